Context: an optimization exercise on an open-source flow, tuned for small area. The choices shown serve that exercise and are no tape-out recipe.
Only simulation tests tie the RTL to the original design; equivalence was not proved.
The runs stand in the order in which they began. Some may have run side by side, so a run need not build on the results above it, and the first need not be the original design.
Some runs may be left out. An edit can pass the tests and still lose a function that they never use.
The clock cells of runs 4 to 19 come from the design's own scripts or RTL, not from TritonCTS.
The clock input has no modelled driver; a real chip could not lean on it and would need a root buffer or a full tree.
Power is estimated from default activity; no workload was simulated.

==> flow/run.sh <==
#!/bin/bash
# synth_recipe.tcl (not shown) runs the flow's synth.tcl, then flattens the netlist and writes it again
# the make line also repeats each setting of config.mk as NAME=value (left out here)
make -C /OpenROAD-flow-scripts/flow DESIGN_CONFIG=/design/flow/config.mk WORK_HOME=/design/flow/orfs CLKGATE_MAP_FILE= SYNTH_SCRIPT=/design/flow/synth_recipe.tcl finish
==> flow/config.mk <==
export PLATFORM = sky130hd
export DESIGN_NAME = FSM
export DESIGN_NICKNAME = FSM
export VERILOG_FILES = /design/flow/design.v
export SDC_FILE = /design/flow/constraint.sdc
export NUM_CORES = 4
export LEC_CHECK = 0
export CAP_MARGIN = 20
export CORE_MARGIN = 2
export CORE_UTILIZATION = 40
export SLEW_MARGIN = 20
==> flow/constraint.sdc <==
create_clock -name core_clock -period 10.0 [get_ports {clk}]
set_input_delay 2.0000 -clock core_clock [delete_from_list [all_inputs] [get_ports {clk}]]
set_output_delay 2.0000 -clock core_clock [all_outputs]
set_load 0.01 [all_outputs]
==> flow/design.v <==
`timescale 1ns / 1ps
module ALU(
    input [2:0] opcode,
    input [7:0] in1,
    input [7:0] in2,
    output reg [7:0] result
    );
    always @(*) begin
        case(opcode)
            3'b000: result = in1 ^ in2;
            3'b001: result = in1 & in2;
            3'b010: result = in1 | in2;
            3'b011: result = in1 + in2;
            3'b100: result = in1 + ((~in2) + 8'b1);  
            default: result = 8'b0;
        endcase
    end
endmodule
`timescale 1ns / 1ps
module BCDtoSevenSeg(
    input [3:0] an,
    output reg [6:0] disp
    );
   always @ (*) begin
    case (an)
        0: disp=7'b0000001;
        1: disp=7'b1001111;
        2: disp=7'b0010010;
        3: disp=7'b0000110;
        4: disp=7'b1001100;
        5: disp=7'b0100100;
        6: disp=7'b0100000;
        7: disp=7'b0001111;
        8: disp=7'b0000000;
        9: disp=7'b0000100;
        10: disp=7'b0001000;
        11: disp=7'b1100000;
        12: disp=7'b0110001;
        13: disp=7'b1000010;
        14: disp=7'b0110000;
        15: disp=7'b0111000;
    endcase
    end
endmodule
`timescale 1ns / 1ps
module DFF(
    input clk,
    input rst,
    input en,
    input D,
    output reg Q
    );
    always @ (posedge clk) begin
        if (rst)
            Q <= 1'b0;
        else if (en)
            Q <= D;
    end
endmodule
`timescale 1ns / 1ps
module DebounceCLK(
    input clkin,
    input rst,
    output reg clkout,
    output rise
    );
    reg [26:0]counter;
    assign rise = (counter == 2_500 - 1) & ~clkout;
    always @(posedge clkin) begin
        if(rst) begin
            counter <= 0;
            clkout <= 1'b0;
        end else if(counter == 2_500 - 1) begin
            counter <= 0;
            clkout <= ~clkout;
        end else
            counter <= counter + 1;
    end
endmodule
`timescale 1ns / 1ps
module Debouncer(
    input clk,
    input rst,
    input pushbutton_in,
    output pushbutton_out
    );
    wire slow_clk, slow_clk_en;
    wire Q1,Q2,Q2_bar;
    DebounceCLK u1(clk,rst,slow_clk,slow_clk_en);
    DFF d0(clk,rst,slow_clk_en,pushbutton_in,Q1);
    DFF d1(clk,rst,slow_clk_en,Q1,Q2);
    assign Q2_bar = ~Q2;
    assign pushbutton_out = Q1 & Q2_bar;
endmodule
`timescale 1ns / 1ps
module DisplayCLK(
    input clkin,
    input rst,
    output reg clkout
    );
    reg [20:0] counter;
    always @(posedge clkin) begin
        if(rst) begin
            counter <= 0;
            clkout <= 0;
        end else if(counter != 500 - 1) begin
            counter <= counter + 1;  
            clkout <= 0;  
        end else begin
            counter <= 0;  
            clkout <= 1;  
        end
    end 
endmodule
`timescale 1ns / 1ps
module DisplayTop(
    input clk,
    input rst,
    input [15:0] display_value,
    output [3:0] an,
    output [6:0] seg
    );
    wire clkout;
    wire [3:0] mux_out;
    wire [1:0] counter_out;
    Four_to_One_MUX a2 (display_value[3:0], display_value[7:4], display_value[11:8], display_value[15:12], counter_out, mux_out);
    DisplayCLK a3 (clk, rst, clkout);
    Two_bit_counter a4 (clk, rst, clkout, counter_out);
    Two_Four_Decoder a5 (counter_out, an);
    BCDtoSevenSeg a6 (mux_out, seg);
endmodule
`timescale 1ns / 1ps
module Four_to_One_MUX(
    input [3:0] A,
    input [3:0] B,
    input [3:0] C,
    input [3:0] D,
    input [1:0] selector,
    output [3:0] mux_out
    );
    assign mux_out = (selector == 0) ? A:
                      (selector == 1) ? B: 
                      (selector == 2) ? C:D;
endmodule
`timescale 1ns / 1ps
module Two_Four_Decoder(
    input [1:0] enable,
    output reg [3:0] an
    );
    always @(enable) begin
        case (enable)
            0: an = 4'b1110;
            1: an = 4'b1101;
            2: an = 4'b1011;
            3: an = 4'b0111; 
        endcase
    end
endmodule
`timescale 1ns / 1ps
module Two_bit_counter(
    input clk,
    input rst,
    input en,
    output [1:0] out
    );
    reg [1:0] temp;
    always @ (posedge clk) begin
        if (rst)
            temp <= 2'b00;
        else if (en)
            temp <= temp + 1;
    end
    assign out = temp;
endmodule
`timescale 1ns / 1ps
module FSM(
    input clk,
    input rst,
    input btnL,
    input btnR,
    input [7:0] sw,
    output [3:0] an,
    output [6:0] seg,
    output reg [3:0] led
    );
    parameter INONE = 2'b00;
    parameter INTWO = 2'b01;
    parameter OPERATION = 2'b10;
    parameter RESULT = 2'b11;
    reg [1:0] current_state;
    reg [1:0] next_state;
    reg [7:0] operand_one;
    reg [7:0] operand_two;
    reg [2:0] alu_op;
    wire [7:0] alu_result;
    ALU a0 (alu_op, operand_one, operand_two, alu_result);
    wire btnL_d;
    wire btnR_d;
    Debouncer c0 (clk, rst, btnL, btnL_d);
    Debouncer c1 (clk, rst, btnR, btnR_d);
    reg btnR_d_prev;
    always @(posedge clk) begin
        if(rst)
            btnR_d_prev <= 1'b0;
        else
            btnR_d_prev <= btnR_d;
    end
    wire btnR_rising_edge = btnR_d & ~btnR_d_prev;
    wire [15:0] display_val = (current_state != RESULT) ? {operand_two, operand_one}: {8'b0, alu_result};
    DisplayTop d0 (clk, rst, display_val, an, seg);
    always @(posedge clk) begin
        if(rst) begin
            current_state <= INONE;
        end else if(btnL_d) begin
            current_state <= INONE;
        end else
            current_state <= next_state;
    end
    always @(*) begin
        case (current_state)
            INONE: begin   
                    if(btnR_rising_edge)
                        next_state = INTWO;
                    else
                        next_state = INONE;
                    end
            INTWO:begin   
                    if(btnR_rising_edge)
                        next_state = OPERATION;
                     else
                        next_state = INTWO;
                  end
            OPERATION:begin   
                    if(btnR_rising_edge)
                        next_state = RESULT;
                    else
                        next_state = OPERATION;
                  end
            RESULT: begin  
                    if(btnL_d)
                        next_state = INONE;
                    else
                        next_state = RESULT;
                    end
            default: next_state = INONE;
        endcase
    end
    always @(posedge clk) begin
        if(rst) begin
            operand_one <= 0;
            operand_two <= 0;
            alu_op <= 0;
        end
        else if(current_state == INONE && next_state == INTWO) begin
            operand_one <= sw;
        end 
        else if(current_state == INTWO && next_state == OPERATION) begin
            operand_two <= sw;
        end
        else if(current_state == OPERATION && next_state == RESULT) begin
            alu_op <= sw[2:0];  
        end
        else if(current_state == RESULT && next_state == INONE) begin
            operand_one <= 0;
            operand_two <= 0;
            alu_op <= 0;
        end
    end
    always @(*) begin
        case(current_state)
            INONE:
                led = 4'b1;
            INTWO:
                led = 4'b10;
            OPERATION:
                led = 4'b100;
            RESULT:
                led = 4'b1000;
        endcase
    end
endmodule
==> flow_summary.yaml, run 1 <==
run_status:
  outcome: "timing/DRC/antenna clean"
sta:
  tightest_slew_ns: 0.686
  finalCritPeriodShare: 0.626
  slew_viol_final: 0
  rsz0062_at_grt: "false"
  tns_ns: 0
  max_slew_margin: 0.542
  fin_skew_ns: 0.00800
  hold_viol: 0
  fmax_ghz: 0.160
  finalCriticalPeriod_ns: 6.26
  finalSetupViolCount: 0
grt:
  met1_usage: 0.228
  grt_pass1_vias: 4986
  antenna_found_initial: 0
  grt_max_degree: 35
  busiest_layer: "met2"
  grt_overflow: 0
  grt_pass1_wl_um: 23500
  use_met3: 0.0304
  grt_usage: 0.176
  met2_usage: 0.297
clock_network:
  cts_resized: 0
  post-cts-setup-buffer-count: 0
  htree_levels: 3
  cts.sinks: 106
  clkTransAtPathRegs_ns: 0.07
  cts-root-buf: "clkbuf_16"
  cts_hold_buf: 0
  clock_latency_ns: 0.35
  cts_buffers: 9
  clockBufferDepth: 2
  cts_tree: "yes"
yosys:
  synth_top_area_share: 0.343
  yosysUniqueCellTypes: 63
  syn_nets: 814
  yosysTopAreaCell: "dfxtp_1"
  syn_area_per_cell_sq_um: 8.15
  synthArstFlopShare: 0
  synthFlopType: "dfxtp_1"
  ys_seq_elements: 106
  synthTopCellsByArea: "dfxtp_1 34%, ha_1 8.3%, xor2_1 6.7%, nor2_1 6.5%, nand3_1 4.7%"
  synthCells: 759
  synth-seq-area-share: 0.343
  yosysWarnings: 8
  synth_edf_count: 0
  syn-cell-area_sq_um: 6180
route:
  first_pass_iters: 6
  routed_wirelength_um: 14100
  wl_per_cell_um: 14.6
  ant_nets: 0
  vias: 5231
  drc: 0
  drtIter0Drc: 317
  viasPerCell: 5.42
floorplanning:
  core_area_sq_um: 15100
  die-area_sq_um: 16500
  die-height_um: 128
  floorplan.initialDensity: 0.408
  rows: 45
  ios: 27
  die_x_um: 128
place:
  dpl_cell_area_sq_um: 6570
  dp_cells: 949
  io_buffers: 26
  dp_hpwl_um: 10300
  routabilityCongestion: 0.946
worst_hold_path:
  min_path_type: "reg -> reg"
worst_setup_path:
  crit_type: "reg -> out"
  worstPathMaxFanout: 5
  cp.required_ns: 8.00
  critPathArrivalTime_ns: 4.26
  start_kind: "register"
  cp-end-kind: "output port"
cells_and_area:
  final_util: 0.453
  layoutNonFillerInstCount: 965
  antenna_cells: 0
  areaGrowthSynthToFinish_pct: 10.9
  drive_above_1_share: 0.0528
  fin_area_sq_um: 6860
  final_nets: 827
flow_run:
  maxCapViolations: 0
power_and_ir_drop:
  vdd_drop_max_mv: 0.131
  powerDensity_nw_per_um2: 116
  p_leak_nw: 2.44
  totalPowerFinal_mw: 0.796
report_power, final:
part	leakage [nW]	internal, mW	switching (mW)	total (mW)
Combinational	1.43	0.00804	0.0112	0.0193
Sequential	0.855	0.425	0.00302	0.428
Clock	0.149	0.194	0.155	0.349
Total	2.44	0.627	0.170	0.796
worst paths after layout:
path              slack (ns)              from  cells past startpoint                to
setup / recovery        3.74    operand_two[0]                     14            seg[3]
hold / removal          0.44  c0.u1.counter[0]                      1  c0.u1.counter[0]
setup reg to reg        7.74  d0.a3.counter[0]                      6  d0.a3.counter[2]
hold reg to reg         0.44  c0.u1.counter[0]                      1  c0.u1.counter[0]
synth_stat cells (2+ instances only):
master / number
a211oi_1: 2
a21oi_1: 42
a221oi_1: 2
a31oi_1: 2
and2_1: 4
and3_1: 7
and4_1: 8
buf_2: 4
buf_6: 3
clkbuf_1: 18
dfxtp_1: 106
fa_1: 2
ha_1: 41
inv_1: 40
mux2_2: 2
mux2i_1: 16
nand2_1: 66
nand2b_1: 6
nand3_1: 58
nand4_1: 17
nor2_1: 107
nor2b_1: 10
nor3_1: 16
nor3b_1: 3
nor4_1: 18
nor4b_1: 2
o2111ai_1: 2
o2111ai_2: 2
o211ai_1: 8
o21a_1: 3
o21ai_0: 20
o21bai_1: 3
o22ai_1: 3
o31a_1: 2
or2_2: 8
or2b_1: 2
or3_1: 11
xnor2_1: 22
xor2_1: 47
logic make-up after synthesis:
| group | synth area share |
|---|---|
| xor+xnor | 0.0977 |
| buf+inv | 0.0451 |
| flops | 0.343 |
| fa+ha+maj | 0.0894 |
| mux | 0.0332 |
| compound gates | 0.115 |
| simple gates | 0.276 |
flip-flops by register name, indices dropped and copies added, names as in the netlist:
register,count
operand_one,8
c0.d1.Q,1
operand_two,8
alu_op,3
btnR_d_prev,1
current_state,2
d0.a3.clkout,1
d0.a4.temp,2
c1.d1.Q,1
c0.u1.clkout,1
d0.a3.counter,21
c0.d0.Q,1
c1.u1.counter,27
c0.u1.counter,27
c1.d0.Q,1
c1.u1.clkout,1
through the flow:
step	hold slack [ns]	setup slack, ns
5_1_grt	0.484	3.48
4_1_cts	0.447	3.75
6_report	0.444	3.74
3_3_place_gp	0.429	4.31
3_5_place_dp	0.434	4.14
2_1_floorplan	0.418	4.99
layout make-up:
type                    instances  area (sq um)
well taps                     188           235
clock buffers                   9           225
fillers                      1474          8290
multi-input cells             587          3780
inverters                      40           150
flip-flops and latches        106          2120
repair buffers                 28           275
clock inverters                 7          67.6
placed cells by master, fill, tap and decap left out, drive strengths merged, types with 3 or more instances in the layout:
| master | n |
|---|---|
| a211oi | 3 |
| a21oi | 43 |
| and2 | 4 |
| and3 | 7 |
| and4 | 8 |
| clkbuf | 9 |
| clkdlybuf4s50 | 26 |
| clkinv | 5 |
| dfxtp | 106 |
| ha | 41 |
| inv | 41 |
| mux2i | 16 |
| nand2 | 66 |
| nand2b | 6 |
| nand3 | 58 |
| nand4 | 17 |
| nor2 | 107 |
| nor2b | 10 |
| nor3 | 16 |
| nor3b | 3 |
| nor4 | 18 |
| o2111ai | 4 |
| o211ai | 8 |
| o21a | 3 |
| o21ai | 20 |
| o21bai | 3 |
| o22ai | 3 |
| or2 | 8 |
| or3 | 11 |
| xnor2 | 22 |
| xor2 | 47 |
per-layer routing:
metal  part of all wire  wire, um  vias up
met4              0.016       221        0
met2               0.48      6760       92
met3              0.038       528       17
li1                   -         -     2652
met5                  0         0        -
met1               0.47      6570     2470
worst max-delay path, stage by stage, from the launching register on:
cell,delay (ns)
dfxtp_1,0.41
ha_1,0.21
inv_1,0.06
fa_1,0.40
and2b_2,0.21
o31ai_1,0.44
mux2i_1,0.25
nor2_1,0.06
o311a_1,0.32
nor2_1,0.31
inv_1,0.15
ha_1,0.30
mux2i_1,0.19
mux2i_1,0.11
clkdlybuf4s50_1,0.49
==> inputs of run 2 (changes only) <==
==> flow/design.v (replaced) <==
`timescale 1ns / 1ps
module FSM(
    input clk,
    input rst,
    input btnL,
    input btnR,
    input [7:0] sw,
    output [3:0] an,
    output reg [6:0] seg,
    output reg [3:0] led
    );
    reg [8:0] d;
    reg [2:0] q5;
    reg [1:0] dig;
    wire wrap = (d == 9'd499);
    wire rise = (d == 9'd498) & (q5 == 3'd4) & ~dig[0];
    always @(posedge clk) begin
        if (rst) begin
            d   <= 9'h1ff;
            q5  <= 3'd0;
            dig <= 2'd0;
        end else begin
            d <= wrap ? 9'd0 : d + 9'd1;
            if (wrap) begin
                q5  <= (q5 == 3'd4) ? 3'd0 : q5 + 3'd1;
                dig <= dig + 2'd1;
            end
        end
    end
    reg q1l, dl, q1r, pr;
    always @(posedge clk) begin
        if (rst) begin
            q1l <= 1'b0;
            dl  <= 1'b0;
            q1r <= 1'b0;
        end else if (rise) begin
            q1l <= btnL;
            dl  <= btnL & ~q1l;
            q1r <= btnR;
        end
    end
    always @(posedge clk)
        pr <= ~rst & rise & btnR & ~q1r;
    reg [1:0] s;
    reg [7:0] op1, op2;
    reg [7:0] alu;
    always @(*) begin
        case (sw[2:0])
            3'd0: alu = op1 ^ op2;
            3'd1: alu = op1 & op2;
            3'd2: alu = op1 | op2;
            3'd3: alu = op1 + op2;
            3'd4: alu = op1 - op2;
            default: alu = 8'd0;
        endcase
    end
    always @(posedge clk) begin
        if (rst) begin
            s   <= 2'd0;
            op1 <= 8'd0;
            op2 <= 8'd0;
        end else begin
            if (dl)
                s <= 2'd0;
            else if (pr && s != 2'd3)
                s <= s + 2'd1;
            case (s)
                2'd0: if (pr) op1 <= sw;
                2'd1: if (pr) op2 <= sw;
                2'd2: if (pr && !dl) begin
                          op1 <= alu;
                          op2 <= 8'd0;
                      end
                2'd3: if (dl) begin
                          op1 <= 8'd0;
                          op2 <= 8'd0;
                      end
            endcase
        end
    end
    always @(*) begin
        case (s)
            2'd0: led = 4'b0001;
            2'd1: led = 4'b0010;
            2'd2: led = 4'b0100;
            2'd3: led = 4'b1000;
        endcase
    end
    reg [3:0] nib;
    always @(*) begin
        case (dig)
            2'd0: nib = op1[3:0];
            2'd1: nib = op1[7:4];
            2'd2: nib = op2[3:0];
            2'd3: nib = op2[7:4];
        endcase
    end
    assign an = ~(4'b0001 << dig);
    always @(*) begin
        case (nib)
            4'h0: seg = 7'b0000001;
            4'h1: seg = 7'b1001111;
            4'h2: seg = 7'b0010010;
            4'h3: seg = 7'b0000110;
            4'h4: seg = 7'b1001100;
            4'h5: seg = 7'b0100100;
            4'h6: seg = 7'b0100000;
            4'h7: seg = 7'b0001111;
            4'h8: seg = 7'b0000000;
            4'h9: seg = 7'b0000100;
            4'ha: seg = 7'b0001000;
            4'hb: seg = 7'b1100000;
            4'hc: seg = 7'b0110001;
            4'hd: seg = 7'b1000010;
            4'he: seg = 7'b0110000;
            4'hf: seg = 7'b0111000;
        endcase
    end
endmodule
==> flow_summary.yaml, run 2 <==
clock_network:
  clockBufferDepth: 2
  cts_hold_buf: 0
  cts-root-buf: "clkbuf_8"
  cts.sinks: 36
  cts_tree: "yes"
  cts_buffers: 5
  post-cts-setup-buffer-count: 0
  clock_latency_ns: 0.30
  cts_resized: 0
  clkTransAtPathRegs_ns: 0.08
  htree_levels: 2
route:
  drc: 0
  dr_wl_met2_um: 3430
  ant_nets: 0
  routed_wirelength_um: 7390
  vias: 2729
  drtIter0Drc: 212
  wl_met1_um: 3570
  first_pass_iters: 5
  viasPerCell: 5.52
  wl_per_cell_um: 15.0
  wl_met3_um: 325
  highest_layer: "met4"
sta:
  fin_skew_ns: 0.00704
  finalCritPeriodShare: 0.502
  hold_viol: 0
  finalCriticalPeriod_ns: 5.02
  max_slew_margin: 0.361
  rsz0062_at_grt: "false"
  tns_ns: 0
  finalSetupViolCount: 0
  slew_viol_final: 0
  tightest_slew_ns: 0.955
  finalWorstSetupSlack_ns: 4.98
  fmax_ghz: 0.199
worst_setup_path:
  critPathArrivalTime_ns: 3.02
  crit_type: "reg -> out"
  crit_chain: "inv_1 -> ha_1 -> a222oi_1 -> mux2i_1 -> inv_1 -> ha_1 -> mux2i_1 -> a21oi_1 -> clkdlybuf4s50_1"
  worstPathMaxFanout: 6
  cp-startpoint: "dig[0]"
  max_stage_delay_ns: 0.55
  start_kind: "register"
  crit_buf_inv: 3
  rrSetupSlack_ns: 7.41
  cp-end-kind: "output port"
  cp.required_ns: 8.00
  slowest_stage: "clkdlybuf4s50_1"
  path_delay_family: "buffers and inverters"
  r2r-start: "op2[0]"
yosys:
  synthArstFlopShare: 0
  syn_area_per_cell_sq_um: 8.23
  synth-seq-area-share: 0.234
  syn_nets: 431
  ys_seq_elements: 36
  synth_most_common_cell: "ha_1"
  synthTopCellsByArea: "dfxtp_1 23%, ha_1 18%, a21oi_1 4.2%, mux2i_1 4.2%, inv_1 4.1%"
  yosys-top-cells-count: "44 x ha_1, 36 x dfxtp_1, 34 x inv_1, 26 x a21oi_1"
  synth_edf_count: 0
  yosysWarnings: 1
  yosysUniqueCellTypes: 56
  synthFlopType: "dfxtp_1"
  syn-cell-area_sq_um: 3080
  synth_top_area_share: 0.234
  synthCells: 374
  yosysTopAreaCell: "dfxtp_1"
cells_and_area:
  most-common-layout-cells: "44 x ha_1, 36 x dfxtp_1, 34 x inv_1"
  regMostFlops: "d"
  layoutNonFillerInstCount: 494
  antenna_cells: 0
  drive_above_1_share: 0.0658
  largest_reg_flops: 9
  mostFrequentLayoutCell: "ha_1"
  top_regs: "d: 9 flops, op1: 8 flops, op2: 8 flops"
  final_util: 0.477
  final_nets: 451
  areaGrowthSynthToFinish_pct: 14.3
place:
  dp_cells: 486
  io_buffers: 26
  dp_slack_ns: 4.75
  dp_hpwl_um: 5480
  routabilityCongestion: 0.891
grt:
  grt_overflow: 0
  grt_pass1_vias: 2591
  grt_usage: 0.185
  grt_max_degree: 27
  grt_pass1_wl_um: 12600
  antenna_found_initial: 0
power_and_ir_drop:
  totalPowerFinal_mw: 0.343
  p_leak_nw: 1.32
  vdd_drop_max_mv: 0.0752
  powerDensity_nw_per_um2: 97.6
floorplanning:
  die_x_um: 91.7
  die-height_um: 91.7
  floorplan.initialDensity: 0.418
  rows: 31
  core_area_sq_um: 7370
  ios: 27
  die-area_sq_um: 8420
flow_run:
  maxCapViolations: 0
run_status:
  outcome: "timing/DRC/antenna clean"
worst_hold_path:
  min_path_type: "reg -> reg"
  hold_start: "q5[2]"
-- run 2: changes by cell type after synthesis, moves of 18 or more --
cell     delta
dfxtp_1    -70
nand2_1    -42
nand3_1    -43
nor2_1     -85
nor4_1     -18
xor2_1     -45
-- run 2: layout make-up --
class                           count  area [sq um]
Fill cell                         740          3850
Multi-Input combinational cell    290          2170
Sequential cell                    36           721
Timing Repair Buffer               27           268
Inverter                           34           128
Tap cell                           99           124
Clock buffer                        5          68.8
Clock inverter                      3          42.5
-- run 2: through the flow --
stage / hold slack (ns) / cell area, sq um
2_1_floorplan: 0.451 / 3080
3_3_place_gp: 0.465 / 3400
3_5_place_dp: 0.478 / 3400
4_1_cts: 0.491 / 3510
5_1_grt: 0.538 / 3520
6_report: 0.485 / 3520
-- run 2: report_power, final --
| part | switching [mW] | leakage, nW | total (mW) | internal (mW) |
|---|---|---|---|---|
| logic | 0.0273 | 0.979 | 0.0492 | 0.0220 |
| clock network | 0.0597 | 0.0541 | 0.134 | 0.0739 |
| registers | 0.00856 | 0.292 | 0.161 | 0.152 |
| total | 0.0955 | 1.32 | 0.343 | 0.248 |
-- run 2: cell families (layout without fill, tap and decap cells) --
| family | after synthesis | count (layout) | synth area share |
|---|---|---|---|
| AO/OA/AOI/OAI | 97 | 97 | 0.213 |
| buffers and inverters | 48 | 69 | 0.0642 |
| AND/OR/NAND/NOR | 119 | 119 | 0.214 |
| flip-flops | 36 | 36 | 0.234 |
| adder cells (fa/ha/maj) | 45 | 45 | 0.185 |
| XOR/XNOR | 13 | 13 | 0.0370 |
| multiplexers | 16 | 16 | 0.0532 |
-- run 2: worst paths after layout --
path	cells past startpoint	endpoint
worst max-delay path	9	seg[3]
worst min-delay path	2	q5[2]
worst max register to register	9	op1[5]
worst min register to register	2	q5[2]
-- run 2: worst reg2reg max path: stages, from the launching register on --
cell and delay, ns:
dfxtp_1 0.45, inv_1 0.11, ha_1 0.31, mux2i_1 0.24, ha_1 0.28, nor2b_1 0.14, o31a_1 0.27, o21a_1 0.19
or4_1 0.46, nand3_1 0.09
-- run 2: per-layer routing --
layer / track usage / up-vias
met5: 0 / -
met2: 0.314 / 59
li1: - / 1367
met4: 0.0423 / 0
met1: 0.250 / 1296
met3: 0.0230 / 7
==> inputs of run 3 (changes only) <==
--- a/flow/design.v
+++ b/flow/design.v
@@ -14,7 +14,7 @@
     reg [1:0] dig;
-    wire wrap = (d == 9'd499);
-    wire rise = (d == 9'd498) & (q5 == 3'd4) & ~dig[0];
+    wire wrap = (d == 9'd55);
+    wire rise = (d == 9'd27) & q5[2] & ~q5[1] & ~dig[0];
     always @(posedge clk) begin
         if (rst) begin
-            d   <= 9'h1ff;
+            d   <= 9'd311;
             q5  <= 3'd0;
@@ -22,6 +22,6 @@
         end else begin
-            d <= wrap ? 9'd0 : d + 9'd1;
+            d <= {d[7:0], d[8] ^ d[4] ^ wrap};
             if (wrap) begin
-                q5  <= (q5 == 3'd4) ? 3'd0 : q5 + 3'd1;
-                dig <= dig + 2'd1;
+                q5  <= {q5[1], q5[0], ~(q5[2] | q5[1])};
+                dig <= {dig[1] ^ dig[0], ~dig[0]};
             end
@@ -45,13 +45,20 @@
     reg [7:0] op1, op2;
-    reg [7:0] alu;
-    always @(*) begin
-        case (sw[2:0])
-            3'd0: alu = op1 ^ op2;
-            3'd1: alu = op1 & op2;
-            3'd2: alu = op1 | op2;
-            3'd3: alu = op1 + op2;
-            3'd4: alu = op1 - op2;
-            default: alu = 8'd0;
-        endcase
-    end
+    wire sub   = sw[2];
+    wire arith = (sw[2:0] == 3'd3) | (sw[2:0] == 3'd4);
+    wire orop  = (sw[2:0] == 3'd2);
+    wire sel_m = (sw[2:0] == 3'd1) | orop;
+    wire sel_s = (sw[2:0] == 3'd0) | arith;
+    wire [7:0] bb = op2 ^ {8{sub}};
+    wire [8:0] x;
+    wire [7:0] m, sm;
+    assign x[0] = arith ? sub : orop;
+    genvar i;
+    generate
+        for (i = 0; i < 8; i = i + 1) begin : fa
+            assign sm[i] = op1[i] ^ bb[i] ^ x[i];
+            assign m[i] = (op1[i] & bb[i]) | (op1[i] & x[i]) | (bb[i] & x[i]);
+            assign x[i+1] = arith ? m[i] : orop;
+        end
+    endgenerate
+    wire [7:0] alu = ({8{sel_m}} & m) | ({8{sel_s}} & sm);
     always @(posedge clk) begin
==> flow/flow/run.sh (new file) <==
#!/bin/bash
# Layout flow:
# 1. the standard synthesis script, without the adder-cell extraction;
# 2. its combinational logic re-mapped for area by ABC (several seeds, the
#    smallest result kept), flip-flops untouched, proven equal with yosys;
# 3. the standard ORFS layout, with buf_1 port buffers and a few clock
#    buffers (flow/clkbuf.tcl) in place of TritonCTS's tree.
set -uo pipefail
W=$(pwd)
RES=$W/orfs/results/$FLOW_PLATFORM/FSM/base
LIB=$FLOW_HOME/platforms/sky130hd/lib/sky130_fd_sc_hd__tt_025C_1v80.lib

bash standard.sh ADDER_MAP_FILE= $RES/1_2_yosys.v > 1_synth.log 2>&1 || exit 1
cp $RES/1_2_yosys.v $W/synth_std.v

subst() {
  sed -e "s|@LIB@|$LIB|g" -e "s|@IN@|$W/synth_std.v|g" -e "s|@OUT@|$3|g" \
      -e "s|@ABC@|$4|g" -e "s|@TOP@|$FLOW_TOP|g" "$1" > "$2"
}
DS="strash; &get -n; &deepsyn -T 40 -S"
i=0
for seed in 1 2 3 4; do
  for map in "dch -f; amap" "&get -n; &dch -f; &nf -a -p -R 1000; &put"; do
    i=$((i+1))
    echo "$DS $seed; &put; $map" | tr ';' '\n' > rs_$i.abc
    subst flow/resynth.ys rs_$i.ys $W/rs_$i.v $W/rs_$i.abc
  done
done
for j in $(seq 1 $i); do echo $j; done | xargs -P ${NUM_CORES:-4} -I{} sh -c 'yosys -s rs_{}.ys > 2_resynth_{}.log 2>&1'
best=""; best_area=""
for j in $(seq 1 $i); do
  a=$(grep "Chip area" 2_resynth_$j.log | tail -1 | awk '{print $NF}')
  [ -z "$a" ] && continue
  if [ -z "$best" ] || awk "BEGIN{exit !($a < $best_area)}"; then best=$j; best_area=$a; fi
done
echo "re-mapping areas:"; grep -H "Chip area" 2_resynth_*.log
if [ -n "$best" ]; then
  subst flow/equiv.ys equiv.ys $W/rs_$best.v none
  if yosys -s equiv.ys > 2_equiv.log 2>&1; then
    echo "re-mapped netlist rs_$best ($best_area) proven equal; using it"
    cp $W/rs_$best.v $RES/1_2_yosys.v
    touch $RES/1_2_yosys.v
  else
    echo "re-mapped netlist not proven equal; keeping the standard netlist"
  fi
fi

export FLOW_FLOW_DIR=$W/flow
export FLOW_CLOCK_SLEW_LIMIT=0.118
bash standard.sh \
  "BUFFER_PORTS_ARGS=-buffer_cell sky130_fd_sc_hd__buf_1" \
  "PRE_CTS_TCL=$W/flow/pre_cts.tcl" \
  finish > 3_layout.log 2>&1 || exit 1
==> flow/flow/clkbuf.tcl (new file) <==
# Drive the clock port's sinks through a few clock buffers, one per group of
# sinks; the groups come from recursive bisection of the sink locations, and
# each buffer is placed at its group's centroid. This replaces TritonCTS's
# two-level tree, which is larger than this small design needs.
proc my_split_groups { items nparts } {
  # items: list of {x y iterm}; returns a list of nparts groups
  if {$nparts <= 1 || [llength $items] <= 1} { return [list $items] }
  set xs [lmap it $items {lindex $it 0}]
  set ys [lmap it $items {lindex $it 1}]
  set dx [expr {[tcl::mathfunc::max {*}$xs] - [tcl::mathfunc::min {*}$xs]}]
  set dy [expr {[tcl::mathfunc::max {*}$ys] - [tcl::mathfunc::min {*}$ys]}]
  set key [expr {$dx >= $dy ? 0 : 1}]
  set sorted [lsort -integer -index $key $items]
  set n1 [expr {$nparts / 2}]
  set cut [expr {int(round(double([llength $items]) * $n1 / $nparts))}]
  set a [lrange $sorted 0 [expr {$cut - 1}]]
  set b [lrange $sorted $cut end]
  return [concat [my_split_groups $a $n1] [my_split_groups $b [expr {$nparts - $n1}]]]
}

proc my_clock_buffers { master_name nbuf } {
  set db [ord::get_db]
  set block [ord::get_db_block]
  set port_net [$block findNet clk]
  set master [$db findMaster $master_name]
  set items {}
  foreach it [$port_net getITerms] {
    set b [[$it getInst] getBBox]
    lappend items [list [expr {([$b xMin] + [$b xMax]) / 2}] [expr {([$b yMin] + [$b yMax]) / 2}] $it]
  }
  $port_net setSigType CLOCK
  set k 0
  foreach group [my_split_groups $items $nbuf] {
    set buf [odb::dbInst_create $block $master clkbuf_$k]
    set net [odb::dbNet_create $block clknet_$k]
    $net setSigType CLOCK
    set sx 0; set sy 0
    foreach item $group {
      set it [lindex $item 2]
      $it disconnect
      $it connect $net
      incr sx [lindex $item 0]; incr sy [lindex $item 1]
    }
    set c [llength $group]
    [$buf findITerm A] connect $port_net
    [$buf findITerm X] connect $net
    $buf setLocation [expr {$sx / $c - [$master getWidth] / 2}] [expr {$sy / $c - [$master getHeight] / 2}]
    $buf setPlacementStatus PLACED
    puts "clock buffer clkbuf_$k ($master_name) drives $c sinks"
    incr k
  }
}

proc my_undo_clock_buffers { } {
  set block [ord::get_db_block]
  set port_net [$block findNet clk]
  foreach inst [$block getInsts] {
    if {![string match clkbuf_* [$inst getName]]} { continue }
    set net [[$inst findITerm X] getNet]
    foreach it [$net getITerms] {
      if {[$it getInst] == $inst} { continue }
      $it disconnect
      $it connect $port_net
    }
    odb::dbInst_destroy $inst
    odb::dbNet_destroy $net
  }
}

proc my_max_clock_slew { } {
  estimate_parasitics -placement
  set worst 0.0
  foreach pin [get_pins */CLK] {
    set s [get_property $pin slew_max]
    if {$s > $worst} { set worst $s }
  }
  return $worst
}

proc my_clock_tree { limit } {
  set configs {
    {sky130_fd_sc_hd__clkbuf_8 1} {sky130_fd_sc_hd__clkbuf_4 2}
    {sky130_fd_sc_hd__clkbuf_4 3} {sky130_fd_sc_hd__clkbuf_16 1}
    {sky130_fd_sc_hd__clkbuf_8 2} {sky130_fd_sc_hd__clkbuf_4 4}
    {sky130_fd_sc_hd__clkbuf_8 3} {sky130_fd_sc_hd__clkbuf_8 4}
  }
  set_propagated_clock [all_clocks]
  foreach cfg $configs {
    my_clock_buffers {*}$cfg
    set s [my_max_clock_slew]
    puts "clock buffers $cfg: estimated worst clock-pin slew $s"
    if {$s <= $limit} {
      unset_propagated_clock [all_clocks]
      return
    }
    my_undo_clock_buffers
  }
  my_clock_buffers {*}[lindex $configs end]
  unset_propagated_clock [all_clocks]
}
==> flow/flow/equiv.ys (new file) <==
# Prove the re-mapped netlist equal to the standard one, flip-flops paired by name.
read_liberty -ignore_miss_func @LIB@
read_verilog @IN@
hierarchy -top @TOP@
flatten
rename -hide w:*.*
rename -hide w:_*
rename @TOP@ gold
design -stash gold
read_liberty -ignore_miss_func @LIB@
read_verilog @OUT@
hierarchy -top @TOP@
flatten
rename -hide w:*.*
rename -hide w:_*
rename @TOP@ gate
design -stash gate
design -copy-from gold -as gold gold
design -copy-from gate -as gate gate
opt_clean
equiv_make gold gate equiv
hierarchy -top equiv
equiv_simple
equiv_induct
equiv_status -assert
==> flow/flow/pre_cts.tcl (new file) <==
# PRE_CTS hook: build the clock buffering with my_clock_tree (clkbuf.tcl)
# instead of TritonCTS; cts.tcl then legalizes and repairs timing as usual.
source $::env(FLOW_FLOW_DIR)/clkbuf.tcl
rename clock_tree_synthesis my_tritoncts
proc clock_tree_synthesis { args } {
  my_clock_tree $::env(FLOW_CLOCK_SLEW_LIMIT)
}
==> flow/flow/resynth.ys (new file) <==
# Re-map the combinational logic of the standard synthesis netlist for area.
# Flip-flop instances (names and cells) are kept as they are.
read_liberty -ignore_miss_func @LIB@
read_verilog @IN@
hierarchy -top @TOP@
blackbox sky130_fd_sc_hd__dfxtp_1
flatten
rename -hide w:*.*
opt_clean
abc -liberty @LIB@ -dont_use sky130_fd_sc_hd__probe_p_8 -dont_use sky130_fd_sc_hd__probec_p_8 -dont_use sky130_fd_sc_hd__lpflow_bleeder_1 -dont_use sky130_fd_sc_hd__lpflow_clkbufkapwr_1 -dont_use sky130_fd_sc_hd__lpflow_clkbufkapwr_16 -dont_use sky130_fd_sc_hd__lpflow_clkbufkapwr_2 -dont_use sky130_fd_sc_hd__lpflow_clkbufkapwr_4 -dont_use sky130_fd_sc_hd__lpflow_clkbufkapwr_8 -dont_use sky130_fd_sc_hd__lpflow_clkinvkapwr_1 -dont_use sky130_fd_sc_hd__lpflow_clkinvkapwr_16 -dont_use sky130_fd_sc_hd__lpflow_clkinvkapwr_2 -dont_use sky130_fd_sc_hd__lpflow_clkinvkapwr_4 -dont_use sky130_fd_sc_hd__lpflow_clkinvkapwr_8 -dont_use sky130_fd_sc_hd__lpflow_decapkapwr_12 -dont_use sky130_fd_sc_hd__lpflow_decapkapwr_3 -dont_use sky130_fd_sc_hd__lpflow_decapkapwr_4 -dont_use sky130_fd_sc_hd__lpflow_decapkapwr_6 -dont_use sky130_fd_sc_hd__lpflow_decapkapwr_8 -dont_use sky130_fd_sc_hd__lpflow_inputiso0n_1 -dont_use sky130_fd_sc_hd__lpflow_inputiso0p_1 -dont_use sky130_fd_sc_hd__lpflow_inputiso1n_1 -dont_use sky130_fd_sc_hd__lpflow_inputiso1p_1 -dont_use sky130_fd_sc_hd__lpflow_inputisolatch_1 -dont_use sky130_fd_sc_hd__lpflow_isobufsrc_1 -dont_use sky130_fd_sc_hd__lpflow_isobufsrc_16 -dont_use sky130_fd_sc_hd__lpflow_isobufsrc_2 -dont_use sky130_fd_sc_hd__lpflow_isobufsrc_4 -dont_use sky130_fd_sc_hd__lpflow_isobufsrc_8 -dont_use sky130_fd_sc_hd__lpflow_isobufsrckapwr_16 -dont_use sky130_fd_sc_hd__lpflow_lsbuf_lh_hl_isowell_tap_1 -dont_use sky130_fd_sc_hd__lpflow_lsbuf_lh_hl_isowell_tap_2 -dont_use sky130_fd_sc_hd__lpflow_lsbuf_lh_hl_isowell_tap_4 -dont_use sky130_fd_sc_hd__lpflow_lsbuf_lh_isowell_4 -dont_use sky130_fd_sc_hd__lpflow_lsbuf_lh_isowell_tap_1 -dont_use sky130_fd_sc_hd__lpflow_lsbuf_lh_isowell_tap_2 -dont_use sky130_fd_sc_hd__lpflow_lsbuf_lh_isowell_tap_4 -dont_use sky130_fd_sc_hd__fill_1 -dont_use sky130_fd_sc_hd__fill_2 -dont_use sky130_fd_sc_hd__fill_4 -dont_use sky130_fd_sc_hd__fill_8  -script @ABC@
setundef -zero
splitnets
opt_clean -purge
hilomap -singleton -hicell sky130_fd_sc_hd__conb_1 HI -locell sky130_fd_sc_hd__conb_1 LO
insbuf -buf sky130_fd_sc_hd__buf_4 A X
opt_clean -purge
stat -liberty @LIB@
write_verilog -noattr -noexpr -nohex -nodec @OUT@
==> flow/standard.sh (new file) <==
#!/bin/bash
# synth_recipe.tcl (not shown) runs the flow's synth.tcl, then flattens the netlist and writes it again
# the make line also repeats each setting of config.mk as NAME=value (left out here)
make -C /OpenROAD-flow-scripts/flow DESIGN_CONFIG=/design/flow/config.mk WORK_HOME=/design/flow/orfs CLKGATE_MAP_FILE= SYNTH_SCRIPT=/design/flow/synth_recipe.tcl "${@:-finish}"
--- a/flow/config.mk
+++ b/flow/config.mk
@@ -7,5 +7,6 @@
 export LEC_CHECK = 0
+export ABC_AREA = 1
 export CAP_MARGIN = 20
 export CORE_MARGIN = 2
-export CORE_UTILIZATION = 40
+export CORE_UTILIZATION = 85
 export SLEW_MARGIN = 20
removed: flow/run.sh
==> flow_summary.yaml, run 3 <==
run_status:
  tool.error: "[ERROR GPL-0301] Utilization 108.547 % exceeds 100%."
  lastStage: "3_1_place_gp_skip_io"
  outcome: "stopped before the end"
floorplanning:
  die-height_um: 50.6
  die_x_um: 50.6
  floorplan.initialDensity: 0.922
  rows: 16
yosys:
  syn_nets: 268
  syn-cell-area_sq_um: 1850
  yosysWarnings: 1
  synthCells: 256
  syn_area_per_cell_sq_um: 7.21
==> inputs of run 4 (changes only) <==
--- a/flow/config.mk
+++ b/flow/config.mk
@@ -10,3 +10,3 @@
 export CORE_MARGIN = 2
-export CORE_UTILIZATION = 85
+export CORE_UTILIZATION = 40
 export SLEW_MARGIN = 20
==> flow_summary.yaml, run 4 <==
run_status:
  outcome: "timing/DRC/antenna clean"
sta:
  fmax_ghz: 0.192
  max_slew_margin: 0.431
  fin_skew_ns: 0.0121
  tightest_slew_ns: 0.845
  rsz0062_at_grt: "false"
  finalCriticalPeriod_ns: 5.20
  finalCritPeriodShare: 0.520
  finalSetupViolCount: 0
  hold_viol: 0
  tns_ns: 0
  slew_viol_final: 0
place:
  routabilityCongestion: 0.876
  dp_hpwl_um: 3470
  dpl_cell_area_sq_um: 2020
  io_buffers: 26
yosys:
  syn-cell-area_sq_um: 1860
  synthCells: 262
  syn_nets: 274
  yosysWarnings: 1
  syn_area_per_cell_sq_um: 7.08
grt:
  grt_pass1_wl_um: 7870
  antenna_found_initial: 0
  grt_pass1_vias: 1748
  grt_usage: 0.180
  grt_max_degree: 21
  grt_overflow: 0
route:
  ant_nets: 0
  routed_wirelength_um: 4510
  vias: 1868
  viasPerCell: 5.45
  wl_per_cell_um: 13.2
  drtIter0Drc: 196
  first_pass_iters: 4
  drc: 0
cells_and_area:
  mostFrequentLayoutCell: "clkinv_1"
  drive_above_1_share: 0.0103
  areaGrowthSynthToFinish_pct: 11.0
  final_util: 0.467
  top_regs: "d: 9 flops, op1: 8 flops, op2: 8 flops"
  regMostFlops: "d"
  final_nets: 305
  antenna_cells: 0
  most-common-layout-cells: "48 x clkinv_1, 37 x nor2_1, 36 x dfxtp_1"
  largest_reg_flops: 9
  fin_area_sq_um: 2060
worst_setup_path:
  start_kind: "input port"
  path_delay_family: "compound AO/OA/AOI/OAI gates"
  cp.required_ns: 10.04
  critPathArrivalTime_ns: 5.24
  crit_chain: "buf_1 -> o221ai_1 -> nand2_1 -> o221ai_1 -> o21ai_0 -> o21ai_0 -> nor2b_1 -> a31o_1 -> nand2_1 -> nand2_1 -> o22ai_1 -> nor2_1 -> a21oi_1 -> nor2_1 -> o21ai_0 -> o21ai_0 -> nor2_1 -> nor2_1 -> a222oi_1 -> clkinv_1"
  worstPathMaxFanout: 12
  max_stage_delay_ns: 0.40
  cp-end-kind: "register"
  crit_buf_inv: 2
  crit_type: "in -> reg"
  slowest_stage: "buf_1"
clock_network:
  cts_hold_buf: 0
  clkTransAtPathRegs_ns: 0.09
  post-cts-setup-buffer-count: 0
  clock_latency_ns: 0.15
  cts_resized: 0
power_and_ir_drop:
  p_leak_nw: 0.673
  vdd_drop_max_mv: 0.112
  powerDensity_nw_per_um2: 112
floorplanning:
  ios: 27
  floorplan.initialDensity: 0.420
  die-height_um: 72.1
  core_area_sq_um: 4410
  die-area_sq_um: 5200
  rows: 24
  die_x_um: 72.1
flow_run:
  maxCapViolations: 0
worst_hold_path:
  min_path_type: "reg -> reg"
-- run 4: area by class of cell --
| type | count | area, sq um |
|---|---|---|
| Fill cell | 474 | 2350 |
| Multi-Input combinational cell | 178 | 955 |
| Sequential cell | 36 | 721 |
| Inverter | 48 | 180 |
| Timing Repair Buffer | 26 | 97.6 |
| Tap cell | 52 | 65.1 |
| Buffer | 3 | 41.3 |
-- run 4: path summary, 6_finish.rpt --
kind | from | endpoint | slack, ns | cells past startpoint
hold / removal | q1r | pr | 0.40 | 1
setup / recovery | sw[0] | op1[7] | 4.80 | 20
hold reg to reg | q1r | pr | 0.40 | 1
setup reg to reg | op1[0] | op1[7] | 6.54 | 21
-- run 4: metrics by stage --
stage | worst slack (ns) | hold WS (ns) | total power [mW] | std cells
2_1_floorplan | 5.47 | 0.399 | 0.163 | 262
3_3_place_gp | 4.86 | 0.412 | 0.171 | 340
3_5_place_dp | 4.73 | 0.409 | 0.170 | 340
4_1_cts | 4.72 | 0.409 | 0.219 | 343
5_1_grt | 4.43 | 0.423 | 0.245 | 343
6_report | 4.80 | 0.400 | 0.232 | 343
-- run 4: where the power goes --
| group | internal [mW] | total, mW | switching, mW |
|---|---|---|---|
| Combinational | 0.00678 | 0.0203 | 0.0135 |
| Clock | 0.0275 | 0.0643 | 0.0368 |
| Sequential | 0.146 | 0.147 | 0.00114 |
| Total | 0.180 | 0.232 | 0.0514 |
-- run 4: metal layers --
| metal | wire, um | GRT usage | up-vias |
|---|---|---|---|
| li1 | - | - | 986 |
| met1 | 2120 | 0.256 | 820 |
| met2 | 2040 | 0.299 | 56 |
| met3 | 306 | 0.0167 | 6 |
| met4 | 51 | 0.0377 | 0 |
| met5 | 0 | 0 | - |
==> inputs of run 5 (changes only) <==
--- a/flow/config.mk
+++ b/flow/config.mk
@@ -9,4 +9,4 @@
 export CAP_MARGIN = 20
-export CORE_MARGIN = 2
-export CORE_UTILIZATION = 40
+export CORE_AREA = 2.3 2.72 60.7 60.3
+export DIE_AREA = 0 0 63 63
 export SLEW_MARGIN = 20
==> flow_summary.yaml, run 5 <==
run_status:
  outcome: "timing/DRC/antenna clean"
worst_setup_path:
  crit_buf_inv: 2
  cp-end-kind: "register"
  start_kind: "input port"
  crit_chain: "buf_1 -> clkinv_1 -> o22ai_1 -> nand2_1 -> a21oi_1 -> or3_1 -> o21ai_0 -> a221oi_1 -> o22ai_1 -> nor2b_1 -> o22ai_1 -> a21oi_1 -> o21ai_0 -> a21oi_1 -> a2111oi_0 -> o21ai_0"
  worstPathMaxFanout: 11
  slowest_stage: "a221oi_1"
  cp-startpoint: "sw[0]"
  crit_type: "in -> reg"
  rrSetupSlack_ns: 6.78
  max_stage_delay_ns: 0.39
  path_delay_family: "compound AO/OA/AOI/OAI gates"
  r2r-start: "op2[1]"
  critPathArrivalTime_ns: 5.22
  cp.required_ns: 10.05
clock_network:
  clock_latency_ns: 0.17
  cts_hold_buf: 0
  cts_resized: 0
  post-cts-setup-buffer-count: 0
  clkTransAtPathRegs_ns: 0.12
power_and_ir_drop:
  powerDensity_nw_per_um2: 112
  p_leak_nw: 0.649
  vdd_drop_max_mv: 0.0783
  pwr-share-comb: 0.097
  pwr-share-clk: 0.254
  netSwitchingPower_mw: 0.0547
  totalPowerFinal_mw: 0.227
  swShare: 0.242
  internal-power_mw: 0.172
  p_seq_frac: 0.649
route:
  first_pass_iters: 4
  viasPerCell: 5.93
  routed_wirelength_um: 4710
  drtIter0Drc: 188
  drc: 0
  ant_nets: 0
  vias: 1956
  wl_per_cell_um: 14.3
yosys:
  syn_area_per_cell_sq_um: 7.21
  syn_nets: 268
  syn-cell-area_sq_um: 1850
  synthCells: 256
  yosysWarnings: 1
worst_hold_path:
  min_path_type: "reg -> reg"
  hold_start: "q1r"
floorplanning:
  die_x_um: 63
  die-height_um: 63
  ios: 27
  die-area_sq_um: 3970
  floorplan.initialDensity: 0.557
  core_area_sq_um: 3310
  rows: 21
grt:
  grt_max_degree: 19
  grt_overflow: 0
  grt_pass1_wl_um: 8210
  antenna_found_initial: 0
  grt_usage: 0.245
  grt_pass1_vias: 1830
cells_and_area:
  antenna_cells: 0
  final_nets: 298
  top_regs: "d: 9 flops, op1: 8 flops, op2: 8 flops"
  largest_reg_flops: 9
  fin_area_sq_um: 2030
  drive_above_1_share: 0.00704
  areaGrowthSynthToFinish_pct: 9.90
  regMostFlops: "d"
  most-common-layout-cells: "45 x clkinv_1, 44 x nor2_1, 36 x dfxtp_1"
  layoutNonFillerInstCount: 330
  final_util: 0.613
  mostFrequentLayoutCell: "clkinv_1"
flow_run:
  maxCapViolations: 0
place:
  dpl_cell_area_sq_um: 2000
  dp_hpwl_um: 3480
  io_buffers: 26
  dp_slack_ns: 4.72
  routabilityCongestion: 0.942
  dp_cells: 328
sta:
  rsz0062_at_grt: "false"
  tightest_slew_ns: 0.990
  finalWorstSetupSlack_ns: 4.83
  max_slew_margin: 0.333
  fin_skew_ns: 0.00719
  finalCriticalPeriod_ns: 5.17
  finalSetupViolCount: 0
  fmax_ghz: 0.193
  hold_viol: 0
  hold-worst-slack_ns: 0.439
  slew_viol_final: 0
  finalCritPeriodShare: 0.517
  tns_ns: 0
-- run 5: power groups by stage --
stage / Combinational (mW) / Sequential (mW) / Clock (mW)
2_1_floorplan: 0.0142 / 0.150 / 0
3_3_place_gp: 0.0212 / 0.150 / 0
3_5_place_dp: 0.0216 / 0.150 / 0
4_1_cts: 0.0217 / 0.150 / 0.0402
5_1_grt: 0.0250 / 0.147 / 0.0634
6_report: 0.0220 / 0.147 / 0.0575
-- run 5: cell type report --
type | instances | area [sq um]
Inverter | 45 | 169
Tap cell | 46 | 57.6
Sequential cell | 36 | 721
Timing Repair Buffer | 26 | 97.6
Fill cell | 344 | 1280
Buffer | 2 | 27.5
Multi-Input combinational cell | 175 | 956
-- run 5: worst paths after layout --
path / to / cells past startpoint
worst max-delay path: op1[7] / 16
worst max register to register: op1[7] / 15
worst min register to register: pr / 1
worst min-delay path: pr / 1
-- run 5: routing by layer --
layer	wire, um	track usage
met1	2170	0.325
met2	2210	0.441
met3	278	0.0126
met4	49	0.0417
met5	0	0
-- run 5: worst register-to-register path, cell delays in order (launching register included) --
cell,delay (ns)
dfxtp_1,0.43
clkinv_1,0.13
a211oi_1,0.22
a31oi_1,0.08
a21oi_1,0.25
or3_1,0.16
o21ai_0,0.14
a221oi_1,0.39
o22ai_1,0.18
nor2b_1,0.18
o22ai_1,0.20
a21oi_1,0.11
o21ai_0,0.17
a21oi_1,0.06
a2111oi_0,0.25
o21ai_0,0.14
==> inputs of run 6 (changes only) <==
--- a/flow/flow/run.sh
+++ b/flow/flow/run.sh
@@ -48,5 +48,7 @@
 export FLOW_FLOW_DIR=$W/flow
-export FLOW_CLOCK_SLEW_LIMIT=0.118
+export FLOW_CLOCK_SLEW_LIMIT=0.108
+export FLOW_EARLY_CLOCK_BUFFER=sky130_fd_sc_hd__clkbuf_4
 bash standard.sh \
   "BUFFER_PORTS_ARGS=-buffer_cell sky130_fd_sc_hd__buf_1" \
+  "PRE_GLOBAL_PLACE_TCL=$W/flow/pre_place.tcl" \
   "PRE_CTS_TCL=$W/flow/pre_cts.tcl" \
==> flow/flow/pre_cts.tcl (replaced) <==
# PRE_CTS hook: replace TritonCTS with the clock buffering of clkbuf.tcl.
# If the early clock buffer meets the slew limit it is kept; else it is
# upsized, and failing that replaced by my_clock_tree's buffers.
source $::env(FLOW_FLOW_DIR)/clkbuf.tcl
rename clock_tree_synthesis my_tritoncts
proc clock_tree_synthesis { args } {
  set limit $::env(FLOW_CLOCK_SLEW_LIMIT)
  set block [ord::get_db_block]
  set buf [$block findInst clkbuf_0]
  if {$buf != "NULL"} {
    set_propagated_clock [all_clocks]
    foreach m {sky130_fd_sc_hd__clkbuf_4 sky130_fd_sc_hd__clkbuf_8 sky130_fd_sc_hd__clkbuf_16} {
      set master [[ord::get_db] findMaster $m]
      if {[[$buf getMaster] getArea] > [$master getArea]} { continue }
      $buf swapMaster $master
      set s [my_max_clock_slew]
      puts "early clock buffer as $m: estimated worst clock-pin slew $s"
      if {$s <= $limit} {
        unset_propagated_clock [all_clocks]
        return
      }
    }
    unset_propagated_clock [all_clocks]
    my_undo_clock_buffers
  }
  my_clock_tree $limit
}
==> flow/flow/pre_place.tcl (new file) <==
# PRE_GLOBAL_PLACE hook: put one clock buffer between the clock port and all
# flip-flops before global placement, so the placer keeps the clock net short.
source $::env(FLOW_FLOW_DIR)/clkbuf.tcl
my_clock_buffers $::env(FLOW_EARLY_CLOCK_BUFFER) 1
==> flow_summary.yaml, run 6 <==
run_status:
  outcome: "timing/DRC/antenna clean"
cells_and_area:
  antenna_cells: 0
  ff_latch_area_sq_um: 721
  areaGrowthSynthToFinish_pct: 10.6
  regMostFlops: "d"
  most-common-layout-cells: "48 x clkinv_1, 37 x nor2_1, 36 x dfxtp_1"
  multi_input_area_sq_um: 955
  final_nets: 305
  mostFrequentLayoutCell: "clkinv_1"
  top_regs: "d: 9 flops, op1: 8 flops, op2: 8 flops"
  num-fill-cells: 332
  drive_above_1_share: 0.0103
  final_util: 0.620
  layoutNonFillerInstCount: 337
  largest_reg_flops: 9
route:
  drc: 0
  ant_nets: 0
  viasPerCell: 5.55
  wl_per_cell_um: 12.7
  vias: 1870
  drtIter0Drc: 194
  routed_wirelength_um: 4270
  first_pass_iters: 4
sta:
  hold-worst-slack_ns: 0.423
  slew_viol_final: 0
  tns_ns: 0
  tightest_slew_ns: 0.750
  max_slew_margin: 0.495
  hold_viol: 0
  fmax_ghz: 0.194
  fin_skew_ns: 0.00935
  finalWorstSetupSlack_ns: 4.84
  rsz0062_at_grt: "false"
  finalSetupViolCount: 0
  finalCriticalPeriod_ns: 5.16
  finalCritPeriodShare: 0.516
clock_network:
  clock_latency_ns: 0.14
  post-cts-setup-buffer-count: 0
  clkTransAtPathRegs_ns: 0.08
  cts_resized: 0
  cts_hold_buf: 0
place:
  dp_slack_ns: 4.73
  routabilityCongestion: 0.821
  io_buffers: 26
  dp_hpwl_um: 3260
  dp_cells: 334
floorplanning:
  die-area_sq_um: 3970
  ios: 27
  die-height_um: 63
  rows: 21
  die_x_um: 63
  core_area_sq_um: 3310
  floorplan.initialDensity: 0.560
grt:
  grt_pass1_vias: 1776
  antenna_found_initial: 0
  grt_overflow: 0
  grt_max_degree: 21
  grt_pass1_wl_um: 7560
  grt_usage: 0.226
yosys:
  synthCells: 262
  yosysWarnings: 1
  syn-cell-area_sq_um: 1860
  syn_area_per_cell_sq_um: 7.08
  syn_nets: 274
worst_setup_path:
  cp.required_ns: 10.02
  cp.depth: 20
  rrSetupSlack_ns: 6.58
  path_delay_family: "compound AO/OA/AOI/OAI gates"
  crit_chain: "buf_1 -> o221ai_1 -> nand2_1 -> o221ai_1 -> o21ai_0 -> o21ai_0 -> nor2b_1 -> a31o_1 -> nand2_1 -> nand2_1 -> o22ai_1 -> nor2_1 -> a21oi_1 -> nor2_1 -> o21ai_0 -> o21ai_0 -> nor2_1 -> nor2_1 -> a222oi_1 -> clkinv_1"
  cp-end-kind: "register"
  slowest_stage: "buf_1"
  crit_buf_inv: 2
  critPathArrivalTime_ns: 5.18
  crit_type: "in -> reg"
  worstPathMaxFanout: 12
  r2r_cells: 21
  max_stage_delay_ns: 0.38
  start_kind: "input port"
worst_hold_path:
  min_path_type: "reg -> reg"
  holdPathStages: 1
flow_run:
  maxCapViolations: 0
power_and_ir_drop:
  powerDensity_nw_per_um2: 112
  vdd_drop_max_mv: 0.101
  p_leak_nw: 0.673
==> run 6: where the power goes <==
group	switching [mW]	leakage [nW]	internal, mW
Clock	0.0355	0.0216	0.0275
Combinational	0.0133	0.359	0.00678
Sequential	0.00123	0.293	0.146
==> run 6: final timing paths <==
| path | end | startpoint |
|---|---|---|
| max | op1[7] | sw[0] |
| min | pr | q1r |
| max reg2reg | op1[7] | op1[0] |
| min reg2reg | pr | q1r |
==> run 6: worst register-to-register path, delay by kind of cell (launching register included) <==
kind,cells,cell delay (ns)
AO/OA/AOI/OAI,10,1.84
buffers and inverters,2,0.22
flip-flops,1,0.37
AND/OR/NAND/NOR,9,0.86
==> run 6: per-stage QoR <==
step,area [sq um],power (mW)
2_1_floorplan,1860,0.163
3_3_place_gp,2010,0.170
3_5_place_dp,2010,0.170
4_1_cts,2050,0.220
5_1_grt,2050,0.241
6_report,2050,0.230
==> run 6: routing by layer <==
| metal | vias up | global-route usage | part of all wire |
|---|---|---|---|
| li1 | 983 | - | - |
| met1 | 840 | 0.307 | 0.49 |
| met2 | 41 | 0.386 | 0.45 |
| met3 | 6 | 0.0162 | 0.045 |
| met4 | 0 | 0.0583 | 0.018 |
| met5 | - | 0 | 0 |
==> run 6: area by class of cell <==
class | instances | area share
repair buffers | 26 | 0.0476
flip-flops and latches | 36 | 0.351
multi-input cells | 178 | 0.465
inverters | 48 | 0.0878
plain buffers | 3 | 0.0201
well taps | 46 | 0.0280
==> inputs of run 7 (changes only) <==
==> flow/flow/run.sh (replaced) <==
#!/bin/bash
# Layout flow:
# 1. the standard synthesis script, without the adder-cell extraction;
# 2. its combinational logic re-mapped for area by ABC in rounds: each round
#    starts several seeded runs (deepsyn, then mapping) from the smallest
#    netlist so far; flip-flops are untouched and the result is proven equal
#    to step 1's netlist with yosys;
# 3. the standard ORFS layout, with buf_1 port buffers and the clock buffered
#    by flow/clkbuf.tcl (one buffer placed with the design, or a few buffers)
#    in place of TritonCTS's tree.
set -uo pipefail
W=$(pwd)
RES=$W/orfs/results/$FLOW_PLATFORM/FSM/base
LIB=$FLOW_HOME/platforms/sky130hd/lib/sky130_fd_sc_hd__tt_025C_1v80.lib
P=${NUM_CORES:-4}
ROUNDS=8

bash standard.sh ADDER_MAP_FILE= $RES/1_2_yosys.v > 1_synth.log 2>&1 || exit 1
cp $RES/1_2_yosys.v $W/synth_std.v

subst() {  # template out in.v out.v abc-script
  sed -e "s|@LIB@|$LIB|g" -e "s|@IN@|$3|g" -e "s|@OUT@|$4|g" \
      -e "s|@ABC@|$5|g" -e "s|@TOP@|$FLOW_TOP|g" "$1" > "$2"
}
area_of() { grep "Chip area" "$1" 2>/dev/null | tail -1 | awk '{print $NF}'; }

mkdir -p rs
best=$W/synth_std.v
best_area=1e9
for r in $(seq 1 $ROUNDS); do
  for c in $(seq 1 $P); do
    seed=$(( (r * P + c) % 101 ))
    if [ $c -eq $P ]; then map="&get -n; &dch -f; &nf -a -p -R 1000; &put"; else map="dch -f; amap"; fi
    echo "strash; &get -n; &deepsyn -T 20 -S $seed; &put; $map" | tr ';' '\n' > rs/r${r}_$c.abc
    subst flow/resynth.ys rs/r${r}_$c.ys $best $W/rs/r${r}_$c.v $W/rs/r${r}_$c.abc
  done
  for c in $(seq 1 $P); do echo $c; done | \
    xargs -P $P -I{} sh -c "yosys -s rs/r${r}_{}.ys > rs/r${r}_{}.log 2>&1"
  for c in $(seq 1 $P); do
    a=$(area_of rs/r${r}_$c.log)
    [ -z "$a" ] && continue
    if awk "BEGIN{exit !($a < $best_area)}"; then best=$W/rs/r${r}_$c.v; best_area=$a; fi
  done
  echo "round $r: best so far $best_area ($best)"
done

if [ "$best" != "$W/synth_std.v" ]; then
  subst flow/equiv.ys equiv.ys $W/synth_std.v $best none
  if yosys -s equiv.ys > 2_equiv.log 2>&1; then
    echo "re-mapped netlist $best ($best_area) proven equal; using it"
    cp $best $RES/1_2_yosys.v
    touch $RES/1_2_yosys.v
  else
    echo "re-mapped netlist not proven equal; keeping the standard netlist"
  fi
fi

export FLOW_FLOW_DIR=$W/flow
export FLOW_CLOCK_SLEW_LIMIT=0.108
export FLOW_EARLY_CLOCK_BUFFER=sky130_fd_sc_hd__clkbuf_4
bash standard.sh \
  "BUFFER_PORTS_ARGS=-buffer_cell sky130_fd_sc_hd__buf_1" \
  "PRE_GLOBAL_PLACE_TCL=$W/flow/pre_place.tcl" \
  "PRE_CTS_TCL=$W/flow/pre_cts.tcl" \
  finish > 3_layout.log 2>&1 || exit 1
--- a/flow/flow/pre_cts.tcl
+++ b/flow/flow/pre_cts.tcl
@@ -10,2 +10,3 @@
   if {$buf != "NULL"} {
+    $buf setDoNotTouch 0
     set_propagated_clock [all_clocks]
==> flow/flow/pre_place.tcl (replaced) <==
# PRE_GLOBAL_PLACE hook: put one clock buffer between the clock port and all
# flip-flops before global placement, so the placer keeps the clock net short.
# It is marked don't-touch so that remove_buffers leaves it; the PRE_CTS hook
# clears the mark.
source $::env(FLOW_FLOW_DIR)/clkbuf.tcl
my_clock_buffers $::env(FLOW_EARLY_CLOCK_BUFFER) 1
[[ord::get_db_block] findInst clkbuf_0] setDoNotTouch 1
==> flow_summary.yaml, run 7 <==
run_status:
  outcome: "timing/DRC/antenna clean"
worst_setup_path:
  cp-end-kind: "output port"
  worstPathMaxFanout: 5
  start_kind: "register"
  cp.required_ns: 8.00
  r2r-start: "op2[1]"
  crit_type: "reg -> out"
  r2r_cells: 20
  reg2reg_to: "op1[7]"
  critPathArrivalTime_ns: 3.15
  rrSetupSlack_ns: 6.54
worst_hold_path:
  holdPathStages: 1
  min_to: "pr"
  min_path_type: "reg -> reg"
  hold_start: "q1r"
sta:
  tightest_slew_ns: 0.746
  rsz0062_at_grt: "false"
  finalSetupViolCount: 0
  fin_skew_ns: 0.0127
  max_slew_margin: 0.503
  tns_ns: 0
  finalCritPeriodShare: 0.515
  hold-worst-slack_ns: 0.423
  hold_viol: 0
  slew_viol_final: 0
  fmax_ghz: 0.194
  finalCriticalPeriod_ns: 5.15
cells_and_area:
  largest_reg_flops: 9
  antenna_cells: 0
  most-common-layout-cells: "46 x clkinv_1, 36 x dfxtp_1, 28 x o22ai_1"
  final_util: 0.599
  top_regs: "d: 9 flops, op1: 8 flops, op2: 8 flops"
  layoutNonFillerInstCount: 317
  num-fill-cells: 336
  mostFrequentLayoutCell: "clkinv_1"
  regMostFlops: "d"
  areaGrowthSynthToFinish_pct: 11.0
  final_nets: 285
  drive_above_1_share: 0.0111
place:
  routabilityCongestion: 0.843
  dp_cells: 315
  io_buffers: 26
  dp_hpwl_um: 3200
power_and_ir_drop:
  p_leak_nw: 0.674
  powerDensity_nw_per_um2: 117
  vdd_drop_max_mv: 0.0885
  totalPowerFinal_mw: 0.233
grt:
  grt_usage: 0.225
  grt_overflow: 0
  met1_usage: 0.329
  grt_pass1_wl_um: 7490
  use_met3: 0.00901
  grt_max_degree: 14
  met2_usage: 0.379
  grt_pass1_vias: 1643
  busiest_layer: "met2"
  antenna_found_initial: 0
route:
  vias: 1770
  drc: 0
  wl_per_cell_um: 13.4
  drtIter0Drc: 132
  viasPerCell: 5.58
  routed_wirelength_um: 4250
  ant_nets: 0
  first_pass_iters: 4
flow_run:
  maxCapViolations: 0
clock_network:
  cts_hold_buf: 0
  clock_latency_ns: 0.14
  cts_resized: 0
  clkTransAtPathRegs_ns: 0.08
  post-cts-setup-buffer-count: 0
yosys:
  yosysWarnings: 1
  syn_area_per_cell_sq_um: 7.38
  syn_nets: 254
  synthCells: 242
  syn-cell-area_sq_um: 1790
floorplanning:
  floorplan.initialDensity: 0.540
  ios: 27
  die-area_sq_um: 3970
  rows: 21
  die-height_um: 63
  die_x_um: 63
  core_area_sq_um: 3310
-- run 7: changes by cell type in the layout (fill, tap and decap cells not counted), moves of 3 or more --
| cell | before | now |
|---|---|---|
| o21a_1 | 1 | 7 |
| nor2_1 | 37 | 27 |
| o211ai_1 | 2 | 7 |
| a21oi_1 | 20 | 6 |
| nand2b_1 | 3 | 0 |
| or2_0 | 14 | 6 |
| nand2_1 | 21 | 25 |
-- run 7: metrics by stage --
step	setup slack [ns]	area, sq um
2_1_floorplan	5.35	1790
3_3_place_gp	5.10	1950
3_5_place_dp	5.06	1950
4_1_cts	5.05	1980
5_1_grt	4.39	1980
6_report	4.85	1980
-- run 7: worst max path at each step --
stage                      start  depth (start not counted)  slack (ns)  endpoint
final                     dig[0]                         17        4.85    seg[0]
after global routing      dig[0]                         17        4.39    seg[0]
after CTS                 dig[0]                         17        5.05    seg[0]
after detailed placement  dig[0]                         17        5.06    seg[0]
after global placement    dig[0]                         17        5.10    seg[0]
after floorplan           dig[0]                         16        5.35    seg[0]
-- run 7: worst max-delay path: stages, from the launching register on --
cell and delay (ns):
dfxtp_1 0.40, clkinv_1 0.15, nand2_1 0.19, o22ai_1 0.11, nor2_1 0.13, clkinv_1 0.09
nor2_1 0.18, nor3_1 0.10, nor2_1 0.13, nand2_1 0.08, o21ai_0 0.10, o21ai_0 0.16
a31oi_1 0.25, o21ai_0 0.15, o31ai_1 0.32, clkinv_1 0.11, o22ai_1 0.16, buf_1 0.17
-- run 7: per-layer routing --
layer / wire length [um] / vias up
li1: - / 929
met1: 2170 / 802
met5: 0 / -
met2: 1910 / 33
met4: 46 / 0
met3: 116 / 6
-- run 7: area by class of cell --
type	instances	area [sq um]	area share
flip-flops and latches	36	721	0.363
repair buffers	26	97.6	0.0492
multi-input cells	160	893	0.450
plain buffers	3	41.3	0.0208
well taps	46	57.6	0.0290
inverters	46	173	0.0871
-- run 7: where the power goes --
part	internal, mW	switching (mW)
sequential	0.146	0.00115
clock	0.0275	0.0366
combinational	0.00736	0.0142
total	0.181	0.0520
==> inputs of run 8 (changes only) <==
--- a/flow/flow/clkbuf.tcl
+++ b/flow/flow/clkbuf.tcl
@@ -80,7 +80,11 @@
 proc my_clock_tree { limit } {
+  # {cell count}, in order of total area
   set configs {
     {sky130_fd_sc_hd__clkbuf_8 1} {sky130_fd_sc_hd__clkbuf_4 2}
+    {sky130_fd_sc_hd__buf_12 1} {sky130_fd_sc_hd__buf_6 2}
     {sky130_fd_sc_hd__clkbuf_4 3} {sky130_fd_sc_hd__clkbuf_16 1}
-    {sky130_fd_sc_hd__clkbuf_8 2} {sky130_fd_sc_hd__clkbuf_4 4}
-    {sky130_fd_sc_hd__clkbuf_8 3} {sky130_fd_sc_hd__clkbuf_8 4}
+    {sky130_fd_sc_hd__clkbuf_8 2} {sky130_fd_sc_hd__buf_8 2}
+    {sky130_fd_sc_hd__clkbuf_4 4} {sky130_fd_sc_hd__buf_6 3}
+    {sky130_fd_sc_hd__buf_12 2} {sky130_fd_sc_hd__clkbuf_8 3}
+    {sky130_fd_sc_hd__buf_8 3} {sky130_fd_sc_hd__clkbuf_8 4}
   }
==> flow_summary.yaml, run 8 <==
run_status:
  outcome: "timing/DRC/antenna clean"
worst_setup_path:
  path_delay_family: "compound AO/OA/AOI/OAI gates"
  crit_type: "in -> reg"
  reg2reg_to: "op1[7]"
  rrSetupSlack_ns: 6.59
  crit_buf_inv: 4
  start_kind: "input port"
  slowest_stage: "o21ai_0"
  r2r_cells: 17
  max_stage_delay_ns: 0.36
  critPathArrivalTime_ns: 5.07
  crit_chain: "buf_1 -> clkinv_1 -> nor3_1 -> a222oi_1 -> o21ai_0 -> clkinv_1 -> a211oi_1 -> clkinv_1 -> o21ai_0 -> o21ai_0 -> a21oi_1 -> nor3_1 -> o311ai_0 -> o221ai_1"
  cp-end-kind: "register"
  r2r-start: "op2[1]"
  worstPathMaxFanout: 7
  cp.required_ns: 9.99
clock_network:
  clock_latency_ns: 0.12
  clkTransAtPathRegs_ns: 0.09
  cts_hold_buf: 0
  cts_resized: 0
  post-cts-setup-buffer-count: 0
power_and_ir_drop:
  powerDensity_nw_per_um2: 112
  vdd_drop_max_mv: 0.104
  p_leak_nw: 0.642
floorplanning:
  die-area_sq_um: 3970
  die-height_um: 63
  floorplan.initialDensity: 0.541
  ios: 27
  die_x_um: 63
  rows: 21
  core_area_sq_um: 3310
cells_and_area:
  layoutNonFillerInstCount: 318
  top_regs: "d: 9 flops, op1: 8 flops, op2: 8 flops"
  num-fill-cells: 326
  fin_area_sq_um: 1990
  ff_latch_area_sq_um: 721
  most-common-layout-cells: "47 x clkinv_1, 36 x dfxtp_1, 32 x o22ai_1"
  largest_reg_flops: 9
  multi_input_area_sq_um: 895
  antenna_cells: 0
  final_nets: 286
  mostFrequentLayoutCell: "clkinv_1"
  drive_above_1_share: 0.0147
  final_util: 0.601
  areaGrowthSynthToFinish_pct: 11.0
  regMostFlops: "d"
place:
  dp_cells: 316
  dpl_cell_area_sq_um: 1960
  io_buffers: 26
  routabilityCongestion: 0.905
  dp_hpwl_um: 3220
grt:
  grt_usage: 0.219
  antenna_found_initial: 0
  use_met3: 0.0126
  grt_overflow: 0
  grt_pass1_vias: 1668
  grt_max_degree: 13
  met2_usage: 0.384
  met1_usage: 0.308
  busiest_layer: "met2"
  grt_pass1_wl_um: 7400
route:
  vias: 1836
  first_pass_iters: 5
  viasPerCell: 5.77
  drc: 0
  routed_wirelength_um: 4300
  ant_nets: 0
  drtIter0Drc: 148
  wl_per_cell_um: 13.5
sta:
  tns_ns: 0
  fmax_ghz: 0.197
  rsz0062_at_grt: "false"
  hold_viol: 0
  finalSetupViolCount: 0
  max_slew_margin: 0.221
  tightest_slew_ns: 1.16
  slew_viol_final: 0
  finalCritPeriodShare: 0.508
  fin_skew_ns: 0.0126
  finalCriticalPeriod_ns: 5.08
yosys:
  yosysWarnings: 1
  syn_nets: 254
  syn_area_per_cell_sq_um: 7.40
  syn-cell-area_sq_um: 1790
  synthCells: 242
worst_hold_path:
  hold_start: "q1r"
  min_to: "pr"
  min_path_type: "reg -> reg"
  holdPathStages: 1
flow_run:
  maxCapViolations: 0
run 8: cell count changes in the layout (fill, tap and decap cells not counted), moves of 2 or more:
cell	change
a21oi_1	+8
o21a_1	-5
o21ai_0	-4
o22ai_1	+4
buf_6	+3
clkbuf_8	-3
nand2_1	-3
o221ai_1	-3
o32ai_1	+3
a221oi_1	-2
a222oi_1	+2
nor2_1	-2
run 8: worst max-delay path by stage:
stage,from,to,slack [ns],cells after the start
finish,sw[2],op1[6],4.92,14
floorplan,sw[2],op1[6],5.60,13
detailed placement,sw[2],op1[6],4.85,14
CTS,sw[2],op1[6],4.85,14
global placement,sw[2],op1[6],4.99,14
global route,sw[2],op1[7],4.59,16
run 8: cell type report:
type                       count  share of cell area
multi-input combinational    159               0.450
sequential                    36               0.362
inverter                      47              0.0887
timing repair buffer          27              0.0529
tap                           46              0.0289
buffer                         3              0.0170
run 8: worst register-to-register path, delay by kind of cell, from the launching register on:
kind,cells,cell delay (ns)
simple gates,1,0.28
compound gates,13,2.26
flops,1,0.33
buf+inv,3,0.41
run 8: report_power, final:
group	internal (mW)	switching [mW]	leakage, nW
registers	0.146	0.00121	0.293
clock network	0.0240	0.0362	0.0182
logic	0.00535	0.0106	0.331
run 8: layer usage:
layer,routed length (um),vias to the layer above
met5,0,-
met4,33,0
met3,203,5
met2,1970,53
met1,2100,822
li1,-,956
run 8: metrics by stage:
stage	worst slack (ns)	power (mW)	hold WS [ns]
final	4.92	0.223	0.414
after global routing	4.59	0.232	0.440
after CTS	4.85	0.212	0.427
after detailed placement	4.85	0.193	0.428
after global placement	4.99	0.193	0.415
after floorplan	5.60	0.160	0.400
==> inputs of run 9 (changes only) <==
--- a/flow/flow/run.sh
+++ b/flow/flow/run.sh
@@ -8,4 +8,3 @@
 # 3. the standard ORFS layout, with buf_1 port buffers and the clock buffered
-#    by flow/clkbuf.tcl (one buffer placed with the design, or a few buffers)
-#    in place of TritonCTS's tree.
+#    by a few buffers from flow/clkbuf.tcl in place of TritonCTS's tree.
 set -uo pipefail
@@ -15,3 +14,3 @@
 P=${NUM_CORES:-4}
-ROUNDS=8
+ROUNDS=12
 
@@ -58,7 +57,5 @@
 export FLOW_FLOW_DIR=$W/flow
-export FLOW_CLOCK_SLEW_LIMIT=0.108
-export FLOW_EARLY_CLOCK_BUFFER=sky130_fd_sc_hd__clkbuf_4
+export FLOW_CLOCK_SLEW_LIMIT=0.110
 bash standard.sh \
   "BUFFER_PORTS_ARGS=-buffer_cell sky130_fd_sc_hd__buf_1" \
-  "PRE_GLOBAL_PLACE_TCL=$W/flow/pre_place.tcl" \
   "PRE_CTS_TCL=$W/flow/pre_cts.tcl" \
==> flow/flow/pre_cts.tcl (replaced) <==
# PRE_CTS hook: replace TritonCTS with the clock buffering of clkbuf.tcl;
# cts.tcl then legalizes the placement and repairs timing as usual.
source $::env(FLOW_FLOW_DIR)/clkbuf.tcl
rename clock_tree_synthesis my_tritoncts
proc clock_tree_synthesis { args } {
  my_clock_tree $::env(FLOW_CLOCK_SLEW_LIMIT)
}
--- a/flow/config.mk
+++ b/flow/config.mk
@@ -11,2 +11,3 @@
 export DIE_AREA = 0 0 63 63
+export GPL_TIMING_DRIVEN = 0
 export SLEW_MARGIN = 20
removed: flow/flow/pre_place.tcl
==> flow_summary.yaml, run 9 <==
cells_and_area:
  final_util: 0.598
  final_nets: 291
  num-fill-cells: 344
  drive_above_1_share: 0.0108
  top_regs: "d: 9 flops, op1: 8 flops, op2: 8 flops"
  antenna_cells: 0
  regMostFlops: "d"
  largest_reg_flops: 9
  layoutNonFillerInstCount: 323
  multi_input_area_sq_um: 902
  mostFrequentLayoutCell: "clkinv_1"
  areaGrowthSynthToFinish_pct: 10.6
  most-common-layout-cells: "46 x clkinv_1, 42 x nor2_1, 36 x dfxtp_1"
  ff_latch_area_sq_um: 721
  fin_area_sq_um: 1980
sta:
  slew_viol_final: 0
  fmax_ghz: 0.217
  tightest_slew_ns: 0.667
  finalCritPeriodShare: 0.461
  fin_skew_ns: 0.00412
  tns_ns: 0
  hold-worst-slack_ns: 0.432
  rsz0062_at_grt: "false"
  finalWorstSetupSlack_ns: 5.39
  max_slew_margin: 0.553
  finalSetupViolCount: 0
  finalCriticalPeriod_ns: 4.61
  hold_viol: 0
route:
  viasPerCell: 5.63
  wl_met3_um: 121
  highest_layer: "met4"
  routed_wirelength_um: 4120
  vias: 1819
  drtIter0Drc: 105
  wl_per_cell_um: 12.8
  first_pass_iters: 4
  ant_nets: 0
  drc: 0
  dr_wl_met2_um: 1800
  wl_met1_um: 2160
worst_setup_path:
  worstPathMaxFanout: 4
  cp.required_ns: 10.00
  reg2reg_to: "op1[7]"
  r2r-start: "op2[1]"
  crit_type: "in -> reg"
  start_kind: "input port"
  rrSetupSlack_ns: 6.66
  cp-end-kind: "register"
  r2r_cells: 17
  critPathArrivalTime_ns: 4.61
clock_network:
  cts_hold_buf: 0
  post-cts-setup-buffer-count: 0
  clock_latency_ns: 0.12
  cts_resized: 0
  clkTransAtPathRegs_ns: 0.09
grt:
  grt_pass1_wl_um: 7120
  antenna_found_initial: 0
  grt_pass1_vias: 1642
  grt_max_degree: 19
  grt_usage: 0.210
  grt_overflow: 0
worst_hold_path:
  min_to: "pr"
  min_path_type: "reg -> reg"
  holdPathStages: 1
  hold_start: "q1r"
place:
  dp_slack_ns: 5.29
  io_buffers: 26
  dp_hpwl_um: 3090
  dp_cells: 321
  dpl_cell_area_sq_um: 1950
  routabilityCongestion: 0.835
power_and_ir_drop:
  vdd_drop_max_mv: 0.107
  powerDensity_nw_per_um2: 112
  p_leak_nw: 0.647
  totalPowerFinal_mw: 0.222
yosys:
  syn-cell-area_sq_um: 1790
  yosysWarnings: 1
  syn_area_per_cell_sq_um: 7.19
  syn_nets: 261
  synthCells: 249
floorplanning:
  core_area_sq_um: 3310
  ios: 27
  rows: 21
  floorplan.initialDensity: 0.541
  die-height_um: 63
  die-area_sq_um: 3970
  die_x_um: 63
run_status:
  outcome: "timing/DRC/antenna clean"
flow_run:
  maxCapViolations: 0
[run 9: layout make-up]
class | instances | share of cell area
Timing Repair Buffer | 26 | 0.0493
Inverter | 46 | 0.0872
Multi-Input combinational cell | 167 | 0.455
Tap cell | 46 | 0.0291
Buffer | 2 | 0.0152
Sequential cell | 36 | 0.364
[run 9: where the power goes]
part	internal (mW)	switching, mW	leakage [nW]
Combinational	0.00606	0.0120	0.340
Clock	0.0230	0.0340	0.0148
Sequential	0.146	0.00114	0.293
[run 9: worst max path at each step]
stage,start,end,slack [ns],cells past startpoint
floorplan,sw[1],op1[7],5.85,13
CTS,sw[1],op1[7],5.28,14
finish,sw[1],op1[7],5.39,14
detailed placement,sw[1],op1[7],5.29,14
global placement,sw[1],op1[7],5.29,14
global route,sw[1],op1[7],5.02,14
[run 9: critical path, stage by stage]
cell and delay (ns):
buf_1 0.16, clkinv_1 0.15, o21ai_0 0.32, clkinv_1 0.14, o21ai_0 0.29, o21ai_0 0.21
nor2_1 0.11, o21ai_0 0.13, nor2b_1 0.18, o22ai_1 0.25, nor2b_1 0.24, o22ai_1 0.12
o211ai_1 0.18, o221ai_1 0.12
[run 9: metal layers]
layer	global-route usage	up-vias
met3	0.00721	5
met5	0	-
met4	0.0167	0
li1	-	945
met2	0.362	37
met1	0.305	832
==> inputs of run 10 (changes only) <==
--- a/flow/design.v
+++ b/flow/design.v
@@ -15,3 +15,3 @@
     wire wrap = (d == 9'd55);
-    wire rise = (d == 9'd27) & q5[2] & ~q5[1] & ~dig[0];
+    wire rise = (d[6:0] == 7'd27) & ~d[8] & q5[2] & ~q5[1] & ~dig[0];
     always @(posedge clk) begin
@@ -29,3 +29,3 @@
     end
-    reg q1l, dl, q1r, pr;
+    reg q1l, pl, q1r, pr;
     always @(posedge clk) begin
@@ -33,3 +33,2 @@
             q1l <= 1'b0;
-            dl  <= 1'b0;
             q1r <= 1'b0;
@@ -37,3 +36,2 @@
             q1l <= btnL;
-            dl  <= btnL & ~q1l;
             q1r <= btnR;
@@ -41,4 +39,6 @@
     end
-    always @(posedge clk)
+    always @(posedge clk) begin
+        pl <= ~rst & rise & btnL & ~q1l;
         pr <= ~rst & rise & btnR & ~q1r;
+    end
     reg [1:0] s;
@@ -69,3 +69,3 @@
         end else begin
-            if (dl)
+            if (pl)
                 s <= 2'd0;
@@ -76,3 +76,3 @@
                 2'd1: if (pr) op2 <= sw;
-                2'd2: if (pr && !dl) begin
+                2'd2: if (pr && !pl) begin
                           op1 <= alu;
@@ -80,3 +80,3 @@
                       end
-                2'd3: if (dl) begin
+                2'd3: if (pl) begin
                           op1 <= 8'd0;
==> flow_summary.yaml, run 10 <==
run_status:
  outcome: "timing/DRC/antenna clean"
route:
  vias: 1886
  drc: 0
  wl_per_cell_um: 13.3
  routed_wirelength_um: 4350
  viasPerCell: 5.77
  first_pass_iters: 4
  ant_nets: 0
  drtIter0Drc: 151
floorplanning:
  ios: 27
  die-height_um: 63
  core_area_sq_um: 3310
  floorplan.initialDensity: 0.547
  die_x_um: 63
  rows: 21
  die-area_sq_um: 3970
flow_run:
  maxCapViolations: 0
yosys:
  syn_area_per_cell_sq_um: 7.21
  yosysWarnings: 1
  syn-cell-area_sq_um: 1810
  syn_nets: 263
  synthCells: 251
grt:
  met2_usage: 0.390
  grt_max_degree: 19
  grt_pass1_vias: 1702
  grt_overflow: 0
  grt_usage: 0.226
  use_met3: 0.00721
  antenna_found_initial: 0
  busiest_layer: "met2"
  met1_usage: 0.321
  grt_pass1_wl_um: 7620
sta:
  tightest_slew_ns: 0.747
  finalCritPeriodShare: 0.485
  slew_viol_final: 0
  max_slew_margin: 0.502
  hold_viol: 0
  fin_skew_ns: 0.00876
  hold-worst-slack_ns: 0.423
  tns_ns: 0
  fmax_ghz: 0.206
  rsz0062_at_grt: "false"
  finalCriticalPeriod_ns: 4.85
  finalSetupViolCount: 0
power_and_ir_drop:
  vdd_drop_max_mv: 0.0922
  totalPowerFinal_mw: 0.227
  p_leak_nw: 0.657
  pwr-share-comb: 0.091
  powerDensity_nw_per_um2: 113
  internal-power_mw: 0.176
  pwr-share-clk: 0.262
  netSwitchingPower_mw: 0.0516
  swShare: 0.227
  p_seq_frac: 0.647
cells_and_area:
  final_nets: 295
  regMostFlops: "d"
  drive_above_1_share: 0.0214
  most-common-layout-cells: "49 x clkinv_1, 38 x nor2_1, 36 x dfxtp_1"
  largest_reg_flops: 9
  num-fill-cells: 335
  areaGrowthSynthToFinish_pct: 11.5
  top_regs: "d: 9 flops, op1: 8 flops, op2: 8 flops"
  layoutNonFillerInstCount: 327
  antenna_cells: 0
  mostFrequentLayoutCell: "clkinv_1"
worst_hold_path:
  min_path_type: "reg -> reg"
  hold_start: "q1l"
  holdPathStages: 1
place:
  dp_hpwl_um: 3270
  routabilityCongestion: 0.790
  dp_cells: 325
  io_buffers: 26
worst_setup_path:
  cp-end-kind: "output port"
  critPathArrivalTime_ns: 2.85
  worstPathMaxFanout: 6
  cp-startpoint: "dig[0]"
  r2r-start: "op2[1]"
  crit_type: "reg -> out"
  r2r_cells: 15
  cp.required_ns: 8.00
  start_kind: "register"
clock_network:
  cts_hold_buf: 0
  post-cts-setup-buffer-count: 0
  clock_latency_ns: 0.13
  cts_resized: 0
  clkTransAtPathRegs_ns: 0.10
## run 10: changes by cell type in the layout (fill, tap and decap cells not counted), sizes merged, moves of 3 or more
cell	before	now
a21oi	11	15
a22oi	0	6
o21ai	15	18
clkinv	46	49
nand2	22	19
o31ai	0	3
o32ai	4	1
nor2	42	38
## run 10: stage by stage
step	setup WS, ns	instance area, sq um	util
5_1_grt	4.77	2020	0.610
6_report	5.15	2020	0.610
3_3_place_gp	3.54	1970	0.594
2_1_floorplan	5.69	1810	-
3_5_place_dp	5.26	1990	0.601
4_1_cts	5.25	2020	0.610
## run 10: final timing paths
check                           endpoint  slack [ns]
worst max register to register    op1[7]        7.32
worst min-delay path                  pl        0.42
worst max-delay path              seg[0]        5.15
worst min register to register        pl        0.42
## run 10: power by group through the flow
stage	Sequential (mW)	Clock, mW	Combinational [mW]
after floorplan	0.150	0	0.0129
after global placement	0.150	0	0.0200
after detailed placement	0.150	0	0.0206
after CTS	0.150	0.0442	0.0208
after global routing	0.147	0.0645	0.0238
final	0.147	0.0594	0.0208
## run 10: critical path, cell delays in order, from the launching register on
cell	delay, ns
dfxtp_1	0.39
clkinv_1	0.14
nand2_1	0.18
o22ai_1	0.10
nor2_1	0.34
nor2_1	0.14
o21ai_0	0.32
o31ai_1	0.17
a21oi_1	0.14
nor2_1	0.06
o21ai_0	0.24
nor2_1	0.08
o32a_1	0.29
buf_1	0.13
## run 10: area by class of cell
class | count | area [sq um] | area share
timing repair buffer | 28 | 108 | 0.0533
multi-input combinational | 166 | 918 | 0.455
buffer | 2 | 30.0 | 0.0149
tap | 46 | 57.6 | 0.0285
sequential | 36 | 721 | 0.357
inverter | 49 | 184 | 0.0911
## run 10: routing by layer
| layer | up-vias | part of all wire |
|---|---|---|
| li1 | 969 | - |
| met1 | 857 | 0.48 |
| met2 | 55 | 0.45 |
| met3 | 5 | 0.048 |
| met4 | 0 | 0.016 |
| met5 | - | 0 |
==> inputs of run 11 (changes only) <==
--- a/flow/flow/run.sh
+++ b/flow/flow/run.sh
@@ -3,6 +3,8 @@
 # 1. the standard synthesis script, without the adder-cell extraction;
-# 2. its combinational logic re-mapped for area by ABC in rounds: each round
-#    starts several seeded runs (deepsyn, then mapping) from the smallest
-#    netlist so far; flip-flops are untouched and the result is proven equal
-#    to step 1's netlist with yosys;
+# 2. its combinational logic re-mapped for area by ABC: flow/netlist.v, a
+#    netlist found by a longer run of the same search before (gen/), is used
+#    as the starting point if yosys proves it equal to step 1's netlist; then
+#    rounds of the search: each round starts several seeded runs (deepsyn,
+#    then mapping) from the smallest netlist so far. Flip-flops are untouched
+#    and the result is proven equal to step 1's netlist with yosys;
 # 3. the standard ORFS layout, with buf_1 port buffers and the clock buffered
@@ -14,3 +16,3 @@
 P=${NUM_CORES:-4}
-ROUNDS=12
+ROUNDS=${FLOW_RS_ROUNDS:-4}
 
@@ -28,2 +30,13 @@
 best_area=1e9
+if [ -f flow/netlist.v ]; then
+  subst flow/equiv.ys equiv_pre.ys $W/synth_std.v $W/flow/netlist.v none
+  subst flow/area.ys area_pre.ys $W/flow/netlist.v none none
+  if yosys -s equiv_pre.ys > 2_equiv_pre.log 2>&1 && yosys -s area_pre.ys > 2_area_pre.log 2>&1; then
+    best=$W/flow/netlist.v
+    best_area=$(area_of 2_area_pre.log)
+    echo "flow/netlist.v proven equal to the standard netlist; starting from it ($best_area)"
+  else
+    echo "flow/netlist.v not proven equal; starting from the standard netlist"
+  fi
+fi
 for r in $(seq 1 $ROUNDS); do
==> flow/flow/area.ys (new file) <==
# Cell area of a mapped netlist.
read_liberty -lib @LIB@
read_verilog @IN@
hierarchy -top @TOP@
stat -liberty @LIB@
==> flow/flow/netlist.v (new file) <==
/* Generated by Yosys 0.63+post (git sha1 UNKNOWN-dirty, g++ 11.4.0-1ubuntu1~22.04.3 -fPIC -O3) */

module FSM(clk, rst, btnL, btnR, sw, an, seg, led);
  input clk;
  wire clk;
  input rst;
  wire rst;
  input btnL;
  wire btnL;
  input btnR;
  wire btnR;
  input [7:0] sw;
  wire [7:0] sw;
  output [3:0] an;
  wire [3:0] an;
  output [6:0] seg;
  wire [6:0] seg;
  output [3:0] led;
  wire [3:0] led;
  wire _036_;
  wire _037_;
  wire _038_;
  wire _039_;
  wire _040_;
  wire _041_;
  wire _042_;
  wire _043_;
  wire _044_;
  wire _045_;
  wire _046_;
  wire _047_;
  wire _048_;
  wire _049_;
  wire _050_;
  wire _051_;
  wire _052_;
  wire _053_;
  wire _054_;
  wire _055_;
  wire _056_;
  wire _057_;
  wire _058_;
  wire _059_;
  wire _060_;
  wire _061_;
  wire _062_;
  wire _063_;
  wire _064_;
  wire _065_;
  wire _066_;
  wire _067_;
  wire _068_;
  wire _069_;
  wire _070_;
  wire _071_;
  wire _072_;
  wire _073_;
  wire _074_;
  wire _075_;
  wire _076_;
  wire _077_;
  wire _078_;
  wire _079_;
  wire _080_;
  wire _081_;
  wire _082_;
  wire _083_;
  wire _084_;
  wire _085_;
  wire _086_;
  wire _087_;
  wire _088_;
  wire _089_;
  wire _090_;
  wire _091_;
  wire _092_;
  wire _093_;
  wire _094_;
  wire _095_;
  wire _096_;
  wire _097_;
  wire _098_;
  wire _099_;
  wire _100_;
  wire _101_;
  wire _102_;
  wire _103_;
  wire _104_;
  wire _105_;
  wire _106_;
  wire _107_;
  wire _108_;
  wire _109_;
  wire _110_;
  wire _111_;
  wire _112_;
  wire _113_;
  wire _114_;
  wire _115_;
  wire _116_;
  wire _117_;
  wire _118_;
  wire _119_;
  wire _120_;
  wire _121_;
  wire _122_;
  wire _123_;
  wire _124_;
  wire _125_;
  wire _126_;
  wire _127_;
  wire _128_;
  wire _129_;
  wire _130_;
  wire _131_;
  wire _132_;
  wire _133_;
  wire _134_;
  wire _135_;
  wire _136_;
  wire _137_;
  wire _138_;
  wire _139_;
  wire _140_;
  wire _141_;
  wire _142_;
  wire _143_;
  wire _144_;
  wire _145_;
  wire _146_;
  wire _147_;
  wire _148_;
  wire _149_;
  wire _150_;
  wire _151_;
  wire _152_;
  wire _153_;
  wire _154_;
  wire _155_;
  wire _156_;
  wire _157_;
  wire _158_;
  wire _159_;
  wire _160_;
  wire _161_;
  wire _162_;
  wire _163_;
  wire _164_;
  wire _165_;
  wire _166_;
  wire _167_;
  wire _168_;
  wire _169_;
  wire _170_;
  wire _171_;
  wire _172_;
  wire _173_;
  wire _174_;
  wire _175_;
  wire _176_;
  wire _177_;
  wire _178_;
  wire _179_;
  wire _180_;
  wire _181_;
  wire _182_;
  wire _183_;
  wire _184_;
  wire _185_;
  wire _000_;
  wire _001_;
  wire _002_;
  wire _003_;
  wire _004_;
  wire _005_;
  wire _006_;
  wire _007_;
  wire _008_;
  wire _009_;
  wire _010_;
  wire _011_;
  wire _012_;
  wire _013_;
  wire _014_;
  wire _015_;
  wire _016_;
  wire _017_;
  wire _018_;
  wire _019_;
  wire _020_;
  wire _021_;
  wire _022_;
  wire _023_;
  wire _024_;
  wire _025_;
  wire _026_;
  wire _027_;
  wire _028_;
  wire _029_;
  wire _030_;
  wire _031_;
  wire _032_;
  wire _033_;
  wire _034_;
  wire _035_;
  wire \d[0] ;
  wire \d[1] ;
  wire \d[2] ;
  wire \d[3] ;
  wire \d[4] ;
  wire \d[5] ;
  wire \d[6] ;
  wire \d[7] ;
  wire \d[8] ;
  wire \dig[0] ;
  wire \dig[1] ;
  wire \op1[0] ;
  wire \op1[1] ;
  wire \op1[2] ;
  wire \op1[3] ;
  wire \op1[4] ;
  wire \op1[5] ;
  wire \op1[6] ;
  wire \op1[7] ;
  wire \op2[0] ;
  wire \op2[1] ;
  wire \op2[2] ;
  wire \op2[3] ;
  wire \op2[4] ;
  wire \op2[5] ;
  wire \op2[6] ;
  wire \op2[7] ;
  wire pl;
  wire pr;
  wire q1l;
  wire q1r;
  wire \q5[0] ;
  wire \q5[1] ;
  wire \q5[2] ;
  wire \s[0] ;
  wire \s[1] ;
  sky130_fd_sc_hd__clkinv_1 _186_ (
    .A(\d[5] ),
    .Y(_185_)
  );
  sky130_fd_sc_hd__clkinv_1 _187_ (
    .A(sw[0]),
    .Y(_036_)
  );
  sky130_fd_sc_hd__clkinv_1 _188_ (
    .A(\op1[0] ),
    .Y(_037_)
  );
  sky130_fd_sc_hd__clkinv_1 _189_ (
    .A(\op2[1] ),
    .Y(_038_)
  );
  sky130_fd_sc_hd__clkinv_1 _190_ (
    .A(\op1[1] ),
    .Y(_039_)
  );
  sky130_fd_sc_hd__clkinv_1 _191_ (
    .A(sw[2]),
    .Y(_040_)
  );
  sky130_fd_sc_hd__clkinv_1 _192_ (
    .A(\op1[2] ),
    .Y(_041_)
  );
  sky130_fd_sc_hd__clkinv_1 _193_ (
    .A(sw[3]),
    .Y(_042_)
  );
  sky130_fd_sc_hd__clkinv_1 _194_ (
    .A(\op1[3] ),
    .Y(_043_)
  );
  sky130_fd_sc_hd__clkinv_1 _195_ (
    .A(sw[4]),
    .Y(_044_)
  );
  sky130_fd_sc_hd__clkinv_1 _196_ (
    .A(\op1[4] ),
    .Y(_045_)
  );
  sky130_fd_sc_hd__clkinv_1 _197_ (
    .A(\op2[0] ),
    .Y(_046_)
  );
  sky130_fd_sc_hd__clkinv_1 _198_ (
    .A(\op2[2] ),
    .Y(_047_)
  );
  sky130_fd_sc_hd__clkinv_1 _199_ (
    .A(\op2[3] ),
    .Y(_048_)
  );
  sky130_fd_sc_hd__clkinv_1 _200_ (
    .A(\op2[4] ),
    .Y(_049_)
  );
  sky130_fd_sc_hd__clkinv_1 _201_ (
    .A(\op2[5] ),
    .Y(_050_)
  );
  sky130_fd_sc_hd__clkinv_1 _202_ (
    .A(\op2[6] ),
    .Y(_051_)
  );
  sky130_fd_sc_hd__clkinv_1 _203_ (
    .A(sw[5]),
    .Y(_052_)
  );
  sky130_fd_sc_hd__clkinv_1 _204_ (
    .A(\op1[5] ),
    .Y(_053_)
  );
  sky130_fd_sc_hd__clkinv_1 _205_ (
    .A(\q5[0] ),
    .Y(_054_)
  );
  sky130_fd_sc_hd__clkinv_1 _206_ (
    .A(\q5[1] ),
    .Y(_055_)
  );
  sky130_fd_sc_hd__clkinv_1 _207_ (
    .A(\d[8] ),
    .Y(_056_)
  );
  sky130_fd_sc_hd__clkinv_1 _208_ (
    .A(\d[2] ),
    .Y(_057_)
  );
  sky130_fd_sc_hd__clkinv_1 _209_ (
    .A(rst),
    .Y(_058_)
  );
  sky130_fd_sc_hd__clkinv_1 _210_ (
    .A(\op2[7] ),
    .Y(_059_)
  );
  sky130_fd_sc_hd__clkinv_1 _211_ (
    .A(\s[0] ),
    .Y(_060_)
  );
  sky130_fd_sc_hd__clkinv_1 _212_ (
    .A(sw[7]),
    .Y(_061_)
  );
  sky130_fd_sc_hd__clkinv_1 _213_ (
    .A(\op1[7] ),
    .Y(_062_)
  );
  sky130_fd_sc_hd__clkinv_1 _214_ (
    .A(\op1[6] ),
    .Y(_063_)
  );
  sky130_fd_sc_hd__clkinv_1 _215_ (
    .A(\dig[0] ),
    .Y(_064_)
  );
  sky130_fd_sc_hd__clkinv_1 _216_ (
    .A(\dig[1] ),
    .Y(_065_)
  );
  sky130_fd_sc_hd__clkinv_1 _217_ (
    .A(sw[6]),
    .Y(_066_)
  );
  sky130_fd_sc_hd__clkinv_1 _218_ (
    .A(sw[1]),
    .Y(_067_)
  );
  sky130_fd_sc_hd__clkinv_1 _219_ (
    .A(\s[1] ),
    .Y(_068_)
  );
  sky130_fd_sc_hd__clkinv_1 _220_ (
    .A(\q5[2] ),
    .Y(_069_)
  );
  sky130_fd_sc_hd__nand2_1 _221_ (
    .A(_064_),
    .B(_065_),
    .Y(an[0])
  );
  sky130_fd_sc_hd__nand2_1 _222_ (
    .A(\dig[0] ),
    .B(_065_),
    .Y(an[1])
  );
  sky130_fd_sc_hd__nand2_1 _223_ (
    .A(_064_),
    .B(\dig[1] ),
    .Y(an[2])
  );
  sky130_fd_sc_hd__nand2_1 _224_ (
    .A(\dig[0] ),
    .B(\dig[1] ),
    .Y(an[3])
  );
  sky130_fd_sc_hd__o22ai_1 _225_ (
    .A1(_037_),
    .A2(an[0]),
    .B1(_046_),
    .B2(an[2]),
    .Y(_070_)
  );
  sky130_fd_sc_hd__o22ai_1 _226_ (
    .A1(_045_),
    .A2(an[1]),
    .B1(_049_),
    .B2(an[3]),
    .Y(_071_)
  );
  sky130_fd_sc_hd__nor2_1 _227_ (
    .A(_070_),
    .B(_071_),
    .Y(_072_)
  );
  sky130_fd_sc_hd__o22ai_1 _228_ (
    .A1(\op2[3] ),
    .A2(an[2]),
    .B1(\op2[7] ),
    .B2(an[3]),
    .Y(_073_)
  );
  sky130_fd_sc_hd__o22ai_1 _229_ (
    .A1(\op1[7] ),
    .A2(an[1]),
    .B1(\op1[3] ),
    .B2(an[0]),
    .Y(_074_)
  );
  sky130_fd_sc_hd__nor2_1 _230_ (
    .A(_073_),
    .B(_074_),
    .Y(_075_)
  );
  sky130_fd_sc_hd__nor2_1 _231_ (
    .A(_072_),
    .B(_075_),
    .Y(_076_)
  );
  sky130_fd_sc_hd__o22ai_1 _232_ (
    .A1(\op2[6] ),
    .A2(an[3]),
    .B1(\op2[2] ),
    .B2(an[2]),
    .Y(_077_)
  );
  sky130_fd_sc_hd__o22ai_1 _233_ (
    .A1(\op1[6] ),
    .A2(an[1]),
    .B1(\op1[2] ),
    .B2(an[0]),
    .Y(_078_)
  );
  sky130_fd_sc_hd__nor2_1 _234_ (
    .A(_077_),
    .B(_078_),
    .Y(_079_)
  );
  sky130_fd_sc_hd__o21ai_0 _235_ (
    .A1(_070_),
    .A2(_071_),
    .B1(_079_),
    .Y(_080_)
  );
  sky130_fd_sc_hd__o22ai_1 _236_ (
    .A1(_039_),
    .A2(an[0]),
    .B1(_038_),
    .B2(an[2]),
    .Y(_081_)
  );
  sky130_fd_sc_hd__o22ai_1 _237_ (
    .A1(_050_),
    .A2(an[3]),
    .B1(_053_),
    .B2(an[1]),
    .Y(_082_)
  );
  sky130_fd_sc_hd__nor2_1 _238_ (
    .A(_081_),
    .B(_082_),
    .Y(_083_)
  );
  sky130_fd_sc_hd__clkinv_1 _239_ (
    .A(_083_),
    .Y(_084_)
  );
  sky130_fd_sc_hd__nor2_1 _240_ (
    .A(_080_),
    .B(_083_),
    .Y(_085_)
  );
  sky130_fd_sc_hd__a31oi_1 _241_ (
    .A1(_072_),
    .A2(_079_),
    .A3(_075_),
    .B1(_085_),
    .Y(_086_)
  );
  sky130_fd_sc_hd__clkinv_1 _242_ (
    .A(_086_),
    .Y(_087_)
  );
  sky130_fd_sc_hd__nand2_1 _243_ (
    .A(_075_),
    .B(_084_),
    .Y(_088_)
  );
  sky130_fd_sc_hd__nor2_1 _244_ (
    .A(_075_),
    .B(_084_),
    .Y(_089_)
  );
  sky130_fd_sc_hd__clkinv_1 _245_ (
    .A(_089_),
    .Y(_090_)
  );
  sky130_fd_sc_hd__nand2_1 _246_ (
    .A(_079_),
    .B(_089_),
    .Y(_091_)
  );
  sky130_fd_sc_hd__nand2_1 _247_ (
    .A(_088_),
    .B(_091_),
    .Y(_092_)
  );
  sky130_fd_sc_hd__a21oi_1 _248_ (
    .A1(_072_),
    .A2(_079_),
    .B1(_092_),
    .Y(_093_)
  );
  sky130_fd_sc_hd__o21ai_0 _249_ (
    .A1(_076_),
    .A2(_084_),
    .B1(_093_),
    .Y(_094_)
  );
  sky130_fd_sc_hd__a21oi_1 _250_ (
    .A1(_086_),
    .A2(_094_),
    .B1(_076_),
    .Y(seg[4])
  );
  sky130_fd_sc_hd__o21ai_0 _251_ (
    .A1(_077_),
    .A2(_078_),
    .B1(_072_),
    .Y(_095_)
  );
  sky130_fd_sc_hd__nand2_1 _252_ (
    .A(_080_),
    .B(_095_),
    .Y(_096_)
  );
  sky130_fd_sc_hd__o22ai_1 _253_ (
    .A1(_090_),
    .A2(_096_),
    .B1(_088_),
    .B2(_095_),
    .Y(_097_)
  );
  sky130_fd_sc_hd__or2_0 _254_ (
    .A(_085_),
    .B(_097_),
    .X(seg[3])
  );
  sky130_fd_sc_hd__o31ai_1 _255_ (
    .A1(_087_),
    .A2(_089_),
    .A3(_080_),
    .B1(_094_),
    .Y(seg[1])
  );
  sky130_fd_sc_hd__nor2_1 _256_ (
    .A(_185_),
    .B(rst),
    .Y(_034_)
  );
  sky130_fd_sc_hd__nor2b_1 _257_ (
    .A(rst),
    .B_N(\d[6] ),
    .Y(_033_)
  );
  sky130_fd_sc_hd__nand2_1 _258_ (
    .A(\d[4] ),
    .B(_056_),
    .Y(_098_)
  );
  sky130_fd_sc_hd__nor2_1 _259_ (
    .A(\d[6] ),
    .B(_098_),
    .Y(_099_)
  );
  sky130_fd_sc_hd__nand3_1 _260_ (
    .A(\d[1] ),
    .B(\d[0] ),
    .C(_099_),
    .Y(_100_)
  );
  sky130_fd_sc_hd__or3_1 _261_ (
    .A(_057_),
    .B(\d[7] ),
    .C(_185_),
    .X(_101_)
  );
  sky130_fd_sc_hd__nor3_1 _262_ (
    .A(\d[3] ),
    .B(_101_),
    .C(_100_),
    .Y(_102_)
  );
  sky130_fd_sc_hd__clkinv_1 _263_ (
    .A(_102_),
    .Y(_103_)
  );
  sky130_fd_sc_hd__nor2_1 _264_ (
    .A(_064_),
    .B(_103_),
    .Y(_104_)
  );
  sky130_fd_sc_hd__a211oi_1 _265_ (
    .A1(_064_),
    .A2(_103_),
    .B1(_104_),
    .C1(rst),
    .Y(_032_)
  );
  sky130_fd_sc_hd__nor2_1 _266_ (
    .A(_060_),
    .B(\s[1] ),
    .Y(led[1])
  );
  sky130_fd_sc_hd__nand2_1 _267_ (
    .A(pr),
    .B(led[1]),
    .Y(_105_)
  );
  sky130_fd_sc_hd__clkinv_1 _268_ (
    .A(_105_),
    .Y(_106_)
  );
  sky130_fd_sc_hd__nor2_1 _269_ (
    .A(pl),
    .B(rst),
    .Y(_107_)
  );
  sky130_fd_sc_hd__o21ai_0 _270_ (
    .A1(\s[0] ),
    .A2(pr),
    .B1(_107_),
    .Y(_108_)
  );
  sky130_fd_sc_hd__nor2_1 _271_ (
    .A(_106_),
    .B(_108_),
    .Y(_031_)
  );
  sky130_fd_sc_hd__nor2_1 _272_ (
    .A(\s[0] ),
    .B(_068_),
    .Y(led[2])
  );
  sky130_fd_sc_hd__nor3_1 _273_ (
    .A(\s[0] ),
    .B(_068_),
    .C(_108_),
    .Y(_109_)
  );
  sky130_fd_sc_hd__o221ai_1 _274_ (
    .A1(_036_),
    .A2(sw[1]),
    .B1(_040_),
    .B2(_067_),
    .C1(_109_),
    .Y(_110_)
  );
  sky130_fd_sc_hd__clkinv_1 _275_ (
    .A(_110_),
    .Y(_111_)
  );
  sky130_fd_sc_hd__nor2_1 _276_ (
    .A(\s[0] ),
    .B(\s[1] ),
    .Y(led[0])
  );
  sky130_fd_sc_hd__nor2_1 _277_ (
    .A(_060_),
    .B(_068_),
    .Y(led[3])
  );
  sky130_fd_sc_hd__a221o_1 _278_ (
    .A1(pr),
    .A2(led[0]),
    .B1(pl),
    .B2(led[3]),
    .C1(rst),
    .X(_112_)
  );
  sky130_fd_sc_hd__a22oi_1 _279_ (
    .A1(sw[0]),
    .A2(_067_),
    .B1(_036_),
    .B2(sw[1]),
    .Y(_113_)
  );
  sky130_fd_sc_hd__or3_1 _280_ (
    .A(_112_),
    .B(_113_),
    .C(sw[2]),
    .X(_114_)
  );
  sky130_fd_sc_hd__a21oi_1 _281_ (
    .A1(\op1[0] ),
    .A2(_114_),
    .B1(_046_),
    .Y(_115_)
  );
  sky130_fd_sc_hd__o21ai_0 _282_ (
    .A1(\op1[0] ),
    .A2(_111_),
    .B1(_115_),
    .Y(_116_)
  );
  sky130_fd_sc_hd__nand3_1 _283_ (
    .A(pr),
    .B(led[0]),
    .C(_058_),
    .Y(_117_)
  );
  sky130_fd_sc_hd__or2_0 _284_ (
    .A(_109_),
    .B(_112_),
    .X(_118_)
  );
  sky130_fd_sc_hd__o21a_1 _285_ (
    .A1(\op2[0] ),
    .A2(_110_),
    .B1(_118_),
    .X(_119_)
  );
  sky130_fd_sc_hd__o221ai_1 _286_ (
    .A1(_036_),
    .A2(_117_),
    .B1(_037_),
    .B2(_119_),
    .C1(_116_),
    .Y(_030_)
  );
  sky130_fd_sc_hd__o21a_1 _287_ (
    .A1(_038_),
    .A2(_114_),
    .B1(_118_),
    .X(_120_)
  );
  sky130_fd_sc_hd__o221ai_1 _288_ (
    .A1(\op1[0] ),
    .A2(sw[2]),
    .B1(sw[0]),
    .B2(_037_),
    .C1(\op2[0] ),
    .Y(_121_)
  );
  sky130_fd_sc_hd__nor2b_1 _289_ (
    .A(\op2[1] ),
    .B_N(_121_),
    .Y(_122_)
  );
  sky130_fd_sc_hd__nor2_1 _290_ (
    .A(_038_),
    .B(_121_),
    .Y(_123_)
  );
  sky130_fd_sc_hd__nor2_1 _291_ (
    .A(_122_),
    .B(_123_),
    .Y(_124_)
  );
  sky130_fd_sc_hd__nand2_1 _292_ (
    .A(_039_),
    .B(_124_),
    .Y(_125_)
  );
  sky130_fd_sc_hd__o21a_1 _293_ (
    .A1(_039_),
    .A2(_124_),
    .B1(_125_),
    .X(_126_)
  );
  sky130_fd_sc_hd__o22a_1 _294_ (
    .A1(_039_),
    .A2(_120_),
    .B1(_110_),
    .B2(_126_),
    .X(_127_)
  );
  sky130_fd_sc_hd__o21ai_0 _295_ (
    .A1(_067_),
    .A2(_117_),
    .B1(_127_),
    .Y(_029_)
  );
  sky130_fd_sc_hd__nor2_1 _296_ (
    .A(_040_),
    .B(_125_),
    .Y(_128_)
  );
  sky130_fd_sc_hd__nor3_1 _297_ (
    .A(_036_),
    .B(_039_),
    .C(_122_),
    .Y(_129_)
  );
  sky130_fd_sc_hd__nor3_1 _298_ (
    .A(_123_),
    .B(_129_),
    .C(_128_),
    .Y(_130_)
  );
  sky130_fd_sc_hd__nor2b_1 _299_ (
    .A(\op2[2] ),
    .B_N(_130_),
    .Y(_131_)
  );
  sky130_fd_sc_hd__nor2_1 _300_ (
    .A(_047_),
    .B(_130_),
    .Y(_132_)
  );
  sky130_fd_sc_hd__o21ai_0 _301_ (
    .A1(_131_),
    .A2(_132_),
    .B1(_041_),
    .Y(_133_)
  );
  sky130_fd_sc_hd__o311ai_0 _302_ (
    .A1(_131_),
    .A2(_132_),
    .A3(_041_),
    .B1(_133_),
    .C1(_111_),
    .Y(_134_)
  );
  sky130_fd_sc_hd__o21a_1 _303_ (
    .A1(_047_),
    .A2(_114_),
    .B1(_118_),
    .X(_135_)
  );
  sky130_fd_sc_hd__o221ai_1 _304_ (
    .A1(_041_),
    .A2(_135_),
    .B1(_040_),
    .B2(_117_),
    .C1(_134_),
    .Y(_028_)
  );
  sky130_fd_sc_hd__o22ai_1 _305_ (
    .A1(sw[0]),
    .A2(_041_),
    .B1(sw[2]),
    .B2(\op1[2] ),
    .Y(_136_)
  );
  sky130_fd_sc_hd__o22ai_1 _306_ (
    .A1(_047_),
    .A2(_130_),
    .B1(_131_),
    .B2(_136_),
    .Y(_137_)
  );
  sky130_fd_sc_hd__nor2b_1 _307_ (
    .A(_048_),
    .B_N(_137_),
    .Y(_138_)
  );
  sky130_fd_sc_hd__nor2_1 _308_ (
    .A(\op2[3] ),
    .B(_137_),
    .Y(_139_)
  );
  sky130_fd_sc_hd__o21ai_0 _309_ (
    .A1(_138_),
    .A2(_139_),
    .B1(_043_),
    .Y(_140_)
  );
  sky130_fd_sc_hd__o311ai_0 _310_ (
    .A1(_138_),
    .A2(_139_),
    .A3(_043_),
    .B1(_140_),
    .C1(_111_),
    .Y(_141_)
  );
  sky130_fd_sc_hd__o21a_1 _311_ (
    .A1(_048_),
    .A2(_114_),
    .B1(_118_),
    .X(_142_)
  );
  sky130_fd_sc_hd__o221ai_1 _312_ (
    .A1(_042_),
    .A2(_117_),
    .B1(_043_),
    .B2(_142_),
    .C1(_141_),
    .Y(_027_)
  );
  sky130_fd_sc_hd__o22ai_1 _313_ (
    .A1(_036_),
    .A2(_043_),
    .B1(_040_),
    .B2(\op1[3] ),
    .Y(_143_)
  );
  sky130_fd_sc_hd__o22ai_1 _314_ (
    .A1(\op2[3] ),
    .A2(_137_),
    .B1(_138_),
    .B2(_143_),
    .Y(_144_)
  );
  sky130_fd_sc_hd__nand2_1 _315_ (
    .A(_049_),
    .B(_144_),
    .Y(_145_)
  );
  sky130_fd_sc_hd__o21ai_0 _316_ (
    .A1(_049_),
    .A2(_144_),
    .B1(_145_),
    .Y(_146_)
  );
  sky130_fd_sc_hd__o21ai_0 _317_ (
    .A1(_045_),
    .A2(_146_),
    .B1(_111_),
    .Y(_147_)
  );
  sky130_fd_sc_hd__a21oi_1 _318_ (
    .A1(_045_),
    .A2(_146_),
    .B1(_147_),
    .Y(_148_)
  );
  sky130_fd_sc_hd__o21a_1 _319_ (
    .A1(_049_),
    .A2(_114_),
    .B1(_118_),
    .X(_149_)
  );
  sky130_fd_sc_hd__nor2_1 _320_ (
    .A(_045_),
    .B(_149_),
    .Y(_150_)
  );
  sky130_fd_sc_hd__nor2_1 _321_ (
    .A(_148_),
    .B(_150_),
    .Y(_151_)
  );
  sky130_fd_sc_hd__o21ai_0 _322_ (
    .A1(_044_),
    .A2(_117_),
    .B1(_151_),
    .Y(_026_)
  );
  sky130_fd_sc_hd__nand2_1 _323_ (
    .A(_058_),
    .B(_106_),
    .Y(_152_)
  );
  sky130_fd_sc_hd__o21a_1 _324_ (
    .A1(_106_),
    .A2(_118_),
    .B1(_117_),
    .X(_153_)
  );
  sky130_fd_sc_hd__o22ai_1 _325_ (
    .A1(_036_),
    .A2(_152_),
    .B1(_046_),
    .B2(_153_),
    .Y(_025_)
  );
  sky130_fd_sc_hd__o22ai_1 _326_ (
    .A1(_038_),
    .A2(_153_),
    .B1(_067_),
    .B2(_152_),
    .Y(_024_)
  );
  sky130_fd_sc_hd__o22ai_1 _327_ (
    .A1(_040_),
    .A2(_152_),
    .B1(_047_),
    .B2(_153_),
    .Y(_023_)
  );
  sky130_fd_sc_hd__o22ai_1 _328_ (
    .A1(_042_),
    .A2(_152_),
    .B1(_048_),
    .B2(_153_),
    .Y(_022_)
  );
  sky130_fd_sc_hd__o22ai_1 _329_ (
    .A1(_044_),
    .A2(_152_),
    .B1(_049_),
    .B2(_153_),
    .Y(_021_)
  );
  sky130_fd_sc_hd__o22ai_1 _330_ (
    .A1(_050_),
    .A2(_153_),
    .B1(_052_),
    .B2(_152_),
    .Y(_020_)
  );
  sky130_fd_sc_hd__o22ai_1 _331_ (
    .A1(_051_),
    .A2(_153_),
    .B1(_066_),
    .B2(_152_),
    .Y(_019_)
  );
  sky130_fd_sc_hd__o22ai_1 _332_ (
    .A1(_040_),
    .A2(\op1[4] ),
    .B1(sw[2]),
    .B2(_045_),
    .Y(_154_)
  );
  sky130_fd_sc_hd__o221ai_1 _333_ (
    .A1(sw[0]),
    .A2(sw[2]),
    .B1(_146_),
    .B2(_154_),
    .C1(_145_),
    .Y(_155_)
  );
  sky130_fd_sc_hd__nor2_1 _334_ (
    .A(_050_),
    .B(_155_),
    .Y(_156_)
  );
  sky130_fd_sc_hd__a21oi_1 _335_ (
    .A1(_050_),
    .A2(_155_),
    .B1(_156_),
    .Y(_157_)
  );
  sky130_fd_sc_hd__nand2_1 _336_ (
    .A(\op1[5] ),
    .B(_157_),
    .Y(_158_)
  );
  sky130_fd_sc_hd__o211ai_1 _337_ (
    .A1(\op1[5] ),
    .A2(_157_),
    .B1(_111_),
    .C1(_158_),
    .Y(_159_)
  );
  sky130_fd_sc_hd__o21a_1 _338_ (
    .A1(_050_),
    .A2(_114_),
    .B1(_118_),
    .X(_160_)
  );
  sky130_fd_sc_hd__o221ai_1 _339_ (
    .A1(_052_),
    .A2(_117_),
    .B1(_053_),
    .B2(_160_),
    .C1(_159_),
    .Y(_018_)
  );
  sky130_fd_sc_hd__nand2_1 _340_ (
    .A(_058_),
    .B(_103_),
    .Y(_161_)
  );
  sky130_fd_sc_hd__nand2_1 _341_ (
    .A(_058_),
    .B(_102_),
    .Y(_162_)
  );
  sky130_fd_sc_hd__o32ai_1 _342_ (
    .A1(\q5[1] ),
    .A2(\q5[2] ),
    .A3(_162_),
    .B1(_054_),
    .B2(_161_),
    .Y(_016_)
  );
  sky130_fd_sc_hd__o22ai_1 _343_ (
    .A1(_054_),
    .A2(_162_),
    .B1(_055_),
    .B2(_161_),
    .Y(_015_)
  );
  sky130_fd_sc_hd__o21ai_0 _344_ (
    .A1(\d[4] ),
    .A2(_056_),
    .B1(_098_),
    .Y(_163_)
  );
  sky130_fd_sc_hd__nand2_1 _345_ (
    .A(_103_),
    .B(_163_),
    .Y(_164_)
  );
  sky130_fd_sc_hd__nand2_1 _346_ (
    .A(_058_),
    .B(_164_),
    .Y(_014_)
  );
  sky130_fd_sc_hd__nor2_1 _347_ (
    .A(_057_),
    .B(rst),
    .Y(_011_)
  );
  sky130_fd_sc_hd__o22ai_1 _348_ (
    .A1(_055_),
    .A2(_162_),
    .B1(_069_),
    .B2(_161_),
    .Y(_010_)
  );
  sky130_fd_sc_hd__o21ai_0 _349_ (
    .A1(\dig[1] ),
    .A2(_104_),
    .B1(_058_),
    .Y(_165_)
  );
  sky130_fd_sc_hd__a21oi_1 _350_ (
    .A1(\dig[1] ),
    .A2(_104_),
    .B1(_165_),
    .Y(_006_)
  );
  sky130_fd_sc_hd__a211oi_1 _351_ (
    .A1(_068_),
    .A2(_105_),
    .B1(pl),
    .C1(rst),
    .Y(_005_)
  );
  sky130_fd_sc_hd__o22ai_1 _352_ (
    .A1(_059_),
    .A2(_153_),
    .B1(_061_),
    .B2(_152_),
    .Y(_004_)
  );
  sky130_fd_sc_hd__a221oi_1 _353_ (
    .A1(sw[0]),
    .A2(\op1[5] ),
    .B1(sw[2]),
    .B2(_053_),
    .C1(_156_),
    .Y(_166_)
  );
  sky130_fd_sc_hd__a21oi_1 _354_ (
    .A1(_050_),
    .A2(_155_),
    .B1(_166_),
    .Y(_167_)
  );
  sky130_fd_sc_hd__nand2_1 _355_ (
    .A(\op2[6] ),
    .B(_167_),
    .Y(_168_)
  );
  sky130_fd_sc_hd__nor2_1 _356_ (
    .A(\op2[6] ),
    .B(_167_),
    .Y(_169_)
  );
  sky130_fd_sc_hd__o22ai_1 _357_ (
    .A1(sw[0]),
    .A2(_063_),
    .B1(sw[2]),
    .B2(\op1[6] ),
    .Y(_170_)
  );
  sky130_fd_sc_hd__o21ai_0 _358_ (
    .A1(_169_),
    .A2(_170_),
    .B1(_168_),
    .Y(_171_)
  );
  sky130_fd_sc_hd__o22ai_1 _359_ (
    .A1(_059_),
    .A2(\op1[7] ),
    .B1(\op2[7] ),
    .B2(_062_),
    .Y(_172_)
  );
  sky130_fd_sc_hd__nand2_1 _360_ (
    .A(_171_),
    .B(_172_),
    .Y(_173_)
  );
  sky130_fd_sc_hd__o211ai_1 _361_ (
    .A1(_171_),
    .A2(_172_),
    .B1(_173_),
    .C1(_111_),
    .Y(_174_)
  );
  sky130_fd_sc_hd__o21a_1 _362_ (
    .A1(_059_),
    .A2(_114_),
    .B1(_118_),
    .X(_175_)
  );
  sky130_fd_sc_hd__o221ai_1 _363_ (
    .A1(_061_),
    .A2(_117_),
    .B1(_062_),
    .B2(_175_),
    .C1(_174_),
    .Y(_003_)
  );
  sky130_fd_sc_hd__nand4_1 _364_ (
    .A(_057_),
    .B(\q5[2] ),
    .C(_064_),
    .D(\d[3] ),
    .Y(_176_)
  );
  sky130_fd_sc_hd__nor4_1 _365_ (
    .A(\d[5] ),
    .B(\q5[1] ),
    .C(_176_),
    .D(_100_),
    .Y(_177_)
  );
  sky130_fd_sc_hd__clkinv_1 _366_ (
    .A(_177_),
    .Y(_178_)
  );
  sky130_fd_sc_hd__o221ai_1 _367_ (
    .A1(q1r),
    .A2(_177_),
    .B1(btnR),
    .B2(_178_),
    .C1(_058_),
    .Y(_179_)
  );
  sky130_fd_sc_hd__clkinv_1 _368_ (
    .A(_179_),
    .Y(_008_)
  );
  sky130_fd_sc_hd__nor2_1 _369_ (
    .A(q1r),
    .B(_179_),
    .Y(_001_)
  );
  sky130_fd_sc_hd__o221ai_1 _370_ (
    .A1(q1l),
    .A2(_177_),
    .B1(btnL),
    .B2(_178_),
    .C1(_058_),
    .Y(_180_)
  );
  sky130_fd_sc_hd__clkinv_1 _371_ (
    .A(_180_),
    .Y(_007_)
  );
  sky130_fd_sc_hd__nor2_1 _372_ (
    .A(q1l),
    .B(_180_),
    .Y(_000_)
  );
  sky130_fd_sc_hd__nor2_1 _373_ (
    .A(_093_),
    .B(_097_),
    .Y(seg[5])
  );
  sky130_fd_sc_hd__o22ai_1 _374_ (
    .A1(_072_),
    .A2(_075_),
    .B1(_096_),
    .B2(seg[5]),
    .Y(seg[2])
  );
  sky130_fd_sc_hd__o32ai_1 _375_ (
    .A1(_072_),
    .A2(_085_),
    .A3(seg[2]),
    .B1(_090_),
    .B2(_096_),
    .Y(seg[6])
  );
  sky130_fd_sc_hd__a21oi_1 _376_ (
    .A1(_086_),
    .A2(_090_),
    .B1(_092_),
    .Y(seg[0])
  );
  sky130_fd_sc_hd__o21ai_0 _377_ (
    .A1(\op2[6] ),
    .A2(_167_),
    .B1(_168_),
    .Y(_181_)
  );
  sky130_fd_sc_hd__nand2_1 _378_ (
    .A(_063_),
    .B(_181_),
    .Y(_182_)
  );
  sky130_fd_sc_hd__o211ai_1 _379_ (
    .A1(_063_),
    .A2(_181_),
    .B1(_182_),
    .C1(_111_),
    .Y(_183_)
  );
  sky130_fd_sc_hd__o21a_1 _380_ (
    .A1(_051_),
    .A2(_114_),
    .B1(_118_),
    .X(_184_)
  );
  sky130_fd_sc_hd__o221ai_1 _381_ (
    .A1(_066_),
    .A2(_117_),
    .B1(_063_),
    .B2(_184_),
    .C1(_183_),
    .Y(_017_)
  );
  sky130_fd_sc_hd__or2_0 _382_ (
    .A(\d[4] ),
    .B(rst),
    .X(_035_)
  );
  sky130_fd_sc_hd__or2_0 _383_ (
    .A(rst),
    .B(\d[3] ),
    .X(_002_)
  );
  sky130_fd_sc_hd__or2_0 _384_ (
    .A(rst),
    .B(\d[0] ),
    .X(_013_)
  );
  sky130_fd_sc_hd__or2_0 _385_ (
    .A(rst),
    .B(\d[1] ),
    .X(_012_)
  );
  sky130_fd_sc_hd__or2_0 _386_ (
    .A(rst),
    .B(\d[7] ),
    .X(_009_)
  );
  sky130_fd_sc_hd__dfxtp_1 \d[0]$_SDFF_PP1_  (
    .CLK(clk),
    .D(_014_),
    .Q(\d[0] )
  );
  sky130_fd_sc_hd__dfxtp_1 \d[1]$_SDFF_PP1_  (
    .CLK(clk),
    .D(_013_),
    .Q(\d[1] )
  );
  sky130_fd_sc_hd__dfxtp_1 \d[2]$_SDFF_PP1_  (
    .CLK(clk),
    .D(_012_),
    .Q(\d[2] )
  );
  sky130_fd_sc_hd__dfxtp_1 \d[3]$_SDFF_PP0_  (
    .CLK(clk),
    .D(_011_),
    .Q(\d[3] )
  );
  sky130_fd_sc_hd__dfxtp_1 \d[4]$_SDFF_PP1_  (
    .CLK(clk),
    .D(_002_),
    .Q(\d[4] )
  );
  sky130_fd_sc_hd__dfxtp_1 \d[5]$_SDFF_PP1_  (
    .CLK(clk),
    .D(_035_),
    .Q(\d[5] )
  );
  sky130_fd_sc_hd__dfxtp_1 \d[6]$_SDFF_PP0_  (
    .CLK(clk),
    .D(_034_),
    .Q(\d[6] )
  );
  sky130_fd_sc_hd__dfxtp_1 \d[7]$_SDFF_PP0_  (
    .CLK(clk),
    .D(_033_),
    .Q(\d[7] )
  );
  sky130_fd_sc_hd__dfxtp_1 \d[8]$_SDFF_PP1_  (
    .CLK(clk),
    .D(_009_),
    .Q(\d[8] )
  );
  sky130_fd_sc_hd__dfxtp_1 \dig[0]$_SDFFE_PP0N_  (
    .CLK(clk),
    .D(_032_),
    .Q(\dig[0] )
  );
  sky130_fd_sc_hd__dfxtp_1 \dig[1]$_SDFFE_PP0N_  (
    .CLK(clk),
    .D(_006_),
    .Q(\dig[1] )
  );
  sky130_fd_sc_hd__dfxtp_1 \op1[0]$_SDFFE_PP0P_  (
    .CLK(clk),
    .D(_030_),
    .Q(\op1[0] )
  );
  sky130_fd_sc_hd__dfxtp_1 \op1[1]$_SDFFE_PP0P_  (
    .CLK(clk),
    .D(_029_),
    .Q(\op1[1] )
  );
  sky130_fd_sc_hd__dfxtp_1 \op1[2]$_SDFFE_PP0P_  (
    .CLK(clk),
    .D(_028_),
    .Q(\op1[2] )
  );
  sky130_fd_sc_hd__dfxtp_1 \op1[3]$_SDFFE_PP0P_  (
    .CLK(clk),
    .D(_027_),
    .Q(\op1[3] )
  );
  sky130_fd_sc_hd__dfxtp_1 \op1[4]$_SDFFE_PP0P_  (
    .CLK(clk),
    .D(_026_),
    .Q(\op1[4] )
  );
  sky130_fd_sc_hd__dfxtp_1 \op1[5]$_SDFFE_PP0P_  (
    .CLK(clk),
    .D(_018_),
    .Q(\op1[5] )
  );
  sky130_fd_sc_hd__dfxtp_1 \op1[6]$_SDFFE_PP0P_  (
    .CLK(clk),
    .D(_017_),
    .Q(\op1[6] )
  );
  sky130_fd_sc_hd__dfxtp_1 \op1[7]$_SDFFE_PP0P_  (
    .CLK(clk),
    .D(_003_),
    .Q(\op1[7] )
  );
  sky130_fd_sc_hd__dfxtp_1 \op2[0]$_SDFFE_PP0P_  (
    .CLK(clk),
    .D(_025_),
    .Q(\op2[0] )
  );
  sky130_fd_sc_hd__dfxtp_1 \op2[1]$_SDFFE_PP0P_  (
    .CLK(clk),
    .D(_024_),
    .Q(\op2[1] )
  );
  sky130_fd_sc_hd__dfxtp_1 \op2[2]$_SDFFE_PP0P_  (
    .CLK(clk),
    .D(_023_),
    .Q(\op2[2] )
  );
  sky130_fd_sc_hd__dfxtp_1 \op2[3]$_SDFFE_PP0P_  (
    .CLK(clk),
    .D(_022_),
    .Q(\op2[3] )
  );
  sky130_fd_sc_hd__dfxtp_1 \op2[4]$_SDFFE_PP0P_  (
    .CLK(clk),
    .D(_021_),
    .Q(\op2[4] )
  );
  sky130_fd_sc_hd__dfxtp_1 \op2[5]$_SDFFE_PP0P_  (
    .CLK(clk),
    .D(_020_),
    .Q(\op2[5] )
  );
  sky130_fd_sc_hd__dfxtp_1 \op2[6]$_SDFFE_PP0P_  (
    .CLK(clk),
    .D(_019_),
    .Q(\op2[6] )
  );
  sky130_fd_sc_hd__dfxtp_1 \op2[7]$_SDFFE_PP0P_  (
    .CLK(clk),
    .D(_004_),
    .Q(\op2[7] )
  );
  sky130_fd_sc_hd__dfxtp_1 \pl$_DFF_P_  (
    .CLK(clk),
    .D(_000_),
    .Q(pl)
  );
  sky130_fd_sc_hd__dfxtp_1 \pr$_DFF_P_  (
    .CLK(clk),
    .D(_001_),
    .Q(pr)
  );
  sky130_fd_sc_hd__dfxtp_1 \q1l$_SDFFE_PP0P_  (
    .CLK(clk),
    .D(_007_),
    .Q(q1l)
  );
  sky130_fd_sc_hd__dfxtp_1 \q1r$_SDFFE_PP0P_  (
    .CLK(clk),
    .D(_008_),
    .Q(q1r)
  );
  sky130_fd_sc_hd__dfxtp_1 \q5[0]$_SDFFE_PP0N_  (
    .CLK(clk),
    .D(_016_),
    .Q(\q5[0] )
  );
  sky130_fd_sc_hd__dfxtp_1 \q5[1]$_SDFFE_PP0N_  (
    .CLK(clk),
    .D(_015_),
    .Q(\q5[1] )
  );
  sky130_fd_sc_hd__dfxtp_1 \q5[2]$_SDFFE_PP0N_  (
    .CLK(clk),
    .D(_010_),
    .Q(\q5[2] )
  );
  sky130_fd_sc_hd__dfxtp_1 \s[0]$_SDFFE_PP0P_  (
    .CLK(clk),
    .D(_031_),
    .Q(\s[0] )
  );
  sky130_fd_sc_hd__dfxtp_1 \s[1]$_SDFFE_PP0P_  (
    .CLK(clk),
    .D(_005_),
    .Q(\s[1] )
  );
endmodule
==> flow_summary.yaml, run 11 <==
cells_and_area:
  layoutNonFillerInstCount: 312
  final_nets: 280
  largest_reg_flops: 9
  mostFrequentLayoutCell: "clkinv_1"
  regMostFlops: "d"
  final_util: 0.586
  drive_above_1_share: 0.00752
  areaGrowthSynthToFinish_pct: 10.5
  most-common-layout-cells: "43 x clkinv_1, 36 x dfxtp_1, 29 x o22ai_1, 29 x nor2_1, 28 x nand2_1"
  antenna_cells: 0
  num-fill-cells: 352
  top_regs: "d: 9 flops, op1: 8 flops, op2: 8 flops"
yosys:
  syn_area_per_cell_sq_um: 7.38
  syn-cell-area_sq_um: 1760
  synthCells: 238
  syn_nets: 250
  yosysWarnings: 1
sta:
  finalCriticalPeriod_ns: 4.96
  slew_viol_final: 0
  max_slew_margin: 0.448
  finalCritPeriodShare: 0.496
  rsz0062_at_grt: "false"
  tns_ns: 0
  fin_skew_ns: 0.00704
  tightest_slew_ns: 0.828
  fmax_ghz: 0.202
  hold-worst-slack_ns: 0.418
  finalSetupViolCount: 0
  finalWorstSetupSlack_ns: 5.04
  hold_viol: 0
floorplanning:
  die-height_um: 63
  floorplan.initialDensity: 0.530
  core_area_sq_um: 3310
  ios: 27
  die_x_um: 63
  rows: 21
  die-area_sq_um: 3970
grt:
  grt_max_degree: 19
  grt_usage: 0.197
  antenna_found_initial: 0
  grt_pass1_wl_um: 6540
  grt_overflow: 0
  grt_pass1_vias: 1448
flow_run:
  maxCapViolations: 0
worst_setup_path:
  r2r_cells: 20
  critPathArrivalTime_ns: 4.93
  crit_type: "in -> reg"
  start_kind: "input port"
  reg2reg_to: "op1[7]"
  cp-end-kind: "register"
  cp.required_ns: 9.97
  worstPathMaxFanout: 7
  r2r-start: "op1[0]"
  rrSetupSlack_ns: 6.60
power_and_ir_drop:
  internal-power_mw: 0.174
  pwr-share-clk: 0.267
  p_leak_nw: 0.646
  powerDensity_nw_per_um2: 116
  pwr-share-comb: 0.079
  p_seq_frac: 0.655
  swShare: 0.224
  netSwitchingPower_mw: 0.0502
  vdd_drop_max_mv: 0.0960
worst_hold_path:
  hold_start: "q1l"
  min_to: "pl"
  min_path_type: "reg -> reg"
  holdPathStages: 1
place:
  routabilityCongestion: 0.912
  io_buffers: 26
  dp_slack_ns: 4.90
  dp_cells: 310
  dp_hpwl_um: 3060
route:
  drc: 0
  first_pass_iters: 4
  ant_nets: 0
  routed_wirelength_um: 4010
  wl_per_cell_um: 12.9
  viasPerCell: 5.54
  drtIter0Drc: 79
  vias: 1729
run_status:
  outcome: "timing/DRC/antenna clean"
clock_network:
  cts_hold_buf: 0
  cts_resized: 0
  clkTransAtPathRegs_ns: 0.10
  clock_latency_ns: 0.13
  post-cts-setup-buffer-count: 0
run 11: changes by cell type in the layout (fill, tap and decap cells not counted), moves of 3 or more:
cell / previous run / this run
a21oi_1: 15 / 5
a22oi_1: 6 / 2
clkinv_1: 49 / 43
nand2_1: 19 / 28
nor2_1: 38 / 29
nor2b_1: 1 / 6
o211ai_1: 5 / 8
o221ai_1: 9 / 12
run 11: power by group through the flow:
stage	combinational (mW)	clock (mW)	sequential [mW]
2_1_floorplan	0.0112	0	0.150
4_1_cts	0.0178	0.0442	0.150
3_5_place_dp	0.0177	0	0.150
3_3_place_gp	0.0176	0	0.150
6_report	0.0177	0.0599	0.147
5_1_grt	0.0200	0.0653	0.147
run 11: per-stage QoR:
step	area, sq um	total power [mW]
2_1_floorplan	1760	0.161
3_3_place_gp	1910	0.168
3_5_place_dp	1910	0.168
4_1_cts	1940	0.212
5_1_grt	1940	0.233
6_report	1940	0.225
run 11: how the worst max path moves through the flow:
stage	slack, ns	cells after the start	start	endpoint
global placement	4.95	21	sw[2]	op1[7]
detailed placement	4.90	20	sw[2]	op1[7]
global route	4.61	21	sw[2]	op1[7]
floorplan	5.54	19	sw[2]	op1[7]
finish	5.04	20	sw[2]	op1[7]
CTS	4.89	20	sw[2]	op1[7]
run 11: per-layer routing:
metal	track usage	wire, um
met5	0	0
met4	0.0167	29
met3	0.0144	182
met2	0.323	1780
met1	0.292	2020
run 11: critical path: stages:
cell and delay [ns]:
buf_1 0.17, o221ai_1 0.26, nor2b_1 0.19, nor2_1 0.08, nand2_1 0.08, nor2_1 0.04
nor3_1 0.25, nor2b_1 0.21, o22ai_1 0.13, nor2b_1 0.17, o22ai_1 0.21, nand2_1 0.10
o21ai_0 0.14, o221ai_1 0.22, a21oi_1 0.16, nor2_1 0.08, nand2_1 0.07, o21ai_0 0.09
o21ai_0 0.16, o221ai_1 0.12
run 11: layout make-up:
type,count,area (sq um),share of cell area
repair buffers,26,97.6,0.0503
multi-input cells,159,873,0.450
well taps,46,57.6,0.0297
plain buffers,2,30.0,0.0155
inverters,43,161,0.0832
flip-flops and latches,36,721,0.371
==> inputs of run 12 (changes only) <==
==> flow/flow/netlist.v (replaced) <==
/* Generated by Yosys 0.63+post (git sha1 UNKNOWN-dirty, g++ 11.4.0-1ubuntu1~22.04.3 -fPIC -O3) */

module FSM(clk, rst, btnL, btnR, sw, an, seg, led);
  input clk;
  wire clk;
  input rst;
  wire rst;
  input btnL;
  wire btnL;
  input btnR;
  wire btnR;
  input [7:0] sw;
  wire [7:0] sw;
  output [3:0] an;
  wire [3:0] an;
  output [6:0] seg;
  wire [6:0] seg;
  output [3:0] led;
  wire [3:0] led;
  wire _036_;
  wire _037_;
  wire _038_;
  wire _039_;
  wire _040_;
  wire _041_;
  wire _042_;
  wire _043_;
  wire _044_;
  wire _045_;
  wire _046_;
  wire _047_;
  wire _048_;
  wire _049_;
  wire _050_;
  wire _051_;
  wire _052_;
  wire _053_;
  wire _054_;
  wire _055_;
  wire _056_;
  wire _057_;
  wire _058_;
  wire _059_;
  wire _060_;
  wire _061_;
  wire _062_;
  wire _063_;
  wire _064_;
  wire _065_;
  wire _066_;
  wire _067_;
  wire _068_;
  wire _069_;
  wire _070_;
  wire _071_;
  wire _072_;
  wire _073_;
  wire _074_;
  wire _075_;
  wire _076_;
  wire _077_;
  wire _078_;
  wire _079_;
  wire _080_;
  wire _081_;
  wire _082_;
  wire _083_;
  wire _084_;
  wire _085_;
  wire _086_;
  wire _087_;
  wire _088_;
  wire _089_;
  wire _090_;
  wire _091_;
  wire _092_;
  wire _093_;
  wire _094_;
  wire _095_;
  wire _096_;
  wire _097_;
  wire _098_;
  wire _099_;
  wire _100_;
  wire _101_;
  wire _102_;
  wire _103_;
  wire _104_;
  wire _105_;
  wire _106_;
  wire _107_;
  wire _108_;
  wire _109_;
  wire _110_;
  wire _111_;
  wire _112_;
  wire _113_;
  wire _114_;
  wire _115_;
  wire _116_;
  wire _117_;
  wire _118_;
  wire _119_;
  wire _120_;
  wire _121_;
  wire _122_;
  wire _123_;
  wire _124_;
  wire _125_;
  wire _126_;
  wire _127_;
  wire _128_;
  wire _129_;
  wire _130_;
  wire _131_;
  wire _132_;
  wire _133_;
  wire _134_;
  wire _135_;
  wire _136_;
  wire _137_;
  wire _138_;
  wire _139_;
  wire _140_;
  wire _141_;
  wire _142_;
  wire _143_;
  wire _144_;
  wire _145_;
  wire _146_;
  wire _147_;
  wire _148_;
  wire _149_;
  wire _150_;
  wire _151_;
  wire _152_;
  wire _153_;
  wire _154_;
  wire _155_;
  wire _156_;
  wire _157_;
  wire _158_;
  wire _159_;
  wire _160_;
  wire _161_;
  wire _162_;
  wire _163_;
  wire _164_;
  wire _165_;
  wire _166_;
  wire _167_;
  wire _168_;
  wire _169_;
  wire _170_;
  wire _171_;
  wire _172_;
  wire _173_;
  wire _174_;
  wire _175_;
  wire _176_;
  wire _177_;
  wire _178_;
  wire _179_;
  wire _180_;
  wire _181_;
  wire _182_;
  wire _183_;
  wire _184_;
  wire _185_;
  wire _186_;
  wire _000_;
  wire _001_;
  wire _002_;
  wire _003_;
  wire _004_;
  wire _005_;
  wire _006_;
  wire _007_;
  wire _008_;
  wire _009_;
  wire _010_;
  wire _011_;
  wire _012_;
  wire _013_;
  wire _014_;
  wire _015_;
  wire _016_;
  wire _017_;
  wire _018_;
  wire _019_;
  wire _020_;
  wire _021_;
  wire _022_;
  wire _023_;
  wire _024_;
  wire _025_;
  wire _026_;
  wire _027_;
  wire _028_;
  wire _029_;
  wire _030_;
  wire _031_;
  wire _032_;
  wire _033_;
  wire _034_;
  wire _035_;
  wire \d[0] ;
  wire \d[1] ;
  wire \d[2] ;
  wire \d[3] ;
  wire \d[4] ;
  wire \d[5] ;
  wire \d[6] ;
  wire \d[7] ;
  wire \d[8] ;
  wire \dig[0] ;
  wire \dig[1] ;
  wire \op1[0] ;
  wire \op1[1] ;
  wire \op1[2] ;
  wire \op1[3] ;
  wire \op1[4] ;
  wire \op1[5] ;
  wire \op1[6] ;
  wire \op1[7] ;
  wire \op2[0] ;
  wire \op2[1] ;
  wire \op2[2] ;
  wire \op2[3] ;
  wire \op2[4] ;
  wire \op2[5] ;
  wire \op2[6] ;
  wire \op2[7] ;
  wire pl;
  wire pr;
  wire q1l;
  wire q1r;
  wire \q5[0] ;
  wire \q5[1] ;
  wire \q5[2] ;
  wire \s[0] ;
  wire \s[1] ;
  sky130_fd_sc_hd__clkinv_1 _187_ (
    .A(rst),
    .Y(_186_)
  );
  sky130_fd_sc_hd__clkinv_1 _188_ (
    .A(\op1[3] ),
    .Y(_036_)
  );
  sky130_fd_sc_hd__clkinv_1 _189_ (
    .A(\op1[4] ),
    .Y(_037_)
  );
  sky130_fd_sc_hd__clkinv_1 _190_ (
    .A(\op1[5] ),
    .Y(_038_)
  );
  sky130_fd_sc_hd__clkinv_1 _191_ (
    .A(\op2[5] ),
    .Y(_039_)
  );
  sky130_fd_sc_hd__clkinv_1 _192_ (
    .A(\q5[2] ),
    .Y(_040_)
  );
  sky130_fd_sc_hd__clkinv_1 _193_ (
    .A(\op2[7] ),
    .Y(_041_)
  );
  sky130_fd_sc_hd__clkinv_1 _194_ (
    .A(\d[3] ),
    .Y(_042_)
  );
  sky130_fd_sc_hd__clkinv_1 _195_ (
    .A(\op2[3] ),
    .Y(_043_)
  );
  sky130_fd_sc_hd__clkinv_1 _196_ (
    .A(\op2[2] ),
    .Y(_044_)
  );
  sky130_fd_sc_hd__clkinv_1 _197_ (
    .A(\op1[6] ),
    .Y(_045_)
  );
  sky130_fd_sc_hd__clkinv_1 _198_ (
    .A(\dig[0] ),
    .Y(_046_)
  );
  sky130_fd_sc_hd__clkinv_1 _199_ (
    .A(sw[0]),
    .Y(_047_)
  );
  sky130_fd_sc_hd__clkinv_1 _200_ (
    .A(sw[1]),
    .Y(_048_)
  );
  sky130_fd_sc_hd__clkinv_1 _201_ (
    .A(\s[0] ),
    .Y(_049_)
  );
  sky130_fd_sc_hd__clkinv_1 _202_ (
    .A(\op2[6] ),
    .Y(_050_)
  );
  sky130_fd_sc_hd__clkinv_1 _203_ (
    .A(sw[2]),
    .Y(_051_)
  );
  sky130_fd_sc_hd__clkinv_1 _204_ (
    .A(\op1[0] ),
    .Y(_052_)
  );
  sky130_fd_sc_hd__clkinv_1 _205_ (
    .A(\op2[0] ),
    .Y(_053_)
  );
  sky130_fd_sc_hd__clkinv_1 _206_ (
    .A(\op1[1] ),
    .Y(_054_)
  );
  sky130_fd_sc_hd__clkinv_1 _207_ (
    .A(\op2[1] ),
    .Y(_055_)
  );
  sky130_fd_sc_hd__clkinv_1 _208_ (
    .A(\op2[4] ),
    .Y(_056_)
  );
  sky130_fd_sc_hd__clkinv_1 _209_ (
    .A(\q5[1] ),
    .Y(_057_)
  );
  sky130_fd_sc_hd__clkinv_1 _210_ (
    .A(\dig[1] ),
    .Y(_058_)
  );
  sky130_fd_sc_hd__clkinv_1 _211_ (
    .A(\s[1] ),
    .Y(_059_)
  );
  sky130_fd_sc_hd__clkinv_1 _212_ (
    .A(sw[3]),
    .Y(_060_)
  );
  sky130_fd_sc_hd__clkinv_1 _213_ (
    .A(sw[4]),
    .Y(_061_)
  );
  sky130_fd_sc_hd__clkinv_1 _214_ (
    .A(sw[5]),
    .Y(_062_)
  );
  sky130_fd_sc_hd__clkinv_1 _215_ (
    .A(\q5[0] ),
    .Y(_063_)
  );
  sky130_fd_sc_hd__clkinv_1 _216_ (
    .A(\d[8] ),
    .Y(_064_)
  );
  sky130_fd_sc_hd__clkinv_1 _217_ (
    .A(sw[7]),
    .Y(_065_)
  );
  sky130_fd_sc_hd__clkinv_1 _218_ (
    .A(sw[6]),
    .Y(_066_)
  );
  sky130_fd_sc_hd__nand2_1 _219_ (
    .A(\dig[0] ),
    .B(_058_),
    .Y(an[1])
  );
  sky130_fd_sc_hd__nand2_1 _220_ (
    .A(_046_),
    .B(_058_),
    .Y(an[0])
  );
  sky130_fd_sc_hd__nand2_1 _221_ (
    .A(_046_),
    .B(\dig[1] ),
    .Y(an[2])
  );
  sky130_fd_sc_hd__nand2_1 _222_ (
    .A(\dig[0] ),
    .B(\dig[1] ),
    .Y(an[3])
  );
  sky130_fd_sc_hd__o22ai_1 _223_ (
    .A1(_037_),
    .A2(an[1]),
    .B1(_053_),
    .B2(an[2]),
    .Y(_067_)
  );
  sky130_fd_sc_hd__o22ai_1 _224_ (
    .A1(_052_),
    .A2(an[0]),
    .B1(_056_),
    .B2(an[3]),
    .Y(_068_)
  );
  sky130_fd_sc_hd__nor2_1 _225_ (
    .A(_067_),
    .B(_068_),
    .Y(_069_)
  );
  sky130_fd_sc_hd__o22ai_1 _226_ (
    .A1(\op2[7] ),
    .A2(an[3]),
    .B1(\op2[3] ),
    .B2(an[2]),
    .Y(_070_)
  );
  sky130_fd_sc_hd__o22ai_1 _227_ (
    .A1(\op1[7] ),
    .A2(an[1]),
    .B1(\op1[3] ),
    .B2(an[0]),
    .Y(_071_)
  );
  sky130_fd_sc_hd__nor2_1 _228_ (
    .A(_070_),
    .B(_071_),
    .Y(_072_)
  );
  sky130_fd_sc_hd__nor2_1 _229_ (
    .A(_069_),
    .B(_072_),
    .Y(_073_)
  );
  sky130_fd_sc_hd__o22ai_1 _230_ (
    .A1(\op2[2] ),
    .A2(an[2]),
    .B1(\op2[6] ),
    .B2(an[3]),
    .Y(_074_)
  );
  sky130_fd_sc_hd__o22ai_1 _231_ (
    .A1(\op1[6] ),
    .A2(an[1]),
    .B1(\op1[2] ),
    .B2(an[0]),
    .Y(_075_)
  );
  sky130_fd_sc_hd__nor2_1 _232_ (
    .A(_074_),
    .B(_075_),
    .Y(_076_)
  );
  sky130_fd_sc_hd__o21ai_0 _233_ (
    .A1(_067_),
    .A2(_068_),
    .B1(_076_),
    .Y(_077_)
  );
  sky130_fd_sc_hd__o22ai_1 _234_ (
    .A1(_054_),
    .A2(an[0]),
    .B1(_055_),
    .B2(an[2]),
    .Y(_078_)
  );
  sky130_fd_sc_hd__o22ai_1 _235_ (
    .A1(_038_),
    .A2(an[1]),
    .B1(_039_),
    .B2(an[3]),
    .Y(_079_)
  );
  sky130_fd_sc_hd__nor2_1 _236_ (
    .A(_078_),
    .B(_079_),
    .Y(_080_)
  );
  sky130_fd_sc_hd__clkinv_1 _237_ (
    .A(_080_),
    .Y(_081_)
  );
  sky130_fd_sc_hd__nor2_1 _238_ (
    .A(_077_),
    .B(_080_),
    .Y(_082_)
  );
  sky130_fd_sc_hd__a31oi_1 _239_ (
    .A1(_069_),
    .A2(_076_),
    .A3(_072_),
    .B1(_082_),
    .Y(_083_)
  );
  sky130_fd_sc_hd__clkinv_1 _240_ (
    .A(_083_),
    .Y(_084_)
  );
  sky130_fd_sc_hd__nand2_1 _241_ (
    .A(_072_),
    .B(_081_),
    .Y(_085_)
  );
  sky130_fd_sc_hd__nor2_1 _242_ (
    .A(_072_),
    .B(_081_),
    .Y(_086_)
  );
  sky130_fd_sc_hd__clkinv_1 _243_ (
    .A(_086_),
    .Y(_087_)
  );
  sky130_fd_sc_hd__nand2_1 _244_ (
    .A(_076_),
    .B(_086_),
    .Y(_088_)
  );
  sky130_fd_sc_hd__nand2_1 _245_ (
    .A(_085_),
    .B(_088_),
    .Y(_089_)
  );
  sky130_fd_sc_hd__a21oi_1 _246_ (
    .A1(_069_),
    .A2(_076_),
    .B1(_089_),
    .Y(_090_)
  );
  sky130_fd_sc_hd__o21ai_0 _247_ (
    .A1(_073_),
    .A2(_081_),
    .B1(_090_),
    .Y(_091_)
  );
  sky130_fd_sc_hd__a21oi_1 _248_ (
    .A1(_083_),
    .A2(_091_),
    .B1(_073_),
    .Y(seg[4])
  );
  sky130_fd_sc_hd__o31ai_1 _249_ (
    .A1(_084_),
    .A2(_086_),
    .A3(_077_),
    .B1(_091_),
    .Y(seg[1])
  );
  sky130_fd_sc_hd__nor2b_1 _250_ (
    .A(rst),
    .B_N(\d[5] ),
    .Y(_034_)
  );
  sky130_fd_sc_hd__nor2b_1 _251_ (
    .A(rst),
    .B_N(\d[6] ),
    .Y(_033_)
  );
  sky130_fd_sc_hd__nand2_1 _252_ (
    .A(\d[4] ),
    .B(_064_),
    .Y(_092_)
  );
  sky130_fd_sc_hd__nor2_1 _253_ (
    .A(\d[6] ),
    .B(_092_),
    .Y(_093_)
  );
  sky130_fd_sc_hd__nand3_1 _254_ (
    .A(\d[1] ),
    .B(\d[0] ),
    .C(_093_),
    .Y(_094_)
  );
  sky130_fd_sc_hd__nand3_1 _255_ (
    .A(_042_),
    .B(\d[5] ),
    .C(\d[2] ),
    .Y(_095_)
  );
  sky130_fd_sc_hd__nor3_1 _256_ (
    .A(\d[7] ),
    .B(_095_),
    .C(_094_),
    .Y(_096_)
  );
  sky130_fd_sc_hd__clkinv_1 _257_ (
    .A(_096_),
    .Y(_097_)
  );
  sky130_fd_sc_hd__nor2_1 _258_ (
    .A(_046_),
    .B(_097_),
    .Y(_098_)
  );
  sky130_fd_sc_hd__a211oi_1 _259_ (
    .A1(_046_),
    .A2(_097_),
    .B1(rst),
    .C1(_098_),
    .Y(_032_)
  );
  sky130_fd_sc_hd__nor2_1 _260_ (
    .A(rst),
    .B(pl),
    .Y(_099_)
  );
  sky130_fd_sc_hd__o21ai_0 _261_ (
    .A1(\s[0] ),
    .A2(pr),
    .B1(_099_),
    .Y(_100_)
  );
  sky130_fd_sc_hd__nor2_1 _262_ (
    .A(_049_),
    .B(\s[1] ),
    .Y(led[1])
  );
  sky130_fd_sc_hd__nand2_1 _263_ (
    .A(pr),
    .B(led[1]),
    .Y(_101_)
  );
  sky130_fd_sc_hd__clkinv_1 _264_ (
    .A(_101_),
    .Y(_102_)
  );
  sky130_fd_sc_hd__nor2_1 _265_ (
    .A(_100_),
    .B(_102_),
    .Y(_031_)
  );
  sky130_fd_sc_hd__nor2_1 _266_ (
    .A(\s[0] ),
    .B(\s[1] ),
    .Y(led[0])
  );
  sky130_fd_sc_hd__nor2_1 _267_ (
    .A(_049_),
    .B(_059_),
    .Y(led[3])
  );
  sky130_fd_sc_hd__a221o_1 _268_ (
    .A1(pr),
    .A2(led[0]),
    .B1(pl),
    .B2(led[3]),
    .C1(rst),
    .X(_103_)
  );
  sky130_fd_sc_hd__nor2_1 _269_ (
    .A(\s[0] ),
    .B(_059_),
    .Y(led[2])
  );
  sky130_fd_sc_hd__nor3_1 _270_ (
    .A(\s[0] ),
    .B(_059_),
    .C(_100_),
    .Y(_104_)
  );
  sky130_fd_sc_hd__nor2_1 _271_ (
    .A(_103_),
    .B(_104_),
    .Y(_105_)
  );
  sky130_fd_sc_hd__a22oi_1 _272_ (
    .A1(sw[0]),
    .A2(_048_),
    .B1(_047_),
    .B2(sw[1]),
    .Y(_106_)
  );
  sky130_fd_sc_hd__nor3_1 _273_ (
    .A(sw[2]),
    .B(_106_),
    .C(_103_),
    .Y(_107_)
  );
  sky130_fd_sc_hd__nor2_1 _274_ (
    .A(_105_),
    .B(_107_),
    .Y(_108_)
  );
  sky130_fd_sc_hd__clkinv_1 _275_ (
    .A(_108_),
    .Y(_109_)
  );
  sky130_fd_sc_hd__o221ai_1 _276_ (
    .A1(_047_),
    .A2(sw[1]),
    .B1(_048_),
    .B2(_051_),
    .C1(_104_),
    .Y(_110_)
  );
  sky130_fd_sc_hd__clkinv_1 _277_ (
    .A(_110_),
    .Y(_111_)
  );
  sky130_fd_sc_hd__a22oi_1 _278_ (
    .A1(\op1[0] ),
    .A2(_109_),
    .B1(_052_),
    .B2(_111_),
    .Y(_112_)
  );
  sky130_fd_sc_hd__o211ai_1 _279_ (
    .A1(_105_),
    .A2(_111_),
    .B1(\op1[0] ),
    .C1(_053_),
    .Y(_113_)
  );
  sky130_fd_sc_hd__nand3_1 _280_ (
    .A(pr),
    .B(led[0]),
    .C(_186_),
    .Y(_114_)
  );
  sky130_fd_sc_hd__clkinv_1 _281_ (
    .A(_114_),
    .Y(_115_)
  );
  sky130_fd_sc_hd__o221ai_1 _282_ (
    .A1(_047_),
    .A2(_114_),
    .B1(_053_),
    .B2(_112_),
    .C1(_113_),
    .Y(_030_)
  );
  sky130_fd_sc_hd__nor2_1 _283_ (
    .A(\op2[1] ),
    .B(_105_),
    .Y(_116_)
  );
  sky130_fd_sc_hd__o221ai_1 _284_ (
    .A1(sw[2]),
    .A2(\op1[0] ),
    .B1(sw[0]),
    .B2(_052_),
    .C1(\op2[0] ),
    .Y(_117_)
  );
  sky130_fd_sc_hd__nor2b_1 _285_ (
    .A(\op2[1] ),
    .B_N(_117_),
    .Y(_118_)
  );
  sky130_fd_sc_hd__nor2_1 _286_ (
    .A(_055_),
    .B(_117_),
    .Y(_119_)
  );
  sky130_fd_sc_hd__nor2_1 _287_ (
    .A(_118_),
    .B(_119_),
    .Y(_120_)
  );
  sky130_fd_sc_hd__o22ai_1 _288_ (
    .A1(_108_),
    .A2(_116_),
    .B1(_110_),
    .B2(_120_),
    .Y(_121_)
  );
  sky130_fd_sc_hd__nand2_1 _289_ (
    .A(\op1[1] ),
    .B(_121_),
    .Y(_122_)
  );
  sky130_fd_sc_hd__nand2_1 _290_ (
    .A(_054_),
    .B(_120_),
    .Y(_123_)
  );
  sky130_fd_sc_hd__o221ai_1 _291_ (
    .A1(_048_),
    .A2(_114_),
    .B1(_110_),
    .B2(_123_),
    .C1(_122_),
    .Y(_029_)
  );
  sky130_fd_sc_hd__nor2_1 _292_ (
    .A(_051_),
    .B(_123_),
    .Y(_124_)
  );
  sky130_fd_sc_hd__nor3_1 _293_ (
    .A(_047_),
    .B(_054_),
    .C(_118_),
    .Y(_125_)
  );
  sky130_fd_sc_hd__nor3_1 _294_ (
    .A(_119_),
    .B(_125_),
    .C(_124_),
    .Y(_126_)
  );
  sky130_fd_sc_hd__nor2b_1 _295_ (
    .A(\op2[2] ),
    .B_N(_126_),
    .Y(_127_)
  );
  sky130_fd_sc_hd__nor2_1 _296_ (
    .A(_044_),
    .B(_126_),
    .Y(_128_)
  );
  sky130_fd_sc_hd__nor2_1 _297_ (
    .A(_127_),
    .B(_128_),
    .Y(_129_)
  );
  sky130_fd_sc_hd__nand2_1 _298_ (
    .A(\op1[2] ),
    .B(_129_),
    .Y(_130_)
  );
  sky130_fd_sc_hd__o21ai_0 _299_ (
    .A1(\op1[2] ),
    .A2(_129_),
    .B1(_130_),
    .Y(_131_)
  );
  sky130_fd_sc_hd__o211ai_1 _300_ (
    .A1(\op2[2] ),
    .A2(_105_),
    .B1(\op1[2] ),
    .C1(_109_),
    .Y(_132_)
  );
  sky130_fd_sc_hd__o221ai_1 _301_ (
    .A1(_051_),
    .A2(_114_),
    .B1(_110_),
    .B2(_131_),
    .C1(_132_),
    .Y(_028_)
  );
  sky130_fd_sc_hd__nand2_1 _302_ (
    .A(\op1[2] ),
    .B(_047_),
    .Y(_133_)
  );
  sky130_fd_sc_hd__o21ai_0 _303_ (
    .A1(\op1[2] ),
    .A2(sw[2]),
    .B1(_133_),
    .Y(_134_)
  );
  sky130_fd_sc_hd__o22ai_1 _304_ (
    .A1(_044_),
    .A2(_126_),
    .B1(_127_),
    .B2(_134_),
    .Y(_135_)
  );
  sky130_fd_sc_hd__nor2b_1 _305_ (
    .A(_043_),
    .B_N(_135_),
    .Y(_136_)
  );
  sky130_fd_sc_hd__nor2_1 _306_ (
    .A(\op2[3] ),
    .B(_135_),
    .Y(_137_)
  );
  sky130_fd_sc_hd__o21ai_0 _307_ (
    .A1(_136_),
    .A2(_137_),
    .B1(_036_),
    .Y(_138_)
  );
  sky130_fd_sc_hd__o311ai_0 _308_ (
    .A1(_136_),
    .A2(_137_),
    .A3(_036_),
    .B1(_111_),
    .C1(_138_),
    .Y(_139_)
  );
  sky130_fd_sc_hd__o211ai_1 _309_ (
    .A1(\op2[3] ),
    .A2(_105_),
    .B1(\op1[3] ),
    .C1(_109_),
    .Y(_140_)
  );
  sky130_fd_sc_hd__o211ai_1 _310_ (
    .A1(_060_),
    .A2(_114_),
    .B1(_140_),
    .C1(_139_),
    .Y(_027_)
  );
  sky130_fd_sc_hd__o22ai_1 _311_ (
    .A1(_036_),
    .A2(_047_),
    .B1(\op1[3] ),
    .B2(_051_),
    .Y(_141_)
  );
  sky130_fd_sc_hd__o22ai_1 _312_ (
    .A1(\op2[3] ),
    .A2(_135_),
    .B1(_136_),
    .B2(_141_),
    .Y(_142_)
  );
  sky130_fd_sc_hd__nand2_1 _313_ (
    .A(_056_),
    .B(_142_),
    .Y(_143_)
  );
  sky130_fd_sc_hd__o21ai_0 _314_ (
    .A1(_056_),
    .A2(_142_),
    .B1(_143_),
    .Y(_144_)
  );
  sky130_fd_sc_hd__nand2_1 _315_ (
    .A(_037_),
    .B(_144_),
    .Y(_145_)
  );
  sky130_fd_sc_hd__o21ai_0 _316_ (
    .A1(_037_),
    .A2(_144_),
    .B1(_145_),
    .Y(_146_)
  );
  sky130_fd_sc_hd__o211ai_1 _317_ (
    .A1(\op2[4] ),
    .A2(_105_),
    .B1(\op1[4] ),
    .C1(_109_),
    .Y(_147_)
  );
  sky130_fd_sc_hd__o221ai_1 _318_ (
    .A1(_061_),
    .A2(_114_),
    .B1(_110_),
    .B2(_146_),
    .C1(_147_),
    .Y(_026_)
  );
  sky130_fd_sc_hd__nand2_1 _319_ (
    .A(_186_),
    .B(_102_),
    .Y(_148_)
  );
  sky130_fd_sc_hd__o21ai_0 _320_ (
    .A1(_105_),
    .A2(_115_),
    .B1(_101_),
    .Y(_149_)
  );
  sky130_fd_sc_hd__o22ai_1 _321_ (
    .A1(_047_),
    .A2(_148_),
    .B1(_053_),
    .B2(_149_),
    .Y(_025_)
  );
  sky130_fd_sc_hd__o22ai_1 _322_ (
    .A1(_055_),
    .A2(_149_),
    .B1(_048_),
    .B2(_148_),
    .Y(_024_)
  );
  sky130_fd_sc_hd__o22ai_1 _323_ (
    .A1(_051_),
    .A2(_148_),
    .B1(_044_),
    .B2(_149_),
    .Y(_023_)
  );
  sky130_fd_sc_hd__o22ai_1 _324_ (
    .A1(_060_),
    .A2(_148_),
    .B1(_043_),
    .B2(_149_),
    .Y(_022_)
  );
  sky130_fd_sc_hd__o22ai_1 _325_ (
    .A1(_061_),
    .A2(_148_),
    .B1(_056_),
    .B2(_149_),
    .Y(_021_)
  );
  sky130_fd_sc_hd__o22ai_1 _326_ (
    .A1(_039_),
    .A2(_149_),
    .B1(_062_),
    .B2(_148_),
    .Y(_020_)
  );
  sky130_fd_sc_hd__o22ai_1 _327_ (
    .A1(_050_),
    .A2(_149_),
    .B1(_066_),
    .B2(_148_),
    .Y(_019_)
  );
  sky130_fd_sc_hd__o22ai_1 _328_ (
    .A1(\op1[4] ),
    .A2(_051_),
    .B1(_037_),
    .B2(sw[2]),
    .Y(_150_)
  );
  sky130_fd_sc_hd__o221ai_1 _329_ (
    .A1(sw[0]),
    .A2(sw[2]),
    .B1(_144_),
    .B2(_150_),
    .C1(_143_),
    .Y(_151_)
  );
  sky130_fd_sc_hd__o22ai_1 _330_ (
    .A1(\op1[5] ),
    .A2(\op2[5] ),
    .B1(_038_),
    .B2(_039_),
    .Y(_152_)
  );
  sky130_fd_sc_hd__nand2_1 _331_ (
    .A(_151_),
    .B(_152_),
    .Y(_153_)
  );
  sky130_fd_sc_hd__o21ai_0 _332_ (
    .A1(_151_),
    .A2(_152_),
    .B1(_153_),
    .Y(_154_)
  );
  sky130_fd_sc_hd__o211ai_1 _333_ (
    .A1(\op2[5] ),
    .A2(_105_),
    .B1(\op1[5] ),
    .C1(_109_),
    .Y(_155_)
  );
  sky130_fd_sc_hd__o221ai_1 _334_ (
    .A1(_062_),
    .A2(_114_),
    .B1(_110_),
    .B2(_154_),
    .C1(_155_),
    .Y(_018_)
  );
  sky130_fd_sc_hd__nand2_1 _335_ (
    .A(_186_),
    .B(_097_),
    .Y(_156_)
  );
  sky130_fd_sc_hd__nand2_1 _336_ (
    .A(_186_),
    .B(_096_),
    .Y(_157_)
  );
  sky130_fd_sc_hd__o32ai_1 _337_ (
    .A1(\q5[2] ),
    .A2(\q5[1] ),
    .A3(_157_),
    .B1(_063_),
    .B2(_156_),
    .Y(_016_)
  );
  sky130_fd_sc_hd__o22ai_1 _338_ (
    .A1(_063_),
    .A2(_157_),
    .B1(_057_),
    .B2(_156_),
    .Y(_015_)
  );
  sky130_fd_sc_hd__o21ai_0 _339_ (
    .A1(\d[4] ),
    .A2(_064_),
    .B1(_092_),
    .Y(_158_)
  );
  sky130_fd_sc_hd__nand2_1 _340_ (
    .A(_097_),
    .B(_158_),
    .Y(_159_)
  );
  sky130_fd_sc_hd__nand2_1 _341_ (
    .A(_186_),
    .B(_159_),
    .Y(_014_)
  );
  sky130_fd_sc_hd__nor2b_1 _342_ (
    .A(rst),
    .B_N(\d[2] ),
    .Y(_011_)
  );
  sky130_fd_sc_hd__o22ai_1 _343_ (
    .A1(_057_),
    .A2(_157_),
    .B1(_040_),
    .B2(_156_),
    .Y(_010_)
  );
  sky130_fd_sc_hd__o21ai_0 _344_ (
    .A1(\dig[1] ),
    .A2(_098_),
    .B1(_186_),
    .Y(_160_)
  );
  sky130_fd_sc_hd__a21oi_1 _345_ (
    .A1(\dig[1] ),
    .A2(_098_),
    .B1(_160_),
    .Y(_006_)
  );
  sky130_fd_sc_hd__a211oi_1 _346_ (
    .A1(_059_),
    .A2(_101_),
    .B1(rst),
    .C1(pl),
    .Y(_005_)
  );
  sky130_fd_sc_hd__o22ai_1 _347_ (
    .A1(_041_),
    .A2(_149_),
    .B1(_065_),
    .B2(_148_),
    .Y(_004_)
  );
  sky130_fd_sc_hd__nand2_1 _348_ (
    .A(\op1[7] ),
    .B(\op2[7] ),
    .Y(_161_)
  );
  sky130_fd_sc_hd__o21ai_0 _349_ (
    .A1(\op1[7] ),
    .A2(\op2[7] ),
    .B1(_161_),
    .Y(_162_)
  );
  sky130_fd_sc_hd__o22ai_1 _350_ (
    .A1(_045_),
    .A2(_047_),
    .B1(\op1[6] ),
    .B2(_051_),
    .Y(_163_)
  );
  sky130_fd_sc_hd__nand2_1 _351_ (
    .A(\op2[6] ),
    .B(_163_),
    .Y(_164_)
  );
  sky130_fd_sc_hd__o22ai_1 _352_ (
    .A1(\op1[5] ),
    .A2(sw[2]),
    .B1(_038_),
    .B2(sw[0]),
    .Y(_165_)
  );
  sky130_fd_sc_hd__nor2_1 _353_ (
    .A(_039_),
    .B(_165_),
    .Y(_166_)
  );
  sky130_fd_sc_hd__a21oi_1 _354_ (
    .A1(_039_),
    .A2(_165_),
    .B1(_151_),
    .Y(_167_)
  );
  sky130_fd_sc_hd__nor2_1 _355_ (
    .A(_166_),
    .B(_167_),
    .Y(_168_)
  );
  sky130_fd_sc_hd__nand2_1 _356_ (
    .A(_164_),
    .B(_168_),
    .Y(_169_)
  );
  sky130_fd_sc_hd__o21ai_0 _357_ (
    .A1(\op2[6] ),
    .A2(_163_),
    .B1(_169_),
    .Y(_170_)
  );
  sky130_fd_sc_hd__nand2_1 _358_ (
    .A(_162_),
    .B(_170_),
    .Y(_171_)
  );
  sky130_fd_sc_hd__o21ai_0 _359_ (
    .A1(_162_),
    .A2(_170_),
    .B1(_171_),
    .Y(_172_)
  );
  sky130_fd_sc_hd__o211ai_1 _360_ (
    .A1(\op2[7] ),
    .A2(_105_),
    .B1(\op1[7] ),
    .C1(_109_),
    .Y(_173_)
  );
  sky130_fd_sc_hd__o221ai_1 _361_ (
    .A1(_065_),
    .A2(_114_),
    .B1(_110_),
    .B2(_172_),
    .C1(_173_),
    .Y(_003_)
  );
  sky130_fd_sc_hd__or4_1 _362_ (
    .A(\q5[1] ),
    .B(\d[2] ),
    .C(\dig[0] ),
    .D(\d[5] ),
    .X(_174_)
  );
  sky130_fd_sc_hd__nor4_1 _363_ (
    .A(_040_),
    .B(_042_),
    .C(_174_),
    .D(_094_),
    .Y(_175_)
  );
  sky130_fd_sc_hd__clkinv_1 _364_ (
    .A(_175_),
    .Y(_176_)
  );
  sky130_fd_sc_hd__o221ai_1 _365_ (
    .A1(q1r),
    .A2(_175_),
    .B1(btnR),
    .B2(_176_),
    .C1(_186_),
    .Y(_177_)
  );
  sky130_fd_sc_hd__clkinv_1 _366_ (
    .A(_177_),
    .Y(_008_)
  );
  sky130_fd_sc_hd__nor2_1 _367_ (
    .A(q1r),
    .B(_177_),
    .Y(_001_)
  );
  sky130_fd_sc_hd__o221ai_1 _368_ (
    .A1(q1l),
    .A2(_175_),
    .B1(btnL),
    .B2(_176_),
    .C1(_186_),
    .Y(_178_)
  );
  sky130_fd_sc_hd__clkinv_1 _369_ (
    .A(_178_),
    .Y(_007_)
  );
  sky130_fd_sc_hd__nor2_1 _370_ (
    .A(q1l),
    .B(_178_),
    .Y(_000_)
  );
  sky130_fd_sc_hd__o21ai_0 _371_ (
    .A1(_074_),
    .A2(_075_),
    .B1(_069_),
    .Y(_179_)
  );
  sky130_fd_sc_hd__nand2_1 _372_ (
    .A(_077_),
    .B(_179_),
    .Y(_180_)
  );
  sky130_fd_sc_hd__o22ai_1 _373_ (
    .A1(_087_),
    .A2(_180_),
    .B1(_085_),
    .B2(_179_),
    .Y(_181_)
  );
  sky130_fd_sc_hd__nor2_1 _374_ (
    .A(_090_),
    .B(_181_),
    .Y(seg[5])
  );
  sky130_fd_sc_hd__o22ai_1 _375_ (
    .A1(_069_),
    .A2(_072_),
    .B1(_180_),
    .B2(seg[5]),
    .Y(seg[2])
  );
  sky130_fd_sc_hd__o32ai_1 _376_ (
    .A1(_069_),
    .A2(_082_),
    .A3(seg[2]),
    .B1(_087_),
    .B2(_180_),
    .Y(seg[6])
  );
  sky130_fd_sc_hd__a21oi_1 _377_ (
    .A1(_083_),
    .A2(_087_),
    .B1(_089_),
    .Y(seg[0])
  );
  sky130_fd_sc_hd__o22ai_1 _378_ (
    .A1(\op1[6] ),
    .A2(\op2[6] ),
    .B1(_045_),
    .B2(_050_),
    .Y(_182_)
  );
  sky130_fd_sc_hd__nand2_1 _379_ (
    .A(_168_),
    .B(_182_),
    .Y(_183_)
  );
  sky130_fd_sc_hd__o21ai_0 _380_ (
    .A1(_168_),
    .A2(_182_),
    .B1(_183_),
    .Y(_184_)
  );
  sky130_fd_sc_hd__o211ai_1 _381_ (
    .A1(\op2[6] ),
    .A2(_105_),
    .B1(\op1[6] ),
    .C1(_109_),
    .Y(_185_)
  );
  sky130_fd_sc_hd__o221ai_1 _382_ (
    .A1(_066_),
    .A2(_114_),
    .B1(_110_),
    .B2(_184_),
    .C1(_185_),
    .Y(_017_)
  );
  sky130_fd_sc_hd__or2_0 _383_ (
    .A(_082_),
    .B(_181_),
    .X(seg[3])
  );
  sky130_fd_sc_hd__or2_0 _384_ (
    .A(rst),
    .B(\d[4] ),
    .X(_035_)
  );
  sky130_fd_sc_hd__nand2_1 _385_ (
    .A(_186_),
    .B(_042_),
    .Y(_002_)
  );
  sky130_fd_sc_hd__or2_0 _386_ (
    .A(rst),
    .B(\d[0] ),
    .X(_013_)
  );
  sky130_fd_sc_hd__or2_0 _387_ (
    .A(rst),
    .B(\d[1] ),
    .X(_012_)
  );
  sky130_fd_sc_hd__or2_0 _388_ (
    .A(rst),
    .B(\d[7] ),
    .X(_009_)
  );
  sky130_fd_sc_hd__dfxtp_1 \d[0]$_SDFF_PP1_  (
    .CLK(clk),
    .D(_014_),
    .Q(\d[0] )
  );
  sky130_fd_sc_hd__dfxtp_1 \d[1]$_SDFF_PP1_  (
    .CLK(clk),
    .D(_013_),
    .Q(\d[1] )
  );
  sky130_fd_sc_hd__dfxtp_1 \d[2]$_SDFF_PP1_  (
    .CLK(clk),
    .D(_012_),
    .Q(\d[2] )
  );
  sky130_fd_sc_hd__dfxtp_1 \d[3]$_SDFF_PP0_  (
    .CLK(clk),
    .D(_011_),
    .Q(\d[3] )
  );
  sky130_fd_sc_hd__dfxtp_1 \d[4]$_SDFF_PP1_  (
    .CLK(clk),
    .D(_002_),
    .Q(\d[4] )
  );
  sky130_fd_sc_hd__dfxtp_1 \d[5]$_SDFF_PP1_  (
    .CLK(clk),
    .D(_035_),
    .Q(\d[5] )
  );
  sky130_fd_sc_hd__dfxtp_1 \d[6]$_SDFF_PP0_  (
    .CLK(clk),
    .D(_034_),
    .Q(\d[6] )
  );
  sky130_fd_sc_hd__dfxtp_1 \d[7]$_SDFF_PP0_  (
    .CLK(clk),
    .D(_033_),
    .Q(\d[7] )
  );
  sky130_fd_sc_hd__dfxtp_1 \d[8]$_SDFF_PP1_  (
    .CLK(clk),
    .D(_009_),
    .Q(\d[8] )
  );
  sky130_fd_sc_hd__dfxtp_1 \dig[0]$_SDFFE_PP0N_  (
    .CLK(clk),
    .D(_032_),
    .Q(\dig[0] )
  );
  sky130_fd_sc_hd__dfxtp_1 \dig[1]$_SDFFE_PP0N_  (
    .CLK(clk),
    .D(_006_),
    .Q(\dig[1] )
  );
  sky130_fd_sc_hd__dfxtp_1 \op1[0]$_SDFFE_PP0P_  (
    .CLK(clk),
    .D(_030_),
    .Q(\op1[0] )
  );
  sky130_fd_sc_hd__dfxtp_1 \op1[1]$_SDFFE_PP0P_  (
    .CLK(clk),
    .D(_029_),
    .Q(\op1[1] )
  );
  sky130_fd_sc_hd__dfxtp_1 \op1[2]$_SDFFE_PP0P_  (
    .CLK(clk),
    .D(_028_),
    .Q(\op1[2] )
  );
  sky130_fd_sc_hd__dfxtp_1 \op1[3]$_SDFFE_PP0P_  (
    .CLK(clk),
    .D(_027_),
    .Q(\op1[3] )
  );
  sky130_fd_sc_hd__dfxtp_1 \op1[4]$_SDFFE_PP0P_  (
    .CLK(clk),
    .D(_026_),
    .Q(\op1[4] )
  );
  sky130_fd_sc_hd__dfxtp_1 \op1[5]$_SDFFE_PP0P_  (
    .CLK(clk),
    .D(_018_),
    .Q(\op1[5] )
  );
  sky130_fd_sc_hd__dfxtp_1 \op1[6]$_SDFFE_PP0P_  (
    .CLK(clk),
    .D(_017_),
    .Q(\op1[6] )
  );
  sky130_fd_sc_hd__dfxtp_1 \op1[7]$_SDFFE_PP0P_  (
    .CLK(clk),
    .D(_003_),
    .Q(\op1[7] )
  );
  sky130_fd_sc_hd__dfxtp_1 \op2[0]$_SDFFE_PP0P_  (
    .CLK(clk),
    .D(_025_),
    .Q(\op2[0] )
  );
  sky130_fd_sc_hd__dfxtp_1 \op2[1]$_SDFFE_PP0P_  (
    .CLK(clk),
    .D(_024_),
    .Q(\op2[1] )
  );
  sky130_fd_sc_hd__dfxtp_1 \op2[2]$_SDFFE_PP0P_  (
    .CLK(clk),
    .D(_023_),
    .Q(\op2[2] )
  );
  sky130_fd_sc_hd__dfxtp_1 \op2[3]$_SDFFE_PP0P_  (
    .CLK(clk),
    .D(_022_),
    .Q(\op2[3] )
  );
  sky130_fd_sc_hd__dfxtp_1 \op2[4]$_SDFFE_PP0P_  (
    .CLK(clk),
    .D(_021_),
    .Q(\op2[4] )
  );
  sky130_fd_sc_hd__dfxtp_1 \op2[5]$_SDFFE_PP0P_  (
    .CLK(clk),
    .D(_020_),
    .Q(\op2[5] )
  );
  sky130_fd_sc_hd__dfxtp_1 \op2[6]$_SDFFE_PP0P_  (
    .CLK(clk),
    .D(_019_),
    .Q(\op2[6] )
  );
  sky130_fd_sc_hd__dfxtp_1 \op2[7]$_SDFFE_PP0P_  (
    .CLK(clk),
    .D(_004_),
    .Q(\op2[7] )
  );
  sky130_fd_sc_hd__dfxtp_1 \pl$_DFF_P_  (
    .CLK(clk),
    .D(_000_),
    .Q(pl)
  );
  sky130_fd_sc_hd__dfxtp_1 \pr$_DFF_P_  (
    .CLK(clk),
    .D(_001_),
    .Q(pr)
  );
  sky130_fd_sc_hd__dfxtp_1 \q1l$_SDFFE_PP0P_  (
    .CLK(clk),
    .D(_007_),
    .Q(q1l)
  );
  sky130_fd_sc_hd__dfxtp_1 \q1r$_SDFFE_PP0P_  (
    .CLK(clk),
    .D(_008_),
    .Q(q1r)
  );
  sky130_fd_sc_hd__dfxtp_1 \q5[0]$_SDFFE_PP0N_  (
    .CLK(clk),
    .D(_016_),
    .Q(\q5[0] )
  );
  sky130_fd_sc_hd__dfxtp_1 \q5[1]$_SDFFE_PP0N_  (
    .CLK(clk),
    .D(_015_),
    .Q(\q5[1] )
  );
  sky130_fd_sc_hd__dfxtp_1 \q5[2]$_SDFFE_PP0N_  (
    .CLK(clk),
    .D(_010_),
    .Q(\q5[2] )
  );
  sky130_fd_sc_hd__dfxtp_1 \s[0]$_SDFFE_PP0P_  (
    .CLK(clk),
    .D(_031_),
    .Q(\s[0] )
  );
  sky130_fd_sc_hd__dfxtp_1 \s[1]$_SDFFE_PP0P_  (
    .CLK(clk),
    .D(_005_),
    .Q(\s[1] )
  );
endmodule
==> flow_summary.yaml, run 12 <==
run_status:
  outcome: "timing/DRC/antenna clean"
floorplanning:
  rows: 21
  die-height_um: 63
  die-area_sq_um: 3970
  floorplan.initialDensity: 0.530
  core_area_sq_um: 3310
  die_x_um: 63
  ios: 27
sta:
  finalCritPeriodShare: 0.496
  finalSetupViolCount: 0
  hold_viol: 0
  slew_viol_final: 0
  max_slew_margin: 0.448
  finalCriticalPeriod_ns: 4.96
  fmax_ghz: 0.202
  rsz0062_at_grt: "false"
  tns_ns: 0
  fin_skew_ns: 0.00704
  tightest_slew_ns: 0.828
cells_and_area:
  mostFrequentLayoutCell: "clkinv_1"
  final_nets: 280
  most-common-layout-cells: "43 x clkinv_1, 36 x dfxtp_1, 29 x o22ai_1, 29 x nor2_1, 28 x nand2_1"
  top_regs: "d: 9 flops, op1: 8 flops, op2: 8 flops"
  largest_reg_flops: 9
  num-fill-cells: 352
  areaGrowthSynthToFinish_pct: 10.5
  regMostFlops: "d"
  drive_above_1_share: 0.00752
  antenna_cells: 0
grt:
  antenna_found_initial: 0
  grt_max_degree: 19
  grt_pass1_wl_um: 6540
  grt_pass1_vias: 1448
  grt_usage: 0.197
  grt_overflow: 0
worst_hold_path:
  min_path_type: "reg -> reg"
worst_setup_path:
  critPathArrivalTime_ns: 4.93
  crit_type: "in -> reg"
  worstPathMaxFanout: 7
  start_kind: "input port"
  cp-end-kind: "register"
  cp.required_ns: 9.97
clock_network:
  clkTransAtPathRegs_ns: 0.10
  clock_latency_ns: 0.13
  cts_resized: 0
  post-cts-setup-buffer-count: 0
  cts_hold_buf: 0
yosys:
  yosysWarnings: 1
  syn_nets: 250
  synthCells: 238
  syn-cell-area_sq_um: 1760
  syn_area_per_cell_sq_um: 7.38
power_and_ir_drop:
  pwr-share-clk: 0.267
  pwr-share-comb: 0.079
  powerDensity_nw_per_um2: 116
  netSwitchingPower_mw: 0.0502
  internal-power_mw: 0.174
  swShare: 0.224
  p_seq_frac: 0.655
  p_leak_nw: 0.646
  vdd_drop_max_mv: 0.0960
  totalPowerFinal_mw: 0.225
route:
  ant_nets: 0
  drc: 0
  wl_per_cell_um: 12.9
  first_pass_iters: 4
  drtIter0Drc: 79
  routed_wirelength_um: 4010
  vias: 1729
  viasPerCell: 5.54
flow_run:
  maxCapViolations: 0
place:
  io_buffers: 26
  dp_hpwl_um: 3060
  routabilityCongestion: 0.912
[run 12: cell counts in the layout (fill, tap and decap cells not counted)]
No cell type changed its count.
[run 12: final cells by class]
type,count,area [sq um],share of cell area
inverter,43,161,0.0832
tap,46,57.6,0.0297
buffer,2,30.0,0.0155
timing repair buffer,26,97.6,0.0503
multi-input combinational,159,873,0.450
sequential,36,721,0.371
[run 12: worst max-delay path, cell delays in order]
cell,delay (ns)
buf_1,0.17
o221ai_1,0.26
nor2b_1,0.19
nor2_1,0.08
nand2_1,0.08
nor2_1,0.04
nor3_1,0.25
nor2b_1,0.21
o22ai_1,0.13
nor2b_1,0.17
o22ai_1,0.21
nand2_1,0.10
o21ai_0,0.14
o221ai_1,0.22
a21oi_1,0.16
nor2_1,0.08
nand2_1,0.07
o21ai_0,0.09
o21ai_0,0.16
o221ai_1,0.12
[run 12: layer usage]
layer  share of wire  up-vias  GRT usage
li1                -      916          -
met1            0.50      774      0.292
met4          0.0072        0     0.0167
met5               0        -          0
met3           0.045        3     0.0144
met2            0.44       36      0.323
[run 12: power groups by stage]
stage               registers [mW]  clock network, mW  logic (mW)
floorplan                    0.150                  0      0.0112
global placement             0.150                  0      0.0176
detailed placement           0.150                  0      0.0177
CTS                          0.150             0.0442      0.0178
global route                 0.147             0.0653      0.0200
finish                       0.147             0.0599      0.0177
[run 12: worst paths after layout]
check | from | endpoint | slack, ns | depth (start not counted)
min reg2reg | q1l | pl | 0.42 | 1
min | q1l | pl | 0.42 | 1
max reg2reg | op1[0] | op1[7] | 6.60 | 20
max | sw[2] | op1[7] | 5.04 | 20
[run 12: through the flow]
stage,hold WS [ns],setup WS (ns),cell area (sq um),utilization,instances
after global placement,0.404,4.95,1910,0.577,310
after detailed placement,0.407,4.90,1910,0.577,310
after global routing,0.444,4.61,1940,0.586,312
after CTS,0.407,4.89,1940,0.586,312
final,0.418,5.04,1940,0.586,312
after floorplan,0.393,5.54,1760,-,238
==> inputs of run 13 (changes only) <==
--- a/flow/design.v
+++ b/flow/design.v
@@ -80,6 +80,4 @@
                       end
-                2'd3: if (pl) begin
-                          op1 <= 8'd0;
-                          op2 <= 8'd0;
-                      end
+                2'd3: if (pl)
+                          op1 <= 8'd0;   
             endcase
==> flow/flow/netlist.v (replaced) <==
/* Generated by Yosys 0.63+post (git sha1 UNKNOWN-dirty, g++ 11.4.0-1ubuntu1~22.04.3 -fPIC -O3) */

module FSM(clk, rst, btnL, btnR, sw, an, seg, led);
  input clk;
  wire clk;
  input rst;
  wire rst;
  input btnL;
  wire btnL;
  input btnR;
  wire btnR;
  input [7:0] sw;
  wire [7:0] sw;
  output [3:0] an;
  wire [3:0] an;
  output [6:0] seg;
  wire [6:0] seg;
  output [3:0] led;
  wire [3:0] led;
  wire _036_;
  wire _037_;
  wire _038_;
  wire _039_;
  wire _040_;
  wire _041_;
  wire _042_;
  wire _043_;
  wire _044_;
  wire _045_;
  wire _046_;
  wire _047_;
  wire _048_;
  wire _049_;
  wire _050_;
  wire _051_;
  wire _052_;
  wire _053_;
  wire _054_;
  wire _055_;
  wire _056_;
  wire _057_;
  wire _058_;
  wire _059_;
  wire _060_;
  wire _061_;
  wire _062_;
  wire _063_;
  wire _064_;
  wire _065_;
  wire _066_;
  wire _067_;
  wire _068_;
  wire _069_;
  wire _070_;
  wire _071_;
  wire _072_;
  wire _073_;
  wire _074_;
  wire _075_;
  wire _076_;
  wire _077_;
  wire _078_;
  wire _079_;
  wire _080_;
  wire _081_;
  wire _082_;
  wire _083_;
  wire _084_;
  wire _085_;
  wire _086_;
  wire _087_;
  wire _088_;
  wire _089_;
  wire _090_;
  wire _091_;
  wire _092_;
  wire _093_;
  wire _094_;
  wire _095_;
  wire _096_;
  wire _097_;
  wire _098_;
  wire _099_;
  wire _100_;
  wire _101_;
  wire _102_;
  wire _103_;
  wire _104_;
  wire _105_;
  wire _106_;
  wire _107_;
  wire _108_;
  wire _109_;
  wire _110_;
  wire _111_;
  wire _112_;
  wire _113_;
  wire _114_;
  wire _115_;
  wire _116_;
  wire _117_;
  wire _118_;
  wire _119_;
  wire _120_;
  wire _121_;
  wire _122_;
  wire _123_;
  wire _124_;
  wire _125_;
  wire _126_;
  wire _127_;
  wire _128_;
  wire _129_;
  wire _130_;
  wire _131_;
  wire _132_;
  wire _133_;
  wire _134_;
  wire _135_;
  wire _136_;
  wire _137_;
  wire _138_;
  wire _139_;
  wire _140_;
  wire _141_;
  wire _142_;
  wire _143_;
  wire _144_;
  wire _145_;
  wire _146_;
  wire _147_;
  wire _148_;
  wire _149_;
  wire _150_;
  wire _151_;
  wire _152_;
  wire _153_;
  wire _154_;
  wire _155_;
  wire _156_;
  wire _157_;
  wire _158_;
  wire _159_;
  wire _160_;
  wire _161_;
  wire _162_;
  wire _163_;
  wire _164_;
  wire _165_;
  wire _166_;
  wire _167_;
  wire _168_;
  wire _169_;
  wire _170_;
  wire _171_;
  wire _172_;
  wire _173_;
  wire _174_;
  wire _175_;
  wire _176_;
  wire _177_;
  wire _178_;
  wire _179_;
  wire _180_;
  wire _181_;
  wire _182_;
  wire _183_;
  wire _184_;
  wire _185_;
  wire _186_;
  wire _187_;
  wire _188_;
  wire _189_;
  wire _000_;
  wire _001_;
  wire _002_;
  wire _003_;
  wire _004_;
  wire _005_;
  wire _006_;
  wire _007_;
  wire _008_;
  wire _009_;
  wire _010_;
  wire _011_;
  wire _012_;
  wire _013_;
  wire _014_;
  wire _015_;
  wire _016_;
  wire _017_;
  wire _018_;
  wire _019_;
  wire _020_;
  wire _021_;
  wire _022_;
  wire _023_;
  wire _024_;
  wire _025_;
  wire _026_;
  wire _027_;
  wire _028_;
  wire _029_;
  wire _030_;
  wire _031_;
  wire _032_;
  wire _033_;
  wire _034_;
  wire _035_;
  wire \d[0] ;
  wire \d[1] ;
  wire \d[2] ;
  wire \d[3] ;
  wire \d[4] ;
  wire \d[5] ;
  wire \d[6] ;
  wire \d[7] ;
  wire \d[8] ;
  wire \dig[0] ;
  wire \dig[1] ;
  wire \op1[0] ;
  wire \op1[1] ;
  wire \op1[2] ;
  wire \op1[3] ;
  wire \op1[4] ;
  wire \op1[5] ;
  wire \op1[6] ;
  wire \op1[7] ;
  wire \op2[0] ;
  wire \op2[1] ;
  wire \op2[2] ;
  wire \op2[3] ;
  wire \op2[4] ;
  wire \op2[5] ;
  wire \op2[6] ;
  wire \op2[7] ;
  wire pl;
  wire pr;
  wire q1l;
  wire q1r;
  wire \q5[0] ;
  wire \q5[1] ;
  wire \q5[2] ;
  wire \s[0] ;
  wire \s[1] ;
  sky130_fd_sc_hd__clkinv_1 _190_ (
    .A(\op1[6] ),
    .Y(_189_)
  );
  sky130_fd_sc_hd__clkinv_1 _191_ (
    .A(\op2[2] ),
    .Y(_036_)
  );
  sky130_fd_sc_hd__clkinv_1 _192_ (
    .A(\op2[4] ),
    .Y(_037_)
  );
  sky130_fd_sc_hd__clkinv_1 _193_ (
    .A(\op1[1] ),
    .Y(_038_)
  );
  sky130_fd_sc_hd__clkinv_1 _194_ (
    .A(\op2[7] ),
    .Y(_039_)
  );
  sky130_fd_sc_hd__clkinv_1 _195_ (
    .A(\dig[1] ),
    .Y(_040_)
  );
  sky130_fd_sc_hd__clkinv_1 _196_ (
    .A(\q5[1] ),
    .Y(_041_)
  );
  sky130_fd_sc_hd__clkinv_1 _197_ (
    .A(\d[5] ),
    .Y(_042_)
  );
  sky130_fd_sc_hd__clkinv_1 _198_ (
    .A(\op1[7] ),
    .Y(_043_)
  );
  sky130_fd_sc_hd__clkinv_1 _199_ (
    .A(sw[2]),
    .Y(_044_)
  );
  sky130_fd_sc_hd__clkinv_1 _200_ (
    .A(rst),
    .Y(_045_)
  );
  sky130_fd_sc_hd__clkinv_1 _201_ (
    .A(\d[2] ),
    .Y(_046_)
  );
  sky130_fd_sc_hd__clkinv_1 _202_ (
    .A(\op1[5] ),
    .Y(_047_)
  );
  sky130_fd_sc_hd__clkinv_1 _203_ (
    .A(sw[0]),
    .Y(_048_)
  );
  sky130_fd_sc_hd__clkinv_1 _204_ (
    .A(\op1[2] ),
    .Y(_049_)
  );
  sky130_fd_sc_hd__clkinv_1 _205_ (
    .A(\s[0] ),
    .Y(_050_)
  );
  sky130_fd_sc_hd__clkinv_1 _206_ (
    .A(\op2[6] ),
    .Y(_051_)
  );
  sky130_fd_sc_hd__clkinv_1 _207_ (
    .A(\op2[0] ),
    .Y(_052_)
  );
  sky130_fd_sc_hd__clkinv_1 _208_ (
    .A(\op2[3] ),
    .Y(_053_)
  );
  sky130_fd_sc_hd__clkinv_1 _209_ (
    .A(\dig[0] ),
    .Y(_054_)
  );
  sky130_fd_sc_hd__clkinv_1 _210_ (
    .A(\q5[2] ),
    .Y(_055_)
  );
  sky130_fd_sc_hd__clkinv_1 _211_ (
    .A(\s[1] ),
    .Y(_056_)
  );
  sky130_fd_sc_hd__clkinv_1 _212_ (
    .A(sw[1]),
    .Y(_057_)
  );
  sky130_fd_sc_hd__clkinv_1 _213_ (
    .A(\op2[1] ),
    .Y(_058_)
  );
  sky130_fd_sc_hd__clkinv_1 _214_ (
    .A(sw[7]),
    .Y(_059_)
  );
  sky130_fd_sc_hd__clkinv_1 _215_ (
    .A(\d[8] ),
    .Y(_060_)
  );
  sky130_fd_sc_hd__clkinv_1 _216_ (
    .A(\q5[0] ),
    .Y(_061_)
  );
  sky130_fd_sc_hd__clkinv_1 _217_ (
    .A(sw[6]),
    .Y(_062_)
  );
  sky130_fd_sc_hd__clkinv_1 _218_ (
    .A(sw[5]),
    .Y(_063_)
  );
  sky130_fd_sc_hd__clkinv_1 _219_ (
    .A(sw[4]),
    .Y(_064_)
  );
  sky130_fd_sc_hd__clkinv_1 _220_ (
    .A(sw[3]),
    .Y(_065_)
  );
  sky130_fd_sc_hd__clkinv_1 _221_ (
    .A(\op2[5] ),
    .Y(_066_)
  );
  sky130_fd_sc_hd__or2_0 _222_ (
    .A(rst),
    .B(\d[3] ),
    .X(_002_)
  );
  sky130_fd_sc_hd__nand2_1 _223_ (
    .A(_040_),
    .B(_054_),
    .Y(an[0])
  );
  sky130_fd_sc_hd__nand2_1 _224_ (
    .A(_040_),
    .B(\dig[0] ),
    .Y(an[1])
  );
  sky130_fd_sc_hd__nand2_1 _225_ (
    .A(\dig[1] ),
    .B(_054_),
    .Y(an[2])
  );
  sky130_fd_sc_hd__nand2_1 _226_ (
    .A(\dig[1] ),
    .B(\dig[0] ),
    .Y(an[3])
  );
  sky130_fd_sc_hd__o22ai_1 _227_ (
    .A1(\op1[2] ),
    .A2(an[0]),
    .B1(\op2[2] ),
    .B2(an[2]),
    .Y(_067_)
  );
  sky130_fd_sc_hd__o22ai_1 _228_ (
    .A1(\op1[6] ),
    .A2(an[1]),
    .B1(\op2[6] ),
    .B2(an[3]),
    .Y(_068_)
  );
  sky130_fd_sc_hd__nor2_1 _229_ (
    .A(_067_),
    .B(_068_),
    .Y(_069_)
  );
  sky130_fd_sc_hd__clkinv_1 _230_ (
    .A(_069_),
    .Y(_070_)
  );
  sky130_fd_sc_hd__o22ai_1 _231_ (
    .A1(\op1[0] ),
    .A2(an[0]),
    .B1(\op2[4] ),
    .B2(an[3]),
    .Y(_071_)
  );
  sky130_fd_sc_hd__o22ai_1 _232_ (
    .A1(\op2[0] ),
    .A2(an[2]),
    .B1(\op1[4] ),
    .B2(an[1]),
    .Y(_072_)
  );
  sky130_fd_sc_hd__nor2_1 _233_ (
    .A(_071_),
    .B(_072_),
    .Y(_073_)
  );
  sky130_fd_sc_hd__clkinv_1 _234_ (
    .A(_073_),
    .Y(_074_)
  );
  sky130_fd_sc_hd__nor2_1 _235_ (
    .A(_070_),
    .B(_073_),
    .Y(_075_)
  );
  sky130_fd_sc_hd__clkinv_1 _236_ (
    .A(_075_),
    .Y(_076_)
  );
  sky130_fd_sc_hd__o22ai_1 _237_ (
    .A1(_066_),
    .A2(an[3]),
    .B1(_038_),
    .B2(an[0]),
    .Y(_077_)
  );
  sky130_fd_sc_hd__o22ai_1 _238_ (
    .A1(_047_),
    .A2(an[1]),
    .B1(_058_),
    .B2(an[2]),
    .Y(_078_)
  );
  sky130_fd_sc_hd__nor2_1 _239_ (
    .A(_077_),
    .B(_078_),
    .Y(_079_)
  );
  sky130_fd_sc_hd__clkinv_1 _240_ (
    .A(_079_),
    .Y(_080_)
  );
  sky130_fd_sc_hd__o22ai_1 _241_ (
    .A1(\op1[3] ),
    .A2(an[0]),
    .B1(\op1[7] ),
    .B2(an[1]),
    .Y(_081_)
  );
  sky130_fd_sc_hd__o22ai_1 _242_ (
    .A1(\op2[7] ),
    .A2(an[3]),
    .B1(\op2[3] ),
    .B2(an[2]),
    .Y(_082_)
  );
  sky130_fd_sc_hd__nor2_1 _243_ (
    .A(_081_),
    .B(_082_),
    .Y(_083_)
  );
  sky130_fd_sc_hd__nor2_1 _244_ (
    .A(_080_),
    .B(_083_),
    .Y(_084_)
  );
  sky130_fd_sc_hd__nor2_1 _245_ (
    .A(_070_),
    .B(_083_),
    .Y(_085_)
  );
  sky130_fd_sc_hd__nor2_1 _246_ (
    .A(_080_),
    .B(_085_),
    .Y(_086_)
  );
  sky130_fd_sc_hd__nor2_1 _247_ (
    .A(_079_),
    .B(_083_),
    .Y(_087_)
  );
  sky130_fd_sc_hd__clkinv_1 _248_ (
    .A(_087_),
    .Y(_088_)
  );
  sky130_fd_sc_hd__o32ai_1 _249_ (
    .A1(_074_),
    .A2(_087_),
    .A3(_086_),
    .B1(_076_),
    .B2(_084_),
    .Y(seg[5])
  );
  sky130_fd_sc_hd__nor2_1 _250_ (
    .A(_069_),
    .B(_074_),
    .Y(_089_)
  );
  sky130_fd_sc_hd__nor2_1 _251_ (
    .A(_087_),
    .B(seg[5]),
    .Y(_090_)
  );
  sky130_fd_sc_hd__nor3_1 _252_ (
    .A(_085_),
    .B(_089_),
    .C(_090_),
    .Y(seg[4])
  );
  sky130_fd_sc_hd__o21ai_0 _253_ (
    .A1(_074_),
    .A2(_083_),
    .B1(_080_),
    .Y(_091_)
  );
  sky130_fd_sc_hd__o21a_1 _254_ (
    .A1(_085_),
    .A2(_089_),
    .B1(_091_),
    .X(seg[2])
  );
  sky130_fd_sc_hd__nor2_1 _255_ (
    .A(_050_),
    .B(\s[1] ),
    .Y(led[1])
  );
  sky130_fd_sc_hd__nand2_1 _256_ (
    .A(pr),
    .B(led[1]),
    .Y(_092_)
  );
  sky130_fd_sc_hd__clkinv_1 _257_ (
    .A(_092_),
    .Y(_093_)
  );
  sky130_fd_sc_hd__nor2_1 _258_ (
    .A(pl),
    .B(rst),
    .Y(_094_)
  );
  sky130_fd_sc_hd__o21ai_0 _259_ (
    .A1(pr),
    .A2(\s[0] ),
    .B1(_094_),
    .Y(_095_)
  );
  sky130_fd_sc_hd__nor2_1 _260_ (
    .A(_093_),
    .B(_095_),
    .Y(_017_)
  );
  sky130_fd_sc_hd__o21ai_0 _261_ (
    .A1(_075_),
    .A2(_089_),
    .B1(_084_),
    .Y(_096_)
  );
  sky130_fd_sc_hd__nor2_1 _262_ (
    .A(_070_),
    .B(_074_),
    .Y(_097_)
  );
  sky130_fd_sc_hd__nor2_1 _263_ (
    .A(_090_),
    .B(_097_),
    .Y(_098_)
  );
  sky130_fd_sc_hd__o21ai_0 _264_ (
    .A1(_079_),
    .A2(_098_),
    .B1(_096_),
    .Y(seg[3])
  );
  sky130_fd_sc_hd__a21boi_0 _265_ (
    .A1(_086_),
    .A2(_097_),
    .B1_N(_096_),
    .Y(_099_)
  );
  sky130_fd_sc_hd__a21oi_1 _266_ (
    .A1(_088_),
    .A2(_099_),
    .B1(_075_),
    .Y(seg[1])
  );
  sky130_fd_sc_hd__nand2_1 _267_ (
    .A(_076_),
    .B(_083_),
    .Y(_100_)
  );
  sky130_fd_sc_hd__a22o_1 _268_ (
    .A1(_087_),
    .A2(_097_),
    .B1(_086_),
    .B2(_100_),
    .X(seg[0])
  );
  sky130_fd_sc_hd__o31ai_1 _269_ (
    .A1(_069_),
    .A2(_074_),
    .A3(_091_),
    .B1(_099_),
    .Y(seg[6])
  );
  sky130_fd_sc_hd__nand2_1 _270_ (
    .A(\d[4] ),
    .B(_060_),
    .Y(_101_)
  );
  sky130_fd_sc_hd__nor2_1 _271_ (
    .A(\d[6] ),
    .B(_101_),
    .Y(_102_)
  );
  sky130_fd_sc_hd__nand3_1 _272_ (
    .A(\d[0] ),
    .B(\d[1] ),
    .C(_102_),
    .Y(_103_)
  );
  sky130_fd_sc_hd__nand4_1 _273_ (
    .A(_046_),
    .B(\d[3] ),
    .C(_054_),
    .D(\q5[2] ),
    .Y(_104_)
  );
  sky130_fd_sc_hd__nor4_1 _274_ (
    .A(\q5[1] ),
    .B(\d[5] ),
    .C(_104_),
    .D(_103_),
    .Y(_105_)
  );
  sky130_fd_sc_hd__clkinv_1 _275_ (
    .A(_105_),
    .Y(_106_)
  );
  sky130_fd_sc_hd__o221ai_1 _276_ (
    .A1(q1l),
    .A2(_105_),
    .B1(btnL),
    .B2(_106_),
    .C1(_045_),
    .Y(_107_)
  );
  sky130_fd_sc_hd__clkinv_1 _277_ (
    .A(_107_),
    .Y(_006_)
  );
  sky130_fd_sc_hd__nor2_1 _278_ (
    .A(q1l),
    .B(_107_),
    .Y(_000_)
  );
  sky130_fd_sc_hd__o221ai_1 _279_ (
    .A1(q1r),
    .A2(_105_),
    .B1(btnR),
    .B2(_106_),
    .C1(_045_),
    .Y(_108_)
  );
  sky130_fd_sc_hd__clkinv_1 _280_ (
    .A(_108_),
    .Y(_007_)
  );
  sky130_fd_sc_hd__nor2_1 _281_ (
    .A(q1r),
    .B(_108_),
    .Y(_001_)
  );
  sky130_fd_sc_hd__nor2_1 _282_ (
    .A(\s[0] ),
    .B(_056_),
    .Y(led[2])
  );
  sky130_fd_sc_hd__nor3_1 _283_ (
    .A(\s[0] ),
    .B(_056_),
    .C(_095_),
    .Y(_109_)
  );
  sky130_fd_sc_hd__or3_1 _284_ (
    .A(rst),
    .B(_109_),
    .C(_093_),
    .X(_110_)
  );
  sky130_fd_sc_hd__nand2_1 _285_ (
    .A(_045_),
    .B(_093_),
    .Y(_111_)
  );
  sky130_fd_sc_hd__o22ai_1 _286_ (
    .A1(_039_),
    .A2(_110_),
    .B1(_059_),
    .B2(_111_),
    .Y(_003_)
  );
  sky130_fd_sc_hd__nor2_1 _287_ (
    .A(_048_),
    .B(sw[1]),
    .Y(_112_)
  );
  sky130_fd_sc_hd__clkinv_1 _288_ (
    .A(_112_),
    .Y(_113_)
  );
  sky130_fd_sc_hd__a21oi_1 _289_ (
    .A1(\op1[0] ),
    .A2(\op2[0] ),
    .B1(_112_),
    .Y(_114_)
  );
  sky130_fd_sc_hd__o32ai_1 _290_ (
    .A1(\op1[0] ),
    .A2(_044_),
    .A3(_052_),
    .B1(_048_),
    .B2(_114_),
    .Y(_115_)
  );
  sky130_fd_sc_hd__nand2_1 _291_ (
    .A(\op2[1] ),
    .B(_115_),
    .Y(_116_)
  );
  sky130_fd_sc_hd__nor2_1 _292_ (
    .A(\op2[1] ),
    .B(_115_),
    .Y(_117_)
  );
  sky130_fd_sc_hd__o22ai_1 _293_ (
    .A1(\op1[1] ),
    .A2(sw[2]),
    .B1(_038_),
    .B2(sw[0]),
    .Y(_118_)
  );
  sky130_fd_sc_hd__a31oi_1 _294_ (
    .A1(_113_),
    .A2(_118_),
    .A3(_116_),
    .B1(_117_),
    .Y(_119_)
  );
  sky130_fd_sc_hd__nand2_1 _295_ (
    .A(\op2[2] ),
    .B(_119_),
    .Y(_120_)
  );
  sky130_fd_sc_hd__nor2_1 _296_ (
    .A(\op2[2] ),
    .B(_119_),
    .Y(_121_)
  );
  sky130_fd_sc_hd__o22ai_1 _297_ (
    .A1(sw[2]),
    .A2(\op1[2] ),
    .B1(sw[0]),
    .B2(_049_),
    .Y(_122_)
  );
  sky130_fd_sc_hd__a31oi_1 _298_ (
    .A1(_113_),
    .A2(_122_),
    .A3(_120_),
    .B1(_121_),
    .Y(_123_)
  );
  sky130_fd_sc_hd__nand2_1 _299_ (
    .A(\op2[3] ),
    .B(_123_),
    .Y(_124_)
  );
  sky130_fd_sc_hd__nor2_1 _300_ (
    .A(\op2[3] ),
    .B(_123_),
    .Y(_125_)
  );
  sky130_fd_sc_hd__a2bb2o_1 _301_ (
    .A1_N(\op1[3] ),
    .A2_N(sw[2]),
    .B1(\op1[3] ),
    .B2(_048_),
    .X(_126_)
  );
  sky130_fd_sc_hd__a31oi_1 _302_ (
    .A1(_113_),
    .A2(_126_),
    .A3(_124_),
    .B1(_125_),
    .Y(_127_)
  );
  sky130_fd_sc_hd__nand2_1 _303_ (
    .A(\op2[4] ),
    .B(_127_),
    .Y(_128_)
  );
  sky130_fd_sc_hd__nor2_1 _304_ (
    .A(\op2[4] ),
    .B(_127_),
    .Y(_129_)
  );
  sky130_fd_sc_hd__a2bb2o_1 _305_ (
    .A1_N(sw[2]),
    .A2_N(\op1[4] ),
    .B1(_048_),
    .B2(\op1[4] ),
    .X(_130_)
  );
  sky130_fd_sc_hd__a31oi_1 _306_ (
    .A1(_113_),
    .A2(_130_),
    .A3(_128_),
    .B1(_129_),
    .Y(_131_)
  );
  sky130_fd_sc_hd__nand2_1 _307_ (
    .A(\op2[5] ),
    .B(_131_),
    .Y(_132_)
  );
  sky130_fd_sc_hd__nor2_1 _308_ (
    .A(\op2[5] ),
    .B(_131_),
    .Y(_133_)
  );
  sky130_fd_sc_hd__o22ai_1 _309_ (
    .A1(sw[2]),
    .A2(\op1[5] ),
    .B1(_047_),
    .B2(sw[0]),
    .Y(_134_)
  );
  sky130_fd_sc_hd__a31oi_1 _310_ (
    .A1(_113_),
    .A2(_134_),
    .A3(_132_),
    .B1(_133_),
    .Y(_135_)
  );
  sky130_fd_sc_hd__nand2_1 _311_ (
    .A(\op2[6] ),
    .B(_135_),
    .Y(_136_)
  );
  sky130_fd_sc_hd__nor2_1 _312_ (
    .A(\op2[6] ),
    .B(_135_),
    .Y(_137_)
  );
  sky130_fd_sc_hd__o22ai_1 _313_ (
    .A1(\op1[6] ),
    .A2(sw[2]),
    .B1(_189_),
    .B2(sw[0]),
    .Y(_138_)
  );
  sky130_fd_sc_hd__a31oi_1 _314_ (
    .A1(_113_),
    .A2(_138_),
    .A3(_136_),
    .B1(_137_),
    .Y(_139_)
  );
  sky130_fd_sc_hd__a32oi_1 _315_ (
    .A1(_039_),
    .A2(_043_),
    .A3(_113_),
    .B1(\op2[7] ),
    .B2(\op1[7] ),
    .Y(_140_)
  );
  sky130_fd_sc_hd__nand2_1 _316_ (
    .A(_139_),
    .B(_140_),
    .Y(_141_)
  );
  sky130_fd_sc_hd__nor2_1 _317_ (
    .A(sw[0]),
    .B(sw[1]),
    .Y(_142_)
  );
  sky130_fd_sc_hd__o21ai_0 _318_ (
    .A1(_044_),
    .A2(_142_),
    .B1(_109_),
    .Y(_143_)
  );
  sky130_fd_sc_hd__clkinv_1 _319_ (
    .A(_143_),
    .Y(_144_)
  );
  sky130_fd_sc_hd__o211ai_1 _320_ (
    .A1(_139_),
    .A2(_140_),
    .B1(_141_),
    .C1(_144_),
    .Y(_145_)
  );
  sky130_fd_sc_hd__nor2_1 _321_ (
    .A(\s[0] ),
    .B(\s[1] ),
    .Y(led[0])
  );
  sky130_fd_sc_hd__nand2_1 _322_ (
    .A(pr),
    .B(led[0]),
    .Y(_146_)
  );
  sky130_fd_sc_hd__nand3_1 _323_ (
    .A(pr),
    .B(led[0]),
    .C(_045_),
    .Y(_147_)
  );
  sky130_fd_sc_hd__nand3_1 _324_ (
    .A(_044_),
    .B(sw[1]),
    .C(_048_),
    .Y(_148_)
  );
  sky130_fd_sc_hd__nor2_1 _325_ (
    .A(_050_),
    .B(_056_),
    .Y(led[3])
  );
  sky130_fd_sc_hd__nand2_1 _326_ (
    .A(_045_),
    .B(_146_),
    .Y(_149_)
  );
  sky130_fd_sc_hd__a221oi_1 _327_ (
    .A1(pl),
    .A2(led[3]),
    .B1(_109_),
    .B2(_148_),
    .C1(_149_),
    .Y(_150_)
  );
  sky130_fd_sc_hd__clkinv_1 _328_ (
    .A(_150_),
    .Y(_151_)
  );
  sky130_fd_sc_hd__o221ai_1 _329_ (
    .A1(_059_),
    .A2(_147_),
    .B1(_043_),
    .B2(_151_),
    .C1(_145_),
    .Y(_004_)
  );
  sky130_fd_sc_hd__or3_1 _330_ (
    .A(_046_),
    .B(\d[7] ),
    .C(_042_),
    .X(_152_)
  );
  sky130_fd_sc_hd__nor3_1 _331_ (
    .A(\d[3] ),
    .B(_152_),
    .C(_103_),
    .Y(_153_)
  );
  sky130_fd_sc_hd__nand2_1 _332_ (
    .A(_045_),
    .B(_153_),
    .Y(_154_)
  );
  sky130_fd_sc_hd__or2_0 _333_ (
    .A(rst),
    .B(_153_),
    .X(_155_)
  );
  sky130_fd_sc_hd__a21oi_1 _334_ (
    .A1(\dig[0] ),
    .A2(_153_),
    .B1(rst),
    .Y(_156_)
  );
  sky130_fd_sc_hd__nand2_1 _335_ (
    .A(\dig[1] ),
    .B(_156_),
    .Y(_157_)
  );
  sky130_fd_sc_hd__o21ai_0 _336_ (
    .A1(an[1]),
    .A2(_154_),
    .B1(_157_),
    .Y(_005_)
  );
  sky130_fd_sc_hd__o22ai_1 _337_ (
    .A1(_055_),
    .A2(_155_),
    .B1(_041_),
    .B2(_154_),
    .Y(_009_)
  );
  sky130_fd_sc_hd__a211oi_1 _338_ (
    .A1(_056_),
    .A2(_092_),
    .B1(pl),
    .C1(rst),
    .Y(_010_)
  );
  sky130_fd_sc_hd__nor2_1 _339_ (
    .A(rst),
    .B(_046_),
    .Y(_011_)
  );
  sky130_fd_sc_hd__o21ai_0 _340_ (
    .A1(\d[4] ),
    .A2(_060_),
    .B1(_101_),
    .Y(_158_)
  );
  sky130_fd_sc_hd__o21a_1 _341_ (
    .A1(rst),
    .A2(_158_),
    .B1(_154_),
    .X(_014_)
  );
  sky130_fd_sc_hd__o22ai_1 _342_ (
    .A1(_061_),
    .A2(_154_),
    .B1(_041_),
    .B2(_155_),
    .Y(_015_)
  );
  sky130_fd_sc_hd__o32ai_1 _343_ (
    .A1(\q5[1] ),
    .A2(\q5[2] ),
    .A3(_154_),
    .B1(_061_),
    .B2(_155_),
    .Y(_016_)
  );
  sky130_fd_sc_hd__o21ai_0 _344_ (
    .A1(\op2[6] ),
    .A2(_135_),
    .B1(_136_),
    .Y(_159_)
  );
  sky130_fd_sc_hd__a21oi_1 _345_ (
    .A1(_144_),
    .A2(_159_),
    .B1(_150_),
    .Y(_160_)
  );
  sky130_fd_sc_hd__nand2_1 _346_ (
    .A(_113_),
    .B(_144_),
    .Y(_161_)
  );
  sky130_fd_sc_hd__o32a_1 _347_ (
    .A1(\op1[6] ),
    .A2(_161_),
    .A3(_159_),
    .B1(_062_),
    .B2(_147_),
    .X(_162_)
  );
  sky130_fd_sc_hd__o21ai_0 _348_ (
    .A1(_189_),
    .A2(_160_),
    .B1(_162_),
    .Y(_018_)
  );
  sky130_fd_sc_hd__o21ai_0 _349_ (
    .A1(\op2[5] ),
    .A2(_131_),
    .B1(_132_),
    .Y(_163_)
  );
  sky130_fd_sc_hd__nand2_1 _350_ (
    .A(_144_),
    .B(_163_),
    .Y(_164_)
  );
  sky130_fd_sc_hd__nand2_1 _351_ (
    .A(_151_),
    .B(_164_),
    .Y(_165_)
  );
  sky130_fd_sc_hd__nor3_1 _352_ (
    .A(\op1[5] ),
    .B(_161_),
    .C(_163_),
    .Y(_166_)
  );
  sky130_fd_sc_hd__a21oi_1 _353_ (
    .A1(\op1[5] ),
    .A2(_165_),
    .B1(_166_),
    .Y(_167_)
  );
  sky130_fd_sc_hd__o21ai_0 _354_ (
    .A1(_063_),
    .A2(_147_),
    .B1(_167_),
    .Y(_019_)
  );
  sky130_fd_sc_hd__o21ai_0 _355_ (
    .A1(\op2[4] ),
    .A2(_127_),
    .B1(_128_),
    .Y(_168_)
  );
  sky130_fd_sc_hd__nand2_1 _356_ (
    .A(_144_),
    .B(_168_),
    .Y(_169_)
  );
  sky130_fd_sc_hd__nand2_1 _357_ (
    .A(_151_),
    .B(_169_),
    .Y(_170_)
  );
  sky130_fd_sc_hd__nor3_1 _358_ (
    .A(\op1[4] ),
    .B(_161_),
    .C(_168_),
    .Y(_171_)
  );
  sky130_fd_sc_hd__a21oi_1 _359_ (
    .A1(\op1[4] ),
    .A2(_170_),
    .B1(_171_),
    .Y(_172_)
  );
  sky130_fd_sc_hd__o21ai_0 _360_ (
    .A1(_064_),
    .A2(_147_),
    .B1(_172_),
    .Y(_020_)
  );
  sky130_fd_sc_hd__o21ai_0 _361_ (
    .A1(\op2[3] ),
    .A2(_123_),
    .B1(_124_),
    .Y(_173_)
  );
  sky130_fd_sc_hd__nand2_1 _362_ (
    .A(_144_),
    .B(_173_),
    .Y(_174_)
  );
  sky130_fd_sc_hd__nand2_1 _363_ (
    .A(_151_),
    .B(_174_),
    .Y(_175_)
  );
  sky130_fd_sc_hd__nor3_1 _364_ (
    .A(\op1[3] ),
    .B(_161_),
    .C(_173_),
    .Y(_176_)
  );
  sky130_fd_sc_hd__a21oi_1 _365_ (
    .A1(\op1[3] ),
    .A2(_175_),
    .B1(_176_),
    .Y(_177_)
  );
  sky130_fd_sc_hd__o21ai_0 _366_ (
    .A1(_065_),
    .A2(_147_),
    .B1(_177_),
    .Y(_021_)
  );
  sky130_fd_sc_hd__o21ai_0 _367_ (
    .A1(\op2[2] ),
    .A2(_119_),
    .B1(_120_),
    .Y(_178_)
  );
  sky130_fd_sc_hd__a21oi_1 _368_ (
    .A1(_144_),
    .A2(_178_),
    .B1(_150_),
    .Y(_179_)
  );
  sky130_fd_sc_hd__o32a_1 _369_ (
    .A1(\op1[2] ),
    .A2(_161_),
    .A3(_178_),
    .B1(_044_),
    .B2(_147_),
    .X(_180_)
  );
  sky130_fd_sc_hd__o21ai_0 _370_ (
    .A1(_049_),
    .A2(_179_),
    .B1(_180_),
    .Y(_022_)
  );
  sky130_fd_sc_hd__o21ai_0 _371_ (
    .A1(\op2[1] ),
    .A2(_115_),
    .B1(_116_),
    .Y(_181_)
  );
  sky130_fd_sc_hd__nand2_1 _372_ (
    .A(_144_),
    .B(_181_),
    .Y(_182_)
  );
  sky130_fd_sc_hd__nand2_1 _373_ (
    .A(_151_),
    .B(_182_),
    .Y(_183_)
  );
  sky130_fd_sc_hd__nor3_1 _374_ (
    .A(\op1[1] ),
    .B(_161_),
    .C(_181_),
    .Y(_184_)
  );
  sky130_fd_sc_hd__a21oi_1 _375_ (
    .A1(\op1[1] ),
    .A2(_183_),
    .B1(_184_),
    .Y(_185_)
  );
  sky130_fd_sc_hd__o21ai_0 _376_ (
    .A1(_057_),
    .A2(_147_),
    .B1(_185_),
    .Y(_023_)
  );
  sky130_fd_sc_hd__nand2_1 _377_ (
    .A(\op1[0] ),
    .B(_150_),
    .Y(_186_)
  );
  sky130_fd_sc_hd__o21a_1 _378_ (
    .A1(\op1[0] ),
    .A2(\op2[0] ),
    .B1(_114_),
    .X(_187_)
  );
  sky130_fd_sc_hd__a31oi_1 _379_ (
    .A1(\op1[0] ),
    .A2(\op2[0] ),
    .A3(_112_),
    .B1(_187_),
    .Y(_188_)
  );
  sky130_fd_sc_hd__o221ai_1 _380_ (
    .A1(_048_),
    .A2(_147_),
    .B1(_143_),
    .B2(_188_),
    .C1(_186_),
    .Y(_024_)
  );
  sky130_fd_sc_hd__o22ai_1 _381_ (
    .A1(_058_),
    .A2(_110_),
    .B1(_057_),
    .B2(_111_),
    .Y(_025_)
  );
  sky130_fd_sc_hd__o22ai_1 _382_ (
    .A1(_052_),
    .A2(_110_),
    .B1(_048_),
    .B2(_111_),
    .Y(_026_)
  );
  sky130_fd_sc_hd__o22ai_1 _383_ (
    .A1(_051_),
    .A2(_110_),
    .B1(_062_),
    .B2(_111_),
    .Y(_027_)
  );
  sky130_fd_sc_hd__o22ai_1 _384_ (
    .A1(_066_),
    .A2(_110_),
    .B1(_063_),
    .B2(_111_),
    .Y(_028_)
  );
  sky130_fd_sc_hd__o22ai_1 _385_ (
    .A1(_037_),
    .A2(_110_),
    .B1(_064_),
    .B2(_111_),
    .Y(_029_)
  );
  sky130_fd_sc_hd__o22ai_1 _386_ (
    .A1(_053_),
    .A2(_110_),
    .B1(_065_),
    .B2(_111_),
    .Y(_030_)
  );
  sky130_fd_sc_hd__o22ai_1 _387_ (
    .A1(_036_),
    .A2(_110_),
    .B1(_044_),
    .B2(_111_),
    .Y(_031_)
  );
  sky130_fd_sc_hd__o21a_1 _388_ (
    .A1(\dig[0] ),
    .A2(_153_),
    .B1(_156_),
    .X(_032_)
  );
  sky130_fd_sc_hd__nor2b_1 _389_ (
    .A(rst),
    .B_N(\d[6] ),
    .Y(_033_)
  );
  sky130_fd_sc_hd__nor2_1 _390_ (
    .A(_042_),
    .B(rst),
    .Y(_034_)
  );
  sky130_fd_sc_hd__or2_0 _391_ (
    .A(rst),
    .B(\d[4] ),
    .X(_035_)
  );
  sky130_fd_sc_hd__or2_0 _392_ (
    .A(rst),
    .B(\d[7] ),
    .X(_008_)
  );
  sky130_fd_sc_hd__or2_0 _393_ (
    .A(rst),
    .B(\d[1] ),
    .X(_012_)
  );
  sky130_fd_sc_hd__or2_0 _394_ (
    .A(rst),
    .B(\d[0] ),
    .X(_013_)
  );
  sky130_fd_sc_hd__dfxtp_1 \d[0]$_SDFF_PP1_  (
    .CLK(clk),
    .D(_014_),
    .Q(\d[0] )
  );
  sky130_fd_sc_hd__dfxtp_1 \d[1]$_SDFF_PP1_  (
    .CLK(clk),
    .D(_013_),
    .Q(\d[1] )
  );
  sky130_fd_sc_hd__dfxtp_1 \d[2]$_SDFF_PP1_  (
    .CLK(clk),
    .D(_012_),
    .Q(\d[2] )
  );
  sky130_fd_sc_hd__dfxtp_1 \d[3]$_SDFF_PP0_  (
    .CLK(clk),
    .D(_011_),
    .Q(\d[3] )
  );
  sky130_fd_sc_hd__dfxtp_1 \d[4]$_SDFF_PP1_  (
    .CLK(clk),
    .D(_002_),
    .Q(\d[4] )
  );
  sky130_fd_sc_hd__dfxtp_1 \d[5]$_SDFF_PP1_  (
    .CLK(clk),
    .D(_035_),
    .Q(\d[5] )
  );
  sky130_fd_sc_hd__dfxtp_1 \d[6]$_SDFF_PP0_  (
    .CLK(clk),
    .D(_034_),
    .Q(\d[6] )
  );
  sky130_fd_sc_hd__dfxtp_1 \d[7]$_SDFF_PP0_  (
    .CLK(clk),
    .D(_033_),
    .Q(\d[7] )
  );
  sky130_fd_sc_hd__dfxtp_1 \d[8]$_SDFF_PP1_  (
    .CLK(clk),
    .D(_008_),
    .Q(\d[8] )
  );
  sky130_fd_sc_hd__dfxtp_1 \dig[0]$_SDFFE_PP0N_  (
    .CLK(clk),
    .D(_032_),
    .Q(\dig[0] )
  );
  sky130_fd_sc_hd__dfxtp_1 \dig[1]$_SDFFE_PP0N_  (
    .CLK(clk),
    .D(_005_),
    .Q(\dig[1] )
  );
  sky130_fd_sc_hd__dfxtp_1 \op1[0]$_SDFFE_PP0P_  (
    .CLK(clk),
    .D(_024_),
    .Q(\op1[0] )
  );
  sky130_fd_sc_hd__dfxtp_1 \op1[1]$_SDFFE_PP0P_  (
    .CLK(clk),
    .D(_023_),
    .Q(\op1[1] )
  );
  sky130_fd_sc_hd__dfxtp_1 \op1[2]$_SDFFE_PP0P_  (
    .CLK(clk),
    .D(_022_),
    .Q(\op1[2] )
  );
  sky130_fd_sc_hd__dfxtp_1 \op1[3]$_SDFFE_PP0P_  (
    .CLK(clk),
    .D(_021_),
    .Q(\op1[3] )
  );
  sky130_fd_sc_hd__dfxtp_1 \op1[4]$_SDFFE_PP0P_  (
    .CLK(clk),
    .D(_020_),
    .Q(\op1[4] )
  );
  sky130_fd_sc_hd__dfxtp_1 \op1[5]$_SDFFE_PP0P_  (
    .CLK(clk),
    .D(_019_),
    .Q(\op1[5] )
  );
  sky130_fd_sc_hd__dfxtp_1 \op1[6]$_SDFFE_PP0P_  (
    .CLK(clk),
    .D(_018_),
    .Q(\op1[6] )
  );
  sky130_fd_sc_hd__dfxtp_1 \op1[7]$_SDFFE_PP0P_  (
    .CLK(clk),
    .D(_004_),
    .Q(\op1[7] )
  );
  sky130_fd_sc_hd__dfxtp_1 \op2[0]$_SDFFE_PP0P_  (
    .CLK(clk),
    .D(_026_),
    .Q(\op2[0] )
  );
  sky130_fd_sc_hd__dfxtp_1 \op2[1]$_SDFFE_PP0P_  (
    .CLK(clk),
    .D(_025_),
    .Q(\op2[1] )
  );
  sky130_fd_sc_hd__dfxtp_1 \op2[2]$_SDFFE_PP0P_  (
    .CLK(clk),
    .D(_031_),
    .Q(\op2[2] )
  );
  sky130_fd_sc_hd__dfxtp_1 \op2[3]$_SDFFE_PP0P_  (
    .CLK(clk),
    .D(_030_),
    .Q(\op2[3] )
  );
  sky130_fd_sc_hd__dfxtp_1 \op2[4]$_SDFFE_PP0P_  (
    .CLK(clk),
    .D(_029_),
    .Q(\op2[4] )
  );
  sky130_fd_sc_hd__dfxtp_1 \op2[5]$_SDFFE_PP0P_  (
    .CLK(clk),
    .D(_028_),
    .Q(\op2[5] )
  );
  sky130_fd_sc_hd__dfxtp_1 \op2[6]$_SDFFE_PP0P_  (
    .CLK(clk),
    .D(_027_),
    .Q(\op2[6] )
  );
  sky130_fd_sc_hd__dfxtp_1 \op2[7]$_SDFFE_PP0P_  (
    .CLK(clk),
    .D(_003_),
    .Q(\op2[7] )
  );
  sky130_fd_sc_hd__dfxtp_1 \pl$_DFF_P_  (
    .CLK(clk),
    .D(_000_),
    .Q(pl)
  );
  sky130_fd_sc_hd__dfxtp_1 \pr$_DFF_P_  (
    .CLK(clk),
    .D(_001_),
    .Q(pr)
  );
  sky130_fd_sc_hd__dfxtp_1 \q1l$_SDFFE_PP0P_  (
    .CLK(clk),
    .D(_006_),
    .Q(q1l)
  );
  sky130_fd_sc_hd__dfxtp_1 \q1r$_SDFFE_PP0P_  (
    .CLK(clk),
    .D(_007_),
    .Q(q1r)
  );
  sky130_fd_sc_hd__dfxtp_1 \q5[0]$_SDFFE_PP0N_  (
    .CLK(clk),
    .D(_016_),
    .Q(\q5[0] )
  );
  sky130_fd_sc_hd__dfxtp_1 \q5[1]$_SDFFE_PP0N_  (
    .CLK(clk),
    .D(_015_),
    .Q(\q5[1] )
  );
  sky130_fd_sc_hd__dfxtp_1 \q5[2]$_SDFFE_PP0N_  (
    .CLK(clk),
    .D(_009_),
    .Q(\q5[2] )
  );
  sky130_fd_sc_hd__dfxtp_1 \s[0]$_SDFFE_PP0P_  (
    .CLK(clk),
    .D(_017_),
    .Q(\s[0] )
  );
  sky130_fd_sc_hd__dfxtp_1 \s[1]$_SDFFE_PP0P_  (
    .CLK(clk),
    .D(_010_),
    .Q(\s[1] )
  );
endmodule
==> flow_summary.yaml, run 13 <==
run_status:
  outcome: "timing/DRC/antenna clean"
place:
  io_buffers: 26
  routabilityCongestion: 0.904
  dp_hpwl_um: 3220
power_and_ir_drop:
  p_leak_nw: 0.642
  vdd_drop_max_mv: 0.0904
  pwr-share-clk: 0.256
  powerDensity_nw_per_um2: 118
  pwr-share-comb: 0.099
  swShare: 0.226
  netSwitchingPower_mw: 0.0515
  p_seq_frac: 0.645
  internal-power_mw: 0.176
cells_and_area:
  mostFrequentLayoutCell: "nor2_1"
  drive_above_1_share: 0.0149
  areaGrowthSynthToFinish_pct: 11.3
  top_regs: "d: 9 flops, op1: 8 flops, op2: 8 flops"
  num-fill-cells: 340
  most-common-layout-cells: "41 x nor2_1, 38 x clkinv_1, 36 x dfxtp_1"
  antenna_cells: 0
  regMostFlops: "d"
  final_util: 0.585
  largest_reg_flops: 9
  final_nets: 282
worst_setup_path:
  worstPathMaxFanout: 8
  rrSetupSlack_ns: 6.30
  critPathArrivalTime_ns: 5.88
  cp-end-kind: "register"
  reg2reg_to: "op1[7]"
  r2r_cells: 20
  r2r-start: "op2[0]"
  start_kind: "input port"
  cp.required_ns: 10.00
  cp-startpoint: "sw[0]"
  crit_type: "in -> reg"
yosys:
  syn_nets: 251
  synthCells: 239
  syn-cell-area_sq_um: 1740
  syn_area_per_cell_sq_um: 7.29
  yosysWarnings: 1
grt:
  grt_pass1_wl_um: 6820
  grt_overflow: 0
  grt_pass1_vias: 1563
  antenna_found_initial: 0
  met1_usage: 0.276
  grt_max_degree: 19
  grt_usage: 0.206
  busiest_layer: "met2"
  met2_usage: 0.376
  use_met3: 0.00901
clock_network:
  cts_hold_buf: 0
  clock_latency_ns: 0.13
  post-cts-setup-buffer-count: 0
  clkTransAtPathRegs_ns: 0.10
  cts_resized: 0
sta:
  slew_viol_final: 0
  finalSetupViolCount: 0
  tns_ns: 0
  finalCritPeriodShare: 0.588
  tightest_slew_ns: 0.583
  rsz0062_at_grt: "false"
  hold_viol: 0
  fin_skew_ns: 0.00721
  finalCriticalPeriod_ns: 5.88
  fmax_ghz: 0.170
  max_slew_margin: 0.608
worst_hold_path:
  hold_start: "q1r"
  min_path_type: "reg -> reg"
  min_to: "pr"
  holdPathStages: 1
route:
  viasPerCell: 5.64
  wl_per_cell_um: 13.1
  first_pass_iters: 4
  drc: 0
  ant_nets: 0
  drtIter0Drc: 177
  vias: 1772
  routed_wirelength_um: 4120
floorplanning:
  ios: 27
  die_x_um: 63
  die-height_um: 63
  floorplan.initialDensity: 0.526
  rows: 21
  die-area_sq_um: 3970
  core_area_sq_um: 3310
flow_run:
  maxCapViolations: 0
[run 13: cell types whose count changed in the layout (fill, tap and decap cells not counted), sizes merged, moves of 7 or more]
cell    before  now
nand2       28   21
nor2        29   41
o211ai       8    1
o21ai       17   24
o22ai       29   18
[run 13: worst max-delay path by stage]
stage,to,slack (ns),cells past startpoint
2_1_floorplan,op1[7],5.12,22
3_3_place_gp,op1[7],4.22,23
3_5_place_dp,op1[7],4.07,23
4_1_cts,op1[7],4.06,23
5_1_grt,op1[7],3.81,23
6_report,op1[7],4.12,23
[run 13: routing by layer]
layer	vias up	share of wire
li1	908	-
met1	815	0.45
met2	46	0.48
met3	3	0.063
met4	0	0.0099
met5	-	0
[run 13: stage by stage]
step	cell area, sq um	worst slack (ns)	hold WS, ns	cells	power, mW
2_1_floorplan	1740	5.12	0.393	239	0.164
3_3_place_gp	1900	4.22	0.408	311	0.172
3_5_place_dp	1910	4.07	0.406	312	0.173
4_1_cts	1940	4.06	0.416	314	0.217
5_1_grt	1940	3.81	0.453	314	0.238
6_report	1940	4.12	0.426	314	0.228
[run 13: cell type report]
cell class | count | area (sq um) | share of cell area
plain buffers | 2 | 30.0 | 0.0155
inverters | 38 | 143 | 0.0736
multi-input cells | 165 | 885 | 0.456
flip-flops and latches | 36 | 721 | 0.372
well taps | 46 | 57.6 | 0.0297
repair buffers | 27 | 103 | 0.0529
[run 13: power groups by stage]
stage          Sequential (mW)  Combinational (mW)  Clock (mW)
2_1_floorplan            0.150              0.0144           0
4_1_cts                  0.150              0.0225      0.0442
5_1_grt                  0.147              0.0253      0.0658
3_3_place_gp             0.150              0.0220           0
3_5_place_dp             0.150              0.0224           0
6_report                 0.147              0.0225      0.0583
[run 13: worst max-delay path: stages]
cell and delay [ns]:
buf_1 0.20, clkinv_1 0.28, nor2_1 0.45, a21oi_1 0.13, o32ai_1 0.24, nand2_1 0.12
a31oi_1 0.27, nand2_1 0.10, o221ai_1 0.07, o21ai_0 0.22, nor2b_1 0.21, o22ai_1 0.19
nand2_1 0.10, o221ai_1 0.07, o21ai_0 0.13, nor2_1 0.14, clkinv_1 0.07, a31oi_1 0.22
nand2_1 0.10, o221ai_1 0.07, o21ai_0 0.17, o211ai_1 0.20, o221ai_1 0.13
==> inputs of run 14 (changes only) <==
--- a/flow/flow/run.sh
+++ b/flow/flow/run.sh
@@ -62,3 +62,10 @@
     echo "re-mapped netlist $best ($best_area) proven equal; using it"
-    cp $best $RES/1_2_yosys.v
+    # cells whose _0 size has the same area as _1: take the stronger _1
+    sed -E 's/sky130_fd_sc_hd__(a21boi|and2|o21ai|o311ai|or2)_0 /sky130_fd_sc_hd__\1_1 /' $best > $W/synth_final.v
+    subst flow/equiv.ys equiv_final.ys $W/synth_std.v $W/synth_final.v none
+    if yosys -s equiv_final.ys > 2_equiv_final.log 2>&1; then
+      cp $W/synth_final.v $RES/1_2_yosys.v
+    else
+      cp $best $RES/1_2_yosys.v
+    fi
     touch $RES/1_2_yosys.v
==> flow/flow/netlist.v (replaced) <==
/* Generated by Yosys 0.63+post (git sha1 UNKNOWN-dirty, g++ 11.4.0-1ubuntu1~22.04.3 -fPIC -O3) */

module FSM(clk, rst, btnL, btnR, sw, an, seg, led);
  input clk;
  wire clk;
  input rst;
  wire rst;
  input btnL;
  wire btnL;
  input btnR;
  wire btnR;
  input [7:0] sw;
  wire [7:0] sw;
  output [3:0] an;
  wire [3:0] an;
  output [6:0] seg;
  wire [6:0] seg;
  output [3:0] led;
  wire [3:0] led;
  wire _036_;
  wire _037_;
  wire _038_;
  wire _039_;
  wire _040_;
  wire _041_;
  wire _042_;
  wire _043_;
  wire _044_;
  wire _045_;
  wire _046_;
  wire _047_;
  wire _048_;
  wire _049_;
  wire _050_;
  wire _051_;
  wire _052_;
  wire _053_;
  wire _054_;
  wire _055_;
  wire _056_;
  wire _057_;
  wire _058_;
  wire _059_;
  wire _060_;
  wire _061_;
  wire _062_;
  wire _063_;
  wire _064_;
  wire _065_;
  wire _066_;
  wire _067_;
  wire _068_;
  wire _069_;
  wire _070_;
  wire _071_;
  wire _072_;
  wire _073_;
  wire _074_;
  wire _075_;
  wire _076_;
  wire _077_;
  wire _078_;
  wire _079_;
  wire _080_;
  wire _081_;
  wire _082_;
  wire _083_;
  wire _084_;
  wire _085_;
  wire _086_;
  wire _087_;
  wire _088_;
  wire _089_;
  wire _090_;
  wire _091_;
  wire _092_;
  wire _093_;
  wire _094_;
  wire _095_;
  wire _096_;
  wire _097_;
  wire _098_;
  wire _099_;
  wire _100_;
  wire _101_;
  wire _102_;
  wire _103_;
  wire _104_;
  wire _105_;
  wire _106_;
  wire _107_;
  wire _108_;
  wire _109_;
  wire _110_;
  wire _111_;
  wire _112_;
  wire _113_;
  wire _114_;
  wire _115_;
  wire _116_;
  wire _117_;
  wire _118_;
  wire _119_;
  wire _120_;
  wire _121_;
  wire _122_;
  wire _123_;
  wire _124_;
  wire _125_;
  wire _126_;
  wire _127_;
  wire _128_;
  wire _129_;
  wire _130_;
  wire _131_;
  wire _132_;
  wire _133_;
  wire _134_;
  wire _135_;
  wire _136_;
  wire _137_;
  wire _138_;
  wire _139_;
  wire _140_;
  wire _141_;
  wire _142_;
  wire _143_;
  wire _144_;
  wire _145_;
  wire _146_;
  wire _147_;
  wire _148_;
  wire _149_;
  wire _150_;
  wire _151_;
  wire _152_;
  wire _153_;
  wire _154_;
  wire _155_;
  wire _156_;
  wire _157_;
  wire _158_;
  wire _159_;
  wire _160_;
  wire _161_;
  wire _162_;
  wire _163_;
  wire _164_;
  wire _165_;
  wire _166_;
  wire _167_;
  wire _168_;
  wire _169_;
  wire _170_;
  wire _171_;
  wire _172_;
  wire _173_;
  wire _174_;
  wire _175_;
  wire _176_;
  wire _177_;
  wire _178_;
  wire _179_;
  wire _180_;
  wire _181_;
  wire _182_;
  wire _183_;
  wire _184_;
  wire _185_;
  wire _186_;
  wire _187_;
  wire _000_;
  wire _001_;
  wire _002_;
  wire _003_;
  wire _004_;
  wire _005_;
  wire _006_;
  wire _007_;
  wire _008_;
  wire _009_;
  wire _010_;
  wire _011_;
  wire _012_;
  wire _013_;
  wire _014_;
  wire _015_;
  wire _016_;
  wire _017_;
  wire _018_;
  wire _019_;
  wire _020_;
  wire _021_;
  wire _022_;
  wire _023_;
  wire _024_;
  wire _025_;
  wire _026_;
  wire _027_;
  wire _028_;
  wire _029_;
  wire _030_;
  wire _031_;
  wire _032_;
  wire _033_;
  wire _034_;
  wire _035_;
  wire \d[0] ;
  wire \d[1] ;
  wire \d[2] ;
  wire \d[3] ;
  wire \d[4] ;
  wire \d[5] ;
  wire \d[6] ;
  wire \d[7] ;
  wire \d[8] ;
  wire \dig[0] ;
  wire \dig[1] ;
  wire \op1[0] ;
  wire \op1[1] ;
  wire \op1[2] ;
  wire \op1[3] ;
  wire \op1[4] ;
  wire \op1[5] ;
  wire \op1[6] ;
  wire \op1[7] ;
  wire \op2[0] ;
  wire \op2[1] ;
  wire \op2[2] ;
  wire \op2[3] ;
  wire \op2[4] ;
  wire \op2[5] ;
  wire \op2[6] ;
  wire \op2[7] ;
  wire pl;
  wire pr;
  wire q1l;
  wire q1r;
  wire \q5[0] ;
  wire \q5[1] ;
  wire \q5[2] ;
  wire \s[0] ;
  wire \s[1] ;
  sky130_fd_sc_hd__clkinv_1 _188_ (
    .A(rst),
    .Y(_187_)
  );
  sky130_fd_sc_hd__clkinv_1 _189_ (
    .A(\op2[0] ),
    .Y(_036_)
  );
  sky130_fd_sc_hd__clkinv_1 _190_ (
    .A(\q5[2] ),
    .Y(_037_)
  );
  sky130_fd_sc_hd__clkinv_1 _191_ (
    .A(sw[1]),
    .Y(_038_)
  );
  sky130_fd_sc_hd__clkinv_1 _192_ (
    .A(\s[1] ),
    .Y(_039_)
  );
  sky130_fd_sc_hd__clkinv_1 _193_ (
    .A(\op2[7] ),
    .Y(_040_)
  );
  sky130_fd_sc_hd__clkinv_1 _194_ (
    .A(\op1[7] ),
    .Y(_041_)
  );
  sky130_fd_sc_hd__clkinv_1 _195_ (
    .A(sw[0]),
    .Y(_042_)
  );
  sky130_fd_sc_hd__clkinv_1 _196_ (
    .A(sw[2]),
    .Y(_043_)
  );
  sky130_fd_sc_hd__clkinv_1 _197_ (
    .A(\op1[5] ),
    .Y(_044_)
  );
  sky130_fd_sc_hd__clkinv_1 _198_ (
    .A(\op1[1] ),
    .Y(_045_)
  );
  sky130_fd_sc_hd__clkinv_1 _199_ (
    .A(\d[5] ),
    .Y(_046_)
  );
  sky130_fd_sc_hd__clkinv_1 _200_ (
    .A(\s[0] ),
    .Y(_047_)
  );
  sky130_fd_sc_hd__clkinv_1 _201_ (
    .A(\dig[0] ),
    .Y(_048_)
  );
  sky130_fd_sc_hd__clkinv_1 _202_ (
    .A(\op2[1] ),
    .Y(_049_)
  );
  sky130_fd_sc_hd__clkinv_1 _203_ (
    .A(\op2[3] ),
    .Y(_050_)
  );
  sky130_fd_sc_hd__clkinv_1 _204_ (
    .A(\op2[5] ),
    .Y(_051_)
  );
  sky130_fd_sc_hd__clkinv_1 _205_ (
    .A(\q5[1] ),
    .Y(_052_)
  );
  sky130_fd_sc_hd__clkinv_1 _206_ (
    .A(\dig[1] ),
    .Y(_053_)
  );
  sky130_fd_sc_hd__clkinv_1 _207_ (
    .A(sw[3]),
    .Y(_054_)
  );
  sky130_fd_sc_hd__clkinv_1 _208_ (
    .A(\q5[0] ),
    .Y(_055_)
  );
  sky130_fd_sc_hd__clkinv_1 _209_ (
    .A(\d[8] ),
    .Y(_056_)
  );
  sky130_fd_sc_hd__clkinv_1 _210_ (
    .A(sw[7]),
    .Y(_057_)
  );
  sky130_fd_sc_hd__clkinv_1 _211_ (
    .A(\d[2] ),
    .Y(_058_)
  );
  sky130_fd_sc_hd__nor2_1 _212_ (
    .A(rst),
    .B(_046_),
    .Y(_034_)
  );
  sky130_fd_sc_hd__nor2b_1 _213_ (
    .A(rst),
    .B_N(\d[6] ),
    .Y(_033_)
  );
  sky130_fd_sc_hd__nand2_1 _214_ (
    .A(\d[4] ),
    .B(_056_),
    .Y(_059_)
  );
  sky130_fd_sc_hd__nor2_1 _215_ (
    .A(\d[6] ),
    .B(_059_),
    .Y(_060_)
  );
  sky130_fd_sc_hd__nand3_1 _216_ (
    .A(\d[1] ),
    .B(\d[0] ),
    .C(_060_),
    .Y(_061_)
  );
  sky130_fd_sc_hd__or3_1 _217_ (
    .A(\d[3] ),
    .B(\d[7] ),
    .C(_046_),
    .X(_062_)
  );
  sky130_fd_sc_hd__nor3_1 _218_ (
    .A(_058_),
    .B(_062_),
    .C(_061_),
    .Y(_063_)
  );
  sky130_fd_sc_hd__clkinv_1 _219_ (
    .A(_063_),
    .Y(_064_)
  );
  sky130_fd_sc_hd__nand2_1 _220_ (
    .A(_187_),
    .B(_064_),
    .Y(_065_)
  );
  sky130_fd_sc_hd__o21ai_0 _221_ (
    .A1(_048_),
    .A2(_064_),
    .B1(_187_),
    .Y(_066_)
  );
  sky130_fd_sc_hd__a21oi_1 _222_ (
    .A1(_048_),
    .A2(_064_),
    .B1(_066_),
    .Y(_032_)
  );
  sky130_fd_sc_hd__nor2_1 _223_ (
    .A(\s[1] ),
    .B(_047_),
    .Y(led[1])
  );
  sky130_fd_sc_hd__nand2_1 _224_ (
    .A(pr),
    .B(led[1]),
    .Y(_067_)
  );
  sky130_fd_sc_hd__clkinv_1 _225_ (
    .A(_067_),
    .Y(_068_)
  );
  sky130_fd_sc_hd__nand2_1 _226_ (
    .A(_187_),
    .B(_068_),
    .Y(_069_)
  );
  sky130_fd_sc_hd__nor2_1 _227_ (
    .A(_039_),
    .B(\s[0] ),
    .Y(led[2])
  );
  sky130_fd_sc_hd__nor2_1 _228_ (
    .A(rst),
    .B(pl),
    .Y(_070_)
  );
  sky130_fd_sc_hd__o21ai_0 _229_ (
    .A1(\s[0] ),
    .A2(pr),
    .B1(_070_),
    .Y(_071_)
  );
  sky130_fd_sc_hd__nor3_1 _230_ (
    .A(_039_),
    .B(\s[0] ),
    .C(_071_),
    .Y(_072_)
  );
  sky130_fd_sc_hd__nor3_1 _231_ (
    .A(rst),
    .B(_072_),
    .C(_068_),
    .Y(_073_)
  );
  sky130_fd_sc_hd__clkinv_1 _232_ (
    .A(_073_),
    .Y(_074_)
  );
  sky130_fd_sc_hd__nand2_1 _233_ (
    .A(\op2[2] ),
    .B(_073_),
    .Y(_075_)
  );
  sky130_fd_sc_hd__o21ai_0 _234_ (
    .A1(_043_),
    .A2(_069_),
    .B1(_075_),
    .Y(_031_)
  );
  sky130_fd_sc_hd__o22ai_1 _235_ (
    .A1(_054_),
    .A2(_069_),
    .B1(_050_),
    .B2(_074_),
    .Y(_030_)
  );
  sky130_fd_sc_hd__a32o_1 _236_ (
    .A1(_187_),
    .A2(_068_),
    .A3(sw[4]),
    .B1(\op2[4] ),
    .B2(_073_),
    .X(_029_)
  );
  sky130_fd_sc_hd__nand3_1 _237_ (
    .A(_187_),
    .B(_068_),
    .C(sw[5]),
    .Y(_076_)
  );
  sky130_fd_sc_hd__o21ai_0 _238_ (
    .A1(_051_),
    .A2(_074_),
    .B1(_076_),
    .Y(_028_)
  );
  sky130_fd_sc_hd__a32o_1 _239_ (
    .A1(_187_),
    .A2(_068_),
    .A3(sw[6]),
    .B1(\op2[6] ),
    .B2(_073_),
    .X(_027_)
  );
  sky130_fd_sc_hd__o22ai_1 _240_ (
    .A1(_042_),
    .A2(_069_),
    .B1(_036_),
    .B2(_074_),
    .Y(_026_)
  );
  sky130_fd_sc_hd__o22ai_1 _241_ (
    .A1(_038_),
    .A2(_069_),
    .B1(_049_),
    .B2(_074_),
    .Y(_025_)
  );
  sky130_fd_sc_hd__o31a_1 _242_ (
    .A1(_038_),
    .A2(sw[0]),
    .A3(sw[2]),
    .B1(_072_),
    .X(_077_)
  );
  sky130_fd_sc_hd__nor2_1 _243_ (
    .A(_039_),
    .B(_047_),
    .Y(led[3])
  );
  sky130_fd_sc_hd__nor2_1 _244_ (
    .A(\s[1] ),
    .B(\s[0] ),
    .Y(led[0])
  );
  sky130_fd_sc_hd__and3_1 _245_ (
    .A(_039_),
    .B(_047_),
    .C(pr),
    .X(_078_)
  );
  sky130_fd_sc_hd__a2111oi_0 _246_ (
    .A1(pl),
    .A2(led[3]),
    .B1(rst),
    .C1(_078_),
    .D1(_077_),
    .Y(_079_)
  );
  sky130_fd_sc_hd__clkinv_1 _247_ (
    .A(_079_),
    .Y(_080_)
  );
  sky130_fd_sc_hd__nand2_1 _248_ (
    .A(\op1[0] ),
    .B(_079_),
    .Y(_081_)
  );
  sky130_fd_sc_hd__nand2_1 _249_ (
    .A(_187_),
    .B(_078_),
    .Y(_082_)
  );
  sky130_fd_sc_hd__nor2_1 _250_ (
    .A(sw[1]),
    .B(sw[0]),
    .Y(_083_)
  );
  sky130_fd_sc_hd__o21ai_0 _251_ (
    .A1(_043_),
    .A2(_083_),
    .B1(_072_),
    .Y(_084_)
  );
  sky130_fd_sc_hd__clkinv_1 _252_ (
    .A(_084_),
    .Y(_085_)
  );
  sky130_fd_sc_hd__nor2_1 _253_ (
    .A(sw[1]),
    .B(_042_),
    .Y(_086_)
  );
  sky130_fd_sc_hd__clkinv_1 _254_ (
    .A(_086_),
    .Y(_087_)
  );
  sky130_fd_sc_hd__a21oi_1 _255_ (
    .A1(\op2[0] ),
    .A2(\op1[0] ),
    .B1(_086_),
    .Y(_088_)
  );
  sky130_fd_sc_hd__o21a_1 _256_ (
    .A1(\op2[0] ),
    .A2(\op1[0] ),
    .B1(_088_),
    .X(_089_)
  );
  sky130_fd_sc_hd__a31oi_1 _257_ (
    .A1(\op2[0] ),
    .A2(\op1[0] ),
    .A3(_086_),
    .B1(_089_),
    .Y(_090_)
  );
  sky130_fd_sc_hd__o221ai_1 _258_ (
    .A1(_042_),
    .A2(_082_),
    .B1(_084_),
    .B2(_090_),
    .C1(_081_),
    .Y(_024_)
  );
  sky130_fd_sc_hd__o32ai_1 _259_ (
    .A1(_036_),
    .A2(_043_),
    .A3(\op1[0] ),
    .B1(_042_),
    .B2(_088_),
    .Y(_091_)
  );
  sky130_fd_sc_hd__nand2_1 _260_ (
    .A(\op2[1] ),
    .B(_091_),
    .Y(_092_)
  );
  sky130_fd_sc_hd__nor2_1 _261_ (
    .A(\op2[1] ),
    .B(_091_),
    .Y(_093_)
  );
  sky130_fd_sc_hd__o21ai_0 _262_ (
    .A1(\op2[1] ),
    .A2(_091_),
    .B1(_092_),
    .Y(_094_)
  );
  sky130_fd_sc_hd__nor2_1 _263_ (
    .A(_079_),
    .B(_094_),
    .Y(_095_)
  );
  sky130_fd_sc_hd__nor2_1 _264_ (
    .A(_079_),
    .B(_085_),
    .Y(_096_)
  );
  sky130_fd_sc_hd__nor3_1 _265_ (
    .A(_045_),
    .B(_095_),
    .C(_096_),
    .Y(_097_)
  );
  sky130_fd_sc_hd__nand2_1 _266_ (
    .A(_085_),
    .B(_087_),
    .Y(_098_)
  );
  sky130_fd_sc_hd__nor3_1 _267_ (
    .A(\op1[1] ),
    .B(_098_),
    .C(_094_),
    .Y(_099_)
  );
  sky130_fd_sc_hd__nor2_1 _268_ (
    .A(_097_),
    .B(_099_),
    .Y(_100_)
  );
  sky130_fd_sc_hd__o21ai_0 _269_ (
    .A1(_038_),
    .A2(_082_),
    .B1(_100_),
    .Y(_023_)
  );
  sky130_fd_sc_hd__o22ai_1 _270_ (
    .A1(sw[2]),
    .A2(\op1[1] ),
    .B1(sw[0]),
    .B2(_045_),
    .Y(_101_)
  );
  sky130_fd_sc_hd__a31oi_1 _271_ (
    .A1(_087_),
    .A2(_101_),
    .A3(_092_),
    .B1(_093_),
    .Y(_102_)
  );
  sky130_fd_sc_hd__nand2_1 _272_ (
    .A(\op2[2] ),
    .B(_102_),
    .Y(_103_)
  );
  sky130_fd_sc_hd__o21ai_0 _273_ (
    .A1(\op2[2] ),
    .A2(_102_),
    .B1(_103_),
    .Y(_104_)
  );
  sky130_fd_sc_hd__o21ai_0 _274_ (
    .A1(_079_),
    .A2(_104_),
    .B1(\op1[2] ),
    .Y(_105_)
  );
  sky130_fd_sc_hd__o32a_1 _275_ (
    .A1(\op1[2] ),
    .A2(_098_),
    .A3(_104_),
    .B1(_096_),
    .B2(_105_),
    .X(_106_)
  );
  sky130_fd_sc_hd__o21ai_0 _276_ (
    .A1(_043_),
    .A2(_082_),
    .B1(_106_),
    .Y(_022_)
  );
  sky130_fd_sc_hd__nor2_1 _277_ (
    .A(\op1[2] ),
    .B(_038_),
    .Y(_107_)
  );
  sky130_fd_sc_hd__o221ai_1 _278_ (
    .A1(\op1[2] ),
    .A2(_043_),
    .B1(_042_),
    .B2(_107_),
    .C1(_103_),
    .Y(_108_)
  );
  sky130_fd_sc_hd__o21ai_0 _279_ (
    .A1(\op2[2] ),
    .A2(_102_),
    .B1(_108_),
    .Y(_109_)
  );
  sky130_fd_sc_hd__nor2b_1 _280_ (
    .A(\op2[3] ),
    .B_N(_109_),
    .Y(_110_)
  );
  sky130_fd_sc_hd__o21bai_1 _281_ (
    .A1(_050_),
    .A2(_109_),
    .B1_N(_110_),
    .Y(_111_)
  );
  sky130_fd_sc_hd__o21ai_0 _282_ (
    .A1(_079_),
    .A2(_111_),
    .B1(\op1[3] ),
    .Y(_112_)
  );
  sky130_fd_sc_hd__o32a_1 _283_ (
    .A1(\op1[3] ),
    .A2(_098_),
    .A3(_111_),
    .B1(_096_),
    .B2(_112_),
    .X(_113_)
  );
  sky130_fd_sc_hd__o21ai_0 _284_ (
    .A1(_054_),
    .A2(_082_),
    .B1(_113_),
    .Y(_021_)
  );
  sky130_fd_sc_hd__nor2_1 _285_ (
    .A(sw[2]),
    .B(\op1[3] ),
    .Y(_114_)
  );
  sky130_fd_sc_hd__a21oi_1 _286_ (
    .A1(_042_),
    .A2(\op1[3] ),
    .B1(_114_),
    .Y(_115_)
  );
  sky130_fd_sc_hd__nor2_1 _287_ (
    .A(_086_),
    .B(_115_),
    .Y(_116_)
  );
  sky130_fd_sc_hd__o22ai_1 _288_ (
    .A1(_050_),
    .A2(_109_),
    .B1(_110_),
    .B2(_116_),
    .Y(_117_)
  );
  sky130_fd_sc_hd__nand2_1 _289_ (
    .A(\op2[4] ),
    .B(_117_),
    .Y(_118_)
  );
  sky130_fd_sc_hd__o21ai_0 _290_ (
    .A1(\op2[4] ),
    .A2(_117_),
    .B1(_118_),
    .Y(_119_)
  );
  sky130_fd_sc_hd__o21ai_0 _291_ (
    .A1(_079_),
    .A2(_119_),
    .B1(\op1[4] ),
    .Y(_120_)
  );
  sky130_fd_sc_hd__nor3_1 _292_ (
    .A(\op1[4] ),
    .B(_098_),
    .C(_119_),
    .Y(_121_)
  );
  sky130_fd_sc_hd__a31oi_1 _293_ (
    .A1(_187_),
    .A2(_078_),
    .A3(sw[4]),
    .B1(_121_),
    .Y(_122_)
  );
  sky130_fd_sc_hd__o21ai_0 _294_ (
    .A1(_096_),
    .A2(_120_),
    .B1(_122_),
    .Y(_020_)
  );
  sky130_fd_sc_hd__nor2_1 _295_ (
    .A(_038_),
    .B(\op1[4] ),
    .Y(_123_)
  );
  sky130_fd_sc_hd__o221ai_1 _296_ (
    .A1(_043_),
    .A2(\op1[4] ),
    .B1(_042_),
    .B2(_123_),
    .C1(_118_),
    .Y(_124_)
  );
  sky130_fd_sc_hd__o21ai_0 _297_ (
    .A1(\op2[4] ),
    .A2(_117_),
    .B1(_124_),
    .Y(_125_)
  );
  sky130_fd_sc_hd__nor2_1 _298_ (
    .A(_051_),
    .B(_125_),
    .Y(_126_)
  );
  sky130_fd_sc_hd__clkinv_1 _299_ (
    .A(_126_),
    .Y(_127_)
  );
  sky130_fd_sc_hd__nor2b_1 _300_ (
    .A(\op2[5] ),
    .B_N(_125_),
    .Y(_128_)
  );
  sky130_fd_sc_hd__or2_0 _301_ (
    .A(_126_),
    .B(_128_),
    .X(_129_)
  );
  sky130_fd_sc_hd__nor2_1 _302_ (
    .A(_079_),
    .B(_129_),
    .Y(_130_)
  );
  sky130_fd_sc_hd__nor3_1 _303_ (
    .A(_044_),
    .B(_130_),
    .C(_096_),
    .Y(_131_)
  );
  sky130_fd_sc_hd__a31oi_1 _304_ (
    .A1(_187_),
    .A2(_078_),
    .A3(sw[5]),
    .B1(_131_),
    .Y(_132_)
  );
  sky130_fd_sc_hd__o31ai_1 _305_ (
    .A1(\op1[5] ),
    .A2(_098_),
    .A3(_129_),
    .B1(_132_),
    .Y(_019_)
  );
  sky130_fd_sc_hd__o22ai_1 _306_ (
    .A1(sw[2]),
    .A2(\op1[5] ),
    .B1(sw[0]),
    .B2(_044_),
    .Y(_133_)
  );
  sky130_fd_sc_hd__a31oi_1 _307_ (
    .A1(_087_),
    .A2(_133_),
    .A3(_127_),
    .B1(_128_),
    .Y(_134_)
  );
  sky130_fd_sc_hd__nand2_1 _308_ (
    .A(\op2[6] ),
    .B(_134_),
    .Y(_135_)
  );
  sky130_fd_sc_hd__o21ai_0 _309_ (
    .A1(\op2[6] ),
    .A2(_134_),
    .B1(_135_),
    .Y(_136_)
  );
  sky130_fd_sc_hd__o21ai_0 _310_ (
    .A1(_079_),
    .A2(_136_),
    .B1(\op1[6] ),
    .Y(_137_)
  );
  sky130_fd_sc_hd__nor3_1 _311_ (
    .A(\op1[6] ),
    .B(_098_),
    .C(_136_),
    .Y(_138_)
  );
  sky130_fd_sc_hd__a31oi_1 _312_ (
    .A1(_187_),
    .A2(_078_),
    .A3(sw[6]),
    .B1(_138_),
    .Y(_139_)
  );
  sky130_fd_sc_hd__o21ai_0 _313_ (
    .A1(_096_),
    .A2(_137_),
    .B1(_139_),
    .Y(_018_)
  );
  sky130_fd_sc_hd__nand2_1 _314_ (
    .A(_187_),
    .B(_063_),
    .Y(_140_)
  );
  sky130_fd_sc_hd__o32ai_1 _315_ (
    .A1(\q5[2] ),
    .A2(\q5[1] ),
    .A3(_140_),
    .B1(_055_),
    .B2(_065_),
    .Y(_016_)
  );
  sky130_fd_sc_hd__o22ai_1 _316_ (
    .A1(_052_),
    .A2(_065_),
    .B1(_055_),
    .B2(_140_),
    .Y(_015_)
  );
  sky130_fd_sc_hd__o21ai_0 _317_ (
    .A1(\d[4] ),
    .A2(_056_),
    .B1(_059_),
    .Y(_141_)
  );
  sky130_fd_sc_hd__nand2_1 _318_ (
    .A(_064_),
    .B(_141_),
    .Y(_142_)
  );
  sky130_fd_sc_hd__nand2_1 _319_ (
    .A(_187_),
    .B(_142_),
    .Y(_014_)
  );
  sky130_fd_sc_hd__nor2_1 _320_ (
    .A(rst),
    .B(_058_),
    .Y(_011_)
  );
  sky130_fd_sc_hd__a211oi_1 _321_ (
    .A1(_039_),
    .A2(_067_),
    .B1(rst),
    .C1(pl),
    .Y(_010_)
  );
  sky130_fd_sc_hd__o22ai_1 _322_ (
    .A1(_037_),
    .A2(_065_),
    .B1(_052_),
    .B2(_140_),
    .Y(_009_)
  );
  sky130_fd_sc_hd__nand2_1 _323_ (
    .A(\dig[0] ),
    .B(_053_),
    .Y(an[1])
  );
  sky130_fd_sc_hd__o22ai_1 _324_ (
    .A1(_053_),
    .A2(_066_),
    .B1(_140_),
    .B2(an[1]),
    .Y(_005_)
  );
  sky130_fd_sc_hd__nor2_1 _325_ (
    .A(\op1[6] ),
    .B(_038_),
    .Y(_143_)
  );
  sky130_fd_sc_hd__o221ai_1 _326_ (
    .A1(\op1[6] ),
    .A2(_043_),
    .B1(_042_),
    .B2(_143_),
    .C1(_135_),
    .Y(_144_)
  );
  sky130_fd_sc_hd__o21ai_0 _327_ (
    .A1(\op2[6] ),
    .A2(_134_),
    .B1(_144_),
    .Y(_145_)
  );
  sky130_fd_sc_hd__o32ai_1 _328_ (
    .A1(\op2[7] ),
    .A2(\op1[7] ),
    .A3(_086_),
    .B1(_040_),
    .B2(_041_),
    .Y(_146_)
  );
  sky130_fd_sc_hd__nand2_1 _329_ (
    .A(_145_),
    .B(_146_),
    .Y(_147_)
  );
  sky130_fd_sc_hd__o211ai_1 _330_ (
    .A1(_145_),
    .A2(_146_),
    .B1(_085_),
    .C1(_147_),
    .Y(_148_)
  );
  sky130_fd_sc_hd__o221ai_1 _331_ (
    .A1(_041_),
    .A2(_080_),
    .B1(_057_),
    .B2(_082_),
    .C1(_148_),
    .Y(_004_)
  );
  sky130_fd_sc_hd__o22ai_1 _332_ (
    .A1(_057_),
    .A2(_069_),
    .B1(_040_),
    .B2(_074_),
    .Y(_003_)
  );
  sky130_fd_sc_hd__nand4_1 _333_ (
    .A(_048_),
    .B(_052_),
    .C(\d[3] ),
    .D(_058_),
    .Y(_149_)
  );
  sky130_fd_sc_hd__nor4_1 _334_ (
    .A(_037_),
    .B(\d[5] ),
    .C(_149_),
    .D(_061_),
    .Y(_150_)
  );
  sky130_fd_sc_hd__clkinv_1 _335_ (
    .A(_150_),
    .Y(_151_)
  );
  sky130_fd_sc_hd__o221ai_1 _336_ (
    .A1(q1r),
    .A2(_150_),
    .B1(btnR),
    .B2(_151_),
    .C1(_187_),
    .Y(_152_)
  );
  sky130_fd_sc_hd__clkinv_1 _337_ (
    .A(_152_),
    .Y(_007_)
  );
  sky130_fd_sc_hd__nor2_1 _338_ (
    .A(q1r),
    .B(_152_),
    .Y(_001_)
  );
  sky130_fd_sc_hd__o221ai_1 _339_ (
    .A1(q1l),
    .A2(_150_),
    .B1(btnL),
    .B2(_151_),
    .C1(_187_),
    .Y(_153_)
  );
  sky130_fd_sc_hd__clkinv_1 _340_ (
    .A(_153_),
    .Y(_006_)
  );
  sky130_fd_sc_hd__nor2_1 _341_ (
    .A(q1l),
    .B(_153_),
    .Y(_000_)
  );
  sky130_fd_sc_hd__nand2_1 _342_ (
    .A(_048_),
    .B(\dig[1] ),
    .Y(an[2])
  );
  sky130_fd_sc_hd__nand2_1 _343_ (
    .A(_048_),
    .B(_053_),
    .Y(an[0])
  );
  sky130_fd_sc_hd__nand2_1 _344_ (
    .A(\dig[0] ),
    .B(\dig[1] ),
    .Y(an[3])
  );
  sky130_fd_sc_hd__o22ai_1 _345_ (
    .A1(\op2[2] ),
    .A2(an[2]),
    .B1(\op1[2] ),
    .B2(an[0]),
    .Y(_154_)
  );
  sky130_fd_sc_hd__o22ai_1 _346_ (
    .A1(\op1[6] ),
    .A2(an[1]),
    .B1(\op2[6] ),
    .B2(an[3]),
    .Y(_155_)
  );
  sky130_fd_sc_hd__nor2_1 _347_ (
    .A(_154_),
    .B(_155_),
    .Y(_156_)
  );
  sky130_fd_sc_hd__clkinv_1 _348_ (
    .A(_156_),
    .Y(_157_)
  );
  sky130_fd_sc_hd__o22ai_1 _349_ (
    .A1(\op1[0] ),
    .A2(an[0]),
    .B1(\op2[4] ),
    .B2(an[3]),
    .Y(_158_)
  );
  sky130_fd_sc_hd__o22ai_1 _350_ (
    .A1(\op1[4] ),
    .A2(an[1]),
    .B1(\op2[0] ),
    .B2(an[2]),
    .Y(_159_)
  );
  sky130_fd_sc_hd__nor2_1 _351_ (
    .A(_158_),
    .B(_159_),
    .Y(_160_)
  );
  sky130_fd_sc_hd__clkinv_1 _352_ (
    .A(_160_),
    .Y(_161_)
  );
  sky130_fd_sc_hd__o22ai_1 _353_ (
    .A1(\op2[7] ),
    .A2(an[3]),
    .B1(\op2[3] ),
    .B2(an[2]),
    .Y(_162_)
  );
  sky130_fd_sc_hd__o22ai_1 _354_ (
    .A1(\op1[3] ),
    .A2(an[0]),
    .B1(\op1[7] ),
    .B2(an[1]),
    .Y(_163_)
  );
  sky130_fd_sc_hd__nor2_1 _355_ (
    .A(_162_),
    .B(_163_),
    .Y(_164_)
  );
  sky130_fd_sc_hd__nor2_1 _356_ (
    .A(_157_),
    .B(_164_),
    .Y(_165_)
  );
  sky130_fd_sc_hd__o22ai_1 _357_ (
    .A1(_049_),
    .A2(an[2]),
    .B1(_045_),
    .B2(an[0]),
    .Y(_166_)
  );
  sky130_fd_sc_hd__o22ai_1 _358_ (
    .A1(_051_),
    .A2(an[3]),
    .B1(_044_),
    .B2(an[1]),
    .Y(_167_)
  );
  sky130_fd_sc_hd__nor2_1 _359_ (
    .A(_166_),
    .B(_167_),
    .Y(_168_)
  );
  sky130_fd_sc_hd__clkinv_1 _360_ (
    .A(_168_),
    .Y(_169_)
  );
  sky130_fd_sc_hd__nor2_1 _361_ (
    .A(_165_),
    .B(_169_),
    .Y(_170_)
  );
  sky130_fd_sc_hd__nand3_1 _362_ (
    .A(_156_),
    .B(_160_),
    .C(_170_),
    .Y(_171_)
  );
  sky130_fd_sc_hd__nor2_1 _363_ (
    .A(_164_),
    .B(_169_),
    .Y(_172_)
  );
  sky130_fd_sc_hd__nor2_1 _364_ (
    .A(_157_),
    .B(_160_),
    .Y(_173_)
  );
  sky130_fd_sc_hd__clkinv_1 _365_ (
    .A(_173_),
    .Y(_174_)
  );
  sky130_fd_sc_hd__nor2_1 _366_ (
    .A(_156_),
    .B(_161_),
    .Y(_175_)
  );
  sky130_fd_sc_hd__o21ai_0 _367_ (
    .A1(_173_),
    .A2(_175_),
    .B1(_172_),
    .Y(_176_)
  );
  sky130_fd_sc_hd__nand2_1 _368_ (
    .A(_171_),
    .B(_176_),
    .Y(_177_)
  );
  sky130_fd_sc_hd__nor2_1 _369_ (
    .A(_164_),
    .B(_168_),
    .Y(_178_)
  );
  sky130_fd_sc_hd__nor2_1 _370_ (
    .A(_172_),
    .B(_174_),
    .Y(_179_)
  );
  sky130_fd_sc_hd__o32ai_1 _371_ (
    .A1(_161_),
    .A2(_178_),
    .A3(_170_),
    .B1(_172_),
    .B2(_174_),
    .Y(seg[5])
  );
  sky130_fd_sc_hd__nor2_1 _372_ (
    .A(_178_),
    .B(seg[5]),
    .Y(_180_)
  );
  sky130_fd_sc_hd__a21oi_1 _373_ (
    .A1(_156_),
    .A2(_160_),
    .B1(_180_),
    .Y(_181_)
  );
  sky130_fd_sc_hd__and3_1 _374_ (
    .A(_164_),
    .B(_174_),
    .C(_181_),
    .X(_182_)
  );
  sky130_fd_sc_hd__or2_0 _375_ (
    .A(_177_),
    .B(_182_),
    .X(seg[6])
  );
  sky130_fd_sc_hd__nor2_1 _376_ (
    .A(_168_),
    .B(_181_),
    .Y(_183_)
  );
  sky130_fd_sc_hd__nor2_1 _377_ (
    .A(_170_),
    .B(_183_),
    .Y(_184_)
  );
  sky130_fd_sc_hd__a21oi_1 _378_ (
    .A1(_164_),
    .A2(_174_),
    .B1(_184_),
    .Y(seg[0])
  );
  sky130_fd_sc_hd__nor2_1 _379_ (
    .A(_177_),
    .B(_178_),
    .Y(_185_)
  );
  sky130_fd_sc_hd__nor2_1 _380_ (
    .A(_173_),
    .B(_185_),
    .Y(seg[1])
  );
  sky130_fd_sc_hd__o21ai_0 _381_ (
    .A1(_168_),
    .A2(_181_),
    .B1(_176_),
    .Y(seg[3])
  );
  sky130_fd_sc_hd__nor2_1 _382_ (
    .A(_068_),
    .B(_071_),
    .Y(_017_)
  );
  sky130_fd_sc_hd__nor2_1 _383_ (
    .A(_165_),
    .B(_175_),
    .Y(_186_)
  );
  sky130_fd_sc_hd__nor3_1 _384_ (
    .A(_179_),
    .B(_182_),
    .C(_186_),
    .Y(seg[2])
  );
  sky130_fd_sc_hd__nor3_1 _385_ (
    .A(_165_),
    .B(_175_),
    .C(_180_),
    .Y(seg[4])
  );
  sky130_fd_sc_hd__or2_0 _386_ (
    .A(rst),
    .B(\d[0] ),
    .X(_013_)
  );
  sky130_fd_sc_hd__or2_0 _387_ (
    .A(rst),
    .B(\d[1] ),
    .X(_012_)
  );
  sky130_fd_sc_hd__or2_0 _388_ (
    .A(rst),
    .B(\d[7] ),
    .X(_008_)
  );
  sky130_fd_sc_hd__or2_0 _389_ (
    .A(rst),
    .B(\d[4] ),
    .X(_035_)
  );
  sky130_fd_sc_hd__or2_0 _390_ (
    .A(rst),
    .B(\d[3] ),
    .X(_002_)
  );
  sky130_fd_sc_hd__dfxtp_1 \d[0]$_SDFF_PP1_  (
    .CLK(clk),
    .D(_014_),
    .Q(\d[0] )
  );
  sky130_fd_sc_hd__dfxtp_1 \d[1]$_SDFF_PP1_  (
    .CLK(clk),
    .D(_013_),
    .Q(\d[1] )
  );
  sky130_fd_sc_hd__dfxtp_1 \d[2]$_SDFF_PP1_  (
    .CLK(clk),
    .D(_012_),
    .Q(\d[2] )
  );
  sky130_fd_sc_hd__dfxtp_1 \d[3]$_SDFF_PP0_  (
    .CLK(clk),
    .D(_011_),
    .Q(\d[3] )
  );
  sky130_fd_sc_hd__dfxtp_1 \d[4]$_SDFF_PP1_  (
    .CLK(clk),
    .D(_002_),
    .Q(\d[4] )
  );
  sky130_fd_sc_hd__dfxtp_1 \d[5]$_SDFF_PP1_  (
    .CLK(clk),
    .D(_035_),
    .Q(\d[5] )
  );
  sky130_fd_sc_hd__dfxtp_1 \d[6]$_SDFF_PP0_  (
    .CLK(clk),
    .D(_034_),
    .Q(\d[6] )
  );
  sky130_fd_sc_hd__dfxtp_1 \d[7]$_SDFF_PP0_  (
    .CLK(clk),
    .D(_033_),
    .Q(\d[7] )
  );
  sky130_fd_sc_hd__dfxtp_1 \d[8]$_SDFF_PP1_  (
    .CLK(clk),
    .D(_008_),
    .Q(\d[8] )
  );
  sky130_fd_sc_hd__dfxtp_1 \dig[0]$_SDFFE_PP0N_  (
    .CLK(clk),
    .D(_032_),
    .Q(\dig[0] )
  );
  sky130_fd_sc_hd__dfxtp_1 \dig[1]$_SDFFE_PP0N_  (
    .CLK(clk),
    .D(_005_),
    .Q(\dig[1] )
  );
  sky130_fd_sc_hd__dfxtp_1 \op1[0]$_SDFFE_PP0P_  (
    .CLK(clk),
    .D(_024_),
    .Q(\op1[0] )
  );
  sky130_fd_sc_hd__dfxtp_1 \op1[1]$_SDFFE_PP0P_  (
    .CLK(clk),
    .D(_023_),
    .Q(\op1[1] )
  );
  sky130_fd_sc_hd__dfxtp_1 \op1[2]$_SDFFE_PP0P_  (
    .CLK(clk),
    .D(_022_),
    .Q(\op1[2] )
  );
  sky130_fd_sc_hd__dfxtp_1 \op1[3]$_SDFFE_PP0P_  (
    .CLK(clk),
    .D(_021_),
    .Q(\op1[3] )
  );
  sky130_fd_sc_hd__dfxtp_1 \op1[4]$_SDFFE_PP0P_  (
    .CLK(clk),
    .D(_020_),
    .Q(\op1[4] )
  );
  sky130_fd_sc_hd__dfxtp_1 \op1[5]$_SDFFE_PP0P_  (
    .CLK(clk),
    .D(_019_),
    .Q(\op1[5] )
  );
  sky130_fd_sc_hd__dfxtp_1 \op1[6]$_SDFFE_PP0P_  (
    .CLK(clk),
    .D(_018_),
    .Q(\op1[6] )
  );
  sky130_fd_sc_hd__dfxtp_1 \op1[7]$_SDFFE_PP0P_  (
    .CLK(clk),
    .D(_004_),
    .Q(\op1[7] )
  );
  sky130_fd_sc_hd__dfxtp_1 \op2[0]$_SDFFE_PP0P_  (
    .CLK(clk),
    .D(_026_),
    .Q(\op2[0] )
  );
  sky130_fd_sc_hd__dfxtp_1 \op2[1]$_SDFFE_PP0P_  (
    .CLK(clk),
    .D(_025_),
    .Q(\op2[1] )
  );
  sky130_fd_sc_hd__dfxtp_1 \op2[2]$_SDFFE_PP0P_  (
    .CLK(clk),
    .D(_031_),
    .Q(\op2[2] )
  );
  sky130_fd_sc_hd__dfxtp_1 \op2[3]$_SDFFE_PP0P_  (
    .CLK(clk),
    .D(_030_),
    .Q(\op2[3] )
  );
  sky130_fd_sc_hd__dfxtp_1 \op2[4]$_SDFFE_PP0P_  (
    .CLK(clk),
    .D(_029_),
    .Q(\op2[4] )
  );
  sky130_fd_sc_hd__dfxtp_1 \op2[5]$_SDFFE_PP0P_  (
    .CLK(clk),
    .D(_028_),
    .Q(\op2[5] )
  );
  sky130_fd_sc_hd__dfxtp_1 \op2[6]$_SDFFE_PP0P_  (
    .CLK(clk),
    .D(_027_),
    .Q(\op2[6] )
  );
  sky130_fd_sc_hd__dfxtp_1 \op2[7]$_SDFFE_PP0P_  (
    .CLK(clk),
    .D(_003_),
    .Q(\op2[7] )
  );
  sky130_fd_sc_hd__dfxtp_1 \pl$_DFF_P_  (
    .CLK(clk),
    .D(_000_),
    .Q(pl)
  );
  sky130_fd_sc_hd__dfxtp_1 \pr$_DFF_P_  (
    .CLK(clk),
    .D(_001_),
    .Q(pr)
  );
  sky130_fd_sc_hd__dfxtp_1 \q1l$_SDFFE_PP0P_  (
    .CLK(clk),
    .D(_006_),
    .Q(q1l)
  );
  sky130_fd_sc_hd__dfxtp_1 \q1r$_SDFFE_PP0P_  (
    .CLK(clk),
    .D(_007_),
    .Q(q1r)
  );
  sky130_fd_sc_hd__dfxtp_1 \q5[0]$_SDFFE_PP0N_  (
    .CLK(clk),
    .D(_016_),
    .Q(\q5[0] )
  );
  sky130_fd_sc_hd__dfxtp_1 \q5[1]$_SDFFE_PP0N_  (
    .CLK(clk),
    .D(_015_),
    .Q(\q5[1] )
  );
  sky130_fd_sc_hd__dfxtp_1 \q5[2]$_SDFFE_PP0N_  (
    .CLK(clk),
    .D(_009_),
    .Q(\q5[2] )
  );
  sky130_fd_sc_hd__dfxtp_1 \s[0]$_SDFFE_PP0P_  (
    .CLK(clk),
    .D(_017_),
    .Q(\s[0] )
  );
  sky130_fd_sc_hd__dfxtp_1 \s[1]$_SDFFE_PP0P_  (
    .CLK(clk),
    .D(_010_),
    .Q(\s[1] )
  );
endmodule
--- a/flow/config.mk
+++ b/flow/config.mk
@@ -8,3 +8,3 @@
 export ABC_AREA = 1
-export CAP_MARGIN = 20
+export CAP_MARGIN = 5
 export CORE_AREA = 2.3 2.72 60.7 60.3
@@ -12,2 +12,2 @@
 export GPL_TIMING_DRIVEN = 0
-export SLEW_MARGIN = 20
+export SLEW_MARGIN = 5
==> flow_summary.yaml, run 14 <==
run_status:
  outcome: "timing/DRC/antenna clean"
place:
  io_buffers: 26
  dp_slack_ns: 4.20
  routabilityCongestion: 0.861
  dp_hpwl_um: 3190
clock_network:
  cts_hold_buf: 0
  clock_latency_ns: 0.13
  clkTransAtPathRegs_ns: 0.10
  cts_resized: 0
  post-cts-setup-buffer-count: 0
worst_hold_path:
  holdPathStages: 1
  hold_start: "q1l"
  min_to: "pl"
  min_path_type: "reg -> reg"
cells_and_area:
  mostFrequentLayoutCell: "dfxtp_1"
  regMostFlops: "d"
  top_regs: "d: 9 flops, op1: 8 flops, op2: 8 flops"
  antenna_cells: 0
  drive_above_1_share: 0.0155
  areaGrowthSynthToFinish_pct: 11.6
  num-fill-cells: 352
  most-common-layout-cells: "36 x dfxtp_1, 31 x clkinv_1, 29 x nor2_1"
  final_nets: 272
  largest_reg_flops: 9
sta:
  rsz0062_at_grt: "false"
  slew_viol_final: 0
  tightest_slew_ns: 1.11
  finalWorstSetupSlack_ns: 4.32
  fmax_ghz: 0.176
  finalSetupViolCount: 0
  finalCriticalPeriod_ns: 5.68
  hold_viol: 0
  fin_skew_ns: 0.00442
  max_slew_margin: 0.257
  finalCritPeriodShare: 0.568
  tns_ns: 0
power_and_ir_drop:
  vdd_drop_max_mv: 0.0624
  powerDensity_nw_per_um2: 120
  p_leak_nw: 0.612
  totalPowerFinal_mw: 0.230
route:
  drc: 0
  drtIter0Drc: 116
  ant_nets: 0
  first_pass_iters: 4
  viasPerCell: 5.71
  vias: 1737
  wl_per_cell_um: 13.6
  routed_wirelength_um: 4140
yosys:
  syn_nets: 241
  yosysWarnings: 1
  syn-cell-area_sq_um: 1720
  syn_area_per_cell_sq_um: 7.49
  synthCells: 229
floorplanning:
  die-area_sq_um: 3970
  ios: 27
  core_area_sq_um: 3310
  die_x_um: 63
  rows: 21
  floorplan.initialDensity: 0.518
  die-height_um: 63
worst_setup_path:
  rrSetupSlack_ns: 6.47
  crit_chain: "buf_1 -> clkinv_1 -> nor2_1 -> a21oi_1 -> o32ai_1 -> nand2_1 -> o221ai_1 -> o21ai_1 -> nor2b_1 -> o22ai_1 -> nand2_1 -> a31oi_1 -> nand2_1 -> o221ai_1 -> o21ai_1 -> nor2b_1 -> o22ai_1 -> nand2_1 -> o221ai_1 -> o21ai_1 -> o211ai_1 -> o221ai_1"
  cp-startpoint: "sw[0]"
  reg2reg_to: "op1[7]"
  crit_buf_inv: 2
  slowest_stage: "nor2_1"
  critPathArrivalTime_ns: 5.69
  cp-end-kind: "register"
  cp.required_ns: 10.01
  worstPathMaxFanout: 11
  max_stage_delay_ns: 0.48
  path_delay_family: "compound AO/OA/AOI/OAI gates"
  r2r-start: "op2[0]"
  start_kind: "input port"
  crit_type: "in -> reg"
  r2r_cells: 19
grt:
  grt_pass1_vias: 1605
  grt_usage: 0.215
  use_met3: 0.0144
  busiest_layer: "met2"
  met2_usage: 0.370
  grt_overflow: 0
  antenna_found_initial: 0
  grt_max_degree: 19
  grt_pass1_wl_um: 7160
  met1_usage: 0.304
flow_run:
  maxCapViolations: 0
-- run 14: metal layers --
layer	vias up	routed length, um
li1	895	-
met1	793	1980
met2	46	1920
met3	3	197
met4	0	41
met5	-	0
-- run 14: power breakdown --
group / internal, mW / leakage (nW) / switching, mW
sequential: 0.146 / 0.293 / 0.00132
clock: 0.0230 / 0.0148 / 0.0366
combinational: 0.00799 / 0.304 / 0.0153
total: 0.177 / 0.612 / 0.0531
-- run 14: worst max path at each step --
stage | cells past startpoint | end | slack [ns]
6_report | 22 | op1[7] | 4.32
3_5_place_dp | 22 | op1[7] | 4.20
4_1_cts | 22 | op1[7] | 4.21
2_1_floorplan | 21 | op1[7] | 5.04
5_1_grt | 22 | op1[7] | 3.73
3_3_place_gp | 5 | op1[3] | 4.14
-- run 14: layout make-up --
cell class / count / area (sq um) / area share
multi-input cells: 162 / 885 / 0.462
well taps: 46 / 57.6 / 0.0301
repair buffers: 27 / 105 / 0.0549
inverters: 31 / 116 / 0.0608
flip-flops and latches: 36 / 721 / 0.376
plain buffers: 2 / 30.0 / 0.0157
-- run 14: stage by stage --
stage	utilization	instances	area, sq um	hold slack (ns)
detailed placement	0.569	302	1880	0.406
finish	0.578	304	1910	0.420
global route	0.578	304	1910	0.446
global placement	0.565	301	1870	0.402
CTS	0.578	304	1910	0.406
floorplan	-	229	1720	0.393
==> inputs of run 15 (changes only) <==
==> flow/flow/netlist.v (replaced) <==
/* Generated by Yosys 0.63+post (git sha1 UNKNOWN-dirty, g++ 11.4.0-1ubuntu1~22.04.3 -fPIC -O3) */

module FSM(clk, rst, btnL, btnR, sw, an, seg, led);
  input clk;
  wire clk;
  input rst;
  wire rst;
  input btnL;
  wire btnL;
  input btnR;
  wire btnR;
  input [7:0] sw;
  wire [7:0] sw;
  output [3:0] an;
  wire [3:0] an;
  output [6:0] seg;
  wire [6:0] seg;
  output [3:0] led;
  wire [3:0] led;
  wire _036_;
  wire _037_;
  wire _038_;
  wire _039_;
  wire _040_;
  wire _041_;
  wire _042_;
  wire _043_;
  wire _044_;
  wire _045_;
  wire _046_;
  wire _047_;
  wire _048_;
  wire _049_;
  wire _050_;
  wire _051_;
  wire _052_;
  wire _053_;
  wire _054_;
  wire _055_;
  wire _056_;
  wire _057_;
  wire _058_;
  wire _059_;
  wire _060_;
  wire _061_;
  wire _062_;
  wire _063_;
  wire _064_;
  wire _065_;
  wire _066_;
  wire _067_;
  wire _068_;
  wire _069_;
  wire _070_;
  wire _071_;
  wire _072_;
  wire _073_;
  wire _074_;
  wire _075_;
  wire _076_;
  wire _077_;
  wire _078_;
  wire _079_;
  wire _080_;
  wire _081_;
  wire _082_;
  wire _083_;
  wire _084_;
  wire _085_;
  wire _086_;
  wire _087_;
  wire _088_;
  wire _089_;
  wire _090_;
  wire _091_;
  wire _092_;
  wire _093_;
  wire _094_;
  wire _095_;
  wire _096_;
  wire _097_;
  wire _098_;
  wire _099_;
  wire _100_;
  wire _101_;
  wire _102_;
  wire _103_;
  wire _104_;
  wire _105_;
  wire _106_;
  wire _107_;
  wire _108_;
  wire _109_;
  wire _110_;
  wire _111_;
  wire _112_;
  wire _113_;
  wire _114_;
  wire _115_;
  wire _116_;
  wire _117_;
  wire _118_;
  wire _119_;
  wire _120_;
  wire _121_;
  wire _122_;
  wire _123_;
  wire _124_;
  wire _125_;
  wire _126_;
  wire _127_;
  wire _128_;
  wire _129_;
  wire _130_;
  wire _131_;
  wire _132_;
  wire _133_;
  wire _134_;
  wire _135_;
  wire _136_;
  wire _137_;
  wire _138_;
  wire _139_;
  wire _140_;
  wire _141_;
  wire _142_;
  wire _143_;
  wire _144_;
  wire _145_;
  wire _146_;
  wire _147_;
  wire _148_;
  wire _149_;
  wire _150_;
  wire _151_;
  wire _152_;
  wire _153_;
  wire _154_;
  wire _155_;
  wire _156_;
  wire _157_;
  wire _158_;
  wire _159_;
  wire _160_;
  wire _161_;
  wire _162_;
  wire _163_;
  wire _164_;
  wire _165_;
  wire _166_;
  wire _167_;
  wire _168_;
  wire _169_;
  wire _170_;
  wire _171_;
  wire _172_;
  wire _173_;
  wire _174_;
  wire _175_;
  wire _176_;
  wire _177_;
  wire _000_;
  wire _001_;
  wire _002_;
  wire _003_;
  wire _004_;
  wire _005_;
  wire _006_;
  wire _007_;
  wire _008_;
  wire _009_;
  wire _010_;
  wire _011_;
  wire _012_;
  wire _013_;
  wire _014_;
  wire _015_;
  wire _016_;
  wire _017_;
  wire _018_;
  wire _019_;
  wire _020_;
  wire _021_;
  wire _022_;
  wire _023_;
  wire _024_;
  wire _025_;
  wire _026_;
  wire _027_;
  wire _028_;
  wire _029_;
  wire _030_;
  wire _031_;
  wire _032_;
  wire _033_;
  wire _034_;
  wire _035_;
  wire \d[0] ;
  wire \d[1] ;
  wire \d[2] ;
  wire \d[3] ;
  wire \d[4] ;
  wire \d[5] ;
  wire \d[6] ;
  wire \d[7] ;
  wire \d[8] ;
  wire \dig[0] ;
  wire \dig[1] ;
  wire \op1[0] ;
  wire \op1[1] ;
  wire \op1[2] ;
  wire \op1[3] ;
  wire \op1[4] ;
  wire \op1[5] ;
  wire \op1[6] ;
  wire \op1[7] ;
  wire \op2[0] ;
  wire \op2[1] ;
  wire \op2[2] ;
  wire \op2[3] ;
  wire \op2[4] ;
  wire \op2[5] ;
  wire \op2[6] ;
  wire \op2[7] ;
  wire pl;
  wire pr;
  wire q1l;
  wire q1r;
  wire \q5[0] ;
  wire \q5[1] ;
  wire \q5[2] ;
  wire \s[0] ;
  wire \s[1] ;
  sky130_fd_sc_hd__clkinv_1 _178_ (
    .A(rst),
    .Y(_177_)
  );
  sky130_fd_sc_hd__clkinv_1 _179_ (
    .A(\op2[5] ),
    .Y(_036_)
  );
  sky130_fd_sc_hd__clkinv_1 _180_ (
    .A(\op2[0] ),
    .Y(_037_)
  );
  sky130_fd_sc_hd__clkinv_1 _181_ (
    .A(\q5[2] ),
    .Y(_038_)
  );
  sky130_fd_sc_hd__clkinv_1 _182_ (
    .A(sw[1]),
    .Y(_039_)
  );
  sky130_fd_sc_hd__clkinv_1 _183_ (
    .A(\s[1] ),
    .Y(_040_)
  );
  sky130_fd_sc_hd__clkinv_1 _184_ (
    .A(\op2[7] ),
    .Y(_041_)
  );
  sky130_fd_sc_hd__clkinv_1 _185_ (
    .A(\op1[7] ),
    .Y(_042_)
  );
  sky130_fd_sc_hd__clkinv_1 _186_ (
    .A(sw[0]),
    .Y(_043_)
  );
  sky130_fd_sc_hd__clkinv_1 _187_ (
    .A(sw[2]),
    .Y(_044_)
  );
  sky130_fd_sc_hd__clkinv_1 _188_ (
    .A(\op1[3] ),
    .Y(_045_)
  );
  sky130_fd_sc_hd__clkinv_1 _189_ (
    .A(\d[3] ),
    .Y(_046_)
  );
  sky130_fd_sc_hd__clkinv_1 _190_ (
    .A(\s[0] ),
    .Y(_047_)
  );
  sky130_fd_sc_hd__clkinv_1 _191_ (
    .A(\op2[2] ),
    .Y(_048_)
  );
  sky130_fd_sc_hd__clkinv_1 _192_ (
    .A(\dig[0] ),
    .Y(_049_)
  );
  sky130_fd_sc_hd__clkinv_1 _193_ (
    .A(\q5[1] ),
    .Y(_050_)
  );
  sky130_fd_sc_hd__clkinv_1 _194_ (
    .A(\dig[1] ),
    .Y(_051_)
  );
  sky130_fd_sc_hd__clkinv_1 _195_ (
    .A(\q5[0] ),
    .Y(_052_)
  );
  sky130_fd_sc_hd__clkinv_1 _196_ (
    .A(\d[8] ),
    .Y(_053_)
  );
  sky130_fd_sc_hd__clkinv_1 _197_ (
    .A(sw[7]),
    .Y(_054_)
  );
  sky130_fd_sc_hd__nor2b_1 _198_ (
    .A(rst),
    .B_N(\d[5] ),
    .Y(_034_)
  );
  sky130_fd_sc_hd__nor2b_1 _199_ (
    .A(rst),
    .B_N(\d[6] ),
    .Y(_033_)
  );
  sky130_fd_sc_hd__nand2_1 _200_ (
    .A(\d[4] ),
    .B(_053_),
    .Y(_055_)
  );
  sky130_fd_sc_hd__nor2_1 _201_ (
    .A(\d[6] ),
    .B(_055_),
    .Y(_056_)
  );
  sky130_fd_sc_hd__nand3_1 _202_ (
    .A(\d[1] ),
    .B(\d[0] ),
    .C(_056_),
    .Y(_057_)
  );
  sky130_fd_sc_hd__nand3_1 _203_ (
    .A(_046_),
    .B(\d[5] ),
    .C(\d[2] ),
    .Y(_058_)
  );
  sky130_fd_sc_hd__nor3_1 _204_ (
    .A(\d[7] ),
    .B(_058_),
    .C(_057_),
    .Y(_059_)
  );
  sky130_fd_sc_hd__clkinv_1 _205_ (
    .A(_059_),
    .Y(_060_)
  );
  sky130_fd_sc_hd__nand2_1 _206_ (
    .A(_177_),
    .B(_060_),
    .Y(_061_)
  );
  sky130_fd_sc_hd__o21ai_0 _207_ (
    .A1(_049_),
    .A2(_060_),
    .B1(_177_),
    .Y(_062_)
  );
  sky130_fd_sc_hd__a21oi_1 _208_ (
    .A1(_049_),
    .A2(_060_),
    .B1(_062_),
    .Y(_032_)
  );
  sky130_fd_sc_hd__nor2_1 _209_ (
    .A(_040_),
    .B(\s[0] ),
    .Y(led[2])
  );
  sky130_fd_sc_hd__nor2_1 _210_ (
    .A(\s[1] ),
    .B(_047_),
    .Y(led[1])
  );
  sky130_fd_sc_hd__nand2_1 _211_ (
    .A(pr),
    .B(led[1]),
    .Y(_063_)
  );
  sky130_fd_sc_hd__clkinv_1 _212_ (
    .A(_063_),
    .Y(_064_)
  );
  sky130_fd_sc_hd__a211oi_1 _213_ (
    .A1(_040_),
    .A2(_063_),
    .B1(rst),
    .C1(pl),
    .Y(_010_)
  );
  sky130_fd_sc_hd__nand2_1 _214_ (
    .A(_047_),
    .B(pr),
    .Y(_065_)
  );
  sky130_fd_sc_hd__nand3_1 _215_ (
    .A(_047_),
    .B(pr),
    .C(_010_),
    .Y(_066_)
  );
  sky130_fd_sc_hd__nand3_1 _216_ (
    .A(_177_),
    .B(_066_),
    .C(_063_),
    .Y(_067_)
  );
  sky130_fd_sc_hd__clkinv_1 _217_ (
    .A(_067_),
    .Y(_068_)
  );
  sky130_fd_sc_hd__nand2_1 _218_ (
    .A(_177_),
    .B(_064_),
    .Y(_069_)
  );
  sky130_fd_sc_hd__o22ai_1 _219_ (
    .A1(_048_),
    .A2(_067_),
    .B1(_044_),
    .B2(_069_),
    .Y(_031_)
  );
  sky130_fd_sc_hd__a32o_1 _220_ (
    .A1(_177_),
    .A2(_064_),
    .A3(sw[3]),
    .B1(\op2[3] ),
    .B2(_068_),
    .X(_030_)
  );
  sky130_fd_sc_hd__a32o_1 _221_ (
    .A1(_177_),
    .A2(_064_),
    .A3(sw[4]),
    .B1(\op2[4] ),
    .B2(_068_),
    .X(_029_)
  );
  sky130_fd_sc_hd__nand3_1 _222_ (
    .A(_177_),
    .B(_064_),
    .C(sw[5]),
    .Y(_070_)
  );
  sky130_fd_sc_hd__o21ai_0 _223_ (
    .A1(_036_),
    .A2(_067_),
    .B1(_070_),
    .Y(_028_)
  );
  sky130_fd_sc_hd__a32o_1 _224_ (
    .A1(_177_),
    .A2(_064_),
    .A3(sw[6]),
    .B1(\op2[6] ),
    .B2(_068_),
    .X(_027_)
  );
  sky130_fd_sc_hd__o22ai_1 _225_ (
    .A1(_037_),
    .A2(_067_),
    .B1(_043_),
    .B2(_069_),
    .Y(_026_)
  );
  sky130_fd_sc_hd__nand2_1 _226_ (
    .A(\op2[1] ),
    .B(_068_),
    .Y(_071_)
  );
  sky130_fd_sc_hd__o21ai_0 _227_ (
    .A1(_039_),
    .A2(_069_),
    .B1(_071_),
    .Y(_025_)
  );
  sky130_fd_sc_hd__a21oi_1 _228_ (
    .A1(_039_),
    .A2(_043_),
    .B1(_044_),
    .Y(_072_)
  );
  sky130_fd_sc_hd__nor2_1 _229_ (
    .A(_066_),
    .B(_072_),
    .Y(_073_)
  );
  sky130_fd_sc_hd__nor2_1 _230_ (
    .A(sw[1]),
    .B(_043_),
    .Y(_074_)
  );
  sky130_fd_sc_hd__clkinv_1 _231_ (
    .A(_074_),
    .Y(_075_)
  );
  sky130_fd_sc_hd__a21oi_1 _232_ (
    .A1(\op2[0] ),
    .A2(\op1[0] ),
    .B1(_074_),
    .Y(_076_)
  );
  sky130_fd_sc_hd__o21a_1 _233_ (
    .A1(\op2[0] ),
    .A2(\op1[0] ),
    .B1(_076_),
    .X(_077_)
  );
  sky130_fd_sc_hd__a31oi_1 _234_ (
    .A1(\op2[0] ),
    .A2(\op1[0] ),
    .A3(_074_),
    .B1(_077_),
    .Y(_078_)
  );
  sky130_fd_sc_hd__nor3_1 _235_ (
    .A(_066_),
    .B(_072_),
    .C(_078_),
    .Y(_079_)
  );
  sky130_fd_sc_hd__nor2_1 _236_ (
    .A(\s[1] ),
    .B(\s[0] ),
    .Y(led[0])
  );
  sky130_fd_sc_hd__nor3_1 _237_ (
    .A(rst),
    .B(\s[1] ),
    .C(_065_),
    .Y(_080_)
  );
  sky130_fd_sc_hd__clkinv_1 _238_ (
    .A(_080_),
    .Y(_081_)
  );
  sky130_fd_sc_hd__a311oi_1 _239_ (
    .A1(sw[1]),
    .A2(_043_),
    .A3(_044_),
    .B1(pl),
    .C1(_065_),
    .Y(_082_)
  );
  sky130_fd_sc_hd__nor2_1 _240_ (
    .A(_040_),
    .B(_047_),
    .Y(led[3])
  );
  sky130_fd_sc_hd__a2111oi_0 _241_ (
    .A1(pl),
    .A2(led[3]),
    .B1(rst),
    .C1(_080_),
    .D1(_082_),
    .Y(_083_)
  );
  sky130_fd_sc_hd__clkinv_1 _242_ (
    .A(_083_),
    .Y(_084_)
  );
  sky130_fd_sc_hd__a21oi_1 _243_ (
    .A1(\op1[0] ),
    .A2(_083_),
    .B1(_079_),
    .Y(_085_)
  );
  sky130_fd_sc_hd__o21ai_0 _244_ (
    .A1(_043_),
    .A2(_081_),
    .B1(_085_),
    .Y(_024_)
  );
  sky130_fd_sc_hd__o32ai_1 _245_ (
    .A1(_037_),
    .A2(_044_),
    .A3(\op1[0] ),
    .B1(_043_),
    .B2(_076_),
    .Y(_086_)
  );
  sky130_fd_sc_hd__nand2_1 _246_ (
    .A(\op2[1] ),
    .B(_086_),
    .Y(_087_)
  );
  sky130_fd_sc_hd__o21ai_0 _247_ (
    .A1(\op2[1] ),
    .A2(_086_),
    .B1(_087_),
    .Y(_088_)
  );
  sky130_fd_sc_hd__nor2_1 _248_ (
    .A(_073_),
    .B(_083_),
    .Y(_089_)
  );
  sky130_fd_sc_hd__o21ai_0 _249_ (
    .A1(_083_),
    .A2(_088_),
    .B1(\op1[1] ),
    .Y(_090_)
  );
  sky130_fd_sc_hd__nand2_1 _250_ (
    .A(_073_),
    .B(_075_),
    .Y(_091_)
  );
  sky130_fd_sc_hd__o32ai_1 _251_ (
    .A1(\op1[1] ),
    .A2(_088_),
    .A3(_091_),
    .B1(_039_),
    .B2(_081_),
    .Y(_092_)
  );
  sky130_fd_sc_hd__o21bai_1 _252_ (
    .A1(_089_),
    .A2(_090_),
    .B1_N(_092_),
    .Y(_023_)
  );
  sky130_fd_sc_hd__nor2_1 _253_ (
    .A(_039_),
    .B(\op1[1] ),
    .Y(_093_)
  );
  sky130_fd_sc_hd__o221ai_1 _254_ (
    .A1(_044_),
    .A2(\op1[1] ),
    .B1(_043_),
    .B2(_093_),
    .C1(_087_),
    .Y(_094_)
  );
  sky130_fd_sc_hd__o21ai_0 _255_ (
    .A1(\op2[1] ),
    .A2(_086_),
    .B1(_094_),
    .Y(_095_)
  );
  sky130_fd_sc_hd__nor2b_1 _256_ (
    .A(\op2[2] ),
    .B_N(_095_),
    .Y(_096_)
  );
  sky130_fd_sc_hd__o21bai_1 _257_ (
    .A1(_048_),
    .A2(_095_),
    .B1_N(_096_),
    .Y(_097_)
  );
  sky130_fd_sc_hd__o21ai_0 _258_ (
    .A1(_083_),
    .A2(_097_),
    .B1(\op1[2] ),
    .Y(_098_)
  );
  sky130_fd_sc_hd__nor3_1 _259_ (
    .A(\op1[2] ),
    .B(_091_),
    .C(_097_),
    .Y(_099_)
  );
  sky130_fd_sc_hd__a21oi_1 _260_ (
    .A1(sw[2]),
    .A2(_080_),
    .B1(_099_),
    .Y(_100_)
  );
  sky130_fd_sc_hd__o21ai_0 _261_ (
    .A1(_089_),
    .A2(_098_),
    .B1(_100_),
    .Y(_022_)
  );
  sky130_fd_sc_hd__nor2_1 _262_ (
    .A(sw[2]),
    .B(\op1[2] ),
    .Y(_101_)
  );
  sky130_fd_sc_hd__a21oi_1 _263_ (
    .A1(_043_),
    .A2(\op1[2] ),
    .B1(_101_),
    .Y(_102_)
  );
  sky130_fd_sc_hd__nor2_1 _264_ (
    .A(_074_),
    .B(_102_),
    .Y(_103_)
  );
  sky130_fd_sc_hd__o22ai_1 _265_ (
    .A1(_048_),
    .A2(_095_),
    .B1(_096_),
    .B2(_103_),
    .Y(_104_)
  );
  sky130_fd_sc_hd__nor2_1 _266_ (
    .A(\op2[3] ),
    .B(_104_),
    .Y(_105_)
  );
  sky130_fd_sc_hd__nand2_1 _267_ (
    .A(\op2[3] ),
    .B(_104_),
    .Y(_106_)
  );
  sky130_fd_sc_hd__o21ai_0 _268_ (
    .A1(\op2[3] ),
    .A2(_104_),
    .B1(_106_),
    .Y(_107_)
  );
  sky130_fd_sc_hd__nor2_1 _269_ (
    .A(_083_),
    .B(_107_),
    .Y(_108_)
  );
  sky130_fd_sc_hd__nor3_1 _270_ (
    .A(\op1[3] ),
    .B(_091_),
    .C(_107_),
    .Y(_109_)
  );
  sky130_fd_sc_hd__a21oi_1 _271_ (
    .A1(sw[3]),
    .A2(_080_),
    .B1(_109_),
    .Y(_110_)
  );
  sky130_fd_sc_hd__o31ai_1 _272_ (
    .A1(_045_),
    .A2(_108_),
    .A3(_089_),
    .B1(_110_),
    .Y(_021_)
  );
  sky130_fd_sc_hd__o22ai_1 _273_ (
    .A1(sw[2]),
    .A2(\op1[3] ),
    .B1(sw[0]),
    .B2(_045_),
    .Y(_111_)
  );
  sky130_fd_sc_hd__a31oi_1 _274_ (
    .A1(_075_),
    .A2(_111_),
    .A3(_106_),
    .B1(_105_),
    .Y(_112_)
  );
  sky130_fd_sc_hd__nand2_1 _275_ (
    .A(\op2[4] ),
    .B(_112_),
    .Y(_113_)
  );
  sky130_fd_sc_hd__o21ai_0 _276_ (
    .A1(\op2[4] ),
    .A2(_112_),
    .B1(_113_),
    .Y(_114_)
  );
  sky130_fd_sc_hd__o21ai_0 _277_ (
    .A1(_083_),
    .A2(_114_),
    .B1(\op1[4] ),
    .Y(_115_)
  );
  sky130_fd_sc_hd__nor3_1 _278_ (
    .A(\op1[4] ),
    .B(_091_),
    .C(_114_),
    .Y(_116_)
  );
  sky130_fd_sc_hd__a21oi_1 _279_ (
    .A1(sw[4]),
    .A2(_080_),
    .B1(_116_),
    .Y(_117_)
  );
  sky130_fd_sc_hd__o21ai_0 _280_ (
    .A1(_089_),
    .A2(_115_),
    .B1(_117_),
    .Y(_020_)
  );
  sky130_fd_sc_hd__nor2_1 _281_ (
    .A(_039_),
    .B(\op1[4] ),
    .Y(_118_)
  );
  sky130_fd_sc_hd__o221ai_1 _282_ (
    .A1(_044_),
    .A2(\op1[4] ),
    .B1(_043_),
    .B2(_118_),
    .C1(_113_),
    .Y(_119_)
  );
  sky130_fd_sc_hd__o21ai_0 _283_ (
    .A1(\op2[4] ),
    .A2(_112_),
    .B1(_119_),
    .Y(_120_)
  );
  sky130_fd_sc_hd__nor2b_1 _284_ (
    .A(\op2[5] ),
    .B_N(_120_),
    .Y(_121_)
  );
  sky130_fd_sc_hd__o21bai_1 _285_ (
    .A1(_036_),
    .A2(_120_),
    .B1_N(_121_),
    .Y(_122_)
  );
  sky130_fd_sc_hd__o21ai_0 _286_ (
    .A1(_083_),
    .A2(_122_),
    .B1(\op1[5] ),
    .Y(_123_)
  );
  sky130_fd_sc_hd__nor3_1 _287_ (
    .A(\op1[5] ),
    .B(_091_),
    .C(_122_),
    .Y(_124_)
  );
  sky130_fd_sc_hd__a21oi_1 _288_ (
    .A1(sw[5]),
    .A2(_080_),
    .B1(_124_),
    .Y(_125_)
  );
  sky130_fd_sc_hd__o21ai_0 _289_ (
    .A1(_089_),
    .A2(_123_),
    .B1(_125_),
    .Y(_019_)
  );
  sky130_fd_sc_hd__nor2_1 _290_ (
    .A(sw[2]),
    .B(\op1[5] ),
    .Y(_126_)
  );
  sky130_fd_sc_hd__a21oi_1 _291_ (
    .A1(_043_),
    .A2(\op1[5] ),
    .B1(_126_),
    .Y(_127_)
  );
  sky130_fd_sc_hd__nor2_1 _292_ (
    .A(_074_),
    .B(_127_),
    .Y(_128_)
  );
  sky130_fd_sc_hd__o22ai_1 _293_ (
    .A1(_036_),
    .A2(_120_),
    .B1(_121_),
    .B2(_128_),
    .Y(_129_)
  );
  sky130_fd_sc_hd__nand2_1 _294_ (
    .A(\op2[6] ),
    .B(_129_),
    .Y(_130_)
  );
  sky130_fd_sc_hd__o21ai_0 _295_ (
    .A1(\op2[6] ),
    .A2(_129_),
    .B1(_130_),
    .Y(_131_)
  );
  sky130_fd_sc_hd__o21ai_0 _296_ (
    .A1(_083_),
    .A2(_131_),
    .B1(\op1[6] ),
    .Y(_132_)
  );
  sky130_fd_sc_hd__nor3_1 _297_ (
    .A(\op1[6] ),
    .B(_091_),
    .C(_131_),
    .Y(_133_)
  );
  sky130_fd_sc_hd__a21oi_1 _298_ (
    .A1(sw[6]),
    .A2(_080_),
    .B1(_133_),
    .Y(_134_)
  );
  sky130_fd_sc_hd__o21ai_0 _299_ (
    .A1(_089_),
    .A2(_132_),
    .B1(_134_),
    .Y(_018_)
  );
  sky130_fd_sc_hd__nand2_1 _300_ (
    .A(_177_),
    .B(_059_),
    .Y(_135_)
  );
  sky130_fd_sc_hd__o32ai_1 _301_ (
    .A1(\q5[2] ),
    .A2(\q5[1] ),
    .A3(_135_),
    .B1(_052_),
    .B2(_061_),
    .Y(_016_)
  );
  sky130_fd_sc_hd__o22ai_1 _302_ (
    .A1(_050_),
    .A2(_061_),
    .B1(_052_),
    .B2(_135_),
    .Y(_015_)
  );
  sky130_fd_sc_hd__o21ai_0 _303_ (
    .A1(\d[4] ),
    .A2(_053_),
    .B1(_055_),
    .Y(_136_)
  );
  sky130_fd_sc_hd__nand2_1 _304_ (
    .A(_060_),
    .B(_136_),
    .Y(_137_)
  );
  sky130_fd_sc_hd__nand2_1 _305_ (
    .A(_177_),
    .B(_137_),
    .Y(_014_)
  );
  sky130_fd_sc_hd__nor2b_1 _306_ (
    .A(rst),
    .B_N(\d[2] ),
    .Y(_011_)
  );
  sky130_fd_sc_hd__o22ai_1 _307_ (
    .A1(_050_),
    .A2(_135_),
    .B1(_038_),
    .B2(_061_),
    .Y(_009_)
  );
  sky130_fd_sc_hd__nand2_1 _308_ (
    .A(\dig[0] ),
    .B(_051_),
    .Y(an[1])
  );
  sky130_fd_sc_hd__o22ai_1 _309_ (
    .A1(_135_),
    .A2(an[1]),
    .B1(_051_),
    .B2(_062_),
    .Y(_005_)
  );
  sky130_fd_sc_hd__nor2_1 _310_ (
    .A(_039_),
    .B(\op1[6] ),
    .Y(_138_)
  );
  sky130_fd_sc_hd__o221ai_1 _311_ (
    .A1(\op1[6] ),
    .A2(_044_),
    .B1(_043_),
    .B2(_138_),
    .C1(_130_),
    .Y(_139_)
  );
  sky130_fd_sc_hd__o21ai_0 _312_ (
    .A1(\op2[6] ),
    .A2(_129_),
    .B1(_139_),
    .Y(_140_)
  );
  sky130_fd_sc_hd__o32ai_1 _313_ (
    .A1(\op2[7] ),
    .A2(\op1[7] ),
    .A3(_074_),
    .B1(_041_),
    .B2(_042_),
    .Y(_141_)
  );
  sky130_fd_sc_hd__nand2_1 _314_ (
    .A(_140_),
    .B(_141_),
    .Y(_142_)
  );
  sky130_fd_sc_hd__o211ai_1 _315_ (
    .A1(_140_),
    .A2(_141_),
    .B1(_073_),
    .C1(_142_),
    .Y(_143_)
  );
  sky130_fd_sc_hd__o221ai_1 _316_ (
    .A1(_054_),
    .A2(_081_),
    .B1(_042_),
    .B2(_084_),
    .C1(_143_),
    .Y(_004_)
  );
  sky130_fd_sc_hd__o22ai_1 _317_ (
    .A1(_054_),
    .A2(_069_),
    .B1(_041_),
    .B2(_067_),
    .Y(_003_)
  );
  sky130_fd_sc_hd__or4_1 _318_ (
    .A(\q5[1] ),
    .B(\d[2] ),
    .C(\dig[0] ),
    .D(\d[5] ),
    .X(_144_)
  );
  sky130_fd_sc_hd__nor4_1 _319_ (
    .A(_038_),
    .B(_046_),
    .C(_144_),
    .D(_057_),
    .Y(_145_)
  );
  sky130_fd_sc_hd__clkinv_1 _320_ (
    .A(_145_),
    .Y(_146_)
  );
  sky130_fd_sc_hd__o221ai_1 _321_ (
    .A1(q1r),
    .A2(_145_),
    .B1(btnR),
    .B2(_146_),
    .C1(_177_),
    .Y(_147_)
  );
  sky130_fd_sc_hd__clkinv_1 _322_ (
    .A(_147_),
    .Y(_007_)
  );
  sky130_fd_sc_hd__nor2_1 _323_ (
    .A(q1r),
    .B(_147_),
    .Y(_001_)
  );
  sky130_fd_sc_hd__o221ai_1 _324_ (
    .A1(q1l),
    .A2(_145_),
    .B1(btnL),
    .B2(_146_),
    .C1(_177_),
    .Y(_148_)
  );
  sky130_fd_sc_hd__clkinv_1 _325_ (
    .A(_148_),
    .Y(_006_)
  );
  sky130_fd_sc_hd__nor2_1 _326_ (
    .A(q1l),
    .B(_148_),
    .Y(_000_)
  );
  sky130_fd_sc_hd__nand2_1 _327_ (
    .A(_049_),
    .B(\dig[1] ),
    .Y(an[2])
  );
  sky130_fd_sc_hd__nand2_1 _328_ (
    .A(\dig[0] ),
    .B(\dig[1] ),
    .Y(an[3])
  );
  sky130_fd_sc_hd__nand2_1 _329_ (
    .A(_049_),
    .B(_051_),
    .Y(an[0])
  );
  sky130_fd_sc_hd__o22ai_1 _330_ (
    .A1(\op1[4] ),
    .A2(an[1]),
    .B1(\op2[4] ),
    .B2(an[3]),
    .Y(_149_)
  );
  sky130_fd_sc_hd__o22ai_1 _331_ (
    .A1(\op2[0] ),
    .A2(an[2]),
    .B1(\op1[0] ),
    .B2(an[0]),
    .Y(_150_)
  );
  sky130_fd_sc_hd__nor2_1 _332_ (
    .A(_149_),
    .B(_150_),
    .Y(_151_)
  );
  sky130_fd_sc_hd__o22ai_1 _333_ (
    .A1(\op2[6] ),
    .A2(an[3]),
    .B1(\op2[2] ),
    .B2(an[2]),
    .Y(_152_)
  );
  sky130_fd_sc_hd__o22ai_1 _334_ (
    .A1(\op1[2] ),
    .A2(an[0]),
    .B1(\op1[6] ),
    .B2(an[1]),
    .Y(_153_)
  );
  sky130_fd_sc_hd__nor2_1 _335_ (
    .A(_152_),
    .B(_153_),
    .Y(_154_)
  );
  sky130_fd_sc_hd__nor2_1 _336_ (
    .A(_151_),
    .B(_154_),
    .Y(_155_)
  );
  sky130_fd_sc_hd__o22ai_1 _337_ (
    .A1(\op2[1] ),
    .A2(an[2]),
    .B1(\op1[5] ),
    .B2(an[1]),
    .Y(_156_)
  );
  sky130_fd_sc_hd__o22ai_1 _338_ (
    .A1(\op1[1] ),
    .A2(an[0]),
    .B1(\op2[5] ),
    .B2(an[3]),
    .Y(_157_)
  );
  sky130_fd_sc_hd__nor2_1 _339_ (
    .A(_156_),
    .B(_157_),
    .Y(_158_)
  );
  sky130_fd_sc_hd__clkinv_1 _340_ (
    .A(_158_),
    .Y(_159_)
  );
  sky130_fd_sc_hd__nor2_1 _341_ (
    .A(_045_),
    .B(an[0]),
    .Y(_160_)
  );
  sky130_fd_sc_hd__o22ai_1 _342_ (
    .A1(_041_),
    .A2(an[3]),
    .B1(_042_),
    .B2(an[1]),
    .Y(_161_)
  );
  sky130_fd_sc_hd__a311oi_1 _343_ (
    .A1(_049_),
    .A2(\dig[1] ),
    .A3(\op2[3] ),
    .B1(_160_),
    .C1(_161_),
    .Y(_162_)
  );
  sky130_fd_sc_hd__clkinv_1 _344_ (
    .A(_162_),
    .Y(_163_)
  );
  sky130_fd_sc_hd__nand2_1 _345_ (
    .A(_159_),
    .B(_162_),
    .Y(_164_)
  );
  sky130_fd_sc_hd__nor2_1 _346_ (
    .A(_159_),
    .B(_162_),
    .Y(_165_)
  );
  sky130_fd_sc_hd__o31ai_1 _347_ (
    .A1(_149_),
    .A2(_150_),
    .A3(_165_),
    .B1(_164_),
    .Y(_166_)
  );
  sky130_fd_sc_hd__nand2_1 _348_ (
    .A(_151_),
    .B(_154_),
    .Y(_167_)
  );
  sky130_fd_sc_hd__o22ai_1 _349_ (
    .A1(_155_),
    .A2(_166_),
    .B1(_164_),
    .B2(_167_),
    .Y(seg[5])
  );
  sky130_fd_sc_hd__nor3_1 _350_ (
    .A(_152_),
    .B(_153_),
    .C(_162_),
    .Y(_168_)
  );
  sky130_fd_sc_hd__nor2_1 _351_ (
    .A(_154_),
    .B(_163_),
    .Y(_169_)
  );
  sky130_fd_sc_hd__nor2_1 _352_ (
    .A(_168_),
    .B(_169_),
    .Y(_170_)
  );
  sky130_fd_sc_hd__a21oi_1 _353_ (
    .A1(_167_),
    .A2(_170_),
    .B1(_165_),
    .Y(_171_)
  );
  sky130_fd_sc_hd__o22ai_1 _354_ (
    .A1(_158_),
    .A2(_167_),
    .B1(_154_),
    .B2(_159_),
    .Y(_172_)
  );
  sky130_fd_sc_hd__nor2b_1 _355_ (
    .A(_172_),
    .B_N(_171_),
    .Y(seg[0])
  );
  sky130_fd_sc_hd__o21ai_0 _356_ (
    .A1(_151_),
    .A2(_154_),
    .B1(_167_),
    .Y(_173_)
  );
  sky130_fd_sc_hd__nand3_1 _357_ (
    .A(_151_),
    .B(_163_),
    .C(_172_),
    .Y(_174_)
  );
  sky130_fd_sc_hd__o21ai_0 _358_ (
    .A1(_164_),
    .A2(_173_),
    .B1(_174_),
    .Y(seg[6])
  );
  sky130_fd_sc_hd__o21a_1 _359_ (
    .A1(_158_),
    .A2(seg[6]),
    .B1(_171_),
    .X(seg[1])
  );
  sky130_fd_sc_hd__nand2_1 _360_ (
    .A(_158_),
    .B(_173_),
    .Y(_175_)
  );
  sky130_fd_sc_hd__o22ai_1 _361_ (
    .A1(_164_),
    .A2(_173_),
    .B1(_169_),
    .B2(_175_),
    .Y(seg[3])
  );
  sky130_fd_sc_hd__nor2_1 _362_ (
    .A(\s[0] ),
    .B(pr),
    .Y(_176_)
  );
  sky130_fd_sc_hd__nor4_1 _363_ (
    .A(rst),
    .B(pl),
    .C(_064_),
    .D(_176_),
    .Y(_017_)
  );
  sky130_fd_sc_hd__nor3b_1 _364_ (
    .A(_155_),
    .B(_168_),
    .C_N(_166_),
    .Y(seg[2])
  );
  sky130_fd_sc_hd__nor2_1 _365_ (
    .A(_166_),
    .B(_170_),
    .Y(seg[4])
  );
  sky130_fd_sc_hd__or2_0 _366_ (
    .A(rst),
    .B(\d[0] ),
    .X(_013_)
  );
  sky130_fd_sc_hd__or2_0 _367_ (
    .A(rst),
    .B(\d[1] ),
    .X(_012_)
  );
  sky130_fd_sc_hd__or2_0 _368_ (
    .A(rst),
    .B(\d[7] ),
    .X(_008_)
  );
  sky130_fd_sc_hd__or2_0 _369_ (
    .A(rst),
    .B(\d[4] ),
    .X(_035_)
  );
  sky130_fd_sc_hd__nand2_1 _370_ (
    .A(_177_),
    .B(_046_),
    .Y(_002_)
  );
  sky130_fd_sc_hd__dfxtp_1 \d[0]$_SDFF_PP1_  (
    .CLK(clk),
    .D(_014_),
    .Q(\d[0] )
  );
  sky130_fd_sc_hd__dfxtp_1 \d[1]$_SDFF_PP1_  (
    .CLK(clk),
    .D(_013_),
    .Q(\d[1] )
  );
  sky130_fd_sc_hd__dfxtp_1 \d[2]$_SDFF_PP1_  (
    .CLK(clk),
    .D(_012_),
    .Q(\d[2] )
  );
  sky130_fd_sc_hd__dfxtp_1 \d[3]$_SDFF_PP0_  (
    .CLK(clk),
    .D(_011_),
    .Q(\d[3] )
  );
  sky130_fd_sc_hd__dfxtp_1 \d[4]$_SDFF_PP1_  (
    .CLK(clk),
    .D(_002_),
    .Q(\d[4] )
  );
  sky130_fd_sc_hd__dfxtp_1 \d[5]$_SDFF_PP1_  (
    .CLK(clk),
    .D(_035_),
    .Q(\d[5] )
  );
  sky130_fd_sc_hd__dfxtp_1 \d[6]$_SDFF_PP0_  (
    .CLK(clk),
    .D(_034_),
    .Q(\d[6] )
  );
  sky130_fd_sc_hd__dfxtp_1 \d[7]$_SDFF_PP0_  (
    .CLK(clk),
    .D(_033_),
    .Q(\d[7] )
  );
  sky130_fd_sc_hd__dfxtp_1 \d[8]$_SDFF_PP1_  (
    .CLK(clk),
    .D(_008_),
    .Q(\d[8] )
  );
  sky130_fd_sc_hd__dfxtp_1 \dig[0]$_SDFFE_PP0N_  (
    .CLK(clk),
    .D(_032_),
    .Q(\dig[0] )
  );
  sky130_fd_sc_hd__dfxtp_1 \dig[1]$_SDFFE_PP0N_  (
    .CLK(clk),
    .D(_005_),
    .Q(\dig[1] )
  );
  sky130_fd_sc_hd__dfxtp_1 \op1[0]$_SDFFE_PP0P_  (
    .CLK(clk),
    .D(_024_),
    .Q(\op1[0] )
  );
  sky130_fd_sc_hd__dfxtp_1 \op1[1]$_SDFFE_PP0P_  (
    .CLK(clk),
    .D(_023_),
    .Q(\op1[1] )
  );
  sky130_fd_sc_hd__dfxtp_1 \op1[2]$_SDFFE_PP0P_  (
    .CLK(clk),
    .D(_022_),
    .Q(\op1[2] )
  );
  sky130_fd_sc_hd__dfxtp_1 \op1[3]$_SDFFE_PP0P_  (
    .CLK(clk),
    .D(_021_),
    .Q(\op1[3] )
  );
  sky130_fd_sc_hd__dfxtp_1 \op1[4]$_SDFFE_PP0P_  (
    .CLK(clk),
    .D(_020_),
    .Q(\op1[4] )
  );
  sky130_fd_sc_hd__dfxtp_1 \op1[5]$_SDFFE_PP0P_  (
    .CLK(clk),
    .D(_019_),
    .Q(\op1[5] )
  );
  sky130_fd_sc_hd__dfxtp_1 \op1[6]$_SDFFE_PP0P_  (
    .CLK(clk),
    .D(_018_),
    .Q(\op1[6] )
  );
  sky130_fd_sc_hd__dfxtp_1 \op1[7]$_SDFFE_PP0P_  (
    .CLK(clk),
    .D(_004_),
    .Q(\op1[7] )
  );
  sky130_fd_sc_hd__dfxtp_1 \op2[0]$_SDFFE_PP0P_  (
    .CLK(clk),
    .D(_026_),
    .Q(\op2[0] )
  );
  sky130_fd_sc_hd__dfxtp_1 \op2[1]$_SDFFE_PP0P_  (
    .CLK(clk),
    .D(_025_),
    .Q(\op2[1] )
  );
  sky130_fd_sc_hd__dfxtp_1 \op2[2]$_SDFFE_PP0P_  (
    .CLK(clk),
    .D(_031_),
    .Q(\op2[2] )
  );
  sky130_fd_sc_hd__dfxtp_1 \op2[3]$_SDFFE_PP0P_  (
    .CLK(clk),
    .D(_030_),
    .Q(\op2[3] )
  );
  sky130_fd_sc_hd__dfxtp_1 \op2[4]$_SDFFE_PP0P_  (
    .CLK(clk),
    .D(_029_),
    .Q(\op2[4] )
  );
  sky130_fd_sc_hd__dfxtp_1 \op2[5]$_SDFFE_PP0P_  (
    .CLK(clk),
    .D(_028_),
    .Q(\op2[5] )
  );
  sky130_fd_sc_hd__dfxtp_1 \op2[6]$_SDFFE_PP0P_  (
    .CLK(clk),
    .D(_027_),
    .Q(\op2[6] )
  );
  sky130_fd_sc_hd__dfxtp_1 \op2[7]$_SDFFE_PP0P_  (
    .CLK(clk),
    .D(_003_),
    .Q(\op2[7] )
  );
  sky130_fd_sc_hd__dfxtp_1 \pl$_DFF_P_  (
    .CLK(clk),
    .D(_000_),
    .Q(pl)
  );
  sky130_fd_sc_hd__dfxtp_1 \pr$_DFF_P_  (
    .CLK(clk),
    .D(_001_),
    .Q(pr)
  );
  sky130_fd_sc_hd__dfxtp_1 \q1l$_SDFFE_PP0P_  (
    .CLK(clk),
    .D(_006_),
    .Q(q1l)
  );
  sky130_fd_sc_hd__dfxtp_1 \q1r$_SDFFE_PP0P_  (
    .CLK(clk),
    .D(_007_),
    .Q(q1r)
  );
  sky130_fd_sc_hd__dfxtp_1 \q5[0]$_SDFFE_PP0N_  (
    .CLK(clk),
    .D(_016_),
    .Q(\q5[0] )
  );
  sky130_fd_sc_hd__dfxtp_1 \q5[1]$_SDFFE_PP0N_  (
    .CLK(clk),
    .D(_015_),
    .Q(\q5[1] )
  );
  sky130_fd_sc_hd__dfxtp_1 \q5[2]$_SDFFE_PP0N_  (
    .CLK(clk),
    .D(_009_),
    .Q(\q5[2] )
  );
  sky130_fd_sc_hd__dfxtp_1 \s[0]$_SDFFE_PP0P_  (
    .CLK(clk),
    .D(_017_),
    .Q(\s[0] )
  );
  sky130_fd_sc_hd__dfxtp_1 \s[1]$_SDFFE_PP0P_  (
    .CLK(clk),
    .D(_010_),
    .Q(\s[1] )
  );
endmodule
--- a/flow/config.mk
+++ b/flow/config.mk
@@ -8,3 +8,3 @@
 export ABC_AREA = 1
-export CAP_MARGIN = 5
+export CAP_MARGIN = 20
 export CORE_AREA = 2.3 2.72 60.7 60.3
@@ -12,2 +12,2 @@
 export GPL_TIMING_DRIVEN = 0
-export SLEW_MARGIN = 5
+export SLEW_MARGIN = 20
==> flow_summary.yaml, run 15 <==
clock_network:
  post-cts-setup-buffer-count: 0
  clock_latency_ns: 0.13
  cts_hold_buf: 0
  cts_resized: 0
  clkTransAtPathRegs_ns: 0.09
route:
  ant_nets: 0
  drc: 0
  routed_wirelength_um: 4140
  wl_per_cell_um: 13.6
  vias: 1733
  drtIter0Drc: 118
  first_pass_iters: 4
  viasPerCell: 5.70
worst_setup_path:
  crit_chain: "buf_1 -> clkinv_1 -> nor2_1 -> a21oi_1 -> o32ai_1 -> nand2_1 -> o221ai_1 -> o21ai_1 -> nor2b_1 -> o22ai_1 -> nand2_1 -> a31oi_1 -> nand2_1 -> o221ai_1 -> o21ai_1 -> nor2b_1 -> o22ai_1 -> nand2_1 -> o221ai_1 -> o21ai_1 -> o211ai_1 -> o221ai_1"
  crit_type: "in -> reg"
  max_stage_delay_ns: 0.48
  slowest_stage: "nor2_1"
  critPathArrivalTime_ns: 5.69
  path_delay_family: "compound AO/OA/AOI/OAI gates"
  cp.required_ns: 10.01
  start_kind: "input port"
  crit_buf_inv: 2
  cp-end-kind: "register"
  worstPathMaxFanout: 11
yosys:
  syn_area_per_cell_sq_um: 7.49
  syn_nets: 241
  yosysWarnings: 1
  synthCells: 229
  syn-cell-area_sq_um: 1720
sta:
  max_slew_margin: 0.545
  finalCritPeriodShare: 0.569
  hold-worst-slack_ns: 0.420
  tightest_slew_ns: 0.676
  hold_viol: 0
  rsz0062_at_grt: "false"
  slew_viol_final: 0
  fin_skew_ns: 0.00591
  fmax_ghz: 0.176
  finalSetupViolCount: 0
  tns_ns: 0
  finalCriticalPeriod_ns: 5.69
cells_and_area:
  final_nets: 272
  regMostFlops: "d"
  layoutNonFillerInstCount: 304
  largest_reg_flops: 9
  antenna_cells: 0
  mostFrequentLayoutCell: "dfxtp_1"
  most-common-layout-cells: "36 x dfxtp_1, 31 x clkinv_1, 29 x nor2_1"
  top_regs: "d: 9 flops, op1: 8 flops, op2: 8 flops"
  areaGrowthSynthToFinish_pct: 11.9
  num-fill-cells: 351
  drive_above_1_share: 0.0194
power_and_ir_drop:
  p_leak_nw: 0.614
  vdd_drop_max_mv: 0.0624
  powerDensity_nw_per_um2: 120
grt:
  grt_max_degree: 19
  grt_pass1_vias: 1605
  grt_overflow: 0
  grt_usage: 0.215
  antenna_found_initial: 0
  grt_pass1_wl_um: 7160
floorplanning:
  rows: 21
  die-area_sq_um: 3970
  floorplan.initialDensity: 0.518
  die-height_um: 63
  ios: 27
  core_area_sq_um: 3310
  die_x_um: 63
worst_hold_path:
  min_path_type: "reg -> reg"
run_status:
  outcome: "timing/DRC/antenna clean"
place:
  dp_cells: 302
  dp_hpwl_um: 3190
  io_buffers: 26
  routabilityCongestion: 0.861
flow_run:
  maxCapViolations: 0
## run 15: cell count changes in the layout (fill, tap and decap cells not counted)
| cell | delta |
|---|---|
| nor3_2 | +1 |
| nor3_1 | -1 |
## run 15: layout make-up
type / instances / area, sq um / share of cell area
buffer: 2 / 30.0 / 0.0156
inverter: 31 / 116 / 0.0606
multi-input combinational: 162 / 890 / 0.463
sequential: 36 / 721 / 0.375
tap: 46 / 57.6 / 0.0300
timing repair buffer: 27 / 105 / 0.0548
## run 15: per-layer routing
| layer | track usage | vias to the layer above | routed length, um |
|---|---|---|---|
| met2 | 0.370 | 47 | 1910 |
| met5 | 0 | - | 0 |
| met4 | 0.0222 | 0 | 41 |
| met1 | 0.304 | 787 | 1980 |
| met3 | 0.0144 | 3 | 210 |
| li1 | - | 896 | - |
## run 15: stage by stage
| step | util | setup slack, ns | power [mW] | area, sq um |
|---|---|---|---|---|
| after floorplan | - | 5.04 | 0.165 | 1720 |
| after global placement | 0.565 | 4.14 | 0.173 | 1870 |
| after detailed placement | 0.569 | 4.20 | 0.174 | 1880 |
| after CTS | 0.578 | 4.21 | 0.218 | 1910 |
| after global routing | 0.580 | 3.73 | 0.238 | 1920 |
| final | 0.580 | 4.31 | 0.230 | 1920 |
## run 15: final timing paths
kind,slack (ns),start,endpoint,depth (start not counted)
max,4.31,sw[0],op1[7],22
min,0.42,q1l,pl,1
max reg2reg,6.47,op2[0],op1[7],19
min reg2reg,0.42,q1l,pl,1
## run 15: where the power goes
part	switching, mW	internal [mW]
combinational	0.0153	0.00799
sequential	0.00131	0.146
clock	0.0361	0.0230
total	0.0527	0.177
==> inputs of run 16 (changes only) <==
--- a/flow/flow/run.sh
+++ b/flow/flow/run.sh
@@ -16,3 +16,3 @@
 P=${NUM_CORES:-4}
-ROUNDS=${FLOW_RS_ROUNDS:-4}
+ROUNDS=${FLOW_RS_ROUNDS:-2}
 
@@ -62,4 +62,4 @@
     echo "re-mapped netlist $best ($best_area) proven equal; using it"
-    # cells whose _0 size has the same area as _1: take the stronger _1
-    sed -E 's/sky130_fd_sc_hd__(a21boi|and2|o21ai|o311ai|or2)_0 /sky130_fd_sc_hd__\1_1 /' $best > $W/synth_final.v
+    # take the stronger _1 size of the _0 cells (the same area but for a2111oi)
+    sed -E 's/sky130_fd_sc_hd__(a21boi|and2|o21ai|o311ai|or2|a2111oi)_0 /sky130_fd_sc_hd__\1_1 /' $best > $W/synth_final.v
     subst flow/equiv.ys equiv_final.ys $W/synth_std.v $W/synth_final.v none
==> flow_summary.yaml, run 16 <==
flow_run:
  maxCapViolations: 0
grt:
  grt_max_degree: 19
  grt_pass1_wl_um: 7260
  grt_overflow: 0
  grt_pass1_vias: 1633
  antenna_found_initial: 0
  grt_usage: 0.217
place:
  dp_slack_ns: 4.28
  dp_hpwl_um: 3200
  io_buffers: 26
  routabilityCongestion: 0.863
sta:
  max_slew_margin: 0.513
  finalCritPeriodShare: 0.563
  tns_ns: 0
  fin_skew_ns: 0.00914
  hold-worst-slack_ns: 0.418
  finalSetupViolCount: 0
  finalWorstSetupSlack_ns: 4.37
  finalCriticalPeriod_ns: 5.63
  rsz0062_at_grt: "false"
  fmax_ghz: 0.178
  slew_viol_final: 0
  hold_viol: 0
  tightest_slew_ns: 0.724
worst_setup_path:
  r2r_cells: 19
  rrSetupSlack_ns: 6.53
  path_delay_family: "compound AO/OA/AOI/OAI gates"
  reg2reg_to: "op1[7]"
  worstPathMaxFanout: 11
  critPathArrivalTime_ns: 5.64
  crit_chain: "buf_1 -> clkinv_1 -> nor2_1 -> a21oi_1 -> o32ai_1 -> nand2_1 -> o221ai_1 -> o21ai_1 -> nor2b_1 -> o22ai_1 -> nand2_1 -> a31oi_1 -> nand2_1 -> o221ai_1 -> o21ai_1 -> nor2b_1 -> o22ai_1 -> nand2_1 -> o221ai_1 -> o21ai_1 -> o211ai_1 -> o221ai_1"
  slowest_stage: "nor2_1"
  crit_buf_inv: 2
  cp.required_ns: 10.01
  cp.depth: 22
  cp-end-kind: "register"
  start_kind: "input port"
  max_stage_delay_ns: 0.48
  r2r-start: "op2[0]"
  crit_type: "in -> reg"
power_and_ir_drop:
  vdd_drop_max_mv: 0.0644
  powerDensity_nw_per_um2: 120
  p_leak_nw: 0.614
run_status:
  outcome: "timing/DRC/antenna clean"
yosys:
  syn-cell-area_sq_um: 1720
  syn_area_per_cell_sq_um: 7.50
  synthCells: 229
  syn_nets: 241
  yosysWarnings: 1
cells_and_area:
  top_regs: "d: 9 flops, op1: 8 flops, op2: 8 flops"
  regMostFlops: "d"
  num-fill-cells: 340
  mostFrequentLayoutCell: "dfxtp_1"
  antenna_cells: 0
  drive_above_1_share: 0.0194
  areaGrowthSynthToFinish_pct: 11.8
  most-common-layout-cells: "36 x dfxtp_1, 31 x clkinv_1, 29 x nor2_1"
  final_nets: 272
  largest_reg_flops: 9
  final_util: 0.580
route:
  drtIter0Drc: 161
  first_pass_iters: 4
  vias: 1711
  ant_nets: 0
  drc: 0
  viasPerCell: 5.63
  routed_wirelength_um: 4130
  wl_per_cell_um: 13.6
worst_hold_path:
  hold_start: "q1r"
  min_to: "pr"
  holdPathStages: 1
  min_path_type: "reg -> reg"
clock_network:
  post-cts-setup-buffer-count: 0
  cts_hold_buf: 0
  clkTransAtPathRegs_ns: 0.09
  clock_latency_ns: 0.13
  cts_resized: 0
floorplanning:
  floorplan.initialDensity: 0.519
  die-height_um: 63
  core_area_sq_um: 3310
  ios: 27
  die_x_um: 63
  die-area_sq_um: 3970
  rows: 21
run 16: power breakdown:
part	internal, mW	total [mW]	switching, mW
clock network	0.0230	0.0595	0.0365
registers	0.146	0.147	0.00128
logic	0.00799	0.0233	0.0153
total	0.177	0.230	0.0531
run 16: layer usage:
metal,track usage,up-vias,share of wire
li1,-,891,-
met2,0.382,37,0.46
met1,0.297,780,0.47
met4,0.0278,0,0.010
met5,0,-,0
met3,0.0180,3,0.060
run 16: through the flow:
stage	power (mW)	cell area (sq um)	std cells
2_1_floorplan	0.165	1720	229
3_3_place_gp	0.173	1870	301
3_5_place_dp	0.174	1880	302
4_1_cts	0.218	1910	304
5_1_grt	0.238	1920	304
6_report	0.230	1920	304
run 16: worst max-delay path by stage:
stage,startpoint,slack [ns],endpoint
2_1_floorplan,sw[0],5.04,op1[7]
3_3_place_gp,sw[0],4.25,op1[7]
3_5_place_dp,sw[0],4.28,op1[7]
4_1_cts,sw[0],4.27,op1[7]
5_1_grt,sw[0],3.76,op1[7]
6_report,sw[0],4.37,op1[7]
run 16: final cells by class:
type	count	area, sq um	area share
sequential	36	721	0.375
inverter	31	116	0.0606
buffer	2	30.0	0.0156
timing repair buffer	27	105	0.0548
tap	46	57.6	0.0300
multi-input combinational	162	890	0.463
==> inputs of run 17 (changes only) <==
--- a/flow/flow/run.sh
+++ b/flow/flow/run.sh
@@ -16,3 +16,3 @@
 P=${NUM_CORES:-4}
-ROUNDS=${FLOW_RS_ROUNDS:-2}
+ROUNDS=${FLOW_RS_ROUNDS:-1}
 
@@ -62,4 +62,4 @@
     echo "re-mapped netlist $best ($best_area) proven equal; using it"
-    # take the stronger _1 size of the _0 cells (the same area but for a2111oi)
-    sed -E 's/sky130_fd_sc_hd__(a21boi|and2|o21ai|o311ai|or2|a2111oi)_0 /sky130_fd_sc_hd__\1_1 /' $best > $W/synth_final.v
+    # cells whose _0 size has the same area as _1: take the stronger _1
+    sed -E 's/sky130_fd_sc_hd__(a21boi|and2|o21ai|o311ai|or2)_0 /sky130_fd_sc_hd__\1_1 /' $best > $W/synth_final.v
     subst flow/equiv.ys equiv_final.ys $W/synth_std.v $W/synth_final.v none
--- a/flow/config.mk
+++ b/flow/config.mk
@@ -12,2 +12,3 @@
 export GPL_TIMING_DRIVEN = 0
+export PLACE_DENSITY = 0.95
 export SLEW_MARGIN = 20
==> flow_summary.yaml, run 17 <==
worst_setup_path:
  r2r-start: "op2[0]"
  cp.required_ns: 10.05
  start_kind: "input port"
  reg2reg_to: "op1[7]"
  crit_type: "in -> reg"
  cp-end-kind: "register"
  r2r_cells: 19
  worstPathMaxFanout: 11
  rrSetupSlack_ns: 6.44
  critPathArrivalTime_ns: 5.79
cells_and_area:
  num-fill-cells: 337
  multi_input_area_sq_um: 885
  areaGrowthSynthToFinish_pct: 11.3
  largest_reg_flops: 9
  most-common-layout-cells: "36 x dfxtp_1, 31 x clkinv_1, 29 x nor2_1"
  regMostFlops: "d"
  ff_latch_area_sq_um: 721
  final_nets: 272
  mostFrequentLayoutCell: "dfxtp_1"
  drive_above_1_share: 0.0155
  antenna_cells: 0
  fin_area_sq_um: 1910
  top_regs: "d: 9 flops, op1: 8 flops, op2: 8 flops"
place:
  dp_hpwl_um: 3210
  dp_slack_ns: 4.23
  io_buffers: 26
  routabilityCongestion: 0.937
  dpl_cell_area_sq_um: 1880
sta:
  finalCriticalPeriod_ns: 5.74
  fin_skew_ns: 0.0104
  hold_viol: 0
  hold-worst-slack_ns: 0.428
  finalCritPeriodShare: 0.574
  finalWorstSetupSlack_ns: 4.26
  fmax_ghz: 0.174
  tightest_slew_ns: 0.974
  slew_viol_final: 0
  finalSetupViolCount: 0
  max_slew_margin: 0.345
  tns_ns: 0
  rsz0062_at_grt: "false"
run_status:
  outcome: "timing/DRC/antenna clean"
clock_network:
  cts_hold_buf: 0
  clkTransAtPathRegs_ns: 0.11
  post-cts-setup-buffer-count: 0
  cts_resized: 0
  clock_latency_ns: 0.17
route:
  wl_per_cell_um: 14.0
  viasPerCell: 6.00
  routed_wirelength_um: 4260
  vias: 1825
  drc: 0
  first_pass_iters: 5
  drtIter0Drc: 132
  ant_nets: 0
floorplanning:
  core_area_sq_um: 3310
  die-area_sq_um: 3970
  die_x_um: 63
  die-height_um: 63
  ios: 27
  floorplan.initialDensity: 0.518
  rows: 21
worst_hold_path:
  hold_start: "q1r"
  min_path_type: "reg -> reg"
  min_to: "pr"
  holdPathStages: 1
yosys:
  syn_area_per_cell_sq_um: 7.49
  synthCells: 229
  syn-cell-area_sq_um: 1720
  yosysWarnings: 1
  syn_nets: 241
power_and_ir_drop:
  powerDensity_nw_per_um2: 118
  p_leak_nw: 0.610
  vdd_drop_max_mv: 0.0928
  totalPowerFinal_mw: 0.226
grt:
  grt_max_degree: 19
  grt_pass1_wl_um: 7070
  grt_overflow: 0
  grt_usage: 0.212
  grt_pass1_vias: 1573
  antenna_found_initial: 0
flow_run:
  maxCapViolations: 0
==> run 17: where the power goes <==
group          leakage (nW)  total, mW  switching (mW)  internal [mW]
logic                 0.303     0.0238          0.0159        0.00788
clock network        0.0144     0.0548          0.0361         0.0187
registers             0.293      0.147         0.00127          0.146
total                 0.610      0.226          0.0533          0.172
==> run 17: worst max path at each step <==
stage | start | endpoint | cells after the start
after global routing | sw[0] | op1[7] | 22
after floorplan | sw[0] | op1[7] | 21
after CTS | sw[0] | op1[7] | 22
after detailed placement | sw[0] | op1[7] | 22
after global placement | sw[0] | op1[7] | 22
final | sw[0] | op1[7] | 22
==> run 17: critical path, cell delays in order <==
cell and delay [ns]:
buf_1 0.10, clkinv_1 0.28, nor2_1 0.54, a21oi_1 0.13, o32ai_1 0.24, nand2_1 0.14
o221ai_1 0.10, o21ai_1 0.13, nor2b_1 0.17, o22ai_1 0.23, nand2_1 0.11, a31oi_1 0.29
nand2_1 0.11, o221ai_1 0.08, o21ai_1 0.13, nor2b_1 0.16, o22ai_1 0.22, nand2_1 0.11
o221ai_1 0.08, o21ai_1 0.11, o211ai_1 0.17, o221ai_1 0.14
==> run 17: per-stage QoR <==
stage                     cells   util
final                       304  0.577
after global routing        304  0.577
after CTS                   304  0.577
after detailed placement    302  0.568
after global placement      301  0.565
after floorplan             229      -
==> run 17: final cells by class <==
type,count,share of cell area
Multi-Input combinational cell,162,0.463
Sequential cell,36,0.377
Inverter,31,0.0609
Timing Repair Buffer,27,0.0537
Tap cell,46,0.0301
Buffer,2,0.0144
==> run 17: layer usage <==
layer	part of all wire	GRT usage	vias to the layer above
met3	0.083	0.0126	8
met5	0	0	-
li1	-	-	886
met1	0.45	0.304	838
met4	0.017	0.0444	0
met2	0.45	0.351	93
==> inputs of run 18 (changes only) <==
--- a/flow/config.mk
+++ b/flow/config.mk
@@ -12,3 +12,3 @@
 export GPL_TIMING_DRIVEN = 0
-export PLACE_DENSITY = 0.95
+export PLACE_DENSITY = 0.85
 export SLEW_MARGIN = 20
==> flow_summary.yaml, run 18 <==
yosys:
  syn_nets: 241
  yosysWarnings: 1
  syn-cell-area_sq_um: 1720
  syn_area_per_cell_sq_um: 7.49
  synthCells: 229
sta:
  fin_skew_ns: 0.0118
  tightest_slew_ns: 0.952
  finalCriticalPeriod_ns: 5.63
  finalSetupViolCount: 0
  hold_viol: 0
  slew_viol_final: 0
  fmax_ghz: 0.178
  max_slew_margin: 0.360
  finalCritPeriodShare: 0.563
  rsz0062_at_grt: "false"
  tns_ns: 0
grt:
  grt_overflow: 0
  grt_max_degree: 19
  grt_pass1_vias: 1564
  grt_pass1_wl_um: 6840
  grt_usage: 0.205
  antenna_found_initial: 0
clock_network:
  cts_resized: 0
  post-cts-setup-buffer-count: 0
  clock_latency_ns: 0.13
  clkTransAtPathRegs_ns: 0.11
  cts_hold_buf: 0
power_and_ir_drop:
  swShare: 0.236
  p_seq_frac: 0.636
  pwr-share-comb: 0.101
  p_leak_nw: 0.611
  netSwitchingPower_mw: 0.0546
  vdd_drop_max_mv: 0.0762
  totalPowerFinal_mw: 0.231
  powerDensity_nw_per_um2: 121
  internal-power_mw: 0.177
  pwr-share-clk: 0.263
cells_and_area:
  num-fill-cells: 324
  drive_above_1_share: 0.0155
  most-common-layout-cells: "36 x dfxtp_1, 31 x clkinv_1, 29 x nor2_1"
  regMostFlops: "d"
  multi_input_area_sq_um: 885
  layoutNonFillerInstCount: 304
  ff_latch_area_sq_um: 721
  mostFrequentLayoutCell: "dfxtp_1"
  final_nets: 272
  antenna_cells: 0
  areaGrowthSynthToFinish_pct: 11.5
  fin_area_sq_um: 1910
  largest_reg_flops: 9
  top_regs: "d: 9 flops, op1: 8 flops, op2: 8 flops"
floorplanning:
  die-height_um: 63
  die-area_sq_um: 3970
  rows: 21
  core_area_sq_um: 3310
  floorplan.initialDensity: 0.518
  die_x_um: 63
  ios: 27
worst_setup_path:
  slowest_stage: "nor2_1"
  start_kind: "input port"
  cp.required_ns: 10.02
  max_stage_delay_ns: 0.48
  critPathArrivalTime_ns: 5.65
  crit_chain: "buf_1 -> clkinv_1 -> nor2_1 -> a21oi_1 -> o32ai_1 -> nand2_1 -> o221ai_1 -> o21ai_1 -> nor2b_1 -> o22ai_1 -> nand2_1 -> a31oi_1 -> nand2_1 -> o221ai_1 -> o21ai_1 -> nor2b_1 -> o22ai_1 -> nand2_1 -> o221ai_1 -> o21ai_1 -> o211ai_1 -> o221ai_1"
  worstPathMaxFanout: 11
  crit_type: "in -> reg"
  cp-end-kind: "register"
route:
  vias: 1803
  routed_wirelength_um: 4110
  drc: 0
  ant_nets: 0
  wl_per_cell_um: 13.5
  first_pass_iters: 4
  drtIter0Drc: 126
  viasPerCell: 5.93
worst_hold_path:
  min_path_type: "reg -> reg"
place:
  dp_hpwl_um: 3140
  io_buffers: 26
  routabilityCongestion: 0.893
  dpl_cell_area_sq_um: 1880
  dp_cells: 302
run_status:
  outcome: "timing/DRC/antenna clean"
flow_run:
  maxCapViolations: 0
==> run 18: cell count changes in the layout (fill, tap and decap cells not counted), sizes merged <==
cell,before,now
buf,27,29
clkbuf,2,0
==> run 18: layout make-up <==
class,instances,share of cell area
Multi-Input combinational cell,162,0.463
Sequential cell,36,0.377
Inverter,31,0.0609
Timing Repair Buffer,27,0.0537
Tap cell,46,0.0301
Buffer,2,0.0157
==> run 18: critical path: cells and delay by family <==
kind / cells / cell delay [ns]
compound gates: 13 / 1.98
buf+inv: 2 / 0.38
simple gates: 7 / 1.26
==> run 18: per-layer routing <==
| metal | global-route usage | part of all wire | up-vias |
|---|---|---|---|
| li1 | - | - | 889 |
| met1 | 0.297 | 0.47 | 812 |
| met2 | 0.348 | 0.44 | 93 |
| met3 | 0.00901 | 0.076 | 9 |
| met4 | 0.0250 | 0.015 | 0 |
| met5 | 0 | 0 | - |
==> run 18: per-stage QoR <==
step / util / hold WS (ns) / setup WS, ns
after floorplan: - / 0.393 / 5.04
after global placement: 0.565 / 0.397 / 4.37
after CTS: 0.577 / 0.406 / 4.30
after global routing: 0.577 / 0.445 / 3.88
final: 0.577 / 0.418 / 4.37
after detailed placement: 0.568 / 0.406 / 4.31
==> run 18: worst paths after layout <==
path,startpoint,endpoint,slack [ns],cells past startpoint
max,sw[0],op1[7],4.37,22
min,q1l,pl,0.42,1
max reg2reg,op2[0],op1[7],6.47,19
min reg2reg,q1l,pl,0.42,1
==> run 18: power groups by stage <==
stage | Sequential (mW) | Clock [mW] | Combinational, mW
after CTS | 0.150 | 0.0442 | 0.0230
after global routing | 0.147 | 0.0647 | 0.0260
after global placement | 0.150 | 0 | 0.0222
final | 0.147 | 0.0609 | 0.0233
after floorplan | 0.150 | 0 | 0.0152
after detailed placement | 0.150 | 0 | 0.0229
==> inputs of run 19 (changes only) <==
--- a/flow/flow/run.sh
+++ b/flow/flow/run.sh
@@ -16,3 +16,3 @@
 P=${NUM_CORES:-4}
-ROUNDS=${FLOW_RS_ROUNDS:-1}
+ROUNDS=${FLOW_RS_ROUNDS:-4}
 
@@ -77,3 +77,3 @@
 export FLOW_FLOW_DIR=$W/flow
-export FLOW_CLOCK_SLEW_LIMIT=0.110
+export FLOW_CLOCK_SLEW_LIMIT=0.105
 bash standard.sh \
--- a/flow/config.mk
+++ b/flow/config.mk
@@ -12,3 +12,3 @@
 export GPL_TIMING_DRIVEN = 0
-export PLACE_DENSITY = 0.85
+export PLACE_DENSITY = 0.95
 export SLEW_MARGIN = 20
==> flow_summary.yaml, run 19 <==
clock_network:
  clock_latency_ns: 0.13
  cts_hold_buf: 0
  clkTransAtPathRegs_ns: 0.10
  cts_resized: 0
  post-cts-setup-buffer-count: 0
sta:
  hold-worst-slack_ns: 0.425
  rsz0062_at_grt: "false"
  finalWorstSetupSlack_ns: 4.18
  fin_skew_ns: 0.00715
  finalCritPeriodShare: 0.582
  finalSetupViolCount: 0
  max_slew_margin: 0.361
  hold_viol: 0
  slew_viol_final: 0
  finalCriticalPeriod_ns: 5.82
  fmax_ghz: 0.172
  tightest_slew_ns: 0.951
  tns_ns: 0
worst_setup_path:
  r2r_cells: 19
  crit_chain: "buf_1 -> clkinv_1 -> nor2_1 -> a21oi_1 -> o32ai_1 -> nand2_1 -> o221ai_1 -> o21ai_1 -> nor2b_1 -> o22ai_1 -> nand2_1 -> a31oi_1 -> nand2_1 -> o221ai_1 -> o21ai_1 -> nor2b_1 -> o22ai_1 -> nand2_1 -> o221ai_1 -> o21ai_1 -> o211ai_1 -> o221ai_1"
  slowest_stage: "nor2_1"
  r2r-start: "op2[0]"
  critPathArrivalTime_ns: 5.83
  crit_type: "in -> reg"
  path_delay_family: "compound AO/OA/AOI/OAI gates"
  worstPathMaxFanout: 11
  start_kind: "input port"
  max_stage_delay_ns: 0.56
  reg2reg_to: "op1[7]"
  crit_buf_inv: 2
  cp-end-kind: "register"
  cp.required_ns: 10.01
  rrSetupSlack_ns: 6.42
cells_and_area:
  drive_above_1_share: 0.0155
  largest_reg_flops: 9
  final_nets: 272
  regMostFlops: "d"
  num-fill-cells: 338
  top_regs: "d: 9 flops, op1: 8 flops, op2: 8 flops"
  most-common-layout-cells: "36 x dfxtp_1, 31 x clkinv_1, 29 x nor2_1"
  final_util: 0.577
  antenna_cells: 0
  areaGrowthSynthToFinish_pct: 11.5
  mostFrequentLayoutCell: "dfxtp_1"
route:
  drc: 0
  vias: 1851
  wl_per_cell_um: 14.2
  ant_nets: 0
  routed_wirelength_um: 4330
  viasPerCell: 6.09
  first_pass_iters: 4
  drtIter0Drc: 95
yosys:
  syn-cell-area_sq_um: 1720
  synthCells: 229
  yosysWarnings: 1
  syn_area_per_cell_sq_um: 7.49
  syn_nets: 241
floorplanning:
  die-area_sq_um: 3970
  core_area_sq_um: 3310
  floorplan.initialDensity: 0.518
  die-height_um: 63
  ios: 27
  rows: 21
  die_x_um: 63
power_and_ir_drop:
  powerDensity_nw_per_um2: 120
  p_leak_nw: 0.611
  vdd_drop_max_mv: 0.0975
grt:
  grt_usage: 0.214
  grt_overflow: 0
  antenna_found_initial: 0
  grt_pass1_vias: 1584
  grt_max_degree: 19
  grt_pass1_wl_um: 7130
worst_hold_path:
  holdPathStages: 1
  min_path_type: "reg -> reg"
  min_to: "pl"
  hold_start: "q1l"
place:
  routabilityCongestion: 0.937
  io_buffers: 26
  dp_slack_ns: 4.23
  dp_hpwl_um: 3210
flow_run:
  maxCapViolations: 0
run_status:
  outcome: "timing/DRC/antenna clean"
==> run 19: metal layers <==
metal,vias up,track usage,wire length [um]
met5,-,0,0
met1,836,0.303,1880
met2,104,0.356,1950
met3,11,0.0144,399
li1,900,-,-
met4,0,0.0528,100
==> run 19: cell type report <==
class / instances / area (sq um) / share of cell area
flip-flops and latches: 36 / 721 / 0.377
well taps: 46 / 57.6 / 0.0301
multi-input cells: 162 / 885 / 0.463
repair buffers: 27 / 103 / 0.0537
plain buffers: 2 / 30.0 / 0.0157
inverters: 31 / 116 / 0.0609
==> run 19: stage by stage <==
stage          total power [mW]  instance area (sq um)  std cells
3_5_place_dp              0.173                   1880        302
2_1_floorplan             0.165                   1720        229
5_1_grt                   0.240                   1910        304
4_1_cts                   0.218                   1910        304
3_3_place_gp              0.172                   1870        301
6_report                  0.230                   1910        304
==> run 19: worst max-delay path by stage <==
stage / start / cells past startpoint / to / slack, ns
floorplan: sw[0] / 21 / op1[7] / 5.04
global placement: sw[0] / 22 / op1[7] / 4.38
detailed placement: sw[0] / 22 / op1[7] / 4.23
CTS: sw[0] / 22 / op1[7] / 4.21
global route: sw[0] / 22 / op1[7] / 3.90
finish: sw[0] / 22 / op1[7] / 4.18
==> run 19: report_power, final <==
group / leakage (nW) / internal, mW / switching, mW / total (mW)
combinational: 0.303 / 0.00788 / 0.0162 / 0.0241
sequential: 0.293 / 0.146 / 0.00126 / 0.147
clock: 0.0148 / 0.0230 / 0.0362 / 0.0592
total: 0.611 / 0.177 / 0.0537 / 0.230

afterwards: timing with drivers on the ports:
The results above use ideal ports. As a check the final layouts listed here were re-extracted and re-timed, cells and wires unchanged.
Step 1, drivers: a clkbuf_16 drives clk and a buf_2 each remaining input, both assumed.
Step 2 moves the port delays by t, midway between the first and last clock arrival at a register: inputs arrive t later, outputs are due t later. That takes back most of the time a late clock gives input paths.
a / b / c = ideal / step 1 / step 2; a / b = the first two.
run	t, ns	setup slack, ns	hold slack, ns	worst setup path at the end	worst slew at a driven data input, ns
run 1	0.388	3.739 / 3.697 / 4.085	0.444 / 0.444 / 0.444	register to output	0.05
run 2	0.321	4.981 / 4.952 / 4.740	0.485 / 0.485 / 0.485	input to register	0.04
run 4	0.182	4.795 / 4.809 / 4.626	0.400 / 0.400 / 0.400	input to register	0.03
run 5	0.200	4.830 / 4.835 / 4.636	0.439 / 0.439 / 0.439	input to register	0.03
run 6	0.183	4.840 / 4.862 / 4.679	0.423 / 0.423 / 0.423	input to register	0.03
run 7	0.181	4.853 / 4.810 / 4.991	0.423 / 0.423 / 0.423	register to output	0.03
run 8	0.162	4.917 / 4.942 / 4.781	0.414 / 0.414 / 0.414	input to register	0.03
run 9	0.163	5.390 / 5.410 / 5.247	0.432 / 0.432 / 0.432	input to register	0.03
run 10	0.167	5.154 / 5.113 / 5.214	0.423 / 0.423 / 0.423	input to register	0.03
run 11	0.168	5.042 / 5.063 / 4.895	0.418 / 0.418 / 0.418	input to register	0.03
run 12	0.168	5.042 / 5.063 / 4.895	0.418 / 0.418 / 0.418	input to register	0.03
run 13	0.167	4.124 / 4.145 / 3.979	0.426 / 0.426 / 0.426	input to register	0.03
run 14	0.171	4.315 / 4.338 / 4.167	0.420 / 0.420 / 0.420	input to register	0.03
run 15	0.171	4.314 / 4.337 / 4.166	0.420 / 0.420 / 0.420	input to register	0.03
run 16	0.173	4.371 / 4.395 / 4.222	0.418 / 0.418 / 0.418	input to register	0.03
run 17	0.197	4.259 / 4.270 / 4.073	0.428 / 0.428 / 0.428	input to register	0.03
run 18	0.168	4.371 / 4.386 / 4.218	0.418 / 0.418 / 0.418	input to register	0.03
run 19	0.168	4.178 / 4.196 / 4.028	0.425 / 0.425 / 0.425	input to register	0.03
After both steps setup and hold are still met in every run listed. The setup slack of run 2, which loses most, moves by -0.029 ns with the drivers and by -0.241 ns with both steps.
